Context: an optimization exercise on an open-source flow, tuned for a short achievable clock period and few clock cycles. The choices shown serve that exercise and are no tape-out recipe. At most, simulation tests tie the RTL to the original design; equivalence was not proved. The runs stand in the order in which they began. Some may have run side by side, so a run need not build on the results above it, and the first need not be the original design. The series may have gaps, and a smaller design here may also do less where the tests do not look. For runs 2 to 11, 13 to 16, 18, 20 to 23 and 26, only the layout was checked, not whether the RTL still works. The flow treats the clock pin as an ideal source, which a real chip does not have. No activity file was given, so power comes from the tool's default toggle rates.

$ cat constraint.sdc
create_clock -name core_clock -period 15.0 [get_ports {clk}]
set_input_delay 3.0000 -clock core_clock [delete_from_list [all_inputs] [get_ports {clk}]]
set_output_delay 3.0000 -clock core_clock [all_outputs]
set_load 0.01 [all_outputs]
$ cat config.mk
export PLATFORM = sky130hd
export DESIGN_NAME = SCPU
export DESIGN_NICKNAME = SCPU
export VERILOG_FILES = /design/flow/design.v
export SDC_FILE = /design/flow/constraint.sdc
export NUM_CORES = 8
export LEC_CHECK = 0
export CAP_MARGIN = 20
export CORE_MARGIN = 2
export CORE_UTILIZATION = 40
export PLACE_DENSITY = 0.6
export SLEW_MARGIN = 20
$ cat run.sh
#!/bin/bash
# synth_recipe.tcl (not shown) runs the flow's synth.tcl, then flattens the netlist and writes it again
# the make line also repeats each setting of config.mk as NAME=value (left out here)
make -C /OpenROAD-flow-scripts/flow DESIGN_CONFIG=/design/flow/config.mk WORK_HOME=/design/flow/orfs CLKGATE_MAP_FILE= SYNTH_SCRIPT=/design/flow/synth_recipe.tcl finish
$ cat design.v
`timescale 1ns / 1ps
module ALU(
    input [31:0] A,
    input [31:0] B,
    input [3:0] ALU_operation,
    output reg [31:0] res,
    output zero
    );
    assign zero = (res == 0);
    always @(*) begin
        case(ALU_operation)
            4'b0000: res = $signed(A) + $signed(B);
            4'b0001: res = $signed(A) - $signed(B);
            4'b0010: res = A << B[4:0];
            4'b0011: res = ($signed(A) < $signed(B));
            4'b0100: res = ($unsigned(A) < $unsigned(B));
            4'b0101: res = A ^ B;
            4'b0110: res = A >> B[4:0];
            4'b0111: res = $signed(A) >>> B[4:0];
            4'b1000: res = A | B;
            4'b1001: res = A & B;
            default: res = 32'b0;
        endcase
    end
endmodule
`timescale 1ns / 1ps
module Regs(
    input clk,
    input rst,
    input [4:0] Rs1_addr, 
    input [4:0] Rs2_addr, 
    input [4:0] Wt_addr, 
    input [31:0] Wt_data, 
    input RegWrite, 
    output [31:0] Rs1_data, 
    output [31:0] Rs2_data
    );
    reg [31:0] temp [31:0];
    assign Rs1_data = temp[Rs1_addr];
    assign Rs2_data = temp[Rs2_addr];
    always @(negedge clk or posedge rst) begin
        if (rst) begin
            temp [0] <= 32'b0;
            temp [1] <= 32'b0;
            temp [2] <= 32'b0;
            temp [3] <= 32'b0;
            temp [4] <= 32'b0;
            temp [5] <= 32'b0;
            temp [6] <= 32'b0;
            temp [7] <= 32'b0;
            temp [8] <= 32'b0;
            temp [9] <= 32'b0;
            temp [10] <= 32'b0;
            temp [11] <= 32'b0;
            temp [12] <= 32'b0;
            temp [13] <= 32'b0;
            temp [14] <= 32'b0;
            temp [15] <= 32'b0;
            temp [16] <= 32'b0;
            temp [17] <= 32'b0;
            temp [18] <= 32'b0;
            temp [19] <= 32'b0;
            temp [20] <= 32'b0;
            temp [21] <= 32'b0;
            temp [22] <= 32'b0;
            temp [23] <= 32'b0;
            temp [24] <= 32'b0;
            temp [25] <= 32'b0;
            temp [26] <= 32'b0;
            temp [27] <= 32'b0;
            temp [28] <= 32'b0;
            temp [29] <= 32'b0;
            temp [30] <= 32'b0;
            temp [31] <= 32'b0;
        end else begin 
            if (RegWrite) begin
                if (Wt_addr != 5'b00000) begin
                    temp[Wt_addr] <= Wt_data;
                end else begin
                    temp[0] = 32'b0;
                end
            end
        end
    end
endmodule
`timescale 1ns / 1ps
module ImmGen(
    input [31:0] inst_field,
    input [2:0] ImmSel,
    output reg [31:0] Imm_out
    );
    always @(*) begin
        case(ImmSel) 
            3'd0: Imm_out = {{20{inst_field[31]}}, inst_field[31:20]};
            3'd1: Imm_out = {{20{inst_field[31]}}, inst_field[31:25], inst_field[11:7]};
            3'd2: Imm_out = {{19{inst_field[31]}}, inst_field[31], inst_field[7], inst_field[30:25], inst_field[11:8], 1'b0};
            3'd3: Imm_out = {{11{inst_field[31]}}, inst_field[31], inst_field[19:12], inst_field[20], inst_field[30:21], 1'b0};
            3'd4: Imm_out = {inst_field[31:12], 12'b0};
            default: Imm_out = 32'b0;
        endcase
    end
endmodule
`timescale 1ns / 1ps
module ALU_ctrl(
    input [2:0]       Fun3,
    input             Fun7,
    input [1:0]       ALU_op,
    output reg [3:0]  ALU_Control
    );
always @(*) begin
    case(ALU_op) 
    2'b00: ALU_Control = 4'd0;  
    2'b01: begin
        case(Fun3) 
        3'd0: ALU_Control = 4'd5;  
        3'd1: ALU_Control = 4'd5;  
        3'd4: ALU_Control = 4'd3;  
        3'd5: ALU_Control = 4'd3;  
        3'd6: ALU_Control = 4'd4;  
        3'd7: ALU_Control = 4'd4;  
        default: ALU_Control = 4'd10;
        endcase
    end
    2'b10: begin
        case(Fun3)
        3'd0: ALU_Control = Fun7 ? 4'd1 : 4'd0;  
        3'd1: ALU_Control = 4'd2;  
        3'd2: ALU_Control = 4'd3;  
        3'd3: ALU_Control = 4'd4;  
        3'd4: ALU_Control = 4'd5;  
        3'd5: ALU_Control = Fun7 ? 4'd7 : 4'd6;  
        3'd6: ALU_Control = 4'd8;  
        3'd7: ALU_Control = 4'd9;  
        default: ALU_Control = 4'd10;
        endcase
    end
    2'b11: begin
        case(Fun3)
        3'd0: ALU_Control = 4'd0;  
        3'd1: ALU_Control = 4'd2;  
        3'd2: ALU_Control = 4'd3;  
        3'd3: ALU_Control = 4'd4;  
        3'd4: ALU_Control = 4'd5;  
        3'd5: ALU_Control = Fun7 ? 4'd7 : 4'd6;  
        3'd6: ALU_Control = 4'd8;  
        3'd7: ALU_Control =  4'd9;  
        default: ALU_Control = 4'd10;
    endcase
    end
    default: ALU_Control = 4'd10;
    endcase
end
endmodule
`timescale 1ns / 1ps
module main_ctrl(
    input [6:0]       OPcode,
    input [2:0]       Fun3,
    input             Fun7,
    output reg [2:0]  ImmSel,
    output reg        ALUSrc_A,   
    output reg        ALUSrc_B,
    output reg [2:0]  MemtoReg,
    output reg [1:0]  Jump,  
    output reg [2:0]  Branch, 
    output reg        sign,  
    output reg [1:0]  width,
    output reg        RegWrite,
    output reg        MemWrite,  
    output reg        MemRead,  
    output reg [1:0]  ALU_op,
    output reg        CPU_MIO
    );
always @(*) begin
    case(OPcode)
    7'b0110011: begin  
        ImmSel = 3'b000;
        ALUSrc_A = 0;
        ALUSrc_B = 0;
        MemtoReg = 3'b000;
        Jump = 2'b00;
        Branch = 3'b000;
        RegWrite = 1;
        MemWrite = 0;
        MemRead = 0;
        ALU_op = 2'b10;
        CPU_MIO = 0;
        if (Fun3 == 3'b011) begin
            sign = 1;
        end else begin 
            sign = 0;
        end
        width = 2'b00;
    end
    7'b0010011: begin  
        ImmSel = 3'b000;
        ALUSrc_A = 0;
        ALUSrc_B = 1;
        MemtoReg = 3'b000;
        Jump = 2'b00;
        Branch = 3'b000;
        RegWrite = 1;
        MemWrite = 0;
        MemRead = 0;
        ALU_op = 2'b11;
        CPU_MIO = 0;
        if (Fun3 == 3'b011) begin
            sign = 1;
        end else begin 
            sign = 0;
        end
        width = 2'b00;
    end
    7'b0000011: begin  
        ImmSel = 3'b000;
        ALUSrc_A = 0;
        ALUSrc_B = 1;
        MemtoReg = 3'b001;
        Jump = 2'b00;
        Branch = 3'b000;
        RegWrite = 1;
        MemWrite = 0;
        MemRead = 1;
        ALU_op = 2'b00;
        CPU_MIO = 1;
        sign = Fun3[2];
        width = Fun3[1:0];
    end
    7'b1100111: begin  
        ImmSel = 3'b000;
        ALUSrc_A = 0;
        ALUSrc_B = 1;
        MemtoReg = 3'b010;
        Jump = 2'b11;
        Branch = 3'b000;
        RegWrite = 1;
        MemWrite = 0;
        MemRead = 0;
        ALU_op = 2'b00;
        CPU_MIO = 0;
        sign = 0;
        width = 2'b00;
    end
    7'b0100011: begin  
        ImmSel = 3'b001;
        ALUSrc_A = 0;
        ALUSrc_B = 1;
        MemtoReg = 3'b000;
        Jump = 2'b00;
        Branch = 3'b000;
        RegWrite = 0;
        MemWrite = 1;
        MemRead = 0;
        ALU_op = 2'b00;
        CPU_MIO = 1;
        sign = 0;
        width = Fun3[1:0];
    end
    7'b1100011: begin  
        ImmSel = 3'b010;
        ALUSrc_A = 0;
        ALUSrc_B = 0;
        MemtoReg = 3'b000;
        Jump = 2'b00;
        case (Fun3)
        3'b000: begin
            Branch = 3'b100;  
            sign = 0;
        end
        3'b001: begin 
            Branch = 3'b101;  
            sign = 0;
        end
        3'b100: begin 
            Branch = 3'b110;  
            sign = 0;
        end
        3'b101: begin 
            Branch = 3'b111;  
            sign = 0;
        end
        3'b110: begin 
            Branch = 3'b110;  
            sign = 1;
        end
        3'b111: begin 
            Branch = 3'b111;  
            sign = 1;
        end
        default: begin 
            Branch = 3'b000;
            sign = 0;
        end
        endcase
        RegWrite = 0;
        MemWrite = 0;
        MemRead = 0;
        ALU_op = 2'b01;
        CPU_MIO = 0;
        width = 2'b00;
    end
    7'b1101111: begin  
        ImmSel = 3'b011;
        ALUSrc_A = 0;
        ALUSrc_B = 0;
        MemtoReg = 3'b010;
        Jump = 2'b10;
        Branch = 3'b000;
        RegWrite = 1;
        MemWrite = 0;
        MemRead = 0;
        ALU_op = 2'b00;
        CPU_MIO = 0;
        sign = 0;
        width = 2'b00;
    end
    7'b0110111: begin  
        ImmSel = 3'b100;
        ALUSrc_A = 0;
        ALUSrc_B = 1;
        MemtoReg = 3'b011;
        Jump = 2'b00;
        Branch = 3'b000;
        RegWrite = 1;
        MemWrite = 0;
        MemRead = 0;
        ALU_op = 2'b00;
        CPU_MIO = 0;
        sign = 0;
        width = 2'b00;
    end
    7'b0010111: begin  
        ImmSel = 3'b100;
        ALUSrc_A = 1;
        ALUSrc_B = 1;
        MemtoReg = 3'b100;
        Jump = 2'b00;
        Branch = 3'b000;
        RegWrite = 1;
        MemWrite = 0;
        MemRead = 0;
        ALU_op = 2'b00;
        CPU_MIO = 0;
        sign = 0;
        width = 2'b00;
    end
    default: begin
        ImmSel = 3'b000;
        ALUSrc_A = 0;
        ALUSrc_B = 0;
        MemtoReg = 3'b000;
        Jump = 2'b00;
        Branch = 3'b000;
        RegWrite = 0;
        MemWrite = 0;
        MemRead = 0;
        ALU_op = 2'b00;
        CPU_MIO = 0;
        sign = 0;
        width = 2'b00;
    end
    endcase
end
endmodule
`timescale 1ns / 1ps
module SCPU_ctrl(
  input [6:0]       OPcode, 
  input [2:0]       Fun3,
  input             Fun7,
  input             MIO_ready,
  output [2:0]  ImmSel,
  output        ALUSrc_A,
  output        ALUSrc_B,
  output  [2:0]  MemtoReg,
  output  [1:0]  Jump,
  output  [2:0]  Branch,
  output         RegWrite,
  output         MemWrite,
  output         MemRead,
  output  [3:0]  ALU_Control,
  output         CPU_MIO,
  output         sign,
  output  [1:0]  width
);
wire [1:0] ALU_op;
main_ctrl U1(.OPcode(OPcode), .Fun3(Fun3), .Fun7(Fun7), .ImmSel(ImmSel), .ALUSrc_A(ALUSrc_A), .ALUSrc_B(ALUSrc_B), .MemtoReg(MemtoReg), .Jump(Jump), .Branch(Branch), .sign(sign), .width(width), .RegWrite(RegWrite), .MemWrite(MemWrite), .MemRead(MemRead), .ALU_op(ALU_op), .CPU_MIO(CPU_MIO));
ALU_ctrl U2(.ALU_op(ALU_op), .Fun3(Fun3), .Fun7(Fun7), .ALU_Control(ALU_Control));
endmodule
`timescale 1ns / 1ps
module stall(
    input [4:0] IF_ID_rs1,
    input [4:0] IF_ID_rs2,
    input [4:0] ID_EX_rd,
    input       ID_EX_MemRead,
    input       BJ,
    input       ID_EX_RegWrite,
    output      bubble
    );
    assign bubble = (ID_EX_MemRead && ID_EX_rd != 0 && ((ID_EX_rd == IF_ID_rs1) || (ID_EX_rd == IF_ID_rs2))) || (BJ && ID_EX_RegWrite && ID_EX_rd!= 0 && ((ID_EX_rd == IF_ID_rs1) || (ID_EX_rd == IF_ID_rs2)));
endmodule
`timescale 1ns / 1ps
module forwarding(
    input [4:0] EX_MEM_rd,
    input [4:0] MEM_WB_rd,
    input [4:0] ID_EX_rs1,
    input [4:0] ID_EX_rs2,
    input [2:0] EX_MEM_MemtoReg,
    input [2:0] MEM_WB_MemtoReg,
    input       EX_MEM_RegWrite,
    input       MEM_WB_RegWrite,
    input       ID_EX_ALUSrc_A, 
    input       ID_EX_ALUSrc_B, 
    output reg [2:0] forwardA,  
    output reg [2:0] forwardB,  
    output reg [1:0] forwardC  
    );
    always @(*) begin
        if (ID_EX_ALUSrc_A) begin
            forwardA = 3'b011;
        end else begin
            if (EX_MEM_RegWrite == 1 && EX_MEM_rd != 0 && EX_MEM_rd == ID_EX_rs1) begin
                if (EX_MEM_MemtoReg == 3'd3) begin 
                    forwardA = 3'b110;
                end else if (EX_MEM_MemtoReg == 3'd2) begin 
                    forwardA = 3'b100;
                end else begin 
                    forwardA = 3'b001;
                end
            end else if (MEM_WB_RegWrite == 1 && MEM_WB_rd != 0 && MEM_WB_rd == ID_EX_rs1) begin
                if (MEM_WB_MemtoReg == 3'd3) begin 
                    forwardA = 3'b111;
                end else if (MEM_WB_MemtoReg == 3'd2) begin 
                    forwardA = 3'b101;
                end else begin 
                    forwardA = 3'b010;
                end
            end else begin
                forwardA = 3'b000;
            end
        end
        if (ID_EX_ALUSrc_B) begin
            forwardB = 3'b011;
        end else begin
            if (EX_MEM_RegWrite == 1 && EX_MEM_rd != 0 && EX_MEM_rd == ID_EX_rs2) begin
                if (EX_MEM_MemtoReg == 3'd3) begin 
                    forwardB = 3'b110;
                end else if (EX_MEM_MemtoReg == 3'd2) begin 
                    forwardB = 3'b100;
                end else begin 
                    forwardB = 3'b001;
                end
            end else if (MEM_WB_RegWrite == 1 && MEM_WB_rd != 0 && MEM_WB_rd == ID_EX_rs2) begin
                if (MEM_WB_MemtoReg == 3'd3) begin 
                    forwardB = 3'b111;
                end else if (MEM_WB_MemtoReg == 3'd2) begin 
                    forwardB = 3'b101;
                end else begin 
                    forwardB = 3'b010;
                end
            end else begin
                forwardB = 3'b000;
            end
        end
        if (EX_MEM_RegWrite ==1 && EX_MEM_rd != 0 && EX_MEM_rd == ID_EX_rs2) begin 
            forwardC = 2'b01;
        end else if (MEM_WB_RegWrite == 1 && MEM_WB_rd != 0 && MEM_WB_rd == ID_EX_rs2) begin
            forwardC = 2'b10;
        end else begin
            forwardC = 2'b00;
        end
    end
endmodule
`timescale 1ns / 1ps
module SCPU(
    input clk,
    input rst,
    input [31:0] inst_in,
    input [31:0] Data_in,
    output reg [3:0] RAM_mask,
    output reg [31:0] Data_out,
    output reg [31:0] Addr_out,
    output reg        MemWrite,
    output reg [31:0] PC_out
    );
reg [31:0] IF_ID_PC, IF_ID_inst_field;
reg [31:0] ID_EX_PC, ID_EX_rs1_data, ID_EX_rs2_data, ID_EX_imm_data;
reg [4:0]  ID_EX_rs1, ID_EX_rs2, ID_EX_rd;
reg [3:0]  ID_EX_ALU_Control;
reg [2:0]  ID_EX_Branch, ID_EX_MemtoReg;
reg [1:0]  ID_EX_Jump, ID_EX_width;
reg        ID_EX_ALUSrc_A, ID_EX_ALUSrc_B, ID_EX_RegWrite, ID_EX_MemWrite, ID_EX_MemRead, ID_EX_sign;
reg [31:0] EX_MEM_PC, EX_MEM_ALU_out, EX_MEM_rs2_data, EX_MEM_imm_data;
reg [4:0]  EX_MEM_rd;
reg [2:0]  EX_MEM_MemtoReg;
reg [1:0]  EX_MEM_Jump, EX_MEM_width;
reg        EX_MEM_RegWrite, EX_MEM_MemWrite, EX_MEM_sign, EX_MEM_ALU_zero;
reg [31:0] MEM_WB_PC, MEM_WB_ALU_out, MEM_WB_imm_data, MEM_WB_Data_in;
reg [4:0]  MEM_WB_rd;
reg [3:0]  MEM_WB_MemtoReg;
reg [1:0]  MEM_WB_width;
reg        MEM_WB_sign, MEM_WB_RegWrite;
reg [31:0] Wt_data;
wire [31:0] PC_next;
reg  [31:0] PC;
always @(*) begin
    PC_out = PC;
end
always @(posedge clk or posedge rst) begin
    if(rst) begin
        PC <= 32'b0;
        IF_ID_PC <= 32'b0;
        IF_ID_inst_field <= 32'b0;
        ID_EX_PC <= 32'b0;
        ID_EX_rs1 <= 5'b0;
        ID_EX_rs2 <= 5'b0;
        ID_EX_rs1_data <= 32'b0;
        ID_EX_rs2_data <= 32'b0;
        ID_EX_imm_data <= 32'b0;
        ID_EX_rd <= 5'b0;
        ID_EX_ALU_Control <= 4'b0;
        ID_EX_Branch <= 3'b0;
        ID_EX_MemtoReg <= 3'b0;
        ID_EX_Jump <= 2'b0;
        ID_EX_width <= 2'b0;
        ID_EX_ALUSrc_A <= 1'b0;
        ID_EX_ALUSrc_B <= 1'b0;
        ID_EX_RegWrite <= 1'b0;
        ID_EX_MemWrite <= 1'b0;
        ID_EX_MemRead <= 1'b0;
        ID_EX_sign <= 1'b0;
        EX_MEM_PC <= 32'b0;
        EX_MEM_ALU_out <= 32'b0;
        EX_MEM_imm_data <= 32'b0;
        EX_MEM_rd <= 5'b0;
        EX_MEM_rs2_data <= 4'b0;
        EX_MEM_MemtoReg <= 3'b0;
        EX_MEM_Jump <= 2'b0;
        EX_MEM_width <= 2'b0;
        EX_MEM_RegWrite <= 1'b0;
        EX_MEM_MemWrite <= 1'b0;
        EX_MEM_sign <= 1'b0;
        EX_MEM_ALU_zero <= 1'b0;
        MEM_WB_PC <= 32'b0;
        MEM_WB_ALU_out <= 32'b0;
        MEM_WB_imm_data <= 32'b0;
        MEM_WB_Data_in <= 32'b0;
        MEM_WB_rd <= 5'b0;
        MEM_WB_MemtoReg <= 3'b0;
        MEM_WB_width <= 2'b0;
        MEM_WB_sign <= 1'b0;
        MEM_WB_RegWrite <= 1'b0;
    end else begin
        if (bubble) begin 
            ID_EX_ALU_Control <= 4'b0;
            ID_EX_Branch <= 3'b0;
            ID_EX_MemtoReg <= 3'b0;
            ID_EX_Jump <= 2'b0;
            ID_EX_width <= 2'b0;
            ID_EX_ALUSrc_A <= 1'b0;
            ID_EX_ALUSrc_B <= 1'b0;
            ID_EX_RegWrite <= 1'b0;
            ID_EX_MemWrite <= 1'b0;
            ID_EX_MemRead <= 1'b0;
            ID_EX_sign <= 1'b0;
        end else if (BJ) begin
            PC <= PC_next;
            IF_ID_PC <= PC;
            IF_ID_inst_field <= 32'h00000013;
            ID_EX_PC <= IF_ID_PC;
            ID_EX_rs1 <= IF_ID_inst_field[19:15];
            ID_EX_rs2 <= IF_ID_inst_field[24:20];
            ID_EX_rs1_data <= rs1_data;
            ID_EX_rs2_data <= rs2_data;
            ID_EX_imm_data <= imm_data;
            ID_EX_rd <= IF_ID_inst_field[11:7];
            ID_EX_ALU_Control <= ALU_Control;
            ID_EX_Branch <= Branch;
            ID_EX_MemtoReg <= MemtoReg;
            ID_EX_Jump <= Jump;
            ID_EX_width <= width;
            ID_EX_ALUSrc_A <= ALUSrc_A;
            ID_EX_ALUSrc_B <= ALUSrc_B;
            ID_EX_RegWrite <= RegWrite;
            ID_EX_MemWrite <= MemWrite_temp;
            ID_EX_MemRead <= MemRead_temp;
            ID_EX_sign <= sign;
        end else begin 
            PC <= PC_next;
            IF_ID_PC <= PC;
            IF_ID_inst_field <= inst_in;
            ID_EX_PC <= IF_ID_PC;
            ID_EX_rs1 <= IF_ID_inst_field[19:15];
            ID_EX_rs2 <= IF_ID_inst_field[24:20];
            ID_EX_rs1_data <= rs1_data;
            ID_EX_rs2_data <= rs2_data;
            ID_EX_imm_data <= imm_data;
            ID_EX_rd <= IF_ID_inst_field[11:7];
            ID_EX_ALU_Control <= ALU_Control;
            ID_EX_Branch <= Branch;
            ID_EX_MemtoReg <= MemtoReg;
            ID_EX_Jump <= Jump;
            ID_EX_width <= width;
            ID_EX_ALUSrc_A <= ALUSrc_A;
            ID_EX_ALUSrc_B <= ALUSrc_B;
            ID_EX_RegWrite <= RegWrite;
            ID_EX_MemWrite <= MemWrite_temp;
            ID_EX_MemRead <= MemRead_temp;
            ID_EX_sign <= sign;
        end
        EX_MEM_PC <= ID_EX_PC;
        EX_MEM_ALU_out <= ALU_res;
        EX_MEM_rs2_data <= rs2_data_temp;
        EX_MEM_imm_data <= ID_EX_imm_data;
        EX_MEM_rd <= ID_EX_rd;
        EX_MEM_MemtoReg <= ID_EX_MemtoReg;
        EX_MEM_Jump <= ID_EX_Jump;
        EX_MEM_width <= ID_EX_width;
        EX_MEM_RegWrite <= ID_EX_RegWrite;
        EX_MEM_MemWrite <= ID_EX_MemWrite;
        EX_MEM_sign <= ID_EX_sign;
        EX_MEM_ALU_zero <= ALU_zero;
        MEM_WB_PC <= EX_MEM_PC;
        MEM_WB_ALU_out <= EX_MEM_ALU_out;
        MEM_WB_imm_data <= EX_MEM_imm_data;
        MEM_WB_Data_in <= Data_in_temp;
        MEM_WB_rd <= EX_MEM_rd;
        MEM_WB_MemtoReg <= EX_MEM_MemtoReg;
        MEM_WB_width <= EX_MEM_width;
        MEM_WB_sign <= EX_MEM_sign;
        MEM_WB_RegWrite <= EX_MEM_RegWrite;
    end
end
wire [31:0] rs1_data, rs2_data, imm_data;
wire [31:0] reg1_data, reg2_data;
wire [31:0] PC_temp;
wire [31:0] jal_addr, jalr_addr, ALU_res_temp;
wire [3:0]  ALU_Control;
wire [2:0]  Branch;
wire [2:0]  MemtoReg, ImmSel;
wire [1:0]  Jump;
wire [1:0]  width;
wire        ALUSrc_A, ALUSrc_B, RegWrite, MemWrite_temp, MemRead_temp, CPU_MIO_temp, sign, BJ, Branch_temp;
assign BJ = (Jump[1] | Branch[2]);
wire [31:0] EX_MEM_result = (EX_MEM_MemtoReg == 3'd1) ? Data_in_temp :
                            (EX_MEM_MemtoReg == 3'd3) ? EX_MEM_imm_data :
                            (EX_MEM_MemtoReg == 3'd2) ? EX_MEM_PC + 4 : EX_MEM_ALU_out;
assign reg1_data = (BJ && EX_MEM_RegWrite && EX_MEM_rd != 0 && (EX_MEM_rd == IF_ID_inst_field[19:15])) ? EX_MEM_result : rs1_data;
assign reg2_data = (BJ && EX_MEM_RegWrite && EX_MEM_rd != 0 && (EX_MEM_rd == IF_ID_inst_field[24:20])) ? EX_MEM_result : rs2_data;
assign jal_addr = IF_ID_PC + imm_data;
assign jalr_addr = reg1_data + imm_data;
assign ALU_res_temp = 
(ALU_Control == 4'd5) ? (reg1_data ^ reg2_data) :
(ALU_Control == 4'd4) ? (reg1_data < reg2_data) :
($signed(reg1_data) < $signed(reg2_data));
assign Branch_temp = Branch[2] && ( ((ALU_res_temp == 32'b0) && (Branch[1:0] == 2'b00)) || ((ALU_res_temp != 32'b0) && (Branch[1:0] == 2'b01)) || ((ALU_res_temp[0] == 1) && (Branch[1:0] == 2'b10)) || ((ALU_res_temp[0] == 0) && (Branch[1:0] == 2'b11)));
assign PC_temp = BJ ? PC : PC + 4;
assign PC_next = Jump[1] ? (Jump[0] ? jalr_addr : jal_addr) : (Branch_temp ? (IF_ID_PC + imm_data) : PC_temp);
Regs U1(
    .clk(clk),
    .rst(rst),
    .RegWrite(MEM_WB_RegWrite),
    .Rs1_addr(IF_ID_inst_field[19:15]),
    .Rs2_addr(IF_ID_inst_field[24:20]),
    .Wt_addr(MEM_WB_rd),
    .Wt_data(Wt_data),
    .Rs1_data(rs1_data),
    .Rs2_data(rs2_data)
);
SCPU_ctrl U2(
    .OPcode(IF_ID_inst_field[6:0]),
    .Fun3(IF_ID_inst_field[14:12]),
    .Fun7(IF_ID_inst_field[30]),
    .MIO_ready(1'b0),
    .ImmSel(ImmSel),
    .ALUSrc_A(ALUSrc_A),
    .ALUSrc_B(ALUSrc_B),
    .MemtoReg(MemtoReg),
    .Jump(Jump),
    .Branch(Branch),
    .RegWrite(RegWrite),
    .MemWrite(MemWrite_temp),
    .MemRead(MemRead_temp),
    .ALU_Control(ALU_Control),
    .CPU_MIO(CPU_MIO_temp),
    .sign(sign),
    .width(width)
);
ImmGen U3(
    .inst_field(IF_ID_inst_field),
    .ImmSel(ImmSel),
    .Imm_out(imm_data)
);
wire bubble;
stall U6(
    .IF_ID_rs1(IF_ID_inst_field[19:15]),
    .IF_ID_rs2(IF_ID_inst_field[24:20]),
    .ID_EX_rd(ID_EX_rd),
    .ID_EX_MemRead(ID_EX_MemRead),
    .BJ(BJ),
    .ID_EX_RegWrite(ID_EX_RegWrite),
    .bubble(bubble)
);
wire [31:0] ALU_A, ALU_B, ALU_res;
wire [31:0] rs2_data_temp;
wire        ALU_zero;
wire [2:0] forwardA, forwardB;
wire [1:0] forwardC;
forwarding U5(
    .EX_MEM_rd(EX_MEM_rd),
    .MEM_WB_rd(MEM_WB_rd),
    .ID_EX_rs1(ID_EX_rs1),
    .ID_EX_rs2(ID_EX_rs2),
    .EX_MEM_RegWrite(EX_MEM_RegWrite),
    .EX_MEM_MemtoReg(EX_MEM_MemtoReg),
    .MEM_WB_RegWrite(MEM_WB_RegWrite),
    .MEM_WB_MemtoReg(MEM_WB_MemtoReg),
    .ID_EX_ALUSrc_A(ID_EX_ALUSrc_A),
    .ID_EX_ALUSrc_B(ID_EX_ALUSrc_B),
    .forwardA(forwardA),
    .forwardB(forwardB),
    .forwardC(forwardC)
);
assign ALU_A = forwardA[2] ? (forwardA[1] ? (forwardA[0] ? MEM_WB_imm_data : EX_MEM_imm_data) : (forwardA[0] ? MEM_WB_PC + 4 : EX_MEM_PC + 4)) : (forwardA[1] ? (forwardA[0] ? ID_EX_PC : Wt_data) : (forwardA[0] ? EX_MEM_ALU_out : ID_EX_rs1_data));
assign ALU_B = forwardB[2] ? (forwardB[1] ? (forwardB[0] ? MEM_WB_imm_data : EX_MEM_imm_data) : (forwardB[0] ? MEM_WB_PC + 4 : EX_MEM_PC + 4)) : (forwardB[1] ? (forwardB[0] ? ID_EX_imm_data : Wt_data) : (forwardB[0] ? EX_MEM_ALU_out : ID_EX_rs2_data));
assign rs2_data_temp = forwardC[1] ? (forwardC[0] ? 32'b0 : Wt_data) : (forwardC[0] ? EX_MEM_result : ID_EX_rs2_data);
ALU U4(
    .A(ALU_A),
    .B(ALU_B),
    .ALU_operation(ID_EX_ALU_Control),
    .res(ALU_res),
    .zero(ALU_zero)
);
always @(*) begin
    Addr_out = EX_MEM_ALU_out;
    MemWrite = EX_MEM_MemWrite;
    Data_out = 32'b0;
    RAM_mask = 4'b0000;
    if({EX_MEM_sign, EX_MEM_width} == 3'd0) begin
        case(EX_MEM_ALU_out[1:0])
            2'd0: begin
                Data_out = {24'b0, EX_MEM_rs2_data[7:0]};
                RAM_mask = 4'b0001;
            end
            2'd1: begin
                Data_out = {16'b0, EX_MEM_rs2_data[7:0], 8'b0};
                RAM_mask = 4'b0010;
            end
            2'd2: begin
                Data_out = {8'b0, EX_MEM_rs2_data[7:0], 16'b0};
                RAM_mask = 4'b0100;
            end
            2'd3: begin
                Data_out = {EX_MEM_rs2_data[7:0], 24'b0};
                RAM_mask = 4'b1000;
            end
            default: begin
                Data_out = 32'b0;
                RAM_mask = 4'b0000;
            end
        endcase
    end else if ({EX_MEM_sign, EX_MEM_width} == 3'd1) begin
        case(EX_MEM_ALU_out[1:0])
            2'd0: begin
                Data_out = {16'b0, EX_MEM_rs2_data[15:0]};
                RAM_mask = 4'b0011;
            end
            2'd1: begin
                Data_out = {8'b0, EX_MEM_rs2_data[15:0], 8'b0};
                RAM_mask = 4'b0110;
            end
            2'd2: begin
                Data_out = {EX_MEM_rs2_data[15:0], 16'b0};
                RAM_mask = 4'b1100;
            end
            default: begin
                Data_out = 32'b0;
                RAM_mask = 4'b0000;
            end
        endcase
    end else if ({EX_MEM_sign, EX_MEM_width} == 3'd2) begin
        Data_out = EX_MEM_rs2_data;
        RAM_mask = 4'b1111;
    end
end
reg [31:0] Data_in_temp;
always @(*) begin 
    case({EX_MEM_sign, EX_MEM_width, EX_MEM_ALU_out[1:0]})
        {3'd0, 2'd0}: Data_in_temp = {{24{Data_in[7]}}, Data_in[7:0]};
        {3'd0, 2'd1}: Data_in_temp = {{24{Data_in[15]}}, Data_in[15:8]};
        {3'd0, 2'd2}: Data_in_temp = {{24{Data_in[23]}}, Data_in[23:16]};
        {3'd0, 2'd3}: Data_in_temp = {{24{Data_in[31]}}, Data_in[31:24]}; 
        {3'd1, 2'd0}: Data_in_temp = {{16{Data_in[15]}}, Data_in[15:0]};
        {3'd1, 2'd1}: Data_in_temp = {{16{Data_in[23]}}, Data_in[23:8]};
        {3'd1, 2'd2}: Data_in_temp = {{16{Data_in[31]}}, Data_in[31:16]};
        {3'd2, 2'd0}: Data_in_temp = Data_in;
        {3'd4, 2'd0}: Data_in_temp = {{24{1'b0}}, Data_in[7:0]};
        {3'd4, 2'd1}: Data_in_temp = {{24{1'b0}}, Data_in[15:8]};
        {3'd4, 2'd2}: Data_in_temp = {{24{1'b0}}, Data_in[23:16]};
        {3'd4, 2'd3}: Data_in_temp = {{24{1'b0}}, Data_in[31:24]};
        {3'd5, 2'd0}: Data_in_temp = {{16{1'b0}}, Data_in[15:0]};
        {3'd5, 2'd1}: Data_in_temp = {{16{1'b0}}, Data_in[23:8]};
        {3'd5, 2'd2}: Data_in_temp = {{16{1'b0}}, Data_in[31:16]};
        default: Data_in_temp = 32'b0;
    endcase
end
always @(*) begin
    case(MEM_WB_MemtoReg) 
        3'd0: Wt_data = MEM_WB_ALU_out;
        3'd1: Wt_data = MEM_WB_Data_in;
        3'd2: Wt_data = MEM_WB_PC + 4;
        3'd3: Wt_data = MEM_WB_imm_data;
        3'd4: Wt_data = MEM_WB_ALU_out;
        default: Wt_data = 32'b0;
    endcase
end
endmodule
==> notes.md, run 1 <==
fin util=about 46%; met1 WL=179 mm; Synth Flop Type=dfrtn_1; slowest CP cell=nor4_1; Fill cells=21300; Layout Cells excl Fill=13000; largest net degree at the start of global routing=162; slowest cell delay on critical path=0.71 ns; DR pass1 iterations=10; CP endpoint kind=register; crit-path cells=a22o_1, a221oi_1, nand3_1, o32a_1, mux2i_1, inv_1, ha_1, nand2_1, nor4_1, and2_1, a211oi_1, a21boi_0, a211o_1, a21oi_1, o221a_2, o221ai_1, buf_4, nand2_1, o311ai_0, a22o_1; CTS Buffer Depth=3; multi-input logic area=between 40000 and 50000 um2; status=timing/DRC/antenna clean; crit path launch type=register; Hold WC Path Type=reg2reg; first-pass GRT wire length=670 mm; overall die width=475 um; crit path max fanout=21; kind of critical path=reg2reg; Worst path depth=20; GP Congestion=1.04; synthesized instance count=~10000; grt total ovfl=0; Clock Skew=0.130 ns; family with the most delay on the worst path=compound AO/OA/AOI/OAI gates; Hold Buf Count CTS=0; Max Cap Violations=0; postcts setup bufs=0; Critical Path AT=between 15 and 20 ns; Remaining DRCs=0; port buffer count=around 170; Die Span Y=~470 um; Layout Nets=slightly above 10000; final setup violating endpoints=0; Post-Route WL=approximately 490 mm; register area share after synthesis=43.9%; post-DP HPWL=311 mm; ANT nets after route=0; hold path depth=0; P&R area growth vs syn=13.1%; Routed met3 length=76.8 mm; adder-cell share of the synthesized area=about 3%; initial antenna violation count=34; Rel. slew slack=7.31%; fin worst setup slack=just under 0.8 ns; Leak Pwr=around 44 nW; count leader, synth=nand2_1; post-synth top area share=between 20 and 30%; Area contributors post-synth=dfrtn_1 (29%), dfrtp_1 (15%), a21oi_1 (5.8%); Slew @ Worst Pin=1.39 ns; syn nets=10300; critical path required time=15.81 ns; FF-to-FF path depth=20; synthesized area=roughly 89000 um2; Async S/R FF share, synth=100%; # H-tree levels=4; Netlist cell types=around 120; Max VDD drop=around 140 uV; Clock transition at path regs=0.06 ns; Synth warnings=9; area leader, netlist=dfrtn_1; setup TNS=0 ns; FP Rows=172; mux share of post-synthesis cell area=3.66%; share of layout cells above drive strength 1=approximately 9.0%; Routed met2 length=between 150 and 200 mm; uppermost layer routed=met5; syn_area_per_cell=approximately 9 um2; Die Area=around 230000 um2; RSZ-0062 raised after global routing=false; Starting Density=about two fifths; pre-CTS setup slack=roughly 1.2 ns; Seq cells post-synth=1556; Worst Path Buf+Inv=2; First DRT Iteration DRCs=between 15000 and 20000; Seq. cell area=roughly 39000 um2; vias in the first global route=84600; root buf cell=clkbuf_16; CTS tree=built; Ports=~170; average wire per standard cell=roughly 38 um; CTS resizes=0; DR vias=91700; compound-gate portion of the synthesized area=26.9%; CTS Buf Count=176; Vias/cell=between 7 and 8; Synth Area in XOR/XNOR=under 10%; PD cells=140 nW/um2; Tot GR Track Use=between 40% and 50%; CTS sink cnt=roughly 1600; total core area=around 220000 um2; largest family of logic cells by synthesized area=compound AO/OA/AOI/OAI gates; Post-synth EDFFs=0; Clock Latency Late Sink=0.90 ns; leading post-synthesis cells by instance count=nand2_1 (1348), nor2_1 (1138), a21oi_1 (1034); Placed Instances=12600; Final Hold Fails=0; Pins Over Slew Limit=0; Post-Synth Simple-Gate Area=16.4%
-- final cells by class --
cell class,count,area share [%]
sequential,1556,38.8
clock inverter,65,0.989
clock buffer,255,5.19
timing repair buffer,453,3.94
multi-input combinational,7519,46.7
inverter,150,0.568
tap,2958,3.69
antenna,36,0.0899
-- stage by stage --
| stage | hold slack, ns | instance area (um2) | power [mW] |
|---|---|---|---|
| after floorplan | 0.331 | 88700 | 7.48 |
| after global placement | 0.339 | 93900 | 9.11 |
| after detailed placement | 0.336 | 93900 | 9.14 |
| after CTS | 0.348 | 100000 | 13.8 |
| after global routing | 0.372 | 100000 | 14.4 |
| final | 0.350 | 100000 | 14.0 |
-- flip-flops by register name (all words and copies together) (netlist names), 4 cells and up --
name               cells
EX_MEM_rd              5
MEM_WB_PC             32
ID_EX_rs1              5
EX_MEM_imm_data       32
PC                    32
ID_EX_rs2_data        32
ID_EX_ALU_Control      4
ID_EX_rs2              5
ID_EX_rs1_data        32
IF_ID_PC              32
EX_MEM_ALU_out        32
MEM_WB_ALU_out        32
IF_ID_inst_field      32
MEM_WB_imm_data       32
MEM_WB_Data_in        32
ID_EX_PC              32
ID_EX_rd               5
EX_MEM_PC             32
MEM_WB_rd              5
U1.temp             1024
EX_MEM_rs2_data       32
ID_EX_imm_data        32
-- placed cells by master, fill, tap and decap left out, types with 99 or more instances in the layout --
master	netlist	routed
inv_1	145	144
nand2_1	1348	1336
mux2i_1	202	202
nor2_1	1138	1054
nor3_1	103	101
o21ai_0	602	598
ha_1	206	206
a221oi_1	358	352
nand4_1	175	175
xnor2_1	109	109
clkbuf_16	0	180
a21oi_1	1034	1031
dfrtn_1	1024	1024
a22oi_1	378	377
a211oi_1	99	99
a22o_1	342	342
clkdlybuf4s50_1	0	166
dfrtp_1	532	530
buf_4	20	276
nand3_1	216	215
-- path summary, 6_finish.rpt --
| check | startpoint | endpoint | slack (ns) |
|---|---|---|---|
| worst max-delay path | U1.temp[11][31] | PC[13] | 0.77 |
| min in group asynchronous | rst | ID_EX_rs2_data[26] | 3.36 |
| max in group asynchronous | rst | U1.temp[22][18] | 3.34 |
| worst min register to register | ID_EX_width[0] | EX_MEM_width[0] | 0.35 |
| worst min-delay path | ID_EX_width[0] | EX_MEM_width[0] | 0.35 |
| worst max register to register | U1.temp[11][31] | PC[13] | 0.77 |
-- power by group --
group	total [mW]	leakage [nW]	internal, mW	switching (mW)
clock network	4.71	3.04	2.74	1.97
registers	5.56	20.7	4.78	0.788
logic	3.73	19.8	1.23	2.49
-- cell families after synthesis --
family,after synthesis
and+or+nand+nor,3327
buffers and inverters,990
xor gates and xnor gates,167
DFF,1556
muxes,300
adders and majority gates,210
AOI/OAI and AO/OA,3515
-- layer usage --
metal	vias to the layer above	global-route usage (%)
met4	42	27.7
met1	44500	54.1
li1	36600	-
met3	2318	18.3
met2	8254	56.7
met5	-	0.606
Testbench counts, summed over its fixed seeds: cycles 69,080.
==> run 2: changes to the inputs <==
==> design.v (replaced) <==
module Regs(
    input clk,
    input [4:0] Rs1_addr,
    input [4:0] Rs2_addr,
    input [4:0] Wt_addr,
    input [31:0] Wt_data,
    input RegWrite,
    output [31:0] Rs1_data,
    output [31:0] Rs2_data
    );
    reg [31:0] r [1:31];
    assign Rs1_data = (Rs1_addr == 5'd0) ? 32'b0 : r[Rs1_addr];
    assign Rs2_data = (Rs2_addr == 5'd0) ? 32'b0 : r[Rs2_addr];
    always @(posedge clk) begin
        if (RegWrite && Wt_addr != 5'd0)
            r[Wt_addr] <= Wt_data;
    end
endmodule
`timescale 1ns / 1ps
module SCPU(
    input clk,
    input rst,
    input [31:0] inst_in,
    input [31:0] Data_in,
    output [3:0] RAM_mask,
    output [31:0] Data_out,
    output [31:0] Addr_out,
    output        MemWrite,
    output [31:0] PC_out
    );
localparam OP_ADD  = 4'd0;
localparam OP_SUB  = 4'd1;
localparam OP_SLL  = 4'd2;
localparam OP_SLT  = 4'd3;
localparam OP_SLTU = 4'd4;
localparam OP_XOR  = 4'd5;
localparam OP_SRL  = 4'd6;
localparam OP_SRA  = 4'd7;
localparam OP_OR   = 4'd8;
localparam OP_AND  = 4'd9;
localparam OP_PASS = 4'd10;
localparam OP_LINK = 4'd11;
reg  [31:0] PC;
reg         d_valid;
reg  [31:0] d_inst, d_pc;
reg         e_valid;
reg  [31:0] e_pc, e_rs1v, e_rs2v, e_imm, e_altpc;
reg  [4:0]  e_rd;
reg  [3:0]  e_op;
reg  [2:0]  e_f3;
reg         e_we, e_load, e_store, e_br, e_jalr, e_pred, e_bimm;
reg         e_fa_m, e_fa_w, e_fb_m, e_fb_w;
reg         m_valid;
reg  [31:0] m_res;
reg  [4:0]  m_rd;
reg         m_we, m_load;
reg  [2:0]  m_f3;
reg         m_store;
reg  [31:0] m_sdata;
reg  [3:0]  m_mask;
reg  [31:0] w_res, w_din;
reg  [4:0]  w_rd;
reg         w_we, w_load;
reg  [2:0]  w_f3;
reg  [1:0]  w_a;
assign PC_out   = PC;
assign Addr_out = m_res;
assign MemWrite = m_store;
assign Data_out = m_sdata;
assign RAM_mask = m_mask;
reg [31:0] w_ld;
always @(*) begin
    case (w_f3)
        3'd0: case (w_a)
                2'd0: w_ld = {{24{w_din[7]}},  w_din[7:0]};
                2'd1: w_ld = {{24{w_din[15]}}, w_din[15:8]};
                2'd2: w_ld = {{24{w_din[23]}}, w_din[23:16]};
                default: w_ld = {{24{w_din[31]}}, w_din[31:24]};
              endcase
        3'd1: w_ld = w_a[1] ? {{16{w_din[31]}}, w_din[31:16]} : {{16{w_din[15]}}, w_din[15:0]};
        3'd4: case (w_a)
                2'd0: w_ld = {24'b0, w_din[7:0]};
                2'd1: w_ld = {24'b0, w_din[15:8]};
                2'd2: w_ld = {24'b0, w_din[23:16]};
                default: w_ld = {24'b0, w_din[31:24]};
              endcase
        3'd5: w_ld = w_a[1] ? {16'b0, w_din[31:16]} : {16'b0, w_din[15:0]};
        default: w_ld = w_din;
    endcase
end
wire [31:0] w_data = w_load ? w_ld : w_res;
wire [6:0] d_opc7 = d_inst[6:0];
wire [4:0] d_opc = d_inst[6:2];
wire [4:0] d_rs1 = d_inst[19:15];
wire [4:0] d_rs2 = d_inst[24:20];
wire [4:0] d_rd  = d_inst[11:7];
wire [2:0] d_f3  = d_inst[14:12];
wire is_lui   = d_opc == 5'b01101;
wire is_auipc = d_opc == 5'b00101;
wire is_jal   = d_opc == 5'b11011;
wire is_jalr  = d_opc == 5'b11001;
wire is_br    = d_opc == 5'b11000;
wire is_load  = d_opc == 5'b00000;
wire is_store = d_opc == 5'b01000;
wire is_opimm = d_opc == 5'b00100;
wire is_op    = d_opc == 5'b01100;
wire uses1 = is_jalr | is_br | is_load | is_store | is_opimm | is_op;
wire uses2 = is_br | is_store | is_op;
wire d_we  = (is_lui | is_auipc | is_jal | is_jalr | is_load | is_opimm | is_op) & (d_rd != 5'd0);
wire [31:0] immI = {{20{d_inst[31]}}, d_inst[31:20]};
wire [31:0] immS = {{20{d_inst[31]}}, d_inst[31:25], d_inst[11:7]};
wire [31:0] immB = {{19{d_inst[31]}}, d_inst[31], d_inst[7], d_inst[30:25], d_inst[11:8], 1'b0};
wire [31:0] immJ = {{11{d_inst[31]}}, d_inst[31], d_inst[19:12], d_inst[20], d_inst[30:21], 1'b0};
wire [31:0] immU = {d_inst[31:12], 12'b0};
wire [31:0] d_tgt = d_pc + (is_jal ? immJ : is_auipc ? immU : immB);
wire [31:0] d_pc4 = d_pc + 32'd4;
reg [3:0] d_op;
always @(*) begin
    if (is_op | is_opimm) begin
        case (d_f3)
            3'd0: d_op = (is_op & d_inst[30]) ? OP_SUB : OP_ADD;
            3'd1: d_op = OP_SLL;
            3'd2: d_op = OP_SLT;
            3'd3: d_op = OP_SLTU;
            3'd4: d_op = OP_XOR;
            3'd5: d_op = d_inst[30] ? OP_SRA : OP_SRL;
            3'd6: d_op = OP_OR;
            default: d_op = OP_AND;
        endcase
    end else if (is_lui | is_auipc | is_jal)
        d_op = OP_PASS;
    else if (is_jalr)
        d_op = OP_LINK;
    else
        d_op = OP_ADD;
end
wire [31:0] d_imm = is_lui ? immU : is_auipc ? d_tgt : is_jal ? d_pc4 : is_store ? immS : immI;
wire [31:0] rf1, rf2;
Regs U1(
    .clk(clk),
    .Rs1_addr(d_rs1),
    .Rs2_addr(d_rs2),
    .Wt_addr(w_rd),
    .Wt_data(w_data),
    .RegWrite(w_we),
    .Rs1_data(rf1),
    .Rs2_data(rf2)
);
wire [31:0] d_rs1v = (w_we && w_rd == d_rs1) ? w_data : rf1;
wire [31:0] d_rs2v = (w_we && w_rd == d_rs2) ? w_data : rf2;
wire stall = d_valid & e_valid & e_load &
             ((uses1 & e_rd == d_rs1) | (uses2 & e_rd == d_rs2));
wire d_pred = is_br & d_inst[31];
wire id_redirect = d_valid & ~stall & (is_jal | d_pred);
wire fa_m = e_valid & e_we & (e_rd == d_rs1);
wire fa_w = m_valid & m_we & (m_rd == d_rs1);
wire fb_m = e_valid & e_we & (e_rd == d_rs2);
wire fb_w = m_valid & m_we & (m_rd == d_rs2);
wire [31:0] ea = e_fa_m ? m_res : e_fa_w ? w_data : e_rs1v;
wire [31:0] eb = e_fb_m ? m_res : e_fb_w ? w_data : e_rs2v;
wire [31:0] bop = e_bimm ? e_imm : eb;
wire [31:0] sum = ea + bop;
wire [31:0] dif = ea - bop;
wire        slt  = $signed(ea) < $signed(bop);
wire        sltu = ea < bop;
reg [31:0] alu;
always @(*) begin
    case (e_op)
        OP_ADD:  alu = sum;
        OP_SUB:  alu = dif;
        OP_SLL:  alu = ea << bop[4:0];
        OP_SLT:  alu = {31'b0, slt};
        OP_SLTU: alu = {31'b0, sltu};
        OP_XOR:  alu = ea ^ bop;
        OP_SRL:  alu = ea >> bop[4:0];
        OP_SRA:  alu = $signed(ea) >>> bop[4:0];
        OP_OR:   alu = ea | bop;
        OP_AND:  alu = ea & bop;
        OP_PASS: alu = e_imm;
        default: alu = e_altpc;
    endcase
end
wire beq  = ea == eb;
wire blt  = $signed(ea) < $signed(eb);
wire bltu = ea < eb;
reg  btaken;
always @(*) begin
    case (e_f3)
        3'd0: btaken = beq;
        3'd1: btaken = ~beq;
        3'd4: btaken = blt;
        3'd5: btaken = ~blt;
        3'd6: btaken = bltu;
        default: btaken = ~bltu;
    endcase
end
wire x_redirect = e_valid & ((e_br & (btaken ^ e_pred)) | e_jalr);
wire [31:0] x_target = e_jalr ? {sum[31:1], 1'b0} : e_altpc;
wire [31:0] sdata = (e_f3[1:0] == 2'd0) ? {4{eb[7:0]}} :
                    (e_f3[1:0] == 2'd1) ? {2{eb[15:0]}} : eb;
wire [3:0]  smask = (e_f3[1:0] == 2'd0) ? (4'b0001 << sum[1:0]) :
                    (e_f3[1:0] == 2'd1) ? (sum[1] ? 4'b1100 : 4'b0011) : 4'b1111;
always @(posedge clk or posedge rst) begin
    if (rst) begin
        PC      <= 32'b0;
        d_valid <= 1'b0;
        e_valid <= 1'b0;
        m_valid <= 1'b0;
        m_store <= 1'b0;
        m_we    <= 1'b0;
        w_we    <= 1'b0;
    end else begin
        if (x_redirect) begin
            PC      <= x_target;
            d_valid <= 1'b0;
        end else if (stall) begin
            PC      <= PC;
        end else if (id_redirect) begin
            PC      <= d_tgt;
            d_valid <= 1'b0;
        end else begin
            PC      <= PC + 32'd4;
            d_valid <= 1'b1;
        end
        e_valid <= d_valid & ~stall & ~x_redirect;
        m_valid <= e_valid;
        m_we    <= e_valid & e_we;
        m_store <= e_valid & e_store;
        w_we    <= m_we;
    end
end
always @(posedge clk) begin
    if (!stall) begin
        d_inst <= inst_in;
        d_pc   <= PC;
    end
    e_pc    <= d_pc;
    e_rs1v  <= d_rs1v;
    e_rs2v  <= d_rs2v;
    e_imm   <= d_imm;
    e_altpc <= (is_br & ~d_inst[31]) ? d_tgt : d_pc4;
    e_rd    <= d_rd;
    e_op    <= d_op;
    e_f3    <= d_f3;
    e_we    <= d_we;
    e_load  <= is_load;
    e_store <= is_store;
    e_br    <= is_br;
    e_jalr  <= is_jalr;
    e_pred  <= d_pred;
    e_bimm  <= ~(is_op | is_br);
    e_fa_m  <= fa_m;
    e_fa_w  <= fa_w;
    e_fb_m  <= fb_m;
    e_fb_w  <= fb_w;
    m_res   <= alu;
    m_rd    <= e_rd;
    m_load  <= e_load;
    m_f3    <= e_f3;
    m_sdata <= sdata;
    m_mask  <= smask;
    w_res   <= m_res;
    w_din   <= Data_in;
    w_rd    <= m_rd;
    w_load  <= m_load;
    w_f3    <= m_f3;
    w_a     <= m_res[1:0];
end
endmodule
--- a/config.mk
+++ b/config.mk
@@ -5,8 +5,10 @@
 export SDC_FILE = /design/flow/constraint.sdc
 export NUM_CORES = 8
 export LEC_CHECK = 0
+export ABC_CLOCK_PERIOD_IN_PS = 4000
 export CAP_MARGIN = 20
 export CORE_MARGIN = 2
 export CORE_UTILIZATION = 40
 export PLACE_DENSITY = 0.6
+export SETUP_SLACK_MARGIN = 5
 export SLEW_MARGIN = 20
==> run 2 against run 1 <==
  * Sequential power is 3% lower
  * Sequential cell count decreased by 153
  * Highest routed layer unchanged
  * First-iteration DRC count fell by 59%
  * Largest power group unchanged
  * Synthesized cell count down 43%
  * Power down 10%
  * Cell count shrank 36%
  * Critical endpoint is now m_res[30]
  * Hold slack lost 0.022 ns
  * Critical path depth down 3
  * Non-clock buffer count down 137
  * Core utilization barely moved
  * Combinational power is 12% lower
==> notes.md, run 2 <==
status=timing/DRC/antenna clean; overall die width=435 um (-8.5%); Area contributors post-synth=edfxtp_1 (43%), mux4_2 (17%), dfxtp_1 (8.4%); port buffer count=164 (-1.2%); PD cells=149 nW/um2 (+6.6%); Max Cap Violations=0 (unchanged); Ports=167 (unchanged); Sequential Power Share=42.8% (+3.1 points); critical path required time=15.63 ns (-0.18 ns); Rel. slew slack=21.2% (+14 points); Comb pwr share=26.1% (-0.5 points); P&R area growth vs syn=13.5%; commonest non-fill, non-tap cell in the layout=edfxtp_1; kind of critical path=reg2reg; Fill cells=16400 (-23%); Die Area=189000 um2 (-16%); post-synth top area share=42.7% (+14 points); CTS tree=built; Largest register FFs=992 (-3.1%); crit path max fanout=32 (+52%); synthesized area=74200 um2 (-16%); synthesized instance count=5698 (-43%); Post-Route WL=285 mm (-42%); Clock Latency Late Sink=0.85 ns (-0.05 ns); multi-input logic area=33400 um2 (-29%); initial antenna violation count=18 (-47%); share of layout cells above drive strength 1=18.3% (+9.2 points); setup TNS=0 ns (unchanged); DR pass1 iterations=6 (-4); Remaining DRCs=0 (unchanged); CTS sink cnt=1403 (-9.8%); Seq cells post-synth=1403 (-9.8%); Pins Over Slew Limit=0 (unchanged); Vias/cell=6.44 (-8.9%); clock share of power=31.1% (-2.6 points); CTS resizes=0 (unchanged); Netlist cell types=101 (-15%); Synth Flop Type=edfxtp_1; Fmax=~120 MHz; DR vias=53900 (-41%); leading post-synthesis cells by instance count=edfxtp_1 (1054), mux4_2 (553), nor2_1 (448); Clock Skew=0.0798 ns (-0.0498 ns); family with the most delay on the worst path=compound AO/OA/AOI/OAI gates; Largest Register=U1.r; ANT nets after route=0 (unchanged); total core area=185000 um2 (-16%); area leader, netlist=edfxtp_1; grt total ovfl=0 (unchanged); count leader, synth=edfxtp_1; Hold WS=0.328 ns (-0.0223 ns); fin util=45.5% (about the same); sw frac=34.9% (-2.6 points); FP Rows=158 (-8.1%); CP dominant cell by count=o31ai_1; Post-synth EDFFs=1054 (+1054); CTS Buffer Depth=3 (unchanged); register area share after synthesis=52.3% (+8.4 points); vias in the first global route=52200 (-38%); Starting Density=40.1% (-0.18 points); RSZ-0062 raised after global routing=false; first-pass GRT wire length=396 mm (-41%); Hold Buf Count CTS=0 (unchanged); Seq. cell area=38900 um2 (-0.17%); Hold WC Path Type=reg2reg; commonest non-fill, non-tap cells in the layout=edfxtp_1 (1054), mux4_2 (553), nor2_1 (413), a21oi_1 (388), nand2_1 (331); Switch Pwr=4.37 mW (-17%); postcts setup bufs=0 (unchanged); CP endpoint kind=register; Worst Path Buf+Inv=1 (-1); root buf cell=clkbuf_16; fin crit period=around 8.5 ns; syn nets=5928 (-43%); slowest cell delay on critical path=0.83 ns (+0.12 ns); Die Span Y=435 um (-8.5%); average wire per standard cell=34.0 um (-9.3%); post-DP HPWL=191 mm (-39%); Layout Nets=5985 (-41%); slowest CP cell=dfxtp_1; Final Hold Fails=0 (unchanged); largest net degree at the start of global routing=78 (-52%); final setup violating endpoints=0 (unchanged); Critical Path AT=9.10 ns (-5.93 ns); cell-internal power=8.16 mW (-6.7%); # H-tree levels=4 (unchanged); Clock transition at path regs=0.06 ns (about the same); Leak Pwr=29.1 nW (-33%); GP Congestion=1.04 (about the same); First DRT Iteration DRCs=6649 (-59%); syn_area_per_cell=13.0 um2 (+48%); crit-path cells=nor2b_1, a32oi_1, o211ai_1, and2_1, inv_1, a221o_1, ha_1, nand2b_1, o311a_1, o31ai_1, a31oi_1, o31ai_1, a211o_1, xnor2_1, a22o_1, nor4_1, o22ai_1; crit path launch type=register; Tot GR Track Use=29.8% (-12 points); Async S/R FF share, synth=2.71% (-97 points); Slew @ Worst Pin=1.18 ns (-0.205 ns); CTS Buf Count=152 (-14%); final period utilization=between 50% and 60%; Synth warnings=2 (-7); Max VDD drop=113 uV (-18%)
## run 2: changes by cell type after synthesis, moves of 144 or more
cell      delta
o21ai_0    -362
a22o_1     -308
dfrtn_1   -1024
dfrtp_1    -494
dfxtp_1    +311
nor2_1     -690
clkbuf_1   -410
mux4_2     +548
nand2_1   -1017
nand4_1    -144
a21oi_1    -643
a22oi_1    -329
edfxtp_1  +1054
a221oi_1   -336
## run 2: per-layer routing
| metal | global-route usage [%] | vias to the layer above | share of wire (%) | wire (um) |
|---|---|---|---|---|
| met5 | 0 | - | 0.019 | 53 |
| met4 | 21.3 | 8 | 8.3 | 23600 |
| met3 | 6.45 | 796 | 9.1 | 25900 |
| met2 | 47.2 | 3083 | 47 | 133000 |
| met1 | 36.2 | 27400 | 36 | 102000 |
| li1 | - | 22600 | - | - |
## run 2: cells by family (layout without fill, tap and decap cells)
| logic type | Yosys count | after routing | share of synthesized area [%] |
|---|---|---|---|
| flip-flops | 1403 | 1403 | 52.3 |
| adder cells (fa/ha/maj) | 164 | 164 | 2.80 |
| XOR/XNOR | 136 | 136 | 1.61 |
| multiplexers | 850 | 850 | 20.8 |
| buffers and inverters | 593 | 780 | 3.07 |
| AND/OR/NAND/NOR | 1168 | 1168 | 7.06 |
| other | 0 | 12 | 0 |
| AO/OA/AOI/OAI | 1384 | 1384 | 12.3 |
## run 2: through the flow
stage          cell area (um2)  cells  power [mW]  setup slack, ns
2_1_floorplan            74200   5698        7.02             9.62
3_3_place_gp             78800   8077        8.57             6.93
3_5_place_dp             78800   8077        8.59             6.81
4_1_cts                  84100   8361        12.5             6.76
5_1_grt                  84100   8368        12.9             6.44
6_report                 84200   8377        12.5             6.52
## run 2: cell type report
type                       count  area share, %
antenna                       12         0.0357
inverter                     180          0.804
clock buffer                 198           4.92
clock inverter                86           1.30
multi-input combinational   3702           39.7
timing repair buffer         316           3.39
sequential                  1403           46.2
tap                         2480           3.69
## run 2: power by group through the flow
stage	combinational [mW]	sequential [mW]	clock (mW)
floorplan	1.89	5.13	0
global placement	3.15	5.42	0
detailed placement	3.17	5.42	0
CTS	3.19	5.34	3.94
global route	3.47	5.36	4.09
finish	3.27	5.37	3.90
## run 2: worst reg2reg max path, stage by stage (launching register included)
cell and delay [ns]:
dfxtp_1 0.83, nor2b_1 0.82, a32oi_1 0.22, o211ai_1 0.40, and2_1 0.30, inv_1 0.42
a221o_1 0.66, ha_1 0.54, nand2b_1 0.20, o311a_1 0.43, o31ai_1 0.68, a31oi_1 0.41
o31ai_1 0.75, a211o_1 0.24, xnor2_1 0.19, a22o_1 0.27, nor4_1 0.67, o22ai_1 0.23
## run 2: path summary, 6_finish.rpt
path,from,end,slack [ns],cells after the start
min in group asynchronous,rst,PC[8],2.71,2
max reg2reg,w_res[1],m_res[30],6.52,17
max in group asynchronous,rst,PC[27],11.68,2
min reg2reg,m_f3[1],w_f3[1],0.33,0
min,m_f3[1],w_f3[1],0.33,0
max,w_res[1],m_res[30],6.52,17
==> run 3: changes to the inputs <==
==> flow/run.sh (new file) <==
#!/bin/bash
# Standard ORFS flow; timing repair aims for slack MARGIN ns beyond the clock period
set -euo pipefail
MARGIN=${MARGIN:-11}
bash standard.sh SETUP_SLACK_MARGIN=$MARGIN finish > flow_make.log 2>&1
==> standard.sh (new file) <==
#!/bin/bash
# synth_recipe.tcl (not shown) runs the flow's synth.tcl, then flattens the netlist and writes it again
# the make line also repeats each setting of config.mk as NAME=value (left out here)
make -C /OpenROAD-flow-scripts/flow DESIGN_CONFIG=/design/flow/config.mk WORK_HOME=/design/flow/orfs CLKGATE_MAP_FILE= SYNTH_SCRIPT=/design/flow/synth_recipe.tcl "${@:-finish}"
removed: run.sh
==> run 3 against run 2 <==
  * Register-to-register slack gained 3.1 ns
  * Power up 9.5%
  * Synthesized area is the same
  * Core utilization rose by 4.5 points
  * Design area grew 9.9%
  * Global-route usage increased by 2.7 points
  * Sequential cell count unchanged
  * Combinational power rose by about 40%
  * First-iteration DRC count is 12% higher
  * Die area stayed put
  * Via count rose by 6.1%
  * Hold slack barely moved
  * Critical endpoint is now m_res[17]
==> notes.md, run 3 <==
slowest CP cell=mux4_2; compound-gate portion of the synthesized area=12.3% (unchanged); Async S/R FF share, synth=2.71% (unchanged); Post-synth EDFFs=1054 (unchanged); CTS sink cnt=1403 (unchanged); status=timing/DRC/antenna clean; Layout Nets=6450 (+7.8%); post-synth top area share=42.7% (unchanged); kind of critical path=reg2reg; register area share after synthesis=52.3% (unchanged); crit path launch type=register; family with the most delay on the worst path=compound AO/OA/AOI/OAI gates; setup TNS=0 ns (unchanged); syn_area_per_cell=13.0 um2 (unchanged); FP Rows=158 (unchanged); area leader, netlist=edfxtp_1; Netlist cell types=101 (unchanged); critical path required time=15.68 ns (+0.05 ns); final period utilization=36.1% (-20 points); Ports=167 (unchanged); Comb pwr share=33.5% (+7.4 points); Leak Pwr=32.3 nW (+11%); initial antenna violation count=10 (-8); crit-path cells=mux4_2, nand2b_1, a41o_2, clkinvlp_4, a21oi_4, inv_1, ha_4, inv_1, o211a_1, nor4b_4, a21oi_2, o41a_1, buf_4, a221oi_2, a21oi_2, a211oi_2, nand3_2, o32a_1; Die Area=189000 um2 (unchanged); fin crit period=5.42 ns (-3.06 ns); adder-cell share of the synthesized area=2.80% (unchanged); Area contributors post-synth=edfxtp_1 (43%), mux4_2 (17%), dfxtp_1 (8.4%); Max VDD drop=122 uV (+7.4%); DR pass1 iterations=12 (+6); Max Cap Violations=0 (unchanged); Post-Synth Simple-Gate Area=7.06% (unchanged); Largest register FFs=992 (unchanged); CTS tree=built; Synth Flop Type=edfxtp_1; Hold Buf Count CTS=0 (unchanged); overall die width=435 um (unchanged); Sequential Power Share=38.9% (-3.9 points); synthesized area=74200 um2 (unchanged); Slew @ Worst Pin=1.21 ns (+0.0305 ns); fin worst setup slack=9.58 ns (+3.06 ns); commonest non-fill, non-tap cells in the layout=edfxtp_1 (1054), mux4_2 (553), buf_4 (460), nor2_1 (393), a21oi_1 (309); crit path max fanout=7 (-78%); Largest Register=U1.r; Final Hold Fails=0 (unchanged); root buf cell=clkbuf_16; cell-internal power=8.80 mW (+7.8%); pre-CTS setup slack=7.48 ns (+0.668 ns); share of layout cells above drive strength 1=35.3% (+17 points); largest family of logic cells by synthesized area=multiplexers; Synth warnings=2 (unchanged); Hold WC Path Type=reg2reg; clock share of power=27.6% (-3.5 points); CTS Buffer Depth=3 (unchanged); PD cells=148 nW/um2 (-0.35%); sw frac=35.9% (+1.0 points); Die Span Y=435 um (unchanged); Worst Path Buf+Inv=4 (+3); Synth Area in XOR/XNOR=1.61% (unchanged); Clock Latency Late Sink=0.82 ns (-0.03 ns); P&R area growth vs syn=24.7%; vias in the first global route=56100 (+7.5%); count leader, synth=edfxtp_1; First DRT Iteration DRCs=7424 (+12%); Fmax=184 MHz (+56%); # H-tree levels=4 (unchanged); Clock transition at path regs=0.06 ns (about the same); Rel. slew slack=18.6% (-2.6 points); Fill cells=15700 (-4.0%); largest net degree at the start of global routing=129 (+65%); CP endpoint kind=register; grt total ovfl=0 (unchanged); multi-input logic area=37100 um2 (+11%); first-pass GRT wire length=430 mm (+8.5%); RSZ-0062 raised after global routing=true; final setup violating endpoints=0 (unchanged); CTS Buf Count=155 (+2.0%); Seq cells post-synth=1403 (unchanged); Critical Path AT=6.10 ns (-3.00 ns); Tot GR Track Use=32.5% (+2.7 points); Switch Pwr=4.93 mW (+13%); Vias/cell=6.48 (+0.61%); port buffer count=164 (unchanged); ANT nets after route=0 (unchanged); leading post-synthesis cells by instance count=edfxtp_1 (1054), mux4_2 (553), nor2_1 (448); Starting Density=40.1% (unchanged); DR vias=57200 (+6.1%); GP Congestion=1.03 (-1.2%); post-DP HPWL=191 mm (-0.42%); average wire per standard cell=35.2 um (+3.4%); syn nets=5928 (unchanged); mux share of post-synthesis cell area=20.8% (unchanged); Pins Over Slew Limit=0 (unchanged); Seq. cell area=39100 um2 (+0.56%); Remaining DRCs=0 (unchanged); commonest non-fill, non-tap cell in the layout=edfxtp_1; slowest cell delay on critical path=0.57 ns (-0.26 ns); Post-Route WL=311 mm (+9.0%); synthesized instance count=5698 (unchanged); total core area=185000 um2 (unchanged); Clock Skew=0.0591 ns (-0.0206 ns)
## run 3: cell counts after synthesis
Identical to the previous run, type by type.
## run 3: power by group through the flow
stage	combinational [mW]	sequential, mW	clock, mW
final	4.59	5.35	3.79
after global routing	4.78	5.34	3.98
after CTS	4.18	5.30	3.82
after detailed placement	3.25	5.41	0
after global placement	3.23	5.41	0
after floorplan	1.97	5.13	0
## run 3: cell type report
class | count | share of cell area, %
diodes | 9 | 0.0244
clock buffers | 207 | 4.56
clock inverters | 75 | 0.840
inverters | 180 | 0.934
multi-input cells | 3709 | 40.1
flip-flops and latches | 1403 | 42.3
well taps | 2480 | 3.36
repair buffers | 749 | 7.76
repair inverters | 22 | 0.139
## run 3: per-layer routing
| layer | routed length [um] | track usage, % | vias to the layer above |
|---|---|---|---|
| li1 | - | - | 23600 |
| met1 | 109000 | 39.5 | 28900 |
| met2 | 140000 | 50.1 | 3740 |
| met3 | 32900 | 8.15 | 1032 |
| met4 | 28400 | 23.9 | 0 |
| met5 | 0 | 0 | - |
## run 3: path summary, 6_finish.rpt
check                      startpoint        end  slack [ns]  cells past startpoint
setup / recovery             w_res[1]  m_res[17]        9.58                     18
hold / removal                m_f3[1]    w_f3[1]        0.33                      0
setup reg to reg             w_res[1]  m_res[17]        9.58                     18
hold reg to reg               m_f3[1]    w_f3[1]        0.33                      0
max in group asynchronous         rst     PC[25]       11.64                      2
min in group asynchronous         rst      PC[5]        2.70                      2
## run 3: per-stage QoR
step / utilization, % / hold WS (ns) / cell area [um2] / total power, mW / cells
after floorplan: - / 0.310 / 74800 / 7.09 / 5698
final: 50.0 / 0.328 / 92500 / 13.7 / 8834
after detailed placement: 42.9 / 0.315 / 79300 / 8.66 / 8075
after CTS: 48.9 / 0.330 / 90500 / 13.3 / 8741
after global routing: 50.0 / 0.335 / 92400 / 14.1 / 8825
after global placement: 42.9 / 0.316 / 79300 / 8.64 / 8075
## run 3: repair_timing
item | CTS | global route
setup buffers | 345 | 83
setup endpoints to repair | 247 | 199
resized for setup | 1193 | 278
gates cloned | 39 | 1
pin swaps | 193 | 156
## run 3: kinds of logic after synthesis
group	count (synthesis)
AO/OA/AOI/OAI	1384
AND/OR/NAND/NOR	1168
XOR/XNOR	136
adder cells (fa/ha/maj)	164
flip-flops	1403
multiplexers	850
buffers and inverters	593
==> run 4: changes to the inputs <==
--- a/design.v
+++ b/design.v
@@ -44,7 +44,7 @@
 reg         d_valid;
 reg  [31:0] d_inst, d_pc;
 reg         e_valid;
-reg  [31:0] e_pc, e_rs1v, e_rs2v, e_imm, e_altpc;
+reg  [31:0] e_rs1v, e_rs2v, e_imm, e_altpc;
 reg  [4:0]  e_rd;
 reg  [3:0]  e_op;
 reg  [2:0]  e_f3;
@@ -58,37 +58,35 @@
 reg         m_store;
 reg  [31:0] m_sdata;
 reg  [3:0]  m_mask;
-reg  [31:0] w_res, w_din;
+reg  [31:0] w_val;
 reg  [4:0]  w_rd;
-reg         w_we, w_load;
-reg  [2:0]  w_f3;
-reg  [1:0]  w_a;
+reg         w_we;
 assign PC_out   = PC;
 assign Addr_out = m_res;
 assign MemWrite = m_store;
 assign Data_out = m_sdata;
 assign RAM_mask = m_mask;
-reg [31:0] w_ld;
-always @(*) begin
-    case (w_f3)
-        3'd0: case (w_a)
-                2'd0: w_ld = {{24{w_din[7]}},  w_din[7:0]};
-                2'd1: w_ld = {{24{w_din[15]}}, w_din[15:8]};
-                2'd2: w_ld = {{24{w_din[23]}}, w_din[23:16]};
-                default: w_ld = {{24{w_din[31]}}, w_din[31:24]};
+reg [31:0] m_ld;
+always @(*) begin
+    case (m_f3)
+        3'd0: case (m_res[1:0])
+                2'd0: m_ld = {{24{Data_in[7]}},  Data_in[7:0]};
+                2'd1: m_ld = {{24{Data_in[15]}}, Data_in[15:8]};
+                2'd2: m_ld = {{24{Data_in[23]}}, Data_in[23:16]};
+                default: m_ld = {{24{Data_in[31]}}, Data_in[31:24]};
               endcase
-        3'd1: w_ld = w_a[1] ? {{16{w_din[31]}}, w_din[31:16]} : {{16{w_din[15]}}, w_din[15:0]};
-        3'd4: case (w_a)
-                2'd0: w_ld = {24'b0, w_din[7:0]};
-                2'd1: w_ld = {24'b0, w_din[15:8]};
-                2'd2: w_ld = {24'b0, w_din[23:16]};
-                default: w_ld = {24'b0, w_din[31:24]};
+        3'd1: m_ld = m_res[1] ? {{16{Data_in[31]}}, Data_in[31:16]} : {{16{Data_in[15]}}, Data_in[15:0]};
+        3'd4: case (m_res[1:0])
+                2'd0: m_ld = {24'b0, Data_in[7:0]};
+                2'd1: m_ld = {24'b0, Data_in[15:8]};
+                2'd2: m_ld = {24'b0, Data_in[23:16]};
+                default: m_ld = {24'b0, Data_in[31:24]};
               endcase
-        3'd5: w_ld = w_a[1] ? {16'b0, w_din[31:16]} : {16'b0, w_din[15:0]};
-        default: w_ld = w_din;
+        3'd5: m_ld = m_res[1] ? {16'b0, Data_in[31:16]} : {16'b0, Data_in[15:0]};
+        default: m_ld = Data_in;
     endcase
 end
-wire [31:0] w_data = w_load ? w_ld : w_res;
+wire [31:0] w_data = w_val;
 wire [6:0] d_opc7 = d_inst[6:0];
 wire [4:0] d_opc = d_inst[6:2];
 wire [4:0] d_rs1 = d_inst[19:15];
@@ -234,7 +232,6 @@
         d_inst <= inst_in;
         d_pc   <= PC;
     end
-    e_pc    <= d_pc;
     e_rs1v  <= d_rs1v;
     e_rs2v  <= d_rs2v;
     e_imm   <= d_imm;
@@ -259,11 +256,7 @@
     m_f3    <= e_f3;
     m_sdata <= sdata;
     m_mask  <= smask;
-    w_res   <= m_res;
-    w_din   <= Data_in;
+    w_val   <= m_load ? m_ld : m_res;
     w_rd    <= m_rd;
-    w_load  <= m_load;
-    w_f3    <= m_f3;
-    w_a     <= m_res[1:0];
 end
 endmodule
==> run 4 against run 3 <==
  * Critical endpoint is now PC[5]
  * Sequential cell count fell by 36
  * Sequential power increased by 2%
  * Hold slack improved by 0.044 ns
  * Still clean on timing, DRC and antenna
  * Synthesized area is 1.3% lower
  * Highest routed layer is now met5
  * Clock power fell by 5.5%
  * Critical path depth up 2
  * Die area fell by 1.3%
  * Via count shrank 3.8%
  * Combinational power fell by 8.9%
  * Non-clock buffer count down 42
  * Clock skew about the same
  * Clock-buffer cell count decreased by 15
==> notes.md, run 4 <==
crit path max fanout=6 (-1); Placed Instances=7917 (-2.0%); CTS sink cnt=1367 (-2.6%); Tot GR Track Use=31.1% (-1.4 points); Die Span Y=432 um (-0.63%); grt total ovfl=0 (unchanged); Area contributors post-synth=edfxtp_1 (43%), mux4_2 (17%), dfxtp_1 (7.5%); Clock Skew=0.0594 ns (+0.000297 ns); Slew @ Worst Pin=0.970 ns (-0.243 ns); Pins Over Slew Limit=0 (unchanged); status=timing/DRC/antenna clean; fin util=49.4% (-0.66 points); Hold WC Path Type=reg2reg; Post-synth EDFFs=1054 (unchanged); compound-gate portion of the synthesized area=10.7% (-1.5 points); Max Cap Violations=0 (unchanged); GP Congestion=0.998 (-3.2%); count leader, synth=edfxtp_1; Post-Synth Simple-Gate Area=7.17% (+0.11 points); Vias/cell=6.41 (-1.1%); Layout Nets=6307 (-2.2%); crit path launch type=register; syn nets=5847 (-1.4%); Remaining DRCs=0 (unchanged); final period utilization=30.0% (-6.2 points); overall die width=432 um (-0.63%); Ports=167 (unchanged); Rel. slew slack=33.5% (+15 points); leading post-synthesis cells by instance count=edfxtp_1 (1054), mux4_2 (562), nand2_1 (448); critical path required time=15.67 ns (about the same); register area share after synthesis=52.0% (-0.31 points); Switch Pwr=4.73 mW (-3.9%); Die Area=187000 um2 (-1.3%); post-DP HPWL=183 mm (-4.2%); Fmax=222 MHz (+21%); ANT nets after route=0 (unchanged); total core area=182000 um2 (-1.3%); Fill cells=15600 (-0.50%); root buf cell=clkbuf_16; CTS Buffer Depth=3 (unchanged); synthesized area=73200 um2 (-1.3%); Seq. cell area=38400 um2 (-1.7%); DR pass1 iterations=6 (-6); clock share of power=27.1% (-0.5 points); Leak Pwr=31.4 nW (-2.9%); fin crit period=4.49 ns (-0.927 ns); First DRT Iteration DRCs=6542 (-12%); initial antenna violation count=20 (+10); Async S/R FF share, synth=2.78% (+0.071 points); Clock transition at path regs=0.06 ns (about the same); vias in the first global route=53200 (-5.1%); Critical Path AT=5.17 ns (-0.93 ns); Layout Cells excl Fill=8591 (-2.8%); Largest register FFs=992 (unchanged); pre-CTS setup slack=8.64 ns (+1.16 ns); kind of critical path=reg2reg; Hold WS=0.372 ns (+0.0444 ns); port buffer count=164 (unchanged); Largest Register=U1.r; PD cells=147 nW/um2 (-1.2%); Synth Flop Type=edfxtp_1; setup TNS=0 ns (unchanged); RSZ-0062 raised after global routing=true; Sequential Power Share=41.3% (+2.4 points); mux share of post-synthesis cell area=22.3% (+1.5 points); DR vias=55000 (-3.8%); FP Rows=157 (-0.63%); Synth warnings=2 (unchanged); fin worst setup slack=10.51 ns (+0.927 ns); share of layout cells above drive strength 1=33.6% (-1.6 points); Max VDD drop=106 uV (-13%); sw frac=35.8% (-0.075 points); Post-Route WL=296 mm (-4.7%); post-synth top area share=43.2% (+0.55 points); first-pass GRT wire length=408 mm (-5.0%); area leader, netlist=edfxtp_1; Starting Density=40.1% (about the same); final setup violating endpoints=0 (unchanged); CTS Buf Count=148 (-4.5%); largest family of logic cells by synthesized area=multiplexers; CTS tree=built; Seq cells post-synth=1367 (-2.6%); multi-input logic area=36300 um2 (-2.2%); largest net degree at the start of global routing=145 (+12%); average wire per standard cell=34.5 um (-2.0%); Comb pwr share=31.6% (-1.9 points); synthesized instance count=5617 (-1.4%); Clock Latency Late Sink=0.83 ns (about the same); # H-tree levels=4 (unchanged); Synth Area in XOR/XNOR=1.94% (+0.33 points); cell-internal power=8.48 mW (-3.6%); adder-cell share of the synthesized area=2.83% (+0.036 points); P&R area growth vs syn=23.0%; CP endpoint kind=register; Netlist cell types=90 (-11%); commonest non-fill, non-tap cell in the layout=edfxtp_1; syn_area_per_cell=13.0 um2 (+0.15%); Final Hold Fails=0 (unchanged); commonest non-fill, non-tap cells in the layout=edfxtp_1 (1054), mux4_2 (562), nand2_1 (432), nor2_1 (387), buf_4 (385)
## run 4: cell types whose count changed in the layout (fill, tap and decap cells not counted), moves of 36 or more
cell / change
buf_4: -75
buf_6: +36
nand2_1: +124
o22ai_1: -74
o21ai_0: +83
dfxtp_1: -49
## run 4: metal layers
metal  vias to the layer above  track usage (%)  share of wire [%]
li1                      22900                -                  -
met1                     28000             37.5                 35
met2                      3196             49.7                 46
met3                       938             6.51                9.4
met4                         8             22.2                9.2
met5                         -                0              0.021
## run 4: repair_timing
item / CTS / global route
gates cloned: 23 / 3
hold endpoints to repair: 0 / 0
endpoints found under the setup margin: 289 / 249
resized for setup: 1150 / 288
setup buffers: 282 / 86
pin swaps: 113 / 146
hold buffers: 0 / 0
## run 4: worst max-delay path: stages (launching register included)
cell      delay, ns
dfxtp_4        0.36
buf_12         0.13
buf_16         0.13
buf_12         0.15
buf_6          0.13
mux2i_4        0.24
o21ai_2        0.09
buf_6          0.15
ha_4           0.26
nand4_1        0.15
buf_4          0.18
nor4_4         0.31
a211oi_2       0.13
or4_4          0.55
a211o_4        0.39
nand3_4        0.21
buf_6          0.14
buf_8          0.11
buf_12         0.10
nand2_8        0.07
a221o_1        0.32
## run 4: through the flow
step	area (um2)	total power [mW]
floorplan	73400	6.97
global placement	77900	8.53
detailed placement	77900	8.55
CTS	88000	12.8
global route	90100	13.6
finish	90100	13.2
## run 4: path summary, 6_finish.rpt
| check | start | endpoint | slack, ns | depth (start not counted) |
|---|---|---|---|---|
| min in group asynchronous | rst | PC[1] | 2.72 | 2 |
| max in group asynchronous | rst | PC[23] | 11.59 | 2 |
| worst max-delay path | e_fa_w | PC[5] | 10.51 | 20 |
| worst max register to register | e_fa_w | PC[5] | 10.51 | 20 |
| worst min register to register | e_load | m_load | 0.37 | 0 |
| worst min-delay path | e_load | m_load | 0.37 | 0 |
## run 4: final cells by class
type / count / area share (%)
clock inverter: 78 / 0.817
clock buffer: 192 / 4.42
antenna: 9 / 0.0250
multi-input combinational: 3708 / 40.3
sequential: 1367 / 42.6
inverter: 145 / 0.714
tap: 2385 / 3.31
timing repair buffer: 707 / 7.83
## run 4: power groups by stage
stage	sequential, mW	combinational [mW]	clock (mW)
detailed placement	5.54	3.00	0
global placement	5.53	3.00	0
CTS	5.43	3.75	3.62
floorplan	5.26	1.71	0
finish	5.45	4.18	3.58
global route	5.49	4.33	3.77
## run 4: cell families after synthesis
group | Yosys count
xor+xnor | 162
fa+ha+maj | 164
buf+inv | 550
compound gates | 1243
flops | 1367
mux | 925
simple gates | 1206
==> run 5: changes to the inputs <==
==> design.v (replaced) <==
module Regs(
    input clk,
    input [4:0] Rs1_addr,
    input [4:0] Rs2_addr,
    input [4:0] Wt_addr,
    input [31:0] Wt_data,
    input RegWrite,
    output [31:0] Rs1_data,
    output [31:0] Rs2_data
    );
    reg [31:0] r [1:31];
    assign Rs1_data = (Rs1_addr == 5'd0) ? 32'b0 : r[Rs1_addr];
    assign Rs2_data = (Rs2_addr == 5'd0) ? 32'b0 : r[Rs2_addr];
    always @(posedge clk) begin
        if (RegWrite && Wt_addr != 5'd0)
            r[Wt_addr] <= Wt_data;
    end
endmodule
`timescale 1ns / 1ps
module SCPU(
    input clk,
    input rst,
    input [31:0] inst_in,
    input [31:0] Data_in,
    output [3:0] RAM_mask,
    output [31:0] Data_out,
    output [31:0] Addr_out,
    output        MemWrite,
    output [31:0] PC_out
    );
reg  [31:0] PC;
reg         d_valid;
reg  [31:0] d_inst, d_pc;
reg  [31:0] e_rs1v, e_rs2v, e_imm, e_kval, e_altpc;
reg  [4:0]  e_rd;
reg  [1:0]  e_w;
reg         e_we, e_load, e_store, e_bimm, e_lu;
reg         e_fa_m, e_fa_w, e_fb_m, e_fb_w;
reg         s_add, s_sub, s_sll, s_sr, s_sra, s_slt, s_sltu, s_xor, s_or, s_and, s_k;
reg         c_eq, c_ne, c_lt, c_ge, c_ltu, c_geu, c_jalr;
reg  [31:0] m_res;
reg  [4:0]  m_rd;
reg         m_we, m_load;
reg  [2:0]  m_f3;
reg         m_store;
reg  [31:0] m_sdata;
reg  [3:0]  m_mask;
reg  [31:0] w_val;
reg  [4:0]  w_rd;
reg         w_we;
assign PC_out   = PC;
assign Addr_out = m_res;
assign MemWrite = m_store;
assign Data_out = m_sdata;
assign RAM_mask = m_mask;
reg [31:0] m_ld;
always @(*) begin
    case (m_f3)
        3'd0: case (m_res[1:0])
                2'd0: m_ld = {{24{Data_in[7]}},  Data_in[7:0]};
                2'd1: m_ld = {{24{Data_in[15]}}, Data_in[15:8]};
                2'd2: m_ld = {{24{Data_in[23]}}, Data_in[23:16]};
                default: m_ld = {{24{Data_in[31]}}, Data_in[31:24]};
              endcase
        3'd1: m_ld = m_res[1] ? {{16{Data_in[31]}}, Data_in[31:16]} : {{16{Data_in[15]}}, Data_in[15:0]};
        3'd4: case (m_res[1:0])
                2'd0: m_ld = {24'b0, Data_in[7:0]};
                2'd1: m_ld = {24'b0, Data_in[15:8]};
                2'd2: m_ld = {24'b0, Data_in[23:16]};
                default: m_ld = {24'b0, Data_in[31:24]};
              endcase
        3'd5: m_ld = m_res[1] ? {16'b0, Data_in[31:16]} : {16'b0, Data_in[15:0]};
        default: m_ld = Data_in;
    endcase
end
wire [4:0] d_opc = d_inst[6:2];
wire [4:0] d_rs1 = d_inst[19:15];
wire [4:0] d_rs2 = d_inst[24:20];
wire [4:0] d_rd  = d_inst[11:7];
wire [2:0] d_f3  = d_inst[14:12];
wire is_lui   = d_opc == 5'b01101;
wire is_auipc = d_opc == 5'b00101;
wire is_jal   = d_opc == 5'b11011;
wire is_jalr  = d_opc == 5'b11001;
wire is_br    = d_opc == 5'b11000;
wire is_load  = d_opc == 5'b00000;
wire is_store = d_opc == 5'b01000;
wire is_opimm = d_opc == 5'b00100;
wire is_op    = d_opc == 5'b01100;
wire is_alu   = is_op | is_opimm;
wire uses1 = is_jalr | is_br | is_load | is_store | is_alu;
wire uses2 = is_br | is_store | is_op;
wire d_we  = (is_lui | is_auipc | is_jal | is_jalr | is_load | is_alu) & (d_rd != 5'd0);
wire [31:0] immI = {{20{d_inst[31]}}, d_inst[31:20]};
wire [31:0] immS = {{20{d_inst[31]}}, d_inst[31:25], d_inst[11:7]};
wire [31:0] immB = {{19{d_inst[31]}}, d_inst[31], d_inst[7], d_inst[30:25], d_inst[11:8], 1'b0};
wire [31:0] immJ = {{11{d_inst[31]}}, d_inst[31], d_inst[19:12], d_inst[20], d_inst[30:21], 1'b0};
wire [31:0] immU = {d_inst[31:12], 12'b0};
wire [31:0] d_tgt = d_pc + (is_jal ? immJ : is_auipc ? immU : immB);
wire [31:0] d_pc4 = d_pc + 32'd4;
wire [31:0] rf1, rf2;
Regs U1(
    .clk(clk),
    .Rs1_addr(d_rs1),
    .Rs2_addr(d_rs2),
    .Wt_addr(w_rd),
    .Wt_data(w_val),
    .RegWrite(w_we),
    .Rs1_data(rf1),
    .Rs2_data(rf2)
);
wire [31:0] d_rs1v = (w_we && w_rd == d_rs1) ? w_val : rf1;
wire [31:0] d_rs2v = (w_we && w_rd == d_rs2) ? w_val : rf2;
wire stall = d_valid & e_load &
             ((uses1 & e_rd == d_rs1) | (uses2 & e_rd == d_rs2));
wire d_pred = is_br & d_inst[31];
wire id_redirect = d_valid & ~stall & (is_jal | d_pred);
wire fa_m = e_we & (e_rd == d_rs1);
wire fa_w = m_we & (m_rd == d_rs1);
wire fb_m = e_we & (e_rd == d_rs2);
wire fb_w = m_we & (m_rd == d_rs2);
wire [31:0] ea = e_fa_m ? m_res : e_fa_w ? w_val : e_rs1v;
wire [31:0] eb = e_fb_m ? m_res : e_fb_w ? w_val : e_rs2v;
wire [31:0] bop = e_bimm ? e_imm : eb;
wire [31:0] sum  = ea + bop;
wire [31:0] dif  = ea - eb;
wire        slt  = $signed(ea) < $signed(bop);
wire        sltu = ea < bop;
wire [31:0] sll  = ea << bop[4:0];
wire [32:0] sra_in = {s_sra & ea[31], ea};
wire [32:0] sr33 = $signed(sra_in) >>> bop[4:0];
wire [31:0] srx  = sr33[31:0];
wire [31:0] alu = ({32{s_add}}  & sum)
                | ({32{s_sub}}  & dif)
                | ({32{s_sll}}  & sll)
                | ({32{s_sr}}   & srx)
                | ({32{s_xor}}  & (ea ^ bop))
                | ({32{s_or}}   & (ea | bop))
                | ({32{s_and}}  & (ea & bop))
                | ({32{s_k}}    & e_kval)
                | {31'b0, (s_slt & slt) | (s_sltu & sltu)};
wire beq  = ea == eb;
wire blt  = $signed(ea) < $signed(eb);
wire bltu = ea < eb;
wire x_redirect = (c_eq & beq) | (c_ne & ~beq) | (c_lt & blt) | (c_ge & ~blt) |
                  (c_ltu & bltu) | (c_geu & ~bltu) | c_jalr;
wire [31:0] jt = ea + e_imm;
wire [31:0] x_target = c_jalr ? {jt[31:1], 1'b0} : e_altpc;
wire [31:0] sdata = (e_w == 2'd0) ? {4{eb[7:0]}} :
                    (e_w == 2'd1) ? {2{eb[15:0]}} : eb;
wire [3:0]  smask = (e_w == 2'd0) ? (4'b0001 << sum[1:0]) :
                    (e_w == 2'd1) ? (sum[1] ? 4'b1100 : 4'b0011) : 4'b1111;
wire [2:0] bf = d_pred ? {d_f3[2:1], ~d_f3[0]} : d_f3;    
wire       v_in = d_valid & ~stall & ~x_redirect;
wire       alu_add = (is_alu & d_f3 == 3'd0 & ~(is_op & d_inst[30])) | is_load | is_store;
always @(posedge clk or posedge rst) begin
    if (rst) begin
        PC      <= 32'b0;
        d_valid <= 1'b0;
        e_we    <= 1'b0;
        e_load  <= 1'b0;
        e_store <= 1'b0;
        c_eq    <= 1'b0;
        c_ne    <= 1'b0;
        c_lt    <= 1'b0;
        c_ge    <= 1'b0;
        c_ltu   <= 1'b0;
        c_geu   <= 1'b0;
        c_jalr  <= 1'b0;
        m_store <= 1'b0;
        m_we    <= 1'b0;
        w_we    <= 1'b0;
    end else begin
        if (x_redirect) begin
            PC      <= x_target;
            d_valid <= 1'b0;
        end else if (stall) begin
            PC      <= PC;
        end else if (id_redirect) begin
            PC      <= d_tgt;
            d_valid <= 1'b0;
        end else begin
            PC      <= PC + 32'd4;
            d_valid <= 1'b1;
        end
        e_we    <= v_in & d_we;
        e_load  <= v_in & is_load;
        e_store <= v_in & is_store;
        c_eq    <= v_in & is_br & (bf == 3'd0);
        c_ne    <= v_in & is_br & (bf == 3'd1);
        c_lt    <= v_in & is_br & (bf == 3'd4);
        c_ge    <= v_in & is_br & (bf == 3'd5);
        c_ltu   <= v_in & is_br & (bf == 3'd6);
        c_geu   <= v_in & is_br & (bf == 3'd7);
        c_jalr  <= v_in & is_jalr;
        m_we    <= e_we;
        m_store <= e_store;
        w_we    <= m_we;
    end
end
always @(posedge clk) begin
    if (!stall) begin
        d_inst <= inst_in;
        d_pc   <= PC;
    end
    e_rs1v  <= d_rs1v;
    e_rs2v  <= d_rs2v;
    e_imm   <= is_store ? immS : immI;
    e_kval  <= is_lui ? immU : is_auipc ? d_tgt : d_pc4;
    e_altpc <= (is_br & ~d_inst[31]) ? d_tgt : d_pc4;
    e_rd    <= d_rd;
    e_w     <= d_f3[1:0];
    e_lu    <= d_f3[2];
    e_bimm  <= ~(is_op | is_br);
    e_fa_m  <= fa_m;
    e_fa_w  <= fa_w;
    e_fb_m  <= fb_m;
    e_fb_w  <= fb_w;
    s_add   <= alu_add;
    s_sub   <= is_op & d_f3 == 3'd0 & d_inst[30];
    s_sll   <= is_alu & d_f3 == 3'd1;
    s_slt   <= is_alu & d_f3 == 3'd2;
    s_sltu  <= is_alu & d_f3 == 3'd3;
    s_xor   <= is_alu & d_f3 == 3'd4;
    s_sr    <= is_alu & d_f3 == 3'd5;
    s_sra   <= d_inst[30];
    s_or    <= is_alu & d_f3 == 3'd6;
    s_and   <= is_alu & d_f3 == 3'd7;
    s_k     <= is_lui | is_auipc | is_jal | is_jalr;
    m_res   <= alu;
    m_rd    <= e_rd;
    m_load  <= e_load;
    m_f3    <= {e_lu, e_w};
    m_sdata <= sdata;
    m_mask  <= smask;
    w_val   <= m_load ? m_ld : m_res;
    w_rd    <= m_rd;
end
endmodule
==> run 5 against run 4 <==
  * Design area grew 0.68%
  * Setup slack gained 0.047 ns
  * Global-route usage decreased by 1.3 points
  * Power decreased by 9.9%
  * First-iteration DRC count rose by 3.1%
  * Clock-buffer cell count increased by 9
  * Sequential share of layout area increased by 0.20 points
  * Non-clock buffer count shrank 90
  * Maximum frequency up 1.1%
  * Critical endpoint is now Addr_out[1]
  * Largest cell class unchanged
==> notes.md, run 5 <==
leading post-synthesis cells by instance count=edfxtp_1 (1054), mux4_2 (557), nand2_1 (414); DR vias=55100 (+0.22%); Die Span Y=436 um (+1.0%); DR pass1 iterations=6 (unchanged); count leader, synth=edfxtp_1; grt total ovfl=0 (unchanged); Starting Density=40.3% (+0.16 points); synthesized area=74700 um2 (+2.0%); fin crit period=4.45 ns (-0.0470 ns); Final Hold Fails=0 (unchanged); Critical Path AT=1.45 ns (-3.72 ns); Ports=167 (unchanged); crit path max fanout=2 (-4); fin util=48.9% (-0.45 points); Die Area=190000 um2 (+2.0%); ANT nets after route=0 (unchanged); commonest non-fill, non-tap cell in the layout=edfxtp_1; Clock transition at path regs=0.07 ns (about the same); Layout Nets=6283 (-0.38%); overall die width=436 um (+1.0%); Post-synth EDFFs=1054 (unchanged); Fmax=225 MHz (+1.1%); RSZ-0062 raised after global routing=true; Placed Instances=8039 (+1.5%); area leader, netlist=edfxtp_1; largest net degree at the start of global routing=116 (-20%); syn nets=5913 (+1.1%); # H-tree levels=4 (unchanged); Vias/cell=6.39 (-0.28%); final setup violating endpoints=0 (unchanged); Max VDD drop=123 uV (+17%); average wire per standard cell=33.6 um (-2.7%); status=timing/DRC/antenna clean; Max Cap Violations=0 (unchanged); setup TNS=0 ns (unchanged); Hold WC Path Type=reg2reg; PD cells=131 nW/um2 (-11%); Post-Route WL=290 mm (-2.2%); Pins Over Slew Limit=0 (unchanged); Seq. cell area=38900 um2 (+1.2%); post-synth top area share=42.4% (-0.86 points); commonest non-fill, non-tap cells in the layout=edfxtp_1 (1054), mux4_2 (557), nand2_1 (400), mux2i_1 (347), buf_4 (337); CTS sink cnt=1387 (+1.5%); Largest register FFs=992 (unchanged); Clock Skew=0.0345 ns (-0.0249 ns); Seq cells post-synth=1387 (+1.5%); Fill cells=16000 (+2.5%); Synth warnings=2 (unchanged); Synth Flop Type=edfxtp_1; first-pass GRT wire length=404 mm (-1.0%); total core area=185000 um2 (+1.6%); register area share after synthesis=51.6% (-0.44 points); Largest Register=U1.r; CTS tree=built; syn_area_per_cell=13.2 um2 (+1.4%); CTS Buf Count=153 (+3.4%); Async S/R FF share, synth=3.32% (+0.54 points); GP Congestion=0.993 (-0.53%); Leak Pwr=32.0 nW (+2.1%); Slew @ Worst Pin=1.05 ns (+0.0844 ns); FP Rows=158 (+0.64%); total chip power=11.9 mW (-9.9%); kind of critical path=reg2out; First DRT Iteration DRCs=6747 (+3.1%); CTS Buffer Depth=3 (unchanged); crit path launch type=register; Rel. slew slack=29.0% (-4.5 points); share of layout cells above drive strength 1=31.7% (-1.9 points); Remaining DRCs=0 (unchanged); final period utilization=29.7% (-0.31 points); Hold Buf Count CTS=0 (unchanged); initial antenna violation count=14 (-30%); crit path from=m_res[1]; hold_sp=e_store; CP endpoint kind=primary output; vias in the first global route=53300 (+0.26%); Tot GR Track Use=29.8% (-1.3 points); port buffer count=164 (unchanged); P&R area growth vs syn=21.4%; root buf cell=clkbuf_16; multi-input logic area=36800 um2 (+1.4%); Area contributors post-synth=edfxtp_1 (42%), mux4_2 (17%), dfxtp_1 (7.7%); critical path required time=12.00 ns (-3.67 ns); Clock Latency Late Sink=0.82 ns (about the same); Netlist cell types=96 (+6.7%); Layout Cells excl Fill=8634 (+0.50%); synthesized instance count=5649 (+0.57%); post-DP HPWL=175 mm (-4.3%); worst r2r src=e_fa_w
[run 5: changes by cell type after synthesis, sizes merged, moves of 13 or more]
cell,before,now
a211oi,93,108
and3,23,43
xor2,50,78
xnor2,112,85
o211ai,61,75
nand2,449,415
a22o,22,9
a21o,37,73
a21oi,384,346
ha,161,194
nor2,437,358
mux2i,318,370
o21ai,303,236
[run 5: power by group]
| part | internal (mW) | switching [mW] | total, mW |
|---|---|---|---|
| clock network | 2.07 | 1.64 | 3.71 |
| registers | 4.48 | 0.339 | 4.82 |
| logic | 1.42 | 1.95 | 3.37 |
| total | 7.97 | 3.93 | 11.9 |
[run 5: stage by stage]
step | setup WS (ns) | hold slack (ns) | area, um2
after floorplan | 10.85 | 0.310 | 74800
after global placement | 9.33 | 0.337 | 79400
after detailed placement | 9.24 | 0.340 | 79400
after CTS | 10.50 | 0.348 | 89100
after global routing | 10.53 | 0.351 | 90700
final | 10.55 | 0.349 | 90700
[run 5: metal layers]
metal / track usage (%) / wire [um] / vias up
met5: 0 / 26 / -
met4: 20.0 / 23200 / 4
met3: 6.53 / 26900 / 879
met2: 46.6 / 133000 / 3148
met1: 37.2 / 107000 / 28200
li1: - / - / 22900
[run 5: cells by family after synthesis]
family | after synthesis | share of synthesized area, %
and+or+nand+nor | 1155 | 7.03
AOI/OAI and AO/OA | 1229 | 10.8
xor gates and xnor gates | 163 | 1.91
DFF | 1387 | 51.6
adders and majority gates | 198 | 3.36
buffers and inverters | 554 | 2.99
muxes | 963 | 22.4
[run 5: path summary, 6_finish.rpt]
kind	slack (ns)	end	depth (start not counted)
worst max-delay path	10.55	Addr_out[1]	2
worst min-delay path	0.35	m_store	0
max in group asynchronous	11.67	PC[19]	3
worst min register to register	0.35	m_store	0
min in group asynchronous	2.76	PC[8]	3
worst max register to register	10.61	PC[24]	18
[run 5: cell type report]
type / count / area share [%]
antenna: 7 / 0.0193
clock buffer: 201 / 4.57
clock inverter: 82 / 0.848
inverter: 151 / 0.759
multi-input combinational: 3709 / 40.6
sequential: 1387 / 42.8
tap: 2480 / 3.42
timing repair buffer: 617 / 6.99
[run 5: worst max-delay path, stage by stage (launching register included)]
cell	delay [ns]
dfxtp_4	0.35
buf_12	0.14
buf_6	0.12
[run 5: what timing repair did]
| item | 4_1_cts | 5_1_grt |
|---|---|---|
| pin swaps | 79 | 115 |
| setup endpoints to repair | 286 | 228 |
| gates cloned | 24 | 0 |
| setup buffers | 224 | 57 |
| gates resized for setup | 1083 | 243 |
==> run 6: changes to the inputs <==
--- a/config.mk
+++ b/config.mk
@@ -8,7 +8,7 @@
 export ABC_CLOCK_PERIOD_IN_PS = 4000
 export CAP_MARGIN = 20
 export CORE_MARGIN = 2
-export CORE_UTILIZATION = 40
-export PLACE_DENSITY = 0.6
+export CORE_UTILIZATION = 60
+export PLACE_DENSITY = 0.72
 export SETUP_SLACK_MARGIN = 5
 export SLEW_MARGIN = 20
==> run 6 against run 5 <==
  * Wire length decreased by 2.4%
  * Sequential power about the same
  * Design area decreased by 0.87%
  * Synthesized area stayed put
  * Sequential cell count did not move
  * Critical path depth shrank 1
  * Cell count fell by 9.2%
  * Clock power grew 1%
  * Hold slack improved by 0.047 ns
  * Largest cell class unchanged
  * Critical endpoint is now Addr_out[14]
==> notes.md, run 6 <==
status=timing/DRC/antenna clean; largest net degree at the start of global routing=155 (+34%); Largest register FFs=992 (unchanged); Fill cells=8058 (-50%); Critical Path AT=1.42 ns (-0.03 ns); vias in the first global route=54900 (+2.9%); GP Congestion=1.03 (+3.9%); port buffer count=164 (unchanged); DR pass1 iterations=7 (+1); root buf cell=clkbuf_16; total chip power=12.0 mW (+0.57%); Die Area=127000 um2 (-33%); critical path required time=12.00 ns (about the same); Max Cap Violations=0 (unchanged); FP Rows=129 (-18%); final period utilization=29.5% (-0.18 points); RSZ-0062 raised after global routing=true; slowest CP cell=dfxtp_4; Async S/R FF share, synth=3.32% (unchanged); Synth Flop Type=edfxtp_1; crit path launch type=register; synthesized instance count=5649 (unchanged); crit-path cells=buf_6; Netlist cell types=96 (unchanged); Layout Cells excl Fill=7840 (-9.2%); CTS Buf Count=145 (-5.2%); setup TNS=0 ns (unchanged); P&R area growth vs syn=20.4%; slowest cell delay on critical path=0.49 ns (+0.14 ns); Starting Density=60.4% (+20 points); fin crit period=4.42 ns (-0.0263 ns); Pins Over Slew Limit=0 (unchanged); Worst Path Buf+Inv=1 (-1); post-synth top area share=42.4% (unchanged); commonest non-fill, non-tap cells in the layout=edfxtp_1 (1054), mux4_2 (557), nand2_1 (408), buf_4 (383), mux2i_1 (346); pre-CTS setup slack=8.82 ns (-0.424 ns); CTS sink cnt=1387 (unchanged); family with the most delay on the worst path=flip-flops; Rel. slew slack=30.0% (+0.99 points); Clock Latency Late Sink=0.83 ns (about the same); share of layout cells above drive strength 1=31.4% (-0.32 points); count leader, synth=edfxtp_1; Remaining DRCs=0 (unchanged); Area contributors post-synth=edfxtp_1 (42%), mux4_2 (17%), dfxtp_1 (7.7%); Ports=167 (unchanged); Design Area, Final=89900 um2 (-0.87%); total core area=124000 um2 (-33%); leading post-synthesis cells by instance count=edfxtp_1 (1054), mux4_2 (557), nand2_1 (414); fin worst setup slack=10.58 ns (+0.0263 ns); Hold WC Path Type=reg2reg; Vias/cell=7.22 (+13%); register area share after synthesis=51.6% (unchanged); commonest non-fill, non-tap cell in the layout=edfxtp_1; kind of critical path=reg2out; syn nets=5913 (unchanged); Hold WS=0.396 ns (+0.0472 ns); grt total ovfl=0 (unchanged); Slew @ Worst Pin=1.05 ns (-0.00364 ns); Leak Pwr=32.4 nW (+1.1%); initial antenna violation count=24 (+10); Largest Register=U1.r; Placed Instances=7186 (-11%); post-DP HPWL=167 mm (-4.6%); Synth warnings=2 (unchanged); Layout Nets=6336 (+0.84%); Post-synth EDFFs=1054 (unchanged); overall die width=357 um (-18%); # H-tree levels=4 (unchanged); DR vias=56600 (+2.6%); Fmax=226 MHz (+0.60%); CTS Buffer Depth=3 (unchanged); First DRT Iteration DRCs=7830 (+16%); area of placed instances=78200 um2 (-1.5%); first-pass GRT wire length=397 mm (-1.8%); synthesized area=74700 um2 (unchanged); CP endpoint kind=primary output; PD cells=133 nW/um2 (+1.5%); Max VDD drop=153 uV (+25%); CTS tree=built; Final Hold Fails=0 (unchanged); syn_area_per_cell=13.2 um2 (unchanged); Tot GR Track Use=44.4% (+15 points); Seq cells post-synth=1387 (unchanged); ANT nets after route=0 (unchanged); average wire per standard cell=36.1 um (+7.5%); Die Span Y=357 um (-18%); fin util=72.7% (+24 points); crit path max fanout=2 (unchanged); Clock transition at path regs=0.06 ns (about the same); Clock Skew=0.0615 ns (+0.0270 ns); final setup violating endpoints=0 (unchanged); Post-Route WL=283 mm (-2.4%); area leader, netlist=edfxtp_1
## run 6: changes by cell type in the layout (fill, tap and decap cells not counted), sizes merged
cell,change
a221o,+2
diode,+5
buf,+57
clkbuf,-12
dlymetal6s2s,-4
bufinv,+9
inv,+1
clkinv,-6
bufbuf,+1
clkinvlp,-4
## run 6: final cells by class
class	count	area [um2]	share of cell area (%)
Sequential cell	1387	38800	43.2
Inverter	151	694	0.772
Tap cell	1637	2050	2.28
Clock buffer	184	3930	4.37
Antenna cell	12	30.0	0.0334
Timing Repair Buffer	676	6810	7.58
Multi-Input combinational cell	3711	36600	40.7
Clock inverter	82	1010	1.12
## run 6: worst paths after layout
| path | startpoint | endpoint | slack (ns) | cells after the start |
|---|---|---|---|---|
| hold / removal | m_rd[2] | w_rd[2] | 0.40 | 0 |
| hold reg to reg | m_rd[2] | w_rd[2] | 0.40 | 0 |
| min in group asynchronous | rst | PC[9] | 2.75 | 3 |
| setup reg to reg | e_fb_w | c_jalr | 10.65 | 18 |
| max in group asynchronous | rst | PC[11] | 11.65 | 3 |
| setup / recovery | m_res[14] | Addr_out[14] | 10.58 | 1 |
## run 6: metal layers
| metal | part of all wire [%] | up-vias | GRT usage [%] |
|---|---|---|---|
| li1 | - | 23100 | - |
| met1 | 33 | 28000 | 52.7 |
| met2 | 45 | 4209 | 67.2 |
| met3 | 12 | 1311 | 13.6 |
| met4 | 10 | 32 | 36.0 |
| met5 | 0.13 | - | 0 |
## run 6: what timing repair did
item / CTS / global route
setup endpoints to repair: 334 / 229
hold buffers: 0 / 0
pin swaps: 84 / 109
setup buffers: 236 / 106
resized for setup: 1033 / 246
cloned: 27 / 5
## run 6: kinds of logic (layout without fill, tap and decap cells)
family | after synthesis | count (layout) | synth area share, %
fa+ha+maj | 198 | 198 | 3.36
other cells | 0 | 12 | 0
compound gates | 1229 | 1231 | 10.8
xor+xnor | 163 | 163 | 1.91
flops | 1387 | 1387 | 51.6
buf+inv | 554 | 1093 | 2.99
simple gates | 1155 | 1156 | 7.03
mux | 963 | 963 | 22.4
## run 6: power breakdown
part / switching, mW / internal (mW)
clock: 1.61 / 2.14
combinational: 1.94 / 1.46
sequential: 0.342 / 4.48
total: 3.89 / 8.08
==> run 7: changes to the inputs <==
--- a/design.v
+++ b/design.v
@@ -29,12 +29,12 @@
     output [31:0] PC_out
     );
 reg  [31:0] PC;
-reg         d_valid;
+reg         d_valid, d_bp;
 reg  [31:0] d_inst, d_pc;
 reg  [31:0] e_rs1v, e_rs2v, e_imm, e_kval, e_altpc;
 reg  [4:0]  e_rd;
 reg  [1:0]  e_w;
-reg         e_we, e_load, e_store, e_bimm, e_lu;
+reg         e_we, e_load, e_store, e_bimm, e_lu, e_kn, e_skip1;
 reg         e_fa_m, e_fa_w, e_fb_m, e_fb_w;
 reg         s_add, s_sub, s_sll, s_sr, s_sra, s_slt, s_sltu, s_xor, s_or, s_and, s_k;
 reg         c_eq, c_ne, c_lt, c_ge, c_ltu, c_geu, c_jalr;
@@ -114,11 +114,26 @@
 wire stall = d_valid & e_load &
              ((uses1 & e_rd == d_rs1) | (uses2 & e_rd == d_rs2));
 wire d_pred = is_br & d_inst[31];
-wire id_redirect = d_valid & ~stall & (is_jal | d_pred);
+wire want_br = is_jal | d_pred;
 wire fa_m = e_we & (e_rd == d_rs1);
 wire fa_w = m_we & (m_rd == d_rs1);
 wire fb_m = e_we & (e_rd == d_rs2);
 wire fb_w = m_we & (m_rd == d_rs2);
+wire jf_ok = is_jalr & ((fa_m & e_kn) | (~fa_m & fa_w & ~m_load));
+wire [31:0] jf_sum = (fa_m ? e_kval : m_res) + immI;
+wire [31:0] id_target = {jf_sum[31:1], 1'b0};
+wire id_go = d_valid & ~stall & jf_ok & ~d_bp;
+wire i_jal = inst_in[6:0] == 7'b1101111;
+wire i_bbr = (inst_in[6:0] == 7'b1100011) & inst_in[31];
+wire [31:0] i_tj = PC + {{11{inst_in[31]}}, inst_in[31], inst_in[19:12], inst_in[20], inst_in[30:21], 1'b0};
+wire [31:0] i_tb = PC + {{19{inst_in[31]}}, inst_in[31], inst_in[7], inst_in[30:25], inst_in[11:8], 1'b0};
+wire        i_jalr = inst_in[6:0] == 7'b1100111;
+wire [31:0] d_kv   = is_auipc ? d_tgt : immU;
+wire        i_fuse = i_jalr & d_valid & (is_auipc | is_lui) & (d_rd != 5'd0) &
+                     (d_rd == inst_in[19:15]) & ~x_squash;
+wire [31:0] i_tr   = d_kv + {{20{inst_in[31]}}, inst_in[31:20]};
+wire        i_pred = i_jal | i_bbr | i_fuse;
+wire [31:0] i_next = i_jal ? i_tj : i_bbr ? i_tb : i_fuse ? {i_tr[31:1], 1'b0} : PC + 32'd4;
 wire [31:0] ea = e_fa_m ? m_res : e_fa_w ? w_val : e_rs1v;
 wire [31:0] eb = e_fb_m ? m_res : e_fb_w ? w_val : e_rs2v;
 wire [31:0] bop = e_bimm ? e_imm : eb;
@@ -142,8 +157,11 @@
 wire beq  = ea == eb;
 wire blt  = $signed(ea) < $signed(eb);
 wire bltu = ea < eb;
-wire x_redirect = (c_eq & beq) | (c_ne & ~beq) | (c_lt & blt) | (c_ge & ~blt) |
-                  (c_ltu & bltu) | (c_geu & ~bltu) | c_jalr;
+wire x_cond = (c_eq & beq) | (c_ne & ~beq) | (c_lt & blt) | (c_ge & ~blt) |
+              (c_ltu & bltu) | (c_geu & ~bltu);
+wire x_squash   = x_cond & e_skip1 & d_valid & ~d_bp;
+wire x_redirect = (x_cond & ~(e_skip1 & d_valid & ~d_bp)) | c_jalr;
+wire id_redirect = id_go & ~x_squash;
 wire [31:0] jt = ea + e_imm;
 wire [31:0] x_target = c_jalr ? {jt[31:1], 1'b0} : e_altpc;
 wire [31:0] sdata = (e_w == 2'd0) ? {4{eb[7:0]}} :
@@ -151,7 +169,7 @@
 wire [3:0]  smask = (e_w == 2'd0) ? (4'b0001 << sum[1:0]) :
                     (e_w == 2'd1) ? (sum[1] ? 4'b1100 : 4'b0011) : 4'b1111;
 wire [2:0] bf = d_pred ? {d_f3[2:1], ~d_f3[0]} : d_f3;    
-wire       v_in = d_valid & ~stall & ~x_redirect;
+wire       v_in = d_valid & ~stall & ~x_redirect & ~x_squash;
 wire       alu_add = (is_alu & d_f3 == 3'd0 & ~(is_op & d_inst[30])) | is_load | is_store;
 always @(posedge clk or posedge rst) begin
     if (rst) begin
@@ -177,10 +195,10 @@
         end else if (stall) begin
             PC      <= PC;
         end else if (id_redirect) begin
-            PC      <= d_tgt;
+            PC      <= id_target;
             d_valid <= 1'b0;
         end else begin
-            PC      <= PC + 32'd4;
+            PC      <= i_next;
             d_valid <= 1'b1;
         end
         e_we    <= v_in & d_we;
@@ -192,7 +210,7 @@
         c_ge    <= v_in & is_br & (bf == 3'd5);
         c_ltu   <= v_in & is_br & (bf == 3'd6);
         c_geu   <= v_in & is_br & (bf == 3'd7);
-        c_jalr  <= v_in & is_jalr;
+        c_jalr  <= v_in & is_jalr & ~jf_ok & ~d_bp;
         m_we    <= e_we;
         m_store <= e_store;
         w_we    <= m_we;
@@ -202,6 +220,7 @@
     if (!stall) begin
         d_inst <= inst_in;
         d_pc   <= PC;
+        d_bp   <= i_pred;
     end
     e_rs1v  <= d_rs1v;
     e_rs2v  <= d_rs2v;
@@ -227,6 +246,8 @@
     s_or    <= is_alu & d_f3 == 3'd6;
     s_and   <= is_alu & d_f3 == 3'd7;
     s_k     <= is_lui | is_auipc | is_jal | is_jalr;
+    e_kn    <= is_lui | is_auipc | is_jal | is_jalr;
+    e_skip1 <= is_br & (immB == 32'd8);
     m_res   <= alu;
     m_rd    <= e_rd;
     m_load  <= e_load;
--- a/config.mk
+++ b/config.mk
@@ -8,7 +8,7 @@
 export ABC_CLOCK_PERIOD_IN_PS = 4000
 export CAP_MARGIN = 20
 export CORE_MARGIN = 2
-export CORE_UTILIZATION = 60
-export PLACE_DENSITY = 0.72
+export CORE_UTILIZATION = 40
+export PLACE_DENSITY = 0.6
 export SETUP_SLACK_MARGIN = 5
 export SLEW_MARGIN = 20
==> run 7 against run 6 <==
  * Still clean on timing, DRC and antenna
  * Cell count is 26% higher
  * Core utilization shrank 23 points
  * Register-to-register slack worse by 1.5 ns
  * Synthesized area rose by 8.2%
  * Die area rose by 61%
  * Non-clock buffer count is 109 higher
  * Largest cell class is now multi-input combinational cells
==> notes.md, run 7 <==
status=timing/DRC/antenna clean; DR pass1 iterations=6 (-1); synthesized area=80800 um2 (+8.2%); Async S/R FF share, synth=3.31% (-0.0048 points); Pins Over Slew Limit=0 (unchanged); Fill cells=17300 (+120%); port buffer count=166 (+1.2%); slowest cell delay on critical path=0.50 ns (about the same); area leader, netlist=edfxtp_1; FP Rows=164 (+27%); Post-Synth Simple-Gate Area=7.92% (+0.90 points); Clock Skew=0.0630 ns (+0.00148 ns); initial antenna violation count=20 (-17%); adder-cell share of the synthesized area=4.89% (+1.5 points); CTS Buffer Depth=3 (unchanged); Max VDD drop=132 uV (-14%); post-synth top area share=39.2% (-3.2 points); CTS tree=built; final period utilization=39.0% (+9.5 points); Seq cells post-synth=1389 (+0.14%); commonest non-fill, non-tap cells in the layout=edfxtp_1 (1055), mux4_2 (562), nand2_1 (458), buf_4 (452), nor2_1 (395); GP Congestion=1.02 (-1.3%); crit-path cells=buf_2, buf_6, ha_4, or3_1, a31oi_1, nor3_1, a21oi_1, nand2_1, a311o_1, o211a_1, o32ai_1, nor4_1, o211ai_1, nand3_1; overall die width=453 um (+27%); Post-synth EDFFs=1055 (+0.095%); share of layout cells above drive strength 1=32.2% (+0.79 points); CTS sink cnt=1389 (+0.14%); pre-CTS setup slack=8.24 ns (-0.574 ns); Clock transition at path regs=0.06 ns (about the same); hold path depth=0 (unchanged); CP endpoint kind=register; root buf cell=clkbuf_16; PD cells=134 nW/um2 (+0.82%); area of placed instances=86500 um2 (+11%); FF-to-FF path depth=30 (+12); average wire per standard cell=34.2 um (-5.1%); largest net degree at the start of global routing=112 (-28%); commonest non-fill, non-tap cell in the layout=edfxtp_1; mux share of post-synthesis cell area=20.7% (-1.6 points); Rel. slew slack=11.9% (-18 points); cell-internal power=8.69 mW (+7.5%); Synth Area in XOR/XNOR=3.00% (+1.1 points); Die Span Y=453 um (+27%); Starting Density=40.3% (-20 points); synthesized instance count=6572 (+16%); Design Area, Final=100000 um2 (+11%); Comb pwr share=34.0% (+5.6 points); Largest register FFs=992 (unchanged); leading post-synthesis cells by instance count=edfxtp_1 (1055), mux4_2 (562), a21oi_1 (494); setup TNS=0 ns (unchanged); fin worst setup slack=9.16 ns (-1.42 ns); total core area=200000 um2 (+62%); # H-tree levels=4 (unchanged); final setup violating endpoints=0 (unchanged); Synth warnings=2 (unchanged); multi-input logic area=43800 um2 (+20%); P&R area growth vs syn=23.9%; Hold Buf Count CTS=0 (unchanged); grt total ovfl=0 (unchanged); syn nets=6949 (+18%); Netlist cell types=93 (-3.1%); sw frac=35.3% (+2.8 points); crit path max fanout=48 (+46); Fmax=171 MHz (-24%); Post-Route WL=339 mm (+20%); register area share after synthesis=47.8% (-3.8 points); ANT nets after route=0 (unchanged); first-pass GRT wire length=468 mm (+18%); Die Area=206000 um2 (+61%); Max Cap Violations=0 (unchanged); critical path required time=15.71 ns (+3.71 ns); CTS Buf Count=155 (+6.9%); syn_area_per_cell=12.3 um2 (-7.0%); Ports=167 (unchanged); fin crit period=5.84 ns (+1.42 ns); largest family of logic cells by synthesized area=multiplexers; vias in the first global route=61900 (+13%); slowest CP cell=o32ai_1; Clock Latency Late Sink=0.85 ns (+0.02 ns); Tot GR Track Use=32.0% (-12 points); Hold WC Path Type=reg2reg; post-DP HPWL=211 mm (+26%); Critical Path AT=6.56 ns (+5.14 ns); Slew @ Worst Pin=1.32 ns (+0.266 ns); Area contributors post-synth=edfxtp_1 (39%), mux4_2 (16%), dfxtp_1 (7.1%); First DRT Iteration DRCs=8667 (+11%); crit path launch type=input pin; Largest Register=U1.r; compound-gate portion of the synthesized area=12.9% (+2.1 points); Critical Path End=PC[28]; Switch Pwr=4.75 mW (+22%); clock share of power=29.9% (-1.4 points); Layout Nets=7476 (+18%); RSZ-0062 raised after global routing=true; worst r2r src=d_inst[5]; Seq. cell area=38900 um2 (+0.10%); Sequential Power Share=36.1% (-4.2 points); Synth Flop Type=edfxtp_1; total chip power=13.4 mW (+12%); DR vias=64200 (+14%); reg2reg end=PC[30]; FF-to-FF setup slack=9.18 ns (-1.47 ns); crit path from=inst_in[31]; Final Hold Fails=0 (unchanged); count leader, synth=edfxtp_1; Vias/cell=6.49 (-10%); Leak Pwr=36.4 nW (+12%); kind of critical path=in2reg; Remaining DRCs=0 (unchanged)
[run 7: cell types whose count changed in the layout (fill, tap and decap cells not counted), sizes merged, moves of 38 or more]
cell    before  now
nor2       358  457
xnor2       85  155
a21oi      346  496
buf        595  708
xor2        78  119
nand3       68  137
nand2      415  476
o21ai      236  311
ha         194  303
a21o        73  139
o21bai      28   66
[run 7: final cells by class]
class | instances | share of cell area [%]
Multi-Input combinational cell | 4595 | 43.8
Tap cell | 2656 | 3.32
Inverter | 173 | 0.729
Sequential cell | 1389 | 38.9
Antenna cell | 11 | 0.0275
Clock buffer | 200 | 4.25
Timing Repair Buffer | 785 | 7.95
Clock inverter | 89 | 1.06
[run 7: worst min path at each step]
stage	startpoint	endpoint	slack, ns
after floorplan	e_lu	m_f3[2]	0.31
after CTS	e_lu	m_f3[2]	0.33
after detailed placement	e_lu	m_f3[2]	0.32
final	e_lu	m_f3[2]	0.33
after global routing	e_lu	m_f3[2]	0.34
after global placement	e_lu	m_f3[2]	0.31
[run 7: power groups by stage]
stage | clock network, mW | registers [mW] | logic [mW]
2_1_floorplan | 0 | 4.78 | 2.18
3_3_place_gp | 0 | 4.96 | 3.38
3_5_place_dp | 0 | 4.97 | 3.38
4_1_cts | 4.04 | 4.83 | 4.12
5_1_grt | 4.20 | 4.85 | 4.78
6_report | 4.01 | 4.85 | 4.57
[run 7: per-stage QoR]
stage	std cells	util, %	hold WS [ns]
detailed placement	9159	43.2	0.319
global placement	9159	43.2	0.313
finish	9898	50.0	0.332
floorplan	6572	-	0.310
global route	9888	50.0	0.344
CTS	9773	48.9	0.331
[run 7: critical path: cells and delay by family]
| family | cells | cell delay, ns |
|---|---|---|
| adders and majority gates | 1 | 0.31 |
| AOI/OAI and AO/OA | 6 | 1.77 |
| buffers and inverters | 2 | 0.51 |
| and+or+nand+nor | 5 | 0.88 |
[run 7: cells by family (layout without fill, tap and decap cells)]
group | count (synthesis) | count (layout)
buffers and inverters | 589 | 1247
other | 0 | 11
AO/OA/AOI/OAI | 1622 | 1623
adder cells (fa/ha/maj) | 311 | 311
XOR/XNOR | 275 | 275
AND/OR/NAND/NOR | 1423 | 1423
multiplexers | 963 | 963
flip-flops | 1389 | 1389
[run 7: repair_timing]
item                                   in CTS  in global routing
setup endpoints to repair                 270                255
buffers inserted                          307                107
endpoints found under the hold margin       0                  0
pin swaps                                 178                197
cloned                                     18                  7
gates resized for setup                  1291                281
[run 7: layer usage]
metal / vias up / GRT usage, % / wire length (um)
met1: 32500 / 39.2 / 123000
met5: - / 0 / 37
li1: 26700 / - / -
met2: 3896 / 49.3 / 152000
met3: 1136 / 8.20 / 34400
met4: 6 / 22.6 / 29500
==> run 8: changes to the inputs <==
--- a/design.v
+++ b/design.v
@@ -31,13 +31,18 @@
 reg  [31:0] PC;
 reg         d_valid, d_bp;
 reg  [31:0] d_inst, d_pc;
+reg  [3:0]  bt_v;
+reg  [1:0]  bt_ptr;
+reg  [31:2] bt_pc [0:3];
+reg  [31:2] bt_tg [0:3];
+reg         e_kill;                      
 reg  [31:0] e_rs1v, e_rs2v, e_imm, e_kval, e_altpc;
 reg  [4:0]  e_rd;
 reg  [1:0]  e_w;
-reg         e_we, e_load, e_store, e_bimm, e_lu, e_kn, e_skip1;
+reg         e_we, e_load, e_store, e_bimm, e_lu, e_kn, e_skip1, e_jalr;
 reg         e_fa_m, e_fa_w, e_fb_m, e_fb_w;
 reg         s_add, s_sub, s_sll, s_sr, s_sra, s_slt, s_sltu, s_xor, s_or, s_and, s_k;
-reg         c_eq, c_ne, c_lt, c_ge, c_ltu, c_geu, c_jalr;
+reg  [8:0]  f_eq, f_ne, f_lt, f_ge, f_ltu, f_geu;    
 reg  [31:0] m_res;
 reg  [4:0]  m_rd;
 reg         m_we, m_load;
@@ -73,6 +78,10 @@
         default: m_ld = Data_in;
     endcase
 end
+wire ex_we    = e_we & ~e_kill;
+wire ex_load  = e_load & ~e_kill;
+wire ex_store = e_store & ~e_kill;
+wire ex_jalr  = e_jalr & ~e_kill;
 wire [4:0] d_opc = d_inst[6:2];
 wire [4:0] d_rs1 = d_inst[19:15];
 wire [4:0] d_rs2 = d_inst[24:20];
@@ -94,8 +103,8 @@
 wire [31:0] immI = {{20{d_inst[31]}}, d_inst[31:20]};
 wire [31:0] immS = {{20{d_inst[31]}}, d_inst[31:25], d_inst[11:7]};
 wire [31:0] immB = {{19{d_inst[31]}}, d_inst[31], d_inst[7], d_inst[30:25], d_inst[11:8], 1'b0};
+wire [31:0] immU = {d_inst[31:12], 12'b0};
 wire [31:0] immJ = {{11{d_inst[31]}}, d_inst[31], d_inst[19:12], d_inst[20], d_inst[30:21], 1'b0};
-wire [31:0] immU = {d_inst[31:12], 12'b0};
 wire [31:0] d_tgt = d_pc + (is_jal ? immJ : is_auipc ? immU : immB);
 wire [31:0] d_pc4 = d_pc + 32'd4;
 wire [31:0] rf1, rf2;
@@ -111,29 +120,33 @@
 );
 wire [31:0] d_rs1v = (w_we && w_rd == d_rs1) ? w_val : rf1;
 wire [31:0] d_rs2v = (w_we && w_rd == d_rs2) ? w_val : rf2;
-wire stall = d_valid & e_load &
+wire stall = d_valid & ex_load &
              ((uses1 & e_rd == d_rs1) | (uses2 & e_rd == d_rs2));
 wire d_pred = is_br & d_inst[31];
+wire fa_m = ex_we & (e_rd == d_rs1);
+wire fa_w = m_we & (m_rd == d_rs1);
+wire fb_m = ex_we & (e_rd == d_rs2);
+wire fb_w = m_we & (m_rd == d_rs2);
 wire want_br = is_jal | d_pred;
-wire fa_m = e_we & (e_rd == d_rs1);
-wire fa_w = m_we & (m_rd == d_rs1);
-wire fb_m = e_we & (e_rd == d_rs2);
-wire fb_w = m_we & (m_rd == d_rs2);
 wire jf_ok = is_jalr & ((fa_m & e_kn) | (~fa_m & fa_w & ~m_load));
 wire [31:0] jf_sum = (fa_m ? e_kval : m_res) + immI;
-wire [31:0] id_target = {jf_sum[31:1], 1'b0};
-wire id_go = d_valid & ~stall & jf_ok & ~d_bp;
-wire i_jal = inst_in[6:0] == 7'b1101111;
-wire i_bbr = (inst_in[6:0] == 7'b1100011) & inst_in[31];
-wire [31:0] i_tj = PC + {{11{inst_in[31]}}, inst_in[31], inst_in[19:12], inst_in[20], inst_in[30:21], 1'b0};
-wire [31:0] i_tb = PC + {{19{inst_in[31]}}, inst_in[31], inst_in[7], inst_in[30:25], inst_in[11:8], 1'b0};
-wire        i_jalr = inst_in[6:0] == 7'b1100111;
-wire [31:0] d_kv   = is_auipc ? d_tgt : immU;
-wire        i_fuse = i_jalr & d_valid & (is_auipc | is_lui) & (d_rd != 5'd0) &
-                     (d_rd == inst_in[19:15]) & ~x_squash;
-wire [31:0] i_tr   = d_kv + {{20{inst_in[31]}}, inst_in[31:20]};
-wire        i_pred = i_jal | i_bbr | i_fuse;
-wire [31:0] i_next = i_jal ? i_tj : i_bbr ? i_tb : i_fuse ? {i_tr[31:1], 1'b0} : PC + 32'd4;
+wire want = want_br | jf_ok;
+wire [31:0] id_target = jf_ok ? {jf_sum[31:1], 1'b0} : want_br ? d_tgt : d_pc4;
+wire id_go  = d_valid & ~stall & (d_bp ? ~want_br : want);
+wire bt_ins = d_valid & ~stall & ~d_bp & want_br;
+reg         bt_hit;
+reg  [31:2] bt_tgt;
+integer bi;
+always @(*) begin
+    bt_hit = 1'b0;
+    bt_tgt = 30'b0;
+    for (bi = 0; bi < 4; bi = bi + 1)
+        if (bt_v[bi] && bt_pc[bi] == PC[31:2]) begin
+            bt_hit = 1'b1;
+            bt_tgt = bt_tgt | bt_tg[bi];
+        end
+end
+wire [31:0] i_next = bt_hit ? {bt_tgt, 2'b00} : PC + 32'd4;
 wire [31:0] ea = e_fa_m ? m_res : e_fa_w ? w_val : e_rs1v;
 wire [31:0] eb = e_fb_m ? m_res : e_fb_w ? w_val : e_rs2v;
 wire [31:0] bop = e_bimm ? e_imm : eb;
@@ -154,65 +167,87 @@
                 | ({32{s_and}}  & (ea & bop))
                 | ({32{s_k}}    & e_kval)
                 | {31'b0, (s_slt & slt) | (s_sltu & sltu)};
-wire beq  = ea == eb;
-wire blt  = $signed(ea) < $signed(eb);
-wire bltu = ea < eb;
-wire x_cond = (c_eq & beq) | (c_ne & ~beq) | (c_lt & blt) | (c_ge & ~blt) |
-              (c_ltu & bltu) | (c_geu & ~bltu);
-wire x_squash   = x_cond & e_skip1 & d_valid & ~d_bp;
-wire x_redirect = (x_cond & ~(e_skip1 & d_valid & ~d_bp)) | c_jalr;
-wire id_redirect = id_go & ~x_squash;
+wire [31:0] av [0:2];
+wire [31:0] bv [0:2];
+assign av[0] = e_rs1v; assign av[1] = m_res; assign av[2] = w_val;
+assign bv[0] = e_rs2v; assign bv[1] = m_res; assign bv[2] = w_val;
+wire [8:0] p_eq, p_lt, p_ltu;
+genvar gi, gj;
+generate
+    for (gi = 0; gi < 3; gi = gi + 1) begin : ga
+        for (gj = 0; gj < 3; gj = gj + 1) begin : gb
+            assign p_eq[gi*3+gj]  = av[gi] == bv[gj];
+            assign p_lt[gi*3+gj]  = $signed(av[gi]) < $signed(bv[gj]);
+            assign p_ltu[gi*3+gj] = av[gi] < bv[gj];
+        end
+    end
+endgenerate
+wire x_cond = ~e_kill & (|((f_eq & p_eq) | (f_ne & ~p_eq) | (f_lt & p_lt) |
+                           (f_ge & ~p_lt) | (f_ltu & p_ltu) | (f_geu & ~p_ltu)));
+wire skip_ok = e_skip1 & d_valid & ~d_bp;
 wire [31:0] jt = ea + e_imm;
-wire [31:0] x_target = c_jalr ? {jt[31:1], 1'b0} : e_altpc;
+wire x_squash    = x_cond & skip_ok;
+wire x_redirect  = (x_cond & ~skip_ok) | ex_jalr;
+wire id_redirect = id_go & ~x_cond & ~ex_jalr;
 wire [31:0] sdata = (e_w == 2'd0) ? {4{eb[7:0]}} :
                     (e_w == 2'd1) ? {2{eb[15:0]}} : eb;
 wire [3:0]  smask = (e_w == 2'd0) ? (4'b0001 << sum[1:0]) :
                     (e_w == 2'd1) ? (sum[1] ? 4'b1100 : 4'b0011) : 4'b1111;
+wire [31:0] pc_nc = ex_jalr ? {jt[31:1], 1'b0} :
+                    stall   ? PC :
+                    id_go   ? id_target : i_next;
+wire        dv_nc = ~ex_jalr & (stall ? d_valid : ~id_go);
+wire [31:0] pc_c  = skip_ok ? i_next : e_altpc;
+wire [31:0] pc_next = x_cond ? pc_c : pc_nc;
 wire [2:0] bf = d_pred ? {d_f3[2:1], ~d_f3[0]} : d_f3;    
-wire       v_in = d_valid & ~stall & ~x_redirect & ~x_squash;
+wire       v_in = d_valid & ~stall;
+wire       vb = v_in & is_br;
+wire [2:0] sa = {fa_w & ~fa_m, fa_m, ~fa_m & ~fa_w};     
+wire [2:0] sb = {fb_w & ~fb_m, fb_m, ~fb_m & ~fb_w};
+wire [8:0] pair = {sa[2] & sb[2], sa[2] & sb[1], sa[2] & sb[0],
+                   sa[1] & sb[2], sa[1] & sb[1], sa[1] & sb[0],
+                   sa[0] & sb[2], sa[0] & sb[1], sa[0] & sb[0]};
 wire       alu_add = (is_alu & d_f3 == 3'd0 & ~(is_op & d_inst[30])) | is_load | is_store;
 always @(posedge clk or posedge rst) begin
     if (rst) begin
         PC      <= 32'b0;
         d_valid <= 1'b0;
+        bt_v    <= 4'b0;
+        bt_ptr  <= 2'b0;
+        e_kill  <= 1'b0;
         e_we    <= 1'b0;
         e_load  <= 1'b0;
         e_store <= 1'b0;
-        c_eq    <= 1'b0;
-        c_ne    <= 1'b0;
-        c_lt    <= 1'b0;
-        c_ge    <= 1'b0;
-        c_ltu   <= 1'b0;
-        c_geu   <= 1'b0;
-        c_jalr  <= 1'b0;
+        e_jalr  <= 1'b0;
+        f_eq    <= 9'b0;
+        f_ne    <= 9'b0;
+        f_lt    <= 9'b0;
+        f_ge    <= 9'b0;
+        f_ltu   <= 9'b0;
+        f_geu   <= 9'b0;
         m_store <= 1'b0;
         m_we    <= 1'b0;
         w_we    <= 1'b0;
     end else begin
-        if (x_redirect) begin
-            PC      <= x_target;
-            d_valid <= 1'b0;
-        end else if (stall) begin
-            PC      <= PC;
-        end else if (id_redirect) begin
-            PC      <= id_target;
-            d_valid <= 1'b0;
-        end else begin
-            PC      <= i_next;
-            d_valid <= 1'b1;
+        PC      <= pc_next;
+        if (bt_ins & ~x_cond & ~ex_jalr) begin
+            bt_v[bt_ptr] <= 1'b1;
+            bt_ptr <= bt_ptr + 2'd1;
         end
+        d_valid <= x_cond ? skip_ok : dv_nc;
+        e_kill  <= x_cond | ex_jalr;
         e_we    <= v_in & d_we;
         e_load  <= v_in & is_load;
         e_store <= v_in & is_store;
-        c_eq    <= v_in & is_br & (bf == 3'd0);
-        c_ne    <= v_in & is_br & (bf == 3'd1);
-        c_lt    <= v_in & is_br & (bf == 3'd4);
-        c_ge    <= v_in & is_br & (bf == 3'd5);
-        c_ltu   <= v_in & is_br & (bf == 3'd6);
-        c_geu   <= v_in & is_br & (bf == 3'd7);
-        c_jalr  <= v_in & is_jalr & ~jf_ok & ~d_bp;
-        m_we    <= e_we;
-        m_store <= e_store;
+        e_jalr  <= v_in & is_jalr & ~jf_ok & ~d_bp;
+        f_eq    <= {9{vb & (bf == 3'd0)}} & pair;
+        f_ne    <= {9{vb & (bf == 3'd1)}} & pair;
+        f_lt    <= {9{vb & (bf == 3'd4)}} & pair;
+        f_ge    <= {9{vb & (bf == 3'd5)}} & pair;
+        f_ltu   <= {9{vb & (bf == 3'd6)}} & pair;
+        f_geu   <= {9{vb & (bf == 3'd7)}} & pair;
+        m_we    <= ex_we;
+        m_store <= ex_store;
         w_we    <= m_we;
     end
 end
@@ -220,7 +255,11 @@
     if (!stall) begin
         d_inst <= inst_in;
         d_pc   <= PC;
-        d_bp   <= i_pred;
+        d_bp   <= bt_hit;
+    end
+    if (bt_ins) begin
+        bt_pc[bt_ptr] <= d_pc[31:2];
+        bt_tg[bt_ptr] <= d_tgt[31:2];
     end
     e_rs1v  <= d_rs1v;
     e_rs2v  <= d_rs2v;
--- a/config.mk
+++ b/config.mk
@@ -8,7 +8,7 @@
 export ABC_CLOCK_PERIOD_IN_PS = 4000
 export CAP_MARGIN = 20
 export CORE_MARGIN = 2
-export CORE_UTILIZATION = 40
-export PLACE_DENSITY = 0.6
+export CORE_UTILIZATION = 60
+export PLACE_DENSITY = 0.72
 export SETUP_SLACK_MARGIN = 5
 export SLEW_MARGIN = 20
==> run 8 against run 7 <==
  * Hold slack gained 0.022 ns
  * Sequential share of layout area grew 3.1 points
  * Core utilization grew 23 points
  * Sequential power grew 24%
  * Non-clock buffer count grew 73
  * First-iteration DRC count grew 27%
  * Design area grew 13%
  * Synthesized cell count grew 15%
  * Clock skew grew 0.0037 ns
  * Power grew 18%
  * Setup slack gained 1.0 ns
  * Sequential cell count grew 289
  * Largest cell class is now sequential cells
  * Largest power group unchanged
==> notes.md, run 8 <==
status=timing/DRC/antenna clean; routing usage on met2=67.8% (+18 points); largest net degree at the start of global routing=126 (+13%); CP endpoint kind=register; Post-synth EDFFs=1295 (+23%); Clock Latency Late Sink=0.86 ns (about the same); met3 Use GR=16.6% (+8.4 points); Ports=167 (unchanged); GP Congestion=1.02 (about the same); Starting Density=60.6% (+20 points); syn_area_per_cell=12.4 um2 (+0.63%); area of placed instances=98300 um2 (+14%); FP Rows=144 (-12%); Hold WS=0.353 ns (+0.0217 ns); Layout Cells excl Fill=10400 (+4.6%); clock share of power=28.2% (-1.7 points); Slew @ Worst Pin=1.26 ns (-0.0600 ns); commonest non-fill, non-tap cells in the layout=edfxtp_1 (1295), mux4_2 (548), nand2_1 (539), buf_4 (472), nor2_1 (468); crit path max fanout=7 (-85%); register area share after synthesis=50.2% (+2.5 points); Fmax=209 MHz (+22%); met1 Usage GRT=57.8% (+19 points); crit path launch type=register; CTS Buffer Depth=3 (unchanged); Async S/R FF share, synth=5.66% (+2.3 points); Die Area=159000 um2 (-23%); CTS tree=built; Largest register FFs=992 (unchanged); Hold WC Path Type=reg2reg; overall die width=399 um (-12%); Critical Path AT=5.50 ns (-1.06 ns); RSZ-0062 raised after global routing=true; Tot GR Track Use=46.9% (+15 points); Pins Over Slew Limit=0 (unchanged); ANT nets after route=0 (unchanged); initial antenna violation count=37 (+85%); fin crit period=4.80 ns (-1.05 ns); Area contributors post-synth=edfxtp_1 (42%), mux4_2 (13%), dfxtp_1 (6.2%); final setup violating endpoints=0 (unchanged); port buffer count=164 (-1.2%); Leak Pwr=41.5 nW (+14%); Synth Flop Type=edfxtp_1; post-synth top area share=41.5% (+2.3 points); critical path required time=15.71 ns (about the same); post-DP HPWL=226 mm (+7.1%); Largest Register=U1.r; DR pass1 iterations=7 (+1); CTS Buf Count=173 (+12%); PD cells=141 nW/um2 (+5.1%); setup TNS=0 ns (unchanged); Max Cap Violations=0 (unchanged); First DRT Iteration DRCs=11000 (+27%); synthesized instance count=7568 (+15%); syn nets=8092 (+16%); Synth warnings=2 (unchanged); vias in the first global route=72200 (+17%); Max VDD drop=145 uV (+10%); Rel. slew slack=16.2% (+4.3 points); count leader, synth=edfxtp_1; most used routing layer in global routing=met2; grt total ovfl=0 (unchanged); share of layout cells above drive strength 1=27.5% (-4.7 points); Design Area, Final=113000 um2 (+13%); leading post-synthesis cells by instance count=edfxtp_1 (1295), nand2_1 (564), mux4_2 (548); Seq. cell area=47300 um2 (+22%); Sequential Power Share=37.8% (+1.7 points); Die Span Y=399 um (-12%); Placed Instances=9508 (+3.8%); Clock Skew=0.0666 ns (+0.00366 ns); average wire per standard cell=36.4 um (+6.2%); CTS sink cnt=1678 (+21%); Seq cells post-synth=1678 (+21%); synthesized area=93600 um2 (+16%); # H-tree levels=4 (unchanged); area leader, netlist=edfxtp_1; sw frac=35.8% (+0.43 points); Layout Nets=8662 (+16%); root buf cell=clkbuf_16; Switch Pwr=5.69 mW (+20%); kind of critical path=reg2reg; Clock transition at path regs=0.07 ns (about the same); Final Hold Fails=0 (unchanged); Remaining DRCs=0 (unchanged); Post-Route WL=377 mm (+11%); Fill cells=10000 (-42%); first-pass GRT wire length=525 mm (+12%); Comb pwr share=34.0% (about the same); final period utilization=32.0% (-7.0 points); commonest non-fill, non-tap cell in the layout=edfxtp_1; total core area=155000 um2 (-23%); P&R area growth vs syn=20.4%; Netlist cell types=89 (-4.3%); Top Registers=U1.r: 992 flops, bt_pc: 120 flops, bt_tg: 120 flops; Vias/cell=7.24 (+11%); Hold Buf Count CTS=0 (unchanged); DR vias=74900 (+17%); multi-input logic area=46900 um2 (+7.0%); cell-internal power=10.2 mW (+18%)
-- run 8: cell count changes in the layout (fill, tap and decap cells not counted), moves of 58 or more --
cell and change:
dfrtp_1 +58, edfxtp_1 +240, ha_1 +185, inv_1 +85, nand2_1 +81, nand4_1 +80, nor2_1 +73, o21ai_0 +72
xnor2_1 +86
-- run 8: final timing paths --
check / start / cells past startpoint / slack, ns / end
worst max register to register: e_fb_w / 19 / 10.20 / m_res[29]
worst min-delay path: e_lu / 0 / 0.35 / m_f3[2]
max in group asynchronous: rst / 4 / 11.19 / PC[2]
min in group asynchronous: rst / 3 / 2.74 / bt_ptr[1]
worst max-delay path: e_fb_w / 19 / 10.20 / m_res[29]
worst min register to register: e_lu / 0 / 0.35 / m_f3[2]
-- run 8: critical path, stage by stage, from the launching register on --
cell	delay, ns
dfxtp_4	0.36
buf_12	0.13
mux2_4	0.32
mux2i_4	0.18
buf_12	0.16
o21a_4	0.14
buf_12	0.14
ha_4	0.20
a21o_1	0.16
a21o_1	0.20
a2111oi_4	0.38
o32ai_4	0.15
a311o_1	0.36
a31o_4	0.26
a22oi_2	0.23
o221ai_2	0.16
o41a_1	0.44
buf_4	0.16
xnor2_2	0.14
a221o_1	0.38
-- run 8: logic make-up (layout without fill, tap and decap cells) --
logic type | after synthesis | in the layout | share of synthesized area, %
other cells | 0 | 29 | 0
xor+xnor | 324 | 324 | 3.03
fa+ha+maj | 458 | 458 | 6.16
compound gates | 1735 | 1735 | 11.9
flops | 1678 | 1678 | 50.2
buf+inv | 744 | 1457 | 3.00
mux | 939 | 939 | 17.4
simple gates | 1690 | 1692 | 8.27
-- run 8: routing by layer --
metal / share of wire, % / routed length, um / up-vias
li1: - / - / 30500
met1: 33 / 126000 / 36400
met2: 43 / 160000 / 6213
met3: 14 / 53400 / 1802
met4: 9.7 / 36400 / 36
met5: 0.12 / 460 / -
-- run 8: power by group through the flow --
stage	sequential [mW]	combinational [mW]	clock, mW
floorplan	5.84	2.45	0
global placement	6.20	3.65	0
detailed placement	6.21	3.70	0
CTS	5.95	4.83	4.48
global route	6.00	5.60	4.65
finish	6.01	5.41	4.49
-- run 8: cell type report --
type	count	share of cell area, %
Clock inverter	107	1.10
Timing Repair Buffer	858	7.82
Multi-Input combinational cell	5148	41.6
Inverter	277	1.07
Timing Repair inverter	2	0.0155
Antenna cell	29	0.0644
Sequential cell	1678	42.0
Clock buffer	213	4.08
Tap cell	2044	2.27
-- run 8: metrics by stage --
step	power (mW)	setup WS [ns]	utilization [%]
after floorplan	8.29	10.44	-
after global placement	9.85	8.97	63.6
after detailed placement	9.90	8.96	63.6
after CTS	15.3	10.23	71.6
after global routing	16.2	10.21	72.9
final	15.9	10.20	72.9
-- run 8: what timing repair did --
action                      CTS  global route
pin swaps                   137           106
setup buffers               384            87
gates cloned                 23             4
gates resized for setup    1164           279
setup endpoints to repair   634           532
==> run 9: changes to the inputs <==
--- a/design.v
+++ b/design.v
@@ -31,10 +31,6 @@
 reg  [31:0] PC;
 reg         d_valid, d_bp;
 reg  [31:0] d_inst, d_pc;
-reg  [3:0]  bt_v;
-reg  [1:0]  bt_ptr;
-reg  [31:2] bt_pc [0:3];
-reg  [31:2] bt_tg [0:3];
 reg         e_kill;                      
 reg  [31:0] e_rs1v, e_rs2v, e_imm, e_kval, e_altpc;
 reg  [4:0]  e_rd;
@@ -104,8 +100,7 @@
 wire [31:0] immS = {{20{d_inst[31]}}, d_inst[31:25], d_inst[11:7]};
 wire [31:0] immB = {{19{d_inst[31]}}, d_inst[31], d_inst[7], d_inst[30:25], d_inst[11:8], 1'b0};
 wire [31:0] immU = {d_inst[31:12], 12'b0};
-wire [31:0] immJ = {{11{d_inst[31]}}, d_inst[31], d_inst[19:12], d_inst[20], d_inst[30:21], 1'b0};
-wire [31:0] d_tgt = d_pc + (is_jal ? immJ : is_auipc ? immU : immB);
+wire [31:0] d_tgt = d_pc + (is_auipc ? immU : immB);
 wire [31:0] d_pc4 = d_pc + 32'd4;
 wire [31:0] rf1, rf2;
 Regs U1(
@@ -127,26 +122,41 @@
 wire fa_w = m_we & (m_rd == d_rs1);
 wire fb_m = ex_we & (e_rd == d_rs2);
 wire fb_w = m_we & (m_rd == d_rs2);
-wire want_br = is_jal | d_pred;
 wire jf_ok = is_jalr & ((fa_m & e_kn) | (~fa_m & fa_w & ~m_load));
 wire [31:0] jf_sum = (fa_m ? e_kval : m_res) + immI;
-wire want = want_br | jf_ok;
-wire [31:0] id_target = jf_ok ? {jf_sum[31:1], 1'b0} : want_br ? d_tgt : d_pc4;
-wire id_go  = d_valid & ~stall & (d_bp ? ~want_br : want);
-wire bt_ins = d_valid & ~stall & ~d_bp & want_br;
-reg         bt_hit;
-reg  [31:2] bt_tgt;
-integer bi;
-always @(*) begin
-    bt_hit = 1'b0;
-    bt_tgt = 30'b0;
-    for (bi = 0; bi < 4; bi = bi + 1)
-        if (bt_v[bi] && bt_pc[bi] == PC[31:2]) begin
-            bt_hit = 1'b1;
-            bt_tgt = bt_tgt | bt_tg[bi];
-        end
-end
-wire [31:0] i_next = bt_hit ? {bt_tgt, 2'b00} : PC + 32'd4;
+wire id_go = d_valid & ~stall & jf_ok & ~d_bp;
+wire [18:0] pc_h13  = PC[31:13];
+wire [18:0] pc_h13p = PC[31:13] + 19'd1;
+wire [18:0] pc_h13m = PC[31:13] - 19'd1;
+wire [10:0] pc_h21  = PC[31:21];
+wire [10:0] pc_h21p = PC[31:21] + 11'd1;
+wire [10:0] pc_h21m = PC[31:21] - 11'd1;
+wire i_jal = inst_in[6:0] == 7'b1101111;
+wire i_bbr = (inst_in[6:0] == 7'b1100011) & inst_in[31];
+wire [12:0] i_ob = {inst_in[31], inst_in[7], inst_in[30:25], inst_in[11:8], 1'b0};
+wire [20:0] i_oj = {inst_in[31], inst_in[19:12], inst_in[20], inst_in[30:21], 1'b0};
+wire [13:0] i_lb = {1'b0, PC[12:0]} + {1'b0, i_ob};
+wire [21:0] i_lj = {1'b0, PC[20:0]} + {1'b0, i_oj};
+wire [18:0] i_hb = inst_in[31] ? (i_lb[13] ? pc_h13 : pc_h13m) : (i_lb[13] ? pc_h13p : pc_h13);
+wire [10:0] i_hj = inst_in[31] ? (i_lj[21] ? pc_h21 : pc_h21m) : (i_lj[21] ? pc_h21p : pc_h21);
+wire [31:0] i_tj = {i_hj, i_lj[20:0]};
+wire [31:0] i_tb = {i_hb, i_lb[12:0]};
+wire        i_pred_nf = i_jal | i_bbr;
+wire [31:0] i_next_nf = i_jal ? i_tj : i_bbr ? i_tb : PC + 32'd4;
+wire        i_jalr = inst_in[6:0] == 7'b1100111;
+wire [19:0] d_kvb  = is_auipc ? d_pc[31:12] : 20'd0;
+wire [11:0] d_kvl  = is_auipc ? d_pc[11:0] : 12'd0;
+wire [19:0] d_kvh  = d_kvb + d_inst[31:12];
+wire [20:0] d_kvp2 = {d_kvb, 1'b1} + {d_inst[31:12], 1'b1};
+wire [19:0] d_kvhp = d_kvp2[20:1];
+wire [19:0] d_kvhm = d_kvb + d_inst[31:12] + 20'hfffff;
+wire        i_fuse = i_jalr & d_valid & (is_auipc | is_lui) & (d_rd != 5'd0) &
+                     (d_rd == inst_in[19:15]);
+wire [12:0] i_lr   = {1'b0, d_kvl} + {1'b0, inst_in[31:20]};
+wire [19:0] i_hr   = inst_in[31] ? (i_lr[12] ? d_kvh : d_kvhm) : (i_lr[12] ? d_kvhp : d_kvh);
+wire [31:0] i_tr   = {i_hr, i_lr[11:0]};
+wire        i_pred = i_pred_nf | i_fuse;
+wire [31:0] i_next = i_fuse ? {i_tr[31:1], 1'b0} : i_next_nf;
 wire [31:0] ea = e_fa_m ? m_res : e_fa_w ? w_val : e_rs1v;
 wire [31:0] eb = e_fb_m ? m_res : e_fb_w ? w_val : e_rs2v;
 wire [31:0] bop = e_bimm ? e_imm : eb;
@@ -195,9 +205,9 @@
                     (e_w == 2'd1) ? (sum[1] ? 4'b1100 : 4'b0011) : 4'b1111;
 wire [31:0] pc_nc = ex_jalr ? {jt[31:1], 1'b0} :
                     stall   ? PC :
-                    id_go   ? id_target : i_next;
+                    id_go   ? {jf_sum[31:1], 1'b0} : i_next;
 wire        dv_nc = ~ex_jalr & (stall ? d_valid : ~id_go);
-wire [31:0] pc_c  = skip_ok ? i_next : e_altpc;
+wire [31:0] pc_c  = skip_ok ? i_next_nf : e_altpc;
 wire [31:0] pc_next = x_cond ? pc_c : pc_nc;
 wire [2:0] bf = d_pred ? {d_f3[2:1], ~d_f3[0]} : d_f3;    
 wire       v_in = d_valid & ~stall;
@@ -212,8 +222,6 @@
     if (rst) begin
         PC      <= 32'b0;
         d_valid <= 1'b0;
-        bt_v    <= 4'b0;
-        bt_ptr  <= 2'b0;
         e_kill  <= 1'b0;
         e_we    <= 1'b0;
         e_load  <= 1'b0;
@@ -230,10 +238,6 @@
         w_we    <= 1'b0;
     end else begin
         PC      <= pc_next;
-        if (bt_ins & ~x_cond & ~ex_jalr) begin
-            bt_v[bt_ptr] <= 1'b1;
-            bt_ptr <= bt_ptr + 2'd1;
-        end
         d_valid <= x_cond ? skip_ok : dv_nc;
         e_kill  <= x_cond | ex_jalr;
         e_we    <= v_in & d_we;
@@ -255,11 +259,7 @@
     if (!stall) begin
         d_inst <= inst_in;
         d_pc   <= PC;
-        d_bp   <= bt_hit;
-    end
-    if (bt_ins) begin
-        bt_pc[bt_ptr] <= d_pc[31:2];
-        bt_tg[bt_ptr] <= d_tgt[31:2];
+        d_bp   <= x_cond ? i_pred_nf : i_pred;
     end
     e_rs1v  <= d_rs1v;
     e_rs2v  <= d_rs2v;
==> run 9 against run 8 <==
  * Sequential power down 15%
  * Via count up 4.5%
  * Combinational power down 4.4%
  * Clock skew up 0.024 ns
  * Global-route usage up 3.8 points
  * Synthesized cell count up 0.59%
  * Setup slack worse by 0.60 ns
  * Clock power down 9.1%
  * Cell count down 1.4%
  * Sequential share of layout area down 4.7 points
  * Wire length up 5.0%
  * Critical endpoint is now PC[25]
  * Largest cell class is now multi-input combinational cells
==> notes.md, run 9 <==
status=timing/DRC/antenna clean; initial antenna violation count=40 (+8.1%); syn nets=8200 (+1.3%); Post-Route WL=395 mm (+5.0%); Critical Path AT=6.12 ns (+0.62 ns); largest net degree at the start of global routing=141 (+12%); Pins Over Slew Limit=0 (unchanged); syn_area_per_cell=11.6 um2 (-6.4%); Post-synth EDFFs=1055 (-19%); average wire per standard cell=38.7 um (+6.5%); commonest non-fill, non-tap cells in the layout=edfxtp_1 (1055), nand2_1 (612), mux4_2 (560), nor2_1 (501), buf_4 (456); GP Congestion=1.08 (+5.7%); Comb pwr share=36.0% (+2.0 points); Synth warnings=2 (unchanged); root buf cell=clkbuf_16; Area contributors post-synth=edfxtp_1 (36%), mux4_2 (14%), ha_1 (7.3%); synthesized area=88100 um2 (-5.9%); Clock Skew=0.0907 ns (+0.0241 ns); Fmax=185 MHz (-11%); share of layout cells above drive strength 1=28.8% (+1.3 points); post-synth top area share=35.9% (-5.6 points); total core area=146000 um2 (-5.7%); Slew @ Worst Pin=1.19 ns (-0.0630 ns); Hold WC Path Type=reg2reg; Seq cells post-synth=1432 (-15%); Switch Pwr=5.40 mW (-5.0%); Design Area, Final=107000 um2 (-5.0%); P&R area growth vs syn=21.6%; leading post-synthesis cells by instance count=edfxtp_1 (1055), nand2_1 (627), mux4_2 (560); area leader, netlist=edfxtp_1; final setup violating endpoints=0 (unchanged); Placed Instances=9414 (-0.99%); Final Hold Fails=0 (unchanged); final period utilization=36.0% (+4.0 points); Leak Pwr=40.1 nW (-3.2%); Vias/cell=7.67 (+6.0%); Synth Flop Type=edfxtp_1; Largest register FFs=992 (unchanged); overall die width=387 um (-2.9%); FP Rows=140 (-2.8%); area of placed instances=92700 um2 (-5.7%); grt total ovfl=0 (unchanged); Clock transition at path regs=0.07 ns (about the same); RSZ-0062 raised after global routing=true; PD cells=134 nW/um2 (-4.9%); CP endpoint kind=register; Fill cells=9337 (-7.0%); clock share of power=28.4% (+0.2 points); cell-internal power=8.97 mW (-12%); vias in the first global route=73900 (+2.2%); DR vias=78300 (+4.5%); Hold Buf Count CTS=0 (unchanged); FF-to-FF path depth=19 (unchanged); commonest non-fill, non-tap cell in the layout=edfxtp_1; Layout Cells excl Fill=10200 (-1.4%); count leader, synth=edfxtp_1; Starting Density=60.5% (-0.085 points); Netlist cell types=95 (+6.7%); Hold WS=0.394 ns (+0.0406 ns); First DRT Iteration DRCs=14100 (+28%); post-DP HPWL=240 mm (+6.5%); Ports=167 (unchanged); ANT nets after route=0 (unchanged); CTS sink cnt=1432 (-15%); # H-tree levels=4 (unchanged); fin util=73.5% (+0.60 points); DR pass1 iterations=13 (+6); CTS Buf Count=149 (-14%); setup TNS=0 ns (unchanged); Async S/R FF share, synth=6.22% (+0.55 points); critical path required time=15.72 ns (about the same); Max Cap Violations=0 (unchanged); reg2reg end=PC[30]; first-pass GRT wire length=544 mm (+3.6%); Die Span Y=387 um (-2.9%); Rel. slew slack=20.4% (+4.2 points); Tot GR Track Use=50.7% (+3.8 points); Clock Latency Late Sink=0.86 ns (about the same); CTS tree=built; Critical Path End=PC[25]; Die Area=150000 um2 (-5.8%); Remaining DRCs=0 (unchanged); FF-to-FF setup slack=9.66 ns (-0.54 ns); fin crit period=5.40 ns (+0.601 ns); CTS Buffer Depth=3 (unchanged); crit path launch type=input pin; crit path from=inst_in[21]; kind of critical path=in2reg; register area share after synthesis=45.0% (-5.2 points); port buffer count=166 (+1.2%); worst r2r src=d_inst[15]; Max VDD drop=163 uV (+12%); Largest Register=U1.r; Layout Nets=8729 (+0.77%); Sequential Power Share=35.6% (-2.2 points); synthesized instance count=7613 (+0.59%); crit path max fanout=4 (-3); sw frac=37.6% (+1.8 points)
[run 9: cell count changes in the layout (fill, tap and decap cells not counted), moves of 26 or more]
cell	before	now
a22oi_1	82	40
nor3_1	47	87
a21oi_1	410	451
ha_4	24	68
xnor2_1	226	125
nor2_1	468	501
and3_1	36	67
a211oi_1	141	93
nand2_1	539	612
xor2_1	73	120
nand4_1	122	87
clkdlybuf4s50_1	59	32
edfxtp_1	1295	1055
a21o_1	106	132
[run 9: worst min path at each step]
stage	from	to	slack (ns)	depth (start not counted)
4_1_cts	e_lu	m_f3[2]	0.39	0
5_1_grt	e_rd[2]	m_rd[2]	0.40	0
6_report	m_rd[0]	w_rd[0]	0.39	0
3_5_place_dp	m_we	w_we	0.38	0
2_1_floorplan	e_lu	m_f3[2]	0.31	0
3_3_place_gp	e_load	m_load	0.38	0
[run 9: metrics by stage]
stage / power (mW) / setup WS, ns
2_1_floorplan: 7.36 / 9.19
3_3_place_gp: 8.87 / 7.92
3_5_place_dp: 8.92 / 7.83
4_1_cts: 13.6 / 9.70
5_1_grt: 14.6 / 9.49
6_report: 14.4 / 9.60
[run 9: layout make-up]
class | instances | area (um2) | share of cell area [%]
Antenna cell | 23 | 57.6 | 0.0537
Clock buffer | 193 | 4010 | 3.75
Clock inverter | 83 | 1210 | 1.13
Inverter | 278 | 1190 | 1.11
Multi-Input combinational cell | 5453 | 49900 | 46.6
Sequential cell | 1432 | 39900 | 37.3
Tap cell | 1917 | 2400 | 2.24
Timing Repair Buffer | 826 | 8440 | 7.88
Timing Repair inverter | 2 | 17.5 | 0.0163
[run 9: critical path, stage by stage]
cell and delay (ns):
buf_8 0.10, ha_4 0.14, inv_2 0.04, fa_2 0.33, nand2b_4 0.17, a2111oi_4 0.32, a2111o_1 0.26, o31ai_4 0.13
buf_4 0.16, a21oi_4 0.25, nor4_2 0.09, a311o_1 0.35, and3_1 0.19, o21ai_1 0.13, nand3_1 0.12, o221ai_2 0.22
a31oi_1 0.10
[run 9: kinds of logic after synthesis]
logic type / count (synthesis) / share of synthesized area [%]
AOI/OAI and AO/OA: 1849 / 13.4
xor gates and xnor gates: 270 / 2.68
adders and majority gates: 521 / 7.48
buffers and inverters: 731 / 3.15
DFF: 1432 / 45.0
muxes: 917 / 18.4
and+or+nand+nor: 1893 / 9.93
[run 9: power by group through the flow]
stage	combinational, mW	sequential [mW]	clock (mW)
floorplan	2.37	4.99	0
global placement	3.64	5.23	0
detailed placement	3.68	5.24	0
CTS	4.50	5.06	4.02
global route	5.34	5.10	4.17
finish	5.17	5.12	4.08
[run 9: timing repair]
item	4_1_cts	5_1_grt
endpoints found under the setup margin	270	252
buffers inserted	308	149
gates resized for setup	1240	428
cloned	29	7
pin swaps	203	226
[run 9: per-layer routing]
layer / vias to the layer above / part of all wire (%) / track usage, %
met4: 38 / 9.0 / 33.4
met1: 37600 / 32 / 63.4
li1: 30500 / - / -
met2: 7891 / 41 / 72.1
met3: 2259 / 17 / 21.2
met5: - / 0.098 / 0
==> run 10: changes to the inputs <==
==> design.v: back to that of run 8 <==
==> flow/run.sh (replaced) <==
#!/bin/bash
# Standard ORFS flow, with two changes to how it optimises timing:
#  * adders are left to ABC as plain logic instead of the library's half/full
#    adder cells (ADDER_MAP_FILE empty), which gives shallower carry logic;
#  * timing repair aims for slack MARGIN ns beyond the clock period.
set -euo pipefail
MARGIN=${MARGIN:-11}
bash standard.sh SETUP_SLACK_MARGIN=$MARGIN ADDER_MAP_FILE= finish > flow_make.log 2>&1
==> run 10 against run 9 <==
  * Clock power rose by 9.3%
  * Critical endpoint is now PC[9]
  * Wire length down 4.4%
  * Sequential cell count grew 246
  * Synthesized area rose by 5.7%
  * Non-clock buffer count rose by 2
  * Global-route usage is 4.2 points lower
  * Combinational power down 2%
  * Largest power group is now registers
==> notes.md, run 10 <==
status=timing/DRC/antenna clean; family with the most delay on the worst path=compound AO/OA/AOI/OAI gates; Synth Area in XOR/XNOR=5.64% (+3.0 points); Post-Route WL=378 mm (-4.4%); Pins Over Slew Limit=0 (unchanged); initial antenna violation count=24 (-40%); post-synth top area share=41.7% (+5.8 points); # H-tree levels=4 (unchanged); final period utilization=31.4% (-4.5 points); synthesized area=93200 um2 (+5.7%); PD cells=141 nW/um2 (+5.1%); leading post-synthesis cells by instance count=edfxtp_1 (1295), nand2_1 (640), nor2_1 (618); ANT nets after route=0 (unchanged); Synth Flop Type=edfxtp_1; Post-synth EDFFs=1295 (+23%); slowest CP cell=xnor2_1; grt total ovfl=0 (unchanged); final setup violating endpoints=0 (unchanged); adder-cell share of the synthesized area=1.60% (-5.9 points); Layout Nets=8257 (-5.4%); Synth warnings=2 (unchanged); register area share after synthesis=50.5% (+5.5 points); post-DP HPWL=219 mm (-8.7%); total core area=154000 um2 (+5.7%); Rel. slew slack=8.37% (-12 points); Max Cap Violations=0 (unchanged); first-pass GRT wire length=523 mm (-3.7%); Clock Skew=0.0643 ns (-0.0264 ns); commonest non-fill, non-tap cells in the layout=edfxtp_1 (1295), nand2_1 (625), nor2_1 (562), mux4_2 (560), buf_4 (469); CP dominant cell by count=buf_4; port buffer count=164 (-1.2%); CTS sink cnt=1678 (+17%); largest net degree at the start of global routing=151 (+7.1%); Starting Density=60.5% (about the same); syn_area_per_cell=11.9 um2 (+2.6%); Hold Buf Count CTS=0 (unchanged); P&R area growth vs syn=19.9%; Fmax=212 MHz (+14%); Vias/cell=7.37 (-3.9%); Routed met2 length=159 mm (-2.5%); RSZ-0062 raised after global routing=true; Die Area=158000 um2 (+5.6%); CP endpoint kind=register; CTS Buffer Depth=3 (unchanged); Ports=167 (unchanged); compound-gate portion of the synthesized area=12.1% (-1.3 points); DR vias=76600 (-2.2%); crit-path cells=buf_12, buf_16, mux2i_4, buf_4, o21a_4, maj3_2, o21ai_4, maj3_2, buf_4, buf_4, o21ai_0, nand2_1, a41o_1, maj3_1, xnor2_1, o21ai_0, a211oi_4, a21oi_2; synthesized instance count=7839 (+3.0%); Slew @ Worst Pin=1.37 ns (+0.176 ns); slowest cell delay on critical path=0.74 ns (+0.39 ns); CTS tree=built; CTS Buf Count=176 (+18%); FP Rows=144 (+2.9%); Tot GR Track Use=46.5% (-4.2 points); commonest non-fill, non-tap cell in the layout=edfxtp_1; Area contributors post-synth=edfxtp_1 (42%), mux4_2 (14%), dfxtp_1 (6.2%); Hold WC Path Type=reg2reg; Critical Path AT=5.43 ns (-0.69 ns); Clock transition at path regs=0.06 ns (about the same); Async S/R FF share, synth=5.66% (-0.55 points); Leak Pwr=38.5 nW (-4.1%); crit path max fanout=7 (+3); average wire per standard cell=36.4 um (-6.1%); Largest register FFs=992 (unchanged); Max VDD drop=124 uV (-24%); Routed met3 length=59.1 mm (-14%); critical path required time=15.71 ns (about the same); root buf cell=clkbuf_16; Post-Synth Simple-Gate Area=9.60% (-0.33 points); Worst Path Buf+Inv=5 (+2); Seq cells post-synth=1678 (+17%); count leader, synth=edfxtp_1; Netlist cell types=110 (+16%); syn nets=7905 (-3.6%); mux share of post-synthesis cell area=17.2% (-1.2 points); DR pass1 iterations=9 (-4); Top Registers=U1.r: 992 flops, bt_pc: 120 flops, bt_tg: 120 flops; uppermost layer routed=met5; First DRT Iteration DRCs=13400 (-4.5%); largest family of logic cells by synthesized area=multiplexers; Clock Latency Late Sink=0.86 ns (about the same); area leader, netlist=edfxtp_1; Layout Cells excl Fill=10400 (+1.8%); setup TNS=0 ns (unchanged); met1 WL=122 mm (-4.5%); overall die width=398 um (+2.8%); Placed Instances=9580 (+1.8%); Largest Register=U1.r; Final Hold Fails=0 (unchanged); share of layout cells above drive strength 1=27.8% (-1.0 points); Die Span Y=398 um (+2.8%); Remaining DRCs=0 (unchanged); GP Congestion=1.05 (-2.7%); crit path launch type=register; fin crit period=4.72 ns (-0.681 ns); kind of critical path=reg2reg; vias in the first global route=72700 (-1.5%); Fill cells=10100 (+7.8%)
[run 10: changes by cell type in the layout (fill, tap and decap cells not counted), moves of 66 or more]
cell,previous run,this run
o21ai_0,328,394
maj3_1,0,126
mux2i_1,321,231
a21o_1,132,24
ha_1,422,0
inv_1,231,131
edfxtp_1,1055,1295
xnor2_1,125,378
ha_4,68,0
[run 10: cell families (layout without fill, tap and decap cells)]
kind of cell / after synthesis / in the layout
and+or+nand+nor: 1942 / 1944
AOI/OAI and AO/OA: 1775 / 1775
DFF: 1678 / 1678
muxes: 891 / 891
buffers and inverters: 805 / 1308
xor gates and xnor gates: 600 / 600
adders and majority gates: 148 / 148
other: 0 / 7
[run 10: cell type report]
cell class              count  area, um2  share of cell area, %
multi-input cells        5358      46400                   41.5
diodes                      7       17.5                 0.0157
well taps                2044       2560                   2.29
flip-flops and latches   1678      47400                   42.4
repair inverters            1       8.76                0.00784
repair buffers            828       8880                   7.96
inverters                 148        609                  0.546
clock inverters            93        973                  0.872
clock buffers             238       4860                   4.35
[run 10: repair_timing]
action                      CTS  global route
setup buffers               323           118
cloned                       32             4
pin swaps                   135           148
gates resized for setup    1193           300
setup endpoints to repair   642           438
[run 10: power by group]
part	leakage, nW	internal, mW	switching (mW)
combinational	20.0	2.04	3.05
clock	2.83	2.49	1.97
sequential	15.6	5.55	0.641
total	38.5	10.1	5.66
[run 10: metrics by stage]
step | setup slack, ns | total power [mW] | utilization (%) | area, um2 | hold WS, ns
after CTS | 10.45 | 15.1 | 70.9 | 109000 | 0.369
after global routing | 10.23 | 16.0 | 72.5 | 112000 | 0.398
after floorplan | 10.66 | 8.42 | - | 93400 | 0.310
final | 10.28 | 15.7 | 72.5 | 112000 | 0.389
after global placement | 8.53 | 9.85 | 62.9 | 96900 | 0.384
after detailed placement | 8.45 | 9.92 | 62.9 | 96900 | 0.385
[run 10: final timing paths]
path                       startpoint  slack [ns]  endpoint  depth (start not counted)
max in group asynchronous         rst       11.18    PC[25]                          4
min in group asynchronous         rst        2.72   m_store                          3
hold reg to reg               e_rd[1]        0.39   m_rd[1]                          0
setup / recovery               e_fa_w       10.28     PC[9]                         18
hold / removal                e_rd[1]        0.39   m_rd[1]                          0
setup reg to reg               e_fa_w       10.28     PC[9]                         18
[run 10: layer usage]
| layer | global-route usage [%] | vias to the layer above |
|---|---|---|
| li1 | - | 30600 |
| met1 | 58.1 | 37100 |
| met2 | 66.5 | 6957 |
| met3 | 16.2 | 1885 |
| met4 | 35.5 | 22 |
| met5 | 0 | - |
==> run 11: changes to the inputs <==
--- a/design.v
+++ b/design.v
@@ -40,9 +40,9 @@
 reg  [4:0]  e_rd;
 reg  [1:0]  e_w;
 reg         e_we, e_load, e_store, e_bimm, e_lu, e_kn, e_skip1, e_jalr;
-reg         e_fa_m, e_fa_w, e_fb_m, e_fb_w;
+reg         e_fa_m, e_fb_m;
 reg         s_add, s_sub, s_sll, s_sr, s_sra, s_slt, s_sltu, s_xor, s_or, s_and, s_k;
-reg  [8:0]  f_eq, f_ne, f_lt, f_ge, f_ltu, f_geu;    
+reg  [3:0]  f_eq, f_ne, f_lt, f_ge, f_ltu, f_geu;    
 reg  [31:0] m_res;
 reg  [4:0]  m_rd;
 reg         m_we, m_load;
@@ -118,15 +118,15 @@
     .Rs1_data(rf1),
     .Rs2_data(rf2)
 );
-wire [31:0] d_rs1v = (w_we && w_rd == d_rs1) ? w_val : rf1;
-wire [31:0] d_rs2v = (w_we && w_rd == d_rs2) ? w_val : rf2;
+wire [31:0] m_val = m_load ? m_ld : m_res;
+wire [31:0] d_rs1v = (m_we && m_rd == d_rs1) ? m_val : (w_we && w_rd == d_rs1) ? w_val : rf1;
+wire [31:0] d_rs2v = (m_we && m_rd == d_rs2) ? m_val : (w_we && w_rd == d_rs2) ? w_val : rf2;
 wire stall = d_valid & ex_load &
              ((uses1 & e_rd == d_rs1) | (uses2 & e_rd == d_rs2));
 wire d_pred = is_br & d_inst[31];
 wire fa_m = ex_we & (e_rd == d_rs1);
-wire fa_w = m_we & (m_rd == d_rs1);
+wire fa_w = m_we & (m_rd == d_rs1);    
 wire fb_m = ex_we & (e_rd == d_rs2);
-wire fb_w = m_we & (m_rd == d_rs2);
 wire want_br = is_jal | d_pred;
 wire jf_ok = is_jalr & ((fa_m & e_kn) | (~fa_m & fa_w & ~m_load));
 wire [31:0] jf_sum = (fa_m ? e_kval : m_res) + immI;
@@ -147,8 +147,8 @@
         end
 end
 wire [31:0] i_next = bt_hit ? {bt_tgt, 2'b00} : PC + 32'd4;
-wire [31:0] ea = e_fa_m ? m_res : e_fa_w ? w_val : e_rs1v;
-wire [31:0] eb = e_fb_m ? m_res : e_fb_w ? w_val : e_rs2v;
+wire [31:0] ea = e_fa_m ? m_res : e_rs1v;
+wire [31:0] eb = e_fb_m ? m_res : e_rs2v;
 wire [31:0] bop = e_bimm ? e_imm : eb;
 wire [31:0] sum  = ea + bop;
 wire [31:0] dif  = ea - eb;
@@ -167,18 +167,18 @@
                 | ({32{s_and}}  & (ea & bop))
                 | ({32{s_k}}    & e_kval)
                 | {31'b0, (s_slt & slt) | (s_sltu & sltu)};
-wire [31:0] av [0:2];
-wire [31:0] bv [0:2];
-assign av[0] = e_rs1v; assign av[1] = m_res; assign av[2] = w_val;
-assign bv[0] = e_rs2v; assign bv[1] = m_res; assign bv[2] = w_val;
-wire [8:0] p_eq, p_lt, p_ltu;
+wire [31:0] av [0:1];
+wire [31:0] bv [0:1];
+assign av[0] = e_rs1v; assign av[1] = m_res;
+assign bv[0] = e_rs2v; assign bv[1] = m_res;
+wire [3:0] p_eq, p_lt, p_ltu;
 genvar gi, gj;
 generate
-    for (gi = 0; gi < 3; gi = gi + 1) begin : ga
-        for (gj = 0; gj < 3; gj = gj + 1) begin : gb
-            assign p_eq[gi*3+gj]  = av[gi] == bv[gj];
-            assign p_lt[gi*3+gj]  = $signed(av[gi]) < $signed(bv[gj]);
-            assign p_ltu[gi*3+gj] = av[gi] < bv[gj];
+    for (gi = 0; gi < 2; gi = gi + 1) begin : ga
+        for (gj = 0; gj < 2; gj = gj + 1) begin : gb
+            assign p_eq[gi*2+gj]  = av[gi] == bv[gj];
+            assign p_lt[gi*2+gj]  = $signed(av[gi]) < $signed(bv[gj]);
+            assign p_ltu[gi*2+gj] = av[gi] < bv[gj];
         end
     end
 endgenerate
@@ -202,11 +202,7 @@
 wire [2:0] bf = d_pred ? {d_f3[2:1], ~d_f3[0]} : d_f3;    
 wire       v_in = d_valid & ~stall;
 wire       vb = v_in & is_br;
-wire [2:0] sa = {fa_w & ~fa_m, fa_m, ~fa_m & ~fa_w};     
-wire [2:0] sb = {fb_w & ~fb_m, fb_m, ~fb_m & ~fb_w};
-wire [8:0] pair = {sa[2] & sb[2], sa[2] & sb[1], sa[2] & sb[0],
-                   sa[1] & sb[2], sa[1] & sb[1], sa[1] & sb[0],
-                   sa[0] & sb[2], sa[0] & sb[1], sa[0] & sb[0]};
+wire [3:0] pair = {fa_m & fb_m, fa_m & ~fb_m, ~fa_m & fb_m, ~fa_m & ~fb_m};
 wire       alu_add = (is_alu & d_f3 == 3'd0 & ~(is_op & d_inst[30])) | is_load | is_store;
 always @(posedge clk or posedge rst) begin
     if (rst) begin
@@ -219,12 +215,12 @@
         e_load  <= 1'b0;
         e_store <= 1'b0;
         e_jalr  <= 1'b0;
-        f_eq    <= 9'b0;
-        f_ne    <= 9'b0;
-        f_lt    <= 9'b0;
-        f_ge    <= 9'b0;
-        f_ltu   <= 9'b0;
-        f_geu   <= 9'b0;
+        f_eq    <= 4'b0;
+        f_ne    <= 4'b0;
+        f_lt    <= 4'b0;
+        f_ge    <= 4'b0;
+        f_ltu   <= 4'b0;
+        f_geu   <= 4'b0;
         m_store <= 1'b0;
         m_we    <= 1'b0;
         w_we    <= 1'b0;
@@ -240,12 +236,12 @@
         e_load  <= v_in & is_load;
         e_store <= v_in & is_store;
         e_jalr  <= v_in & is_jalr & ~jf_ok & ~d_bp;
-        f_eq    <= {9{vb & (bf == 3'd0)}} & pair;
-        f_ne    <= {9{vb & (bf == 3'd1)}} & pair;
-        f_lt    <= {9{vb & (bf == 3'd4)}} & pair;
-        f_ge    <= {9{vb & (bf == 3'd5)}} & pair;
-        f_ltu   <= {9{vb & (bf == 3'd6)}} & pair;
-        f_geu   <= {9{vb & (bf == 3'd7)}} & pair;
+        f_eq    <= {4{vb & (bf == 3'd0)}} & pair;
+        f_ne    <= {4{vb & (bf == 3'd1)}} & pair;
+        f_lt    <= {4{vb & (bf == 3'd4)}} & pair;
+        f_ge    <= {4{vb & (bf == 3'd5)}} & pair;
+        f_ltu   <= {4{vb & (bf == 3'd6)}} & pair;
+        f_geu   <= {4{vb & (bf == 3'd7)}} & pair;
         m_we    <= ex_we;
         m_store <= ex_store;
         w_we    <= m_we;
@@ -271,9 +267,7 @@
     e_lu    <= d_f3[2];
     e_bimm  <= ~(is_op | is_br);
     e_fa_m  <= fa_m;
-    e_fa_w  <= fa_w;
     e_fb_m  <= fb_m;
-    e_fb_w  <= fb_w;
     s_add   <= alu_add;
     s_sub   <= is_op & d_f3 == 3'd0 & d_inst[30];
     s_sll   <= is_alu & d_f3 == 3'd1;
==> run 11 against run 10 <==
  * Sequential cell count down 29
  * Still clean
  * Die area down 3.2%
  * Design area shrank 3.2%
  * Clock power fell by 2%
  * Setup slack better by 0.19 ns
  * Clock skew decreased by 0.022 ns
==> notes.md, run 11 <==
P&R area growth vs syn=19.8% (about the same); Largest Register=U1.r; syn nets=7366 (-6.8%); Critical Path AT=1.53 ns (-3.90 ns); slowest CP cell=dfrtp_4; crit path from=PC[14]; Synth warnings=2 (unchanged); status=timing/DRC/antenna clean; total chip power=15.5 mW (-1.8%); critical path required time=12.00 ns (-3.71 ns); area of placed instances=94200 um2 (-2.8%); largest net degree at the start of global routing=151 (unchanged); final setup violating endpoints=0 (unchanged); fin worst setup slack=10.47 ns (+0.187 ns); Max Cap Violations=0 (unchanged); Async S/R FF share, synth=4.12% (-1.5 points); Final Hold Fails=0 (unchanged); cell-internal power=9.85 mW (-2.4%); setup TNS=0 ns (unchanged); Die Area=153000 um2 (-3.2%); Fill cells=9645 (-4.2%); Vias/cell=7.50 (+1.7%); Worst Path Buf+Inv=1 (-4); hold_sp=e_load; Seq cells post-synth=1649 (-1.7%); first-pass GRT wire length=523 mm (-0.13%); Top Registers=U1.r: 992 flops, bt_pc: 120 flops, bt_tg: 120 flops; leading post-synthesis cells by instance count=edfxtp_1 (1295), mux4_2 (549), nor2_1 (538); Synth Flop Type=edfxtp_1; Clock Skew=0.0423 ns (-0.0221 ns); count leader, synth=edfxtp_1; Largest register FFs=992 (unchanged); DR pass1 iterations=10 (+1); Hold WS=0.367 ns (-0.0210 ns); Ports=167 (unchanged); overall die width=392 um (-1.6%); Sequential Power Share=39.6% (+0.3 points); post-DP HPWL=229 mm (+4.7%); worst r2r src=e_rs1v[7]; area leader, netlist=edfxtp_1; CP endpoint kind=primary output; clock share of power=28.3% (about the same); pre-CTS setup slack=8.90 ns (+0.451 ns); register area share after synthesis=51.3% (+0.87 points); fin crit period=4.53 ns (-0.187 ns); Die Span Y=392 um (-1.6%); Switch Pwr=5.62 mW (-0.69%); CTS sink cnt=1649 (-1.7%); vias in the first global route=70700 (-2.7%); Placed Instances=9108 (-4.9%); Post-Route WL=379 mm (+0.17%); average wire per standard cell=38.5 um (+5.7%); port buffer count=164 (unchanged); Layout Nets=7749 (-6.2%); Tot GR Track Use=48.3% (+1.8 points); Leak Pwr=37.3 nW (-3.0%); Clock transition at path regs=0.06 ns (about the same); synthesized instance count=7300 (-6.9%); Pins Over Slew Limit=0 (unchanged); commonest non-fill, non-tap cell in the layout=edfxtp_1; crit-path cells=buf_6; Post-synth EDFFs=1295 (unchanged); initial antenna violation count=18 (-25%); fin util=72.3% (-0.24 points); CTS Buf Count=170 (-3.4%); Fmax=221 MHz (+4.1%); # H-tree levels=4 (unchanged); syn_area_per_cell=12.4 um2 (+4.0%); grt total ovfl=0 (unchanged); crit path launch type=register; commonest non-fill, non-tap cells in the layout=edfxtp_1 (1295), mux4_2 (549), nand2_1 (495), nor2_1 (480), buf_4 (453); DR vias=73800 (-3.6%); total core area=150000 um2 (-2.9%); Netlist cell types=125 (+14%); ANT nets after route=0 (unchanged); Hold WC Path Type=reg2reg; sw frac=36.3% (+0.39 points); Max VDD drop=160 uV (+29%); GP Congestion=1.04 (-0.42%); root buf cell=clkbuf_16; RSZ-0062 raised after global routing=true; Clock Latency Late Sink=0.85 ns (about the same); synthesized area=90200 um2 (-3.2%); FP Rows=142 (-1.4%); First DRT Iteration DRCs=12300 (-8.4%); family with the most delay on the worst path=flip-flops; Area contributors post-synth=edfxtp_1 (43%), mux4_2 (14%), dfxtp_1 (6.3%); Starting Density=60.3% (-0.19 points); PD cells=143 nW/um2 (+1.5%); CTS tree=built; slowest cell delay on critical path=0.55 ns (-0.19 ns); crit path max fanout=2 (-5); Rel. slew slack=16.4% (+8.0 points); CTS Buffer Depth=3 (unchanged); Layout Cells excl Fill=9848 (-5.3%); Design Area, Final=108000 um2 (-3.2%); Slew @ Worst Pin=1.25 ns (-0.123 ns); share of layout cells above drive strength 1=30.7% (+3.0 points); Comb pwr share=32.1% (-0.2 points); kind of critical path=reg2out; Remaining DRCs=0 (unchanged); final period utilization=30.2% (-1.2 points); post-synth top area share=43.1% (+1.4 points)
run 11: cell count changes after synthesis, sizes merged, moves of 37 or more:
cell and delta:
o21ai -93, clkbuf -37, mux2 +63, nand2 -117
buf -42, maj3 -57, nor2 -78, o21a -54
a221oi +56, a21oi -39, xnor2 -82
run 11: per-layer routing:
layer | track usage [%] | up-vias | wire length (um)
li1 | - | 29100 | -
met1 | 60.2 | 36100 | 125000
met2 | 71.8 | 6755 | 165000
met3 | 16.0 | 1832 | 55600
met4 | 33.0 | 24 | 33400
met5 | 0 | - | 245
run 11: what timing repair did:
item,4_1_cts,5_1_grt
endpoints found under the setup margin,716,426
cloned,23,5
buffers inserted,246,145
gates resized for setup,1186,385
pin swaps,91,175
hold buffers,0,0
endpoints found under the hold margin,0,0
run 11: cell type report:
type,instances,area [um2],share of cell area [%]
flip-flops and latches,1649,46600,43.1
multi-input cells,4929,44700,41.3
repair buffers,781,7900,7.31
clock buffers,224,4670,4.32
well taps,2016,2520,2.33
clock inverters,91,1000,0.925
inverters,149,649,0.601
repair inverters,3,33.8,0.0313
diodes,6,15.0,0.0139
run 11: logic make-up (layout without fill, tap and decap cells):
| logic type | count (synthesis) | after routing | synth area share, % |
|---|---|---|---|
| other cells | 0 | 6 | 0 |
| flops | 1649 | 1649 | 51.3 |
| xor+xnor | 499 | 499 | 4.87 |
| compound gates | 1644 | 1645 | 12.0 |
| simple gates | 1738 | 1740 | 9.10 |
| buf+inv | 727 | 1248 | 3.23 |
| mux | 952 | 954 | 18.4 |
| fa+ha+maj | 91 | 91 | 1.02 |
run 11: worst paths after layout:
kind | endpoint | slack [ns] | cells past startpoint
max | PC_out[14] | 10.47 | 1
min | m_load | 0.37 | 0
max reg2reg | PC[30] | 10.57 | 15
min reg2reg | m_load | 0.37 | 0
max in group asynchronous | PC[12] | 11.56 | 3
min in group asynchronous | m_store | 2.70 | 3
run 11: power groups by stage:
stage          Sequential [mW]  Clock (mW)  Combinational (mW)
3_5_place_dp              6.29           0                3.45
3_3_place_gp              6.27           0                3.43
5_1_grt                   6.12        4.52                5.07
2_1_floorplan             5.79           0                2.32
6_report                  6.12        4.38                4.96
4_1_cts                   6.06        4.36                4.33
==> run 12: changes to the inputs <==
--- a/design.v
+++ b/design.v
@@ -35,14 +35,13 @@
 reg  [1:0]  bt_ptr;
 reg  [31:2] bt_pc [0:3];
 reg  [31:2] bt_tg [0:3];
-reg         e_kill;                      
 reg  [31:0] e_rs1v, e_rs2v, e_imm, e_kval, e_altpc;
 reg  [4:0]  e_rd;
 reg  [1:0]  e_w;
-reg         e_we, e_load, e_store, e_bimm, e_lu, e_kn, e_skip1, e_jalr;
-reg         e_fa_m, e_fb_m;
+reg         e_we, e_load, e_store, e_bimm, e_lu, e_kn, e_skip1;
+reg         e_fa_m, e_fa_w, e_fb_m, e_fb_w;
 reg         s_add, s_sub, s_sll, s_sr, s_sra, s_slt, s_sltu, s_xor, s_or, s_and, s_k;
-reg  [3:0]  f_eq, f_ne, f_lt, f_ge, f_ltu, f_geu;    
+reg         c_eq, c_ne, c_lt, c_ge, c_ltu, c_geu, c_jalr;
 reg  [31:0] m_res;
 reg  [4:0]  m_rd;
 reg         m_we, m_load;
@@ -78,10 +77,6 @@
         default: m_ld = Data_in;
     endcase
 end
-wire ex_we    = e_we & ~e_kill;
-wire ex_load  = e_load & ~e_kill;
-wire ex_store = e_store & ~e_kill;
-wire ex_jalr  = e_jalr & ~e_kill;
 wire [4:0] d_opc = d_inst[6:2];
 wire [4:0] d_rs1 = d_inst[19:15];
 wire [4:0] d_rs2 = d_inst[24:20];
@@ -103,8 +98,8 @@
 wire [31:0] immI = {{20{d_inst[31]}}, d_inst[31:20]};
 wire [31:0] immS = {{20{d_inst[31]}}, d_inst[31:25], d_inst[11:7]};
 wire [31:0] immB = {{19{d_inst[31]}}, d_inst[31], d_inst[7], d_inst[30:25], d_inst[11:8], 1'b0};
+wire [31:0] immJ = {{11{d_inst[31]}}, d_inst[31], d_inst[19:12], d_inst[20], d_inst[30:21], 1'b0};
 wire [31:0] immU = {d_inst[31:12], 12'b0};
-wire [31:0] immJ = {{11{d_inst[31]}}, d_inst[31], d_inst[19:12], d_inst[20], d_inst[30:21], 1'b0};
 wire [31:0] d_tgt = d_pc + (is_jal ? immJ : is_auipc ? immU : immB);
 wire [31:0] d_pc4 = d_pc + 32'd4;
 wire [31:0] rf1, rf2;
@@ -118,21 +113,21 @@
     .Rs1_data(rf1),
     .Rs2_data(rf2)
 );
-wire [31:0] m_val = m_load ? m_ld : m_res;
-wire [31:0] d_rs1v = (m_we && m_rd == d_rs1) ? m_val : (w_we && w_rd == d_rs1) ? w_val : rf1;
-wire [31:0] d_rs2v = (m_we && m_rd == d_rs2) ? m_val : (w_we && w_rd == d_rs2) ? w_val : rf2;
-wire stall = d_valid & ex_load &
+wire [31:0] d_rs1v = (w_we && w_rd == d_rs1) ? w_val : rf1;
+wire [31:0] d_rs2v = (w_we && w_rd == d_rs2) ? w_val : rf2;
+wire stall = d_valid & e_load &
              ((uses1 & e_rd == d_rs1) | (uses2 & e_rd == d_rs2));
 wire d_pred = is_br & d_inst[31];
-wire fa_m = ex_we & (e_rd == d_rs1);
-wire fa_w = m_we & (m_rd == d_rs1);    
-wire fb_m = ex_we & (e_rd == d_rs2);
 wire want_br = is_jal | d_pred;
+wire fa_m = e_we & (e_rd == d_rs1);
+wire fa_w = m_we & (m_rd == d_rs1);
+wire fb_m = e_we & (e_rd == d_rs2);
+wire fb_w = m_we & (m_rd == d_rs2);
 wire jf_ok = is_jalr & ((fa_m & e_kn) | (~fa_m & fa_w & ~m_load));
 wire [31:0] jf_sum = (fa_m ? e_kval : m_res) + immI;
 wire want = want_br | jf_ok;
 wire [31:0] id_target = jf_ok ? {jf_sum[31:1], 1'b0} : want_br ? d_tgt : d_pc4;
-wire id_go  = d_valid & ~stall & (d_bp ? ~want_br : want);
+wire id_go = d_valid & ~stall & (d_bp ? ~want_br : want);
 wire bt_ins = d_valid & ~stall & ~d_bp & want_br;
 reg         bt_hit;
 reg  [31:2] bt_tgt;
@@ -146,9 +141,8 @@
             bt_tgt = bt_tgt | bt_tg[bi];
         end
 end
-wire [31:0] i_next = bt_hit ? {bt_tgt, 2'b00} : PC + 32'd4;
-wire [31:0] ea = e_fa_m ? m_res : e_rs1v;
-wire [31:0] eb = e_fb_m ? m_res : e_rs2v;
+wire [31:0] ea = e_fa_m ? m_res : e_fa_w ? w_val : e_rs1v;
+wire [31:0] eb = e_fb_m ? m_res : e_fb_w ? w_val : e_rs2v;
 wire [31:0] bop = e_bimm ? e_imm : eb;
 wire [31:0] sum  = ea + bop;
 wire [31:0] dif  = ea - eb;
@@ -167,42 +161,22 @@
                 | ({32{s_and}}  & (ea & bop))
                 | ({32{s_k}}    & e_kval)
                 | {31'b0, (s_slt & slt) | (s_sltu & sltu)};
-wire [31:0] av [0:1];
-wire [31:0] bv [0:1];
-assign av[0] = e_rs1v; assign av[1] = m_res;
-assign bv[0] = e_rs2v; assign bv[1] = m_res;
-wire [3:0] p_eq, p_lt, p_ltu;
-genvar gi, gj;
-generate
-    for (gi = 0; gi < 2; gi = gi + 1) begin : ga
-        for (gj = 0; gj < 2; gj = gj + 1) begin : gb
-            assign p_eq[gi*2+gj]  = av[gi] == bv[gj];
-            assign p_lt[gi*2+gj]  = $signed(av[gi]) < $signed(bv[gj]);
-            assign p_ltu[gi*2+gj] = av[gi] < bv[gj];
-        end
-    end
-endgenerate
-wire x_cond = ~e_kill & (|((f_eq & p_eq) | (f_ne & ~p_eq) | (f_lt & p_lt) |
-                           (f_ge & ~p_lt) | (f_ltu & p_ltu) | (f_geu & ~p_ltu)));
-wire skip_ok = e_skip1 & d_valid & ~d_bp;
+wire beq  = ea == eb;
+wire blt  = $signed(ea) < $signed(eb);
+wire bltu = ea < eb;
+wire x_cond = (c_eq & beq) | (c_ne & ~beq) | (c_lt & blt) | (c_ge & ~blt) |
+              (c_ltu & bltu) | (c_geu & ~bltu);
+wire x_squash   = x_cond & e_skip1 & d_valid & ~d_bp;
+wire x_redirect = (x_cond & ~(e_skip1 & d_valid & ~d_bp)) | c_jalr;
+wire id_redirect = id_go & ~x_squash;
 wire [31:0] jt = ea + e_imm;
-wire x_squash    = x_cond & skip_ok;
-wire x_redirect  = (x_cond & ~skip_ok) | ex_jalr;
-wire id_redirect = id_go & ~x_cond & ~ex_jalr;
+wire [31:0] x_target = c_jalr ? {jt[31:1], 1'b0} : e_altpc;
 wire [31:0] sdata = (e_w == 2'd0) ? {4{eb[7:0]}} :
                     (e_w == 2'd1) ? {2{eb[15:0]}} : eb;
 wire [3:0]  smask = (e_w == 2'd0) ? (4'b0001 << sum[1:0]) :
                     (e_w == 2'd1) ? (sum[1] ? 4'b1100 : 4'b0011) : 4'b1111;
-wire [31:0] pc_nc = ex_jalr ? {jt[31:1], 1'b0} :
-                    stall   ? PC :
-                    id_go   ? id_target : i_next;
-wire        dv_nc = ~ex_jalr & (stall ? d_valid : ~id_go);
-wire [31:0] pc_c  = skip_ok ? i_next : e_altpc;
-wire [31:0] pc_next = x_cond ? pc_c : pc_nc;
 wire [2:0] bf = d_pred ? {d_f3[2:1], ~d_f3[0]} : d_f3;    
-wire       v_in = d_valid & ~stall;
-wire       vb = v_in & is_br;
-wire [3:0] pair = {fa_m & fb_m, fa_m & ~fb_m, ~fa_m & fb_m, ~fa_m & ~fb_m};
+wire       v_in = d_valid & ~stall & ~x_redirect & ~x_squash;
 wire       alu_add = (is_alu & d_f3 == 3'd0 & ~(is_op & d_inst[30])) | is_load | is_store;
 always @(posedge clk or posedge rst) begin
     if (rst) begin
@@ -210,40 +184,48 @@
         d_valid <= 1'b0;
         bt_v    <= 4'b0;
         bt_ptr  <= 2'b0;
-        e_kill  <= 1'b0;
         e_we    <= 1'b0;
         e_load  <= 1'b0;
         e_store <= 1'b0;
-        e_jalr  <= 1'b0;
-        f_eq    <= 4'b0;
-        f_ne    <= 4'b0;
-        f_lt    <= 4'b0;
-        f_ge    <= 4'b0;
-        f_ltu   <= 4'b0;
-        f_geu   <= 4'b0;
+        c_eq    <= 1'b0;
+        c_ne    <= 1'b0;
+        c_lt    <= 1'b0;
+        c_ge    <= 1'b0;
+        c_ltu   <= 1'b0;
+        c_geu   <= 1'b0;
+        c_jalr  <= 1'b0;
         m_store <= 1'b0;
         m_we    <= 1'b0;
         w_we    <= 1'b0;
     end else begin
-        PC      <= pc_next;
-        if (bt_ins & ~x_cond & ~ex_jalr) begin
+        if (x_redirect) begin
+            PC      <= x_target;
+            d_valid <= 1'b0;
+        end else if (stall) begin
+            PC      <= PC;
+        end else if (id_redirect) begin
+            PC      <= id_target;
+            d_valid <= 1'b0;
+        end else begin
+            PC      <= bt_hit ? {bt_tgt, 2'b00} : PC + 32'd4;
+            d_valid <= 1'b1;
+        end
+        if (bt_ins & ~x_redirect & ~x_squash) begin
             bt_v[bt_ptr] <= 1'b1;
             bt_ptr <= bt_ptr + 2'd1;
         end
-        d_valid <= x_cond ? skip_ok : dv_nc;
-        e_kill  <= x_cond | ex_jalr;
         e_we    <= v_in & d_we;
         e_load  <= v_in & is_load;
         e_store <= v_in & is_store;
-        e_jalr  <= v_in & is_jalr & ~jf_ok & ~d_bp;
-        f_eq    <= {4{vb & (bf == 3'd0)}} & pair;
-        f_ne    <= {4{vb & (bf == 3'd1)}} & pair;
-        f_lt    <= {4{vb & (bf == 3'd4)}} & pair;
-        f_ge    <= {4{vb & (bf == 3'd5)}} & pair;
-        f_ltu   <= {4{vb & (bf == 3'd6)}} & pair;
-        f_geu   <= {4{vb & (bf == 3'd7)}} & pair;
-        m_we    <= ex_we;
-        m_store <= ex_store;
+        c_eq    <= v_in & is_br & (bf == 3'd0);
+        c_ne    <= v_in & is_br & (bf == 3'd1);
+        c_lt    <= v_in & is_br & (bf == 3'd4);
+        c_ge    <= v_in & is_br & (bf == 3'd5);
+        c_ltu   <= v_in & is_br & (bf == 3'd6);
+        c_geu   <= v_in & is_br & (bf == 3'd7);
+        c_jalr  <= v_in & is_jalr & ~jf_ok;
+        m_we    <= e_we;
+        m_store <= e_store;
         w_we    <= m_we;
     end
 end
@@ -267,7 +249,9 @@
     e_lu    <= d_f3[2];
     e_bimm  <= ~(is_op | is_br);
     e_fa_m  <= fa_m;
+    e_fa_w  <= fa_w;
     e_fb_m  <= fb_m;
+    e_fb_w  <= fb_w;
     s_add   <= alu_add;
     s_sub   <= is_op & d_f3 == 3'd0 & d_inst[30];
     s_sll   <= is_alu & d_f3 == 3'd1;
==> flow/run.sh (replaced) <==
#!/bin/bash
# Standard ORFS flow; timing repair aims for slack MARGIN ns beyond the clock period
set -euo pipefail
MARGIN=${MARGIN:-11}
bash standard.sh SETUP_SLACK_MARGIN=$MARGIN finish > flow_make.log 2>&1
--- a/config.mk
+++ b/config.mk
@@ -8,7 +8,7 @@
 export ABC_CLOCK_PERIOD_IN_PS = 4000
 export CAP_MARGIN = 20
 export CORE_MARGIN = 2
-export CORE_UTILIZATION = 60
-export PLACE_DENSITY = 0.72
+export CORE_UTILIZATION = 40
+export PLACE_DENSITY = 0.6
 export SETUP_SLACK_MARGIN = 5
 export SLEW_MARGIN = 20
==> run 12 against run 11 <==
  * Cell count is 2.8% higher
  * Combinational power is 7.7% lower
  * Wire length is 10% lower
  * Clock power is 5.5% higher
  * Power is 2.0% lower
  * Critical path type is now reg2reg
  * Die area is 44% higher
  * Hold slack worse by 0.018 ns
  * Maximum frequency is 2.1% lower
  * First-iteration DRC count is 34% lower
  * Sequential share of layout area is 0.43 points higher
  * Global-route usage is 19 points lower
  * Setup slack worse by 0.095 ns
==> notes.md, run 12 <==
status=timing/DRC/antenna clean; crit-path cells=buf_12, buf_16, mux2i_4, nor2_1, a21oi_2, buf_6, clkinvlp_4, ha_4, nand4_1, or4b_4, buf_6, nor2_4, mux2i_4, nand2_4, o21ai_4, buf_12, a211oi_1, o31a_1, a221oi_2; Tot GR Track Use=29.8% (-19 points); CTS Buf Count=179 (+5.3%); CP endpoint kind=register; crit path launch type=register; PD cells=143 nW/um2 (-0.26%); area leader, netlist=edfxtp_1; total core area=215000 um2 (+44%); Async S/R FF share, synth=3.18% (-0.94 points); port buffer count=164 (unchanged); Ports=167 (unchanged); final period utilization=30.8% (+0.64 points); commonest non-fill, non-tap cells in the layout=edfxtp_1 (1295), mux4_2 (561), buf_4 (448), nand2_1 (443), nor2_1 (385); Top Registers=U1.r: 992 flops, bt_pc: 120 flops, bt_tg: 120 flops; Seq cells post-synth=1635 (-0.85%); Largest register FFs=992 (unchanged); syn nets=6907 (-6.2%); Die Area=220000 um2 (+44%); Clock transition at path regs=0.06 ns (about the same); Clock Latency Late Sink=0.87 ns (+0.02 ns); slowest cell delay on critical path=0.63 ns (+0.08 ns); share of layout cells above drive strength 1=30.1% (-0.58 points); count leader, synth=edfxtp_1; Synth Flop Type=edfxtp_1; Remaining DRCs=0 (unchanged); family with the most delay on the worst path=simple AND/OR/NAND/NOR gates; Final Hold Fails=0 (unchanged); CTS sink cnt=1635 (-0.85%); leading post-synthesis cells by instance count=edfxtp_1 (1295), mux4_2 (561), nand2_1 (458); fin util=49.4% (-23 points); CTS tree=built; grt total ovfl=0 (unchanged); setup TNS=0 ns (unchanged); Area contributors post-synth=edfxtp_1 (45%), mux4_2 (15%), dfxtp_1 (6.7%); FF-to-FF setup slack=10.38 ns (-0.19 ns); Netlist cell types=100 (-20%); post-DP HPWL=211 mm (-8.0%); fin crit period=4.62 ns (+0.0954 ns); root buf cell=clkbuf_16; crit path max fanout=8 (+6); DR pass1 iterations=6 (-4); Largest Register=U1.r; average wire per standard cell=33.5 um (-13%); Hold WC Path Type=reg2reg; Post-Route WL=339 mm (-10%); First DRT Iteration DRCs=8076 (-34%); Max VDD drop=130 uV (-18%); vias in the first global route=61900 (-13%); Vias/cell=6.32 (-16%); critical path required time=15.73 ns (+3.73 ns); slowest CP cell=or4b_4; Hold Buf Count CTS=0 (unchanged); overall die width=469 um (+20%); Max Cap Violations=0 (unchanged); Post-synth EDFFs=1295 (unchanged); register area share after synthesis=53.1% (+1.7 points); RSZ-0062 raised after global routing=true; GP Congestion=0.961 (-7.7%); Slew @ Worst Pin=1.10 ns (-0.149 ns); Design Area, Final=106000 um2 (-1.8%); Rel. slew slack=26.3% (+9.9 points); Starting Density=40.3% (-20 points); final setup violating endpoints=0 (unchanged); Critical Path AT=5.35 ns (+3.82 ns); area of placed instances=92400 um2 (-2.0%); P&R area growth vs syn=22.6%; Clock Skew=0.0655 ns (+0.0232 ns); synthesized instance count=6607 (-9.5%); Layout Nets=7433 (-4.1%); CTS Buffer Depth=3 (unchanged); DR vias=64000 (-13%); commonest non-fill, non-tap cell in the layout=edfxtp_1; kind of critical path=reg2reg; post-synth top area share=44.9% (+1.8 points); Fill cells=18400 (+90%); largest net degree at the start of global routing=156 (+3.3%); FP Rows=170 (+20%); synthesized area=86600 um2 (-4.0%); # H-tree levels=4 (unchanged); ANT nets after route=0 (unchanged); Die Span Y=469 um (+20%); Pins Over Slew Limit=0 (unchanged); first-pass GRT wire length=468 mm (-10%); Synth warnings=2 (unchanged); initial antenna violation count=30 (+12); syn_area_per_cell=13.1 um2 (+6.1%); Leak Pwr=37.5 nW (+0.46%); Fmax=216 MHz (-2.1%); Worst Path Buf+Inv=6 (+5)
-- run 12: path summary, 6_finish.rpt --
| check | endpoint | cells after the start | from |
|---|---|---|---|
| hold / removal | m_f3[2] | 0 | e_lu |
| setup reg to reg | PC[3] | 19 | e_fa_w |
| max in group asynchronous | PC[7] | 3 | rst |
| hold reg to reg | m_f3[2] | 0 | e_lu |
| min in group asynchronous | PC[29] | 3 | rst |
| setup / recovery | PC[3] | 19 | e_fa_w |
-- run 12: worst reg2reg max path: stages, from the launching register on --
cell and delay, ns:
dfxtp_4 0.37, buf_12 0.14, buf_16 0.19, mux2i_4 0.28, nor2_1 0.09, a21oi_2 0.12, buf_6 0.16, clkinvlp_4 0.17
ha_4 0.31, nand4_1 0.18, or4b_4 0.63, buf_6 0.15, nor2_4 0.19, mux2i_4 0.37, nand2_4 0.14, o21ai_4 0.24
buf_12 0.16, a211oi_1 0.06, o31a_1 0.31, a221oi_2 0.28
-- run 12: area by class of cell --
class,count,area [um2],area share (%)
sequential,1635,46300,43.6
inverter,170,762,0.718
tap,2838,3550,3.34
timing repair buffer,794,8050,7.58
clock inverter,111,1360,1.28
multi-input combinational,4353,41400,39.0
antenna,5,12.5,0.0118
clock buffer,220,4770,4.49
-- run 12: repair_timing --
item | 4_1_cts | 5_1_grt
cloned | 24 | 5
pin swaps | 128 | 138
setup buffers | 278 | 128
gates resized for setup | 1159 | 217
setup endpoints to repair | 389 | 492
hold endpoints to repair | 0 | 0
-- run 12: metal layers --
| layer | global-route usage (%) | wire (um) | vias up |
|---|---|---|---|
| met5 | 0 | 69 | - |
| met3 | 6.24 | 32400 | 978 |
| met2 | 46.5 | 153000 | 3713 |
| met4 | 19.4 | 26500 | 10 |
| li1 | - | - | 26900 |
| met1 | 37.8 | 127000 | 32400 |
-- run 12: per-stage QoR --
| step | hold WS [ns] | instances | setup WS (ns) | power, mW |
|---|---|---|---|---|
| after floorplan | 0.310 | 6607 | 10.74 | 8.02 |
| after global placement | 0.319 | 9355 | 8.39 | 9.56 |
| after detailed placement | 0.315 | 9355 | 8.34 | 9.59 |
| after CTS | 0.345 | 9988 | 10.39 | 14.8 |
| after global routing | 0.361 | 10100 | 10.35 | 15.6 |
| final | 0.349 | 10100 | 10.38 | 15.2 |
-- run 12: power breakdown --
group / switching (mW) / total, mW / internal (mW)
Clock: 1.94 / 4.62 / 2.67
Combinational: 2.69 / 4.58 / 1.89
Sequential: 0.480 / 5.95 / 5.47
-- run 12: cells by family after synthesis --
family | count (synthesis) | synth area share, %
compound gates | 1438 | 10.8
xor+xnor | 327 | 3.31
fa+ha+maj | 234 | 3.42
buf+inv | 625 | 2.79
flops | 1635 | 53.1
mux | 955 | 19.2
simple gates | 1393 | 7.40
Testbench counts for the RTL of run 12, summed over its fixed seeds: cycles 60,095.
==> run 13: changes to the inputs <==
--- a/design.v
+++ b/design.v
@@ -29,19 +29,21 @@
     output [31:0] PC_out
     );
 reg  [31:0] PC;
+reg  [31:0] PC_n, Addr_n;
 reg         d_valid, d_bp;
 reg  [31:0] d_inst, d_pc;
 reg  [3:0]  bt_v;
 reg  [1:0]  bt_ptr;
 reg  [31:2] bt_pc [0:3];
 reg  [31:2] bt_tg [0:3];
+reg         e_kill;                      
 reg  [31:0] e_rs1v, e_rs2v, e_imm, e_kval, e_altpc;
 reg  [4:0]  e_rd;
 reg  [1:0]  e_w;
-reg         e_we, e_load, e_store, e_bimm, e_lu, e_kn, e_skip1;
-reg         e_fa_m, e_fa_w, e_fb_m, e_fb_w;
+reg         e_we, e_load, e_store, e_bimm, e_lu, e_kn, e_skip1, e_jalr;
+reg         e_fa_m, e_fb_m;
 reg         s_add, s_sub, s_sll, s_sr, s_sra, s_slt, s_sltu, s_xor, s_or, s_and, s_k;
-reg         c_eq, c_ne, c_lt, c_ge, c_ltu, c_geu, c_jalr;
+reg  [3:0]  f_eq, f_ne, f_lt, f_ge, f_ltu, f_geu;    
 reg  [31:0] m_res;
 reg  [4:0]  m_rd;
 reg         m_we, m_load;
@@ -52,8 +54,8 @@
 reg  [31:0] w_val;
 reg  [4:0]  w_rd;
 reg         w_we;
-assign PC_out   = PC;
-assign Addr_out = m_res;
+assign PC_out   = ~PC_n;
+assign Addr_out = ~Addr_n;
 assign MemWrite = m_store;
 assign Data_out = m_sdata;
 assign RAM_mask = m_mask;
@@ -77,6 +79,10 @@
         default: m_ld = Data_in;
     endcase
 end
+wire ex_we    = e_we & ~e_kill;
+wire ex_load  = e_load & ~e_kill;
+wire ex_store = e_store & ~e_kill;
+wire ex_jalr  = e_jalr & ~e_kill;
 wire [4:0] d_opc = d_inst[6:2];
 wire [4:0] d_rs1 = d_inst[19:15];
 wire [4:0] d_rs2 = d_inst[24:20];
@@ -98,8 +104,8 @@
 wire [31:0] immI = {{20{d_inst[31]}}, d_inst[31:20]};
 wire [31:0] immS = {{20{d_inst[31]}}, d_inst[31:25], d_inst[11:7]};
 wire [31:0] immB = {{19{d_inst[31]}}, d_inst[31], d_inst[7], d_inst[30:25], d_inst[11:8], 1'b0};
+wire [31:0] immU = {d_inst[31:12], 12'b0};
 wire [31:0] immJ = {{11{d_inst[31]}}, d_inst[31], d_inst[19:12], d_inst[20], d_inst[30:21], 1'b0};
-wire [31:0] immU = {d_inst[31:12], 12'b0};
 wire [31:0] d_tgt = d_pc + (is_jal ? immJ : is_auipc ? immU : immB);
 wire [31:0] d_pc4 = d_pc + 32'd4;
 wire [31:0] rf1, rf2;
@@ -113,21 +119,21 @@
     .Rs1_data(rf1),
     .Rs2_data(rf2)
 );
-wire [31:0] d_rs1v = (w_we && w_rd == d_rs1) ? w_val : rf1;
-wire [31:0] d_rs2v = (w_we && w_rd == d_rs2) ? w_val : rf2;
-wire stall = d_valid & e_load &
+wire [31:0] m_val = m_load ? m_ld : m_res;
+wire [31:0] d_rs1v = (m_we && m_rd == d_rs1) ? m_val : (w_we && w_rd == d_rs1) ? w_val : rf1;
+wire [31:0] d_rs2v = (m_we && m_rd == d_rs2) ? m_val : (w_we && w_rd == d_rs2) ? w_val : rf2;
+wire stall = d_valid & ex_load &
              ((uses1 & e_rd == d_rs1) | (uses2 & e_rd == d_rs2));
 wire d_pred = is_br & d_inst[31];
+wire fa_m = ex_we & (e_rd == d_rs1);
+wire fa_w = m_we & (m_rd == d_rs1);    
+wire fb_m = ex_we & (e_rd == d_rs2);
 wire want_br = is_jal | d_pred;
-wire fa_m = e_we & (e_rd == d_rs1);
-wire fa_w = m_we & (m_rd == d_rs1);
-wire fb_m = e_we & (e_rd == d_rs2);
-wire fb_w = m_we & (m_rd == d_rs2);
 wire jf_ok = is_jalr & ((fa_m & e_kn) | (~fa_m & fa_w & ~m_load));
 wire [31:0] jf_sum = (fa_m ? e_kval : m_res) + immI;
 wire want = want_br | jf_ok;
 wire [31:0] id_target = jf_ok ? {jf_sum[31:1], 1'b0} : want_br ? d_tgt : d_pc4;
-wire id_go = d_valid & ~stall & (d_bp ? ~want_br : want);
+wire id_go  = d_valid & ~stall & (d_bp ? ~want_br : want);
 wire bt_ins = d_valid & ~stall & ~d_bp & want_br;
 reg         bt_hit;
 reg  [31:2] bt_tgt;
@@ -141,8 +147,9 @@
             bt_tgt = bt_tgt | bt_tg[bi];
         end
 end
-wire [31:0] ea = e_fa_m ? m_res : e_fa_w ? w_val : e_rs1v;
-wire [31:0] eb = e_fb_m ? m_res : e_fb_w ? w_val : e_rs2v;
+wire [31:0] i_next = bt_hit ? {bt_tgt, 2'b00} : PC + 32'd4;
+wire [31:0] ea = e_fa_m ? m_res : e_rs1v;
+wire [31:0] eb = e_fb_m ? m_res : e_rs2v;
 wire [31:0] bop = e_bimm ? e_imm : eb;
 wire [31:0] sum  = ea + bop;
 wire [31:0] dif  = ea - eb;
@@ -161,71 +168,85 @@
                 | ({32{s_and}}  & (ea & bop))
                 | ({32{s_k}}    & e_kval)
                 | {31'b0, (s_slt & slt) | (s_sltu & sltu)};
-wire beq  = ea == eb;
-wire blt  = $signed(ea) < $signed(eb);
-wire bltu = ea < eb;
-wire x_cond = (c_eq & beq) | (c_ne & ~beq) | (c_lt & blt) | (c_ge & ~blt) |
-              (c_ltu & bltu) | (c_geu & ~bltu);
-wire x_squash   = x_cond & e_skip1 & d_valid & ~d_bp;
-wire x_redirect = (x_cond & ~(e_skip1 & d_valid & ~d_bp)) | c_jalr;
-wire id_redirect = id_go & ~x_squash;
+wire [31:0] av [0:1];
+wire [31:0] bv [0:1];
+assign av[0] = e_rs1v; assign av[1] = m_res;
+assign bv[0] = e_rs2v; assign bv[1] = m_res;
+wire [3:0] p_eq, p_lt, p_ltu;
+genvar gi, gj;
+generate
+    for (gi = 0; gi < 2; gi = gi + 1) begin : ga
+        for (gj = 0; gj < 2; gj = gj + 1) begin : gb
+            assign p_eq[gi*2+gj]  = av[gi] == bv[gj];
+            assign p_lt[gi*2+gj]  = $signed(av[gi]) < $signed(bv[gj]);
+            assign p_ltu[gi*2+gj] = av[gi] < bv[gj];
+        end
+    end
+endgenerate
+wire x_cond = ~e_kill & (|((f_eq & p_eq) | (f_ne & ~p_eq) | (f_lt & p_lt) |
+                           (f_ge & ~p_lt) | (f_ltu & p_ltu) | (f_geu & ~p_ltu)));
+wire skip_ok = e_skip1 & d_valid & ~d_bp;
 wire [31:0] jt = ea + e_imm;
-wire [31:0] x_target = c_jalr ? {jt[31:1], 1'b0} : e_altpc;
+wire x_squash    = x_cond & skip_ok;
+wire x_redirect  = (x_cond & ~skip_ok) | ex_jalr;
+wire id_redirect = id_go & ~x_cond & ~ex_jalr;
 wire [31:0] sdata = (e_w == 2'd0) ? {4{eb[7:0]}} :
                     (e_w == 2'd1) ? {2{eb[15:0]}} : eb;
 wire [3:0]  smask = (e_w == 2'd0) ? (4'b0001 << sum[1:0]) :
                     (e_w == 2'd1) ? (sum[1] ? 4'b1100 : 4'b0011) : 4'b1111;
+wire [31:0] pc_nc = ex_jalr ? {jt[31:1], 1'b0} :
+                    stall   ? PC :
+                    id_go   ? id_target : i_next;
+wire        dv_nc = ~ex_jalr & (stall ? d_valid : ~id_go);
+wire [31:0] pc_c  = skip_ok ? i_next : e_altpc;
+wire [31:0] pc_next = x_cond ? pc_c : pc_nc;
 wire [2:0] bf = d_pred ? {d_f3[2:1], ~d_f3[0]} : d_f3;    
-wire       v_in = d_valid & ~stall & ~x_redirect & ~x_squash;
+wire       v_in = d_valid & ~stall;
+wire       vb = v_in & is_br;
+wire [3:0] pair = {fa_m & fb_m, fa_m & ~fb_m, ~fa_m & fb_m, ~fa_m & ~fb_m};
 wire       alu_add = (is_alu & d_f3 == 3'd0 & ~(is_op & d_inst[30])) | is_load | is_store;
 always @(posedge clk or posedge rst) begin
     if (rst) begin
         PC      <= 32'b0;
+        PC_n    <= 32'hffffffff;
         d_valid <= 1'b0;
         bt_v    <= 4'b0;
         bt_ptr  <= 2'b0;
+        e_kill  <= 1'b0;
         e_we    <= 1'b0;
         e_load  <= 1'b0;
         e_store <= 1'b0;
-        c_eq    <= 1'b0;
-        c_ne    <= 1'b0;
-        c_lt    <= 1'b0;
-        c_ge    <= 1'b0;
-        c_ltu   <= 1'b0;
-        c_geu   <= 1'b0;
-        c_jalr  <= 1'b0;
+        e_jalr  <= 1'b0;
+        f_eq    <= 4'b0;
+        f_ne    <= 4'b0;
+        f_lt    <= 4'b0;
+        f_ge    <= 4'b0;
+        f_ltu   <= 4'b0;
+        f_geu   <= 4'b0;
         m_store <= 1'b0;
         m_we    <= 1'b0;
         w_we    <= 1'b0;
     end else begin
-        if (x_redirect) begin
-            PC      <= x_target;
-            d_valid <= 1'b0;
-        end else if (stall) begin
-            PC      <= PC;
-        end else if (id_redirect) begin
-            PC      <= id_target;
-            d_valid <= 1'b0;
-        end else begin
-            PC      <= bt_hit ? {bt_tgt, 2'b00} : PC + 32'd4;
-            d_valid <= 1'b1;
-        end
-        if (bt_ins & ~x_redirect & ~x_squash) begin
+        PC      <= pc_next;
+        PC_n    <= ~pc_next;
+        if (bt_ins & ~x_cond & ~ex_jalr) begin
             bt_v[bt_ptr] <= 1'b1;
             bt_ptr <= bt_ptr + 2'd1;
         end
+        d_valid <= x_cond ? skip_ok : dv_nc;
+        e_kill  <= x_cond | ex_jalr;
         e_we    <= v_in & d_we;
         e_load  <= v_in & is_load;
         e_store <= v_in & is_store;
-        c_eq    <= v_in & is_br & (bf == 3'd0);
-        c_ne    <= v_in & is_br & (bf == 3'd1);
-        c_lt    <= v_in & is_br & (bf == 3'd4);
-        c_ge    <= v_in & is_br & (bf == 3'd5);
-        c_ltu   <= v_in & is_br & (bf == 3'd6);
-        c_geu   <= v_in & is_br & (bf == 3'd7);
-        c_jalr  <= v_in & is_jalr & ~jf_ok;
-        m_we    <= e_we;
-        m_store <= e_store;
+        e_jalr  <= v_in & is_jalr & ~jf_ok & ~d_bp;
+        f_eq    <= {4{vb & (bf == 3'd0)}} & pair;
+        f_ne    <= {4{vb & (bf == 3'd1)}} & pair;
+        f_lt    <= {4{vb & (bf == 3'd4)}} & pair;
+        f_ge    <= {4{vb & (bf == 3'd5)}} & pair;
+        f_ltu   <= {4{vb & (bf == 3'd6)}} & pair;
+        f_geu   <= {4{vb & (bf == 3'd7)}} & pair;
+        m_we    <= ex_we;
+        m_store <= ex_store;
         w_we    <= m_we;
     end
 end
@@ -249,9 +270,7 @@
     e_lu    <= d_f3[2];
     e_bimm  <= ~(is_op | is_br);
     e_fa_m  <= fa_m;
-    e_fa_w  <= fa_w;
     e_fb_m  <= fb_m;
-    e_fb_w  <= fb_w;
     s_add   <= alu_add;
     s_sub   <= is_op & d_f3 == 3'd0 & d_inst[30];
     s_sll   <= is_alu & d_f3 == 3'd1;
@@ -266,6 +285,7 @@
     e_kn    <= is_lui | is_auipc | is_jal | is_jalr;
     e_skip1 <= is_br & (immB == 32'd8);
     m_res   <= alu;
+    Addr_n  <= ~alu;
     m_rd    <= e_rd;
     m_load  <= e_load;
     m_f3    <= {e_lu, e_w};
==> flow/run.sh (replaced) <==
#!/bin/bash
# Standard ORFS flow, with two changes to how it optimises timing:
#  * adders are left to ABC as plain logic instead of the library's half/full
#    adder cells (ADDER_MAP_FILE empty), which gives shallower carry logic;
#  * timing repair aims for slack MARGIN ns beyond the clock period.
set -euo pipefail
MARGIN=${MARGIN:-11}
bash standard.sh SETUP_SLACK_MARGIN=$MARGIN ADDER_MAP_FILE= finish > flow_make.log 2>&1
--- a/config.mk
+++ b/config.mk
@@ -8,7 +8,7 @@
 export ABC_CLOCK_PERIOD_IN_PS = 4000
 export CAP_MARGIN = 20
 export CORE_MARGIN = 2
-export CORE_UTILIZATION = 40
-export PLACE_DENSITY = 0.6
+export CORE_UTILIZATION = 60
+export PLACE_DENSITY = 0.72
 export SETUP_SLACK_MARGIN = 5
 export SLEW_MARGIN = 20
==> run 13 against run 12 <==
  * Critical path type is now reg2out
  * Hold slack better by 0.012 ns
  * Critical path depth is 17 lower
  * Register-to-register slack better by 0.21 ns
  * Still clean on timing, DRC and antenna
  * Sequential cell count is 78 higher
  * Non-clock buffer count is 73 lower
  * Sequential power is 11% higher
  * Clock-buffer cell count is 4 higher
  * Cell count is 0.90% higher
==> notes.md, run 13 <==
status=timing/DRC/antenna clean; Starting Density=60.4% (+20 points); Post-synth EDFFs=1295 (unchanged); CTS sink cnt=1713 (+4.8%); register area share after synthesis=51.4% (-1.7 points); Synth warnings=2 (unchanged); CTS tree=built; crit path max fanout=1 (-7); CTS Buffer Depth=3 (unchanged); P&R area growth vs syn=19.7%; first-pass GRT wire length=558 mm (+19%); Pins Over Slew Limit=0 (unchanged); grt total ovfl=0 (unchanged); Clock Latency Late Sink=0.91 ns (+0.04 ns); vias in the first global route=74700 (+21%); syn nets=7787 (+13%); CP endpoint kind=primary output; Max VDD drop=122 uV (-6.3%); count leader, synth=edfxtp_1; port buffer count=164 (unchanged); Post-Route WL=402 mm (+19%); ANT nets after route=0 (unchanged); total core area=154000 um2 (-28%); post-DP HPWL=238 mm (+13%); Critical Path AT=1.54 ns (-3.81 ns); critical path required time=12.00 ns (-3.73 ns); FP Rows=144 (-15%); pre-CTS setup slack=8.46 ns (+0.117 ns); share of layout cells above drive strength 1=29.4% (-0.74 points); post-synth top area share=41.8% (-3.1 points); Clock Skew=0.0981 ns (+0.0327 ns); Largest Register=U1.r; Slew @ Worst Pin=1.21 ns (+0.117 ns); PD cells=146 nW/um2 (+2.0%); # H-tree levels=4 (unchanged); Ports=167 (unchanged); Clock transition at path regs=0.07 ns (about the same); final period utilization=30.3% (-0.53 points); CTS Buf Count=173 (-3.4%); DR pass1 iterations=8 (+2); Area contributors post-synth=edfxtp_1 (42%), mux4_2 (13%), dfxtp_1 (6.8%); Fmax=220 MHz (+1.8%); syn_area_per_cell=12.1 um2 (-8.1%); fin worst setup slack=10.46 ns (+0.0800 ns); Async S/R FF share, synth=5.84% (+2.7 points); DR vias=78100 (+22%); Hold WC Path Type=reg2reg; largest net degree at the start of global routing=160 (+2.6%); crit path launch type=register; Top Registers=U1.r: 992 flops, bt_pc: 120 flops, bt_tg: 120 flops; synthesized area=93100 um2 (+7.4%); fin crit period=4.54 ns (-0.0800 ns); commonest non-fill, non-tap cell in the layout=edfxtp_1; leading post-synthesis cells by instance count=edfxtp_1 (1295), nor2_1 (582), mux4_2 (548); First DRT Iteration DRCs=13400 (+65%); Netlist cell types=107 (+7.0%); average wire per standard cell=39.4 um (+18%); Tot GR Track Use=49.7% (+20 points); kind of critical path=reg2out; Synth Flop Type=edfxtp_1; Remaining DRCs=0 (unchanged); commonest non-fill, non-tap cells in the layout=edfxtp_1 (1295), mux4_2 (548), nor2_1 (524), nand2_1 (488), a21oi_1 (452); Largest register FFs=992 (unchanged); Max Cap Violations=0 (unchanged); area leader, netlist=edfxtp_1; root buf cell=clkbuf_16; Vias/cell=7.65 (+21%); Hold Buf Count CTS=0 (unchanged); Layout Nets=8074 (+8.6%); Rel. slew slack=19.1% (-7.2 points); Final Hold Fails=0 (unchanged); final setup violating endpoints=0 (unchanged); Die Span Y=398 um (-15%); synthesized instance count=7721 (+17%); GP Congestion=1.03 (+6.6%); overall die width=398 um (-15%); Seq cells post-synth=1713 (+4.8%); Layout Cells excl Fill=10200 (+0.90%); Die Area=158000 um2 (-28%); Leak Pwr=38.9 nW (+3.6%); fin util=72.3% (+23 points); setup TNS=0 ns (unchanged); RSZ-0062 raised after global routing=true; initial antenna violation count=24 (-20%); Placed Instances=9513 (+1.7%)
run 13: cell count changes in the layout (fill, tap and decap cells not counted), moves of 60 or more:
cell / before / now
o21ai_0: 226 / 310
maj3_1: 0 / 89
dfxtp_2: 34 / 97
buf_4: 448 / 384
ha_1: 181 / 0
mux2_2: 31 / 91
a21oi_1: 351 / 452
xor2_1: 77 / 146
nor2_1: 385 / 524
a221oi_1: 31 / 100
mux2i_1: 329 / 195
run 13: per-layer routing:
layer	track usage [%]	part of all wire [%]	up-vias
li1	-	-	30400
met1	63.1	33	37900
met2	70.9	42	7740
met3	16.9	15	2054
met4	37.0	9.7	18
met5	0.817	0.081	-
run 13: final timing paths:
path / from / endpoint / slack [ns] / depth (start not counted)
worst min-delay path: e_lu / m_f3[2] / 0.36 / 0
worst min register to register: e_lu / m_f3[2] / 0.36 / 0
worst max-delay path: PC_n[20] / PC_out[20] / 10.46 / 2
min in group asynchronous: rst / m_store / 2.70 / 3
worst max register to register: e_rs1v[26] / register / 10.59 / 18
max in group asynchronous: rst / PC[5] / 11.14 / 4
run 13: area by class of cell:
type | instances | area (um2)
timing repair buffer | 721 | 7670
fill | 9916 | 42700
multi-input combinational | 5160 | 46300
sequential | 1713 | 48000
clock inverter | 100 | 1210
clock buffer | 224 | 4610
inverter | 239 | 950
antenna | 16 | 40.0
tap | 2044 | 2560
run 13: repair_timing:
| item | 4_1_cts | 5_1_grt |
|---|---|---|
| setup buffers | 230 | 85 |
| pin swaps | 137 | 90 |
| resized for setup | 1209 | 354 |
| setup endpoints to repair | 738 | 508 |
| gates cloned | 41 | 8 |
run 13: logic make-up after synthesis:
family	after synthesis	share of synthesized area, %
fa+ha+maj	103	1.11
xor+xnor	500	4.71
flops	1713	51.4
simple gates	1794	9.00
compound gates	1850	13.0
mux	904	17.3
buf+inv	857	3.57
run 13: critical path, stage by stage, from the launching register on:
cell and delay, ns:
dfstp_2 0.53, inv_2 0.05, buf_6 0.11
run 13: stage by stage:
step | hold slack [ns] | total power [mW] | cell area (um2)
3_5_place_dp | 0.358 | 10.2 | 97100
6_report | 0.361 | 16.2 | 111000
5_1_grt | 0.366 | 16.5 | 111000
3_3_place_gp | 0.349 | 10.2 | 97100
2_1_floorplan | 0.310 | 8.59 | 93400
4_1_cts | 0.369 | 15.5 | 109000
run 13: where the power goes:
| group | leakage (nW) | internal (mW) | switching (mW) | total [mW] |
|---|---|---|---|---|
| Combinational | 20.3 | 2.05 | 2.97 | 5.02 |
| Clock | 2.82 | 2.48 | 2.14 | 4.62 |
| Sequential | 15.8 | 5.73 | 0.851 | 6.58 |
| Total | 38.9 | 10.3 | 5.96 | 16.2 |
==> run 14: changes to the inputs <==
--- a/config.mk
+++ b/config.mk
@@ -9,6 +9,8 @@
 export CAP_MARGIN = 20
 export CORE_MARGIN = 2
 export CORE_UTILIZATION = 60
+export CTS_CLUSTER_DIAMETER = 80
+export CTS_CLUSTER_SIZE = 24
 export PLACE_DENSITY = 0.72
 export SETUP_SLACK_MARGIN = 5
 export SLEW_MARGIN = 20
==> run 14 against run 13 <==
  * Largest cell class unchanged
  * Design area is 2.3% lower
  * Core utilization is 1.6 points lower
  * Sequential share of layout area is 1.1 points higher
  * Still clean
  * Maximum frequency is 0.59% lower
==> notes.md, run 14 <==
status=timing/DRC/antenna clean; Largest Register=U1.r; Layout Cells excl Fill=10100 (-1.5%); port buffer count=164 (unchanged); Fmax=219 MHz (-0.59%); syn nets=7787 (unchanged); FP Rows=144 (unchanged); ANT nets after route=0 (unchanged); initial antenna violation count=21 (-13%); Rel. slew slack=17.8% (-1.3 points); root buf cell=clkbuf_16; Remaining DRCs=0 (unchanged); synthesized instance count=7721 (unchanged); first-pass GRT wire length=526 mm (-5.7%); CTS Buf Count=96 (-45%); Synth Flop Type=edfxtp_1; GP Congestion=1.03 (unchanged); Max VDD drop=142 uV (+16%); Layout Nets=8000 (-0.92%); Starting Density=60.4% (unchanged); final setup violating endpoints=0 (unchanged); Hold Buf Count CTS=0 (unchanged); Clock Latency Late Sink=0.80 ns (-0.11 ns); area of placed instances=97100 um2 (unchanged); syn_area_per_cell=12.1 um2 (unchanged); critical path required time=15.65 ns (+3.65 ns); crit path launch type=register; Area contributors post-synth=edfxtp_1 (42%), mux4_2 (13%), dfxtp_1 (6.8%); vias in the first global route=71500 (-4.3%); fin worst setup slack=10.43 ns (-0.0271 ns); grt total ovfl=0 (unchanged); area leader, netlist=edfxtp_1; Post-synth EDFFs=1295 (unchanged); largest net degree at the start of global routing=160 (unchanged); pre-CTS setup slack=8.46 ns (unchanged); Largest register FFs=992 (unchanged); overall die width=398 um (unchanged); Pins Over Slew Limit=0 (unchanged); Placed Instances=9513 (unchanged); Netlist cell types=107 (unchanged); Async S/R FF share, synth=5.84% (unchanged); leading post-synthesis cells by instance count=edfxtp_1 (1295), nor2_1 (582), mux4_2 (548); Clock transition at path regs=0.10 ns (+0.03 ns); Final Hold Fails=0 (unchanged); fin crit period=4.57 ns (+0.0271 ns); CTS Buffer Depth=3 (unchanged); Synth warnings=2 (unchanged); kind of critical path=reg2reg; fin util=70.6% (-1.6 points); total core area=154000 um2 (unchanged); Die Area=158000 um2 (unchanged); average wire per standard cell=37.7 um (-4.3%); DR pass1 iterations=9 (+1); CTS sink cnt=1713 (unchanged); Clock Skew=0.0654 ns (-0.0327 ns); Seq cells post-synth=1713 (unchanged); commonest non-fill, non-tap cell in the layout=edfxtp_1; Leak Pwr=37.7 nW (-3.1%); Hold WS=0.385 ns (+0.0238 ns); Critical Path AT=5.22 ns (+3.68 ns); final period utilization=30.5% (+0.18 points); RSZ-0062 raised after global routing=true; Post-Route WL=380 mm (-5.7%); # H-tree levels=3 (-1); Die Span Y=398 um (unchanged); Slew @ Worst Pin=1.22 ns (+0.0111 ns); Vias/cell=7.53 (-1.5%); Fill cells=10300 (+4.1%); total chip power=14.6 mW (-9.9%); Top Registers=U1.r: 992 flops, bt_pc: 120 flops, bt_tg: 120 flops; First DRT Iteration DRCs=12700 (-4.8%); DR vias=75800 (-3.0%); Hold WC Path Type=reg2reg; post-synth top area share=41.8% (unchanged); P&R area growth vs syn=16.9%; Max Cap Violations=0 (unchanged); post-DP HPWL=238 mm (unchanged); Tot GR Track Use=46.8% (-3.0 points); setup TNS=0 ns (unchanged); CTS tree=built; crit path max fanout=6 (+5); Design Area, Final=109000 um2 (-2.3%); PD cells=134 nW/um2 (-7.8%); share of layout cells above drive strength 1=29.3% (-0.056 points); CP endpoint kind=register; synthesized area=93100 um2 (unchanged); Ports=167 (unchanged); register area share after synthesis=51.4% (unchanged); count leader, synth=edfxtp_1; commonest non-fill, non-tap cells in the layout=edfxtp_1 (1295), mux4_2 (548), nor2_1 (518), nand2_1 (483), a21oi_1 (447)
==> run 14: power breakdown <==
group / switching [mW] / total (mW) / internal [mW]
registers: 0.831 / 6.56 / 5.72
clock network: 1.77 / 3.09 / 1.32
logic: 2.92 / 4.95 / 2.03
==> run 14: final timing paths <==
check	endpoint	startpoint	cells past startpoint	slack, ns
worst min register to register	m_f3[2]	e_lu	0	0.39
worst max-delay path	m_res[30]	e_fb_m	18	10.43
worst max register to register	m_res[30]	e_fb_m	18	10.43
worst min-delay path	m_f3[2]	e_lu	0	0.39
max in group asynchronous	PC[3]	rst	4	11.19
min in group asynchronous	asynchronous set/reset pin	rst	3	2.77
==> run 14: metal layers <==
| metal | vias to the layer above | global-route usage [%] | routed length [um] | share of wire, % |
|---|---|---|---|---|
| met3 | 1656 | 12.9 | 54400 | 14 |
| met1 | 37300 | 61.4 | 129000 | 34 |
| met2 | 6670 | 68.0 | 163000 | 43 |
| li1 | 30200 | - | - | - |
| met5 | - | 0.0605 | 110 | 0.029 |
| met4 | 16 | 31.8 | 33400 | 8.8 |
==> run 14: worst max-delay path, stage by stage, from the launching register on <==
cell	delay, ns
dfxtp_4	0.51
mux2i_4	0.35
clkinvlp_4	0.14
buf_6	0.14
buf_6	0.11
mux2i_4	0.18
buf_12	0.14
o21ai_4	0.07
a41oi_4	0.28
a211oi_4	0.11
o2bb2ai_4	0.21
a311oi_4	0.42
buf_4	0.20
a21oi_4	0.05
a31o_4	0.28
o31a_1	0.31
maj3_2	0.36
xor2_2	0.20
a221o_1	0.35
==> run 14: cells by family (layout without fill, tap and decap cells) <==
family,Yosys count,after routing,synth area share (%)
AO/OA/AOI/OAI,1850,1851,13.0
AND/OR/NAND/NOR,1794,1800,9.00
flip-flops,1713,1713,51.4
multiplexers,904,906,17.3
buffers and inverters,857,1136,3.57
XOR/XNOR,500,500,4.71
adder cells (fa/ha/maj),103,103,1.11
other,0,15,0
==> run 14: layout make-up <==
class                      instances  area, um2  share of cell area, %
tap                             2044       2560                   2.35
antenna                           15       37.5                 0.0345
timing repair inverter             1       8.76                0.00805
sequential                      1713      48100                   44.2
clock buffer                     136       2580                   2.38
multi-input combinational       5160      46400                   42.7
clock inverter                    37        667                  0.613
inverter                         239        946                  0.869
timing repair buffer             723       7510                   6.90
==> run 14: what timing repair did <==
item,in CTS,in global routing
gates cloned,34,15
endpoints found under the setup margin,756,575
resized for setup,1175,491
pin swaps,104,153
buffers inserted,186,132
==> run 15: changes to the inputs <==
--- a/design.v
+++ b/design.v
@@ -28,8 +28,8 @@
     output        MemWrite,
     output [31:0] PC_out
     );
-reg  [31:0] PC;
-reg  [31:0] PC_n, Addr_n;
+reg  [31:0] PC_o, PC_n, Addr_n;
+wire [31:0] PC = ~PC_n;
 reg         d_valid, d_bp;
 reg  [31:0] d_inst, d_pc;
 reg  [3:0]  bt_v;
@@ -54,7 +54,7 @@
 reg  [31:0] w_val;
 reg  [4:0]  w_rd;
 reg         w_we;
-assign PC_out   = ~PC_n;
+assign PC_out   = PC_o;
 assign Addr_out = ~Addr_n;
 assign MemWrite = m_store;
 assign Data_out = m_sdata;
@@ -106,7 +106,10 @@
 wire [31:0] immB = {{19{d_inst[31]}}, d_inst[31], d_inst[7], d_inst[30:25], d_inst[11:8], 1'b0};
 wire [31:0] immU = {d_inst[31:12], 12'b0};
 wire [31:0] immJ = {{11{d_inst[31]}}, d_inst[31], d_inst[19:12], d_inst[20], d_inst[30:21], 1'b0};
-wire [31:0] d_tgt = d_pc + (is_jal ? immJ : is_auipc ? immU : immB);
+wire [31:0] tgt_b = d_pc + immB;
+wire [31:0] tgt_j = d_pc + immJ;
+wire [31:0] tgt_u = {d_pc[31:12] + d_inst[31:12], d_pc[11:0]};
+wire [31:0] d_tgt = is_jal ? tgt_j : tgt_b;    
 wire [31:0] d_pc4 = d_pc + 32'd4;
 wire [31:0] rf1, rf2;
 Regs U1(
@@ -207,7 +210,7 @@
 wire       alu_add = (is_alu & d_f3 == 3'd0 & ~(is_op & d_inst[30])) | is_load | is_store;
 always @(posedge clk or posedge rst) begin
     if (rst) begin
-        PC      <= 32'b0;
+        PC_o    <= 32'b0;
         PC_n    <= 32'hffffffff;
         d_valid <= 1'b0;
         bt_v    <= 4'b0;
@@ -227,9 +230,9 @@
         m_we    <= 1'b0;
         w_we    <= 1'b0;
     end else begin
-        PC      <= pc_next;
+        PC_o    <= pc_next;
         PC_n    <= ~pc_next;
-        if (bt_ins & ~x_cond & ~ex_jalr) begin
+        if (bt_ins) begin
             bt_v[bt_ptr] <= 1'b1;
             bt_ptr <= bt_ptr + 2'd1;
         end
@@ -263,8 +266,8 @@
     e_rs1v  <= d_rs1v;
     e_rs2v  <= d_rs2v;
     e_imm   <= is_store ? immS : immI;
-    e_kval  <= is_lui ? immU : is_auipc ? d_tgt : d_pc4;
-    e_altpc <= (is_br & ~d_inst[31]) ? d_tgt : d_pc4;
+    e_kval  <= is_lui ? immU : is_auipc ? tgt_u : d_pc4;
+    e_altpc <= (is_br & ~d_inst[31]) ? tgt_b : d_pc4;
     e_rd    <= d_rd;
     e_w     <= d_f3[1:0];
     e_lu    <= d_f3[2];
==> run 15 against run 14 <==
  * Clock skew is 0.0040 ns higher
  * Design area is 0.14% lower
  * Setup slack better by 0.16 ns
  * Sequential cell count stayed put
  * Register-to-register slack better by 0.35 ns
  * Cell count is 0.40% higher
  * Die area is 0.40% higher
==> notes.md, run 15 <==
Max VDD drop=142 uV (about the same); FP Rows=144 (unchanged); post-synth top area share=41.6% (-0.17 points); Largest Register=U1.r; overall die width=399 um (+0.20%); Leak Pwr=37.9 nW (+0.75%); Top Registers=U1.r: 992 flops, bt_pc: 120 flops, bt_tg: 120 flops; Clock transition at path regs=0.09 ns (about the same); total core area=154000 um2 (+0.23%); Layout Cells excl Fill=10100 (+0.40%); RSZ-0062 raised after global routing=true; critical path required time=12.00 ns (-3.65 ns); kind of critical path=reg2out; syn_area_per_cell=12.1 um2 (+0.69%); crit-path cells=buf_6; Fmax=226 MHz (+3.5%); first-pass GRT wire length=506 mm (-3.7%); First DRT Iteration DRCs=12000 (-5.6%); P&R area growth vs syn=16.3%; largest net degree at the start of global routing=113 (-29%); CTS Buf Count=97 (+1.0%); family with the most delay on the worst path=flip-flops; GP Congestion=1.02 (-0.28%); commonest non-fill, non-tap cell in the layout=edfxtp_1; DR pass1 iterations=10 (+1); Netlist cell types=115 (+7.5%); syn nets=7765 (-0.28%); leading post-synthesis cells by instance count=edfxtp_1 (1295), nor2_1 (614), mux4_2 (553); crit path launch type=register; Hold WC Path Type=reg2reg; Async S/R FF share, synth=5.84% (unchanged); Worst Path Buf+Inv=1 (-4); Slew @ Worst Pin=1.13 ns (-0.0930 ns); Die Area=159000 um2 (+0.40%); Placed Instances=9495 (-0.19%); Ports=167 (unchanged); Post-Route WL=363 mm (-4.3%); area leader, netlist=edfxtp_1; Critical Path AT=1.42 ns (-3.80 ns); Synth Flop Type=edfxtp_1; Clock Latency Late Sink=0.80 ns (about the same); synthesized area=93400 um2 (+0.40%); PD cells=131 nW/um2 (-2.6%); Rel. slew slack=24.3% (+6.5 points); CTS sink cnt=1713 (unchanged); Clock Skew=0.0694 ns (+0.00397 ns); Die Span Y=399 um (+0.20%); Post-synth EDFFs=1295 (unchanged); Max Cap Violations=0 (unchanged); Layout Nets=8040 (+0.50%); Vias/cell=7.35 (-2.3%); port buffer count=164 (unchanged); slowest cell delay on critical path=0.48 ns (-0.03 ns); CTS tree=built; vias in the first global route=69300 (-3.0%); Tot GR Track Use=44.9% (-1.9 points); final setup violating endpoints=0 (unchanged); share of layout cells above drive strength 1=29.1% (-0.21 points); Comb pwr share=32.2% (-1.7 points); Remaining DRCs=0 (unchanged); count leader, synth=edfxtp_1; crit path max fanout=1 (-5); sw frac=37.1% (-0.72 points); Starting Density=60.5% (+0.10 points); commonest non-fill, non-tap cells in the layout=edfxtp_1 (1295), mux4_2 (553), nor2_1 (551), nand2_1 (530), buf_4 (459); Largest register FFs=992 (unchanged); # H-tree levels=3 (unchanged); Hold Buf Count CTS=0 (unchanged); average wire per standard cell=35.9 um (-4.7%); root buf cell=clkbuf_16; DR vias=74300 (-2.0%); cell-internal power=8.93 mW (-1.6%); CP endpoint kind=primary output; setup TNS=0 ns (unchanged); Sequential Power Share=45.7% (+0.8 points); grt total ovfl=0 (unchanged); Pins Over Slew Limit=0 (unchanged); fin crit period=4.42 ns (-0.155 ns); register area share after synthesis=51.2% (-0.21 points); Area contributors post-synth=edfxtp_1 (42%), mux4_2 (13%), dfxtp_1 (6.8%); Final Hold Fails=0 (unchanged); clock share of power=22.1% (+0.9 points); final period utilization=29.4% (-1.0 points); synthesized instance count=7699 (-0.28%); Switch Pwr=5.27 mW (-4.6%); ANT nets after route=0 (unchanged); slowest CP cell=dfrtp_2; CTS Buffer Depth=3 (unchanged); Seq cells post-synth=1713 (unchanged); post-DP HPWL=229 mm (-3.8%); Synth warnings=2 (unchanged); initial antenna violation count=22 (+4.8%); status=timing/DRC/antenna clean
==> run 15: cell types whose count changed in the layout (fill, tap and decap cells not counted), sizes merged, moves of 13 or more <==
cell / delta
nand3: -34
buf: +57
a211oi: -13
nor2b: +18
nor2: +29
a21oi: -79
xnor2: -35
maj3: -16
nand2: +44
xor2: +90
mux2: +13
and3: -19
mux2i: +22
o21ai: -25
==> run 15: final cells by class <==
cell class                      instances  area, um2
Timing Repair Buffer                  767       7380
Sequential cell                      1713      48000
Clock inverter                         46        667
Timing Repair inverter                  6       52.6
Inverter                              229        938
Clock buffer                          138       2730
Antenna cell                            5       12.5
Tap cell                             2044       2560
Fill cell                           10600      45700
Multi-Input combinational cell       5160      46300
==> run 15: kinds of logic (layout without fill, tap and decap cells) <==
family,Yosys count,after routing,synth area share (%)
simple gates,1839,1844,9.09
compound gates,1728,1728,12.3
flops,1713,1713,51.2
mux,944,946,17.8
buf+inv,833,1186,3.59
xor+xnor,555,555,5.20
fa+ha+maj,87,87,0.936
other cells,0,5,0
==> run 15: through the flow <==
step                      util [%]  instance area, um2  setup WS (ns)  hold WS (ns)  power, mW
after floorplan                  -               93700          10.47         0.310       8.57
after global placement        63.0               97200           8.87         0.317       10.2
final                         70.4              109000          10.58         0.338       14.2
after detailed placement      63.0               97200           8.78         0.318       10.2
after CTS                     68.1              105000          10.59         0.337       13.6
after global routing          70.4              109000          10.59         0.353       14.5
==> run 15: worst paths after layout <==
| kind | from | end | slack, ns | depth (start not counted) |
|---|---|---|---|---|
| max | PC_o[30] | PC_out[30] | 10.58 | 1 |
| min in group asynchronous | rst | f_eq[0] | 3.00 | 3 |
| min reg2reg | e_lu | m_f3[2] | 0.34 | 0 |
| min | e_lu | m_f3[2] | 0.34 | 0 |
| max in group asynchronous | rst | PC_n[5] | 11.15 | 4 |
| max reg2reg | e_fa_m | PC_o[24] | 10.78 | 18 |
==> run 15: repair_timing <==
item | CTS | global route
cloned | 25 | 4
setup endpoints to repair | 660 | 491
buffers inserted | 228 | 167
gates resized for setup | 1017 | 490
pin swaps | 115 | 182
==> run 15: per-layer routing <==
metal  global-route usage, %  up-vias  wire length, um
li1                        -    30000                -
met1                    60.2    36700           126000
met2                    65.6     6218           156000
met3                    11.6     1341            51800
met4                    28.3       22            29300
met5                       0        -              140
==> run 15: power by group through the flow <==
| stage | clock network (mW) | logic [mW] | registers (mW) |
|---|---|---|---|
| floorplan | 0 | 2.53 | 6.04 |
| global placement | 0 | 3.58 | 6.58 |
| detailed placement | 0 | 3.61 | 6.60 |
| CTS | 3.13 | 4.03 | 6.44 |
| global route | 3.29 | 4.75 | 6.50 |
| finish | 3.14 | 4.57 | 6.49 |
==> run 16: changes to the inputs <==
--- a/flow/run.sh
+++ b/flow/run.sh
@@ -4,5 +4,5 @@
 #    adder cells (ADDER_MAP_FILE empty), which gives shallower carry logic;
 #  * timing repair aims for slack MARGIN ns beyond the clock period.
 set -euo pipefail
-MARGIN=${MARGIN:-11}
+MARGIN=${MARGIN:-12}
 bash standard.sh SETUP_SLACK_MARGIN=$MARGIN ADDER_MAP_FILE= finish > flow_make.log 2>&1
==> run 16 against run 15 <==
  * First-iteration DRC count grew 14%
  * Die area unchanged
  * Highest routed layer unchanged
  * Sequential power about the same
  * Wire length rose by 8.1%
  * Synthesized cell count did not move
==> notes.md, run 16 <==
GP Congestion=1.04 (+1.5%); PD cells=126 nW/um2 (-3.2%); crit path max fanout=1 (unchanged); overall die width=399 um (unchanged); CTS Buffer Depth=3 (unchanged); Clock Latency Late Sink=0.82 ns (+0.02 ns); FP Rows=144 (unchanged); Largest Register=U1.r; Post-synth EDFFs=1295 (unchanged); P&R area growth vs syn=26.8%; Rel. slew slack=18.3% (-6.0 points); Synth Flop Type=edfxtp_1; final period utilization=29.4% (about the same); area of placed instances=98500 um2 (+1.3%); post-DP HPWL=223 mm (-2.5%); CTS sink cnt=1713 (unchanged); pre-CTS setup slack=8.92 ns (+0.138 ns); leading post-synthesis cells by instance count=edfxtp_1 (1295), nor2_1 (614), mux4_2 (553); Max VDD drop=138 uV (-3.0%); Ports=167 (unchanged); total chip power=15.0 mW (+5.5%); slowest cell delay on critical path=0.45 ns (-0.03 ns); # H-tree levels=3 (unchanged); Tot GR Track Use=47.3% (+2.4 points); slowest CP cell=dfrtp_1; Netlist cell types=115 (unchanged); status=timing/DRC/antenna clean; Seq cells post-synth=1713 (unchanged); Slew @ Worst Pin=1.22 ns (+0.0858 ns); Pins Over Slew Limit=0 (unchanged); synthesized area=93400 um2 (unchanged); share of layout cells above drive strength 1=39.4% (+10 points); root buf cell=clkbuf_16; count leader, synth=edfxtp_1; Async S/R FF share, synth=5.84% (unchanged); setup TNS=0 ns (unchanged); ANT nets after route=0 (unchanged); Clock Skew=0.0940 ns (+0.0246 ns); Die Area=159000 um2 (unchanged); total core area=154000 um2 (unchanged); port buffer count=164 (unchanged); fin crit period=4.42 ns (-0.000200 ns); DR vias=79300 (+6.7%); Largest register FFs=992 (unchanged); Area contributors post-synth=edfxtp_1 (42%), mux4_2 (13%), dfxtp_1 (6.8%); Final Hold Fails=0 (unchanged); Remaining DRCs=0 (unchanged); register area share after synthesis=51.2% (unchanged); Max Cap Violations=0 (unchanged); Starting Density=60.5% (unchanged); Die Span Y=399 um (unchanged); mux share of post-synthesis cell area=17.8% (unchanged); post-synth top area share=41.6% (unchanged); Vias/cell=7.54 (+2.6%); CTS tree=built; commonest non-fill, non-tap cells in the layout=edfxtp_1 (1295), buf_4 (591), mux4_2 (553), nor2_1 (508), nand2_1 (482); adder-cell share of the synthesized area=0.936% (unchanged); Worst Path Buf+Inv=1 (unchanged); first-pass GRT wire length=534 mm (+5.5%); synthesized instance count=7699 (unchanged); family with the most delay on the worst path=flip-flops; CP endpoint kind=primary output; syn_area_per_cell=12.1 um2 (unchanged); CTS Buf Count=93 (-4.1%); syn nets=7765 (unchanged); grt total ovfl=0 (unchanged); commonest non-fill, non-tap cell in the layout=edfxtp_1; kind of critical path=reg2out; area leader, netlist=edfxtp_1; critical path required time=12.00 ns (about the same); initial antenna violation count=21 (-4.5%); Clock transition at path regs=0.10 ns (about the same); Fmax=226 MHz (about the same); largest family of logic cells by synthesized area=multiplexers; Post-Synth Simple-Gate Area=9.09% (unchanged); Synth warnings=2 (unchanged); final setup violating endpoints=0 (unchanged); Leak Pwr=41.9 nW (+10%); Layout Nets=8461 (+5.2%); Synth Area in XOR/XNOR=5.20% (unchanged); largest net degree at the start of global routing=73 (-35%); Top Registers=U1.r: 992 flops, bt_pc: 120 flops, bt_tg: 120 flops; vias in the first global route=73900 (+6.5%); Critical Path AT=1.42 ns (about the same); Post-Route WL=393 mm (+8.1%); crit path launch type=register; Design Area, Final=118000 um2 (+9.1%); average wire per standard cell=37.3 um (+3.9%); crit-path cells=buf_6; fin worst setup slack=10.58 ns (+0.000200 ns); Hold WC Path Type=reg2reg; Fill cells=9004 (-15%); RSZ-0062 raised after global routing=true; DR pass1 iterations=10 (unchanged); compound-gate portion of the synthesized area=12.3% (unchanged); First DRT Iteration DRCs=13600 (+14%)
run 16: metal layers:
layer	global-route usage, %	wire length (um)	up-vias
met5	0	177	-
met4	33.4	38900	18
met3	17.2	62300	2308
met2	68.5	165000	7397
met1	59.1	126000	38700
li1	-	-	30900
run 16: repair_timing:
action	CTS	global route
buffers inserted	520	249
pin swaps	323	331
endpoints found under the setup margin	917	785
gates resized for setup	1855	690
cloned	77	17
hold buffers	0	0
run 16: path summary, 6_finish.rpt:
check / start / end / slack, ns / cells past startpoint
worst min register to register: e_lu / m_f3[2] / 0.36 / 0
worst max-delay path: PC_o[26] / PC_out[26] / 10.58 / 1
max in group asynchronous: rst / PC_n[12] / 12.21 / 5
worst max register to register: d_inst[15] / PC_o[22] / 10.77 / 17
worst min-delay path: e_lu / m_f3[2] / 0.36 / 0
min in group asynchronous: rst / e_kill / 2.49 / 4
run 16: report_power, final:
| part | total [mW] | leakage [nW] | switching (mW) | internal [mW] |
|---|---|---|---|---|
| logic | 5.57 | 24.7 | 3.26 | 2.31 |
| clock network | 2.91 | 1.42 | 1.68 | 1.23 |
| registers | 6.50 | 15.8 | 0.786 | 5.72 |
| total | 15.0 | 41.9 | 5.72 | 9.26 |
run 16: cell families (layout without fill, tap and decap cells):
logic type	after synthesis	count (layout)
AOI/OAI and AO/OA	1728	1728
xor gates and xnor gates	555	555
adders and majority gates	87	87
buffers and inverters	833	1574
DFF	1713	1713
muxes	944	948
other	0	17
and+or+nand+nor	1839	1851
run 16: area by class of cell:
| class | instances | area, um2 | share of cell area, % |
|---|---|---|---|
| diodes | 17 | 42.5 | 0.0359 |
| clock buffers | 122 | 2500 | 2.11 |
| clock inverters | 34 | 442 | 0.373 |
| inverters | 229 | 960 | 0.810 |
| multi-input cells | 5169 | 50200 | 42.4 |
| flip-flops and latches | 1713 | 48200 | 40.7 |
| well taps | 2044 | 2560 | 2.16 |
| repair buffers | 1188 | 13600 | 11.4 |
| repair inverters | 1 | 8.76 | 0.00739 |
run 16: metrics by stage:
step | utilization, % | std cells | hold slack, ns
after floorplan | - | 7699 | 0.310
after global routing | 76.7 | 10500 | 0.345
after detailed placement | 63.8 | 9480 | 0.315
after global placement | 63.8 | 9480 | 0.317
final | 76.7 | 10500 | 0.356
after CTS | 73.2 | 10200 | 0.337
==> run 17: changes to the inputs <==
--- a/design.v
+++ b/design.v
@@ -37,11 +37,11 @@
 reg  [31:2] bt_pc [0:3];
 reg  [31:2] bt_tg [0:3];
 reg         e_kill;                      
-reg  [31:0] e_rs1v, e_rs2v, e_imm, e_kval, e_altpc;
+reg  [31:0] e_rs1v, e_rs2v, e_sv, e_kval, e_altpc;    
 reg  [4:0]  e_rd;
 reg  [1:0]  e_w;
-reg         e_we, e_load, e_store, e_bimm, e_lu, e_kn, e_skip1, e_jalr;
-reg         e_fa_m, e_fb_m;
+reg         e_we, e_load, e_store, e_lu, e_kn, e_skip1, e_jalr;
+reg         e_fa_m, e_fb_m, e_fs_m;
 reg         s_add, s_sub, s_sll, s_sr, s_sra, s_slt, s_sltu, s_xor, s_or, s_and, s_k;
 reg  [3:0]  f_eq, f_ne, f_lt, f_ge, f_ltu, f_geu;    
 reg  [31:0] m_res;
@@ -153,7 +153,8 @@
 wire [31:0] i_next = bt_hit ? {bt_tgt, 2'b00} : PC + 32'd4;
 wire [31:0] ea = e_fa_m ? m_res : e_rs1v;
 wire [31:0] eb = e_fb_m ? m_res : e_rs2v;
-wire [31:0] bop = e_bimm ? e_imm : eb;
+wire [31:0] bop = eb;
+wire [31:0] es = e_fs_m ? m_res : e_sv;      
 wire [31:0] sum  = ea + bop;
 wire [31:0] dif  = ea - eb;
 wire        slt  = $signed(ea) < $signed(bop);
@@ -189,12 +190,12 @@
 wire x_cond = ~e_kill & (|((f_eq & p_eq) | (f_ne & ~p_eq) | (f_lt & p_lt) |
                            (f_ge & ~p_lt) | (f_ltu & p_ltu) | (f_geu & ~p_ltu)));
 wire skip_ok = e_skip1 & d_valid & ~d_bp;
-wire [31:0] jt = ea + e_imm;
+wire [31:0] jt = sum;
 wire x_squash    = x_cond & skip_ok;
 wire x_redirect  = (x_cond & ~skip_ok) | ex_jalr;
 wire id_redirect = id_go & ~x_cond & ~ex_jalr;
-wire [31:0] sdata = (e_w == 2'd0) ? {4{eb[7:0]}} :
-                    (e_w == 2'd1) ? {2{eb[15:0]}} : eb;
+wire [31:0] sdata = (e_w == 2'd0) ? {4{es[7:0]}} :
+                    (e_w == 2'd1) ? {2{es[15:0]}} : es;
 wire [3:0]  smask = (e_w == 2'd0) ? (4'b0001 << sum[1:0]) :
                     (e_w == 2'd1) ? (sum[1] ? 4'b1100 : 4'b0011) : 4'b1111;
 wire [31:0] pc_nc = ex_jalr ? {jt[31:1], 1'b0} :
@@ -207,6 +208,7 @@
 wire       v_in = d_valid & ~stall;
 wire       vb = v_in & is_br;
 wire [3:0] pair = {fa_m & fb_m, fa_m & ~fb_m, ~fa_m & fb_m, ~fa_m & ~fb_m};
+wire       d_bimm = ~(is_op | is_br);
 wire       alu_add = (is_alu & d_f3 == 3'd0 & ~(is_op & d_inst[30])) | is_load | is_store;
 always @(posedge clk or posedge rst) begin
     if (rst) begin
@@ -264,16 +266,16 @@
         bt_tg[bt_ptr] <= d_tgt[31:2];
     end
     e_rs1v  <= d_rs1v;
-    e_rs2v  <= d_rs2v;
-    e_imm   <= is_store ? immS : immI;
+    e_rs2v  <= d_bimm ? (is_store ? immS : immI) : d_rs2v;
+    e_sv    <= d_rs2v;
     e_kval  <= is_lui ? immU : is_auipc ? tgt_u : d_pc4;
     e_altpc <= (is_br & ~d_inst[31]) ? tgt_b : d_pc4;
     e_rd    <= d_rd;
     e_w     <= d_f3[1:0];
     e_lu    <= d_f3[2];
-    e_bimm  <= ~(is_op | is_br);
     e_fa_m  <= fa_m;
-    e_fb_m  <= fb_m;
+    e_fb_m  <= fb_m & ~d_bimm;
+    e_fs_m  <= fb_m;
     s_add   <= alu_add;
     s_sub   <= is_op & d_f3 == 3'd0 & d_inst[30];
     s_sll   <= is_alu & d_f3 == 3'd1;
--- a/flow/run.sh
+++ b/flow/run.sh
@@ -4,5 +4,5 @@
 #    adder cells (ADDER_MAP_FILE empty), which gives shallower carry logic;
 #  * timing repair aims for slack MARGIN ns beyond the clock period.
 set -euo pipefail
-MARGIN=${MARGIN:-12}
+MARGIN=${MARGIN:-11}
 bash standard.sh SETUP_SLACK_MARGIN=$MARGIN ADDER_MAP_FILE= finish > flow_make.log 2>&1
==> run 17 against run 16 <==
  * Largest power group unchanged
  * Largest cell class is now sequential cells
  * Power down 5.2%
  * Synthesized area fell by 1.8%
  * Sequential share of layout area grew 3.8 points
  * Critical path depth unchanged
  * Core utilization is 4.7 points lower
  * Sequential cell count rose by 21
==> notes.md, run 17 <==
CTS sink cnt=1734 (+1.2%); Vias/cell=7.30 (-3.2%); Tot GR Track Use=44.7% (-2.6 points); final period utilization=29.3% (-0.096 points); Post-Synth Simple-Gate Area=8.52% (-0.58 points); hold path depth=0 (unchanged); Placed Instances=9256 (-2.4%); hold_sp=e_lu; Clock Skew=0.0567 ns (-0.0373 ns); family with the most delay on the worst path=flip-flops; PD cells=130 nW/um2 (+2.6%); Layout Nets=7956 (-6.0%); fin worst setup slack=10.60 ns (+0.0144 ns); Die Area=156000 um2 (-1.8%); worst r2r src=d_inst[16]; Hold WC Path Type=reg2reg; Die Span Y=395 um (-0.88%); crit-path cells=buf_2; initial antenna violation count=15 (-29%); P&R area growth vs syn=19.2%; Pins Over Slew Limit=0 (unchanged); Remaining DRCs=0 (unchanged); Fmax=227 MHz (+0.33%); FF-to-FF setup slack=10.73 ns (-0.04 ns); Worst Path Buf+Inv=1 (unchanged); FF-to-FF path depth=18 (+1); met1 Usage GRT=58.2% (-0.89 points); RSZ-0062 raised after global routing=true; Area contributors post-synth=edfxtp_1 (42%), mux4_2 (14%), dfxtp_1 (7.4%); most used routing layer in global routing=met2; Worst path depth=1 (unchanged); Layout Cells excl Fill=9996 (-5.0%); adder-cell share of the synthesized area=0.894% (-0.042 points); Leak Pwr=38.3 nW (-8.5%); DR pass1 iterations=27 (+17); largest net degree at the start of global routing=140 (+92%); Netlist cell types=98 (-15%); Synth Area in XOR/XNOR=4.87% (-0.33 points); Synth warnings=2 (unchanged); final setup violating endpoints=0 (unchanged); First DRT Iteration DRCs=11800 (-13%); Final Hold Fails=0 (unchanged); CP endpoint kind=primary output; CTS Buffer Depth=3 (unchanged); Largest register FFs=992 (unchanged); first-pass GRT wire length=497 mm (-6.9%); Max VDD drop=137 uV (about the same); worst min-delay path endpoint=m_f3[2]; root buf cell=clkbuf_16; CTS tree=built; compound-gate portion of the synthesized area=12.1% (-0.18 points); grt total ovfl=0 (unchanged); crit path launch type=register; kind of critical path=reg2out; largest family of logic cells by synthesized area=multiplexers; pre-CTS setup slack=8.67 ns (-0.255 ns); Seq. cell area=48600 um2 (+0.91%); DR vias=73000 (-8.0%); critical path required time=12.00 ns (about the same); post-synth top area share=42.4% (+0.75 points); slowest cell delay on critical path=0.46 ns (about the same); Critical Path AT=1.40 ns (-0.02 ns); post-DP HPWL=221 mm (-0.84%); vias in the first global route=67900 (-8.0%); Post-synth EDFFs=1295 (unchanged); reg2reg end=PC_o[15]; count leader, synth=edfxtp_1; fin util=72.0% (-4.7 points); area leader, netlist=edfxtp_1; Fill cells=9971 (+11%); GP Congestion=1.04 (+0.53%); leading post-synthesis cells by instance count=edfxtp_1 (1295), nor2_1 (588), nand2_1 (573); fin crit period=4.40 ns (-0.0144 ns); CTS Buf Count=98 (+5.4%); Top Registers=U1.r: 992 flops, bt_pc: 120 flops, bt_tg: 120 flops; synthesized instance count=7510 (-2.5%); Async S/R FF share, synth=5.77% (-0.071 points); met3 Use GR=12.6% (-4.5 points); Ports=167 (unchanged); register area share after synthesis=52.5% (+1.4 points); status=timing/DRC/antenna clean; routing usage on met2=66.0% (-2.5 points); Clock transition at path regs=0.09 ns (about the same); Clock Latency Late Sink=0.79 ns (-0.03 ns); area of placed instances=95600 um2 (-3.0%); FP Rows=143 (-0.69%); # H-tree levels=3 (unchanged); Rel. slew slack=14.9% (-3.3 points); Slew @ Worst Pin=1.27 ns (+0.0495 ns); ANT nets after route=0 (unchanged); syn_area_per_cell=12.2 um2 (+0.70%); crit path max fanout=1 (unchanged); commonest non-fill, non-tap cell in the layout=edfxtp_1; overall die width=395 um (-0.88%); Synth Flop Type=edfxtp_1; average wire per standard cell=36.1 um (-3.4%); synthesized area=91800 um2 (-1.8%); setup TNS=0 ns (unchanged); multi-input logic area=45000 um2 (-10%); Largest Register=U1.r; syn nets=7576 (-2.4%); share of layout cells above drive strength 1=32.2% (-7.2 points); total core area=152000 um2 (-1.6%); Design Area, Final=109000 um2 (-7.6%); Max Cap Violations=0 (unchanged); Seq cells post-synth=1734 (+1.2%); port buffer count=164 (unchanged); slowest CP cell=dfrtp_1; commonest non-fill, non-tap cells in the layout=edfxtp_1 (1295), mux4_2 (553), nand2_1 (533), buf_4 (519), nor2_1 (518); mux share of post-synthesis cell area=17.5% (-0.25 points); Starting Density=60.4% (-0.093 points); Hold Buf Count CTS=0 (unchanged); Post-Route WL=361 mm (-8.2%)
## run 17: cell count changes in the layout (fill, tap and decap cells not counted), sizes merged, moves of 28 or more
cell | before | now
buf | 1110 | 808
a21oi | 424 | 471
a211oi | 152 | 119
xnor2 | 304 | 272
a221o | 13 | 41
o21ai | 391 | 363
## run 17: repair_timing
action / 4_1_cts / 5_1_grt
cloned: 38 / 16
resized for setup: 1355 / 510
setup endpoints to repair: 754 / 474
pin swaps: 223 / 236
setup buffers: 327 / 183
## run 17: worst max path at each step
stage / slack (ns) / to / start
after floorplan: 10.35 / e_rs2v[10] / Data_in[7]
after global placement: 8.81 / PC_o[30] / d_inst[18]
after detailed placement: 8.67 / PC_o[30] / d_inst[19]
after CTS: 10.60 / PC_out[10] / PC_o[10]
after global routing: 10.62 / PC_out[10] / PC_o[10]
final: 10.60 / PC_out[10] / PC_o[10]
## run 17: logic make-up (layout without fill, tap and decap cells)
kind of cell / after synthesis / after routing
compound gates: 1693 / 1695
xor+xnor: 509 / 509
simple gates: 1733 / 1734
mux: 900 / 900
fa+ha+maj: 82 / 82
buf+inv: 859 / 1308
flops: 1734 / 1734
other cells: 0 / 4
## run 17: cell type report
class	instances	share of cell area, %
Timing Repair Buffer	893	8.22
Inverter	238	0.880
Timing Repair inverter	5	0.0400
Clock buffer	130	2.42
Multi-Input combinational cell	4920	41.1
Clock inverter	42	0.575
Sequential cell	1734	44.4
Antenna cell	4	0.00915
Tap cell	2030	2.32
## run 17: report_power, final
part	switching [mW]	total (mW)	internal, mW
logic	2.80	4.63	1.83
clock network	1.75	3.12	1.37
registers	0.704	6.44	5.74
## run 17: layer usage
| layer | vias to the layer above | share of wire (%) |
|---|---|---|
| met5 | - | 0.042 |
| met4 | 20 | 8.5 |
| met3 | 1464 | 14 |
| met2 | 6077 | 43 |
| met1 | 36000 | 34 |
| li1 | 29400 | - |
## run 17: through the flow
stage / hold WS (ns) / power (mW)
floorplan: 0.310 / 8.39
global placement: 0.315 / 9.92
detailed placement: 0.318 / 9.96
CTS: 0.340 / 13.5
global route: 0.349 / 14.5
finish: 0.342 / 14.2
Testbench counts for the RTL of run 17, summed over its fixed seeds: cycles 60,095.
==> run 18: changes to the inputs <==
--- a/design.v
+++ b/design.v
@@ -40,7 +40,7 @@
 reg  [31:0] e_rs1v, e_rs2v, e_sv, e_kval, e_altpc;    
 reg  [4:0]  e_rd;
 reg  [1:0]  e_w;
-reg         e_we, e_load, e_store, e_lu, e_kn, e_skip1, e_jalr;
+reg         e_we, e_load, e_store, e_lu, e_kn, e_skip1, e_jalr, e_isadd;
 reg         e_fa_m, e_fb_m, e_fs_m;
 reg         s_add, s_sub, s_sll, s_sr, s_sra, s_slt, s_sltu, s_xor, s_or, s_and, s_k;
 reg  [3:0]  f_eq, f_ne, f_lt, f_ge, f_ltu, f_geu;    
@@ -136,8 +136,6 @@
 wire [31:0] jf_sum = (fa_m ? e_kval : m_res) + immI;
 wire want = want_br | jf_ok;
 wire [31:0] id_target = jf_ok ? {jf_sum[31:1], 1'b0} : want_br ? d_tgt : d_pc4;
-wire id_go  = d_valid & ~stall & (d_bp ? ~want_br : want);
-wire bt_ins = d_valid & ~stall & ~d_bp & want_br;
 reg         bt_hit;
 reg  [31:2] bt_tgt;
 integer bi;
@@ -191,6 +189,13 @@
                            (f_ge & ~p_lt) | (f_ltu & p_ltu) | (f_geu & ~p_ltu)));
 wire skip_ok = e_skip1 & d_valid & ~d_bp;
 wire [31:0] jt = sum;
+wire        sum_z = ((ea ^ bop) == {ea[30:0] | bop[30:0], 1'b0});
+wire        fz_ok = is_br & (d_f3[2:1] == 2'b00) & ex_we & e_isadd &
+                    (((d_rs2 == 5'd0) & (e_rd == d_rs1)) | ((d_rs1 == 5'd0) & (e_rd == d_rs2)));
+wire        fz_t  = sum_z ^ d_f3[0];               
+wire id_go  = d_valid & ~stall & (fz_ok ? (fz_t ^ d_bp) : d_bp ? ~want_br : want);
+wire bt_ins = d_valid & ~stall & ~d_bp & (fz_ok ? fz_t : want_br);
+wire [31:0] id_tgt2 = fz_ok ? (fz_t ? d_tgt : d_pc4) : id_target;
 wire x_squash    = x_cond & skip_ok;
 wire x_redirect  = (x_cond & ~skip_ok) | ex_jalr;
 wire id_redirect = id_go & ~x_cond & ~ex_jalr;
@@ -200,13 +205,13 @@
                     (e_w == 2'd1) ? (sum[1] ? 4'b1100 : 4'b0011) : 4'b1111;
 wire [31:0] pc_nc = ex_jalr ? {jt[31:1], 1'b0} :
                     stall   ? PC :
-                    id_go   ? id_target : i_next;
+                    id_go   ? id_tgt2 : i_next;
 wire        dv_nc = ~ex_jalr & (stall ? d_valid : ~id_go);
 wire [31:0] pc_c  = skip_ok ? i_next : e_altpc;
 wire [31:0] pc_next = x_cond ? pc_c : pc_nc;
 wire [2:0] bf = d_pred ? {d_f3[2:1], ~d_f3[0]} : d_f3;    
 wire       v_in = d_valid & ~stall;
-wire       vb = v_in & is_br;
+wire       vb = v_in & is_br & ~fz_ok;
 wire [3:0] pair = {fa_m & fb_m, fa_m & ~fb_m, ~fa_m & fb_m, ~fa_m & ~fb_m};
 wire       d_bimm = ~(is_op | is_br);
 wire       alu_add = (is_alu & d_f3 == 3'd0 & ~(is_op & d_inst[30])) | is_load | is_store;
@@ -277,6 +282,7 @@
     e_fb_m  <= fb_m & ~d_bimm;
     e_fs_m  <= fb_m;
     s_add   <= alu_add;
+    e_isadd <= is_alu & d_f3 == 3'd0 & ~(is_op & d_inst[30]);
     s_sub   <= is_op & d_f3 == 3'd0 & d_inst[30];
     s_sll   <= is_alu & d_f3 == 3'd1;
     s_slt   <= is_alu & d_f3 == 3'd2;
==> run 18 against run 17 <==
  * Synthesized area is 1.2% higher
  * Sequential share of layout area down 0.91 points
  * Hold slack lost 0.0013 ns
  * Synthesized cell count is 2.4% higher
  * First-iteration DRC count is 2.3% lower
  * Critical path depth up 9
  * Critical endpoint is now e_rs1v[13]
  * Largest cell class unchanged
==> notes.md, run 18 <==
setup TNS=0 ns (unchanged); cell-internal power=9.01 mW (+0.65%); first-pass GRT wire length=513 mm (+3.1%); hold_sp=e_lu; compound-gate portion of the synthesized area=12.4% (+0.35 points); Largest Register=U1.r; Slew @ Worst Pin=1.23 ns (-0.0420 ns); Async S/R FF share, synth=5.76% (about the same); Clock Skew=0.0678 ns (+0.0111 ns); Synth Area in XOR/XNOR=4.99% (+0.12 points); critical path required time=15.67 ns (+3.67 ns); largest net degree at the start of global routing=80 (-43%); grt total ovfl=0 (unchanged); Synth Flop Type=edfxtp_1; Post-Route WL=376 mm (+4.1%); kind of critical path=in2reg; Starting Density=60.4% (-0.068 points); First DRT Iteration DRCs=11500 (-2.3%); Area contributors post-synth=edfxtp_1 (42%), mux4_2 (13%), dfxtp_1 (7.3%); Sequential Power Share=45.2% (-0.2 points); syn_area_per_cell=12.1 um2 (-1.2%); status=timing/DRC/antenna clean; slowest cell delay on critical path=0.74 ns (+0.28 ns); ANT nets after route=0 (unchanged); CTS Buf Count=95 (-3.1%); Hold Buf Count CTS=0 (unchanged); adder-cell share of the synthesized area=0.768% (-0.13 points); CTS tree=built; GP Congestion=1.09 (+4.6%); synthesized instance count=7690 (+2.4%); Pins Over Slew Limit=0 (unchanged); synthesized area=92900 um2 (+1.2%); DR pass1 iterations=9 (-67%); Worst Path Buf+Inv=2 (+1); Leak Pwr=39.0 nW (+1.6%); Comb pwr share=33.4% (+0.8 points); DR vias=75100 (+2.9%); Tot GR Track Use=45.7% (+1.0 points); worst r2r src=e_fa_m; fin worst setup slack=10.42 ns (-0.183 ns); Vias/cell=7.38 (+1.1%); post-synth top area share=41.9% (-0.49 points); port buffer count=164 (unchanged); Clock transition at path regs=0.09 ns (about the same); initial antenna violation count=22 (+7); reg2reg end=PC_o[11]; Synth warnings=2 (unchanged); mux share of post-synthesis cell area=17.0% (-0.47 points); leading post-synthesis cells by instance count=edfxtp_1 (1295), nor2_1 (632), mux4_2 (551); total core area=154000 um2 (+1.3%); Critical Path AT=5.26 ns (+3.86 ns); Layout Nets=8125 (+2.1%); overall die width=397 um (+0.58%); Clock Latency Late Sink=0.80 ns (about the same); final period utilization=30.6% (+1.2 points); register area share after synthesis=51.9% (-0.59 points); # H-tree levels=3 (unchanged); Top Registers=U1.r: 992 flops, bt_pc: 120 flops, bt_tg: 120 flops; average wire per standard cell=36.9 um (+2.3%); Post-synth EDFFs=1295 (unchanged); fin crit period=4.58 ns (+0.183 ns); share of layout cells above drive strength 1=30.7% (-1.5 points); Netlist cell types=106 (+8.2%); FF-to-FF setup slack=10.43 ns (-0.30 ns); pre-CTS setup slack=8.36 ns (-0.304 ns); Switch Pwr=5.32 mW (+1.3%); Seq cells post-synth=1735 (+0.058%); Rel. slew slack=17.7% (+2.8 points); FF-to-FF path depth=19 (+1); worst min-delay path endpoint=m_f3[2]; CP endpoint kind=register; crit path launch type=input pin; CTS sink cnt=1735 (+0.058%); crit-path cells=buf_6, nor2b_4, a211oi_4, a2111oi_4, a21oi_4, a21oi_4, o211ai_1, o21ai_4, buf_6, mux2_4; family with the most delay on the worst path=compound AO/OA/AOI/OAI gates; Die Area=158000 um2 (+1.2%); PD cells=129 nW/um2 (-0.87%); syn nets=7756 (+2.4%); CTS Buffer Depth=3 (unchanged); commonest non-fill, non-tap cell in the layout=edfxtp_1; final setup violating endpoints=0 (unchanged); Max VDD drop=115 uV (-16%); Remaining DRCs=0 (unchanged); clock share of power=21.4% (-0.6 points); crit path max fanout=5 (+4); Final Hold Fails=0 (unchanged); commonest non-fill, non-tap cells in the layout=edfxtp_1 (1295), nor2_1 (565), mux4_2 (551), nand2_1 (507), buf_4 (451); sw frac=37.1% (+0.14 points); Largest register FFs=992 (unchanged); Hold WC Path Type=reg2reg; Ports=167 (unchanged); FP Rows=144 (+0.70%); Fmax=218 MHz (-4.0%); largest family of logic cells by synthesized area=multiplexers; area leader, netlist=edfxtp_1; slowest CP cell=o211ai_1; Die Span Y=397 um (+0.58%); Fill cells=10000 (+0.75%); post-DP HPWL=231 mm (+4.5%); Max Cap Violations=0 (unchanged); count leader, synth=edfxtp_1; hold path depth=0 (unchanged); Post-Synth Simple-Gate Area=9.10% (+0.59 points); RSZ-0062 raised after global routing=true; root buf cell=clkbuf_16; P&R area growth vs syn=19.9%; vias in the first global route=70000 (+3.1%)
## run 18: changes by cell type after synthesis, sizes merged, moves of 21 or more
cell	change
mux2i	+21
buf	+52
clkbuf	-29
nor2b	+31
nand2	-36
mux2	-37
a211oi	+44
nor2	+44
o21ai	+26
xor2	+24
## run 18: per-stage QoR
| step | total power [mW] | hold WS [ns] | instances | instance area (um2) | utilization [%] |
|---|---|---|---|---|---|
| after detailed placement | 10.1 | 0.318 | 9439 | 96600 | 62.8 |
| after global placement | 10.0 | 0.311 | 9439 | 96600 | 62.8 |
| after global routing | 14.6 | 0.343 | 10200 | 111000 | 72.4 |
| after floorplan | 8.51 | 0.310 | 7690 | 93100 | - |
| final | 14.3 | 0.341 | 10200 | 111000 | 72.4 |
| after CTS | 13.6 | 0.337 | 9940 | 107000 | 69.6 |
## run 18: worst max-delay path by stage
stage               startpoint           to  depth (start not counted)
global route        Data_in[7]   e_rs2v[14]                         11
finish              Data_in[7]   e_rs1v[13]                         10
CTS                 Data_in[7]   e_rs2v[14]                         11
floorplan               e_fb_m  bt_pc[0][0]                         16
global placement        e_fb_m     register                         15
detailed placement      e_fb_m     register                         15
## run 18: final cells by class
type | count | area [um2] | share of cell area, %
timing repair buffer | 907 | 10200 | 9.13
inverter | 241 | 968 | 0.870
multi-input combinational | 5076 | 46000 | 41.3
clock buffer | 122 | 2580 | 2.32
antenna | 9 | 22.5 | 0.0202
tap | 2044 | 2560 | 2.30
clock inverter | 37 | 622 | 0.558
timing repair inverter | 3 | 26.3 | 0.0236
sequential | 1735 | 48500 | 43.5
## run 18: kinds of logic (layout without fill, tap and decap cells)
group / Yosys count / after routing
simple gates: 1834 / 1835
fa+ha+maj: 71 / 71
buf+inv: 885 / 1310
flops: 1735 / 1735
compound gates: 1754 / 1757
other cells: 0 / 9
xor+xnor: 529 / 529
mux: 882 / 884
## run 18: power groups by stage
stage | logic [mW] | registers (mW) | clock network, mW
after global routing | 4.92 | 6.49 | 3.20
after floorplan | 2.43 | 6.08 | 0
after CTS | 4.12 | 6.43 | 3.05
after detailed placement | 3.51 | 6.57 | 0
after global placement | 3.48 | 6.56 | 0
final | 4.78 | 6.48 | 3.06
## run 18: routing by layer
| layer | vias to the layer above | GRT usage (%) | part of all wire [%] |
|---|---|---|---|
| met3 | 1592 | 13.9 | 14 |
| met5 | - | 0 | 0.052 |
| met4 | 24 | 31.4 | 9.0 |
| met1 | 37000 | 59.0 | 34 |
| met2 | 6338 | 66.8 | 43 |
| li1 | 30100 | - | - |
## run 18: timing repair
action	4_1_cts	5_1_grt
cloned	55	19
setup buffers	287	206
endpoints found under the setup margin	730	593
gates resized for setup	1333	558
pin swaps	158	188
==> run 19: changes to the inputs <==
==> design.v: back to that of run 17 <==
==> flow/run.sh (replaced) <==
#!/bin/bash
# The standard ORFS flow (standard.sh, unchanged synthesis), except
# that timing repair aims for a slack of MARGIN ns beyond the clock period,
# so that the layout is optimised well past what the 15 ns clock needs.
set -euo pipefail
MARGIN=${MARGIN:-11}
bash standard.sh SETUP_SLACK_MARGIN=$MARGIN finish > flow_make.log 2>&1
==> run 19 against run 18 <==
  * Sequential share of layout area increased by 2.0 points
  * Hold slack improved by 0.0080 ns
  * Sequential cell count down 1
  * Via count shrank 5.9%
  * Largest cell class unchanged
  * Synthesized cell count decreased by 3.4%
  * Register-to-register slack worse by 0.14 ns
  * Combinational power about the same
==> notes.md, run 19 <==
Die Span Y=397 um (-0.11%); crit path max fanout=6 (+1); synthesized instance count=7426 (-3.4%); register area share after synthesis=52.0% (+0.094 points); CTS tree=built; hold_sp=e_lu; crit path launch type=register; RSZ-0062 raised after global routing=true; root buf cell=clkbuf_16; Clock transition at path regs=0.10 ns (about the same); # H-tree levels=3 (unchanged); Async S/R FF share, synth=5.77% (about the same); Largest register FFs=992 (unchanged); status=timing/DRC/antenna clean; Top Registers=U1.r: 992 flops, bt_pc: 120 flops, bt_tg: 120 flops; critical path required time=15.65 ns (-0.02 ns); commonest non-fill, non-tap cell in the layout=edfxtp_1; Vias/cell=7.26 (-1.6%); leading post-synthesis cells by instance count=edfxtp_1 (1295), nand2_1 (560), mux4_2 (542); port buffer count=164 (unchanged); final setup violating endpoints=0 (unchanged); Fill cells=10700 (+6.4%); area leader, netlist=edfxtp_1; DR pass1 iterations=9 (unchanged); Hold WC Path Type=reg2reg; Seq. cell area=48400 um2 (about the same); post-synth top area share=42.0% (+0.093 points); post-DP HPWL=232 mm (+0.13%); Final Hold Fails=0 (unchanged); FP Rows=144 (unchanged); Hold WS=0.349 ns (+0.00804 ns); CTS Buffer Depth=3 (unchanged); Slew @ Worst Pin=1.19 ns (-0.0393 ns); overall die width=397 um (-0.11%); syn nets=7787 (+0.40%); total chip power=14.4 mW (+0.44%); Netlist cell types=106 (unchanged); Leak Pwr=38.4 nW (-1.4%); Starting Density=60.3% (-0.064 points); CTS sink cnt=1734 (-0.058%); Layout Nets=7972 (-1.9%); largest net degree at the start of global routing=150 (+88%); GP Congestion=1.09 (-0.50%); Largest Register=U1.r; total core area=154000 um2 (-0.12%); Ports=167 (unchanged); Fmax=212 MHz (-2.7%); Seq cells post-synth=1734 (-0.058%); kind of critical path=reg2reg; grt total ovfl=0 (unchanged); Synth warnings=2 (unchanged); Post-Route WL=355 mm (-5.5%); Hold Buf Count CTS=0 (unchanged); Die Area=158000 um2 (-0.22%); DR vias=70700 (-5.9%); multi-input logic area=44900 um2 (-2.3%); commonest non-fill, non-tap cells in the layout=edfxtp_1 (1295), nand2_1 (544), mux4_2 (542), nor2_1 (467), a21oi_1 (397); initial antenna violation count=19 (-14%); Remaining DRCs=0 (unchanged); worst r2r src=d_inst[15]; Max Cap Violations=0 (unchanged); Tot GR Track Use=44.5% (-1.3 points); vias in the first global route=67700 (-3.4%); Clock Latency Late Sink=0.81 ns (about the same); Clock Skew=0.0792 ns (+0.0114 ns); First DRT Iteration DRCs=10100 (-12%); ANT nets after route=0 (unchanged); syn_area_per_cell=12.5 um2 (+3.3%); Synth Flop Type=edfxtp_1; CP endpoint kind=register; count leader, synth=edfxtp_1; Rel. slew slack=20.1% (+2.4 points); share of layout cells above drive strength 1=26.6% (-4.2 points); synthesized area=92700 um2 (-0.22%); fin crit period=4.71 ns (+0.125 ns); Pins Over Slew Limit=0 (unchanged); Critical Path AT=5.36 ns (+0.10 ns); setup TNS=0 ns (unchanged); Post-synth EDFFs=1295 (unchanged); P&R area growth vs syn=14.7%; average wire per standard cell=36.5 um (-1.2%); first-pass GRT wire length=496 mm (-3.3%); Area contributors post-synth=edfxtp_1 (42%), mux4_2 (13%), dfxtp_1 (7.3%); PD cells=135 nW/um2 (+5.2%); final period utilization=31.4% (+0.83 points); CTS Buf Count=95 (unchanged); Max VDD drop=176 uV (+53%); crit path from=d_inst[15]
[run 19: cell types whose count changed in the layout (fill, tap and decap cells not counted), sizes merged, moves of 60 or more]
cell	before	now
xnor2	269	139
buf	829	515
xor2	260	200
inv	247	330
maj3	71	0
ha	0	289
nor2	634	521
[run 19: critical path, stage by stage (launching register included)]
cell and delay (ns):
edfxtp_1 0.53, xnor2_4 0.20, nand3_2 0.10, or2_4 0.39, inv_16 0.11, mux2i_2 0.23
nand2b_4 0.17, fa_2 0.22, nand2b_4 0.13, a21oi_4 0.07, o31ai_4 0.33, a211oi_2 0.14
or3_1 0.38, a31oi_1 0.21, xor2_1 0.36, o311ai_1 0.15, or3_4 0.38, a221oi_4 0.37
a21oi_1 0.08
[run 19: stage by stage]
step	area, um2	util, %	setup slack [ns]	instances
after floorplan	93400	-	10.38	7426
after global placement	96800	63.0	9.08	9274
after detailed placement	96900	63.0	9.06	9277
after CTS	104000	67.8	10.38	9639
after global routing	106000	69.2	10.19	9720
final	106000	69.2	10.29	9728
[run 19: cell type report]
class                      count  area share, %
sequential                  1734           45.6
multi-input combinational   4863           42.2
timing repair buffer         591           5.44
tap                         2044           2.41
clock buffer                 118           2.39
inverter                     321           1.21
clock inverter                43          0.673
timing repair inverter         5         0.0588
antenna                        9         0.0212
[run 19: final timing paths]
path	end	slack (ns)	depth (start not counted)
setup reg to reg	PC_o[26]	10.29	18
setup / recovery	PC_o[26]	10.29	18
min in group asynchronous	PC_o[10]	2.58	2
hold reg to reg	m_f3[2]	0.35	0
max in group asynchronous	e_kill	11.52	3
hold / removal	m_f3[2]	0.35	0
[run 19: power breakdown]
part	switching [mW]	total (mW)	internal (mW)
registers	0.720	6.54	5.82
logic	3.01	4.76	1.75
clock network	1.70	3.09	1.39
total	5.43	14.4	8.95
[run 19: repair_timing]
action,in CTS,in global routing
pin swaps,143,152
gates cloned,22,2
buffers inserted,179,77
setup endpoints to repair,709,401
resized for setup,1024,339
[run 19: routing by layer]
layer  vias up  GRT usage [%]  routed length, um
met1     35000           58.0             123000
met3      1249           13.4              49300
met2      5461           65.4             154000
li1      28900              -                  -
met5         -              0                164
met4        24           28.2              28500
[run 19: cell families after synthesis]
| family | after synthesis | share of synthesized area, % |
|---|---|---|
| simple gates | 1633 | 8.09 |
| compound gates | 1752 | 12.6 |
| xor+xnor | 339 | 3.20 |
| buf+inv | 829 | 3.51 |
| mux | 844 | 16.5 |
| flops | 1734 | 52.0 |
| fa+ha+maj | 295 | 4.03 |
Testbench counts for the RTL of run 19, summed over its fixed seeds: cycles 60,095.
==> run 20: changes to the inputs <==
--- a/design.v
+++ b/design.v
@@ -40,14 +40,13 @@
 reg  [31:0] e_rs1v, e_rs2v, e_sv, e_kval, e_altpc;    
 reg  [4:0]  e_rd;
 reg  [1:0]  e_w;
-reg         e_we, e_load, e_store, e_lu, e_kn, e_skip1, e_jalr;
+reg         e_we, e_load, e_store, e_lu, e_kn, e_skip1, e_jalr, e_isadd;
 reg         e_fa_m, e_fb_m, e_fs_m;
 reg         s_add, s_sub, s_sll, s_sr, s_sra, s_slt, s_sltu, s_xor, s_or, s_and, s_k;
 reg  [3:0]  f_eq, f_ne, f_lt, f_ge, f_ltu, f_geu;    
 reg  [31:0] m_res;
 reg  [4:0]  m_rd;
 reg         m_we, m_load;
-reg  [2:0]  m_f3;
 reg         m_store;
 reg  [31:0] m_sdata;
 reg  [3:0]  m_mask;
@@ -59,26 +58,17 @@
 assign MemWrite = m_store;
 assign Data_out = m_sdata;
 assign RAM_mask = m_mask;
-reg [31:0] m_ld;
-always @(*) begin
-    case (m_f3)
-        3'd0: case (m_res[1:0])
-                2'd0: m_ld = {{24{Data_in[7]}},  Data_in[7:0]};
-                2'd1: m_ld = {{24{Data_in[15]}}, Data_in[15:8]};
-                2'd2: m_ld = {{24{Data_in[23]}}, Data_in[23:16]};
-                default: m_ld = {{24{Data_in[31]}}, Data_in[31:24]};
-              endcase
-        3'd1: m_ld = m_res[1] ? {{16{Data_in[31]}}, Data_in[31:16]} : {{16{Data_in[15]}}, Data_in[15:0]};
-        3'd4: case (m_res[1:0])
-                2'd0: m_ld = {24'b0, Data_in[7:0]};
-                2'd1: m_ld = {24'b0, Data_in[15:8]};
-                2'd2: m_ld = {24'b0, Data_in[23:16]};
-                default: m_ld = {24'b0, Data_in[31:24]};
-              endcase
-        3'd5: m_ld = m_res[1] ? {16'b0, Data_in[31:16]} : {16'b0, Data_in[15:0]};
-        default: m_ld = Data_in;
-    endcase
-end
+reg  [3:0]  l_b0, l_b1, l_sg;     
+reg         l_f1, l_w;            
+wire [7:0]  din_b [0:3];
+assign din_b[0] = Data_in[7:0];   assign din_b[1] = Data_in[15:8];
+assign din_b[2] = Data_in[23:16]; assign din_b[3] = Data_in[31:24];
+wire        l_s = |(l_sg & {Data_in[31], Data_in[23], Data_in[15], Data_in[7]});
+wire [7:0]  l_y0 = ({8{l_b0[0]}} & din_b[0]) | ({8{l_b0[1]}} & din_b[1]) |
+                   ({8{l_b0[2]}} & din_b[2]) | ({8{l_b0[3]}} & din_b[3]);
+wire [7:0]  l_y1 = ({8{l_b1[0]}} & din_b[0]) | ({8{l_b1[1]}} & din_b[1]) |
+                   ({8{l_b1[2]}} & din_b[2]) | ({8{l_b1[3]}} & din_b[3]) | {8{l_f1 & l_s}};
+wire [31:0] m_ld = {l_w ? Data_in[31:16] : {16{l_s}}, l_y1, l_y0};
 wire ex_we    = e_we & ~e_kill;
 wire ex_load  = e_load & ~e_kill;
 wire ex_store = e_store & ~e_kill;
@@ -122,9 +112,10 @@
     .Rs1_data(rf1),
     .Rs2_data(rf2)
 );
-wire [31:0] m_val = m_load ? m_ld : m_res;
-wire [31:0] d_rs1v = (m_we && m_rd == d_rs1) ? m_val : (w_we && w_rd == d_rs1) ? w_val : rf1;
-wire [31:0] d_rs2v = (m_we && m_rd == d_rs2) ? m_val : (w_we && w_rd == d_rs2) ? w_val : rf2;
+wire        b1_m = m_we && m_rd == d_rs1;
+wire        b2_m = m_we && m_rd == d_rs2;
+wire [31:0] d_rs1v = (b1_m & m_load) ? m_ld : b1_m ? m_res : (w_we && w_rd == d_rs1) ? w_val : rf1;
+wire [31:0] d_rs2v = (b2_m & m_load) ? m_ld : b2_m ? m_res : (w_we && w_rd == d_rs2) ? w_val : rf2;
 wire stall = d_valid & ex_load &
              ((uses1 & e_rd == d_rs1) | (uses2 & e_rd == d_rs2));
 wire d_pred = is_br & d_inst[31];
@@ -136,8 +127,6 @@
 wire [31:0] jf_sum = (fa_m ? e_kval : m_res) + immI;
 wire want = want_br | jf_ok;
 wire [31:0] id_target = jf_ok ? {jf_sum[31:1], 1'b0} : want_br ? d_tgt : d_pc4;
-wire id_go  = d_valid & ~stall & (d_bp ? ~want_br : want);
-wire bt_ins = d_valid & ~stall & ~d_bp & want_br;
 reg         bt_hit;
 reg  [31:2] bt_tgt;
 integer bi;
@@ -191,6 +180,13 @@
                            (f_ge & ~p_lt) | (f_ltu & p_ltu) | (f_geu & ~p_ltu)));
 wire skip_ok = e_skip1 & d_valid & ~d_bp;
 wire [31:0] jt = sum;
+wire        sum_z = ((ea ^ bop) == {ea[30:0] | bop[30:0], 1'b0});
+wire        fz_ok = is_br & (d_f3[2:1] == 2'b00) & ex_we & e_isadd &
+                    (((d_rs2 == 5'd0) & (e_rd == d_rs1)) | ((d_rs1 == 5'd0) & (e_rd == d_rs2)));
+wire        fz_t  = sum_z ^ d_f3[0];               
+wire id_go  = d_valid & ~stall & (fz_ok ? (fz_t ^ d_bp) : d_bp ? ~want_br : want);
+wire bt_ins = d_valid & ~stall & ~d_bp & (fz_ok ? fz_t : want_br);
+wire [31:0] id_tgt2 = fz_ok ? (fz_t ? d_tgt : d_pc4) : id_target;
 wire x_squash    = x_cond & skip_ok;
 wire x_redirect  = (x_cond & ~skip_ok) | ex_jalr;
 wire id_redirect = id_go & ~x_cond & ~ex_jalr;
@@ -200,13 +196,13 @@
                     (e_w == 2'd1) ? (sum[1] ? 4'b1100 : 4'b0011) : 4'b1111;
 wire [31:0] pc_nc = ex_jalr ? {jt[31:1], 1'b0} :
                     stall   ? PC :
-                    id_go   ? id_target : i_next;
+                    id_go   ? id_tgt2 : i_next;
 wire        dv_nc = ~ex_jalr & (stall ? d_valid : ~id_go);
 wire [31:0] pc_c  = skip_ok ? i_next : e_altpc;
 wire [31:0] pc_next = x_cond ? pc_c : pc_nc;
 wire [2:0] bf = d_pred ? {d_f3[2:1], ~d_f3[0]} : d_f3;    
 wire       v_in = d_valid & ~stall;
-wire       vb = v_in & is_br;
+wire       vb = v_in & is_br & ~fz_ok;
 wire [3:0] pair = {fa_m & fb_m, fa_m & ~fb_m, ~fa_m & fb_m, ~fa_m & ~fb_m};
 wire       d_bimm = ~(is_op | is_br);
 wire       alu_add = (is_alu & d_f3 == 3'd0 & ~(is_op & d_inst[30])) | is_load | is_store;
@@ -277,6 +273,7 @@
     e_fb_m  <= fb_m & ~d_bimm;
     e_fs_m  <= fb_m;
     s_add   <= alu_add;
+    e_isadd <= is_alu & d_f3 == 3'd0 & ~(is_op & d_inst[30]);
     s_sub   <= is_op & d_f3 == 3'd0 & d_inst[30];
     s_sll   <= is_alu & d_f3 == 3'd1;
     s_slt   <= is_alu & d_f3 == 3'd2;
@@ -293,7 +290,13 @@
     Addr_n  <= ~alu;
     m_rd    <= e_rd;
     m_load  <= e_load;
-    m_f3    <= {e_lu, e_w};
+    l_b0    <= (e_w == 2'd2) ? 4'b0001 : (4'b0001 << sum[1:0]);
+    l_b1    <= (e_w == 2'd2) ? 4'b0010 : (e_w == 2'd1) ? (sum[1] ? 4'b1000 : 4'b0010) : 4'b0000;
+    l_f1    <= (e_w == 2'd0);
+    l_w     <= (e_w == 2'd2);
+    l_sg    <= e_lu ? 4'b0000 :
+               (e_w == 2'd0) ? (4'b0001 << sum[1:0]) :
+               (e_w == 2'd1) ? (sum[1] ? 4'b1000 : 4'b0010) : 4'b0000;
     m_sdata <= sdata;
     m_mask  <= smask;
     w_val   <= m_load ? m_ld : m_res;
==> run 20 against run 19 <==
  * Sequential cell count rose by 10
  * Register-to-register slack got worse by 0.19 ns
  * Largest cell class unchanged
  * Sequential share of layout area fell by 1.2 points
  * Power rose by 3.8%
  * Core utilization rose by 2.8 points
  * Synthesized area fell by 0.67%
==> notes.md, run 20 <==
P&R area growth vs syn=18.9%; average wire per standard cell=37.1 um (+1.7%); post-synth top area share=42.3% (+0.28 points); Critical Path AT=5.55 ns (+0.19 ns); Die Area=157000 um2 (-0.66%); FF-to-FF setup slack=10.10 ns (-0.19 ns); synthesized area=92000 um2 (-0.67%); Starting Density=60.5% (+0.23 points); FP Rows=143 (-0.69%); # H-tree levels=3 (unchanged); Fill cells=10100 (-5.7%); hold_sp=m_rd[0]; Clock transition at path regs=0.10 ns (about the same); commonest non-fill, non-tap cell in the layout=edfxtp_1; Async S/R FF share, synth=5.73% (-0.033 points); initial antenna violation count=27 (+8); CTS sink cnt=1744 (+0.58%); fin util=72.0% (+2.8 points); syn nets=7680 (-1.4%); CP endpoint kind=register; reg2reg end=PC_o[14]; Slew @ Worst Pin=1.29 ns (+0.0998 ns); count leader, synth=edfxtp_1; Worst path depth=19 (+1); status=timing/DRC/antenna clean; worst r2r src=d_inst[19]; DR pass1 iterations=32 (+23); final setup violating endpoints=0 (unchanged); Worst Path Buf+Inv=2 (+1); DR vias=71600 (+1.3%); total chip power=14.9 mW (+3.8%); compound-gate portion of the synthesized area=11.2% (-1.4 points); Fmax=204 MHz (-3.9%); critical path required time=15.65 ns (about the same); Largest register FFs=992 (unchanged); Top Registers=U1.r: 992 flops, bt_pc: 120 flops, bt_tg: 120 flops; share of layout cells above drive strength 1=29.3% (+2.7 points); adder-cell share of the synthesized area=4.06% (+0.027 points); CTS Buffer Depth=3 (unchanged); First DRT Iteration DRCs=11500 (+14%); crit-path cells=xor2_2, nor3_4, and2_4, buf_6, buf_16, nand2_1, o21ai_2, ha_2, nor3_1, nor2_2, nand2_1, o21ai_2, nor4_4, nor2_2, xor2_2, a222oi_1, nand2_1, a21oi_2, mux2i_1; slowest cell delay on critical path=0.89 ns (+0.36 ns); Hold WC Path Type=reg2reg; Netlist cell types=97 (-8.5%); slowest CP cell=a222oi_1; CP dominant cell by count=nand2_1; RSZ-0062 raised after global routing=true; Leak Pwr=39.6 nW (+3.1%); Post-Synth Simple-Gate Area=8.07% (-0.017 points); Die Span Y=396 um (-0.33%); fin crit period=4.90 ns (+0.193 ns); Clock Skew=0.0793 ns (+0.0000953 ns); largest net degree at the start of global routing=75 (-50%); post-DP HPWL=228 mm (-1.4%); commonest non-fill, non-tap cells in the layout=edfxtp_1 (1295), mux4_2 (569), nor2_1 (525), nand2_1 (463), a21oi_1 (442); kind of critical path=reg2reg; syn_area_per_cell=12.6 um2 (+0.78%); mux share of post-synthesis cell area=17.0% (+0.45 points); largest family of logic cells by synthesized area=multiplexers; root buf cell=clkbuf_16; Clock Latency Late Sink=0.81 ns (about the same); Rel. slew slack=13.4% (-6.7 points); Tot GR Track Use=45.2% (+0.72 points); hold path depth=0 (unchanged); total core area=152000 um2 (-1.0%); CTS Buf Count=97 (+2.1%); family with the most delay on the worst path=simple AND/OR/NAND/NOR gates; Synth Flop Type=edfxtp_1; register area share after synthesis=52.6% (+0.57 points); Area contributors post-synth=edfxtp_1 (42%), mux4_2 (14%), dfxtp_1 (7.6%); Max Cap Violations=0 (unchanged); area leader, netlist=edfxtp_1; Seq cells post-synth=1744 (+0.58%); Ports=167 (unchanged); Post-synth EDFFs=1295 (unchanged); setup TNS=0 ns (unchanged); CTS tree=built; Remaining DRCs=0 (unchanged); grt total ovfl=0 (unchanged); crit path launch type=register; GP Congestion=1.09 (+0.10%); Largest Register=U1.r; final period utilization=32.7% (+1.3 points); Post-Route WL=364 mm (+2.5%); crit path max fanout=7 (+1); port buffer count=164 (unchanged); overall die width=396 um (-0.33%); PD cells=136 nW/um2 (+0.85%); worst min-delay path endpoint=w_rd[0]; vias in the first global route=68000 (+0.42%); Synth Area in XOR/XNOR=3.64% (+0.43 points); Vias/cell=7.30 (+0.52%); Final Hold Fails=0 (unchanged); Layout Nets=8043 (+0.89%); ANT nets after route=0 (unchanged); Max VDD drop=134 uV (-24%); synthesized instance count=7319 (-1.4%); leading post-synthesis cells by instance count=edfxtp_1 (1295), nor2_1 (572), mux4_2 (569); FF-to-FF path depth=19 (+1); first-pass GRT wire length=501 mm (+0.93%); Synth warnings=2 (unchanged); Pins Over Slew Limit=0 (unchanged)
[run 20: changes by cell type after synthesis, sizes merged, moves of 27 or more]
cell    change
a211oi     -93
a21oi      +27
mux2i      -28
mux4       +27
nand2      -82
nand2b     +28
nor2       +51
[run 20: worst register-to-register path: cells and delay by family (launching register included)]
family	cells	cell delay, ns
AOI/OAI and AO/OA	4	1.34
xor gates and xnor gates	2	0.43
adders and majority gates	1	0.33
buffers and inverters	2	0.31
DFF	1	0.54
muxes	1	0.12
and+or+nand+nor	9	1.70
[run 20: through the flow]
step           setup slack (ns)  instances  hold WS [ns]  instance area [um2]
4_1_cts                   10.37       9682         0.408               107000
6_report                  10.10       9802         0.405               109000
3_5_place_dp               8.43       9155         0.395                96200
5_1_grt                   10.04       9793         0.417               109000
3_3_place_gp               8.54       9155         0.386                96200
2_1_floorplan             10.65       7319         0.363                92800
[run 20: cell type report]
| type | instances | area (um2) | share of cell area (%) |
|---|---|---|---|
| flip-flops and latches | 1744 | 48600 | 44.4 |
| repair buffers | 750 | 8240 | 7.53 |
| multi-input cells | 4768 | 45400 | 41.5 |
| well taps | 2030 | 2540 | 2.32 |
| inverters | 321 | 1280 | 1.17 |
| clock inverters | 46 | 724 | 0.662 |
| clock buffers | 134 | 2610 | 2.38 |
| diodes | 9 | 22.5 | 0.0206 |
[run 20: where the power goes]
group	total, mW	switching [mW]	internal (mW)
clock network	3.13	1.76	1.37
logic	5.22	3.28	1.94
registers	6.59	0.743	5.85
[run 20: cell families after synthesis]
| kind of cell | Yosys count |
|---|---|
| mux | 842 |
| xor+xnor | 382 |
| fa+ha+maj | 295 |
| flops | 1744 |
| buf+inv | 823 |
| compound gates | 1606 |
| simple gates | 1627 |
[run 20: worst max-delay path by stage]
stage                     start  slack (ns)      endpoint
floorplan           Data_in[23]       10.65    e_rs2v[21]
global placement         e_fa_m        8.54  bt_tg[3][12]
detailed placement       e_fa_m        8.43   bt_tg[3][1]
CTS                  d_inst[17]       10.37      PC_o[31]
global route         d_inst[19]       10.04       PC_o[8]
finish               d_inst[19]       10.10      PC_o[14]
[run 20: repair_timing]
action                      CTS  global route
setup endpoints to repair   669           538
hold buffers                  0             0
pin swaps                   170           184
buffers inserted            289           106
gates cloned                 58             5
gates resized for setup    1244           394
[run 20: per-layer routing]
metal,share of wire (%),global-route usage [%],up-vias
met4,8.5,29.5,35
met1,34,58.1,35200
met5,0.17,1.26,-
met2,43,66.4,6007
met3,14,14.3,1537
li1,-,-,28800
==> run 21: changes to the inputs <==
--- a/design.v
+++ b/design.v
@@ -1,20 +1,28 @@
 module Regs(
     input clk,
-    input [4:0] Rs1_addr,
-    input [4:0] Rs2_addr,
-    input [4:0] Wt_addr,
+    input [31:0] Rs1_sel,
+    input [31:0] Rs2_sel,
+    input [31:0] Wt_sel,
     input [31:0] Wt_data,
-    input RegWrite,
     output [31:0] Rs1_data,
     output [31:0] Rs2_data
     );
-    reg [31:0] r [1:31];
-    assign Rs1_data = (Rs1_addr == 5'd0) ? 32'b0 : r[Rs1_addr];
-    assign Rs2_data = (Rs2_addr == 5'd0) ? 32'b0 : r[Rs2_addr];
-    always @(posedge clk) begin
-        if (RegWrite && Wt_addr != 5'd0)
-            r[Wt_addr] <= Wt_data;
+    reg [31:0] x [1:31];
+    reg [31:0] rd1, rd2;
+    integer i;
+    always @(posedge clk)
+        for (i = 1; i < 32; i = i + 1)
+            if (Wt_sel[i]) x[i] <= Wt_data;
+    always @(*) begin
+        rd1 = 32'b0;
+        rd2 = 32'b0;
+        for (i = 1; i < 32; i = i + 1) begin
+            rd1 = rd1 | ({32{Rs1_sel[i]}} & x[i]);
+            rd2 = rd2 | ({32{Rs2_sel[i]}} & x[i]);
+        end
     end
+    assign Rs1_data = rd1;
+    assign Rs2_data = rd2;
 endmodule
 `timescale 1ns / 1ps
 module SCPU(
@@ -28,8 +36,9 @@
     output        MemWrite,
     output [31:0] PC_out
     );
-reg  [31:0] PC_o, PC_n, Addr_n;
-wire [31:0] PC = ~PC_n;
+reg  [31:0] PC_o, PC_i, Addr_n;
+reg         r0;
+wire [31:0] PC = r0 ? 32'b0 : PC_i;
 reg         d_valid, d_bp;
 reg  [31:0] d_inst, d_pc;
 reg  [3:0]  bt_v;
@@ -102,13 +111,13 @@
 wire [31:0] d_tgt = is_jal ? tgt_j : tgt_b;    
 wire [31:0] d_pc4 = d_pc + 32'd4;
 wire [31:0] rf1, rf2;
+reg  [31:0] d_s1, d_s2, w_sel;
 Regs U1(
     .clk(clk),
-    .Rs1_addr(d_rs1),
-    .Rs2_addr(d_rs2),
-    .Wt_addr(w_rd),
+    .Rs1_sel(d_s1),
+    .Rs2_sel(d_s2),
+    .Wt_sel(w_sel),
     .Wt_data(w_val),
-    .RegWrite(w_we),
     .Rs1_data(rf1),
     .Rs2_data(rf2)
 );
@@ -209,7 +218,7 @@
 always @(posedge clk or posedge rst) begin
     if (rst) begin
         PC_o    <= 32'b0;
-        PC_n    <= 32'hffffffff;
+        r0      <= 1'b1;
         d_valid <= 1'b0;
         bt_v    <= 4'b0;
         bt_ptr  <= 2'b0;
@@ -229,7 +238,7 @@
         w_we    <= 1'b0;
     end else begin
         PC_o    <= pc_next;
-        PC_n    <= ~pc_next;
+        r0      <= 1'b0;
         if (bt_ins) begin
             bt_v[bt_ptr] <= 1'b1;
             bt_ptr <= bt_ptr + 2'd1;
@@ -252,7 +261,11 @@
     end
 end
 always @(posedge clk) begin
+    PC_i    <= pc_next;
+    w_sel   <= {31'b0, m_we} << m_rd;
     if (!stall) begin
+        d_s1   <= {31'b0, 1'b1} << inst_in[19:15];
+        d_s2   <= {31'b0, 1'b1} << inst_in[24:20];
         d_inst <= inst_in;
         d_pc   <= PC;
         d_bp   <= bt_hit;
==> flow/run.sh (replaced) <==
#!/bin/bash
# The standard ORFS flow (standard.sh) with two changes to how the
# layout is optimised:
#  * adders are left to ABC as plain logic instead of the library's half/full
#    adder cells (ADDER_MAP_FILE empty), which gives shallower carry logic;
#    registers, their names and cell types are the same as in the standard
#    synthesis;
#  * timing repair aims for a slack of MARGIN ns beyond the clock period, so
#    the layout is optimised well past what the 15 ns clock needs.
set -euo pipefail
MARGIN=${MARGIN:-11}
bash standard.sh SETUP_SLACK_MARGIN=$MARGIN ADDER_MAP_FILE= finish > flow_make.log 2>&1
==> run 21 against run 20 <==
  * Cell count increased by 9.9%
  * Critical path depth decreased by 3
  * Sequential power shrank about 10%
  * Clock skew up 0.0016 ns
  * Clock-buffer cell count is 15 higher
  * Design area is 3.1% lower
  * Sequential cell count grew 84
  * Critical endpoint is now PC_o[1]
  * Highest routed layer unchanged
==> notes.md, run 21 <==
post-synth top area share=44.7% (+2.5 points); Max VDD drop=138 uV (+3.3%); critical path required time=15.65 ns (about the same); grt total ovfl=0 (unchanged); Seq cells post-synth=1828 (+4.8%); Remaining DRCs=0 (unchanged); DR pass1 iterations=14 (-56%); Critical Path AT=5.35 ns (-0.20 ns); vias in the first global route=79000 (+16%); ANT nets after route=0 (unchanged); CTS tree=built; Largest register FFs=992 (unchanged); Placed Instances=10200 (+11%); Layout Cells excl Fill=10800 (+9.9%); final setup violating endpoints=0 (unchanged); Rel. slew slack=13.3% (-0.053 points); worst min-delay path endpoint=m_load; worst r2r src=m_res[6]; Post-synth EDFFs=1357 (+4.8%); Pins Over Slew Limit=0 (unchanged); Fill cells=11100 (+10%); final period utilization=31.3% (-1.4 points); Leak Pwr=36.8 nW (-7.2%); Synth warnings=3 (+1); CTS Buffer Depth=3 (unchanged); FF-to-FF path depth=16 (-3); Max Cap Violations=0 (unchanged); Ports=167 (unchanged); P&R area growth vs syn=16.3%; total core area=151000 um2 (-0.47%); First DRT Iteration DRCs=18600 (+61%); commonest non-fill, non-tap cells in the layout=edfxtp_1 (1357), nor2_1 (651), nand2_1 (623), buf_4 (433); Async S/R FF share, synth=3.77% (-2.0 points); share of layout cells above drive strength 1=18.1% (-11 points); root buf cell=clkbuf_16; Hold Buf Count CTS=0 (unchanged); GP Congestion=1.06 (-2.3%); Clock Latency Late Sink=0.86 ns (+0.05 ns); hold path depth=0 (unchanged); FF-to-FF setup slack=10.30 ns (+0.20 ns); Die Area=155000 um2 (-0.99%); overall die width=394 um (-0.50%); Die Span Y=394 um (-0.50%); # H-tree levels=3 (unchanged); synthesized area=91100 um2 (-1.0%); reg2reg end=PC_o[1]; Layout Nets=8702 (+8.2%); register area share after synthesis=55.4% (+2.8 points); Routed met3 length=82.5 mm (+59%); post-DP HPWL=268 mm (+17%); CTS Buf Count=101 (+4.1%); crit path launch type=register; PD cells=110 nW/um2 (-20%); Fmax=213 MHz (+4.3%); area leader, netlist=edfxtp_1; uppermost layer routed=met5; leading post-synthesis cells by instance count=edfxtp_1 (1357), nor2_1 (679), nand2_1 (642); syn_area_per_cell=10.8 um2 (-14%); commonest non-fill, non-tap cell in the layout=edfxtp_1; kind of critical path=reg2reg; area of placed instances=94900 um2 (-1.4%); initial antenna violation count=25 (-7.4%); Starting Density=60.2% (-0.32 points); Clock transition at path regs=0.10 ns (about the same); synthesized instance count=8418 (+15%); status=timing/DRC/antenna clean; met1 WL=137 mm (+11%); pre-CTS setup slack=7.88 ns (-0.552 ns); Final Hold Fails=0 (unchanged); syn nets=8484 (+10%); FP Rows=143 (unchanged); RSZ-0062 raised after global routing=true; DR vias=86400 (+21%); Clock Skew=0.0809 ns (+0.00158 ns); port buffer count=164 (unchanged); Routed met2 length=172 mm (+10%); Netlist cell types=104 (+7.2%); fin crit period=4.70 ns (-0.203 ns); Design Area, Final=106000 um2 (-3.1%); largest net degree at the start of global routing=78 (+4.0%); Top Registers=U1.x: 992 flops, bt_pc: 120 flops, bt_tg: 120 flops; Largest Register=U1.x; Area contributors post-synth=edfxtp_1 (45%), dfxtp_1 (8.8%), a221oi_1 (3.7%); total chip power=11.6 mW (-22%); setup TNS=0 ns (unchanged); average wire per standard cell=41.3 um (+11%); CTS sink cnt=1828 (+4.8%); Hold WC Path Type=reg2reg; hold_sp=e_load; Slew @ Worst Pin=1.30 ns (+0.0144 ns); crit path max fanout=11 (+4); Synth Flop Type=edfxtp_1; Post-Route WL=444 mm (+22%); first-pass GRT wire length=603 mm (+21%); fin worst setup slack=10.30 ns (+0.203 ns); Tot GR Track Use=55.1% (+9.9 points); CP endpoint kind=register; count leader, synth=edfxtp_1; Vias/cell=8.02 (+9.9%)
[run 21: cell type report]
class | count | area [um2] | share of cell area [%]
multi-input cells | 5721 | 40500 | 38.2
repair buffers | 782 | 8000 | 7.54
clock inverters | 35 | 592 | 0.558
diodes | 24 | 60.1 | 0.0567
inverters | 202 | 817 | 0.771
flip-flops and latches | 1828 | 50700 | 47.9
clock buffers | 149 | 2780 | 2.63
well taps | 2030 | 2540 | 2.40
[run 21: worst max path at each step]
stage / startpoint / end / slack [ns]
global route: e_rs1v[25] / PC_o[25] / 10.27
global placement: e_fa_m / bt_tg[1][27] / 7.93
detailed placement: e_fa_m / bt_tg[1][6] / 7.88
CTS: e_kill / PC_o[24] / 10.47
floorplan: e_fb_m / bt_pc[0][0] / 10.13
finish: m_res[6] / PC_o[1] / 10.30
[run 21: per-layer routing]
layer / global-route usage [%] / vias to the layer above
met5: 1.14 / -
met4: 44.8 / 32
met3: 25.8 / 3078
met2: 74.9 / 9603
met1: 66.4 / 40600
li1: - / 33100
[run 21: stage by stage]
stage                     hold WS, ns  util [%]
after floorplan                 0.329         -
after global placement          0.374      62.7
after detailed placement        0.374      62.7
after CTS                       0.396      68.0
after global routing            0.423      70.0
final                           0.411      70.0
[run 21: cell families (layout without fill, tap and decap cells)]
kind of cell / after synthesis / count (layout) / synth area share (%)
other: 1 / 25 / 0.00412
xor gates and xnor gates: 456 / 456 / 4.39
adders and majority gates: 71 / 71 / 0.784
muxes: 165 / 167 / 1.89
AOI/OAI and AO/OA: 2720 / 2720 / 21.7
buffers and inverters: 872 / 1168 / 3.77
DFF: 1828 / 1828 / 55.4
and+or+nand+nor: 2305 / 2306 / 12.0
[run 21: critical path, stage by stage, from the launching register on]
cell       delay, ns
dfxtp_1         0.86
inv_1           0.29
o21ai_0         0.53
xnor2_2         0.21
nand4_1         0.17
and4b_1         0.29
nand4_1         0.29
xor2_4          0.31
buf_12          0.17
buf_8           0.12
nand2_8         0.07
o2bb2ai_4       0.18
buf_12          0.14
buf_8           0.14
o21ai_2         0.19
a21oi_1         0.11
o22ai_1         0.45
[run 21: where the power goes]
group / internal [mW] / switching [mW] / leakage (nW) / total (mW)
Clock: 1.37 / 1.86 / 1.59 / 3.23
Combinational: 0.851 / 1.62 / 18.1 / 2.47
Sequential: 5.62 / 0.299 / 17.1 / 5.92
[run 21: timing repair]
item / 4_1_cts / 5_1_grt
pin swaps: 103 / 147
resized for setup: 1010 / 365
cloned: 33 / 16
setup endpoints to repair: 736 / 589
buffers inserted: 207 / 127
==> run 22: changes to the inputs <==
--- a/design.v
+++ b/design.v
@@ -49,7 +49,7 @@
 reg  [31:0] e_rs1v, e_rs2v, e_sv, e_kval, e_altpc;    
 reg  [4:0]  e_rd;
 reg  [1:0]  e_w;
-reg         e_we, e_load, e_store, e_lu, e_kn, e_skip1, e_jalr, e_isadd;
+reg         e_we, e_load, e_store, e_lu, e_kn, e_skip1, e_jalr;
 reg         e_fa_m, e_fb_m, e_fs_m;
 reg         s_add, s_sub, s_sll, s_sr, s_sra, s_slt, s_sltu, s_xor, s_or, s_and, s_k;
 reg  [3:0]  f_eq, f_ne, f_lt, f_ge, f_ltu, f_geu;    
@@ -189,13 +189,8 @@
                            (f_ge & ~p_lt) | (f_ltu & p_ltu) | (f_geu & ~p_ltu)));
 wire skip_ok = e_skip1 & d_valid & ~d_bp;
 wire [31:0] jt = sum;
-wire        sum_z = ((ea ^ bop) == {ea[30:0] | bop[30:0], 1'b0});
-wire        fz_ok = is_br & (d_f3[2:1] == 2'b00) & ex_we & e_isadd &
-                    (((d_rs2 == 5'd0) & (e_rd == d_rs1)) | ((d_rs1 == 5'd0) & (e_rd == d_rs2)));
-wire        fz_t  = sum_z ^ d_f3[0];               
-wire id_go  = d_valid & ~stall & (fz_ok ? (fz_t ^ d_bp) : d_bp ? ~want_br : want);
-wire bt_ins = d_valid & ~stall & ~d_bp & (fz_ok ? fz_t : want_br);
-wire [31:0] id_tgt2 = fz_ok ? (fz_t ? d_tgt : d_pc4) : id_target;
+wire id_go  = d_valid & ~stall & (d_bp ? ~want_br : want);
+wire bt_ins = d_valid & ~stall & ~d_bp & want_br;
 wire x_squash    = x_cond & skip_ok;
 wire x_redirect  = (x_cond & ~skip_ok) | ex_jalr;
 wire id_redirect = id_go & ~x_cond & ~ex_jalr;
@@ -205,13 +200,13 @@
                     (e_w == 2'd1) ? (sum[1] ? 4'b1100 : 4'b0011) : 4'b1111;
 wire [31:0] pc_nc = ex_jalr ? {jt[31:1], 1'b0} :
                     stall   ? PC :
-                    id_go   ? id_tgt2 : i_next;
+                    id_go   ? id_target : i_next;
 wire        dv_nc = ~ex_jalr & (stall ? d_valid : ~id_go);
 wire [31:0] pc_c  = skip_ok ? i_next : e_altpc;
 wire [31:0] pc_next = x_cond ? pc_c : pc_nc;
 wire [2:0] bf = d_pred ? {d_f3[2:1], ~d_f3[0]} : d_f3;    
 wire       v_in = d_valid & ~stall;
-wire       vb = v_in & is_br & ~fz_ok;
+wire       vb = v_in & is_br;
 wire [3:0] pair = {fa_m & fb_m, fa_m & ~fb_m, ~fa_m & fb_m, ~fa_m & ~fb_m};
 wire       d_bimm = ~(is_op | is_br);
 wire       alu_add = (is_alu & d_f3 == 3'd0 & ~(is_op & d_inst[30])) | is_load | is_store;
@@ -286,7 +281,6 @@
     e_fb_m  <= fb_m & ~d_bimm;
     e_fs_m  <= fb_m;
     s_add   <= alu_add;
-    e_isadd <= is_alu & d_f3 == 3'd0 & ~(is_op & d_inst[30]);
     s_sub   <= is_op & d_f3 == 3'd0 & d_inst[30];
     s_sll   <= is_alu & d_f3 == 3'd1;
     s_slt   <= is_alu & d_f3 == 3'd2;
==> run 22 against run 21 <==
  * Clock power barely moved
  * Wire length down 3.3%
  * Global-route usage decreased by 1.4 points
  * Highest routed layer unchanged
  * Power is 12% higher
==> notes.md, run 22 <==
status=timing/DRC/antenna clean; Clock transition at path regs=0.10 ns (about the same); crit-path cells=buf_12, xnor2_4, nor3_4, nand3_4, a221o_1, nand4_1, a41oi_4, maj3_2, o21ai_4, o311ai_4, nand3_2, or3b_4, a222oi_1, o31a_1; first-pass GRT wire length=579 mm (-4.0%); FP Rows=142 (-0.70%); Slew @ Worst Pin=1.42 ns (+0.120 ns); commonest non-fill, non-tap cells in the layout=edfxtp_1 (1357), nor2_1 (620), nand2_1 (585), buf_4 (405), a221oi_1 (349); post-synth top area share=44.9% (+0.22 points); Clock Skew=0.0596 ns (-0.0213 ns); Top Registers=U1.x: 992 flops, bt_pc: 120 flops, bt_tg: 120 flops; crit path launch type=register; Netlist cell types=125 (+20%); Pins Over Slew Limit=0 (unchanged); slowest cell delay on critical path=1.01 ns (+0.15 ns); crit path from=d_inst[27]; Area contributors post-synth=edfxtp_1 (45%), dfxtp_1 (8.9%), a221oi_1 (3.6%); port buffer count=164 (unchanged); CTS sink cnt=1827 (-0.055%); Post-synth EDFFs=1357 (unchanged); Die Span Y=393 um (-0.24%); # H-tree levels=3 (unchanged); syn_area_per_cell=11.0 um2 (+2.1%); worst r2r src=d_inst[27]; ANT nets after route=0 (unchanged); GP Congestion=1.06 (+0.28%); area leader, netlist=edfxtp_1; root buf cell=clkbuf_16; hold_sp=e_load; Max Cap Violations=0 (unchanged); CTS tree=built; post-DP HPWL=257 mm (-4.3%); pre-CTS setup slack=8.76 ns (+0.881 ns); CP endpoint kind=register; slowest CP cell=a222oi_1; synthesized area=90700 um2 (-0.48%); largest net degree at the start of global routing=70 (-10%); Largest register FFs=992 (unchanged); First DRT Iteration DRCs=18000 (-3.0%); DR vias=84000 (-2.8%); commonest non-fill, non-tap cell in the layout=edfxtp_1; syn nets=8275 (-2.5%); Largest Register=U1.x; final period utilization=31.5% (+0.18 points); overall die width=393 um (-0.24%); CTS Buffer Depth=3 (unchanged); share of layout cells above drive strength 1=18.0% (-0.13 points); initial antenna violation count=26 (+4.0%); Fmax=212 MHz (-0.57%); Die Area=154000 um2 (-0.47%); P&R area growth vs syn=15.1%; DR pass1 iterations=14 (unchanged); Rel. slew slack=5.36% (-8.0 points); Critical Path AT=5.46 ns (+0.11 ns); family with the most delay on the worst path=compound AO/OA/AOI/OAI gates; Seq. cell area=50700 um2 (about the same); synthesized instance count=8209 (-2.5%); Layout Nets=8454 (-2.8%); Starting Density=60.5% (+0.28 points); Synth warnings=3 (unchanged); total core area=150000 um2 (-0.93%); RSZ-0062 raised after global routing=true; Hold WC Path Type=reg2reg; Ports=167 (unchanged); final setup violating endpoints=0 (unchanged); register area share after synthesis=55.7% (+0.24 points); fin util=69.6% (-0.42 points); Vias/cell=8.00 (-0.32%); Final Hold Fails=0 (unchanged); Async S/R FF share, synth=3.78% (about the same); Tot GR Track Use=53.7% (-1.4 points); Worst Path Buf+Inv=1 (-4); count leader, synth=edfxtp_1; fin crit period=4.73 ns (+0.0270 ns); CTS Buf Count=100 (-0.99%); kind of critical path=reg2reg; vias in the first global route=76000 (-3.9%); leading post-synthesis cells by instance count=edfxtp_1 (1357), nor2_1 (636), nand2_1 (597); PD cells=125 nW/um2 (+14%); Post-Route WL=430 mm (-3.3%); Leak Pwr=36.1 nW (-1.7%); grt total ovfl=0 (unchanged); Clock Latency Late Sink=0.85 ns (about the same); setup TNS=0 ns (unchanged); critical path required time=15.73 ns (+0.08 ns); crit path max fanout=3 (-8); Max VDD drop=131 uV (-5.1%); multi-input logic area=39700 um2 (-2.0%); Synth Flop Type=edfxtp_1; Remaining DRCs=0 (unchanged); fin worst setup slack=10.27 ns (-0.0270 ns); Seq cells post-synth=1827 (-0.055%); Fill cells=11100 (-0.54%); average wire per standard cell=40.9 um (-0.87%)
==> run 22: report_power, final <==
group	switching [mW]	internal (mW)	total [mW]
clock network	1.85	1.40	3.25
registers	0.569	5.82	6.38
logic	2.15	1.23	3.39
total	4.58	8.45	13.0
==> run 22: area by class of cell <==
| type | count | share of cell area [%] |
|---|---|---|
| Inverter | 195 | 0.755 |
| Antenna cell | 19 | 0.0455 |
| Clock buffer | 144 | 2.66 |
| Tap cell | 2016 | 2.42 |
| Multi-Input combinational cell | 5551 | 38.0 |
| Clock inverter | 39 | 0.602 |
| Timing Repair Buffer | 713 | 6.91 |
| Sequential cell | 1827 | 48.6 |
==> run 22: final timing paths <==
kind / slack [ns] / endpoint / cells past startpoint
min in group asynchronous: 2.72 / PC_o[10] / 3
max: 10.27 / PC_o[31] / 14
max in group asynchronous: 11.52 / e_kill / 3
min reg2reg: 0.39 / m_load / 0
min: 0.39 / m_load / 0
max reg2reg: 10.27 / PC_o[31] / 14
==> run 22: worst register-to-register path: stages (launching register included) <==
cell	delay (ns)
edfxtp_1	0.46
buf_12	0.19
xnor2_4	0.16
nor3_4	0.31
nand3_4	0.16
a221o_1	0.38
nand4_1	0.26
a41oi_4	0.16
maj3_2	0.39
o21ai_4	0.19
o311ai_4	0.15
nand3_2	0.10
or3b_4	0.40
a222oi_1	1.01
o31a_1	0.28
==> run 22: metrics by stage <==
step	power [mW]	instance area [um2]	instances	hold slack, ns
after floorplan	7.84	90800	8209	0.329
after CTS	12.5	102000	10400	0.381
after global routing	13.2	104000	10500	0.397
after global placement	9.08	94200	9973	0.351
after detailed placement	9.12	94200	9973	0.360
final	13.0	104000	10500	0.385
==> run 22: repair_timing <==
action,4_1_cts,5_1_grt
setup buffers,202,91
hold buffers,0,0
setup endpoints to repair,769,445
gates cloned,25,10
pin swaps,97,118
resized for setup,970,352
==> run 22: layer usage <==
| layer | GRT usage, % | wire (um) | vias to the layer above |
|---|---|---|---|
| met3 | 23.2 | 75900 | 2963 |
| met1 | 64.5 | 134000 | 39600 |
| li1 | - | - | 32300 |
| met2 | 74.0 | 167000 | 9113 |
| met4 | 43.9 | 51100 | 46 |
| met5 | 5.23 | 1370 | - |
==> run 22: cell families (layout without fill, tap and decap cells) <==
| logic type | Yosys count | in the layout | synth area share (%) |
|---|---|---|---|
| mux | 194 | 194 | 2.32 |
| simple gates | 2224 | 2226 | 11.9 |
| flops | 1827 | 1827 | 55.7 |
| buf+inv | 834 | 1091 | 3.69 |
| compound gates | 2630 | 2631 | 21.4 |
| fa+ha+maj | 77 | 77 | 0.862 |
| other cells | 1 | 20 | 0.00414 |
| xor+xnor | 422 | 422 | 4.08 |
==> run 23: changes to the inputs <==
==> flow/run.sh (replaced) <==
#!/bin/bash
# The standard ORFS flow (standard.sh) with these changes to how the
# layout is optimised:
#  * adders are left to ABC as plain logic instead of the library's half/full
#    adder cells (ADDER_MAP_FILE empty), which gives shallower carry logic;
#    registers, their names and cell types are the same as in the standard
#    synthesis;
#  * timing repair aims for a slack of MARGIN ns beyond the clock period, so
#    the layout is optimised well past what the 15 ns clock needs;
#  * after clock tree synthesis, one more repair pass (flow/post_cts.tcl).
set -euo pipefail
MARGIN=${MARGIN:-11}
HERE=$(pwd)
bash standard.sh SETUP_SLACK_MARGIN=$MARGIN ADDER_MAP_FILE= POST_CTS_TCL=$HERE/flow/post_cts.tcl finish > flow_make.log 2>&1
==> flow/post_cts.tcl (new file) <==
# Extra setup repair after clock tree synthesis, aimed at the paths closest
# to the limit, then re-legalise the placement.
repair_timing -setup -setup_margin 10.75 -repair_tns 100 -verbose
detailed_placement
check_placement -verbose
==> run 23 against run 22 <==
  * Still clean on timing, DRC and antenna
  * Non-clock buffer count is 47 higher
  * Die area stayed put
  * Maximum frequency grew 0.45%
  * Critical path type unchanged
  * Critical endpoint unchanged
  * Highest routed layer unchanged
==> notes.md, run 23 <==
Clock transition at path regs=0.09 ns (about the same); Top Registers=U1.x: 992 flops, bt_pc: 120 flops, bt_tg: 120 flops; Synth warnings=3 (unchanged); CTS tree=built; first-pass GRT wire length=583 mm (+0.64%); grt total ovfl=0 (unchanged); slowest cell delay on critical path=1.03 ns (+0.02 ns); Post-synth EDFFs=1357 (unchanged); crit path max fanout=4 (+1); CP endpoint kind=register; DR pass1 iterations=17 (+3); final period utilization=31.4% (-0.14 points); total core area=150000 um2 (unchanged); fin util=70.1% (+0.46 points); synthesized instance count=8209 (unchanged); crit path launch type=register; syn nets=8275 (unchanged); area leader, netlist=edfxtp_1; register area share after synthesis=55.7% (unchanged); Synth Flop Type=edfxtp_1; First DRT Iteration DRCs=17800 (-1.1%); Clock Latency Late Sink=0.84 ns (about the same); Fmax=213 MHz (+0.45%); met1 Usage GRT=64.9% (+0.40 points); PD cells=125 nW/um2 (about the same); family with the most delay on the worst path=compound AO/OA/AOI/OAI gates; ANT nets after route=0 (unchanged); DR vias=84200 (+0.24%); Critical Path AT=5.42 ns (-0.04 ns); overall die width=393 um (unchanged); Die Area=154000 um2 (unchanged); Vias/cell=7.98 (-0.21%); CTS sink cnt=1827 (unchanged); fin worst setup slack=10.29 ns (+0.0212 ns); Max Cap Violations=0 (unchanged); Final Hold Fails=0 (unchanged); routing usage on met2=74.3% (+0.31 points); Die Span Y=393 um (unchanged); synthesized area=90700 um2 (unchanged); Slew @ Worst Pin=1.37 ns (-0.0450 ns); Hold WS=0.389 ns (+0.00335 ns); worst r2r src=d_inst[27]; slowest CP cell=a222oi_1; fin crit period=4.71 ns (-0.0212 ns); Largest Register=U1.x; most used routing layer in global routing=met2; Design Area, Final=105000 um2 (+0.66%); Max VDD drop=131 uV (about the same); Seq cells post-synth=1827 (unchanged); Ports=167 (unchanged); critical path required time=15.72 ns (about the same); Leak Pwr=36.4 nW (+0.82%); hold path depth=0 (unchanged); commonest non-fill, non-tap cells in the layout=edfxtp_1 (1357), nor2_1 (620), nand2_1 (583), buf_4 (438), a221oi_1 (347); Rel. slew slack=8.36% (+3.0 points); Seq. cell area=50800 um2 (about the same); area of placed instances=94200 um2 (unchanged); pre-CTS setup slack=8.76 ns (unchanged); average wire per standard cell=41.0 um (+0.16%); crit-path cells=buf_12, xnor2_4, nor3_4, nand3_4, a221o_1, nand4_1, a41oi_4, maj3_2, o21ai_4, o311ai_4, nand3_2, or3b_4, a222oi_1, o31a_1; Hold WC Path Type=reg2reg; kind of critical path=reg2reg; Pins Over Slew Limit=0 (unchanged); post-synth top area share=44.9% (unchanged); multi-input logic area=39800 um2 (+0.30%); met3 Use GR=23.6% (+0.46 points); FP Rows=142 (unchanged); status=timing/DRC/antenna clean; Starting Density=60.5% (unchanged); P&R area growth vs syn=15.9%; Remaining DRCs=0 (unchanged); Post-Route WL=432 mm (+0.61%); reg2reg end=PC_o[31]; Largest register FFs=992 (unchanged); Fill cells=10900 (-0.97%); share of layout cells above drive strength 1=18.8% (+0.81 points); vias in the first global route=76300 (+0.44%); Async S/R FF share, synth=3.78% (unchanged); FF-to-FF path depth=14 (unchanged); hold_sp=e_load; FF-to-FF setup slack=10.29 ns (+0.02 ns); Tot GR Track Use=54.0% (+0.37 points); largest net degree at the start of global routing=70 (unchanged); Clock Skew=0.0592 ns (-0.000352 ns); leading post-synthesis cells by instance count=edfxtp_1 (1357), nor2_1 (636), nand2_1 (597); worst min-delay path endpoint=m_load; count leader, synth=edfxtp_1; Netlist cell types=125 (unchanged); RSZ-0062 raised after global routing=true; commonest non-fill, non-tap cell in the layout=edfxtp_1; final setup violating endpoints=0 (unchanged); Layout Nets=8501 (+0.56%); port buffer count=164 (unchanged); post-DP HPWL=257 mm (unchanged); GP Congestion=1.06 (unchanged); Worst Path Buf+Inv=1 (unchanged); syn_area_per_cell=11.0 um2 (unchanged); Area contributors post-synth=edfxtp_1 (45%), dfxtp_1 (8.9%), a221oi_1 (3.6%); setup TNS=0 ns (unchanged); initial antenna violation count=26 (unchanged)
==> run 23: worst max path at each step <==
stage | cells after the start | startpoint | to
3_5_place_dp | 14 | e_fb_m | PC_o[27]
2_1_floorplan | 8 | Data_in[23] | e_rs2v[12]
5_1_grt | 14 | d_inst[27] | PC_o[31]
3_3_place_gp | 14 | e_fb_m | PC_o[27]
6_report | 14 | d_inst[27] | PC_o[31]
==> run 23: kinds of logic after synthesis <==
group | count (synthesis) | synth area share, %
other | 1 | 0.00414
and+or+nand+nor | 2224 | 11.9
buffers and inverters | 834 | 3.69
muxes | 194 | 2.32
AOI/OAI and AO/OA | 2630 | 21.4
xor gates and xnor gates | 422 | 4.08
DFF | 1827 | 55.7
adders and majority gates | 77 | 0.862
==> run 23: worst reg2reg max path: stages (launching register included) <==
cell,delay [ns]
edfxtp_1,0.45
buf_12,0.18
xnor2_4,0.16
nor3_4,0.31
nand3_4,0.16
a221o_1,0.35
nand4_1,0.27
a41oi_4,0.17
maj3_2,0.40
o21ai_4,0.20
o311ai_4,0.14
nand3_2,0.10
or3b_4,0.40
a222oi_1,1.03
o31a_1,0.29
==> run 23: stage by stage <==
stage	std cells	total power, mW
global route	10500	13.3
floorplan	8209	7.84
detailed placement	9973	9.12
finish	10600	13.1
global placement	9973	9.08
==> run 23: routing by layer <==
layer | wire [um] | share of wire (%) | vias up
met3 | 76500 | 18 | 3058
met2 | 169000 | 39 | 9139
met5 | 919 | 0.21 | -
li1 | - | - | 32400
met1 | 134000 | 31 | 39600
met4 | 51600 | 12 | 42
==> run 23: cell type report <==
class	count	area share [%]
repair buffers	760	7.37
well taps	2016	2.40
diodes	19	0.0452
multi-input cells	5551	37.9
clock inverters	39	0.598
inverters	195	0.748
clock buffers	144	2.64
flip-flops and latches	1827	48.3
==> run 23: power breakdown <==
group | switching, mW | total [mW] | internal (mW)
combinational | 2.19 | 3.47 | 1.28
clock | 1.85 | 3.25 | 1.40
sequential | 0.567 | 6.38 | 5.82
total | 4.61 | 13.1 | 8.50
==> run 24: changes to the inputs <==
--- a/design.v
+++ b/design.v
@@ -1,28 +1,20 @@
 module Regs(
     input clk,
-    input [31:0] Rs1_sel,
-    input [31:0] Rs2_sel,
-    input [31:0] Wt_sel,
+    input [4:0] Rs1_addr,
+    input [4:0] Rs2_addr,
+    input [4:0] Wt_addr,
     input [31:0] Wt_data,
+    input RegWrite,
     output [31:0] Rs1_data,
     output [31:0] Rs2_data
     );
-    reg [31:0] x [1:31];
-    reg [31:0] rd1, rd2;
-    integer i;
-    always @(posedge clk)
-        for (i = 1; i < 32; i = i + 1)
-            if (Wt_sel[i]) x[i] <= Wt_data;
-    always @(*) begin
-        rd1 = 32'b0;
-        rd2 = 32'b0;
-        for (i = 1; i < 32; i = i + 1) begin
-            rd1 = rd1 | ({32{Rs1_sel[i]}} & x[i]);
-            rd2 = rd2 | ({32{Rs2_sel[i]}} & x[i]);
-        end
+    reg [31:0] r [1:31];
+    assign Rs1_data = (Rs1_addr == 5'd0) ? 32'b0 : r[Rs1_addr];
+    assign Rs2_data = (Rs2_addr == 5'd0) ? 32'b0 : r[Rs2_addr];
+    always @(posedge clk) begin
+        if (RegWrite && Wt_addr != 5'd0)
+            r[Wt_addr] <= Wt_data;
     end
-    assign Rs1_data = rd1;
-    assign Rs2_data = rd2;
 endmodule
 `timescale 1ns / 1ps
 module SCPU(
@@ -49,13 +41,14 @@
 reg  [31:0] e_rs1v, e_rs2v, e_sv, e_kval, e_altpc;    
 reg  [4:0]  e_rd;
 reg  [1:0]  e_w;
-reg         e_we, e_load, e_store, e_lu, e_kn, e_skip1, e_jalr;
+reg         e_we, e_load, e_store, e_lu, e_kn, e_skip1, e_jalr, e_isadd;
 reg         e_fa_m, e_fb_m, e_fs_m;
 reg         s_add, s_sub, s_sll, s_sr, s_sra, s_slt, s_sltu, s_xor, s_or, s_and, s_k;
 reg  [3:0]  f_eq, f_ne, f_lt, f_ge, f_ltu, f_geu;    
 reg  [31:0] m_res;
 reg  [4:0]  m_rd;
 reg         m_we, m_load;
+reg  [2:0]  m_f3;
 reg         m_store;
 reg  [31:0] m_sdata;
 reg  [3:0]  m_mask;
@@ -67,17 +60,26 @@
 assign MemWrite = m_store;
 assign Data_out = m_sdata;
 assign RAM_mask = m_mask;
-reg  [3:0]  l_b0, l_b1, l_sg;     
-reg         l_f1, l_w;            
-wire [7:0]  din_b [0:3];
-assign din_b[0] = Data_in[7:0];   assign din_b[1] = Data_in[15:8];
-assign din_b[2] = Data_in[23:16]; assign din_b[3] = Data_in[31:24];
-wire        l_s = |(l_sg & {Data_in[31], Data_in[23], Data_in[15], Data_in[7]});
-wire [7:0]  l_y0 = ({8{l_b0[0]}} & din_b[0]) | ({8{l_b0[1]}} & din_b[1]) |
-                   ({8{l_b0[2]}} & din_b[2]) | ({8{l_b0[3]}} & din_b[3]);
-wire [7:0]  l_y1 = ({8{l_b1[0]}} & din_b[0]) | ({8{l_b1[1]}} & din_b[1]) |
-                   ({8{l_b1[2]}} & din_b[2]) | ({8{l_b1[3]}} & din_b[3]) | {8{l_f1 & l_s}};
-wire [31:0] m_ld = {l_w ? Data_in[31:16] : {16{l_s}}, l_y1, l_y0};
+reg [31:0] m_ld;
+always @(*) begin
+    case (m_f3)
+        3'd0: case (m_res[1:0])
+                2'd0: m_ld = {{24{Data_in[7]}},  Data_in[7:0]};
+                2'd1: m_ld = {{24{Data_in[15]}}, Data_in[15:8]};
+                2'd2: m_ld = {{24{Data_in[23]}}, Data_in[23:16]};
+                default: m_ld = {{24{Data_in[31]}}, Data_in[31:24]};
+              endcase
+        3'd1: m_ld = m_res[1] ? {{16{Data_in[31]}}, Data_in[31:16]} : {{16{Data_in[15]}}, Data_in[15:0]};
+        3'd4: case (m_res[1:0])
+                2'd0: m_ld = {24'b0, Data_in[7:0]};
+                2'd1: m_ld = {24'b0, Data_in[15:8]};
+                2'd2: m_ld = {24'b0, Data_in[23:16]};
+                default: m_ld = {24'b0, Data_in[31:24]};
+              endcase
+        3'd5: m_ld = m_res[1] ? {16'b0, Data_in[31:16]} : {16'b0, Data_in[15:0]};
+        default: m_ld = Data_in;
+    endcase
+end
 wire ex_we    = e_we & ~e_kill;
 wire ex_load  = e_load & ~e_kill;
 wire ex_store = e_store & ~e_kill;
@@ -111,20 +113,19 @@
 wire [31:0] d_tgt = is_jal ? tgt_j : tgt_b;    
 wire [31:0] d_pc4 = d_pc + 32'd4;
 wire [31:0] rf1, rf2;
-reg  [31:0] d_s1, d_s2, w_sel;
 Regs U1(
     .clk(clk),
-    .Rs1_sel(d_s1),
-    .Rs2_sel(d_s2),
-    .Wt_sel(w_sel),
+    .Rs1_addr(d_rs1 & {5{d_valid}}),    
+    .Rs2_addr(d_rs2 & {5{d_valid}}),
+    .Wt_addr(w_rd),
     .Wt_data(w_val),
+    .RegWrite(w_we),
     .Rs1_data(rf1),
     .Rs2_data(rf2)
 );
-wire        b1_m = m_we && m_rd == d_rs1;
-wire        b2_m = m_we && m_rd == d_rs2;
-wire [31:0] d_rs1v = (b1_m & m_load) ? m_ld : b1_m ? m_res : (w_we && w_rd == d_rs1) ? w_val : rf1;
-wire [31:0] d_rs2v = (b2_m & m_load) ? m_ld : b2_m ? m_res : (w_we && w_rd == d_rs2) ? w_val : rf2;
+wire [31:0] m_val = m_load ? m_ld : m_res;
+wire [31:0] d_rs1v = (m_we && m_rd == d_rs1) ? m_val : (w_we && w_rd == d_rs1) ? w_val : rf1;
+wire [31:0] d_rs2v = (m_we && m_rd == d_rs2) ? m_val : (w_we && w_rd == d_rs2) ? w_val : rf2;
 wire stall = d_valid & ex_load &
              ((uses1 & e_rd == d_rs1) | (uses2 & e_rd == d_rs2));
 wire d_pred = is_br & d_inst[31];
@@ -189,8 +190,13 @@
                            (f_ge & ~p_lt) | (f_ltu & p_ltu) | (f_geu & ~p_ltu)));
 wire skip_ok = e_skip1 & d_valid & ~d_bp;
 wire [31:0] jt = sum;
-wire id_go  = d_valid & ~stall & (d_bp ? ~want_br : want);
-wire bt_ins = d_valid & ~stall & ~d_bp & want_br;
+wire        sum_z = ((ea ^ bop) == {ea[30:0] | bop[30:0], 1'b0});
+wire        fz_ok = is_br & (d_f3[2:1] == 2'b00) & ex_we & e_isadd &
+                    (((d_rs2 == 5'd0) & (e_rd == d_rs1)) | ((d_rs1 == 5'd0) & (e_rd == d_rs2)));
+wire        fz_t  = sum_z ^ d_f3[0];               
+wire id_go  = d_valid & ~stall & (fz_ok ? (fz_t ^ d_bp) : d_bp ? ~want_br : want);
+wire bt_ins = d_valid & ~stall & ~d_bp & (fz_ok ? fz_t : want_br);
+wire [31:0] id_tgt2 = fz_ok ? (fz_t ? d_tgt : d_pc4) : id_target;
 wire x_squash    = x_cond & skip_ok;
 wire x_redirect  = (x_cond & ~skip_ok) | ex_jalr;
 wire id_redirect = id_go & ~x_cond & ~ex_jalr;
@@ -200,13 +206,13 @@
                     (e_w == 2'd1) ? (sum[1] ? 4'b1100 : 4'b0011) : 4'b1111;
 wire [31:0] pc_nc = ex_jalr ? {jt[31:1], 1'b0} :
                     stall   ? PC :
-                    id_go   ? id_target : i_next;
+                    id_go   ? id_tgt2 : i_next;
 wire        dv_nc = ~ex_jalr & (stall ? d_valid : ~id_go);
 wire [31:0] pc_c  = skip_ok ? i_next : e_altpc;
 wire [31:0] pc_next = x_cond ? pc_c : pc_nc;
 wire [2:0] bf = d_pred ? {d_f3[2:1], ~d_f3[0]} : d_f3;    
 wire       v_in = d_valid & ~stall;
-wire       vb = v_in & is_br;
+wire       vb = v_in & is_br & ~fz_ok;
 wire [3:0] pair = {fa_m & fb_m, fa_m & ~fb_m, ~fa_m & fb_m, ~fa_m & ~fb_m};
 wire       d_bimm = ~(is_op | is_br);
 wire       alu_add = (is_alu & d_f3 == 3'd0 & ~(is_op & d_inst[30])) | is_load | is_store;
@@ -257,10 +263,7 @@
 end
 always @(posedge clk) begin
     PC_i    <= pc_next;
-    w_sel   <= {31'b0, m_we} << m_rd;
     if (!stall) begin
-        d_s1   <= {31'b0, 1'b1} << inst_in[19:15];
-        d_s2   <= {31'b0, 1'b1} << inst_in[24:20];
         d_inst <= inst_in;
         d_pc   <= PC;
         d_bp   <= bt_hit;
@@ -281,6 +284,7 @@
     e_fb_m  <= fb_m & ~d_bimm;
     e_fs_m  <= fb_m;
     s_add   <= alu_add;
+    e_isadd <= is_alu & d_f3 == 3'd0 & ~(is_op & d_inst[30]);
     s_sub   <= is_op & d_f3 == 3'd0 & d_inst[30];
     s_sll   <= is_alu & d_f3 == 3'd1;
     s_slt   <= is_alu & d_f3 == 3'd2;
@@ -297,13 +301,7 @@
     Addr_n  <= ~alu;
     m_rd    <= e_rd;
     m_load  <= e_load;
-    l_b0    <= (e_w == 2'd2) ? 4'b0001 : (4'b0001 << sum[1:0]);
-    l_b1    <= (e_w == 2'd2) ? 4'b0010 : (e_w == 2'd1) ? (sum[1] ? 4'b1000 : 4'b0010) : 4'b0000;
-    l_f1    <= (e_w == 2'd0);
-    l_w     <= (e_w == 2'd2);
-    l_sg    <= e_lu ? 4'b0000 :
-               (e_w == 2'd0) ? (4'b0001 << sum[1:0]) :
-               (e_w == 2'd1) ? (sum[1] ? 4'b1000 : 4'b0010) : 4'b0000;
+    m_f3    <= {e_lu, e_w};
     m_sdata <= sdata;
     m_mask  <= smask;
     w_val   <= m_load ? m_ld : m_res;
==> flow/run.sh (replaced) <==
#!/bin/bash
# The standard ORFS flow (standard.sh) with two changes to how the
# layout is optimised:
#  * adders are left to ABC as plain logic instead of the library's half/full
#    adder cells (ADDER_MAP_FILE empty), which gives shallower carry logic;
#    registers, their names and cell types are the same as in the standard
#    synthesis;
#  * timing repair aims for a slack of MARGIN ns beyond the clock period, so
#    the layout is optimised well past what the 15 ns clock needs.
set -euo pipefail
MARGIN=${MARGIN:-11}
bash standard.sh SETUP_SLACK_MARGIN=$MARGIN ADDER_MAP_FILE= finish > flow_make.log 2>&1
removed: flow/post_cts.tcl
==> run 24 against run 23 <==
  * Still clean on timing, DRC and antenna
  * Clock skew rose by 0.0060 ns
  * Clock-buffer cell count fell by 24
  * Design area rose by 8.5%
  * Synthesized area rose by 6.0%
  * Sequential share of layout area fell by 6.2 points
  * Sequential power fell by 11%
  * Clock power fell by 4%
  * Global-route usage fell by 2.7 points
  * Maximum frequency rose by 3.2%
  * Non-clock buffer count rose by 108
  * Via count rose by 8.0%
==> notes.md, run 24 <==
Remaining DRCs=0 (unchanged); Synth Flop Type=edfxtp_1; commonest non-fill, non-tap cell in the layout=edfxtp_1; GP Congestion=1.08 (+1.0%); fin util=71.8% (+1.7 points); setup TNS=0 ns (unchanged); ANT nets after route=0 (unchanged); Hold WS=0.377 ns (-0.0117 ns); Async S/R FF share, synth=4.00% (+0.22 points); FP Rows=146 (+2.8%); first-pass GRT wire length=601 mm (+3.1%); RSZ-0062 raised after global routing=true; Layout Nets=9920 (+17%); syn nets=9765 (+18%); crit path max fanout=8 (+4); synthesized area=96200 um2 (+6.0%); CTS Buf Count=98; crit path from=e_fb_m; met1 WL=140 mm (+4.8%); Leak Pwr=40.0 nW (+9.8%); PD cells=105 nW/um2 (-16%); Top Registers=U1.r: 992 flops, bt_pc: 120 flops, bt_tg: 120 flops; status=timing/DRC/antenna clean; average wire per standard cell=36.4 um (-11%); First DRT Iteration DRCs=16600 (-6.6%); # H-tree levels=3; initial antenna violation count=35 (+35%); cell-internal power=7.83 mW (-7.9%); total core area=159000 um2 (+5.9%); CTS Buffer Depth=3; Ports=167 (unchanged); Routed met2 length=176 mm (+4.2%); vias in the first global route=84200 (+10%); Final Hold Fails=0 (unchanged); overall die width=404 um (+2.9%); Synth warnings=2 (-1); Max Cap Violations=0 (unchanged); syn_area_per_cell=9.91 um2 (-10%); DR pass1 iterations=16 (-1); crit path launch type=register; uppermost layer routed=met5; commonest non-fill, non-tap cells in the layout=edfxtp_1 (1295), nand2_1 (1195), nor2_1 (683), a21oi_1 (533), o21ai_0 (500); Vias/cell=7.58 (-5.0%); post-synth top area share=40.4% (-4.5 points); worst r2r src=e_fb_m; Critical Path AT=5.07 ns (-0.35 ns); post-DP HPWL=262 mm (+1.9%); Max VDD drop=122 uV (-6.7%); hold_sp=e_load; synthesized instance count=9699 (+18%); Netlist cell types=107 (-14%); Die Area=163000 um2 (+6.0%); CTS sink cnt=1726 (-5.5%); count leader, synth=edfxtp_1; Routed met3 length=76.1 mm (-0.53%); Seq cells post-synth=1726 (-5.5%); largest net degree at the start of global routing=145 (+110%); grt total ovfl=0 (unchanged); Post-Route WL=437 mm (+1.0%); Area contributors post-synth=edfxtp_1 (40%), dfxtp_1 (7.5%), nand2_1 (4.9%); P&R area growth vs syn=18.5%; DR vias=91000 (+8.0%); share of layout cells above drive strength 1=20.7% (+2.0 points); Clock Latency Late Sink=0.82 ns (-0.02 ns); Hold Buf Count CTS=0; total chip power=12.0 mW (-8.3%); register area share after synthesis=49.8% (-5.9 points); fin crit period=4.56 ns (-0.145 ns); Tot GR Track Use=51.3% (-2.7 points); Largest Register=U1.r; Clock transition at path regs=0.09 ns (about the same); critical path required time=15.50 ns (-0.22 ns); Hold WC Path Type=reg2reg; leading post-synthesis cells by instance count=edfxtp_1 (1295), nand2_1 (1249), nor2_1 (765); port buffer count=164 (unchanged); Starting Density=60.6% (+0.10 points); CP endpoint kind=register; Rel. slew slack=11.3% (+2.9 points); Switch Pwr=4.18 mW (-9.2%); Comb pwr share=26.8% (+0.3 points); CTS tree=built; Design Area, Final=114000 um2 (+8.5%); area leader, netlist=edfxtp_1; Slew @ Worst Pin=1.32 ns (-0.0529 ns); Fmax=219 MHz (+3.2%); Pins Over Slew Limit=0 (unchanged); root buf cell=clkbuf_16; Post-synth EDFFs=1295 (-4.6%); area of placed instances=99700 um2 (+5.8%); clock share of power=25.9% (+1.1 points); kind of critical path=reg2reg; final period utilization=30.4% (-0.96 points); Largest register FFs=992 (unchanged); final setup violating endpoints=0 (unchanged); Clock Skew=0.0652 ns (+0.00604 ns); Sequential Power Share=47.2% (-1.5 points); Die Span Y=404 um (+2.9%); sw frac=34.8% (-0.33 points)
## run 24: cell count changes in the layout (fill, tap and decap cells not counted), moves of 157 or more
cell      previous run  this run
a21oi_1            303       533
a221oi_1           347       190
a22o_1             338        19
a22oi_1            326       103
a31oi_1            102       274
mux2i_1             93       291
nand2_1            583      1195
o21ai_0            321       500
## run 24: worst max-delay path: stages (launching register included)
cell	delay [ns]
dfxtp_4	0.38
buf_12	0.14
buf_12	0.13
buf_16	0.13
and2_4	0.22
buf_16	0.18
buf_12	0.13
a21oi_4	0.15
a31oi_4	0.12
nor4b_4	0.31
nand4b_1	0.24
nor4_4	0.25
buf_4	0.21
and3b_2	0.27
nor2_4	0.06
buf_12	0.15
nand2_8	0.09
o21ai_4	0.15
nor2_4	0.22
nand2_2	0.12
nor2_4	0.16
buf_12	0.18
buf_12	0.12
buf_16	0.14
## run 24: what timing repair did
action	CTS	global route
endpoints found under the setup margin	725	560
pin swaps	198	153
gates resized for setup	1397	380
hold endpoints to repair	0	0
buffers inserted	314	96
cloned	68	16
## run 24: power by group through the flow
stage / Combinational, mW / Clock, mW / Sequential, mW
after floorplan: 1.56 / 0 / 5.55
after global placement: 2.44 / 0 / 5.73
after detailed placement: 2.46 / 0 / 5.74
after CTS: 2.88 / 3.07 / 5.64
after global routing: 3.26 / 3.23 / 5.68
final: 3.22 / 3.12 / 5.67
## run 24: routing by layer
metal | vias up | GRT usage [%]
li1 | 36600 | -
met1 | 43100 | 62.8
met2 | 8692 | 72.3
met3 | 2556 | 21.5
met4 | 38 | 38.4
met5 | - | 0
## run 24: area by class of cell
cell class / instances / area, um2
clock inverter: 41 / 651
timing repair buffer: 868 / 10100
antenna: 16 / 40.0
sequential: 1726 / 48000
fill: 11200 / 44800
multi-input combinational: 6960 / 49200
inverter: 200 / 821
clock buffer: 120 / 2600
tap: 2072 / 2590
## run 24: worst paths after layout
kind | to | slack [ns] | depth (start not counted)
min | m_load | 0.38 | 0
min reg2reg | m_load | 0.38 | 0
max reg2reg | bt_tg[1][14] | 10.44 | 23
min in group asynchronous | PC_o[0] | 2.44 | 2
max | bt_tg[1][14] | 10.44 | 23
max in group asynchronous | d_valid | 11.39 | 3
## run 24: stage by stage
step | cells | setup slack, ns
after floorplan | 9699 | 9.96
after global placement | 11300 | 8.02
after detailed placement | 11300 | 7.94
after CTS | 11900 | 10.60
after global routing | 12000 | 10.43
final | 12000 | 10.44
## run 24: logic make-up (layout without fill, tap and decap cells)
family,after synthesis,after routing,synth area share [%]
other,1,17,0.00390
adders and majority gates,78,78,0.824
AOI/OAI and AO/OA,2777,2777,19.0
and+or+nand+nor,3062,3075,14.5
xor gates and xnor gates,460,460,4.20
muxes,568,569,7.50
buffers and inverters,1027,1229,4.24
DFF,1726,1726,49.8
Testbench counts for the RTL of run 24, summed over its fixed seeds: cycles 59,148.
==> run 25: changes to the inputs <==
--- a/design.v
+++ b/design.v
@@ -41,7 +41,7 @@
 reg  [31:0] e_rs1v, e_rs2v, e_sv, e_kval, e_altpc;    
 reg  [4:0]  e_rd;
 reg  [1:0]  e_w;
-reg         e_we, e_load, e_store, e_lu, e_kn, e_skip1, e_jalr, e_isadd;
+reg         e_we, e_load, e_store, e_lu, e_kn, e_skip1, e_jalr;
 reg         e_fa_m, e_fb_m, e_fs_m;
 reg         s_add, s_sub, s_sll, s_sr, s_sra, s_slt, s_sltu, s_xor, s_or, s_and, s_k;
 reg  [3:0]  f_eq, f_ne, f_lt, f_ge, f_ltu, f_geu;    
@@ -137,6 +137,8 @@
 wire [31:0] jf_sum = (fa_m ? e_kval : m_res) + immI;
 wire want = want_br | jf_ok;
 wire [31:0] id_target = jf_ok ? {jf_sum[31:1], 1'b0} : want_br ? d_tgt : d_pc4;
+wire id_go  = d_valid & ~stall & (d_bp ? ~want_br : want);
+wire bt_ins = d_valid & ~stall & ~d_bp & want_br;
 reg         bt_hit;
 reg  [31:2] bt_tgt;
 integer bi;
@@ -190,13 +192,6 @@
                            (f_ge & ~p_lt) | (f_ltu & p_ltu) | (f_geu & ~p_ltu)));
 wire skip_ok = e_skip1 & d_valid & ~d_bp;
 wire [31:0] jt = sum;
-wire        sum_z = ((ea ^ bop) == {ea[30:0] | bop[30:0], 1'b0});
-wire        fz_ok = is_br & (d_f3[2:1] == 2'b00) & ex_we & e_isadd &
-                    (((d_rs2 == 5'd0) & (e_rd == d_rs1)) | ((d_rs1 == 5'd0) & (e_rd == d_rs2)));
-wire        fz_t  = sum_z ^ d_f3[0];               
-wire id_go  = d_valid & ~stall & (fz_ok ? (fz_t ^ d_bp) : d_bp ? ~want_br : want);
-wire bt_ins = d_valid & ~stall & ~d_bp & (fz_ok ? fz_t : want_br);
-wire [31:0] id_tgt2 = fz_ok ? (fz_t ? d_tgt : d_pc4) : id_target;
 wire x_squash    = x_cond & skip_ok;
 wire x_redirect  = (x_cond & ~skip_ok) | ex_jalr;
 wire id_redirect = id_go & ~x_cond & ~ex_jalr;
@@ -206,13 +201,13 @@
                     (e_w == 2'd1) ? (sum[1] ? 4'b1100 : 4'b0011) : 4'b1111;
 wire [31:0] pc_nc = ex_jalr ? {jt[31:1], 1'b0} :
                     stall   ? PC :
-                    id_go   ? id_tgt2 : i_next;
+                    id_go   ? id_target : i_next;
 wire        dv_nc = ~ex_jalr & (stall ? d_valid : ~id_go);
 wire [31:0] pc_c  = skip_ok ? i_next : e_altpc;
 wire [31:0] pc_next = x_cond ? pc_c : pc_nc;
 wire [2:0] bf = d_pred ? {d_f3[2:1], ~d_f3[0]} : d_f3;    
 wire       v_in = d_valid & ~stall;
-wire       vb = v_in & is_br & ~fz_ok;
+wire       vb = v_in & is_br;
 wire [3:0] pair = {fa_m & fb_m, fa_m & ~fb_m, ~fa_m & fb_m, ~fa_m & ~fb_m};
 wire       d_bimm = ~(is_op | is_br);
 wire       alu_add = (is_alu & d_f3 == 3'd0 & ~(is_op & d_inst[30])) | is_load | is_store;
@@ -284,7 +279,6 @@
     e_fb_m  <= fb_m & ~d_bimm;
     e_fs_m  <= fb_m;
     s_add   <= alu_add;
-    e_isadd <= is_alu & d_f3 == 3'd0 & ~(is_op & d_inst[30]);
     s_sub   <= is_op & d_f3 == 3'd0 & d_inst[30];
     s_sll   <= is_alu & d_f3 == 3'd1;
     s_slt   <= is_alu & d_f3 == 3'd2;
==> run 25 against run 24 <==
  * Core utilization is 0.082 points lower
  * Sequential cell count decreased by 1
  * Register-to-register slack improved by 0.08 ns
  * Via count decreased by 3.6%
  * Global-route usage shrank 0.057 points
  * Critical endpoint is now m_res[30]
  * Largest power group is now combinational logic
==> notes.md, run 25 <==
status=timing/DRC/antenna clean; post-synth top area share=41.5% (+1.0 points); synthesized instance count=9261 (-4.5%); worst r2r src=e_fb_m; PD cells=155 nW/um2 (+47%); Die Area=159000 um2 (-2.5%); hold_sp=e_lu; Slew @ Worst Pin=1.25 ns (-0.0683 ns); worst min-delay path endpoint=m_f3[2]; count leader, synth=edfxtp_1; initial antenna violation count=16 (-54%); Rel. slew slack=15.7% (+4.4 points); CTS sink cnt=1725 (-0.058%); fin worst setup slack=10.52 ns (+0.0843 ns); final setup violating endpoints=0 (unchanged); DR vias=87700 (-3.6%); Hold WC Path Type=reg2reg; Leak Pwr=39.4 nW (-1.4%); Layout Nets=9558 (-3.6%); setup TNS=0 ns (unchanged); largest net degree at the start of global routing=142 (-2.1%); fin crit period=4.48 ns (-0.0843 ns); Largest Register=U1.r; Max Cap Violations=0 (unchanged); Clock transition at path regs=0.09 ns (about the same); Area contributors post-synth=edfxtp_1 (41%), dfxtp_1 (7.7%), nand2_1 (5.0%); GP Congestion=1.09 (+1.1%); CTS Buffer Depth=3 (unchanged); kind of critical path=reg2reg; Netlist cell types=114 (+6.5%); Clock Skew=0.0626 ns (-0.00260 ns); reg2reg end=m_res[30]; register area share after synthesis=51.0% (+1.2 points); Starting Density=60.2% (-0.33 points); Vias/cell=7.53 (-0.70%); CTS Buf Count=97 (-1.0%); share of layout cells above drive strength 1=22.5% (+1.7 points); Fill cells=10900 (-2.6%); Post-synth EDFFs=1295 (unchanged); Largest register FFs=992 (unchanged); Die Span Y=399 um (-1.2%); Placed Instances=10900 (-3.5%); Critical Path AT=5.17 ns (+0.10 ns); Post-Route WL=425 mm (-2.7%); crit path launch type=register; Max VDD drop=135 uV (+11%); Clock Latency Late Sink=0.81 ns (about the same); overall die width=399 um (-1.2%); Hold WS=0.336 ns (-0.0408 ns); Synth Flop Type=edfxtp_1; FF-to-FF path depth=17 (-26%); leading post-synthesis cells by instance count=edfxtp_1 (1295), nand2_1 (1238), nor2_1 (724); port buffer count=164 (unchanged); First DRT Iteration DRCs=16300 (-2.2%); P&R area growth vs syn=19.0%; RSZ-0062 raised after global routing=true; hold path depth=0 (unchanged); post-DP HPWL=253 mm (-3.3%); root buf cell=clkbuf_16; Final Hold Fails=0 (unchanged); syn_area_per_cell=10.1 um2 (+2.1%); first-pass GRT wire length=583 mm (-3.0%); Tot GR Track Use=51.3% (-0.057 points); Ports=167 (unchanged); average wire per standard cell=36.5 um (+0.27%); grt total ovfl=0 (unchanged); total core area=156000 um2 (-1.9%); synthesized area=93800 um2 (-2.5%); final period utilization=29.8% (-0.56 points); DR pass1 iterations=14 (-2); Layout Cells excl Fill=11600 (-3.0%); CTS tree=built; Fmax=223 MHz (+1.9%); syn nets=9327 (-4.5%); pre-CTS setup slack=8.33 ns (+0.385 ns); commonest non-fill, non-tap cells in the layout=edfxtp_1 (1295), nand2_1 (1189), nor2_1 (651), buf_4 (479), a21oi_1 (465); # H-tree levels=3 (unchanged); area leader, netlist=edfxtp_1; FP Rows=145 (-0.68%); commonest non-fill, non-tap cell in the layout=edfxtp_1; FF-to-FF setup slack=10.52 ns (+0.08 ns); Pins Over Slew Limit=0 (unchanged); CP endpoint kind=register; Async S/R FF share, synth=4.00% (about the same); ANT nets after route=0 (unchanged); vias in the first global route=81300 (-3.4%); crit path max fanout=65 (+57); Remaining DRCs=0 (unchanged); Top Registers=U1.r: 992 flops, bt_pc: 120 flops, bt_tg: 120 flops; critical path required time=15.70 ns (+0.20 ns); Seq cells post-synth=1725 (-0.058%); Synth warnings=2 (unchanged)
run 25: where the power goes:
group          internal, mW  leakage, nW  switching, mW
Combinational          2.73         21.9           5.04
Clock                  1.40         1.61           1.78
Sequential             5.68         15.9          0.686
Total                  9.81         39.4           7.51
run 25: logic make-up after synthesis:
group,count (synthesis),synth area share (%)
xor gates and xnor gates,422,3.94
buffers and inverters,972,4.14
muxes,571,7.78
other,1,0.00400
AOI/OAI and AO/OA,2585,18.3
DFF,1725,51.0
and+or+nand+nor,2885,13.8
adders and majority gates,100,1.08
run 25: per-stage QoR:
step,utilization (%),area (um2),total power [mW]
4_1_cts,69.7,108000,16.2
5_1_grt,71.7,112000,17.5
3_3_place_gp,62.6,97400,12.1
6_report,71.7,112000,17.3
2_1_floorplan,-,94100,9.51
3_5_place_dp,62.6,97400,12.1
run 25: repair_timing:
action / in CTS / in global routing
hold endpoints to repair: 0 / 0
gates cloned: 51 / 11
pin swaps: 198 / 173
setup endpoints to repair: 679 / 571
buffers inserted: 327 / 121
gates resized for setup: 1394 / 443
hold buffers: 0 / 0
run 25: area by class of cell:
class	instances	area (um2)	share of cell area, %
Clock buffer	140	2700	2.42
Antenna cell	14	35.0	0.0314
Tap cell	2058	2570	2.31
Clock inverter	43	658	0.590
Timing Repair Buffer	889	9610	8.61
Inverter	203	838	0.751
Multi-Input combinational cell	6576	47200	42.3
Sequential cell	1725	48000	43.0
run 25: worst max-delay path: stages (launching register included):
cell and delay, ns:
dfxtp_4 0.42, buf_12 0.16, buf_12 0.15, buf_16 0.14
buf_4 0.14, buf_4 0.17, nor2_1 0.20, a21oi_4 0.05
buf_6 0.28, nand2_1 0.12, nand2_1 0.12, nand2_1 0.09
o21ai_0 0.31, o21ai_0 0.92, a21oi_1 0.31, a21oi_1 0.37
o21ai_2 0.10, or3_1 0.34
run 25: how the worst max path moves through the flow:
stage           startpoint            to  slack [ns]  cells past startpoint
3_3_place_gp            r0      PC_o[12]        8.41                     14
3_5_place_dp    d_inst[18]  bt_tg[2][24]        8.33                     14
5_1_grt         d_inst[17]      PC_o[31]       10.50                     17
6_report            e_fb_m     m_res[30]       10.52                     17
4_1_cts             e_fa_m     m_res[31]       10.63                     16
2_1_floorplan  Data_in[31]    e_rs2v[13]       10.34                     10
run 25: per-layer routing:
| layer | up-vias | global-route usage (%) | wire length, um |
|---|---|---|---|
| met5 | - | 0.182 | 276 |
| met3 | 2473 | 21.7 | 72000 |
| met4 | 20 | 40.5 | 43800 |
| li1 | 35200 | - | - |
| met2 | 8503 | 71.7 | 171000 |
| met1 | 41500 | 62.1 | 137000 |
Testbench counts for the RTL of run 25, summed over its fixed seeds: cycles 60,095.
==> run 26: changes to the inputs <==
--- a/design.v
+++ b/design.v
@@ -43,6 +43,7 @@
 reg  [1:0]  e_w;
 reg         e_we, e_load, e_store, e_lu, e_kn, e_skip1, e_jalr;
 reg         e_fa_m, e_fb_m, e_fs_m;
+reg         e_fa_mh, e_fb_mh;
 reg         s_add, s_sub, s_sll, s_sr, s_sra, s_slt, s_sltu, s_xor, s_or, s_and, s_k;
 reg  [3:0]  f_eq, f_ne, f_lt, f_ge, f_ltu, f_geu;    
 reg  [31:0] m_res;
@@ -152,8 +153,8 @@
         end
 end
 wire [31:0] i_next = bt_hit ? {bt_tgt, 2'b00} : PC + 32'd4;
-wire [31:0] ea = e_fa_m ? m_res : e_rs1v;
-wire [31:0] eb = e_fb_m ? m_res : e_rs2v;
+wire [31:0] ea = {e_fa_mh ? m_res[31:16] : e_rs1v[31:16], e_fa_m ? m_res[15:0] : e_rs1v[15:0]};
+wire [31:0] eb = {e_fb_mh ? m_res[31:16] : e_rs2v[31:16], e_fb_m ? m_res[15:0] : e_rs2v[15:0]};
 wire [31:0] bop = eb;
 wire [31:0] es = e_fs_m ? m_res : e_sv;      
 wire [31:0] sum  = ea + bop;
@@ -277,6 +278,8 @@
     e_lu    <= d_f3[2];
     e_fa_m  <= fa_m;
     e_fb_m  <= fb_m & ~d_bimm;
+    e_fa_mh <= fa_m & (is_alu | is_load | is_store | is_jalr);
+    e_fb_mh <= fb_m & is_op;
     e_fs_m  <= fb_m;
     s_add   <= alu_add;
     s_sub   <= is_op & d_f3 == 3'd0 & d_inst[30];
==> run 26 against run 25 <==
  * Clock power about the same
  * The layout now fails its checks (capacitance limit, slew limit)
  * Largest power group is now registers
  * Sequential cell count is 2 higher
  * Sequential power decreased by 11%
  * Global-route usage is 3.2 points lower
  * Wire length down 5.2%
  * Setup slack lost 0.21 ns
  * Power is 31% lower
  * Core utilization is 0.16 points lower
==> notes.md, run 26 <==
status=complete, but fails checks; Fail Reasons=capacitance limit, slew limit; Rel. slew slack=-43.0% (-59 points); share of layout cells above drive strength 1=21.3% (-1.1 points); Clock Latency Late Sink=0.80 ns (about the same); post-DP HPWL=239 mm (-5.7%); overall die width=399 um (about the same); Tot GR Track Use=48.1% (-3.2 points); kind of critical path=reg2reg; Largest register FFs=992 (unchanged); commonest non-fill, non-tap cells in the layout=edfxtp_1 (1295), nand2_1 (1188), nor2_1 (663), a21oi_1 (589), buf_4 (486); Synth warnings=2 (unchanged); total core area=156000 um2 (unchanged); Synth Flop Type=edfxtp_1; grt total ovfl=0 (unchanged); Clock Skew=0.0675 ns (+0.00490 ns); Max Cap Violations=1 (+1); RSZ-0062 raised after global routing=true; CP endpoint kind=register; area leader, netlist=edfxtp_1; initial antenna violation count=18 (+2); DR pass1 iterations=9 (-5); Max VDD drop=133 uV (-1.8%); crit path max fanout=6 (-91%); port buffer count=164 (unchanged); Layout Nets=9667 (+1.1%); Ports=167 (unchanged); average wire per standard cell=34.3 um (-5.9%); Post-synth EDFFs=1295 (unchanged); CTS Buf Count=99 (+2.1%); FP Rows=145 (unchanged); Post-Route WL=403 mm (-5.2%); P&R area growth vs syn=18.8%; Die Span Y=399 um (about the same); setup TNS=0 ns (unchanged); CTS tree=built; final period utilization=31.2% (+1.4 points); largest net degree at the start of global routing=80 (-44%); Leak Pwr=40.4 nW (+2.4%); syn_area_per_cell=10.0 um2 (-1.1%); Fmax=213 MHz (-4.5%); Final Hold Fails=0 (unchanged); Seq cells post-synth=1727 (+0.12%); Hold WC Path Type=reg2reg; Pins Over Slew Limit=3 (+3); Remaining DRCs=0 (unchanged); ANT nets after route=0 (unchanged); Fill cells=11100 (+1.3%); crit path launch type=register; Starting Density=60.2% (about the same); Netlist cell types=105 (-7.9%); First DRT Iteration DRCs=14800 (-9.1%); Largest Register=U1.r; Slew @ Worst Pin=2.13 ns (+0.876 ns); Critical Path AT=5.38 ns (+0.21 ns); leading post-synthesis cells by instance count=edfxtp_1 (1295), nand2_1 (1242), nor2_1 (735); DR vias=86400 (-1.5%); Async S/R FF share, synth=4.00% (-0.0046 points); Hold WS=0.362 ns (+0.0258 ns); first-pass GRT wire length=552 mm (-5.4%); fin crit period=4.69 ns (+0.210 ns); Vias/cell=7.36 (-2.2%); critical path required time=15.69 ns (about the same); commonest non-fill, non-tap cell in the layout=edfxtp_1; post-synth top area share=41.5% (about the same); syn nets=9429 (+1.1%); final setup violating endpoints=0 (unchanged); register area share after synthesis=51.1% (+0.056 points); count leader, synth=edfxtp_1; CTS Buffer Depth=3 (unchanged); # H-tree levels=3 (unchanged); root buf cell=clkbuf_16; Design Area, Final=111000 um2 (-0.23%); PD cells=107 nW/um2 (-31%); vias in the first global route=79800 (-1.9%); CTS sink cnt=1727 (+0.12%); GP Congestion=1.07 (-1.7%); Die Area=159000 um2 (about the same); Top Registers=U1.r: 992 flops, bt_pc: 120 flops, bt_tg: 120 flops; synthesized area=93800 um2 (about the same); Area contributors post-synth=edfxtp_1 (41%), dfxtp_1 (7.8%), nand2_1 (5.0%); FF-to-FF setup slack=10.31 ns (-0.21 ns); synthesized instance count=9363 (+1.1%); Clock transition at path regs=0.10 ns (about the same); area of placed instances=97500 um2 (+0.10%)
run 26: layer usage:
layer  part of all wire (%)  track usage, %
met4                    9.9            36.9
met2                     42            70.1
met5                  0.043               0
met1                     33            58.3
met3                     16            17.3
run 26: cell type report:
| cell class | count | area [um2] | share of cell area (%) |
|---|---|---|---|
| clock inverter | 50 | 682 | 0.612 |
| tap | 2058 | 2570 | 2.31 |
| multi-input combinational | 6636 | 46500 | 41.8 |
| antenna | 9 | 22.5 | 0.0202 |
| timing repair buffer | 894 | 9740 | 8.75 |
| inverter | 238 | 963 | 0.865 |
| sequential | 1727 | 48100 | 43.2 |
| clock buffer | 119 | 2680 | 2.41 |
| timing repair inverter | 5 | 42.5 | 0.0382 |
run 26: where the power goes:
| group | total [mW] | switching (mW) | internal [mW] | leakage (nW) |
|---|---|---|---|---|
| clock network | 3.18 | 1.79 | 1.40 | 1.63 |
| logic | 3.04 | 1.94 | 1.10 | 22.6 |
| registers | 5.67 | 0.323 | 5.34 | 16.2 |
| total | 11.9 | 4.05 | 7.84 | 40.4 |
run 26: timing repair:
item                                    4_1_cts  5_1_grt
hold buffers                                  0        0
buffers inserted                            282      162
endpoints found under the setup margin      730      610
gates cloned                                 58       17
resized for setup                          1311      524
pin swaps                                   187      180
run 26: critical path, stage by stage, from the launching register on:
cell and delay, ns:
dfxtp_4 0.40, buf_6 0.14, buf_16 0.14, buf_6 0.11, mux2_8 0.26, a21oi_4 0.06
o31a_1 0.33, o31a_1 0.27, buf_4 0.15, o21ai_0 0.19, a21oi_1 0.15, xnor2_1 1.61
nor2_1 0.17, a21oi_1 0.33, a211oi_4 0.09, a21oi_4 0.20
run 26: worst paths after layout:
kind | start | depth (start not counted) | to
hold reg to reg | e_lu | 0 | m_f3[2]
setup / recovery | e_fb_m | 15 | PC_o[9]
setup reg to reg | e_fb_m | 15 | PC_o[9]
max in group asynchronous | rst | 3 | PC_o[9]
min in group asynchronous | rst | 2 | f_ge[0]
hold / removal | e_lu | 0 | m_f3[2]
run 26: stage by stage:
step | instances | utilization (%) | power (mW) | setup WS [ns]
CTS | 11500 | 69.1 | 11.4 | 10.58
global placement | 11000 | 62.6 | 8.02 | 8.09
global route | 11700 | 71.5 | 12.1 | 10.32
finish | 11700 | 71.6 | 11.9 | 10.31
detailed placement | 11000 | 62.6 | 8.04 | 8.04
floorplan | 9363 | - | 7.03 | 10.20
run 26: logic make-up (layout without fill, tap and decap cells):
logic type / after synthesis / after routing / share of synthesized area [%]
buffers and inverters: 1007 / 1306 / 4.16
flip-flops: 1727 / 1727 / 51.1
XOR/XNOR: 447 / 447 / 4.18
other: 1 / 10 / 0.00400
AO/OA/AOI/OAI: 2604 / 2604 / 18.0
AND/OR/NAND/NOR: 2901 / 2905 / 13.7
multiplexers: 587 / 590 / 7.91
adder cells (fa/ha/maj): 89 / 89 / 0.960
==> run 27: changes to the inputs <==
==> design.v: back to that of run 24 <==
--- a/flow/run.sh
+++ b/flow/run.sh
@@ -8,5 +8,5 @@
 #  * timing repair aims for a slack of MARGIN ns beyond the clock period, so
 #    the layout is optimised well past what the 15 ns clock needs.
 set -euo pipefail
-MARGIN=${MARGIN:-11}
+MARGIN=${MARGIN:-10.6}
 bash standard.sh SETUP_SLACK_MARGIN=$MARGIN ADDER_MAP_FILE= finish > flow_make.log 2>&1
==> run 27 against run 26 <==
  * The run now finishes clean
  * First-iteration DRC count grew 0.98%
  * Maximum frequency up 3.0%
  * Critical path depth did not move
  * Synthesized area increased by 2.6%
  * Clock power down 2%
  * Register-to-register slack improved by 0.14 ns
  * Setup slack improved by 0.14 ns
  * Synthesized cell count up 3.6%
  * Non-clock buffer count shrank 236
  * Die area grew 2.5%
  * Clock-buffer cell count down 2
  * Largest power group unchanged
==> notes.md, run 27 <==
Async S/R FF share, synth=4.00% (about the same); status=timing/DRC/antenna clean; total core area=159000 um2 (+2.0%); CTS Buf Count=98 (-1.0%); Max Cap Violations=0 (-1); Clock transition at path regs=0.10 ns (about the same); largest net degree at the start of global routing=155 (+94%); vias in the first global route=81900 (+2.6%); Critical Path End=PC_i[10]; Starting Density=60.6% (+0.35 points); Placed Instances=11300 (+2.8%); leading post-synthesis cells by instance count=edfxtp_1 (1295), nand2_1 (1249), nor2_1 (765); port buffer count=164 (unchanged); syn_area_per_cell=9.91 um2 (-0.99%); Final Hold Fails=0 (unchanged); post-synth top area share=40.4% (-1.0 points); Critical Path AT=5.18 ns (-0.20 ns); crit path launch type=register; area of placed instances=99700 um2 (+2.3%); Clock Skew=0.0702 ns (+0.00271 ns); fin crit period=4.55 ns (-0.137 ns); post-DP HPWL=265 mm (+11%); critical path required time=15.63 ns (-0.06 ns); Hold WC Path Type=reg2reg; synthesized area=96200 um2 (+2.6%); Post-synth EDFFs=1295 (unchanged); FF-to-FF setup slack=10.45 ns (+0.14 ns); Post-Route WL=420 mm (+4.3%); root buf cell=clkbuf_16; Seq cells post-synth=1726 (-0.058%); Top Registers=U1.r: 992 flops, bt_pc: 120 flops, bt_tg: 120 flops; kind of critical path=reg2reg; Die Area=163000 um2 (+2.5%); Layout Nets=9698 (+0.32%); Tot GR Track Use=49.1% (+1.0 points); Synth warnings=2 (unchanged); overall die width=404 um (+1.3%); First DRT Iteration DRCs=14900 (+0.98%); Max VDD drop=136 uV (+2.5%); fin worst setup slack=10.45 ns (+0.137 ns); Largest Register=U1.r; FP Rows=146 (+0.69%); synthesized instance count=9699 (+3.6%); Clock Latency Late Sink=0.83 ns (+0.03 ns); reg2reg end=PC_i[10]; worst r2r src=e_fa_m; Ports=167 (unchanged); count leader, synth=edfxtp_1; grt total ovfl=0 (unchanged); final setup violating endpoints=0 (unchanged); register area share after synthesis=49.8% (-1.3 points); pre-CTS setup slack=8.13 ns (+0.0879 ns); Largest register FFs=992 (unchanged); CTS Buffer Depth=3 (unchanged); average wire per standard cell=35.7 um (+3.9%); area leader, netlist=edfxtp_1; crit path max fanout=17 (+11); crit path from=e_fa_m; share of layout cells above drive strength 1=15.9% (-5.4 points); first-pass GRT wire length=578 mm (+4.9%); DR vias=88800 (+2.8%); setup TNS=0 ns (unchanged); GP Congestion=1.05 (-1.9%); Hold WS=0.379 ns (+0.0175 ns); PD cells=107 nW/um2 (+0.40%); CTS tree=built; Fmax=220 MHz (+3.0%); Leak Pwr=38.0 nW (-5.9%); P&R area growth vs syn=13.7%; Slew @ Worst Pin=1.28 ns (-0.849 ns); Layout Cells excl Fill=11800 (+0.40%); Fill cells=11700 (+5.8%); commonest non-fill, non-tap cell in the layout=edfxtp_1; CTS sink cnt=1726 (-0.058%); Synth Flop Type=edfxtp_1; syn nets=9765 (+3.6%); Pins Over Slew Limit=0 (-3); Vias/cell=7.53 (+2.4%); Die Span Y=404 um (+1.3%); ANT nets after route=0 (unchanged); # H-tree levels=3 (unchanged); Hold Buf Count CTS=0 (unchanged); DR pass1 iterations=10 (+1); Design Area, Final=109000 um2 (-1.9%); initial antenna violation count=24 (+6); RSZ-0062 raised after global routing=true; final period utilization=30.3% (-0.91 points); commonest non-fill, non-tap cells in the layout=edfxtp_1 (1295), nand2_1 (1218), nor2_1 (706), a21oi_1 (566), o21ai_0 (536); Area contributors post-synth=edfxtp_1 (40%), dfxtp_1 (7.5%), nand2_1 (4.9%); Rel. slew slack=14.0% (+57 points); CP endpoint kind=register; FF-to-FF path depth=15 (unchanged); Remaining DRCs=0 (unchanged); Netlist cell types=107 (+1.9%)
## run 27: changes by cell type in the layout (fill, tap and decap cells not counted), sizes merged, moves of 28 or more
cell           before  now
a221oi            143  209
buf               788  485
a21o               55   27
mux2               80  117
nor2b             176  217
mux2i             395  342
inv               250  207
a21oi             674  615
o21ai             492  636
clkdlybuf4s15       1   51
## run 27: report_power, final
part           internal, mW  switching [mW]  total [mW]
clock                  1.38            1.76        3.13
combinational         0.962            1.96        2.92
sequential             5.33           0.321        5.65
## run 27: how the worst min path moves through the flow
stage	from	to	slack (ns)	cells past startpoint
2_1_floorplan	e_lu	m_f3[2]	0.31	0
3_3_place_gp	e_load	m_load	0.36	0
3_5_place_dp	e_load	m_load	0.36	0
4_1_cts	m_rd[2]	w_rd[2]	0.38	0
5_1_grt	m_rd[2]	w_rd[2]	0.38	0
6_report	m_rd[2]	w_rd[2]	0.38	0
## run 27: cell type report
class                   instances  area [um2]  area share, %
clock buffers                 117        2580           2.36
flip-flops and latches       1726       48000           43.9
well taps                    2072        2590           2.37
repair buffers                658        6990           6.40
diodes                         11        27.5         0.0252
clock inverters                51         732          0.670
multi-input cells            6948       47600           43.5
inverters                     200         831          0.760
## run 27: layer usage
layer	routed length [um]	track usage, %	up-vias
met5	125	0	-
met4	39800	35.5	20
met3	67300	16.8	2106
met2	174000	70.7	8342
met1	139000	61.7	42200
li1	-	-	36100
## run 27: kinds of logic (layout without fill, tap and decap cells)
kind of cell	after synthesis	after routing	share of synthesized area [%]
mux	568	568	7.50
xor+xnor	460	460	4.20
flops	1726	1726	49.8
other cells	1	12	0.00390
compound gates	2777	2777	19.0
fa+ha+maj	78	78	0.824
buf+inv	1027	1026	4.24
simple gates	3062	3064	14.5
## run 27: per-stage QoR
step	utilization (%)	total power, mW
global placement	62.8	8.17
floorplan	-	7.11
CTS	67.2	11.4
finish	68.9	11.7
global route	68.8	11.9
detailed placement	62.8	8.21
## run 27: repair_timing
action / 4_1_cts / 5_1_grt
hold endpoints to repair: 0 / 0
cloned: 23 / 21
pin swaps: 69 / 109
endpoints found under the setup margin: 648 / 416
buffers inserted: 115 / 97
resized for setup: 715 / 367
## run 27: worst max-delay path, stage by stage, from the launching register on
cell	delay [ns]
dfxtp_4	0.37
buf_12	0.13
buf_16	0.22
mux2i_1	0.83
nand2_1	0.22
xnor2_1	0.23
nor2_1	0.09
and4b_2	0.33
and3b_2	0.28
o311a_4	0.39
a41o_4	0.29
buf_6	0.14
buf_16	0.16
nand3_1	0.10
o221ai_2	0.10
a221o_2	0.48
Testbench counts for the RTL of run 27, summed over its fixed seeds: cycles 59,148.
==> run 28: changes to the inputs <==
--- a/flow/run.sh
+++ b/flow/run.sh
@@ -8,5 +8,5 @@
 #  * timing repair aims for a slack of MARGIN ns beyond the clock period, so
 #    the layout is optimised well past what the 15 ns clock needs.
 set -euo pipefail
-MARGIN=${MARGIN:-10.6}
+MARGIN=${MARGIN:-11}
 bash standard.sh SETUP_SLACK_MARGIN=$MARGIN ADDER_MAP_FILE= finish > flow_make.log 2>&1
--- a/config.mk
+++ b/config.mk
@@ -8,9 +8,9 @@
 export ABC_CLOCK_PERIOD_IN_PS = 4000
 export CAP_MARGIN = 20
 export CORE_MARGIN = 2
-export CORE_UTILIZATION = 60
+export CORE_UTILIZATION = 50
 export CTS_CLUSTER_DIAMETER = 80
 export CTS_CLUSTER_SIZE = 24
-export PLACE_DENSITY = 0.72
+export PLACE_DENSITY = 0.65
 export SETUP_SLACK_MARGIN = 5
 export SLEW_MARGIN = 20
==> run 28 against run 27 <==
  * Power grew 5.4%
  * Setup slack lost 0.078 ns
  * Global-route usage shrank 5.8 points
  * Clock-buffer cell count grew 2
  * Clock skew grew 0.0099 ns
  * Via count grew 0.13%
==> notes.md, run 28 <==
Synth warnings=2 (unchanged); cell-internal power=8.03 mW (+4.6%); Hold WS=0.403 ns (+0.0236 ns); Synth Flop Type=edfxtp_1; Switch Pwr=4.32 mW (+7.0%); kind of critical path=reg2reg; status=timing/DRC/antenna clean; multi-input logic area=49400 um2 (+3.8%); slowest cell delay on critical path=0.57 ns (-0.26 ns); Design Area, Final=116000 um2 (+5.9%); commonest non-fill, non-tap cells in the layout=edfxtp_1 (1295), nand2_1 (1198), nor2_1 (694), a21oi_1 (527), o21ai_0 (495); syn_area_per_cell=9.91 um2 (unchanged); Pins Over Slew Limit=0 (unchanged); final period utilization=30.9% (+0.52 points); root buf cell=clkbuf_16; CTS Buffer Depth=3 (unchanged); critical path required time=15.54 ns (-0.09 ns); final setup violating endpoints=0 (unchanged); crit path max fanout=10 (-7); CTS sink cnt=1726 (unchanged); Async S/R FF share, synth=4.00% (unchanged); # H-tree levels=3 (unchanged); Largest Register=U1.r; register area share after synthesis=49.8% (unchanged); crit path launch type=register; worst r2r src=m_res[18]; DR vias=88900 (+0.13%); synthesized instance count=9699 (unchanged); Max Cap Violations=0 (unchanged); synthesized area=96200 um2 (unchanged); Final Hold Fails=0 (unchanged); Hold WC Path Type=reg2reg; FF-to-FF setup slack=10.37 ns (-0.08 ns); port buffer count=164 (unchanged); Fmax=216 MHz (-1.7%); Remaining DRCs=0 (unchanged); PD cells=107 nW/um2 (-0.44%); Seq cells post-synth=1726 (unchanged); setup TNS=0 ns (unchanged); slowest CP cell=dfxtp_2; GP Congestion=1.04 (-0.60%); Clock transition at path regs=0.09 ns (about the same); commonest non-fill, non-tap cell in the layout=edfxtp_1; count leader, synth=edfxtp_1; crit-path cells=inv_1, o21ai_2, a31oi_2, nor4b_4, nand4b_1, nor4_4, buf_4, and3b_2, buf_6, nor2_4, buf_12, nand2_8, o21ai_4, nor2_4, nand2_2, nor2_4, buf_12, buf_12, buf_12, buf_16; crit path from=m_res[18]; Vias/cell=7.10 (-5.8%); First DRT Iteration DRCs=13500 (-9.6%); post-synth top area share=40.4% (unchanged); FP Rows=160 (+9.6%); Largest register FFs=992 (unchanged); Top Registers=U1.r: 992 flops, bt_pc: 120 flops, bt_tg: 120 flops; DR pass1 iterations=12 (+2); share of layout cells above drive strength 1=21.9% (+6.0 points); Leak Pwr=40.5 nW (+6.7%); average wire per standard cell=35.3 um (-0.93%); CP dominant cell by count=buf_12; Die Area=196000 um2 (+20%); Ports=167 (unchanged); Max VDD drop=103 uV (-25%); Post-synth EDFFs=1295 (unchanged); fin crit period=4.63 ns (+0.0782 ns); clock share of power=27.5% (+0.7 points); CP endpoint kind=register; Comb pwr share=26.5% (+1.5 points); Die Span Y=443 um (+9.5%); area leader, netlist=edfxtp_1; Clock Latency Late Sink=0.86 ns (+0.03 ns); vias in the first global route=83100 (+1.4%); Clock Skew=0.0802 ns (+0.00993 ns); RSZ-0062 raised after global routing=true; sw frac=35.0% (+0.51 points); largest net degree at the start of global routing=130 (-16%); Layout Nets=9981 (+2.9%); Rel. slew slack=9.52% (-4.5 points); P&R area growth vs syn=20.4%; post-DP HPWL=272 mm (+2.7%); CTS Buf Count=105 (+7.1%); Post-Route WL=443 mm (+5.3%); Seq. cell area=48100 um2 (+0.16%); Tot GR Track Use=43.3% (-5.8 points); hold_sp=m_rd[1]; first-pass GRT wire length=612 mm (+5.8%); syn nets=9765 (unchanged); initial antenna violation count=24 (unchanged); grt total ovfl=0 (unchanged); total core area=191000 um2 (+20%); ANT nets after route=0 (unchanged); leading post-synthesis cells by instance count=edfxtp_1 (1295), nand2_1 (1249), nor2_1 (765); Area contributors post-synth=edfxtp_1 (40%), dfxtp_1 (7.5%), nand2_1 (4.9%); area of placed instances=100000 um2 (+0.67%); overall die width=443 um (+9.5%); CTS tree=built; Critical Path AT=5.17 ns (about the same); Sequential Power Share=46.0% (-2.3 points); Fill cells=15400 (+32%); Netlist cell types=107 (unchanged); Starting Density=50.5% (-10 points); Slew @ Worst Pin=1.35 ns (+0.0697 ns)
==> run 28: cell counts after synthesis <==
Identical to the previous run, type by type.
==> run 28: path summary, 6_finish.rpt <==
check / end / cells past startpoint
setup / recovery: bt_tg[1][17] / 20
max in group asynchronous: PC_o[25] / 2
hold / removal: w_rd[1] / 0
setup reg to reg: bt_tg[1][17] / 20
hold reg to reg: w_rd[1] / 0
min in group asynchronous: f_ne[2] / 3
==> run 28: power groups by stage <==
stage                     registers, mW  clock network, mW  logic [mW]
after floorplan                    5.55                  0        1.56
after global placement             5.74                  0        2.48
after detailed placement           5.75                  0        2.50
after CTS                          5.65               3.39        2.92
after global routing               5.69               3.54        3.34
final                              5.68               3.40        3.27
==> run 28: worst max-delay path: cells and delay by family, from the launching register on <==
family,cells,cell delay [ns]
compound gates,3,0.49
buf+inv,8,1.50
flops,1,0.57
simple gates,9,1.79
==> run 28: timing repair <==
action,4_1_cts,5_1_grt
hold buffers,0,0
setup endpoints to repair,681,570
setup buffers,344,99
gates resized for setup,1472,417
pin swaps,201,165
gates cloned,67,12
==> run 28: final cells by class <==
cell class | count | area share [%]
Multi-Input combinational cell | 6957 | 42.6
Sequential cell | 1726 | 41.5
Timing Repair Buffer | 924 | 9.16
Tap cell | 2511 | 2.71
Clock buffer | 119 | 2.35
Clock inverter | 68 | 0.883
Inverter | 200 | 0.702
Antenna cell | 17 | 0.0367
Timing Repair inverter | 1 | 0.00432
==> run 28: stage by stage <==
| step | util [%] | std cells | setup slack (ns) | power, mW |
|---|---|---|---|---|
| 6_report | 60.7 | 12500 | 10.37 | 12.3 |
| 3_5_place_dp | 52.7 | 11800 | 8.22 | 8.25 |
| 5_1_grt | 60.7 | 12500 | 10.41 | 12.6 |
| 3_3_place_gp | 52.7 | 11800 | 8.31 | 8.22 |
| 4_1_cts | 59.2 | 12400 | 10.53 | 12.0 |
| 2_1_floorplan | - | 9699 | 9.96 | 7.11 |
==> run 28: logic make-up (layout without fill, tap and decap cells) <==
group / Yosys count / in the layout / synth area share [%]
and+or+nand+nor: 3062 / 3073 / 14.5
AOI/OAI and AO/OA: 2777 / 2777 / 19.0
DFF: 1726 / 1726 / 49.8
buffers and inverters: 1027 / 1312 / 4.24
muxes: 568 / 568 / 7.50
xor gates and xnor gates: 460 / 460 / 4.20
adders and majority gates: 78 / 78 / 0.824
other: 1 / 18 / 0.00390
==> run 28: layer usage <==
layer / wire length [um] / track usage [%] / vias to the layer above
li1: - / - / 36700
met1: 152000 / 53.3 / 43100
met2: 189000 / 64.5 / 7242
met3: 58500 / 12.5 / 1878
met4: 41900 / 32.8 / 20
met5: 140 / 0 / -
==> run 29: changes to the inputs <==
--- a/config.mk
+++ b/config.mk
@@ -8,9 +8,7 @@
 export ABC_CLOCK_PERIOD_IN_PS = 4000
 export CAP_MARGIN = 20
 export CORE_MARGIN = 2
-export CORE_UTILIZATION = 50
-export CTS_CLUSTER_DIAMETER = 80
-export CTS_CLUSTER_SIZE = 24
-export PLACE_DENSITY = 0.65
+export CORE_UTILIZATION = 60
+export PLACE_DENSITY = 0.72
 export SETUP_SLACK_MARGIN = 5
 export SLEW_MARGIN = 20
==> run 29 against run 28 <==
  * Sequential cell count did not move
  * Sequential power barely moved
  * Clock-buffer cell count rose by 101
  * Design area rose by 0.72%
  * Wire length barely moved
  * Clock skew rose by 0.0022 ns
  * Combinational power fell by 2%
  * Critical endpoint is now bt_pc[1][13]
==> notes.md, run 29 <==
Seq. cell area=48100 um2 (about the same); Layout Nets=9980 (-0.010%); CTS tree=built; RSZ-0062 raised after global routing=true; mux share of post-synthesis cell area=7.50% (unchanged); commonest non-fill, non-tap cells in the layout=edfxtp_1 (1295), nand2_1 (1196), nor2_1 (688), a21oi_1 (531), o21ai_0 (499); slowest cell delay on critical path=0.45 ns (-0.12 ns); CTS Buffer Depth=3 (unchanged); clock share of power=34.5% (+7.0 points); status=timing/DRC/antenna clean; Top Registers=U1.r: 992 flops, bt_pc: 120 flops, bt_tg: 120 flops; FP Rows=146 (-8.8%); area leader, netlist=edfxtp_1; Fill cells=10700 (-30%); cell-internal power=9.09 mW (+13%); GP Congestion=1.08 (+3.2%); initial antenna violation count=24 (unchanged); Hold WS=0.370 ns (-0.0328 ns); ANT nets after route=0 (unchanged); largest family of logic cells by synthesized area=compound AO/OA/AOI/OAI gates; Ports=167 (unchanged); critical path required time=15.56 ns (+0.02 ns); reg2reg end=bt_pc[1][13]; Hold WC Path Type=reg2reg; Starting Density=60.6% (+10 points); average wire per standard cell=36.4 um (+2.9%); Pins Over Slew Limit=0 (unchanged); Max VDD drop=154 uV (+50%); DR pass1 iterations=16 (+4); final setup violating endpoints=0 (unchanged); sw frac=33.1% (-1.9 points); Vias/cell=7.58 (+6.8%); Final Hold Fails=0 (unchanged); Max Cap Violations=0 (unchanged); leading post-synthesis cells by instance count=edfxtp_1 (1295), nand2_1 (1249), nor2_1 (765); P&R area growth vs syn=21.3%; FF-to-FF setup slack=10.40 ns (+0.03 ns); multi-input logic area=49200 um2 (-0.27%); Die Span Y=404 um (-8.6%); register area share after synthesis=49.8% (unchanged); total core area=159000 um2 (-17%); Post-Synth Simple-Gate Area=14.5% (unchanged); Die Area=163000 um2 (-17%); final period utilization=30.7% (-0.20 points); CTS sink cnt=1726 (unchanged); post-synth top area share=40.4% (unchanged); share of layout cells above drive strength 1=21.6% (-0.30 points); Critical Path AT=5.16 ns (about the same); count leader, synth=edfxtp_1; adder-cell share of the synthesized area=0.824% (unchanged); DR vias=92200 (+3.7%); CP endpoint kind=register; overall die width=404 um (-8.6%); Remaining DRCs=0 (unchanged); CTS Buf Count=179 (+70%); compound-gate portion of the synthesized area=19.0% (unchanged); Largest Register=U1.r; # H-tree levels=4 (+1); commonest non-fill, non-tap cell in the layout=edfxtp_1; Post-Route WL=442 mm (about the same); Switch Pwr=4.50 mW (+4.1%); CP dominant cell by count=buf_12; Hold Buf Count CTS=0 (unchanged); Worst Path Buf+Inv=11 (+3); Rel. slew slack=4.08% (-5.4 points); Synth Area in XOR/XNOR=4.20% (unchanged); Synth Flop Type=edfxtp_1; Comb pwr share=23.7% (-2.8 points); PD cells=117 nW/um2 (+9.2%); crit path from=e_fb_m; crit path launch type=register; Seq cells post-synth=1726 (unchanged); Clock Skew=0.0823 ns (+0.00217 ns); Slew @ Worst Pin=1.43 ns (+0.0787 ns); Netlist cell types=107 (unchanged); worst r2r src=e_fb_m; first-pass GRT wire length=605 mm (-1.1%); Synth warnings=2 (unchanged); Critical Path End=bt_pc[1][13]; grt total ovfl=0 (unchanged); Post-synth EDFFs=1295 (unchanged); root buf cell=clkbuf_16; syn_area_per_cell=9.91 um2 (unchanged); Clock Latency Late Sink=0.89 ns (+0.03 ns); port buffer count=164 (unchanged); post-DP HPWL=262 mm (-3.7%); Async S/R FF share, synth=4.00% (unchanged); Sequential Power Share=41.8% (-4.2 points); crit path max fanout=8 (-2); family with the most delay on the worst path=buffers and inverters; FF-to-FF path depth=23 (+15%); syn nets=9765 (unchanged); synthesized area=96200 um2 (unchanged); First DRT Iteration DRCs=17400 (+29%); Area contributors post-synth=edfxtp_1 (40%), dfxtp_1 (7.5%), nand2_1 (4.9%); Clock transition at path regs=0.07 ns (-0.02 ns); Worst path depth=23 (+15%); kind of critical path=reg2reg; crit-path cells=buf_16, buf_12, clkinvlp_4, buf_12, buf_4, o22ai_1, a211oi_4, xnor2_1, o211a_1, and4b_2, and3b_2, nor2_4, buf_12, nand2_8, o21ai_4, nor2_4, buf_6, nand2_4, nor2_4, buf_12, buf_6, buf_6, buf_16; vias in the first global route=85500 (+2.9%); synthesized instance count=9699 (unchanged); slowest CP cell=dfxtp_4; largest net degree at the start of global routing=145 (+12%); Tot GR Track Use=51.6% (+8.3 points); fin crit period=4.60 ns (-0.0306 ns); Leak Pwr=41.3 nW (+2.0%); Largest register FFs=992 (unchanged); Fmax=218 MHz (+0.66%); setup TNS=0 ns (unchanged)
[run 29: how the worst min path moves through the flow]
stage                 from  endpoint  slack [ns]  cells after the start
finish              e_load    m_load        0.37                      0
global route          e_lu   m_f3[2]        0.39                      0
CTS                 e_load    m_load        0.37                      0
detailed placement  e_load    m_load        0.35                      0
global placement    e_load    m_load        0.35                      0
floorplan             e_lu   m_f3[2]        0.31                      0
[run 29: cell type report]
type,count,area share (%)
timing repair buffer,843,8.36
clock inverter,119,1.14
tap,2072,2.22
antenna,14,0.0300
clock buffer,220,4.12
sequential,1726,41.2
multi-input combinational,6964,42.2
inverter,200,0.701
[run 29: worst register-to-register path: cells and delay by family, from the launching register on]
family	cells	cell delay [ns]
xor gates and xnor gates	1	0.33
and+or+nand+nor	7	1.24
AOI/OAI and AO/OA	4	0.72
buffers and inverters	11	1.61
DFF	1	0.45
[run 29: timing repair]
item,CTS,global route
endpoints found under the setup margin,725,562
gates cloned,67,16
pin swaps,190,160
endpoints found under the hold margin,0,0
setup buffers,282,108
resized for setup,1367,410
[run 29: metal layers]
| metal | routed length (um) | track usage [%] | share of wire (%) | up-vias |
|---|---|---|---|---|
| met5 | 198 | 0.208 | 0.045 | - |
| met4 | 43800 | 38.2 | 9.9 | 26 |
| met3 | 76700 | 21.6 | 17 | 2612 |
| met2 | 179000 | 73.2 | 41 | 9013 |
| met1 | 142000 | 62.8 | 32 | 43700 |
| li1 | - | - | - | 36800 |
[run 29: power groups by stage]
stage / Sequential, mW / Combinational [mW] / Clock (mW)
floorplan: 5.55 / 1.56 / 0
global route: 5.69 / 3.25 / 4.83
CTS: 5.65 / 2.83 / 4.63
detailed placement: 5.74 / 2.46 / 0
global placement: 5.73 / 2.44 / 0
finish: 5.68 / 3.22 / 4.68
[run 29: metrics by stage]
stage / utilization [%] / cell area, um2 / power (mW) / setup slack, ns / cells
2_1_floorplan: - / 96600 / 7.11 / 9.96 / 9699
3_3_place_gp: 62.8 / 99700 / 8.17 / 8.02 / 11300
3_5_place_dp: 62.8 / 99700 / 8.20 / 7.94 / 11300
4_1_cts: 71.5 / 114000 / 13.1 / 10.53 / 12000
5_1_grt: 73.4 / 117000 / 13.8 / 10.38 / 12100
6_report: 73.5 / 117000 / 13.6 / 10.40 / 12200
[run 29: kinds of logic (layout without fill, tap and decap cells)]
group,count (synthesis),after routing
AOI/OAI and AO/OA,2777,2777
and+or+nand+nor,3062,3079
xor gates and xnor gates,460,460
other,1,15
muxes,568,569
DFF,1726,1726
buffers and inverters,1027,1382
adders and majority gates,78,78
==> run 30: changes to the inputs <==
--- a/config.mk
+++ b/config.mk
@@ -8,7 +8,9 @@
 export ABC_CLOCK_PERIOD_IN_PS = 4000
 export CAP_MARGIN = 20
 export CORE_MARGIN = 2
-export CORE_UTILIZATION = 60
-export PLACE_DENSITY = 0.72
+export CORE_UTILIZATION = 55
+export CTS_CLUSTER_DIAMETER = 80
+export CTS_CLUSTER_SIZE = 24
+export PLACE_DENSITY = 0.6
 export SETUP_SLACK_MARGIN = 5
 export SLEW_MARGIN = 20
==> run 30 against run 29 <==
  * Core utilization shrank 7.7 points
  * Sequential share of layout area grew 0.85 points
  * Non-clock buffer count grew 41
  * Global-route usage shrank 5.7 points
  * Sequential cell count is the same
  * Register-to-register slack gained 0.04 ns
  * Wire length shrank 1.6%
  * Sequential power is essentially flat
  * Synthesized cell count is the same
  * Maximum frequency grew 0.94%
  * Via count shrank 3.6%
==> notes.md, run 30 <==
status=timing/DRC/antenna clean; Critical Path AT=5.20 ns (+0.04 ns); worst r2r src=e_fb_m; Placed Instances=11600 (+2.4%); crit-path cells=buf_12, buf_12, and2_4, buf_12, a31oi_4, a31oi_4, nor4b_4, nand4b_1, nor4_4, buf_4, buf_6, a21boi_4, o21ai_4, a41o_4, buf_12, nand2_1, a211oi_2, a211oi_1, a221o_1; total core area=174000 um2 (+9.5%); port buffer count=164 (unchanged); Post-synth EDFFs=1295 (unchanged); CTS tree=built; register area share after synthesis=49.8% (unchanged); Leak Pwr=40.1 nW (-3.0%); Synth Flop Type=edfxtp_1; Clock Latency Late Sink=0.85 ns (-0.04 ns); commonest non-fill, non-tap cell in the layout=edfxtp_1; Post-Route WL=435 mm (-1.6%); Seq cells post-synth=1726 (unchanged); share of layout cells above drive strength 1=21.1% (-0.44 points); family with the most delay on the worst path=compound AO/OA/AOI/OAI gates; slowest CP cell=nor4b_4; root buf cell=clkbuf_16; post-synth top area share=40.4% (unchanged); DR pass1 iterations=10 (-6); crit path max fanout=12 (+4); leading post-synthesis cells by instance count=edfxtp_1 (1295), nand2_1 (1249), nor2_1 (765); Fmax=220 MHz (+0.94%); Top Registers=U1.r: 992 flops, bt_pc: 120 flops, bt_tg: 120 flops; final period utilization=30.4% (-0.29 points); Rel. slew slack=4.46% (+0.37 points); P&R area growth vs syn=18.8%; crit path launch type=register; FP Rows=153 (+4.8%); syn nets=9765 (unchanged); Worst Path Buf+Inv=6 (-5); setup TNS=0 ns (unchanged); Area contributors post-synth=edfxtp_1 (40%), dfxtp_1 (7.5%), nand2_1 (4.9%); average wire per standard cell=35.4 um (-2.7%); FF-to-FF path depth=19 (-17%); reg2reg end=PC_o[15]; Layout Cells excl Fill=12300 (+1.1%); Largest register FFs=992 (unchanged); CTS Buf Count=104 (-42%); kind of critical path=reg2reg; # H-tree levels=3 (-1); synthesized area=96200 um2 (unchanged); hold_sp=e_lu; CP endpoint kind=register; fin crit period=4.55 ns (-0.0428 ns); Final Hold Fails=0 (unchanged); synthesized instance count=9699 (unchanged); Layout Nets=9938 (-0.42%); CP dominant cell by count=buf_12; FF-to-FF setup slack=10.45 ns (+0.04 ns); Vias/cell=7.23 (-4.6%); Synth warnings=2 (unchanged); Hold Buf Count CTS=0 (unchanged); grt total ovfl=0 (unchanged); critical path required time=15.64 ns (+0.08 ns); CTS sink cnt=1726 (unchanged); Starting Density=55.3% (-5.3 points); Die Area=178000 um2 (+9.0%); Tot GR Track Use=46.0% (-5.7 points); CTS Buffer Depth=3 (unchanged); First DRT Iteration DRCs=14000 (-19%); final setup violating endpoints=0 (unchanged); RSZ-0062 raised after global routing=true; Ports=167 (unchanged); GP Congestion=1.04 (-3.5%); ANT nets after route=0 (unchanged); Die Span Y=422 um (+4.4%); PD cells=107 nW/um2 (-8.2%); Clock transition at path regs=0.09 ns (+0.02 ns); Remaining DRCs=0 (unchanged); commonest non-fill, non-tap cells in the layout=edfxtp_1 (1295), nand2_1 (1199), nor2_1 (692), a21oi_1 (536), o21ai_0 (496); Hold WC Path Type=reg2reg; Netlist cell types=107 (unchanged); worst min-delay path endpoint=m_f3[2]; total chip power=12.2 mW (-10%); hold path depth=0 (unchanged); DR vias=88900 (-3.6%); overall die width=422 um (+4.4%); first-pass GRT wire length=591 mm (-2.3%); Hold WS=0.333 ns (-0.0376 ns); largest net degree at the start of global routing=107 (-26%); Clock Skew=0.0600 ns (-0.0223 ns); slowest cell delay on critical path=0.42 ns (-0.03 ns); area leader, netlist=edfxtp_1; Max VDD drop=138 uV (-10%); Slew @ Worst Pin=1.43 ns (-0.000172 ns); vias in the first global route=81500 (-4.7%); count leader, synth=edfxtp_1; Largest Register=U1.r; post-DP HPWL=268 mm (+2.3%); Async S/R FF share, synth=4.00% (unchanged); initial antenna violation count=31 (+29%); Max Cap Violations=0 (unchanged); Pins Over Slew Limit=0 (unchanged); syn_area_per_cell=9.91 um2 (unchanged)
run 30: changes by cell type in the layout (fill, tap and decap cells not counted), moves of 8 or more:
cell / before / now
buf_4: 393 / 476
clkinv_2: 36 / 8
dfxtp_2: 117 / 109
clkbuf_8: 11 / 3
clkbuf_1: 26 / 11
buf_6: 155 / 133
inv_12: 0 / 8
buf_8: 25 / 17
clkbuf_16: 196 / 135
clkinv_1: 36 / 0
o21ai_2: 48 / 59
bufinv_16: 18 / 6
buf_16: 43 / 29
run 30: cell type report:
cell class / instances / area, um2
flip-flops and latches: 1726 / 48100
multi-input cells: 6956 / 49000
clock buffers: 120 / 2720
clock inverters: 67 / 961
repair buffers: 884 / 9790
inverters: 200 / 823
fillers: 13600 / 59600
diodes: 10 / 25.0
well taps: 2325 / 2910
run 30: worst reg2reg max path, stage by stage, from the launching register on:
cell and delay (ns):
dfxtp_4 0.39, buf_12 0.15, buf_12 0.14, and2_4 0.22, buf_12 0.17, a31oi_4 0.20
a31oi_4 0.13, nor4b_4 0.43, nand4b_1 0.26, nor4_4 0.30, buf_4 0.18, buf_6 0.11
a21boi_4 0.07, o21ai_4 0.22, a41o_4 0.33, buf_12 0.20, nand2_1 0.17, a211oi_2 0.26
a211oi_1 0.07, a221o_1 0.40
run 30: kinds of logic after synthesis:
logic type	synth area share, %
DFF	49.8
and+or+nand+nor	14.5
adders and majority gates	0.824
other	0.00390
AOI/OAI and AO/OA	19.0
muxes	7.50
xor gates and xnor gates	4.20
buffers and inverters	4.24
run 30: worst max-delay path by stage:
stage	cells past startpoint	slack (ns)	from	to
floorplan	15	9.96	e_fb_m	bt_pc[2][0]
finish	19	10.45	e_fb_m	PC_o[15]
detailed placement	16	8.03	d_inst[19]	PC_o[22]
global placement	16	8.12	d_inst[19]	PC_o[22]
CTS	1	10.54	PC_o[22]	PC_out[22]
global route	17	10.33	d_inst[18]	PC_o[9]
run 30: repair_timing:
action	in CTS	in global routing
setup endpoints to repair	705	587
gates resized for setup	1157	562
gates cloned	38	42
pin swaps	150	151
buffers inserted	211	200
run 30: where the power goes:
| part | total [mW] | switching [mW] | leakage (nW) | internal (mW) |
|---|---|---|---|---|
| registers | 5.65 | 0.311 | 16.0 | 5.34 |
| clock network | 3.37 | 1.87 | 1.77 | 1.49 |
| logic | 3.20 | 2.08 | 22.3 | 1.12 |
| total | 12.2 | 4.27 | 40.1 | 7.95 |
run 30: per-layer routing:
layer | part of all wire [%] | GRT usage (%) | up-vias
met3 | 14 | 12.4 | 1956
met4 | 9.5 | 33.6 | 22
met5 | 0.033 | 0 | -
li1 | - | - | 36600
met2 | 43 | 69.1 | 7364
met1 | 34 | 57.1 | 42900
run 30: metrics by stage:
| stage | cell area [um2] | setup WS, ns | utilization, % |
|---|---|---|---|
| final | 114000 | 10.45 | 65.7 |
| after global routing | 114000 | 10.33 | 65.7 |
| after CTS | 109000 | 10.54 | 62.9 |
| after detailed placement | 100000 | 8.03 | 57.6 |
| after global placement | 100000 | 8.12 | 57.6 |
| after floorplan | 96600 | 9.96 | - |

[separate check: timing with driven ports]
The flow's constraints put no driver on any port. The routed layouts listed below were extracted and timed again, unchanged, in two steps. Step 1: set_driving_cell puts a clkbuf_16 on clk and a buf_2 on each other input, an assumption about the parent block. Step 2 adds t to the input delays and takes it off the output delays; t is the mean of the earliest and latest rising clock arrival at the registers after step 1. Input paths then give back, and output paths get back, about the clock's delay inside the block. a / b / c = ideal / step 1 / step 2; a / b = the first two.
| run | t, ns | slack for setup (ns) | worst register clock-pin slew, ns |
|---|---|---|---|
| run 2 | 0.889 | 6.523 / 6.523 / 6.523 | 0.08 / 0.08 |
| run 3 | 0.871 | 9.578 / 9.578 / 9.578 | 0.07 / 0.07 |
| run 4 | 0.883 | 10.505 / 10.461 / 10.081 | 0.07 / 0.07 |
| run 5 | 0.904 | 10.552 / 10.464 / 10.339 | 0.07 / 0.07 |
| run 6 | 0.876 | 10.578 / 10.498 / 10.037 | 0.07 / 0.07 |
| run 7 | 0.899 | 9.157 / 9.181 / 8.320 | 0.07 / 0.07 |
| run 8 | 0.918 | 10.204 / 10.204 / 10.168 | 0.08 / 0.08 |
| run 9 | 0.901 | 9.603 / 9.476 / 8.574 | 0.08 / 0.08 |
| run 10 | 0.908 | 10.284 / 10.284 / 10.135 | 0.07 / 0.07 |
| run 11 | 0.922 | 10.471 / 10.380 / 10.119 | 0.07 / 0.07 |
| run 12 | 0.923 | 10.376 / 10.376 / 10.083 | 0.07 / 0.07 |
| run 13 | 0.951 | 10.456 / 10.361 / 10.030 | 0.11 / 0.11 |
| run 14 | 0.870 | 10.428 / 10.389 / 10.179 | 0.11 / 0.11 |
| run 15 | 0.857 | 10.584 / 10.491 / 10.047 | 0.10 / 0.10 |
| run 16 | 0.859 | 10.584 / 10.496 / 10.058 | 0.11 / 0.11 |
| run 17 | 0.855 | 10.598 / 10.504 / 9.864 | 0.10 / 0.10 |
| run 18 | 0.857 | 10.415 / 10.429 / 9.607 | 0.11 / 0.11 |
| run 19 | 0.859 | 10.290 / 10.290 / 9.885 | 0.10 / 0.10 |
| run 20 | 0.863 | 10.097 / 10.097 / 10.097 | 0.12 / 0.12 |
| run 21 | 0.917 | 10.300 / 10.300 / 10.147 | 0.10 / 0.10 |
| run 22 | 0.913 | 10.273 / 10.273 / 10.139 | 0.10 / 0.10 |
| run 23 | 0.908 | 10.295 / 10.295 / 10.162 | 0.11 / 0.11 |
| run 24 | 0.885 | 10.439 / 10.439 / 9.935 | 0.10 / 0.10 |
| run 25 | 0.879 | 10.523 / 10.523 / 9.911 | 0.11 / 0.11 |
| run 26 | 0.856 | 10.313 / 10.313 / 9.764 | 0.11 / 0.11 |
| run 27 | 0.897 | 10.450 / 10.450 / 9.838 | 0.10 / 0.10 |
| run 28 | 0.912 | 10.372 / 10.372 / 9.938 | 0.10 / 0.10 |
| run 29 | 0.940 | 10.402 / 10.402 / 9.894 | 0.07 / 0.07 |
| run 30 | 0.912 | 10.445 / 10.445 / 9.906 | 0.10 / 0.10 |
For run 9, which loses most, drivers alone change the setup slack by -0.127 ns; drivers and shift together by -1.029 ns.
